Source: an optimization exercise on an open RTL-to-GDS flow (aim: small area and a short achievable clock period). Production flows keep margins and buffers that such runs may drop.
At most, simulation tests tie the RTL to the original design; equivalence was not proved.
Runs are listed by start time; runs that overlapped did not see each other's results, and the first one shown may already differ from the original design.
The series may have gaps, and a smaller design here may also do less where the tests do not look.
No functional check of the RTL was part of runs 1, 2 and 5 to 13.

==> flow/design.v <==
module thumb (read_instruction_n, instruction_address,
              instruction, read_data_n, write_data_n,
              data_address, data_in, data_out, reset_n, clk);
  output read_instruction_n;   
  output [32-1:0] instruction_address;  
  input [16-1:0] instruction;   
  output read_data_n;      
  output write_data_n;     
  output [32-1:0] data_address;  
  input [32-1:0] data_in;        
  output [32-1:0] data_out;      
  input reset_n;     
  input clk;         
  reg read_instruction_n, read_data_n, write_data_n;
  wire [32-1:0] instruction_address;
  reg [32-1:0] data_address;
  wire [16-1:0] instruction;
  wire [32-1:0] data_in;
  wire [32-1:0] data_out;
  wire reset_n;
  wire clk;
  reg [32-1:0] PC;         
  reg [32-1:0] LR;         
  reg [32-1:0] SP;         
  reg [16-1:0] IR;        
  reg [32-1:0] R [8-1:0];  
  reg N_Flag;              
  reg Z_Flag;              
  reg C_Flag;              
  reg V_Flag;              
  reg branch_taken;        
  reg [32-1:0] branch_target;  
  reg [32:0] ALU_out;      
  reg [32-1:0] DR;         
  integer i, wb_i;                 
  integer found_i, found_wb_i;     
  reg [16-1:0] IF_IR;     
  reg [32-1:0] IF_PC, ID_PC;            
  reg [32-1:0] ID_Rd, ID_Rn, ID_Rm_Rs;  
  reg [32-1:0] EX_ALU_out; 
  reg [5:0] ID_opcode, EX_opcode;  
  reg [10:0] ID_imm_offset;  
  reg [7:0] EX_imm_offset;   
  reg [3:0] ID_cond;         
  reg [2:0] ID_Rd_code, EX_Rd_code;   
  assign instruction_address = PC;   
  assign data_out = DR;   
  function condition_passed;
    input [3:0] cond_code;   
  begin
    case (cond_code)   
      4'b0000: condition_passed = Z_Flag;   
      4'b0001: condition_passed = ~Z_Flag;  
      4'b0010: condition_passed = C_Flag;   
      4'b0011: condition_passed = ~C_Flag;  
      4'b0100: condition_passed = N_Flag;   
      4'b0101: condition_passed = ~N_Flag;  
      4'b0110: condition_passed = V_Flag;   
      4'b0111: condition_passed = ~V_Flag;  
      4'b1000: condition_passed = (C_Flag & (~Z_Flag));  
      4'b1001: condition_passed = ((~C_Flag) & Z_Flag);  
      4'b1010: condition_passed = (N_Flag == V_Flag);   
      4'b1011: condition_passed = (N_Flag != V_Flag);   
      4'b1100: condition_passed = ~Z_Flag & (N_Flag == V_Flag);
      4'b1101: condition_passed = Z_Flag & (N_Flag != V_Flag);
      4'b1110: condition_passed = 1'b1;     
      default: condition_passed = 1'b1;  
    endcase
  end   
  endfunction   
  always @(negedge reset_n or posedge clk) begin
    if (~reset_n) begin
      PC <= 0;               
      read_instruction_n <= 0;  
      IF_IR <= 16'hDE00;  
    end
    else begin         
      read_instruction_n <= 0;  
      if (branch_taken) begin   
        PC <= branch_target;    
        IF_IR <= 16'hDE00;   
        IF_PC <= branch_target;            
      end
      else begin
        PC <= PC + 2;          
        IF_IR <= instruction;  
        IF_PC <= PC + 2;       
      end
    end
  end   
  always @(posedge clk) begin
    case (IF_IR[16-1:13])
      3'b000: begin  
        case (IF_IR[12:11])
          2'b11: begin
            case (IF_IR[10:9])
              2'b10: begin  
                ID_opcode <= 6'b00_0001;
                ID_imm_offset[2:0] <= IF_IR[8:6];
                ID_Rn <= R[IF_IR[5:3]];
                ID_Rd <= R[IF_IR[2:0]];
                ID_Rd_code <= IF_IR[2:0];
              end
              2'b00: begin
                ID_opcode <= 6'b00_0011;
                ID_Rm_Rs <= R[IF_IR[8:6]];
                ID_Rn <= R[IF_IR[5:3]];
                ID_Rd <= R[IF_IR[2:0]];
                ID_Rd_code <= IF_IR[2:0];
              end
              2'b11: begin
                ID_opcode <= 6'b11_0101;
                ID_imm_offset[2:0] <= IF_IR[8:6];
                ID_Rn <= R[IF_IR[5:3]];
                ID_Rd <= R[IF_IR[2:0]];
                ID_Rd_code <= IF_IR[2:0];
              end
              default: begin  
                ID_opcode <= 6'b11_0111;
                ID_Rm_Rs <= R[IF_IR[8:6]];
                ID_Rn <= R[IF_IR[5:3]];
                ID_Rd <= R[IF_IR[2:0]];
                ID_Rd_code <= IF_IR[2:0];
              end
            endcase
          end  
          2'b10: begin
            ID_opcode <= 6'b00_1000;
            ID_imm_offset[4:0] <= IF_IR[10:6];
            ID_Rm_Rs <= R[IF_IR[5:3]];
            ID_Rd <= R[IF_IR[2:0]];
            ID_Rd_code <= IF_IR[2:0];
          end
          2'b00: begin
            ID_opcode <= 6'b01_1110;
            ID_imm_offset[4:0] <= IF_IR[10:6];
            ID_Rm_Rs <= R[IF_IR[5:3]];
            ID_Rd <= R[IF_IR[2:0]];
            ID_Rd_code <= IF_IR[2:0];
          end
          default: begin  
            ID_opcode <= 6'b10_0000;
            ID_imm_offset[4:0] <= IF_IR[10:6];
            ID_Rm_Rs <= R[IF_IR[5:3]];
            ID_Rd <= R[IF_IR[2:0]];
            ID_Rd_code <= IF_IR[2:0];
          end
        endcase
      end  
      3'b001: begin  
        case (IF_IR[12:11])
          2'b10: begin
            ID_opcode <= 6'b00_0010;
            ID_Rd <= R[IF_IR[10:8]];
            ID_Rd_code <= IF_IR[10:8];
            ID_imm_offset[7:0] <= IF_IR[7:0];
          end
          2'b01: begin
            ID_opcode <= 6'b01_0000;
            ID_Rn <= R[IF_IR[10:8]];
            ID_imm_offset[7:0] <= IF_IR[7:0];
          end
          2'b00: begin
            ID_opcode <= 6'b10_0010;
            ID_Rd <= R[IF_IR[10:8]];
            ID_Rd_code <= IF_IR[10:8];
            ID_imm_offset[7:0] <= IF_IR[7:0];
          end
          default: begin  
            ID_opcode <= 6'b11_0110;
            ID_Rd <= R[IF_IR[10:8]];
            ID_Rd_code <= IF_IR[10:8];
            ID_imm_offset[7:0] <= IF_IR[7:0];
          end
        endcase
      end  
      3'b010: begin  
        casex (IF_IR[12:6])
          7'b000_0101: begin
            ID_opcode <= 6'b00_0000;
            ID_Rm_Rs <= R[IF_IR[5:3]];
            ID_Rd <= R[IF_IR[2:0]];
            ID_Rd_code <= IF_IR[2:0];
          end
          7'b000_0000: begin
            ID_opcode <= 6'b00_0111;
            ID_Rm_Rs <= R[IF_IR[5:3]];
            ID_Rd <= R[IF_IR[2:0]];
            ID_Rd_code <= IF_IR[2:0];
          end
          7'b000_0100: begin
            ID_opcode <= 6'b00_1001;
            ID_Rm_Rs <= R[IF_IR[5:3]];
            ID_Rd <= R[IF_IR[2:0]];
            ID_Rd_code <= IF_IR[2:0];
          end
          7'b000_1110: begin
            ID_opcode <= 6'b00_1100;
            ID_Rm_Rs <= R[IF_IR[5:3]];
            ID_Rd <= R[IF_IR[2:0]];
            ID_Rd_code <= IF_IR[2:0];
          end
          7'b000_1011: begin
            ID_opcode <= 6'b00_1111;
            ID_Rm_Rs <= R[IF_IR[5:3]];
            ID_Rn <= R[IF_IR[2:0]];
          end
          7'b000_1010: begin
            ID_opcode <= 6'b01_0001;
            ID_Rm_Rs <= R[IF_IR[5:3]];
            ID_Rn <= R[IF_IR[2:0]];
          end
          7'b000_0001: begin
            ID_opcode <= 6'b01_0010;
            ID_Rm_Rs <= R[IF_IR[5:3]];
            ID_Rd <= R[IF_IR[2:0]];
            ID_Rd_code <= IF_IR[2:0];
          end
          7'b000_0010: begin
            ID_opcode <= 6'b01_1111;
            ID_Rm_Rs <= R[IF_IR[5:3]];
            ID_Rd <= R[IF_IR[2:0]];
            ID_Rd_code <= IF_IR[2:0];
          end
          7'b000_0011: begin
            ID_opcode <= 6'b10_0001;
            ID_Rm_Rs <= R[IF_IR[5:3]];
            ID_Rd <= R[IF_IR[2:0]];
            ID_Rd_code <= IF_IR[2:0];
          end
          7'b000_0111: begin
            ID_opcode <= 6'b10_1011;
            ID_Rm_Rs <= R[IF_IR[5:3]];
            ID_Rd <= R[IF_IR[2:0]];
            ID_Rd_code <= IF_IR[2:0];
          end
          7'b000_0110: begin
            ID_opcode <= 6'b10_1100;
            ID_Rm_Rs <= R[IF_IR[5:3]];
            ID_Rd <= R[IF_IR[2:0]];
            ID_Rd_code <= IF_IR[2:0];
          end
          7'b000_1101: begin
            ID_opcode <= 6'b10_0011;
            ID_Rm_Rs <= R[IF_IR[5:3]];
            ID_Rd <= R[IF_IR[2:0]];
            ID_Rd_code <= IF_IR[2:0];
          end
          7'b000_1111: begin
            ID_opcode <= 6'b10_0100;
            ID_Rm_Rs <= R[IF_IR[5:3]];
            ID_Rd <= R[IF_IR[2:0]];
            ID_Rd_code <= IF_IR[2:0];
          end
          7'b000_1001: begin
            ID_opcode <= 6'b10_0101;
            ID_Rm_Rs <= R[IF_IR[5:3]];
            ID_Rd <= R[IF_IR[2:0]];
            ID_Rd_code <= IF_IR[2:0];
          end
          7'b000_1100: begin
            ID_opcode <= 6'b10_0110;
            ID_Rm_Rs <= R[IF_IR[5:3]];
            ID_Rd <= R[IF_IR[2:0]];
            ID_Rd_code <= IF_IR[2:0];
          end
          7'b000_1000: begin
            ID_opcode <= 6'b11_1010;
            ID_Rm_Rs <= R[IF_IR[5:3]];
            ID_Rn <= R[IF_IR[2:0]];
          end
          7'b1100_xxx: begin
            ID_opcode <= 6'b01_0101;
            ID_Rm_Rs <= R[IF_IR[8:6]];
            ID_Rn <= R[IF_IR[5:3]];
            ID_Rd <= R[IF_IR[2:0]];
            ID_Rd_code <= IF_IR[2:0];
          end
          7'b01_xxxxx: begin
            ID_opcode <= 6'b01_0110;
            ID_Rd <= R[IF_IR[10:8]];
            ID_Rd_code <= IF_IR[10:8];
            ID_imm_offset[7:0] <= IF_IR[7:0];
          end
          7'b1110_xxx: begin
            ID_opcode <= 6'b01_1001;
            ID_Rm_Rs <= R[IF_IR[8:6]];
            ID_Rn <= R[IF_IR[5:3]];
            ID_Rd <= R[IF_IR[2:0]];
            ID_Rd_code <= IF_IR[2:0];
          end
          7'b1101_xxx: begin
            ID_opcode <= 6'b01_1011;
            ID_Rm_Rs <= R[IF_IR[8:6]];
            ID_Rn <= R[IF_IR[5:3]];
            ID_Rd <= R[IF_IR[2:0]];
            ID_Rd_code <= IF_IR[2:0];
          end
          7'b1011_xxx: begin
            ID_opcode <= 6'b01_1100;
            ID_Rm_Rs <= R[IF_IR[8:6]];
            ID_Rn <= R[IF_IR[5:3]];
            ID_Rd <= R[IF_IR[2:0]];
            ID_Rd_code <= IF_IR[2:0];
          end
          7'b1111_xxx: begin
            ID_opcode <= 6'b01_1101;
            ID_Rm_Rs <= R[IF_IR[8:6]];
            ID_Rn <= R[IF_IR[5:3]];
            ID_Rd <= R[IF_IR[2:0]];
            ID_Rd_code <= IF_IR[2:0];
          end
          7'b1000_xxx: begin
            ID_opcode <= 6'b10_1111;
            ID_Rm_Rs <= R[IF_IR[8:6]];
            ID_Rn <= R[IF_IR[5:3]];
            ID_Rd <= R[IF_IR[2:0]];
            ID_Rd_code <= IF_IR[2:0];
          end
          7'b1010_xxx: begin
            ID_opcode <= 6'b11_0010;
            ID_Rm_Rs <= R[IF_IR[8:6]];
            ID_Rn <= R[IF_IR[5:3]];
            ID_Rd <= R[IF_IR[2:0]];
            ID_Rd_code <= IF_IR[2:0];
          end
          7'b1001_xxx: begin
            ID_opcode <= 6'b11_0100;
            ID_Rm_Rs <= R[IF_IR[8:6]];
            ID_Rn <= R[IF_IR[5:3]];
            ID_Rd <= R[IF_IR[2:0]];
            ID_Rd_code <= IF_IR[2:0];
          end
          default: ID_opcode <= 6'b11_1111;
        endcase
      end  
      3'b011: begin  
        case (IF_IR[12:11])
          2'b01: begin
            ID_opcode <= 6'b01_0100;
            ID_imm_offset[4:0] <= IF_IR[10:6];
            ID_Rn <= R[IF_IR[5:3]];
            ID_Rd <= R[IF_IR[2:0]];
            ID_Rd_code <= IF_IR[2:0];
          end
          2'b11: begin
            ID_opcode <= 6'b01_1000;
            ID_imm_offset[4:0] <= IF_IR[10:6];
            ID_Rn <= R[IF_IR[5:3]];
            ID_Rd <= R[IF_IR[2:0]];
            ID_Rd_code <= IF_IR[2:0];
          end
          2'b00: begin
            ID_opcode <= 6'b10_1110;
            ID_imm_offset[4:0] <= IF_IR[10:6];
            ID_Rn <= R[IF_IR[5:3]];
            ID_Rd <= R[IF_IR[2:0]];
            ID_Rd_code <= IF_IR[2:0];
          end
          default: begin  
            ID_opcode <= 6'b11_0001;
            ID_imm_offset[4:0] <= IF_IR[10:6];
            ID_Rn <= R[IF_IR[5:3]];
            ID_Rd <= R[IF_IR[2:0]];
            ID_Rd_code <= IF_IR[2:0];
          end
        endcase
      end  
      3'b100: begin  
        case (IF_IR[12:11])
          2'b11: begin
            ID_opcode <= 6'b01_0111;
            ID_Rd <= R[IF_IR[10:8]];
            ID_Rd_code <= IF_IR[10:8];
            ID_imm_offset[7:0] <= IF_IR[7:0];
          end
          2'b01: begin
            ID_opcode <= 6'b01_1010;
            ID_imm_offset[4:0] <= IF_IR[10:6];
            ID_Rn <= R[IF_IR[5:3]];
            ID_Rd <= R[IF_IR[2:0]];
            ID_Rd_code <= IF_IR[2:0];
          end
          2'b10: begin
            ID_opcode <= 6'b11_0000;
            ID_Rd <= R[IF_IR[10:8]];
            ID_Rd_code <= IF_IR[10:8];
            ID_imm_offset[7:0] <= IF_IR[7:0];
          end
          default: begin  
            ID_opcode <= 6'b11_0011;
            ID_imm_offset[4:0] <= IF_IR[10:6];
            ID_Rn <= R[IF_IR[5:3]];
            ID_Rd <= R[IF_IR[2:0]];
            ID_Rd_code <= IF_IR[2:0];
          end
        endcase
      end  
      3'b101: begin  
        case (IF_IR[12:11])
          2'b00: begin  
            ID_opcode <= 6'b00_0100;
            ID_Rd <= R[IF_IR[10:8]];
            ID_Rd_code <= IF_IR[10:8];
            ID_imm_offset[7:0] <= IF_IR[7:0];
          end
          2'b01: begin  
            ID_opcode <= 6'b00_0101;
            ID_Rd <= R[IF_IR[10:8]];
            ID_Rd_code <= IF_IR[10:8];
            ID_imm_offset[7:0] <= IF_IR[7:0];
          end
          2'b10: begin  
            case (IF_IR[10:8])
              3'b000: begin
                if (IF_IR[7] == 1'b0) begin
                  ID_opcode <= 6'b00_0110;
                  ID_imm_offset[6:0] <= IF_IR[6:0];
                end
                else begin  
                  ID_opcode <= 6'b11_1000;
                  ID_imm_offset[6:0] <= IF_IR[6:0];
                end
              end
              3'b100: begin
                ID_opcode <= 6'b10_1001;
                ID_imm_offset[7:0] <= IF_IR[7:0];
              end
              3'b101: begin
                ID_opcode <= 6'b10_1010;
                ID_imm_offset[7:0] <= IF_IR[7:0];
              end
              default: ID_opcode <= 6'b11_1111;
            endcase
          end  
          default: begin  
            case (IF_IR[10:8])
              3'b100: begin
                ID_opcode <= 6'b10_0111;
                ID_imm_offset[7:0] <= IF_IR[7:0];
              end
              3'b101: begin
                ID_opcode <= 6'b10_1000;
                ID_imm_offset[7:0] <= IF_IR[7:0];
              end
              default: ID_opcode <= 6'b11_1111;
            endcase
          end  
        endcase
      end  
      3'b110: begin  
        case (IF_IR[12:11])
          2'b01: begin
            ID_opcode <= 6'b01_0011;
            ID_Rn <= R[IF_IR[10:8]];
            ID_imm_offset[7:0] <= IF_IR[7:0];
          end
          2'b00: begin
            ID_opcode <= 6'b10_1101;
            ID_Rn <= R[IF_IR[10:8]];
            ID_imm_offset[7:0] <= IF_IR[7:0];
          end
          default: begin  
            if (IF_IR[11:8] == 4'b1110) ID_opcode <= 6'b11_1111;
            else if (IF_IR[11:8] == 4'b1111) begin
              ID_opcode <= 6'b11_1001;  
              ID_imm_offset[7:0] <= IF_IR[7:0];
            end
            else begin  
              ID_opcode <= 6'b00_1010;
              ID_cond <= IF_IR[11:8];
              ID_imm_offset[7:0] <= IF_IR[7:0];
            end
          end  
        endcase
      end  
      3'b111: begin  
        case (IF_IR[12:11])
          2'b00: begin
            ID_opcode <= 6'b00_1011;
            ID_imm_offset <= IF_IR[10:0];
          end
          2'b10: begin
            ID_opcode <= 6'b00_1101;
            ID_imm_offset <= IF_IR[10:0];
          end
          2'b11: begin
            ID_opcode <= 6'b00_1110;
            ID_imm_offset <= IF_IR[10:0];
          end   
          default: ID_opcode <= 6'b11_1111;
        endcase
      end  
      default: ID_opcode <= 6'b11_1111;  
    endcase
    if (branch_taken)
      ID_opcode <= 6'b11_1111;
    ID_PC <= IF_PC;
  end   
  always @(negedge reset_n or posedge clk) begin
    if (~reset_n) begin
      branch_taken <= 1'b0;   
      read_data_n <= 1'b1;    
      write_data_n <= 1'b1;
      EX_opcode <= 6'b11_1111;    
      SP <= 0;
      LR <= 0;
      N_Flag <= 1'b0;
      Z_Flag <= 1'b0;
      C_Flag <= 1'b0;
      V_Flag <= 1'b0;
    end
    else begin   
      read_data_n <= 1'b1;    
      write_data_n <= 1'b1;
      if (branch_taken) begin
        EX_opcode <= 6'b11_1111;
        branch_taken <= 1'b0;
      end
      else begin
        case (ID_opcode)   
          6'b00_0000: ALU_out = ID_Rd + ID_Rm_Rs + C_Flag;
          6'b00_0001: ALU_out = ID_Rn + ID_imm_offset[2:0];
          6'b00_0010: ALU_out = ID_Rd + ID_imm_offset[7:0];
          6'b00_0011: ALU_out = ID_Rn + ID_Rm_Rs;
          6'b00_0100: EX_ALU_out <= (ID_PC & 33'hfffffffc)
            + {ID_imm_offset[7:0], 2'b00};  
          6'b00_0101: EX_ALU_out <= SP + {ID_imm_offset[7:0], 2'b00};
          6'b00_0110: SP <= SP + {ID_imm_offset[6:0], 2'b00};
          6'b00_0111: ALU_out = ID_Rd & ID_Rm_Rs;
          6'b00_1000: begin
            if (ID_imm_offset[4:0] == 0) begin
              if (ID_Rm_Rs[32-1] == 0)
                ALU_out = 0;
              else
                ALU_out = 33'h1ffffffff;  
            end
            else begin   
              ALU_out = {1'b0, ID_Rm_Rs};
              for (i = 0;  i < 32;  i = i + 1) begin
                if (i < ID_imm_offset[4:0]) begin
                  {ALU_out[32-1:0], ALU_out[32]} =
                    {ALU_out[32-1:0], ALU_out[32]} >> 1;
                  ALU_out[32-1] = ID_Rm_Rs[32-1];
                end  
              end  
            end  
          end  
          6'b00_1001: begin
            if (ID_Rm_Rs[7:0] < 32) begin
              ALU_out = {1'b0, ID_Rd};
              for (i = 0;  i < 32;  i = i + 1) begin
                if (i < ID_Rm_Rs[7:0]) begin
                  {ALU_out[32-1:0], ALU_out[32]} =
                    {ALU_out[32-1:0], ALU_out[32]} >> 1;
                  ALU_out[32-1] = ID_Rd[32-1];
                end  
              end  
            end  
            else begin  
              if (ID_Rd[32-1] == 0)
                ALU_out = 0;
              else  
                ALU_out = 33'h1ffffffff;  
            end  
          end  
          6'b00_1010: begin   
            if (condition_passed(ID_cond)) begin
              for (i = 32-1;  i > 8;  i = i - 1)
                ALU_out[i] = ID_imm_offset[7];  
              ALU_out[8:1] = ID_imm_offset[7:0];
              ALU_out[0] = 1'b0;
              branch_taken <= 1'b1;
              branch_target <= ID_PC+2 + ALU_out[32-1:0];
            end
          end  
          6'b00_1011: begin   
            for (i = 32-1;  i > 11;  i = i - 1)
              ALU_out[i] = ID_imm_offset[10];  
            ALU_out[11:1] = ID_imm_offset[10:0];
            ALU_out[0] = 1'b0;
            branch_taken <= 1'b1;
            branch_target <= (ID_PC+2) + ALU_out[32-1:0];
          end  
          6'b00_1100: ALU_out[32-1:0] = ID_Rd & (~ID_Rm_Rs);
          6'b00_1101: begin
            for (i = 32-1;  i > 22;  i = i - 1)
              ALU_out[i] = ID_imm_offset[10];
            ALU_out[22:12] = ID_imm_offset[10:0];
            for (i = 11;  i >= 0;  i = i - 1)
              ALU_out[i] = 1'b0;
            LR <= ID_PC + ALU_out[32-1:0];
          end  
          6'b00_1110: begin
            ALU_out = LR + {ID_imm_offset[10:0], 1'b0};
            branch_taken <= 1'b1;
            branch_target <= ALU_out[32-1:0];
            LR <= ALU_out[32-1:0] | 'h00000001;
          end  
          6'b00_1111: ALU_out = ID_Rn + ID_Rm_Rs;
          6'b01_0000: ALU_out = ID_Rn - ID_imm_offset[7:0];
          6'b01_0001: ALU_out = ID_Rn - ID_Rm_Rs;
          6'b01_0010: ALU_out = ID_Rd ^ ID_Rm_Rs;  
          6'b01_0100: ALU_out = ID_Rn + {ID_imm_offset[4:0], 2'b00};
          6'b01_0101, 6'b01_1001, 6'b01_1011, 6'b01_1100, 6'b01_1101:
                  ALU_out = ID_Rn + ID_Rm_Rs;
          6'b01_0110: ALU_out = {ID_PC[32-1:2], 2'b00}
                            + {ID_imm_offset[7:0], 2'b00};
          6'b01_0111: ALU_out = SP + {ID_imm_offset[7:0], 2'b00};
          6'b01_1000: ALU_out = ID_Rn + ID_imm_offset[4:0];
          6'b01_1010: ALU_out = ID_Rn + {ID_imm_offset[4:0], 1'b0};
          6'b01_1110: ALU_out = {1'b0,ID_Rm_Rs} <<ID_imm_offset[4:0];
          6'b01_1111: if (ID_Rm_Rs[7:0] <= 32)
                    ALU_out = {1'b0, ID_Rd} << ID_Rm_Rs[7:0];
                  else
                    ALU_out = 0;
          6'b10_0000: {ALU_out[32-1:0], ALU_out[32]}
                    = {ID_Rm_Rs, 1'b0} >> ID_imm_offset[4:0];         
          6'b10_0001: if (ID_Rm_Rs[7:0] <= 32)
                    {ALU_out[32-1:0],ALU_out[32]}
                      = {ID_Rd, 1'b0} >> ID_Rm_Rs[7:0];         
                  else
                    ALU_out = 0;
          6'b10_0010: ALU_out[32-1:0] =
                    {24'b0, ID_imm_offset[7:0]};
          6'b10_0011: ALU_out[32-1:0] = ID_Rd * ID_Rm_Rs;
          6'b10_0100: ALU_out[32-1:0] = ~ID_Rm_Rs;
          6'b10_0101: ALU_out = 0 - {ID_Rm_Rs[32-1], ID_Rm_Rs};
          6'b10_0110: ALU_out[32-1:0] = ID_Rd | ID_Rm_Rs;
          6'b10_0111: begin  
            data_address <= SP;
            read_data_n <= 1'b0;
            SP <= SP + 4;
            EX_imm_offset[7:0] <= ID_imm_offset[7:0];
          end  
          6'b10_1001: begin  
            ALU_out[32-1:0] = SP - 4;
            found_i = 0;
            for (i = 0;  i < 8; i = i + 1)
              if (ID_imm_offset[i])  
                found_i = i;
            DR <= R[found_i];
            write_data_n <= 1'b0;
            data_address <= ALU_out[32-1:0];
            SP <= ALU_out[32-1:0];
            EX_imm_offset[7:0] <= ID_imm_offset[7:0];
          end  
          6'b10_1011: {ALU_out[32-1:0], ALU_out[32]} =
                    {ID_Rd, 1'b0} >> ID_Rm_Rs[4:0];         
          6'b10_1100: ALU_out = ID_Rd - ID_Rm_Rs - (~C_Flag);
          6'b10_1110: ALU_out = ID_Rn + {ID_imm_offset[4:0], 2'b00};
          6'b10_1111, 6'b11_0010, 6'b11_0100:
                  ALU_out = ID_Rn + ID_Rm_Rs;
          6'b11_0000: ALU_out = SP + {ID_imm_offset[7:0], 2'b00};
          6'b11_0001: ALU_out = ID_Rn + ID_imm_offset[4:0];
          6'b11_0011: ALU_out = ID_Rn + {ID_imm_offset[4:0], 1'b0};
          6'b11_0101: ALU_out = ID_Rn - ID_imm_offset[2:0];
          6'b11_0110: ALU_out = ID_Rd - ID_imm_offset[7:0];
          6'b11_0111: ALU_out = ID_Rn - ID_Rm_Rs;
          6'b11_1000: SP <= SP - {ID_imm_offset[6:0], 2'b00};
          6'b11_1001: begin  
            branch_taken <= 1'b1;
            branch_target <= ID_PC - 2;  
          end
          6'b11_1010: begin
            ALU_out = ID_Rn & ID_Rm_Rs;
            N_Flag <= ALU_out[32-1];
            Z_Flag <= (ALU_out[32-1:0] == 0);
          end
          default: ALU_out = 'bx;   
        endcase
        case (ID_opcode)   
          6'b00_0001: begin  
            EX_ALU_out[32-1:0] <=ALU_out[32-1:0];
            N_Flag <= ALU_out[32-1];
            Z_Flag <= (ALU_out[32-1:0] == 0);
            if (ID_imm_offset[2:0] != 3'b000) begin   
              C_Flag <= ALU_out[32];
              V_Flag <=
                (ALU_out[32] != ALU_out[32-1]);
            end
          end
          6'b00_0000, 6'b00_0010, 6'b00_0011, 6'b00_1111, 6'b01_0000, 6'b01_0001,
          6'b10_0101, 6'b10_1100, 6'b11_0101, 6'b11_0110, 6'b11_0111: begin
            EX_ALU_out[32-1:0] <= ALU_out[32-1:0];
            N_Flag <= ALU_out[32-1];
            Z_Flag <= (ALU_out[32-1:0] == 0);
            C_Flag <= ALU_out[32];
            V_Flag <=
              (ALU_out[32] != ALU_out[32-1]);
          end
          6'b00_1000, 6'b00_1001, 6'b01_1110, 6'b01_1111, 6'b10_0001: begin
            EX_ALU_out[32-1:0] <=ALU_out[32-1:0];
            N_Flag <= ALU_out[32-1];
            Z_Flag <= (ALU_out[32-1:0] == 0);
            C_Flag <= ALU_out[32];
          end
          6'b01_0100, 6'b01_0101, 6'b01_0110, 6'b01_0111, 6'b01_1000, 6'b01_1001,
          6'b01_1010, 6'b01_1011, 6'b01_1100, 6'b01_1101: begin
            data_address <= ALU_out[32-1:0];
            read_data_n <= 1'b0;
          end
          6'b10_0000: begin
            if (ID_imm_offset[4:0] == 0) begin
              C_Flag <= ALU_out[32-1];
              EX_ALU_out[32-1:0] <= 'b0;
            end
            else begin
              C_Flag <= ALU_out[32];
              EX_ALU_out[32-1:0] <=
                ALU_out[32-1:0];
            end
            N_Flag <= ALU_out[32-1];
            Z_Flag <= (ALU_out[32-1:0] == 0);
          end  
          6'b00_0111, 6'b00_1100, 6'b01_0010, 6'b10_0010, 6'b10_0011, 6'b10_0100, 6'b10_0110: begin
            EX_ALU_out[32-1:0] <=
              ALU_out[32-1:0];
            N_Flag <= ALU_out[32-1];
            Z_Flag <= (ALU_out[32-1:0] == 0);
          end
          6'b10_1011: begin
            if (ID_Rm_Rs[7:0] == 0)
              EX_ALU_out[32-1:0] <= ID_Rd;
            else if (ID_Rm_Rs[4:0] == 0) begin
              C_Flag <= ALU_out[32-1];
              EX_ALU_out[32-1:0] <= ID_Rd;
            end
            else begin  
              C_Flag <= ALU_out[32];
              EX_ALU_out[32-1:0] <=
                ALU_out[32-1:0];
            end
            N_Flag <= ALU_out[32-1];
            Z_Flag <= (ALU_out[32-1:0] == 0);
          end  
          6'b00_0100, 6'b00_0101: ;  
          6'b10_1110, 6'b10_1111, 6'b11_0000, 6'b11_0001, 6'b11_0010, 6'b11_0011,
          6'b11_0100: begin
            data_address <= ALU_out[32-1:0];
            DR <= ID_Rd;
            write_data_n <= 1'b0;
          end
          default: EX_ALU_out <= 'bx;
        endcase  
        EX_opcode <= ID_opcode;
        EX_Rd_code <= ID_Rd_code;
      end  
    end  
  end  
  always @(negedge reset_n or posedge clk) begin
    if (~reset_n)
      for (wb_i = 0;  wb_i < 8;  wb_i = wb_i + 1)
        R[wb_i] <= 'hffffffff;   
    else case (EX_opcode)
      6'b00_0000, 6'b00_0001, 6'b00_0010, 6'b00_0011, 6'b00_0100, 6'b00_0101, 6'b00_0111,
      6'b00_1000, 6'b00_1001, 6'b00_1100, 6'b01_0010, 6'b01_1110, 6'b01_1111, 6'b10_0000,
      6'b10_0001, 6'b10_0010, 6'b10_0011, 6'b10_0100, 6'b10_0101, 6'b10_1011,
      6'b10_1100, 6'b11_0101, 6'b11_0110, 6'b11_0111:
        R[EX_Rd_code] <= EX_ALU_out;   
      6'b01_0100, 6'b01_0101, 6'b01_0110, 6'b01_0111:
        R[EX_Rd_code] <= data_in;   
      6'b01_1000, 6'b01_1001: R[EX_Rd_code] <= {24'b0, data_in[7:0]};
      6'b01_1010, 6'b01_1011: R[EX_Rd_code] <=
                    {16'b0, data_in[16-1:0]};
      6'b01_1100: if (data_in[7])
                R[EX_Rd_code] <= {24'hffffff, data_in[7:0]};
              else
                R[EX_Rd_code] <= {24'h000000, data_in[7:0]};
      6'b01_1101: if (data_in[16-1])
                R[EX_Rd_code] <=              
                  {16'hffff, data_in[16-1:0]};
              else
                R[EX_Rd_code] <=              
                  {16'h0000, data_in[16-1:0]};
      6'b10_0111: begin
        found_wb_i = 0;
        for (wb_i = 0;  wb_i < 8;  wb_i = wb_i + 1)
          if (EX_imm_offset[wb_i])  
            found_wb_i = wb_i;
        R[found_wb_i] <= data_in;
      end  
      6'b11_1111: found_wb_i = 32'bx;
      default: found_wb_i = 32'bx;
    endcase
  end  
endmodule
==> flow/run.sh <==
#!/bin/bash
# synth_recipe.tcl (not shown) runs the flow's synth.tcl, then flattens the netlist and writes it again
# the make line also repeats each setting of config.mk as NAME=value (left out here)
make -C /OpenROAD-flow-scripts/flow DESIGN_CONFIG=/design/flow/config.mk WORK_HOME=/design/flow/orfs CLKGATE_MAP_FILE= SYNTH_SCRIPT=/design/flow/synth_recipe.tcl finish
==> flow/config.mk <==
export PLATFORM = sky130hd
export DESIGN_NAME = thumb
export DESIGN_NICKNAME = thumb
export VERILOG_FILES = /design/flow/design.v
export SDC_FILE = /design/flow/constraint.sdc
export NUM_CORES = 4
export LEC_CHECK = 0
export CAP_MARGIN = 40
export CORE_MARGIN = 2
export CORE_UTILIZATION = 30
export GPL_ROUTABILITY_DRIVEN = 1
export PLACE_DENSITY = 0.45
export SLEW_MARGIN = 20
==> flow/constraint.sdc <==
create_clock -name core_clock -period 15.0 [get_ports {clk}]
set_input_delay 3.0000 -clock core_clock [delete_from_list [all_inputs] [get_ports {clk}]]
set_output_delay 3.0000 -clock core_clock [all_outputs]
set_load 0.01 [all_outputs]
==> results of run 1 <==
## through the flow
stage,std cells,instance area (um^2)
floorplan,13370,101100
global placement,17700,110400
detailed placement,17880,112200
CTS,18060,115400
global route,18130,116000
finish,18210,116200
## cells by family (layout without fill, tap and decap cells)
kind of cell | after synthesis | in the layout | synth area share
and+or+nand+nor | 4634 | 4634 | 0.2023
AOI/OAI and AO/OA | 4157 | 4157 | 0.2697
buffers and inverters | 1860 | 2094 | 0.07048
adders and majority gates | 904 | 904 | 0.1435
DFF | 734 | 734 | 0.1988
xor gates and xnor gates | 556 | 556 | 0.04817
muxes | 520 | 520 | 0.06693
other | 1 | 98 | 0.00003709
## layer usage
layer / vias up / global-route usage / wire length (um)
met5: - / 0 / 428
met3: 2387 / 0.1645 / 99100
met4: 42 / 0.3754 / 81730
li1: 48890 / - / -
met2: 9471 / 0.6457 / 324300
met1: 61160 / 0.5840 / 320500
## area by class of cell
class	instances	area, um^2	area share
Clock inverter	56	529.3	0.004554
Sequential cell	734	20130	0.1732
Multi-Input combinational cell	10770	74720	0.6429
Antenna cell	97	242.7	0.002089
Inverter	831	3123	0.02687
Timing Repair Buffer	1086	9109	0.07838
Tap cell	4515	5649	0.04861
Clock buffer	121	2714	0.02335
## critical path: cells and delay by family (launching register included)
kind	cells	cell delay (ns)
adders and majority gates	9	4.42
AOI/OAI and AO/OA	9	2.21
and+or+nand+nor	10	2.19
buffers and inverters	9	1.89
DFF	1	0.34
## layout by cell type, fill, tap and decap left out, types with 100 or more instances in the layout
master and instances:
fa_1 426, mux4_2 111, a221oi_1 207, nand2_1 1879, ha_1 477, nand3_1 351, a21oi_1 941, clkdlybuf4s50_1 146
xnor2_1 354, clkbuf_16 103, buf_4 784, o21ai_0 1077, nor4_1 115, o221ai_1 130, nor3_1 318, o22ai_1 224
inv_1 780, a31oi_1 146, o211ai_1 141, dfstp_2 269, a22oi_1 185, xor2_1 192, edfxtp_1 317, nor2_1 1276
a211oi_1 144, mux2i_1 272, dfrtp_1 100, mux2_2 134
## worst paths after layout
kind / from / end / slack (ns) / cells after the start
min in group asynchronous: reset_n / IF_IR[4]$_DFF_PN0_ / 2.11 / 1
worst max-delay path: ID_Rd[14]$_DFFE_PP_ / Z_Flag$_DFFE_PN0P_ / 3.70 / 37
worst max register to register: ID_Rd[14]$_DFFE_PP_ / Z_Flag$_DFFE_PN0P_ / 3.70 / 37
max in group asynchronous: reset_n / SP[22]$_DFFE_PN0P_ / 10.87 / 3
worst min-delay path: IF_PC[22]$_DFFE_PP_ / ID_PC[22]$_DFF_P_ / 0.28 / 0
worst min register to register: IF_PC[22]$_DFFE_PP_ / ID_PC[22]$_DFF_P_ / 0.28 / 0
==> flow_summary.toml, run 1 <==
[status]
status = "complete, no violations"

[critical_path]
crit_path_max_incr_delay_ns = 0.79
crit_path_end_kind = "flip-flop"
arrival_ns = 12.01
required_ns = 15.72
cp_max_fo = 11
cp-start-kind = "flip-flop"
critPathKind = "reg -> reg"
cpMaxStageDelayCell = "clkinv_1"
path_common_cell = "fa_1"

[timing]
hold_viol = 0
tightest_slew_ns = 1.167
fmax_ghz = 0.08852
setup_tns_ns = 0
hold_slack_ns = 0.2840
layout_min_cycle_time_ns = 11.30
finClkSkew_ns = 0.1182
finalCritPeriodShare = 0.7531
slew_headroom = 0.2194
slew_viol_final = 0
setup_violations = 0
rsz0062_at_grt = "false"
setup_ws_ns = 3.704

[floorplanning]
core.rowCount = 213
die_w_um = 584.5
core_area_um2 = 336100
ios = 149
start_util = 0.3008
die-area_um2 = 341700
die_y_um = 584.5

[run]
maxCapViolCount = 0

[cells_and_area]
syn2layout_area_growth_pct = 14.95
largest_reg_flops = 256
n_fill_cell = 36260
finalNetCount = 14480
layout-drive-gt1-share = 0.1444
fin_util = 0.3458
regMostFlops = "R"

[synth]
synth_top_area_frac = 0.09415
synth-async-reset-ratio = 0.5163
ys_top_cells_by_area = "edfxtp_1, fa_1, dfstp_2"
synth.most_common_cell = "nand2_1"
synth.distinct_cells = 127
synth_edf_count = 317
synth_cells = 13370
syn_area_per_cell_um2 = 7.564
syn-num-nets = 14320
netlist_area_um2 = 101100
synth-seq-cells = 734
synth_flop_cell = "edfxtp_1"
synth_common_cells = "nand2_1, nor2_1, o21ai_0"
yosys.area.top_type = "edfxtp_1"
yosysSeqAreaShare = 0.1988
ys.warnings.count = 2

[clock_tree]
h-tree-depth = 3
insertion_delay_ns = 0.91
cts-root-buf = "clkbuf_16"
postCtsHoldBufs = 0
cts_tree = "yes"
post_cts_buffers = 0
cts_max_path_buffers = 4
cts.reportedPaths.clkPinSlew_ns = 0.06
post_cts_resized = 0
cts_buffers = 98
clock-sinks = 734

[route]
drtAntennaViolNets = 0
viasPerCell = 6.696
drc_errors = 0
dr.pass1.iters = 10
routed_wl_um = 826000
dr_total_vias = 121900
first_iter_violations = 20140
wl_per_cell_um = 45.36

[placed_design]
io_buffer_count = 147
gp_congestion = 1.147
dp_hpwl_um = 640700
place_ws_ns = 3.462

[grt]
antenna_found_initial = 136
grt_max_degree = 83
grt_usage = 0.4677
grt_pass1_wl_um = 1081000
grt-ovfl-total = 0
grt_pass1_vias = 111200

[hold_path]
holdCritPathClass = "reg -> reg"
Power of run 1 is left out: the tool's default activity adds up to more than one toggle a clock period on the data nets, which glitch-free logic cannot reach.
==> run 2: changes to the inputs <==
==> flow/design.v (replaced) <==
module thumb (read_instruction_n, instruction_address,
              instruction, read_data_n, write_data_n,
              data_address, data_in, data_out, reset_n, clk);
  output read_instruction_n;
  output [31:0] instruction_address;
  input [15:0] instruction;
  output read_data_n;
  output write_data_n;
  output [31:0] data_address;
  input [31:0] data_in;
  output [31:0] data_out;
  input reset_n;
  input clk;
  reg read_data_n, write_data_n;
  reg [31:0] PC, SP, LR;
  reg [31:0] R [0:7];
  reg [7:0] rvalid;           
  reg N_Flag, Z_Flag, C_Flag, V_Flag;
  reg [15:0] IF_IR;
  reg if_bub;                 
  reg branch_taken;
  reg [31:0] opA, opB, opS;
  reg e_a32, e_b32, e_cin1, e_cinc;
  reg e_radd, e_rlog, e_rshr, e_rshl, e_rmul;
  reg [3:0] e_tt;
  reg e_fill;
  reg e_fN, e_fZ, e_fC, e_fV;
  reg e_lsr0, e_zpre, e_rorc;
  reg e_wb, e_ld, e_st;
  reg [2:0] e_rd;
  reg [2:0] e_ldt;            
  reg e_spwe, e_lrwe, e_lror1, e_br, e_bc;
  reg [3:0] e_cond;
  reg [31:0] EXR, DR;
  reg w_we, w_ld;
  reg [2:0] w_rd;
  reg [2:0] w_ldt;
  assign read_instruction_n = 1'b0;
  assign instruction_address = PC;
  assign data_address = EXR;
  assign data_out = DR;
  integer i;
  wire ldb = w_ldt[0], ldh = w_ldt[1], lds = w_ldt[2];
  wire [31:0] wb_data;
  assign wb_data[7:0] = w_ld ? data_in[7:0] : EXR[7:0];
  assign wb_data[15:8] = w_ld ? (ldb ? {8{lds & data_in[7]}} : data_in[15:8])
                              : EXR[15:8];
  assign wb_data[31:16] = w_ld ? (ldb ? {16{lds & data_in[7]}} :
                                  ldh ? {16{lds & data_in[15]}} :
                                  data_in[31:16]) : EXR[31:16];
  wire exv = ~branch_taken;
  wire cin = e_cinc ? C_Flag : e_cin1;
  wire [32:0] S = {e_a32, opA} + {e_b32, opB} + {32'b0, cin};
  wire [31:0] L;
  genvar g;
  generate for (g = 0; g < 32; g = g + 1) begin : lg
    assign L[g] = e_tt[{opA[g], opB[g]}];
  end endgenerate
  wire [32:0] sh0 = {opA, 1'b0};
  wire [32:0] sh1 = opB[0] ? {e_fill, sh0[32:1]} : sh0;
  wire [32:0] sh2 = opB[1] ? {{2{e_fill}}, sh1[32:2]} : sh1;
  wire [32:0] sh3 = opB[2] ? {{4{e_fill}}, sh2[32:4]} : sh2;
  wire [32:0] sh4 = opB[3] ? {{8{e_fill}}, sh3[32:8]} : sh3;
  wire [32:0] sh5 = opB[4] ? {{16{e_fill}}, sh4[32:16]} : sh4;
  wire [32:0] sh6 = opB[5] ? {{32{e_fill}}, sh5[32]} : sh5;
  wire [31:0] SH = sh6[32:1];
  wire shc = sh6[0];
  wire [31:0] SHL;
  generate for (g = 0; g < 32; g = g + 1) begin : rv
    assign SHL[g] = SH[31-g];
  end endgenerate
  wire [31:0] ms, mc;
  thumb_mul mul (.a(opA), .b(opB), .s(ms), .c(mc));
  wire [31:0] P = ms + mc;
  wire [31:0] res = ({32{e_radd}} & S[31:0]) | ({32{e_rlog}} & L) |
                    ({32{e_rshr}} & SH) | ({32{e_rshl}} & SHL) |
                    ({32{e_rmul}} & P);
  wire Nn = e_lsr0 ? shc : res[31];
  wire Zn = e_lsr0 ? e_zpre : (res == 32'b0);
  wire Cn = e_radd ? S[32] : (e_rorc ? opA[31] : shc);
  wire Vn = S[32] ^ S[31];
  reg cpass;
  always @* begin
    case (e_cond)
      4'b0000: cpass = Z_Flag;
      4'b0001: cpass = ~Z_Flag;
      4'b0010: cpass = C_Flag;
      4'b0011: cpass = ~C_Flag;
      4'b0100: cpass = N_Flag;
      4'b0101: cpass = ~N_Flag;
      4'b0110: cpass = V_Flag;
      4'b0111: cpass = ~V_Flag;
      4'b1000: cpass = C_Flag & ~Z_Flag;
      4'b1001: cpass = ~C_Flag & Z_Flag;
      4'b1010: cpass = (N_Flag == V_Flag);
      4'b1011: cpass = (N_Flag != V_Flag);
      4'b1100: cpass = ~Z_Flag & (N_Flag == V_Flag);
      4'b1101: cpass = Z_Flag & (N_Flag != V_Flag);
      default: cpass = 1'b1;
    endcase
  end
  wire sp_we = exv & e_spwe;
  wire lr_we = exv & e_lrwe;
  wire [31:0] SP_next = sp_we ? S[31:0] : SP;
  wire [31:0] LR_next = lr_we ? {S[31:1], S[0] | e_lror1} : LR;
  wire [15:0] ir = IF_IR;
  wire idv = ~if_bub & ~branch_taken;
  reg [2:0] found;
  always @* begin
    found = 3'd0;
    for (i = 0; i < 8; i = i + 1)
      if (ir[i]) found = i;
  end
  wire f_dp = (ir[15:10] == 6'b010000);
  wire f_i8 = (ir[15:13] == 3'b001);
  wire [2:0] ix = f_i8 ? ir[10:8] : (f_dp ? ir[2:0] : ir[5:3]);
  wire [2:0] iy = f_dp ? ir[5:3] : ir[8:6];
  wire is_push = (ir[15:8] == 8'b10110100);
  wire is_pop = (ir[15:8] == 8'b10111100);
  wire [2:0] iz = is_push ? found : ((ir[15:12] == 4'b1001) ? ir[10:8] : ir[2:0]);
  wire [31:0] X = R[ix] | {32{~rvalid[ix]}};
  wire [31:0] Y = R[iy] | {32{~rvalid[iy]}};
  wire [31:0] Zr = R[iz] | {32{~rvalid[iz]}};
  wire fwd = is_push & w_we & (w_rd == found);
  wire [31:0] Zv = fwd ? wb_data : Zr;
  wire [31:0] Xrev;
  generate for (g = 0; g < 32; g = g + 1) begin : xr
    assign Xrev[g] = X[31-g];
  end endgenerate
  wire [31:0] pc2 = PC + 32'd2;
  reg [2:0] asel;      
  reg [1:0] bsel;      
  reg [3:0] ksel;      
  reg binv;
  reg a32, b32, cin1, cinc;
  reg radd, rlog, rshr, rshl, rmul;
  reg [3:0] tt;
  reg fill_s;          
  reg fN, fZ, fC, fV;
  reg lsr0, rorc;
  reg wb, ld, st;
  reg [2:0] rd, ldt;
  reg spwe, lrwe, lror1, br, bc;
  reg [1:0] amode;     
  reg ror;
  wire [7:0] rs8 = Y[7:0];
  wire [4:0] imm5 = ir[10:6];
  reg [5:0] amt;
  always @* begin
    case (amode)
      2'd0: amt = {1'b0, imm5};
      2'd1: amt = (imm5 == 5'd0) ? 6'd32 : {1'b0, imm5};
      2'd2: amt = (rs8 > 8'd32) ? 6'd33 : rs8[5:0];
      default: amt = ror ? {1'b0, rs8[4:0]} :
                     ((rs8 >= 8'd32) ? 6'd32 : {1'b0, rs8[4:0]});
    endcase
  end
  always @* begin
    asel = 3'd0; bsel = 2'd0; ksel = 4'd0; binv = 1'b0;
    a32 = 1'b0; b32 = 1'b0; cin1 = 1'b0; cinc = 1'b0;
    radd = 1'b0; rlog = 1'b0; rshr = 1'b0; rshl = 1'b0; rmul = 1'b0;
    tt = 4'b0000; fill_s = 1'b0;
    fN = 1'b0; fZ = 1'b0; fC = 1'b0; fV = 1'b0;
    lsr0 = 1'b0; rorc = 1'b0;
    wb = 1'b0; ld = 1'b0; st = 1'b0; rd = ir[2:0]; ldt = 3'b000;
    spwe = 1'b0; lrwe = 1'b0; lror1 = 1'b0; br = 1'b0; bc = 1'b0;
    amode = 2'd0; ror = 1'b0;
    case (ir[15:13])
      3'b000: begin
        if (ir[12:11] == 2'b11) begin     
          radd = 1'b1; wb = 1'b1; fN = 1'b1; fZ = 1'b1;
          bsel = ir[10] ? 2'd2 : 2'd0;    
          ksel = 4'd0;
          binv = ir[9]; b32 = ir[9]; cin1 = ir[9];
          if (ir[10] == 1'b0 || ir[9] == 1'b1 || ir[8:6] != 3'b000) begin
            fC = 1'b1; fV = 1'b1;
          end
        end
        else begin                        
          wb = 1'b1; fN = 1'b1; fZ = 1'b1; fC = 1'b1;
          bsel = 2'd3;
          case (ir[12:11])
            2'b00: begin asel = 3'd1; rshl = 1'b1; amode = 2'd0; end
            2'b01: begin rshr = 1'b1; amode = 2'd1; lsr0 = (imm5 == 5'd0); end
            default: begin rshr = 1'b1; amode = 2'd1; fill_s = 1'b1; end
          endcase
        end
      end
      3'b001: begin                       
        rd = ir[10:8]; fN = 1'b1; fZ = 1'b1;
        bsel = 2'd2; ksel = 4'd1;
        case (ir[12:11])
          2'b00: begin rlog = 1'b1; tt = 4'b1010; wb = 1'b1; end        
          2'b01: begin radd = 1'b1; binv = 1'b1; b32 = 1'b1; cin1 = 1'b1;
                       fC = 1'b1; fV = 1'b1; end                          
          2'b10: begin radd = 1'b1; wb = 1'b1; fC = 1'b1; fV = 1'b1; end  
          default: begin radd = 1'b1; binv = 1'b1; b32 = 1'b1; cin1 = 1'b1;
                       wb = 1'b1; fC = 1'b1; fV = 1'b1; end               
        endcase
      end
      3'b010: begin
        if (ir[12:10] == 3'b000) begin    
          fN = 1'b1; fZ = 1'b1;
          case (ir[9:6])
            4'h0: begin rlog = 1'b1; tt = 4'b1000; wb = 1'b1; end   
            4'h1: begin rlog = 1'b1; tt = 4'b0110; wb = 1'b1; end   
            4'h2: begin asel = 3'd1; bsel = 2'd3; amode = 2'd2; rshl = 1'b1;
                        fC = 1'b1; wb = 1'b1; end                   
            4'h3: begin bsel = 2'd3; amode = 2'd2; rshr = 1'b1;
                        fC = 1'b1; wb = 1'b1; end                   
            4'h4: begin bsel = 2'd3; amode = 2'd3; rshr = 1'b1; fill_s = 1'b1;
                        fC = 1'b1; wb = 1'b1; end                   
            4'h5: begin radd = 1'b1; cinc = 1'b1; fC = 1'b1; fV = 1'b1;
                        wb = 1'b1; end                              
            4'h6: begin radd = 1'b1; bsel = 2'd1; cinc = 1'b1; b32 = |Y[31:1];
                        fC = 1'b1; fV = 1'b1; wb = 1'b1; end       
            4'h7: begin bsel = 2'd3; amode = 2'd3; ror = 1'b1; rshr = 1'b1;
                        fC = (rs8 != 8'd0); rorc = (rs8[4:0] == 5'd0);
                        wb = 1'b1; end                              
            4'h8: begin rlog = 1'b1; tt = 4'b1000; end              
            4'h9: begin radd = 1'b1; asel = 3'd7; binv = 1'b1; b32 = ~Y[31];
                        cin1 = 1'b1; fC = 1'b1; fV = 1'b1; wb = 1'b1; end  
            4'hA: begin radd = 1'b1; binv = 1'b1; b32 = 1'b1; cin1 = 1'b1;
                        fC = 1'b1; fV = 1'b1; end                   
            4'hB: begin radd = 1'b1; fC = 1'b1; fV = 1'b1; end      
            4'hC: begin rlog = 1'b1; tt = 4'b1110; end             
            4'hD: begin rmul = 1'b1; wb = 1'b1; end                 
            4'hE: begin rlog = 1'b1; tt = 4'b0100; wb = 1'b1; end   
            default: begin rlog = 1'b1; tt = 4'b0101; wb = 1'b1; end  
          endcase
        end
        else if (ir[12:11] == 2'b01) begin    
          asel = 3'd3; bsel = 2'd2; ksel = 4'd5; radd = 1'b1;
          ld = 1'b1; wb = 1'b1; rd = ir[10:8];
        end
        else if (ir[12] == 1'b1) begin        
          radd = 1'b1;
          case (ir[11:9])
            3'b000: st = 1'b1;
            3'b001: st = 1'b1;
            3'b010: st = 1'b1;
            3'b011: begin ld = 1'b1; ldt = 3'b101; end
            3'b100: begin ld = 1'b1; ldt = 3'b000; end
            3'b101: begin ld = 1'b1; ldt = 3'b010; end
            3'b110: begin ld = 1'b1; ldt = 3'b001; end
            default: begin ld = 1'b1; ldt = 3'b110; end
          endcase
          wb = ld;
        end
      end
      3'b011: begin                       
        radd = 1'b1; bsel = 2'd2;
        ksel = ir[12] ? 4'd3 : 4'd2;      
        ld = ir[11]; st = ~ir[11]; wb = ir[11];
        ldt = ir[12] ? 3'b001 : 3'b000;
      end
      3'b100: begin
        radd = 1'b1; bsel = 2'd2;
        ld = ir[11]; st = ~ir[11]; wb = ir[11];
        if (ir[12] == 1'b0) begin         
          ksel = 4'd4; ldt = 3'b010;
        end
        else begin                        
          asel = 3'd5; ksel = 4'd5; rd = ir[10:8];
        end
      end
      3'b101: begin
        if (ir[12] == 1'b0) begin         
          radd = 1'b1; bsel = 2'd2; ksel = 4'd5; wb = 1'b1; rd = ir[10:8];
          asel = ir[11] ? 3'd5 : 3'd3;
        end
        else if (ir[11:8] == 4'b0000) begin   
          radd = 1'b1; bsel = 2'd2; ksel = 4'd6; asel = 3'd5; spwe = 1'b1;
          binv = ir[7]; cin1 = ir[7];
        end
        else if (ir[11:8] == 4'b0100) begin   
          radd = 1'b1; bsel = 2'd2; ksel = 4'd8; asel = 3'd5; spwe = 1'b1;
          st = 1'b1;
        end
        else if (ir[11:8] == 4'b1100) begin   
          rlog = 1'b1; tt = 4'b1100; bsel = 2'd2; ksel = 4'd7; asel = 3'd5;
          spwe = 1'b1; ld = 1'b1; wb = 1'b1; rd = found;
        end
      end
      3'b110: begin
        if (ir[12] == 1'b1) begin
          if (ir[11:8] == 4'b1111) begin      
            radd = 1'b1; asel = 3'd2; bsel = 2'd2; ksel = 4'd13; br = 1'b1;
          end
          else if (ir[11:8] != 4'b1110) begin  
            radd = 1'b1; asel = 3'd4; bsel = 2'd2; ksel = 4'd9; bc = 1'b1;
          end
        end
      end
      default: begin
        case (ir[12:11])
          2'b00: begin radd = 1'b1; asel = 3'd4; bsel = 2'd2; ksel = 4'd10;
                       br = 1'b1; end           
          2'b10: begin radd = 1'b1; asel = 3'd2; bsel = 2'd2; ksel = 4'd11;
                       lrwe = 1'b1; end         
          2'b11: begin radd = 1'b1; asel = 3'd6; bsel = 2'd2; ksel = 4'd12;
                       lrwe = 1'b1; lror1 = 1'b1; br = 1'b1; end   
          default: ;
        endcase
      end
    endcase
  end
  reg [31:0] K;
  always @* begin
    case (ksel)
      4'd0: K = {29'b0, ir[8:6]};
      4'd1: K = {24'b0, ir[7:0]};
      4'd2: K = {25'b0, ir[10:6], 2'b0};
      4'd3: K = {27'b0, ir[10:6]};
      4'd4: K = {26'b0, ir[10:6], 1'b0};
      4'd5: K = {22'b0, ir[7:0], 2'b0};
      4'd6: K = {23'b0, ir[6:0], 2'b0};
      4'd7: K = 32'd4;
      4'd8: K = 32'hfffffffc;
      4'd9: K = {{23{ir[7]}}, ir[7:0], 1'b0};
      4'd10: K = {{20{ir[10]}}, ir[10:0], 1'b0};
      4'd11: K = {{9{ir[10]}}, ir[10:0], 12'b0};
      4'd12: K = {20'b0, ir[10:0], 1'b0};
      default: K = 32'hfffffffe;
    endcase
  end
  reg [31:0] A_d, B_d;
  wire [31:0] nY2 = ~Y + 32'd2;
  always @* begin
    case (asel)
      3'd0: A_d = X;
      3'd1: A_d = Xrev;
      3'd2: A_d = PC;
      3'd3: A_d = {PC[31:2], 2'b00};
      3'd4: A_d = pc2;
      3'd5: A_d = SP_next;
      3'd6: A_d = LR_next;
      default: A_d = 32'b0;
    endcase
    case (bsel)
      2'd0: B_d = Y ^ {32{binv}};
      2'd1: B_d = nY2;
      2'd2: B_d = K ^ {32{binv}};
      default: B_d = {26'b0, amt};
    endcase
  end
  always @(posedge clk) begin
    opA <= A_d;
    opB <= B_d;
    opS <= Zv;
    e_a32 <= a32; e_b32 <= b32; e_cin1 <= cin1; e_cinc <= cinc;
    e_radd <= radd; e_rlog <= rlog; e_rshr <= rshr; e_rshl <= rshl;
    e_rmul <= rmul;
    e_tt <= tt;
    e_fill <= fill_s & X[31];
    e_lsr0 <= lsr0; e_zpre <= (X == 32'b0); e_rorc <= rorc;
    e_rd <= rd; e_ldt <= ldt;
    e_cond <= ir[11:8];
    e_lror1 <= lror1;
    e_fN <= idv & fN; e_fZ <= idv & fZ; e_fC <= idv & fC; e_fV <= idv & fV;
    e_wb <= idv & wb; e_ld <= idv & ld; e_st <= idv & st;
    e_spwe <= idv & spwe; e_lrwe <= idv & lrwe;
    e_br <= idv & br; e_bc <= idv & bc;
  end
  always @(negedge reset_n or posedge clk) begin
    if (~reset_n) begin
      PC <= 32'b0;
      if_bub <= 1'b1;
    end
    else begin
      PC <= branch_taken ? EXR : pc2;
      if_bub <= branch_taken;
    end
  end
  always @(posedge clk) IF_IR <= instruction;
  always @(negedge reset_n or posedge clk) begin
    if (~reset_n) begin
      branch_taken <= 1'b0;
      read_data_n <= 1'b1;
      write_data_n <= 1'b1;
      w_we <= 1'b0;
      SP <= 32'b0;
      LR <= 32'b0;
      N_Flag <= 1'b0;
      Z_Flag <= 1'b0;
      C_Flag <= 1'b0;
      V_Flag <= 1'b0;
    end
    else begin
      branch_taken <= exv & (e_br | (e_bc & cpass));
      read_data_n <= ~(exv & e_ld);
      write_data_n <= ~(exv & e_st);
      w_we <= exv & e_wb;
      SP <= SP_next;
      LR <= LR_next;
      if (exv & e_fN) N_Flag <= Nn;
      if (exv & e_fZ) Z_Flag <= Zn;
      if (exv & e_fC) C_Flag <= Cn;
      if (exv & e_fV) V_Flag <= Vn;
    end
  end
  always @(posedge clk) begin
    EXR <= res;
    DR <= opS;
    w_rd <= e_rd;
    w_ld <= e_ld;
    w_ldt <= e_ldt;
  end
  always @(negedge reset_n or posedge clk) begin
    if (~reset_n)
      rvalid <= 8'b0;
    else if (w_we)
      rvalid[w_rd] <= 1'b1;
  end
  always @(posedge clk) begin
    if (w_we) R[w_rd] <= wb_data;
  end
endmodule
module thumb_mul (a, b, s, c);
  input [31:0] a, b;
  output [31:0] s, c;
  wire one0 = b[0] ^ 1'b0;
  wire two0 = (b[1] & ~b[0] & ~1'b0) | (~b[1] & b[0] & 1'b0);
  wire neg0 = b[1];
  wire pp0_0 = ((one0 & a[0]) | (two0 & 1'b0)) ^ neg0;
  wire pp0_1 = ((one0 & a[1]) | (two0 & a[0])) ^ neg0;
  wire pp0_2 = ((one0 & a[2]) | (two0 & a[1])) ^ neg0;
  wire pp0_3 = ((one0 & a[3]) | (two0 & a[2])) ^ neg0;
  wire pp0_4 = ((one0 & a[4]) | (two0 & a[3])) ^ neg0;
  wire pp0_5 = ((one0 & a[5]) | (two0 & a[4])) ^ neg0;
  wire pp0_6 = ((one0 & a[6]) | (two0 & a[5])) ^ neg0;
  wire pp0_7 = ((one0 & a[7]) | (two0 & a[6])) ^ neg0;
  wire pp0_8 = ((one0 & a[8]) | (two0 & a[7])) ^ neg0;
  wire pp0_9 = ((one0 & a[9]) | (two0 & a[8])) ^ neg0;
  wire pp0_10 = ((one0 & a[10]) | (two0 & a[9])) ^ neg0;
  wire pp0_11 = ((one0 & a[11]) | (two0 & a[10])) ^ neg0;
  wire pp0_12 = ((one0 & a[12]) | (two0 & a[11])) ^ neg0;
  wire pp0_13 = ((one0 & a[13]) | (two0 & a[12])) ^ neg0;
  wire pp0_14 = ((one0 & a[14]) | (two0 & a[13])) ^ neg0;
  wire pp0_15 = ((one0 & a[15]) | (two0 & a[14])) ^ neg0;
  wire pp0_16 = ((one0 & a[16]) | (two0 & a[15])) ^ neg0;
  wire pp0_17 = ((one0 & a[17]) | (two0 & a[16])) ^ neg0;
  wire pp0_18 = ((one0 & a[18]) | (two0 & a[17])) ^ neg0;
  wire pp0_19 = ((one0 & a[19]) | (two0 & a[18])) ^ neg0;
  wire pp0_20 = ((one0 & a[20]) | (two0 & a[19])) ^ neg0;
  wire pp0_21 = ((one0 & a[21]) | (two0 & a[20])) ^ neg0;
  wire pp0_22 = ((one0 & a[22]) | (two0 & a[21])) ^ neg0;
  wire pp0_23 = ((one0 & a[23]) | (two0 & a[22])) ^ neg0;
  wire pp0_24 = ((one0 & a[24]) | (two0 & a[23])) ^ neg0;
  wire pp0_25 = ((one0 & a[25]) | (two0 & a[24])) ^ neg0;
  wire pp0_26 = ((one0 & a[26]) | (two0 & a[25])) ^ neg0;
  wire pp0_27 = ((one0 & a[27]) | (two0 & a[26])) ^ neg0;
  wire pp0_28 = ((one0 & a[28]) | (two0 & a[27])) ^ neg0;
  wire pp0_29 = ((one0 & a[29]) | (two0 & a[28])) ^ neg0;
  wire pp0_30 = ((one0 & a[30]) | (two0 & a[29])) ^ neg0;
  wire pp0_31 = ((one0 & a[31]) | (two0 & a[30])) ^ neg0;
  wire one1 = b[2] ^ b[1];
  wire two1 = (b[3] & ~b[2] & ~b[1]) | (~b[3] & b[2] & b[1]);
  wire neg1 = b[3];
  wire pp1_2 = ((one1 & a[0]) | (two1 & 1'b0)) ^ neg1;
  wire pp1_3 = ((one1 & a[1]) | (two1 & a[0])) ^ neg1;
  wire pp1_4 = ((one1 & a[2]) | (two1 & a[1])) ^ neg1;
  wire pp1_5 = ((one1 & a[3]) | (two1 & a[2])) ^ neg1;
  wire pp1_6 = ((one1 & a[4]) | (two1 & a[3])) ^ neg1;
  wire pp1_7 = ((one1 & a[5]) | (two1 & a[4])) ^ neg1;
  wire pp1_8 = ((one1 & a[6]) | (two1 & a[5])) ^ neg1;
  wire pp1_9 = ((one1 & a[7]) | (two1 & a[6])) ^ neg1;
  wire pp1_10 = ((one1 & a[8]) | (two1 & a[7])) ^ neg1;
  wire pp1_11 = ((one1 & a[9]) | (two1 & a[8])) ^ neg1;
  wire pp1_12 = ((one1 & a[10]) | (two1 & a[9])) ^ neg1;
  wire pp1_13 = ((one1 & a[11]) | (two1 & a[10])) ^ neg1;
  wire pp1_14 = ((one1 & a[12]) | (two1 & a[11])) ^ neg1;
  wire pp1_15 = ((one1 & a[13]) | (two1 & a[12])) ^ neg1;
  wire pp1_16 = ((one1 & a[14]) | (two1 & a[13])) ^ neg1;
  wire pp1_17 = ((one1 & a[15]) | (two1 & a[14])) ^ neg1;
  wire pp1_18 = ((one1 & a[16]) | (two1 & a[15])) ^ neg1;
  wire pp1_19 = ((one1 & a[17]) | (two1 & a[16])) ^ neg1;
  wire pp1_20 = ((one1 & a[18]) | (two1 & a[17])) ^ neg1;
  wire pp1_21 = ((one1 & a[19]) | (two1 & a[18])) ^ neg1;
  wire pp1_22 = ((one1 & a[20]) | (two1 & a[19])) ^ neg1;
  wire pp1_23 = ((one1 & a[21]) | (two1 & a[20])) ^ neg1;
  wire pp1_24 = ((one1 & a[22]) | (two1 & a[21])) ^ neg1;
  wire pp1_25 = ((one1 & a[23]) | (two1 & a[22])) ^ neg1;
  wire pp1_26 = ((one1 & a[24]) | (two1 & a[23])) ^ neg1;
  wire pp1_27 = ((one1 & a[25]) | (two1 & a[24])) ^ neg1;
  wire pp1_28 = ((one1 & a[26]) | (two1 & a[25])) ^ neg1;
  wire pp1_29 = ((one1 & a[27]) | (two1 & a[26])) ^ neg1;
  wire pp1_30 = ((one1 & a[28]) | (two1 & a[27])) ^ neg1;
  wire pp1_31 = ((one1 & a[29]) | (two1 & a[28])) ^ neg1;
  wire one2 = b[4] ^ b[3];
  wire two2 = (b[5] & ~b[4] & ~b[3]) | (~b[5] & b[4] & b[3]);
  wire neg2 = b[5];
  wire pp2_4 = ((one2 & a[0]) | (two2 & 1'b0)) ^ neg2;
  wire pp2_5 = ((one2 & a[1]) | (two2 & a[0])) ^ neg2;
  wire pp2_6 = ((one2 & a[2]) | (two2 & a[1])) ^ neg2;
  wire pp2_7 = ((one2 & a[3]) | (two2 & a[2])) ^ neg2;
  wire pp2_8 = ((one2 & a[4]) | (two2 & a[3])) ^ neg2;
  wire pp2_9 = ((one2 & a[5]) | (two2 & a[4])) ^ neg2;
  wire pp2_10 = ((one2 & a[6]) | (two2 & a[5])) ^ neg2;
  wire pp2_11 = ((one2 & a[7]) | (two2 & a[6])) ^ neg2;
  wire pp2_12 = ((one2 & a[8]) | (two2 & a[7])) ^ neg2;
  wire pp2_13 = ((one2 & a[9]) | (two2 & a[8])) ^ neg2;
  wire pp2_14 = ((one2 & a[10]) | (two2 & a[9])) ^ neg2;
  wire pp2_15 = ((one2 & a[11]) | (two2 & a[10])) ^ neg2;
  wire pp2_16 = ((one2 & a[12]) | (two2 & a[11])) ^ neg2;
  wire pp2_17 = ((one2 & a[13]) | (two2 & a[12])) ^ neg2;
  wire pp2_18 = ((one2 & a[14]) | (two2 & a[13])) ^ neg2;
  wire pp2_19 = ((one2 & a[15]) | (two2 & a[14])) ^ neg2;
  wire pp2_20 = ((one2 & a[16]) | (two2 & a[15])) ^ neg2;
  wire pp2_21 = ((one2 & a[17]) | (two2 & a[16])) ^ neg2;
  wire pp2_22 = ((one2 & a[18]) | (two2 & a[17])) ^ neg2;
  wire pp2_23 = ((one2 & a[19]) | (two2 & a[18])) ^ neg2;
  wire pp2_24 = ((one2 & a[20]) | (two2 & a[19])) ^ neg2;
  wire pp2_25 = ((one2 & a[21]) | (two2 & a[20])) ^ neg2;
  wire pp2_26 = ((one2 & a[22]) | (two2 & a[21])) ^ neg2;
  wire pp2_27 = ((one2 & a[23]) | (two2 & a[22])) ^ neg2;
  wire pp2_28 = ((one2 & a[24]) | (two2 & a[23])) ^ neg2;
  wire pp2_29 = ((one2 & a[25]) | (two2 & a[24])) ^ neg2;
  wire pp2_30 = ((one2 & a[26]) | (two2 & a[25])) ^ neg2;
  wire pp2_31 = ((one2 & a[27]) | (two2 & a[26])) ^ neg2;
  wire one3 = b[6] ^ b[5];
  wire two3 = (b[7] & ~b[6] & ~b[5]) | (~b[7] & b[6] & b[5]);
  wire neg3 = b[7];
  wire pp3_6 = ((one3 & a[0]) | (two3 & 1'b0)) ^ neg3;
  wire pp3_7 = ((one3 & a[1]) | (two3 & a[0])) ^ neg3;
  wire pp3_8 = ((one3 & a[2]) | (two3 & a[1])) ^ neg3;
  wire pp3_9 = ((one3 & a[3]) | (two3 & a[2])) ^ neg3;
  wire pp3_10 = ((one3 & a[4]) | (two3 & a[3])) ^ neg3;
  wire pp3_11 = ((one3 & a[5]) | (two3 & a[4])) ^ neg3;
  wire pp3_12 = ((one3 & a[6]) | (two3 & a[5])) ^ neg3;
  wire pp3_13 = ((one3 & a[7]) | (two3 & a[6])) ^ neg3;
  wire pp3_14 = ((one3 & a[8]) | (two3 & a[7])) ^ neg3;
  wire pp3_15 = ((one3 & a[9]) | (two3 & a[8])) ^ neg3;
  wire pp3_16 = ((one3 & a[10]) | (two3 & a[9])) ^ neg3;
  wire pp3_17 = ((one3 & a[11]) | (two3 & a[10])) ^ neg3;
  wire pp3_18 = ((one3 & a[12]) | (two3 & a[11])) ^ neg3;
  wire pp3_19 = ((one3 & a[13]) | (two3 & a[12])) ^ neg3;
  wire pp3_20 = ((one3 & a[14]) | (two3 & a[13])) ^ neg3;
  wire pp3_21 = ((one3 & a[15]) | (two3 & a[14])) ^ neg3;
  wire pp3_22 = ((one3 & a[16]) | (two3 & a[15])) ^ neg3;
  wire pp3_23 = ((one3 & a[17]) | (two3 & a[16])) ^ neg3;
  wire pp3_24 = ((one3 & a[18]) | (two3 & a[17])) ^ neg3;
  wire pp3_25 = ((one3 & a[19]) | (two3 & a[18])) ^ neg3;
  wire pp3_26 = ((one3 & a[20]) | (two3 & a[19])) ^ neg3;
  wire pp3_27 = ((one3 & a[21]) | (two3 & a[20])) ^ neg3;
  wire pp3_28 = ((one3 & a[22]) | (two3 & a[21])) ^ neg3;
  wire pp3_29 = ((one3 & a[23]) | (two3 & a[22])) ^ neg3;
  wire pp3_30 = ((one3 & a[24]) | (two3 & a[23])) ^ neg3;
  wire pp3_31 = ((one3 & a[25]) | (two3 & a[24])) ^ neg3;
  wire one4 = b[8] ^ b[7];
  wire two4 = (b[9] & ~b[8] & ~b[7]) | (~b[9] & b[8] & b[7]);
  wire neg4 = b[9];
  wire pp4_8 = ((one4 & a[0]) | (two4 & 1'b0)) ^ neg4;
  wire pp4_9 = ((one4 & a[1]) | (two4 & a[0])) ^ neg4;
  wire pp4_10 = ((one4 & a[2]) | (two4 & a[1])) ^ neg4;
  wire pp4_11 = ((one4 & a[3]) | (two4 & a[2])) ^ neg4;
  wire pp4_12 = ((one4 & a[4]) | (two4 & a[3])) ^ neg4;
  wire pp4_13 = ((one4 & a[5]) | (two4 & a[4])) ^ neg4;
  wire pp4_14 = ((one4 & a[6]) | (two4 & a[5])) ^ neg4;
  wire pp4_15 = ((one4 & a[7]) | (two4 & a[6])) ^ neg4;
  wire pp4_16 = ((one4 & a[8]) | (two4 & a[7])) ^ neg4;
  wire pp4_17 = ((one4 & a[9]) | (two4 & a[8])) ^ neg4;
  wire pp4_18 = ((one4 & a[10]) | (two4 & a[9])) ^ neg4;
  wire pp4_19 = ((one4 & a[11]) | (two4 & a[10])) ^ neg4;
  wire pp4_20 = ((one4 & a[12]) | (two4 & a[11])) ^ neg4;
  wire pp4_21 = ((one4 & a[13]) | (two4 & a[12])) ^ neg4;
  wire pp4_22 = ((one4 & a[14]) | (two4 & a[13])) ^ neg4;
  wire pp4_23 = ((one4 & a[15]) | (two4 & a[14])) ^ neg4;
  wire pp4_24 = ((one4 & a[16]) | (two4 & a[15])) ^ neg4;
  wire pp4_25 = ((one4 & a[17]) | (two4 & a[16])) ^ neg4;
  wire pp4_26 = ((one4 & a[18]) | (two4 & a[17])) ^ neg4;
  wire pp4_27 = ((one4 & a[19]) | (two4 & a[18])) ^ neg4;
  wire pp4_28 = ((one4 & a[20]) | (two4 & a[19])) ^ neg4;
  wire pp4_29 = ((one4 & a[21]) | (two4 & a[20])) ^ neg4;
  wire pp4_30 = ((one4 & a[22]) | (two4 & a[21])) ^ neg4;
  wire pp4_31 = ((one4 & a[23]) | (two4 & a[22])) ^ neg4;
  wire one5 = b[10] ^ b[9];
  wire two5 = (b[11] & ~b[10] & ~b[9]) | (~b[11] & b[10] & b[9]);
  wire neg5 = b[11];
  wire pp5_10 = ((one5 & a[0]) | (two5 & 1'b0)) ^ neg5;
  wire pp5_11 = ((one5 & a[1]) | (two5 & a[0])) ^ neg5;
  wire pp5_12 = ((one5 & a[2]) | (two5 & a[1])) ^ neg5;
  wire pp5_13 = ((one5 & a[3]) | (two5 & a[2])) ^ neg5;
  wire pp5_14 = ((one5 & a[4]) | (two5 & a[3])) ^ neg5;
  wire pp5_15 = ((one5 & a[5]) | (two5 & a[4])) ^ neg5;
  wire pp5_16 = ((one5 & a[6]) | (two5 & a[5])) ^ neg5;
  wire pp5_17 = ((one5 & a[7]) | (two5 & a[6])) ^ neg5;
  wire pp5_18 = ((one5 & a[8]) | (two5 & a[7])) ^ neg5;
  wire pp5_19 = ((one5 & a[9]) | (two5 & a[8])) ^ neg5;
  wire pp5_20 = ((one5 & a[10]) | (two5 & a[9])) ^ neg5;
  wire pp5_21 = ((one5 & a[11]) | (two5 & a[10])) ^ neg5;
  wire pp5_22 = ((one5 & a[12]) | (two5 & a[11])) ^ neg5;
  wire pp5_23 = ((one5 & a[13]) | (two5 & a[12])) ^ neg5;
  wire pp5_24 = ((one5 & a[14]) | (two5 & a[13])) ^ neg5;
  wire pp5_25 = ((one5 & a[15]) | (two5 & a[14])) ^ neg5;
  wire pp5_26 = ((one5 & a[16]) | (two5 & a[15])) ^ neg5;
  wire pp5_27 = ((one5 & a[17]) | (two5 & a[16])) ^ neg5;
  wire pp5_28 = ((one5 & a[18]) | (two5 & a[17])) ^ neg5;
  wire pp5_29 = ((one5 & a[19]) | (two5 & a[18])) ^ neg5;
  wire pp5_30 = ((one5 & a[20]) | (two5 & a[19])) ^ neg5;
  wire pp5_31 = ((one5 & a[21]) | (two5 & a[20])) ^ neg5;
  wire one6 = b[12] ^ b[11];
  wire two6 = (b[13] & ~b[12] & ~b[11]) | (~b[13] & b[12] & b[11]);
  wire neg6 = b[13];
  wire pp6_12 = ((one6 & a[0]) | (two6 & 1'b0)) ^ neg6;
  wire pp6_13 = ((one6 & a[1]) | (two6 & a[0])) ^ neg6;
  wire pp6_14 = ((one6 & a[2]) | (two6 & a[1])) ^ neg6;
  wire pp6_15 = ((one6 & a[3]) | (two6 & a[2])) ^ neg6;
  wire pp6_16 = ((one6 & a[4]) | (two6 & a[3])) ^ neg6;
  wire pp6_17 = ((one6 & a[5]) | (two6 & a[4])) ^ neg6;
  wire pp6_18 = ((one6 & a[6]) | (two6 & a[5])) ^ neg6;
  wire pp6_19 = ((one6 & a[7]) | (two6 & a[6])) ^ neg6;
  wire pp6_20 = ((one6 & a[8]) | (two6 & a[7])) ^ neg6;
  wire pp6_21 = ((one6 & a[9]) | (two6 & a[8])) ^ neg6;
  wire pp6_22 = ((one6 & a[10]) | (two6 & a[9])) ^ neg6;
  wire pp6_23 = ((one6 & a[11]) | (two6 & a[10])) ^ neg6;
  wire pp6_24 = ((one6 & a[12]) | (two6 & a[11])) ^ neg6;
  wire pp6_25 = ((one6 & a[13]) | (two6 & a[12])) ^ neg6;
  wire pp6_26 = ((one6 & a[14]) | (two6 & a[13])) ^ neg6;
  wire pp6_27 = ((one6 & a[15]) | (two6 & a[14])) ^ neg6;
  wire pp6_28 = ((one6 & a[16]) | (two6 & a[15])) ^ neg6;
  wire pp6_29 = ((one6 & a[17]) | (two6 & a[16])) ^ neg6;
  wire pp6_30 = ((one6 & a[18]) | (two6 & a[17])) ^ neg6;
  wire pp6_31 = ((one6 & a[19]) | (two6 & a[18])) ^ neg6;
  wire one7 = b[14] ^ b[13];
  wire two7 = (b[15] & ~b[14] & ~b[13]) | (~b[15] & b[14] & b[13]);
  wire neg7 = b[15];
  wire pp7_14 = ((one7 & a[0]) | (two7 & 1'b0)) ^ neg7;
  wire pp7_15 = ((one7 & a[1]) | (two7 & a[0])) ^ neg7;
  wire pp7_16 = ((one7 & a[2]) | (two7 & a[1])) ^ neg7;
  wire pp7_17 = ((one7 & a[3]) | (two7 & a[2])) ^ neg7;
  wire pp7_18 = ((one7 & a[4]) | (two7 & a[3])) ^ neg7;
  wire pp7_19 = ((one7 & a[5]) | (two7 & a[4])) ^ neg7;
  wire pp7_20 = ((one7 & a[6]) | (two7 & a[5])) ^ neg7;
  wire pp7_21 = ((one7 & a[7]) | (two7 & a[6])) ^ neg7;
  wire pp7_22 = ((one7 & a[8]) | (two7 & a[7])) ^ neg7;
  wire pp7_23 = ((one7 & a[9]) | (two7 & a[8])) ^ neg7;
  wire pp7_24 = ((one7 & a[10]) | (two7 & a[9])) ^ neg7;
  wire pp7_25 = ((one7 & a[11]) | (two7 & a[10])) ^ neg7;
  wire pp7_26 = ((one7 & a[12]) | (two7 & a[11])) ^ neg7;
  wire pp7_27 = ((one7 & a[13]) | (two7 & a[12])) ^ neg7;
  wire pp7_28 = ((one7 & a[14]) | (two7 & a[13])) ^ neg7;
  wire pp7_29 = ((one7 & a[15]) | (two7 & a[14])) ^ neg7;
  wire pp7_30 = ((one7 & a[16]) | (two7 & a[15])) ^ neg7;
  wire pp7_31 = ((one7 & a[17]) | (two7 & a[16])) ^ neg7;
  wire one8 = b[16] ^ b[15];
  wire two8 = (b[17] & ~b[16] & ~b[15]) | (~b[17] & b[16] & b[15]);
  wire neg8 = b[17];
  wire pp8_16 = ((one8 & a[0]) | (two8 & 1'b0)) ^ neg8;
  wire pp8_17 = ((one8 & a[1]) | (two8 & a[0])) ^ neg8;
  wire pp8_18 = ((one8 & a[2]) | (two8 & a[1])) ^ neg8;
  wire pp8_19 = ((one8 & a[3]) | (two8 & a[2])) ^ neg8;
  wire pp8_20 = ((one8 & a[4]) | (two8 & a[3])) ^ neg8;
  wire pp8_21 = ((one8 & a[5]) | (two8 & a[4])) ^ neg8;
  wire pp8_22 = ((one8 & a[6]) | (two8 & a[5])) ^ neg8;
  wire pp8_23 = ((one8 & a[7]) | (two8 & a[6])) ^ neg8;
  wire pp8_24 = ((one8 & a[8]) | (two8 & a[7])) ^ neg8;
  wire pp8_25 = ((one8 & a[9]) | (two8 & a[8])) ^ neg8;
  wire pp8_26 = ((one8 & a[10]) | (two8 & a[9])) ^ neg8;
  wire pp8_27 = ((one8 & a[11]) | (two8 & a[10])) ^ neg8;
  wire pp8_28 = ((one8 & a[12]) | (two8 & a[11])) ^ neg8;
  wire pp8_29 = ((one8 & a[13]) | (two8 & a[12])) ^ neg8;
  wire pp8_30 = ((one8 & a[14]) | (two8 & a[13])) ^ neg8;
  wire pp8_31 = ((one8 & a[15]) | (two8 & a[14])) ^ neg8;
  wire one9 = b[18] ^ b[17];
  wire two9 = (b[19] & ~b[18] & ~b[17]) | (~b[19] & b[18] & b[17]);
  wire neg9 = b[19];
  wire pp9_18 = ((one9 & a[0]) | (two9 & 1'b0)) ^ neg9;
  wire pp9_19 = ((one9 & a[1]) | (two9 & a[0])) ^ neg9;
  wire pp9_20 = ((one9 & a[2]) | (two9 & a[1])) ^ neg9;
  wire pp9_21 = ((one9 & a[3]) | (two9 & a[2])) ^ neg9;
  wire pp9_22 = ((one9 & a[4]) | (two9 & a[3])) ^ neg9;
  wire pp9_23 = ((one9 & a[5]) | (two9 & a[4])) ^ neg9;
  wire pp9_24 = ((one9 & a[6]) | (two9 & a[5])) ^ neg9;
  wire pp9_25 = ((one9 & a[7]) | (two9 & a[6])) ^ neg9;
  wire pp9_26 = ((one9 & a[8]) | (two9 & a[7])) ^ neg9;
  wire pp9_27 = ((one9 & a[9]) | (two9 & a[8])) ^ neg9;
  wire pp9_28 = ((one9 & a[10]) | (two9 & a[9])) ^ neg9;
  wire pp9_29 = ((one9 & a[11]) | (two9 & a[10])) ^ neg9;
  wire pp9_30 = ((one9 & a[12]) | (two9 & a[11])) ^ neg9;
  wire pp9_31 = ((one9 & a[13]) | (two9 & a[12])) ^ neg9;
  wire one10 = b[20] ^ b[19];
  wire two10 = (b[21] & ~b[20] & ~b[19]) | (~b[21] & b[20] & b[19]);
  wire neg10 = b[21];
  wire pp10_20 = ((one10 & a[0]) | (two10 & 1'b0)) ^ neg10;
  wire pp10_21 = ((one10 & a[1]) | (two10 & a[0])) ^ neg10;
  wire pp10_22 = ((one10 & a[2]) | (two10 & a[1])) ^ neg10;
  wire pp10_23 = ((one10 & a[3]) | (two10 & a[2])) ^ neg10;
  wire pp10_24 = ((one10 & a[4]) | (two10 & a[3])) ^ neg10;
  wire pp10_25 = ((one10 & a[5]) | (two10 & a[4])) ^ neg10;
  wire pp10_26 = ((one10 & a[6]) | (two10 & a[5])) ^ neg10;
  wire pp10_27 = ((one10 & a[7]) | (two10 & a[6])) ^ neg10;
  wire pp10_28 = ((one10 & a[8]) | (two10 & a[7])) ^ neg10;
  wire pp10_29 = ((one10 & a[9]) | (two10 & a[8])) ^ neg10;
  wire pp10_30 = ((one10 & a[10]) | (two10 & a[9])) ^ neg10;
  wire pp10_31 = ((one10 & a[11]) | (two10 & a[10])) ^ neg10;
  wire one11 = b[22] ^ b[21];
  wire two11 = (b[23] & ~b[22] & ~b[21]) | (~b[23] & b[22] & b[21]);
  wire neg11 = b[23];
  wire pp11_22 = ((one11 & a[0]) | (two11 & 1'b0)) ^ neg11;
  wire pp11_23 = ((one11 & a[1]) | (two11 & a[0])) ^ neg11;
  wire pp11_24 = ((one11 & a[2]) | (two11 & a[1])) ^ neg11;
  wire pp11_25 = ((one11 & a[3]) | (two11 & a[2])) ^ neg11;
  wire pp11_26 = ((one11 & a[4]) | (two11 & a[3])) ^ neg11;
  wire pp11_27 = ((one11 & a[5]) | (two11 & a[4])) ^ neg11;
  wire pp11_28 = ((one11 & a[6]) | (two11 & a[5])) ^ neg11;
  wire pp11_29 = ((one11 & a[7]) | (two11 & a[6])) ^ neg11;
  wire pp11_30 = ((one11 & a[8]) | (two11 & a[7])) ^ neg11;
  wire pp11_31 = ((one11 & a[9]) | (two11 & a[8])) ^ neg11;
  wire one12 = b[24] ^ b[23];
  wire two12 = (b[25] & ~b[24] & ~b[23]) | (~b[25] & b[24] & b[23]);
  wire neg12 = b[25];
  wire pp12_24 = ((one12 & a[0]) | (two12 & 1'b0)) ^ neg12;
  wire pp12_25 = ((one12 & a[1]) | (two12 & a[0])) ^ neg12;
  wire pp12_26 = ((one12 & a[2]) | (two12 & a[1])) ^ neg12;
  wire pp12_27 = ((one12 & a[3]) | (two12 & a[2])) ^ neg12;
  wire pp12_28 = ((one12 & a[4]) | (two12 & a[3])) ^ neg12;
  wire pp12_29 = ((one12 & a[5]) | (two12 & a[4])) ^ neg12;
  wire pp12_30 = ((one12 & a[6]) | (two12 & a[5])) ^ neg12;
  wire pp12_31 = ((one12 & a[7]) | (two12 & a[6])) ^ neg12;
  wire one13 = b[26] ^ b[25];
  wire two13 = (b[27] & ~b[26] & ~b[25]) | (~b[27] & b[26] & b[25]);
  wire neg13 = b[27];
  wire pp13_26 = ((one13 & a[0]) | (two13 & 1'b0)) ^ neg13;
  wire pp13_27 = ((one13 & a[1]) | (two13 & a[0])) ^ neg13;
  wire pp13_28 = ((one13 & a[2]) | (two13 & a[1])) ^ neg13;
  wire pp13_29 = ((one13 & a[3]) | (two13 & a[2])) ^ neg13;
  wire pp13_30 = ((one13 & a[4]) | (two13 & a[3])) ^ neg13;
  wire pp13_31 = ((one13 & a[5]) | (two13 & a[4])) ^ neg13;
  wire one14 = b[28] ^ b[27];
  wire two14 = (b[29] & ~b[28] & ~b[27]) | (~b[29] & b[28] & b[27]);
  wire neg14 = b[29];
  wire pp14_28 = ((one14 & a[0]) | (two14 & 1'b0)) ^ neg14;
  wire pp14_29 = ((one14 & a[1]) | (two14 & a[0])) ^ neg14;
  wire pp14_30 = ((one14 & a[2]) | (two14 & a[1])) ^ neg14;
  wire pp14_31 = ((one14 & a[3]) | (two14 & a[2])) ^ neg14;
  wire one15 = b[30] ^ b[29];
  wire two15 = (b[31] & ~b[30] & ~b[29]) | (~b[31] & b[30] & b[29]);
  wire neg15 = b[31];
  wire pp15_30 = ((one15 & a[0]) | (two15 & 1'b0)) ^ neg15;
  wire pp15_31 = ((one15 & a[1]) | (two15 & a[0])) ^ neg15;
  wire hs1;
  wire hc2;
  assign hs1 = pp0_24 ^ pp1_24;
  assign hc2 = pp0_24 & pp1_24;
  wire hs3;
  wire hc4;
  assign hs3 = pp0_25 ^ pp1_25;
  assign hc4 = pp0_25 & pp1_25;
  wire fs5;
  wire fc6;
  assign fs5 = pp0_26 ^ pp1_26 ^ pp2_26;
  assign fc6 = (pp0_26 & pp1_26) | (pp2_26 & (pp0_26 ^ pp1_26));
  wire hs7;
  wire hc8;
  assign hs7 = pp3_26 ^ pp4_26;
  assign hc8 = pp3_26 & pp4_26;
  wire fs9;
  wire fc10;
  assign fs9 = pp0_27 ^ pp1_27 ^ pp2_27;
  assign fc10 = (pp0_27 & pp1_27) | (pp2_27 & (pp0_27 ^ pp1_27));
  wire hs11;
  wire hc12;
  assign hs11 = pp3_27 ^ pp4_27;
  assign hc12 = pp3_27 & pp4_27;
  wire fs13;
  wire fc14;
  assign fs13 = pp0_28 ^ pp1_28 ^ pp2_28;
  assign fc14 = (pp0_28 & pp1_28) | (pp2_28 & (pp0_28 ^ pp1_28));
  wire fs15;
  wire fc16;
  assign fs15 = pp3_28 ^ pp4_28 ^ pp5_28;
  assign fc16 = (pp3_28 & pp4_28) | (pp5_28 & (pp3_28 ^ pp4_28));
  wire hs17;
  wire hc18;
  assign hs17 = pp6_28 ^ pp7_28;
  assign hc18 = pp6_28 & pp7_28;
  wire fs19;
  wire fc20;
  assign fs19 = pp0_29 ^ pp1_29 ^ pp2_29;
  assign fc20 = (pp0_29 & pp1_29) | (pp2_29 & (pp0_29 ^ pp1_29));
  wire fs21;
  wire fc22;
  assign fs21 = pp3_29 ^ pp4_29 ^ pp5_29;
  assign fc22 = (pp3_29 & pp4_29) | (pp5_29 & (pp3_29 ^ pp4_29));
  wire hs23;
  wire hc24;
  assign hs23 = pp6_29 ^ pp7_29;
  assign hc24 = pp6_29 & pp7_29;
  wire fs25;
  wire fc26;
  assign fs25 = pp0_30 ^ pp1_30 ^ pp2_30;
  assign fc26 = (pp0_30 & pp1_30) | (pp2_30 & (pp0_30 ^ pp1_30));
  wire fs27;
  wire fc28;
  assign fs27 = pp3_30 ^ pp4_30 ^ pp5_30;
  assign fc28 = (pp3_30 & pp4_30) | (pp5_30 & (pp3_30 ^ pp4_30));
  wire fs29;
  wire fc30;
  assign fs29 = pp6_30 ^ pp7_30 ^ pp8_30;
  assign fc30 = (pp6_30 & pp7_30) | (pp8_30 & (pp6_30 ^ pp7_30));
  wire hs31;
  wire hc32;
  assign hs31 = pp9_30 ^ pp10_30;
  assign hc32 = pp9_30 & pp10_30;
  wire fs33;
  wire fc34;
  assign fs33 = pp0_31 ^ pp1_31 ^ pp2_31;
  assign fc34 = (pp0_31 & pp1_31) | (pp2_31 & (pp0_31 ^ pp1_31));
  wire fs35;
  wire fc36;
  assign fs35 = pp3_31 ^ pp4_31 ^ pp5_31;
  assign fc36 = (pp3_31 & pp4_31) | (pp5_31 & (pp3_31 ^ pp4_31));
  wire fs37;
  wire fc38;
  assign fs37 = pp6_31 ^ pp7_31 ^ pp8_31;
  assign fc38 = (pp6_31 & pp7_31) | (pp8_31 & (pp6_31 ^ pp7_31));
  wire hs39;
  wire hc40;
  assign hs39 = pp9_31 ^ pp10_31;
  assign hc40 = pp9_31 & pp10_31;
  wire hs41;
  wire hc42;
  assign hs41 = pp0_16 ^ pp1_16;
  assign hc42 = pp0_16 & pp1_16;
  wire hs43;
  wire hc44;
  assign hs43 = pp0_17 ^ pp1_17;
  assign hc44 = pp0_17 & pp1_17;
  wire fs45;
  wire fc46;
  assign fs45 = pp0_18 ^ pp1_18 ^ pp2_18;
  assign fc46 = (pp0_18 & pp1_18) | (pp2_18 & (pp0_18 ^ pp1_18));
  wire hs47;
  wire hc48;
  assign hs47 = pp3_18 ^ pp4_18;
  assign hc48 = pp3_18 & pp4_18;
  wire fs49;
  wire fc50;
  assign fs49 = pp0_19 ^ pp1_19 ^ pp2_19;
  assign fc50 = (pp0_19 & pp1_19) | (pp2_19 & (pp0_19 ^ pp1_19));
  wire hs51;
  wire hc52;
  assign hs51 = pp3_19 ^ pp4_19;
  assign hc52 = pp3_19 & pp4_19;
  wire fs53;
  wire fc54;
  assign fs53 = pp0_20 ^ pp1_20 ^ pp2_20;
  assign fc54 = (pp0_20 & pp1_20) | (pp2_20 & (pp0_20 ^ pp1_20));
  wire fs55;
  wire fc56;
  assign fs55 = pp3_20 ^ pp4_20 ^ pp5_20;
  assign fc56 = (pp3_20 & pp4_20) | (pp5_20 & (pp3_20 ^ pp4_20));
  wire hs57;
  wire hc58;
  assign hs57 = pp6_20 ^ pp7_20;
  assign hc58 = pp6_20 & pp7_20;
  wire fs59;
  wire fc60;
  assign fs59 = pp0_21 ^ pp1_21 ^ pp2_21;
  assign fc60 = (pp0_21 & pp1_21) | (pp2_21 & (pp0_21 ^ pp1_21));
  wire fs61;
  wire fc62;
  assign fs61 = pp3_21 ^ pp4_21 ^ pp5_21;
  assign fc62 = (pp3_21 & pp4_21) | (pp5_21 & (pp3_21 ^ pp4_21));
  wire hs63;
  wire hc64;
  assign hs63 = pp6_21 ^ pp7_21;
  assign hc64 = pp6_21 & pp7_21;
  wire fs65;
  wire fc66;
  assign fs65 = pp0_22 ^ pp1_22 ^ pp2_22;
  assign fc66 = (pp0_22 & pp1_22) | (pp2_22 & (pp0_22 ^ pp1_22));
  wire fs67;
  wire fc68;
  assign fs67 = pp3_22 ^ pp4_22 ^ pp5_22;
  assign fc68 = (pp3_22 & pp4_22) | (pp5_22 & (pp3_22 ^ pp4_22));
  wire fs69;
  wire fc70;
  assign fs69 = pp6_22 ^ pp7_22 ^ pp8_22;
  assign fc70 = (pp6_22 & pp7_22) | (pp8_22 & (pp6_22 ^ pp7_22));
  wire hs71;
  wire hc72;
  assign hs71 = pp9_22 ^ pp10_22;
  assign hc72 = pp9_22 & pp10_22;
  wire fs73;
  wire fc74;
  assign fs73 = pp0_23 ^ pp1_23 ^ pp2_23;
  assign fc74 = (pp0_23 & pp1_23) | (pp2_23 & (pp0_23 ^ pp1_23));
  wire fs75;
  wire fc76;
  assign fs75 = pp3_23 ^ pp4_23 ^ pp5_23;
  assign fc76 = (pp3_23 & pp4_23) | (pp5_23 & (pp3_23 ^ pp4_23));
  wire fs77;
  wire fc78;
  assign fs77 = pp6_23 ^ pp7_23 ^ pp8_23;
  assign fc78 = (pp6_23 & pp7_23) | (pp8_23 & (pp6_23 ^ pp7_23));
  wire hs79;
  wire hc80;
  assign hs79 = pp9_23 ^ pp10_23;
  assign hc80 = pp9_23 & pp10_23;
  wire fs81;
  wire fc82;
  assign fs81 = pp2_24 ^ pp3_24 ^ pp4_24;
  assign fc82 = (pp2_24 & pp3_24) | (pp4_24 & (pp2_24 ^ pp3_24));
  wire fs83;
  wire fc84;
  assign fs83 = pp5_24 ^ pp6_24 ^ pp7_24;
  assign fc84 = (pp5_24 & pp6_24) | (pp7_24 & (pp5_24 ^ pp6_24));
  wire fs85;
  wire fc86;
  assign fs85 = pp8_24 ^ pp9_24 ^ pp10_24;
  assign fc86 = (pp8_24 & pp9_24) | (pp10_24 & (pp8_24 ^ pp9_24));
  wire fs87;
  wire fc88;
  assign fs87 = pp11_24 ^ pp12_24 ^ neg12;
  assign fc88 = (pp11_24 & pp12_24) | (neg12 & (pp11_24 ^ pp12_24));
  wire fs89;
  wire fc90;
  assign fs89 = pp2_25 ^ pp3_25 ^ pp4_25;
  assign fc90 = (pp2_25 & pp3_25) | (pp4_25 & (pp2_25 ^ pp3_25));
  wire fs91;
  wire fc92;
  assign fs91 = pp5_25 ^ pp6_25 ^ pp7_25;
  assign fc92 = (pp5_25 & pp6_25) | (pp7_25 & (pp5_25 ^ pp6_25));
  wire fs93;
  wire fc94;
  assign fs93 = pp8_25 ^ pp9_25 ^ pp10_25;
  assign fc94 = (pp8_25 & pp9_25) | (pp10_25 & (pp8_25 ^ pp9_25));
  wire fs95;
  wire fc96;
  assign fs95 = pp11_25 ^ pp12_25 ^ hs3;
  assign fc96 = (pp11_25 & pp12_25) | (hs3 & (pp11_25 ^ pp12_25));
  wire fs97;
  wire fc98;
  assign fs97 = pp5_26 ^ pp6_26 ^ pp7_26;
  assign fc98 = (pp5_26 & pp6_26) | (pp7_26 & (pp5_26 ^ pp6_26));
  wire fs99;
  wire fc100;
  assign fs99 = pp8_26 ^ pp9_26 ^ pp10_26;
  assign fc100 = (pp8_26 & pp9_26) | (pp10_26 & (pp8_26 ^ pp9_26));
  wire fs101;
  wire fc102;
  assign fs101 = pp11_26 ^ pp12_26 ^ pp13_26;
  assign fc102 = (pp11_26 & pp12_26) | (pp13_26 & (pp11_26 ^ pp12_26));
  wire fs103;
  wire fc104;
  assign fs103 = neg13 ^ fs5 ^ hs7;
  assign fc104 = (neg13 & fs5) | (hs7 & (neg13 ^ fs5));
  wire fs105;
  wire fc106;
  assign fs105 = pp5_27 ^ pp6_27 ^ pp7_27;
  assign fc106 = (pp5_27 & pp6_27) | (pp7_27 & (pp5_27 ^ pp6_27));
  wire fs107;
  wire fc108;
  assign fs107 = pp8_27 ^ pp9_27 ^ pp10_27;
  assign fc108 = (pp8_27 & pp9_27) | (pp10_27 & (pp8_27 ^ pp9_27));
  wire fs109;
  wire fc110;
  assign fs109 = pp11_27 ^ pp12_27 ^ pp13_27;
  assign fc110 = (pp11_27 & pp12_27) | (pp13_27 & (pp11_27 ^ pp12_27));
  wire fs111;
  wire fc112;
  assign fs111 = fs9 ^ hs11 ^ fc6;
  assign fc112 = (fs9 & hs11) | (fc6 & (fs9 ^ hs11));
  wire fs113;
  wire fc114;
  assign fs113 = pp8_28 ^ pp9_28 ^ pp10_28;
  assign fc114 = (pp8_28 & pp9_28) | (pp10_28 & (pp8_28 ^ pp9_28));
  wire fs115;
  wire fc116;
  assign fs115 = pp11_28 ^ pp12_28 ^ pp13_28;
  assign fc116 = (pp11_28 & pp12_28) | (pp13_28 & (pp11_28 ^ pp12_28));
  wire fs117;
  wire fc118;
  assign fs117 = pp14_28 ^ neg14 ^ fs13;
  assign fc118 = (pp14_28 & neg14) | (fs13 & (pp14_28 ^ neg14));
  wire fs119;
  wire fc120;
  assign fs119 = fs15 ^ hs17 ^ fc10;
  assign fc120 = (fs15 & hs17) | (fc10 & (fs15 ^ hs17));
  wire fs121;
  wire fc122;
  assign fs121 = pp8_29 ^ pp9_29 ^ pp10_29;
  assign fc122 = (pp8_29 & pp9_29) | (pp10_29 & (pp8_29 ^ pp9_29));
  wire fs123;
  wire fc124;
  assign fs123 = pp11_29 ^ pp12_29 ^ pp13_29;
  assign fc124 = (pp11_29 & pp12_29) | (pp13_29 & (pp11_29 ^ pp12_29));
  wire fs125;
  wire fc126;
  assign fs125 = pp14_29 ^ fs19 ^ fs21;
  assign fc126 = (pp14_29 & fs19) | (fs21 & (pp14_29 ^ fs19));
  wire fs127;
  wire fc128;
  assign fs127 = hs23 ^ fc14 ^ fc16;
  assign fc128 = (hs23 & fc14) | (fc16 & (hs23 ^ fc14));
  wire fs129;
  wire fc130;
  assign fs129 = pp11_30 ^ pp12_30 ^ pp13_30;
  assign fc130 = (pp11_30 & pp12_30) | (pp13_30 & (pp11_30 ^ pp12_30));
  wire fs131;
  wire fc132;
  assign fs131 = pp14_30 ^ pp15_30 ^ neg15;
  assign fc132 = (pp14_30 & pp15_30) | (neg15 & (pp14_30 ^ pp15_30));
  wire fs133;
  wire fc134;
  assign fs133 = fs25 ^ fs27 ^ fs29;
  assign fc134 = (fs25 & fs27) | (fs29 & (fs25 ^ fs27));
  wire fs135;
  wire fc136;
  assign fs135 = hs31 ^ fc20 ^ fc22;
  assign fc136 = (hs31 & fc20) | (fc22 & (hs31 ^ fc20));
  wire fs137;
  wire fc138;
  assign fs137 = pp11_31 ^ pp12_31 ^ pp13_31;
  assign fc138 = (pp11_31 & pp12_31) | (pp13_31 & (pp11_31 ^ pp12_31));
  wire fs139;
  wire fc140;
  assign fs139 = pp14_31 ^ pp15_31 ^ fs33;
  assign fc140 = (pp14_31 & pp15_31) | (fs33 & (pp14_31 ^ pp15_31));
  wire fs141;
  wire fc142;
  assign fs141 = fs35 ^ fs37 ^ hs39;
  assign fc142 = (fs35 & fs37) | (hs39 & (fs35 ^ fs37));
  wire fs143;
  wire fc144;
  assign fs143 = fc26 ^ fc28 ^ fc30;
  assign fc144 = (fc26 & fc28) | (fc30 & (fc26 ^ fc28));
  wire hs145;
  wire hc146;
  assign hs145 = pp0_10 ^ pp1_10;
  assign hc146 = pp0_10 & pp1_10;
  wire hs147;
  wire hc148;
  assign hs147 = pp0_11 ^ pp1_11;
  assign hc148 = pp0_11 & pp1_11;
  wire fs149;
  wire fc150;
  assign fs149 = pp0_12 ^ pp1_12 ^ pp2_12;
  assign fc150 = (pp0_12 & pp1_12) | (pp2_12 & (pp0_12 ^ pp1_12));
  wire hs151;
  wire hc152;
  assign hs151 = pp3_12 ^ pp4_12;
  assign hc152 = pp3_12 & pp4_12;
  wire fs153;
  wire fc154;
  assign fs153 = pp0_13 ^ pp1_13 ^ pp2_13;
  assign fc154 = (pp0_13 & pp1_13) | (pp2_13 & (pp0_13 ^ pp1_13));
  wire hs155;
  wire hc156;
  assign hs155 = pp3_13 ^ pp4_13;
  assign hc156 = pp3_13 & pp4_13;
  wire fs157;
  wire fc158;
  assign fs157 = pp0_14 ^ pp1_14 ^ pp2_14;
  assign fc158 = (pp0_14 & pp1_14) | (pp2_14 & (pp0_14 ^ pp1_14));
  wire fs159;
  wire fc160;
  assign fs159 = pp3_14 ^ pp4_14 ^ pp5_14;
  assign fc160 = (pp3_14 & pp4_14) | (pp5_14 & (pp3_14 ^ pp4_14));
  wire hs161;
  wire hc162;
  assign hs161 = pp6_14 ^ pp7_14;
  assign hc162 = pp6_14 & pp7_14;
  wire fs163;
  wire fc164;
  assign fs163 = pp0_15 ^ pp1_15 ^ pp2_15;
  assign fc164 = (pp0_15 & pp1_15) | (pp2_15 & (pp0_15 ^ pp1_15));
  wire fs165;
  wire fc166;
  assign fs165 = pp3_15 ^ pp4_15 ^ pp5_15;
  assign fc166 = (pp3_15 & pp4_15) | (pp5_15 & (pp3_15 ^ pp4_15));
  wire hs167;
  wire hc168;
  assign hs167 = pp6_15 ^ pp7_15;
  assign hc168 = pp6_15 & pp7_15;
  wire fs169;
  wire fc170;
  assign fs169 = pp2_16 ^ pp3_16 ^ pp4_16;
  assign fc170 = (pp2_16 & pp3_16) | (pp4_16 & (pp2_16 ^ pp3_16));
  wire fs171;
  wire fc172;
  assign fs171 = pp5_16 ^ pp6_16 ^ pp7_16;
  assign fc172 = (pp5_16 & pp6_16) | (pp7_16 & (pp5_16 ^ pp6_16));
  wire fs173;
  wire fc174;
  assign fs173 = pp8_16 ^ neg8 ^ hs41;
  assign fc174 = (pp8_16 & neg8) | (hs41 & (pp8_16 ^ neg8));
  wire fs175;
  wire fc176;
  assign fs175 = pp2_17 ^ pp3_17 ^ pp4_17;
  assign fc176 = (pp2_17 & pp3_17) | (pp4_17 & (pp2_17 ^ pp3_17));
  wire fs177;
  wire fc178;
  assign fs177 = pp5_17 ^ pp6_17 ^ pp7_17;
  assign fc178 = (pp5_17 & pp6_17) | (pp7_17 & (pp5_17 ^ pp6_17));
  wire fs179;
  wire fc180;
  assign fs179 = pp8_17 ^ hs43 ^ hc42;
  assign fc180 = (pp8_17 & hs43) | (hc42 & (pp8_17 ^ hs43));
  wire fs181;
  wire fc182;
  assign fs181 = pp5_18 ^ pp6_18 ^ pp7_18;
  assign fc182 = (pp5_18 & pp6_18) | (pp7_18 & (pp5_18 ^ pp6_18));
  wire fs183;
  wire fc184;
  assign fs183 = pp8_18 ^ pp9_18 ^ neg9;
  assign fc184 = (pp8_18 & pp9_18) | (neg9 & (pp8_18 ^ pp9_18));
  wire fs185;
  wire fc186;
  assign fs185 = fs45 ^ hs47 ^ hc44;
  assign fc186 = (fs45 & hs47) | (hc44 & (fs45 ^ hs47));
  wire fs187;
  wire fc188;
  assign fs187 = pp5_19 ^ pp6_19 ^ pp7_19;
  assign fc188 = (pp5_19 & pp6_19) | (pp7_19 & (pp5_19 ^ pp6_19));
  wire fs189;
  wire fc190;
  assign fs189 = pp8_19 ^ pp9_19 ^ fs49;
  assign fc190 = (pp8_19 & pp9_19) | (fs49 & (pp8_19 ^ pp9_19));
  wire fs191;
  wire fc192;
  assign fs191 = hs51 ^ fc46 ^ hc48;
  assign fc192 = (hs51 & fc46) | (hc48 & (hs51 ^ fc46));
  wire fs193;
  wire fc194;
  assign fs193 = pp8_20 ^ pp9_20 ^ pp10_20;
  assign fc194 = (pp8_20 & pp9_20) | (pp10_20 & (pp8_20 ^ pp9_20));
  wire fs195;
  wire fc196;
  assign fs195 = neg10 ^ fs53 ^ fs55;
  assign fc196 = (neg10 & fs53) | (fs55 & (neg10 ^ fs53));
  wire fs197;
  wire fc198;
  assign fs197 = hs57 ^ fc50 ^ hc52;
  assign fc198 = (hs57 & fc50) | (hc52 & (hs57 ^ fc50));
  wire fs199;
  wire fc200;
  assign fs199 = pp8_21 ^ pp9_21 ^ pp10_21;
  assign fc200 = (pp8_21 & pp9_21) | (pp10_21 & (pp8_21 ^ pp9_21));
  wire fs201;
  wire fc202;
  assign fs201 = fs59 ^ fs61 ^ hs63;
  assign fc202 = (fs59 & fs61) | (hs63 & (fs59 ^ fs61));
  wire fs203;
  wire fc204;
  assign fs203 = fc54 ^ fc56 ^ hc58;
  assign fc204 = (fc54 & fc56) | (hc58 & (fc54 ^ fc56));
  wire fs205;
  wire fc206;
  assign fs205 = pp11_22 ^ neg11 ^ fs65;
  assign fc206 = (pp11_22 & neg11) | (fs65 & (pp11_22 ^ neg11));
  wire fs207;
  wire fc208;
  assign fs207 = fs67 ^ fs69 ^ hs71;
  assign fc208 = (fs67 & fs69) | (hs71 & (fs67 ^ fs69));
  wire fs209;
  wire fc210;
  assign fs209 = fc60 ^ fc62 ^ hc64;
  assign fc210 = (fc60 & fc62) | (hc64 & (fc60 ^ fc62));
  wire fs211;
  wire fc212;
  assign fs211 = pp11_23 ^ fs73 ^ fs75;
  assign fc212 = (pp11_23 & fs73) | (fs75 & (pp11_23 ^ fs73));
  wire fs213;
  wire fc214;
  assign fs213 = fs77 ^ hs79 ^ fc66;
  assign fc214 = (fs77 & hs79) | (fc66 & (fs77 ^ hs79));
  wire fs215;
  wire fc216;
  assign fs215 = fc68 ^ fc70 ^ hc72;
  assign fc216 = (fc68 & fc70) | (hc72 & (fc68 ^ fc70));
  wire fs217;
  wire fc218;
  assign fs217 = hs1 ^ fs81 ^ fs83;
  assign fc218 = (hs1 & fs81) | (fs83 & (hs1 ^ fs81));
  wire fs219;
  wire fc220;
  assign fs219 = fs85 ^ fs87 ^ fc74;
  assign fc220 = (fs85 & fs87) | (fc74 & (fs85 ^ fs87));
  wire fs221;
  wire fc222;
  assign fs221 = fc76 ^ fc78 ^ hc80;
  assign fc222 = (fc76 & fc78) | (hc80 & (fc76 ^ fc78));
  wire fs223;
  wire fc224;
  assign fs223 = hc2 ^ fs89 ^ fs91;
  assign fc224 = (hc2 & fs89) | (fs91 & (hc2 ^ fs89));
  wire fs225;
  wire fc226;
  assign fs225 = fs93 ^ fs95 ^ fc82;
  assign fc226 = (fs93 & fs95) | (fc82 & (fs93 ^ fs95));
  wire fs227;
  wire fc228;
  assign fs227 = fc84 ^ fc86 ^ fc88;
  assign fc228 = (fc84 & fc86) | (fc88 & (fc84 ^ fc86));
  wire fs229;
  wire fc230;
  assign fs229 = hc4 ^ fs97 ^ fs99;
  assign fc230 = (hc4 & fs97) | (fs99 & (hc4 ^ fs97));
  wire fs231;
  wire fc232;
  assign fs231 = fs101 ^ fs103 ^ fc90;
  assign fc232 = (fs101 & fs103) | (fc90 & (fs101 ^ fs103));
  wire fs233;
  wire fc234;
  assign fs233 = fc92 ^ fc94 ^ fc96;
  assign fc234 = (fc92 & fc94) | (fc96 & (fc92 ^ fc94));
  wire fs235;
  wire fc236;
  assign fs235 = hc8 ^ fs105 ^ fs107;
  assign fc236 = (hc8 & fs105) | (fs107 & (hc8 ^ fs105));
  wire fs237;
  wire fc238;
  assign fs237 = fs109 ^ fs111 ^ fc98;
  assign fc238 = (fs109 & fs111) | (fc98 & (fs109 ^ fs111));
  wire fs239;
  wire fc240;
  assign fs239 = fc100 ^ fc102 ^ fc104;
  assign fc240 = (fc100 & fc102) | (fc104 & (fc100 ^ fc102));
  wire fs241;
  wire fc242;
  assign fs241 = hc12 ^ fs113 ^ fs115;
  assign fc242 = (hc12 & fs113) | (fs115 & (hc12 ^ fs113));
  wire fs243;
  wire fc244;
  assign fs243 = fs117 ^ fs119 ^ fc106;
  assign fc244 = (fs117 & fs119) | (fc106 & (fs117 ^ fs119));
  wire fs245;
  wire fc246;
  assign fs245 = fc108 ^ fc110 ^ fc112;
  assign fc246 = (fc108 & fc110) | (fc112 & (fc108 ^ fc110));
  wire fs247;
  wire fc248;
  assign fs247 = hc18 ^ fs121 ^ fs123;
  assign fc248 = (hc18 & fs121) | (fs123 & (hc18 ^ fs121));
  wire fs249;
  wire fc250;
  assign fs249 = fs125 ^ fs127 ^ fc114;
  assign fc250 = (fs125 & fs127) | (fc114 & (fs125 ^ fs127));
  wire fs251;
  wire fc252;
  assign fs251 = fc116 ^ fc118 ^ fc120;
  assign fc252 = (fc116 & fc118) | (fc120 & (fc116 ^ fc118));
  wire fs253;
  wire fc254;
  assign fs253 = hc24 ^ fs129 ^ fs131;
  assign fc254 = (hc24 & fs129) | (fs131 & (hc24 ^ fs129));
  wire fs255;
  wire fc256;
  assign fs255 = fs133 ^ fs135 ^ fc122;
  assign fc256 = (fs133 & fs135) | (fc122 & (fs133 ^ fs135));
  wire fs257;
  wire fc258;
  assign fs257 = fc124 ^ fc126 ^ fc128;
  assign fc258 = (fc124 & fc126) | (fc128 & (fc124 ^ fc126));
  wire fs259;
  wire fc260;
  assign fs259 = hc32 ^ fs137 ^ fs139;
  assign fc260 = (hc32 & fs137) | (fs139 & (hc32 ^ fs137));
  wire fs261;
  wire fc262;
  assign fs261 = fs141 ^ fs143 ^ fc130;
  assign fc262 = (fs141 & fs143) | (fc130 & (fs141 ^ fs143));
  wire fs263;
  wire fc264;
  assign fs263 = fc132 ^ fc134 ^ fc136;
  assign fc264 = (fc132 & fc134) | (fc136 & (fc132 ^ fc134));
  wire hs265;
  wire hc266;
  assign hs265 = pp0_6 ^ pp1_6;
  assign hc266 = pp0_6 & pp1_6;
  wire hs267;
  wire hc268;
  assign hs267 = pp0_7 ^ pp1_7;
  assign hc268 = pp0_7 & pp1_7;
  wire fs269;
  wire fc270;
  assign fs269 = pp0_8 ^ pp1_8 ^ pp2_8;
  assign fc270 = (pp0_8 & pp1_8) | (pp2_8 & (pp0_8 ^ pp1_8));
  wire hs271;
  wire hc272;
  assign hs271 = pp3_8 ^ pp4_8;
  assign hc272 = pp3_8 & pp4_8;
  wire fs273;
  wire fc274;
  assign fs273 = pp0_9 ^ pp1_9 ^ pp2_9;
  assign fc274 = (pp0_9 & pp1_9) | (pp2_9 & (pp0_9 ^ pp1_9));
  wire hs275;
  wire hc276;
  assign hs275 = pp3_9 ^ pp4_9;
  assign hc276 = pp3_9 & pp4_9;
  wire fs277;
  wire fc278;
  assign fs277 = pp2_10 ^ pp3_10 ^ pp4_10;
  assign fc278 = (pp2_10 & pp3_10) | (pp4_10 & (pp2_10 ^ pp3_10));
  wire fs279;
  wire fc280;
  assign fs279 = pp5_10 ^ neg5 ^ hs145;
  assign fc280 = (pp5_10 & neg5) | (hs145 & (pp5_10 ^ neg5));
  wire fs281;
  wire fc282;
  assign fs281 = pp2_11 ^ pp3_11 ^ pp4_11;
  assign fc282 = (pp2_11 & pp3_11) | (pp4_11 & (pp2_11 ^ pp3_11));
  wire fs283;
  wire fc284;
  assign fs283 = pp5_11 ^ hs147 ^ hc146;
  assign fc284 = (pp5_11 & hs147) | (hc146 & (pp5_11 ^ hs147));
  wire fs285;
  wire fc286;
  assign fs285 = pp5_12 ^ pp6_12 ^ neg6;
  assign fc286 = (pp5_12 & pp6_12) | (neg6 & (pp5_12 ^ pp6_12));
  wire fs287;
  wire fc288;
  assign fs287 = fs149 ^ hs151 ^ hc148;
  assign fc288 = (fs149 & hs151) | (hc148 & (fs149 ^ hs151));
  wire fs289;
  wire fc290;
  assign fs289 = pp5_13 ^ pp6_13 ^ fs153;
  assign fc290 = (pp5_13 & pp6_13) | (fs153 & (pp5_13 ^ pp6_13));
  wire fs291;
  wire fc292;
  assign fs291 = hs155 ^ fc150 ^ hc152;
  assign fc292 = (hs155 & fc150) | (hc152 & (hs155 ^ fc150));
  wire fs293;
  wire fc294;
  assign fs293 = neg7 ^ fs157 ^ fs159;
  assign fc294 = (neg7 & fs157) | (fs159 & (neg7 ^ fs157));
  wire fs295;
  wire fc296;
  assign fs295 = hs161 ^ fc154 ^ hc156;
  assign fc296 = (hs161 & fc154) | (hc156 & (hs161 ^ fc154));
  wire fs297;
  wire fc298;
  assign fs297 = fs163 ^ fs165 ^ hs167;
  assign fc298 = (fs163 & fs165) | (hs167 & (fs163 ^ fs165));
  wire fs299;
  wire fc300;
  assign fs299 = fc158 ^ fc160 ^ hc162;
  assign fc300 = (fc158 & fc160) | (hc162 & (fc158 ^ fc160));
  wire fs301;
  wire fc302;
  assign fs301 = fs169 ^ fs171 ^ fs173;
  assign fc302 = (fs169 & fs171) | (fs173 & (fs169 ^ fs171));
  wire fs303;
  wire fc304;
  assign fs303 = fc164 ^ fc166 ^ hc168;
  assign fc304 = (fc164 & fc166) | (hc168 & (fc164 ^ fc166));
  wire fs305;
  wire fc306;
  assign fs305 = fs175 ^ fs177 ^ fs179;
  assign fc306 = (fs175 & fs177) | (fs179 & (fs175 ^ fs177));
  wire fs307;
  wire fc308;
  assign fs307 = fc170 ^ fc172 ^ fc174;
  assign fc308 = (fc170 & fc172) | (fc174 & (fc170 ^ fc172));
  wire fs309;
  wire fc310;
  assign fs309 = fs181 ^ fs183 ^ fs185;
  assign fc310 = (fs181 & fs183) | (fs185 & (fs181 ^ fs183));
  wire fs311;
  wire fc312;
  assign fs311 = fc176 ^ fc178 ^ fc180;
  assign fc312 = (fc176 & fc178) | (fc180 & (fc176 ^ fc178));
  wire fs313;
  wire fc314;
  assign fs313 = fs187 ^ fs189 ^ fs191;
  assign fc314 = (fs187 & fs189) | (fs191 & (fs187 ^ fs189));
  wire fs315;
  wire fc316;
  assign fs315 = fc182 ^ fc184 ^ fc186;
  assign fc316 = (fc182 & fc184) | (fc186 & (fc182 ^ fc184));
  wire fs317;
  wire fc318;
  assign fs317 = fs193 ^ fs195 ^ fs197;
  assign fc318 = (fs193 & fs195) | (fs197 & (fs193 ^ fs195));
  wire fs319;
  wire fc320;
  assign fs319 = fc188 ^ fc190 ^ fc192;
  assign fc320 = (fc188 & fc190) | (fc192 & (fc188 ^ fc190));
  wire fs321;
  wire fc322;
  assign fs321 = fs199 ^ fs201 ^ fs203;
  assign fc322 = (fs199 & fs201) | (fs203 & (fs199 ^ fs201));
  wire fs323;
  wire fc324;
  assign fs323 = fc194 ^ fc196 ^ fc198;
  assign fc324 = (fc194 & fc196) | (fc198 & (fc194 ^ fc196));
  wire fs325;
  wire fc326;
  assign fs325 = fs205 ^ fs207 ^ fs209;
  assign fc326 = (fs205 & fs207) | (fs209 & (fs205 ^ fs207));
  wire fs327;
  wire fc328;
  assign fs327 = fc200 ^ fc202 ^ fc204;
  assign fc328 = (fc200 & fc202) | (fc204 & (fc200 ^ fc202));
  wire fs329;
  wire fc330;
  assign fs329 = fs211 ^ fs213 ^ fs215;
  assign fc330 = (fs211 & fs213) | (fs215 & (fs211 ^ fs213));
  wire fs331;
  wire fc332;
  assign fs331 = fc206 ^ fc208 ^ fc210;
  assign fc332 = (fc206 & fc208) | (fc210 & (fc206 ^ fc208));
  wire fs333;
  wire fc334;
  assign fs333 = fs217 ^ fs219 ^ fs221;
  assign fc334 = (fs217 & fs219) | (fs221 & (fs217 ^ fs219));
  wire fs335;
  wire fc336;
  assign fs335 = fc212 ^ fc214 ^ fc216;
  assign fc336 = (fc212 & fc214) | (fc216 & (fc212 ^ fc214));
  wire fs337;
  wire fc338;
  assign fs337 = fs223 ^ fs225 ^ fs227;
  assign fc338 = (fs223 & fs225) | (fs227 & (fs223 ^ fs225));
  wire fs339;
  wire fc340;
  assign fs339 = fc218 ^ fc220 ^ fc222;
  assign fc340 = (fc218 & fc220) | (fc222 & (fc218 ^ fc220));
  wire fs341;
  wire fc342;
  assign fs341 = fs229 ^ fs231 ^ fs233;
  assign fc342 = (fs229 & fs231) | (fs233 & (fs229 ^ fs231));
  wire fs343;
  wire fc344;
  assign fs343 = fc224 ^ fc226 ^ fc228;
  assign fc344 = (fc224 & fc226) | (fc228 & (fc224 ^ fc226));
  wire fs345;
  wire fc346;
  assign fs345 = fs235 ^ fs237 ^ fs239;
  assign fc346 = (fs235 & fs237) | (fs239 & (fs235 ^ fs237));
  wire fs347;
  wire fc348;
  assign fs347 = fc230 ^ fc232 ^ fc234;
  assign fc348 = (fc230 & fc232) | (fc234 & (fc230 ^ fc232));
  wire fs349;
  wire fc350;
  assign fs349 = fs241 ^ fs243 ^ fs245;
  assign fc350 = (fs241 & fs243) | (fs245 & (fs241 ^ fs243));
  wire fs351;
  wire fc352;
  assign fs351 = fc236 ^ fc238 ^ fc240;
  assign fc352 = (fc236 & fc238) | (fc240 & (fc236 ^ fc238));
  wire fs353;
  wire fc354;
  assign fs353 = fs247 ^ fs249 ^ fs251;
  assign fc354 = (fs247 & fs249) | (fs251 & (fs247 ^ fs249));
  wire fs355;
  wire fc356;
  assign fs355 = fc242 ^ fc244 ^ fc246;
  assign fc356 = (fc242 & fc244) | (fc246 & (fc242 ^ fc244));
  wire fs357;
  wire fc358;
  assign fs357 = fs253 ^ fs255 ^ fs257;
  assign fc358 = (fs253 & fs255) | (fs257 & (fs253 ^ fs255));
  wire fs359;
  wire fc360;
  assign fs359 = fc248 ^ fc250 ^ fc252;
  assign fc360 = (fc248 & fc250) | (fc252 & (fc248 ^ fc250));
  wire fs361;
  wire fc362;
  assign fs361 = fs259 ^ fs261 ^ fs263;
  assign fc362 = (fs259 & fs261) | (fs263 & (fs259 ^ fs261));
  wire fs363;
  wire fc364;
  assign fs363 = fc254 ^ fc256 ^ fc258;
  assign fc364 = (fc254 & fc256) | (fc258 & (fc254 ^ fc256));
  wire hs365;
  wire hc366;
  assign hs365 = pp0_4 ^ pp1_4;
  assign hc366 = pp0_4 & pp1_4;
  wire hs367;
  wire hc368;
  assign hs367 = pp0_5 ^ pp1_5;
  assign hc368 = pp0_5 & pp1_5;
  wire fs369;
  wire fc370;
  assign fs369 = pp2_6 ^ pp3_6 ^ neg3;
  assign fc370 = (pp2_6 & pp3_6) | (neg3 & (pp2_6 ^ pp3_6));
  wire fs371;
  wire fc372;
  assign fs371 = pp2_7 ^ pp3_7 ^ hs267;
  assign fc372 = (pp2_7 & pp3_7) | (hs267 & (pp2_7 ^ pp3_7));
  wire fs373;
  wire fc374;
  assign fs373 = neg4 ^ fs269 ^ hs271;
  assign fc374 = (neg4 & fs269) | (hs271 & (neg4 ^ fs269));
  wire fs375;
  wire fc376;
  assign fs375 = fs273 ^ hs275 ^ fc270;
  assign fc376 = (fs273 & hs275) | (fc270 & (fs273 ^ hs275));
  wire fs377;
  wire fc378;
  assign fs377 = fs277 ^ fs279 ^ fc274;
  assign fc378 = (fs277 & fs279) | (fc274 & (fs277 ^ fs279));
  wire fs379;
  wire fc380;
  assign fs379 = fs281 ^ fs283 ^ fc278;
  assign fc380 = (fs281 & fs283) | (fc278 & (fs281 ^ fs283));
  wire fs381;
  wire fc382;
  assign fs381 = fs285 ^ fs287 ^ fc282;
  assign fc382 = (fs285 & fs287) | (fc282 & (fs285 ^ fs287));
  wire fs383;
  wire fc384;
  assign fs383 = fs289 ^ fs291 ^ fc286;
  assign fc384 = (fs289 & fs291) | (fc286 & (fs289 ^ fs291));
  wire fs385;
  wire fc386;
  assign fs385 = fs293 ^ fs295 ^ fc290;
  assign fc386 = (fs293 & fs295) | (fc290 & (fs293 ^ fs295));
  wire fs387;
  wire fc388;
  assign fs387 = fs297 ^ fs299 ^ fc294;
  assign fc388 = (fs297 & fs299) | (fc294 & (fs297 ^ fs299));
  wire fs389;
  wire fc390;
  assign fs389 = fs301 ^ fs303 ^ fc298;
  assign fc390 = (fs301 & fs303) | (fc298 & (fs301 ^ fs303));
  wire fs391;
  wire fc392;
  assign fs391 = fs305 ^ fs307 ^ fc302;
  assign fc392 = (fs305 & fs307) | (fc302 & (fs305 ^ fs307));
  wire fs393;
  wire fc394;
  assign fs393 = fs309 ^ fs311 ^ fc306;
  assign fc394 = (fs309 & fs311) | (fc306 & (fs309 ^ fs311));
  wire fs395;
  wire fc396;
  assign fs395 = fs313 ^ fs315 ^ fc310;
  assign fc396 = (fs313 & fs315) | (fc310 & (fs313 ^ fs315));
  wire fs397;
  wire fc398;
  assign fs397 = fs317 ^ fs319 ^ fc314;
  assign fc398 = (fs317 & fs319) | (fc314 & (fs317 ^ fs319));
  wire fs399;
  wire fc400;
  assign fs399 = fs321 ^ fs323 ^ fc318;
  assign fc400 = (fs321 & fs323) | (fc318 & (fs321 ^ fs323));
  wire fs401;
  wire fc402;
  assign fs401 = fs325 ^ fs327 ^ fc322;
  assign fc402 = (fs325 & fs327) | (fc322 & (fs325 ^ fs327));
  wire fs403;
  wire fc404;
  assign fs403 = fs329 ^ fs331 ^ fc326;
  assign fc404 = (fs329 & fs331) | (fc326 & (fs329 ^ fs331));
  wire fs405;
  wire fc406;
  assign fs405 = fs333 ^ fs335 ^ fc330;
  assign fc406 = (fs333 & fs335) | (fc330 & (fs333 ^ fs335));
  wire fs407;
  wire fc408;
  assign fs407 = fs337 ^ fs339 ^ fc334;
  assign fc408 = (fs337 & fs339) | (fc334 & (fs337 ^ fs339));
  wire fs409;
  wire fc410;
  assign fs409 = fs341 ^ fs343 ^ fc338;
  assign fc410 = (fs341 & fs343) | (fc338 & (fs341 ^ fs343));
  wire fs411;
  wire fc412;
  assign fs411 = fs345 ^ fs347 ^ fc342;
  assign fc412 = (fs345 & fs347) | (fc342 & (fs345 ^ fs347));
  wire fs413;
  wire fc414;
  assign fs413 = fs349 ^ fs351 ^ fc346;
  assign fc414 = (fs349 & fs351) | (fc346 & (fs349 ^ fs351));
  wire fs415;
  wire fc416;
  assign fs415 = fs353 ^ fs355 ^ fc350;
  assign fc416 = (fs353 & fs355) | (fc350 & (fs353 ^ fs355));
  wire fs417;
  wire fc418;
  assign fs417 = fs357 ^ fs359 ^ fc354;
  assign fc418 = (fs357 & fs359) | (fc354 & (fs357 ^ fs359));
  wire fs419;
  wire fc420;
  assign fs419 = fs361 ^ fs363 ^ fc358;
  assign fc420 = (fs361 & fs363) | (fc358 & (fs361 ^ fs363));
  wire hs421;
  wire hc422;
  assign hs421 = pp0_2 ^ pp1_2;
  assign hc422 = pp0_2 & pp1_2;
  wire hs423;
  wire hc424;
  assign hs423 = pp0_3 ^ pp1_3;
  assign hc424 = pp0_3 & pp1_3;
  wire fs425;
  wire fc426;
  assign fs425 = pp2_4 ^ neg2 ^ hs365;
  assign fc426 = (pp2_4 & neg2) | (hs365 & (pp2_4 ^ neg2));
  wire fs427;
  wire fc428;
  assign fs427 = pp2_5 ^ hs367 ^ hc366;
  assign fc428 = (pp2_5 & hs367) | (hc366 & (pp2_5 ^ hs367));
  wire fs429;
  wire fc430;
  assign fs429 = hs265 ^ fs369 ^ hc368;
  assign fc430 = (hs265 & fs369) | (hc368 & (hs265 ^ fs369));
  wire fs431;
  wire fc432;
  assign fs431 = hc266 ^ fs371 ^ fc370;
  assign fc432 = (hc266 & fs371) | (fc370 & (hc266 ^ fs371));
  wire fs433;
  wire fc434;
  assign fs433 = hc268 ^ fs373 ^ fc372;
  assign fc434 = (hc268 & fs373) | (fc372 & (hc268 ^ fs373));
  wire fs435;
  wire fc436;
  assign fs435 = hc272 ^ fs375 ^ fc374;
  assign fc436 = (hc272 & fs375) | (fc374 & (hc272 ^ fs375));
  wire fs437;
  wire fc438;
  assign fs437 = hc276 ^ fs377 ^ fc376;
  assign fc438 = (hc276 & fs377) | (fc376 & (hc276 ^ fs377));
  wire fs439;
  wire fc440;
  assign fs439 = fc280 ^ fs379 ^ fc378;
  assign fc440 = (fc280 & fs379) | (fc378 & (fc280 ^ fs379));
  wire fs441;
  wire fc442;
  assign fs441 = fc284 ^ fs381 ^ fc380;
  assign fc442 = (fc284 & fs381) | (fc380 & (fc284 ^ fs381));
  wire fs443;
  wire fc444;
  assign fs443 = fc288 ^ fs383 ^ fc382;
  assign fc444 = (fc288 & fs383) | (fc382 & (fc288 ^ fs383));
  wire fs445;
  wire fc446;
  assign fs445 = fc292 ^ fs385 ^ fc384;
  assign fc446 = (fc292 & fs385) | (fc384 & (fc292 ^ fs385));
  wire fs447;
  wire fc448;
  assign fs447 = fc296 ^ fs387 ^ fc386;
  assign fc448 = (fc296 & fs387) | (fc386 & (fc296 ^ fs387));
  wire fs449;
  wire fc450;
  assign fs449 = fc300 ^ fs389 ^ fc388;
  assign fc450 = (fc300 & fs389) | (fc388 & (fc300 ^ fs389));
  wire fs451;
  wire fc452;
  assign fs451 = fc304 ^ fs391 ^ fc390;
  assign fc452 = (fc304 & fs391) | (fc390 & (fc304 ^ fs391));
  wire fs453;
  wire fc454;
  assign fs453 = fc308 ^ fs393 ^ fc392;
  assign fc454 = (fc308 & fs393) | (fc392 & (fc308 ^ fs393));
  wire fs455;
  wire fc456;
  assign fs455 = fc312 ^ fs395 ^ fc394;
  assign fc456 = (fc312 & fs395) | (fc394 & (fc312 ^ fs395));
  wire fs457;
  wire fc458;
  assign fs457 = fc316 ^ fs397 ^ fc396;
  assign fc458 = (fc316 & fs397) | (fc396 & (fc316 ^ fs397));
  wire fs459;
  wire fc460;
  assign fs459 = fc320 ^ fs399 ^ fc398;
  assign fc460 = (fc320 & fs399) | (fc398 & (fc320 ^ fs399));
  wire fs461;
  wire fc462;
  assign fs461 = fc324 ^ fs401 ^ fc400;
  assign fc462 = (fc324 & fs401) | (fc400 & (fc324 ^ fs401));
  wire fs463;
  wire fc464;
  assign fs463 = fc328 ^ fs403 ^ fc402;
  assign fc464 = (fc328 & fs403) | (fc402 & (fc328 ^ fs403));
  wire fs465;
  wire fc466;
  assign fs465 = fc332 ^ fs405 ^ fc404;
  assign fc466 = (fc332 & fs405) | (fc404 & (fc332 ^ fs405));
  wire fs467;
  wire fc468;
  assign fs467 = fc336 ^ fs407 ^ fc406;
  assign fc468 = (fc336 & fs407) | (fc406 & (fc336 ^ fs407));
  wire fs469;
  wire fc470;
  assign fs469 = fc340 ^ fs409 ^ fc408;
  assign fc470 = (fc340 & fs409) | (fc408 & (fc340 ^ fs409));
  wire fs471;
  wire fc472;
  assign fs471 = fc344 ^ fs411 ^ fc410;
  assign fc472 = (fc344 & fs411) | (fc410 & (fc344 ^ fs411));
  wire fs473;
  wire fc474;
  assign fs473 = fc348 ^ fs413 ^ fc412;
  assign fc474 = (fc348 & fs413) | (fc412 & (fc348 ^ fs413));
  wire fs475;
  wire fc476;
  assign fs475 = fc352 ^ fs415 ^ fc414;
  assign fc476 = (fc352 & fs415) | (fc414 & (fc352 ^ fs415));
  wire fs477;
  wire fc478;
  assign fs477 = fc356 ^ fs417 ^ fc416;
  assign fc478 = (fc356 & fs417) | (fc416 & (fc356 ^ fs417));
  wire fs479;
  wire fc480;
  assign fs479 = fc360 ^ fs419 ^ fc418;
  assign fc480 = (fc360 & fs419) | (fc418 & (fc360 ^ fs419));
  assign s[0] = pp0_0;
  assign c[0] = neg0;
  assign s[1] = pp0_1;
  assign c[1] = 1'b0;
  assign s[2] = neg1;
  assign c[2] = hs421;
  assign s[3] = hs423;
  assign c[3] = hc422;
  assign s[4] = fs425;
  assign c[4] = hc424;
  assign s[5] = fs427;
  assign c[5] = fc426;
  assign s[6] = fs429;
  assign c[6] = fc428;
  assign s[7] = fs431;
  assign c[7] = fc430;
  assign s[8] = fs433;
  assign c[8] = fc432;
  assign s[9] = fs435;
  assign c[9] = fc434;
  assign s[10] = fs437;
  assign c[10] = fc436;
  assign s[11] = fs439;
  assign c[11] = fc438;
  assign s[12] = fs441;
  assign c[12] = fc440;
  assign s[13] = fs443;
  assign c[13] = fc442;
  assign s[14] = fs445;
  assign c[14] = fc444;
  assign s[15] = fs447;
  assign c[15] = fc446;
  assign s[16] = fs449;
  assign c[16] = fc448;
  assign s[17] = fs451;
  assign c[17] = fc450;
  assign s[18] = fs453;
  assign c[18] = fc452;
  assign s[19] = fs455;
  assign c[19] = fc454;
  assign s[20] = fs457;
  assign c[20] = fc456;
  assign s[21] = fs459;
  assign c[21] = fc458;
  assign s[22] = fs461;
  assign c[22] = fc460;
  assign s[23] = fs463;
  assign c[23] = fc462;
  assign s[24] = fs465;
  assign c[24] = fc464;
  assign s[25] = fs467;
  assign c[25] = fc466;
  assign s[26] = fs469;
  assign c[26] = fc468;
  assign s[27] = fs471;
  assign c[27] = fc470;
  assign s[28] = fs473;
  assign c[28] = fc472;
  assign s[29] = fs475;
  assign c[29] = fc474;
  assign s[30] = fs477;
  assign c[30] = fc476;
  assign s[31] = fs479;
  assign c[31] = fc478;
endmodule
==> run 2 against run 1 <==
Still clean on timing, DRC and antenna. Setup slack gained 2.8 ns. Clock-buffer cell count shrank 18. Global-route usage shrank 19 points. Synthesized cell count shrank 55%. First-iteration DRC count shrank 70%. Flip-flop and latch count shrank 145. Fmax grew 33%. Die area shrank 47%. Core utilization shrank 0.59 points. Clock skew shrank 0.091 ns. Wire length shrank 69%. Critical endpoint unchanged.
==> flow_summary.toml, run 2 <==
[clock_tree]
cts_max_path_buffers = 3
postCtsHoldBufs = 0
cts.reportedPaths.clkPinSlew_ns = 0.07
post_cts_buffers = 0
cts-root-buf = "clkbuf_16"
post_cts_resized = 0
insertion_delay_ns = 0.66
clock-sinks = 589
h-tree-depth = 3
cts_tree = "yes"
cts_buffers = 73

[synth]
synth.distinct_cells = 111
synth.most_common_cell = "nand2_1"
ys_top_cells_by_area = "edfxtp_1, mux4_2, dfxtp_1"
synth-seq-cells = 589
synth_edf_count = 256
synth_top_family_by_area = "compound AO/OA/AOI/OAI gates"
synth-async-reset-ratio = 0.1919
synth_fa_ha_area_frac = 0.1012
yosys.area_share.simple = 0.1528
synth_common_cells = "nand2_1, o21ai_0, nor2_1"
ys.warnings.count = 1
synth_xor_area_frac = 0.03996
yosysSeqAreaShare = 0.2820
yosys.area.top_type = "edfxtp_1"
synth-compound-area-share = 0.2244
netlist_area_um2 = 52920
syn_area_per_cell_um2 = 8.808
synth_flop_cell = "edfxtp_1"
synth_mux_area_frac = 0.1329
syn-num-nets = 6351
synth_cells = 6008
synth_top_area_frac = 0.1453

[cells_and_area]
n_fill_cell = 18210
final_cell_mix = "nand2_1, o21ai_0, nor2_1, a21oi_1, inv_1"
finalNetCount = 6203
largest_reg_flops = 256
regMostFlops = "R"
syn2layout_area_growth_pct = 12.87
final_cells = 8267
layout-drive-gt1-share = 0.1304
final_common_cell = "nand2_1"

[route]
drtAntennaViolNets = 0
dr.pass1.iters = 8
drc_errors = 0
first_iter_violations = 5956
routed_wl_um = 257000
viasPerCell = 6.086
wl_per_cell_um = 31.08
dr_total_vias = 50320

[hold_path]
min_delay_worst_endpoint = "DR[26]$_DFF_P_"
min_path_cells = 0
worstHoldStart = "opS[26]$_DFF_P_"
holdCritPathClass = "reg -> reg"

[placed_design]
gp_congestion = 0.9965
dp.cells = 8117
dp_hpwl_um = 184500
io_buffer_count = 147

[timing]
finClkSkew_ns = 0.02706
rsz0062_at_grt = "false"
slew_viol_final = 0
tightest_slew_ns = 0.9818
fmax_ghz = 0.1176
slew_headroom = 0.3386
hold_viol = 0
setup_tns_ns = 0
layout_min_cycle_time_ns = 8.500
finalCritPeriodShare = 0.5667
setup_violations = 0

[floorplanning]
ios = 149
die_y_um = 424.0
die-area_um2 = 179800
die_w_um = 424.0
core.rowCount = 154
core_area_um2 = 175700
start_util = 0.3011

[grt]
antenna_found_initial = 16
grt_usage = 0.2779
grt_pass1_vias = 48070
grt_max_degree = 81
grt_pass1_wl_um = 365800
grt-ovfl-total = 0

[critical_path]
required_ns = 15.57
path_delay_family = "adder cells"
cp_max_fo = 78
path_common_cell = "fa_1"
ff2ff_path_depth = 26
r2r_setup_slack_ns = 6.50
crit_path_end_kind = "flip-flop"
arrival_ns = 9.07
cp-start-kind = "flip-flop"
critPathKind = "reg -> reg"
cp_num_buf_inv = 6
timing.rr.end = "Z_Flag$_DFFE_PN0P_"
r2r-start = "opB[5]$_DFF_P_"
cpMaxStageDelayCell = "buf_4"
critPathLaunch = "opB[5]$_DFF_P_"
crit_path_max_incr_delay_ns = 0.67

[run]
maxCapViolCount = 0

[status]
status = "complete, no violations"
-- run 2: changes by cell type in the layout (fill, tap and decap cells not counted), moves of 159 or more --
cell,change
inv_1,-494
xnor2_1,-221
nor2_1,-842
nand2_1,-1228
ha_1,-372
nor3_1,-235
dfstp_2,-266
o21ai_0,-613
nand3_1,-212
dfxtp_1,+159
a21oi_1,-545
buf_4,-577
fa_1,-238
-- run 2: worst max-delay path by stage --
stage	endpoint	slack (ns)	depth (start not counted)
4_1_cts	Z_Flag$_DFFE_PN0P_	6.66	26
2_1_floorplan	Z_Flag$_DFFE_PN0P_	7.00	31
3_5_place_dp	Z_Flag$_DFFE_PN0P_	6.64	26
5_1_grt	Z_Flag$_DFFE_PN0P_	5.91	26
6_report	Z_Flag$_DFFE_PN0P_	6.50	26
3_3_place_gp	Z_Flag$_DFFE_PN0P_	6.75	26
-- run 2: cell type report --
type | instances | area [um^2] | area share
antenna | 6 | 15.01 | 0.0002514
clock buffer | 103 | 2190 | 0.03666
clock inverter | 33 | 454.2 | 0.007604
inverter | 294 | 1104 | 0.01848
multi-input combinational | 4523 | 34700 | 0.5810
sequential | 589 | 14970 | 0.2506
tap | 2340 | 2928 | 0.04902
timing repair buffer | 379 | 3367 | 0.05637
-- run 2: cells by family (layout without fill, tap and decap cells) --
| kind of cell | Yosys count | in the layout |
|---|---|---|
| AOI/OAI and AO/OA | 1824 | 1824 |
| xor gates and xnor gates | 232 | 232 |
| adders and majority gates | 321 | 321 |
| buffers and inverters | 896 | 809 |
| DFF | 589 | 589 |
| muxes | 420 | 420 |
| other | 1 | 7 |
| and+or+nand+nor | 1725 | 1725 |
-- run 2: worst register-to-register path, cell delays in order, from the launching register on --
cell	delay, ns
dfxtp_4	0.45
buf_4	0.55
buf_4	0.68
or3_1	0.25
o211ai_1	0.08
o21ai_0	0.11
o21ai_0	0.14
fa_1	0.52
inv_1	0.06
fa_1	0.55
fa_1	0.45
fa_1	0.55
inv_1	0.06
fa_1	0.54
inv_1	0.06
ha_1	0.43
a21oi_1	0.33
o21ai_0	0.23
a221oi_1	0.46
inv_1	0.14
o21ai_0	0.36
o2111ai_1	0.20
a2111oi_0	0.41
nand4_1	0.20
nor3_1	0.20
nand4_1	0.18
o31ai_1	0.24
-- run 2: metrics by stage --
| stage | hold slack (ns) | area, um^2 | util | setup WS [ns] |
|---|---|---|---|---|
| after floorplan | 0.3096 | 52920 | - | 7.003 |
| after global placement | 0.3116 | 56610 | 0.3221 | 6.748 |
| after detailed placement | 0.3121 | 56950 | 0.3241 | 6.642 |
| after CTS | 0.3258 | 59590 | 0.3391 | 6.656 |
| after global routing | 0.3340 | 59720 | 0.3398 | 5.915 |
| final | 0.3235 | 59730 | 0.3399 | 6.500 |
-- run 2: routing by layer --
metal | wire [um] | track usage
met1 | 101500 | 0.3510
met2 | 120500 | 0.4570
met3 | 20220 | 0.04824
met4 | 14730 | 0.1370
met5 | 30 | 0
Power of run 2 is left out for the same reason.
==> run 3: changes to the inputs <==
--- a/flow/design.v
+++ b/flow/design.v
@@ -17,4 +17,5 @@
   reg [7:0] rvalid;           
   reg N_Flag, Z_Flag, C_Flag, V_Flag;
+  reg n_mul, z_exr, z_mul;    
   reg [15:0] IF_IR;
   reg if_bub;                 
@@ -33,5 +34,5 @@
   reg [3:0] e_cond;
   reg [31:0] EXR, DR;
-  reg w_we, w_ld;
+  reg w_we, w_ld, w_mul;
   reg [2:0] w_rd;
   reg [2:0] w_ldt;
@@ -43,10 +44,12 @@
   wire ldb = w_ldt[0], ldh = w_ldt[1], lds = w_ldt[2];
   wire [31:0] wb_data;
-  assign wb_data[7:0] = w_ld ? data_in[7:0] : EXR[7:0];
+  wire [31:0] P = EXR + DR;
+  wire [31:0] wr = w_mul ? P : EXR;
+  assign wb_data[7:0] = w_ld ? data_in[7:0] : wr[7:0];
   assign wb_data[15:8] = w_ld ? (ldb ? {8{lds & data_in[7]}} : data_in[15:8])
-                              : EXR[15:8];
+                              : wr[15:8];
   assign wb_data[31:16] = w_ld ? (ldb ? {16{lds & data_in[7]}} :
                                   ldh ? {16{lds & data_in[15]}} :
-                                  data_in[31:16]) : EXR[31:16];
+                                  data_in[31:16]) : wr[31:16];
   wire exv = ~branch_taken;
   wire cin = e_cinc ? C_Flag : e_cin1;
@@ -72,10 +75,10 @@
   wire [31:0] ms, mc;
   thumb_mul mul (.a(opA), .b(opB), .s(ms), .c(mc));
-  wire [31:0] P = ms + mc;
   wire [31:0] res = ({32{e_radd}} & S[31:0]) | ({32{e_rlog}} & L) |
                     ({32{e_rshr}} & SH) | ({32{e_rshl}} & SHL) |
-                    ({32{e_rmul}} & P);
+                    ({32{e_rmul}} & ms);
   wire Nn = e_lsr0 ? shc : res[31];
-  wire Zn = e_lsr0 ? e_zpre : (res == 32'b0);
+  wire N_eff = n_mul ? P[31] : N_Flag;
+  wire Z_eff = z_exr ? (EXR == 32'b0) : (z_mul ? (P == 32'b0) : Z_Flag);
   wire Cn = e_radd ? S[32] : (e_rorc ? opA[31] : shc);
   wire Vn = S[32] ^ S[31];
@@ -83,18 +86,18 @@
   always @* begin
     case (e_cond)
-      4'b0000: cpass = Z_Flag;
-      4'b0001: cpass = ~Z_Flag;
+      4'b0000: cpass = Z_eff;
+      4'b0001: cpass = ~Z_eff;
       4'b0010: cpass = C_Flag;
       4'b0011: cpass = ~C_Flag;
-      4'b0100: cpass = N_Flag;
-      4'b0101: cpass = ~N_Flag;
+      4'b0100: cpass = N_eff;
+      4'b0101: cpass = ~N_eff;
       4'b0110: cpass = V_Flag;
       4'b0111: cpass = ~V_Flag;
-      4'b1000: cpass = C_Flag & ~Z_Flag;
-      4'b1001: cpass = ~C_Flag & Z_Flag;
-      4'b1010: cpass = (N_Flag == V_Flag);
-      4'b1011: cpass = (N_Flag != V_Flag);
-      4'b1100: cpass = ~Z_Flag & (N_Flag == V_Flag);
-      4'b1101: cpass = Z_Flag & (N_Flag != V_Flag);
+      4'b1000: cpass = C_Flag & ~Z_eff;
+      4'b1001: cpass = ~C_Flag & Z_eff;
+      4'b1010: cpass = (N_eff == V_Flag);
+      4'b1011: cpass = (N_eff != V_Flag);
+      4'b1100: cpass = ~Z_eff & (N_eff == V_Flag);
+      4'b1101: cpass = Z_eff & (N_eff != V_Flag);
       default: cpass = 1'b1;
     endcase
@@ -119,7 +122,23 @@
   wire is_pop = (ir[15:8] == 8'b10111100);
   wire [2:0] iz = is_push ? found : ((ir[15:12] == 4'b1001) ? ir[10:8] : ir[2:0]);
-  wire [31:0] X = R[ix] | {32{~rvalid[ix]}};
-  wire [31:0] Y = R[iy] | {32{~rvalid[iy]}};
-  wire [31:0] Zr = R[iz] | {32{~rvalid[iz]}};
+  function [31:0] rread;
+    input [2:0] idx;
+    input [255:0] rf;
+    input [7:0] vld;
+    integer k;
+    reg [7:0] sel;
+    begin
+      sel = 8'b0;
+      sel[idx] = 1'b1;
+      sel = sel & vld;
+      rread = {32{~|sel}};
+      for (k = 0; k < 8; k = k + 1)
+        rread = rread | ({32{sel[k]}} & rf[32*k +: 32]);
+    end
+  endfunction
+  wire [255:0] rflat = {R[7], R[6], R[5], R[4], R[3], R[2], R[1], R[0]};
+  wire [31:0] X = rread(ix, rflat, rvalid);
+  wire [31:0] Y = rread(iy, rflat, rvalid);
+  wire [31:0] Zr = rread(iz, rflat, rvalid);
   wire fwd = is_push & w_we & (w_rd == found);
   wire [31:0] Zv = fwd ? wb_data : Zr;
@@ -384,4 +403,7 @@
       N_Flag <= 1'b0;
       Z_Flag <= 1'b0;
+      n_mul <= 1'b0;
+      z_exr <= 1'b0;
+      z_mul <= 1'b0;
       C_Flag <= 1'b0;
       V_Flag <= 1'b0;
@@ -394,6 +416,16 @@
       SP <= SP_next;
       LR <= LR_next;
-      if (exv & e_fN) N_Flag <= Nn;
-      if (exv & e_fZ) Z_Flag <= Zn;
+      if (exv & e_fN) begin
+        N_Flag <= Nn; n_mul <= e_rmul;
+      end
+      else begin
+        N_Flag <= N_eff; n_mul <= 1'b0;
+      end
+      if (exv & e_fZ) begin
+        Z_Flag <= e_zpre; z_exr <= ~e_lsr0 & ~e_rmul; z_mul <= e_rmul;
+      end
+      else begin
+        Z_Flag <= Z_eff; z_exr <= 1'b0; z_mul <= 1'b0;
+      end
       if (exv & e_fC) C_Flag <= Cn;
       if (exv & e_fV) V_Flag <= Vn;
@@ -402,5 +434,6 @@
   always @(posedge clk) begin
     EXR <= res;
-    DR <= opS;
+    DR <= e_rmul ? mc : opS;
+    w_mul <= e_rmul;
     w_rd <= e_rd;
     w_ld <= e_ld;
==> run 3 against run 2 <==
Still clean. Core utilization about the same. Wire length up 0.51%. Final cell count up 2.3%. Setup slack better by 1.5 ns. Non-clock buffer count up 14.
==> flow_summary.toml, run 3 <==
[floorplanning]
ios = 149
die_y_um = 419.8
start_util = 0.3020
die_w_um = 419.8
core.rowCount = 152
die-area_um2 = 176200
core_area_um2 = 171700

[synth]
ys_top_cells_by_area = "edfxtp_1, dfxtp_1, fa_1"
synth_cells = 6278
synth-seq-cells = 592
synth_flop_cell = "edfxtp_1"
yosysSeqAreaShare = 0.2891
synth.most_common_cell = "nand2_1"
synth_top_area_frac = 0.1482
synth_common_cells = "nand2_1, o21ai_0, clkbuf_1"
synth.distinct_cells = 99
netlist_area_um2 = 51860
synth_edf_count = 256
ys.warnings.count = 1
syn_area_per_cell_um2 = 8.261
synth-async-reset-ratio = 0.1943
yosys.area.top_type = "edfxtp_1"
syn-num-nets = 6631

[clock_tree]
h-tree-depth = 3
cts-root-buf = "clkbuf_16"
cts.reportedPaths.clkPinSlew_ns = 0.07
insertion_delay_ns = 0.67
post_cts_resized = 0
cts_tree = "yes"
clock-sinks = 592
cts_max_path_buffers = 3
postCtsHoldBufs = 0
cts_buffers = 68
post_cts_buffers = 0

[grt]
grt_usage = 0.2838
grt-ovfl-total = 0
grt_max_degree = 87
antenna_found_initial = 18
grt_pass1_wl_um = 365000
grt_pass1_vias = 48220

[cells_and_area]
final_cells = 8461
layout-drive-gt1-share = 0.09174
final_cell_mix = "nand2_1, o21ai_0, nor2_1, a21oi_1, edfxtp_1"
largest_reg_flops = 256
regMostFlops = "R"
final_common_cell = "nand2_1"
syn2layout_area_growth_pct = 12.45
finalNetCount = 6437
final_cell_area_um2 = 58320

[critical_path]
path_cells = "buf_4 -> nor2b_1 -> nand2b_1 -> and2_1 -> buf_4 -> a22oi_1 -> o21ai_0 -> fa_1 -> fa_1 -> fa_1 -> fa_1 -> fa_1 -> xor2_1 -> xnor2_1 -> xnor2_1 -> xnor2_1 -> xnor2_1 -> xnor2_1 -> xnor2_1 -> o221ai_1 -> nand2b_1 -> a31oi_1"
arrival_ns = 7.54
cpMaxStageDelayCell = "dfxtp_4"
cp-start-kind = "flip-flop"
critPathKind = "reg -> reg"
crit_path_end_kind = "flip-flop"
crit_path_max_incr_delay_ns = 0.75
required_ns = 15.52
path_common_cell = "xnor2_1"
cp_num_buf_inv = 2
path_delay_family = "adder cells"
cp_max_fo = 59
ff2ff_path_depth = 22
crit_cells = 22

[timing]
finClkSkew_ns = 0.03653
slew_viol_final = 0
tightest_slew_ns = 1.005
slew_headroom = 0.3252
layout_min_cycle_time_ns = 7.020
rsz0062_at_grt = "false"
hold_viol = 0
fmax_ghz = 0.1425
setup_violations = 0
setup_tns_ns = 0
finalCritPeriodShare = 0.4680

[route]
dr.pass1.iters = 13
drc_errors = 0
viasPerCell = 6.161
first_iter_violations = 7469
routed_wl_um = 258300
drtAntennaViolNets = 0
wl_per_cell_um = 30.53
dr_total_vias = 52130

[placed_design]
gp_congestion = 0.9824
dp.cells = 8315
placed_area_um2 = 55840
dp_hpwl_um = 183200
io_buffer_count = 147

[status]
status = "complete, no violations"

[run]
maxCapViolCount = 0

[hold_path]
min_path_cells = 0
holdCritPathClass = "reg -> reg"
run 3: cell count changes after synthesis, moves of 40 or more:
cell	previous run	this run
mux4_2	218	37
a222oi_1	5	185
inv_1	286	112
nand2_1	653	822
o21ai_0	465	612
a211oi_1	168	27
maj3_1	28	131
clkbuf_1	443	536
buf_2	58	9
a221oi_1	110	63
o211ai_1	48	88
run 3: cell families after synthesis:
kind of cell	Yosys count	share of synthesized area
AO/OA/AOI/OAI	2101	0.2665
XOR/XNOR	242	0.04087
buffers and inverters	771	0.05609
AND/OR/NAND/NOR	1923	0.1701
adder cells (fa/ha/maj)	434	0.1257
multiplexers	214	0.05158
flip-flops	592	0.2891
other	1	0.00007231
run 3: final cells by class:
| type | instances | area (um^2) |
|---|---|---|
| Fill cell | 17850 | 113400 |
| Multi-Input combinational cell | 4915 | 34120 |
| Sequential cell | 592 | 15070 |
| Timing Repair Buffer | 393 | 3495 |
| Tap cell | 2310 | 2890 |
| Clock buffer | 87 | 1918 |
| Inverter | 114 | 427.9 |
| Clock inverter | 36 | 360.3 |
| Antenna cell | 14 | 35.03 |
run 3: path summary, 6_finish.rpt:
path | from | endpoint | slack, ns
worst max-delay path | opB[3]$_DFF_P_ | N_Flag$_DFF_PN0_ | 7.98
worst min-delay path | e_rd[0]$_DFF_P_ | w_rd[0]$_DFF_P_ | 0.32
worst max register to register | opB[3]$_DFF_P_ | N_Flag$_DFF_PN0_ | 7.98
worst min register to register | e_rd[0]$_DFF_P_ | w_rd[0]$_DFF_P_ | 0.32
max in group asynchronous | reset_n | LR[26]$_DFF_PN0_ | 11.69
min in group asynchronous | reset_n | rvalid[1]$_DFFE_PN0P_ | 2.18
run 3: layer usage:
layer,share of wire,track usage
met1,0.39,0.3595
met2,0.45,0.4558
met3,0.079,0.03975
met4,0.073,0.1758
met5,0.00038,0
run 3: metrics by stage:
stage	utilization	setup WS, ns	hold WS (ns)
global placement	0.3230	8.035	0.3174
CTS	0.3384	8.101	0.3266
detailed placement	0.3252	8.118	0.3144
floorplan	-	8.186	0.3096
finish	0.3396	7.980	0.3242
global route	0.3396	7.643	0.3387
Power of run 3 is left out for the same reason.
==> run 4: changes to the inputs <==
--- a/flow/config.mk
+++ b/flow/config.mk
@@ -6,4 +6,5 @@
 export NUM_CORES = 4
 export LEC_CHECK = 0
+export ABC_AREA = 1
 export CAP_MARGIN = 40
 export CORE_MARGIN = 2
==> run 4 against run 3 <==
Still clean on timing, DRC and antenna. Global-route usage increased by 3.4 points. Core utilization increased by 0.66 points. Fmax increased by 6.6%. Design area decreased by 7.0%. Non-clock buffer count decreased by 87. Hold slack about the same. Setup slack improved by 0.43 ns. Clock-buffer cell count increased by 16. Synthesized cell count increased by 2.9%. Clock skew increased by 0.022 ns. Synthesized area decreased by 8.5%. Critical endpoint is now EXR[30]$_DFF_P_.
==> flow_summary.toml, run 4 <==
[status]
status = "complete, no violations"

[floorplanning]
core_area_um2 = 156600
die_w_um = 401.7
die-area_um2 = 161400
ios = 149
start_util = 0.3031
core.rowCount = 145
die_y_um = 401.7

[placed_design]
io_buffer_count = 147
dp.cells = 8490
gp_congestion = 0.9784
dp_hpwl_um = 199500
placed_area_um2 = 51500

[cells_and_area]
final_common_cell = "nand2_1"
layout-drive-gt1-share = 0.06797
final_cell_mix = "nand2_1, inv_1, o21ai_0, nor2_1, o22ai_1"
finalNetCount = 6868
fin_util = 0.3462
regMostFlops = "R"
syn2layout_area_growth_pct = 14.24
final_cell_area_um2 = 54210
largest_reg_flops = 256
final_cells = 8637

[clock_tree]
postCtsHoldBufs = 0
h-tree-depth = 3
cts_tree = "yes"
cts-root-buf = "clkbuf_16"
post_cts_buffers = 0
clock-sinks = 592
post_cts_resized = 0
cts_max_path_buffers = 3
insertion_delay_ns = 0.72
cts.reportedPaths.clkPinSlew_ns = 0.06
cts_buffers = 74

[grt]
grt_pass1_vias = 47050
grt-ovfl-total = 0
antenna_found_initial = 22
use_met1 = 0.4317
grt_usage = 0.3178
grt_pass1_wl_um = 366700
busiest_layer = "met2"
grt_max_degree = 59
met3_usage = 0.07130
grt_use_met2 = 0.4759

[route]
first_iter_violations = 6666
drtAntennaViolNets = 0
viasPerCell = 5.759
dr.pass1.iters = 8
dr_total_vias = 49740
wl_per_cell_um = 30.61
routed_wl_um = 264400
drc_errors = 0

[timing]
setup_violations = 0
fmax_ghz = 0.1518
setup_tns_ns = 0
tightest_slew_ns = 0.9672
finClkSkew_ns = 0.05894
layout_min_cycle_time_ns = 6.588
slew_viol_final = 0
rsz0062_at_grt = "false"
finalCritPeriodShare = 0.4392
slew_headroom = 0.3522
hold_viol = 0

[critical_path]
cp_max_fo = 27
arrival_ns = 7.11
cp-start-kind = "flip-flop"
required_ns = 15.52
critPathKind = "reg -> reg"
crit_path_end_kind = "flip-flop"

[synth]
syn_area_per_cell_um2 = 7.349
synth_cells = 6457
yosysSeqAreaShare = 0.3160
netlist_area_um2 = 47450
synth.distinct_cells = 74
synth_edf_count = 256
synth.most_common_cell = "nand2_1"
yosys.area.top_type = "edfxtp_1"
synth-seq-cells = 592
ys_top_cells_by_area = "edfxtp_1, nand2_1, dfxtp_1"
synth_common_cells = "nand2_1, inv_1, o21ai_0"
synth_top_area_frac = 0.1620
ys.warnings.count = 1
synth-async-reset-ratio = 0.1943
syn-num-nets = 6810
synth_flop_cell = "edfxtp_1"

[hold_path]
holdCritPathClass = "reg -> reg"

[run]
maxCapViolCount = 0
[run 4: cell types whose count changed after synthesis, moves of 131 or more]
cell / change
inv_1: +650
a222oi_1: -185
clkbuf_1: -290
maj3_1: -131
o22ai_1: +280
nand2_1: +760
xor2_1: +187
nand3_1: +148
o21ai_0: -167
[run 4: routing by layer]
layer,up-vias,wire length [um]
met2,3007,112900
li1,21830,-
met1,24350,109800
met5,-,73
met4,10,14010
met3,540,27520
[run 4: area by class of cell]
class	count	area, um^2
Antenna cell	3	7.507
Timing Repair Buffer	306	2750
Fill cell	16870	102400
Multi-Input combinational cell	4722	28170
Tap cell	2058	2575
Sequential cell	592	15000
Clock buffer	103	2113
Clock inverter	34	509.2
Inverter	819	3079
[run 4: metrics by stage]
step	worst slack, ns	hold WS, ns
2_1_floorplan	9.694	0.3096
3_3_place_gp	8.487	0.3138
3_5_place_dp	8.525	0.3121
4_1_cts	8.500	0.3254
5_1_grt	8.030	0.3317
6_report	8.412	0.3240
[run 4: worst paths after layout]
check | from | end | slack, ns | depth (start not counted)
worst max-delay path | opB[3]$_DFF_P_ | EXR[30]$_DFF_P_ | 8.41 | 17
worst min-delay path | e_rd[1]$_DFF_P_ | w_rd[1]$_DFF_P_ | 0.32 | 0
worst max register to register | opB[3]$_DFF_P_ | EXR[30]$_DFF_P_ | 8.41 | 17
worst min register to register | e_rd[1]$_DFF_P_ | w_rd[1]$_DFF_P_ | 0.32 | 0
max in group asynchronous | reset_n | PC[5]$_DFF_PN0_ | 11.55 | 3
min in group asynchronous | reset_n | rvalid[7]$_DFFE_PN0P_ | 2.25 | 1
[run 4: cells by family (layout without fill, tap and decap cells)]
family                   count (synthesis)  count (layout)  share of synthesized area
AND/OR/NAND/NOR                       2548            2548                     0.2253
flip-flops                             592             592                     0.3160
other                                    1               4                 0.00007903
buffers and inverters                 1143            1262                    0.09268
XOR/XNOR                               338             338                    0.06239
multiplexers                             2               2                  0.0004219
adder cells (fa/ha/maj)                303             303                     0.1098
AO/OA/AOI/OAI                         1530            1530                     0.1934
[run 4: worst max-delay path, cell delays in order (launching register included)]
cell       delay, ns
dfxtp_2         0.65
clkinv_1        0.38
buf_4           0.32
nand2_1         0.43
inv_1           0.24
o21ai_2         0.16
buf_4           0.35
o22ai_1         0.14
xor2_1          0.19
fa_1            0.47
fa_1            0.52
fa_1            0.58
fa_1            0.46
fa_1            0.58
inv_1           0.07
fa_1            0.52
a22oi_1         0.21
o2111ai_1       0.14
Power of run 4 is left out for the same reason.
==> run 5: changes to the inputs <==
--- a/flow/design.v
+++ b/flow/design.v
@@ -22,4 +22,5 @@
   reg branch_taken;
   reg [31:0] opA, opB, opS;
+  reg [15:0] e_one, e_two, e_neg;   
   reg e_a32, e_b32, e_cin1, e_cinc;
   reg e_radd, e_rlog, e_rshr, e_rshl, e_rmul;
@@ -74,5 +75,5 @@
   end endgenerate
   wire [31:0] ms, mc;
-  thumb_mul mul (.a(opA), .b(opB), .s(ms), .c(mc));
+  thumb_mul mul (.a(opA), .one(e_one), .two(e_two), .neg(e_neg), .s(ms), .c(mc));
   wire [31:0] res = ({32{e_radd}} & S[31:0]) | ({32{e_rlog}} & L) |
                     ({32{e_rshr}} & SH) | ({32{e_rshl}} & SHL) |
@@ -109,17 +110,27 @@
   wire [15:0] ir = IF_IR;
   wire idv = ~if_bub & ~branch_taken;
-  reg [2:0] found;
-  always @* begin
-    found = 3'd0;
-    for (i = 0; i < 8; i = i + 1)
-      if (ir[i]) found = i;
-  end
-  wire f_dp = (ir[15:10] == 6'b010000);
-  wire f_i8 = (ir[15:13] == 3'b001);
-  wire [2:0] ix = f_i8 ? ir[10:8] : (f_dp ? ir[2:0] : ir[5:3]);
-  wire [2:0] iy = f_dp ? ir[5:3] : ir[8:6];
+  function [2:0] hibit;
+    input [7:0] l;
+    integer k;
+    begin
+      hibit = 3'd0;
+      for (k = 0; k < 8; k = k + 1)
+        if (l[k]) hibit = k;
+    end
+  endfunction
+  wire [15:0] in = instruction;
+  wire n_dp = (in[15:10] == 6'b010000);
+  wire n_i8 = (in[15:13] == 3'b001);
+  wire n_push = (in[15:8] == 8'b10110100);
+  wire [2:0] ix_n = n_i8 ? in[10:8] : (n_dp ? in[2:0] : in[5:3]);
+  wire [2:0] iy_n = n_dp ? in[5:3] : in[8:6];
+  wire [2:0] iz_n = n_push ? hibit(in[7:0]) :
+                    ((in[15:12] == 4'b1001) ? in[10:8] : in[2:0]);
+  reg [2:0] ix, iy, iz;
+  always @(posedge clk) begin
+    ix <= ix_n; iy <= iy_n; iz <= iz_n;
+  end
+  wire [2:0] found = hibit(ir[7:0]);
   wire is_push = (ir[15:8] == 8'b10110100);
-  wire is_pop = (ir[15:8] == 8'b10111100);
-  wire [2:0] iz = is_push ? found : ((ir[15:12] == 4'b1001) ? ir[10:8] : ir[2:0]);
   function [31:0] rread;
     input [2:0] idx;
@@ -141,5 +152,5 @@
   wire [31:0] Y = rread(iy, rflat, rvalid);
   wire [31:0] Zr = rread(iz, rflat, rvalid);
-  wire fwd = is_push & w_we & (w_rd == found);
+  wire fwd = is_push & w_we & (w_rd == iz);
   wire [31:0] Zv = fwd ? wb_data : Zr;
   wire [31:0] Xrev;
@@ -368,4 +379,10 @@
     opB <= B_d;
     opS <= Zv;
+    for (i = 0; i < 16; i = i + 1) begin
+      e_one[i] <= Y[2*i] ^ ((i == 0) ? 1'b0 : Y[2*i-1]);
+      e_two[i] <= (Y[2*i+1] & ~Y[2*i] & ~((i == 0) ? 1'b0 : Y[2*i-1])) |
+                  (~Y[2*i+1] & Y[2*i] & ((i == 0) ? 1'b0 : Y[2*i-1]));
+      e_neg[i] <= Y[2*i+1];
+    end
     e_a32 <= a32; e_b32 <= b32; e_cin1 <= cin1; e_cinc <= cinc;
     e_radd <= radd; e_rlog <= rlog; e_rshr <= rshr; e_rshl <= rshl;
@@ -450,10 +467,11 @@
   end
 endmodule
-module thumb_mul (a, b, s, c);
-  input [31:0] a, b;
+module thumb_mul (a, one, two, neg, s, c);
+  input [31:0] a;
+  input [15:0] one, two, neg;
   output [31:0] s, c;
-  wire one0 = b[0] ^ 1'b0;
-  wire two0 = (b[1] & ~b[0] & ~1'b0) | (~b[1] & b[0] & 1'b0);
-  wire neg0 = b[1];
+  wire one0 = one[0];
+  wire two0 = two[0];
+  wire neg0 = neg[0];
   wire pp0_0 = ((one0 & a[0]) | (two0 & 1'b0)) ^ neg0;
   wire pp0_1 = ((one0 & a[1]) | (two0 & a[0])) ^ neg0;
@@ -488,7 +506,7 @@
   wire pp0_30 = ((one0 & a[30]) | (two0 & a[29])) ^ neg0;
   wire pp0_31 = ((one0 & a[31]) | (two0 & a[30])) ^ neg0;
-  wire one1 = b[2] ^ b[1];
-  wire two1 = (b[3] & ~b[2] & ~b[1]) | (~b[3] & b[2] & b[1]);
-  wire neg1 = b[3];
+  wire one1 = one[1];
+  wire two1 = two[1];
+  wire neg1 = neg[1];
   wire pp1_2 = ((one1 & a[0]) | (two1 & 1'b0)) ^ neg1;
   wire pp1_3 = ((one1 & a[1]) | (two1 & a[0])) ^ neg1;
@@ -521,7 +539,7 @@
   wire pp1_30 = ((one1 & a[28]) | (two1 & a[27])) ^ neg1;
   wire pp1_31 = ((one1 & a[29]) | (two1 & a[28])) ^ neg1;
-  wire one2 = b[4] ^ b[3];
-  wire two2 = (b[5] & ~b[4] & ~b[3]) | (~b[5] & b[4] & b[3]);
-  wire neg2 = b[5];
+  wire one2 = one[2];
+  wire two2 = two[2];
+  wire neg2 = neg[2];
   wire pp2_4 = ((one2 & a[0]) | (two2 & 1'b0)) ^ neg2;
   wire pp2_5 = ((one2 & a[1]) | (two2 & a[0])) ^ neg2;
@@ -552,7 +570,7 @@
   wire pp2_30 = ((one2 & a[26]) | (two2 & a[25])) ^ neg2;
   wire pp2_31 = ((one2 & a[27]) | (two2 & a[26])) ^ neg2;
-  wire one3 = b[6] ^ b[5];
-  wire two3 = (b[7] & ~b[6] & ~b[5]) | (~b[7] & b[6] & b[5]);
-  wire neg3 = b[7];
+  wire one3 = one[3];
+  wire two3 = two[3];
+  wire neg3 = neg[3];
   wire pp3_6 = ((one3 & a[0]) | (two3 & 1'b0)) ^ neg3;
   wire pp3_7 = ((one3 & a[1]) | (two3 & a[0])) ^ neg3;
@@ -581,7 +599,7 @@
   wire pp3_30 = ((one3 & a[24]) | (two3 & a[23])) ^ neg3;
   wire pp3_31 = ((one3 & a[25]) | (two3 & a[24])) ^ neg3;
-  wire one4 = b[8] ^ b[7];
-  wire two4 = (b[9] & ~b[8] & ~b[7]) | (~b[9] & b[8] & b[7]);
-  wire neg4 = b[9];
+  wire one4 = one[4];
+  wire two4 = two[4];
+  wire neg4 = neg[4];
   wire pp4_8 = ((one4 & a[0]) | (two4 & 1'b0)) ^ neg4;
   wire pp4_9 = ((one4 & a[1]) | (two4 & a[0])) ^ neg4;
@@ -608,7 +626,7 @@
   wire pp4_30 = ((one4 & a[22]) | (two4 & a[21])) ^ neg4;
   wire pp4_31 = ((one4 & a[23]) | (two4 & a[22])) ^ neg4;
-  wire one5 = b[10] ^ b[9];
-  wire two5 = (b[11] & ~b[10] & ~b[9]) | (~b[11] & b[10] & b[9]);
-  wire neg5 = b[11];
+  wire one5 = one[5];
+  wire two5 = two[5];
+  wire neg5 = neg[5];
   wire pp5_10 = ((one5 & a[0]) | (two5 & 1'b0)) ^ neg5;
   wire pp5_11 = ((one5 & a[1]) | (two5 & a[0])) ^ neg5;
@@ -633,7 +651,7 @@
   wire pp5_30 = ((one5 & a[20]) | (two5 & a[19])) ^ neg5;
   wire pp5_31 = ((one5 & a[21]) | (two5 & a[20])) ^ neg5;
-  wire one6 = b[12] ^ b[11];
-  wire two6 = (b[13] & ~b[12] & ~b[11]) | (~b[13] & b[12] & b[11]);
-  wire neg6 = b[13];
+  wire one6 = one[6];
+  wire two6 = two[6];
+  wire neg6 = neg[6];
   wire pp6_12 = ((one6 & a[0]) | (two6 & 1'b0)) ^ neg6;
   wire pp6_13 = ((one6 & a[1]) | (two6 & a[0])) ^ neg6;
@@ -656,7 +674,7 @@
   wire pp6_30 = ((one6 & a[18]) | (two6 & a[17])) ^ neg6;
   wire pp6_31 = ((one6 & a[19]) | (two6 & a[18])) ^ neg6;
-  wire one7 = b[14] ^ b[13];
-  wire two7 = (b[15] & ~b[14] & ~b[13]) | (~b[15] & b[14] & b[13]);
-  wire neg7 = b[15];
+  wire one7 = one[7];
+  wire two7 = two[7];
+  wire neg7 = neg[7];
   wire pp7_14 = ((one7 & a[0]) | (two7 & 1'b0)) ^ neg7;
   wire pp7_15 = ((one7 & a[1]) | (two7 & a[0])) ^ neg7;
@@ -677,7 +695,7 @@
   wire pp7_30 = ((one7 & a[16]) | (two7 & a[15])) ^ neg7;
   wire pp7_31 = ((one7 & a[17]) | (two7 & a[16])) ^ neg7;
-  wire one8 = b[16] ^ b[15];
-  wire two8 = (b[17] & ~b[16] & ~b[15]) | (~b[17] & b[16] & b[15]);
-  wire neg8 = b[17];
+  wire one8 = one[8];
+  wire two8 = two[8];
+  wire neg8 = neg[8];
   wire pp8_16 = ((one8 & a[0]) | (two8 & 1'b0)) ^ neg8;
   wire pp8_17 = ((one8 & a[1]) | (two8 & a[0])) ^ neg8;
@@ -696,7 +714,7 @@
   wire pp8_30 = ((one8 & a[14]) | (two8 & a[13])) ^ neg8;
   wire pp8_31 = ((one8 & a[15]) | (two8 & a[14])) ^ neg8;
-  wire one9 = b[18] ^ b[17];
-  wire two9 = (b[19] & ~b[18] & ~b[17]) | (~b[19] & b[18] & b[17]);
-  wire neg9 = b[19];
+  wire one9 = one[9];
+  wire two9 = two[9];
+  wire neg9 = neg[9];
   wire pp9_18 = ((one9 & a[0]) | (two9 & 1'b0)) ^ neg9;
   wire pp9_19 = ((one9 & a[1]) | (two9 & a[0])) ^ neg9;
@@ -713,7 +731,7 @@
   wire pp9_30 = ((one9 & a[12]) | (two9 & a[11])) ^ neg9;
   wire pp9_31 = ((one9 & a[13]) | (two9 & a[12])) ^ neg9;
-  wire one10 = b[20] ^ b[19];
-  wire two10 = (b[21] & ~b[20] & ~b[19]) | (~b[21] & b[20] & b[19]);
-  wire neg10 = b[21];
+  wire one10 = one[10];
+  wire two10 = two[10];
+  wire neg10 = neg[10];
   wire pp10_20 = ((one10 & a[0]) | (two10 & 1'b0)) ^ neg10;
   wire pp10_21 = ((one10 & a[1]) | (two10 & a[0])) ^ neg10;
@@ -728,7 +746,7 @@
   wire pp10_30 = ((one10 & a[10]) | (two10 & a[9])) ^ neg10;
   wire pp10_31 = ((one10 & a[11]) | (two10 & a[10])) ^ neg10;
-  wire one11 = b[22] ^ b[21];
-  wire two11 = (b[23] & ~b[22] & ~b[21]) | (~b[23] & b[22] & b[21]);
-  wire neg11 = b[23];
+  wire one11 = one[11];
+  wire two11 = two[11];
+  wire neg11 = neg[11];
   wire pp11_22 = ((one11 & a[0]) | (two11 & 1'b0)) ^ neg11;
   wire pp11_23 = ((one11 & a[1]) | (two11 & a[0])) ^ neg11;
@@ -741,7 +759,7 @@
   wire pp11_30 = ((one11 & a[8]) | (two11 & a[7])) ^ neg11;
   wire pp11_31 = ((one11 & a[9]) | (two11 & a[8])) ^ neg11;
-  wire one12 = b[24] ^ b[23];
-  wire two12 = (b[25] & ~b[24] & ~b[23]) | (~b[25] & b[24] & b[23]);
-  wire neg12 = b[25];
+  wire one12 = one[12];
+  wire two12 = two[12];
+  wire neg12 = neg[12];
   wire pp12_24 = ((one12 & a[0]) | (two12 & 1'b0)) ^ neg12;
   wire pp12_25 = ((one12 & a[1]) | (two12 & a[0])) ^ neg12;
@@ -752,7 +770,7 @@
   wire pp12_30 = ((one12 & a[6]) | (two12 & a[5])) ^ neg12;
   wire pp12_31 = ((one12 & a[7]) | (two12 & a[6])) ^ neg12;
-  wire one13 = b[26] ^ b[25];
-  wire two13 = (b[27] & ~b[26] & ~b[25]) | (~b[27] & b[26] & b[25]);
-  wire neg13 = b[27];
+  wire one13 = one[13];
+  wire two13 = two[13];
+  wire neg13 = neg[13];
   wire pp13_26 = ((one13 & a[0]) | (two13 & 1'b0)) ^ neg13;
   wire pp13_27 = ((one13 & a[1]) | (two13 & a[0])) ^ neg13;
@@ -761,14 +779,14 @@
   wire pp13_30 = ((one13 & a[4]) | (two13 & a[3])) ^ neg13;
   wire pp13_31 = ((one13 & a[5]) | (two13 & a[4])) ^ neg13;
-  wire one14 = b[28] ^ b[27];
-  wire two14 = (b[29] & ~b[28] & ~b[27]) | (~b[29] & b[28] & b[27]);
-  wire neg14 = b[29];
+  wire one14 = one[14];
+  wire two14 = two[14];
+  wire neg14 = neg[14];
   wire pp14_28 = ((one14 & a[0]) | (two14 & 1'b0)) ^ neg14;
   wire pp14_29 = ((one14 & a[1]) | (two14 & a[0])) ^ neg14;
   wire pp14_30 = ((one14 & a[2]) | (two14 & a[1])) ^ neg14;
   wire pp14_31 = ((one14 & a[3]) | (two14 & a[2])) ^ neg14;
-  wire one15 = b[30] ^ b[29];
-  wire two15 = (b[31] & ~b[30] & ~b[29]) | (~b[31] & b[30] & b[29]);
-  wire neg15 = b[31];
+  wire one15 = one[15];
+  wire two15 = two[15];
+  wire neg15 = neg[15];
   wire pp15_30 = ((one15 & a[0]) | (two15 & 1'b0)) ^ neg15;
   wire pp15_31 = ((one15 & a[1]) | (two15 & a[0])) ^ neg15;
==> run 5 against run 4 <==
Still clean on timing, DRC and antenna. Sequential share of layout area rose by 1.7 points. Clock-buffer cell count fell by 1. Synthesized area rose by 0.87%. Wire length rose by 0.31%. Synthesized cell count fell by 5.6%. Non-clock buffer count rose by 17. Hold slack improved by 0.0042 ns. Setup slack improved by 0.71 ns. Register-to-register slack improved by 0.71 ns. Critical endpoint is now e_b32$_DFF_P_.
==> flow_summary.toml, run 5 <==
[status]
status = "complete, no violations"

[critical_path]
crit_path_end_kind = "flip-flop"
ff2ff_path_depth = 21
r2r-start = "iy[0]$_DFF_P_"
cp_max_fo = 29
crit_path_max_incr_delay_ns = 0.62
critPathKind = "reg -> reg"
path_cells = "inv_1 -> ha_1 -> xnor2_4 -> nand4_4 -> inv_2 -> nor2_1 -> nand2_2 -> buf_4 -> nand4_2 -> inv_2 -> ha_1 -> nand4_1 -> inv_1 -> nand4_1 -> nor2_1 -> nand3_1 -> nor2_1 -> nand4_1 -> nor3_1 -> o221a_2 -> a21oi_1"
r2r_setup_slack_ns = 9.12
cpMaxStageDelayCell = "inv_2"
critPathLaunch = "iy[0]$_DFF_P_"
arrival_ns = 6.48
cp-start-kind = "flip-flop"
timing.rr.end = "e_b32$_DFF_P_"
required_ns = 15.60

[route]
viasPerCell = 5.787
drc_errors = 0
routed_wl_um = 265200
drtAntennaViolNets = 0
dr_total_vias = 48130
dr.pass1.iters = 10
first_iter_violations = 6256
wl_per_cell_um = 31.89

[cells_and_area]
final_common_cell = "nand2_1"
syn2layout_area_growth_pct = 14.63
final_cell_mix = "nand2_1, inv_1, o21ai_0, o22ai_1, nor2_1"
n_fill_cell = 16650
layout-drive-gt1-share = 0.07209
largest_reg_flops = 256
finalNetCount = 6542
regMostFlops = "R"

[floorplanning]
die-area_um2 = 162800
die_y_um = 403.4
start_util = 0.3022
ios = 149
die_w_um = 403.4
core.rowCount = 146
core_area_um2 = 158400

[synth]
yosysSeqAreaShare = 0.3371
synth-async-reset-ratio = 0.1772
synth_xor_area_frac = 0.07139
yosys.area_share.simple = 0.1759
synth_mux_area_frac = 0.005150
synth_top_area_frac = 0.1606
synth_common_cells = "nand2_1, inv_1, o21ai_0"
syn_area_per_cell_um2 = 7.856
synth-compound-area-share = 0.2046
synth_cells = 6093
ys.warnings.count = 1
synth_flop_cell = "dfxtp_1"
synth_top_family_by_area = "compound AO/OA/AOI/OAI gates"
synth_edf_count = 256
syn-num-nets = 6461
synth_fa_ha_area_frac = 0.1128
ys_top_cells_by_area = "edfxtp_1, dfxtp_1, nand2_1"
netlist_area_um2 = 47860
yosys.area.top_type = "edfxtp_1"
synth-seq-cells = 649
synth.most_common_cell = "nand2_1"
synth.distinct_cells = 79

[hold_path]
min_path_cells = 0
holdCritPathClass = "reg -> reg"
min_delay_worst_endpoint = "w_rd[1]$_DFF_P_"
worstHoldStart = "e_rd[1]$_DFF_P_"

[timing]
fmax_ghz = 0.1700
slew_viol_final = 0
finalCritPeriodShare = 0.3921
hold_viol = 0
tightest_slew_ns = 1.048
setup_tns_ns = 0
finClkSkew_ns = 0.04016
layout_min_cycle_time_ns = 5.881
setup_violations = 0
slew_headroom = 0.2937
rsz0062_at_grt = "false"

[clock_tree]
cts-root-buf = "clkbuf_16"
h-tree-depth = 3
insertion_delay_ns = 0.72
clock-sinks = 649
postCtsHoldBufs = 0
post_cts_resized = 0
cts_buffers = 80
cts_tree = "yes"
cts.reportedPaths.clkPinSlew_ns = 0.06
post_cts_buffers = 0
cts_max_path_buffers = 3

[grt]
grt_usage = 0.3181
grt_max_degree = 76
grt_pass1_vias = 45690
grt_pass1_wl_um = 365700
grt-ovfl-total = 0
antenna_found_initial = 21

[placed_design]
dp_hpwl_um = 200400
gp_congestion = 0.9939
io_buffer_count = 147

[run]
maxCapViolCount = 0
==> run 5: cell count changes after synthesis, moves of 16 or more <==
cell / previous run / this run
a21oi_1: 322 / 291
a221oi_1: 39 / 96
a22oi_1: 44 / 23
a31oi_1: 27 / 11
a41oi_1: 10 / 31
buf_1: 32 / 51
dfxtp_1: 221 / 278
mux2i_1: 2 / 19
nand2_1: 1582 / 1185
nand3_1: 251 / 184
nor2_1: 440 / 365
o221ai_1: 17 / 33
o22ai_1: 408 / 434
xor2_1: 292 / 348
==> run 5: through the flow <==
| stage | utilization | cells | setup slack, ns | hold slack [ns] | cell area, um^2 |
|---|---|---|---|---|---|
| after CTS | 0.3456 | 8300 | 9.194 | 0.3295 | 54730 |
| final | 0.3464 | 8316 | 9.119 | 0.3282 | 54870 |
| after global routing | 0.3464 | 8314 | 8.798 | 0.3355 | 54860 |
| after global placement | 0.3268 | 8130 | 9.347 | 0.3144 | 51750 |
| after detailed placement | 0.3281 | 8150 | 9.220 | 0.3128 | 51960 |
| after floorplan | - | 6093 | 10.05 | 0.3096 | 47860 |
==> run 5: routing by layer <==
layer | GRT usage | vias to the layer above | share of wire
li1 | - | 21000 | -
met1 | 0.4221 | 23560 | 0.41
met2 | 0.4882 | 2913 | 0.44
met3 | 0.06579 | 639 | 0.095
met4 | 0.1631 | 10 | 0.061
met5 | 0 | - | 0.00025
==> run 5: worst max-delay path by stage <==
stage	to	slack, ns
floorplan	EXR[30]$_DFF_P_	10.05
finish	e_b32$_DFF_P_	9.12
CTS	e_b32$_DFF_P_	9.19
global placement	e_b32$_DFF_P_	9.35
detailed placement	e_b32$_DFF_P_	9.22
global route	e_b32$_DFF_P_	8.80
==> run 5: cell families (layout without fill, tap and decap cells) <==
| kind of cell | count (synthesis) | after routing |
|---|---|---|
| simple gates | 1974 | 1974 |
| compound gates | 1585 | 1585 |
| buf+inv | 1154 | 1303 |
| flops | 649 | 649 |
| xor+xnor | 388 | 388 |
| fa+ha+maj | 318 | 318 |
| mux | 24 | 24 |
| other cells | 1 | 3 |
==> run 5: cell type report <==
type	instances	area [um^2]	area share
clock inverter	48	574.3	0.01047
multi-input combinational	4290	27360	0.4987
inverter	830	3120	0.05687
sequential	649	16140	0.2941
timing repair buffer	323	2874	0.05238
clock buffer	102	2198	0.04007
tap	2072	2592	0.04725
antenna	2	5.005	0.00009122
==> run 5: critical path, delay by kind of cell, from the launching register on <==
kind	cells	cell delay, ns
compound gates	2	0.28
xor+xnor	1	0.36
fa+ha+maj	2	0.58
buf+inv	5	1.53
flops	1	0.47
simple gates	11	2.54
Power of run 5 is left out for the same reason.
## Run 6: large edit since run 5, in outline
flow/design.v: 1817 -> 1733 lines; modules unchanged: 0
  thumb: edited, 468 -> 470 lines
  thumb_mul: edited, 1349 -> 1263 lines, shown in part
==> module thumb, changes in run 6 <==
@@ -34,5 +34,5 @@
   reg e_spwe, e_lrwe, e_lror1, e_br, e_bc;
   reg [3:0] e_cond;
-  reg [31:0] EXR, DR;
+  reg [31:0] EXR, DR, MR;     
   reg w_we, w_ld, w_mul;
   reg [2:0] w_rd;
@@ -45,5 +45,7 @@
   wire ldb = w_ldt[0], ldh = w_ldt[1], lds = w_ldt[2];
   wire [31:0] wb_data;
-  wire [31:0] P = EXR + DR;
+  wire [31:0] q1 = EXR ^ DR ^ MR;
+  wire [31:0] q2 = (EXR & DR) | (MR & (EXR ^ DR));
+  wire [31:0] P = q1 + {q2[30:0], 1'b0};
   wire [31:0] wr = w_mul ? P : EXR;
   assign wb_data[7:0] = w_ld ? data_in[7:0] : wr[7:0];
@@ -74,9 +76,8 @@
     assign SHL[g] = SH[31-g];
   end endgenerate
-  wire [31:0] ms, mc;
-  thumb_mul mul (.a(opA), .one(e_one), .two(e_two), .neg(e_neg), .s(ms), .c(mc));
+  wire [31:0] ms, mc, mt;
+  thumb_mul mul (.a(opA), .one(e_one), .two(e_two), .neg(e_neg), .s(ms), .c(mc), .t(mt));
   wire [31:0] res = ({32{e_radd}} & S[31:0]) | ({32{e_rlog}} & L) |
-                    ({32{e_rshr}} & SH) | ({32{e_rshl}} & SHL) |
-                    ({32{e_rmul}} & ms);
+                    ({32{e_rshr}} & SH) | ({32{e_rshl}} & SHL);
   wire Nn = e_lsr0 ? shc : res[31];
   wire N_eff = n_mul ? P[31] : N_Flag;
@@ -450,5 +451,6 @@
   end
   always @(posedge clk) begin
-    EXR <= res;
+    EXR <= e_rmul ? ms : res;
+    MR <= mt;
     DR <= e_rmul ? mc : opS;
     w_mul <= e_rmul;
==> module thumb_mul, changes in run 6, first 60 of 1541 lines <==
@@ -1,6 +1,6 @@
-module thumb_mul (a, one, two, neg, s, c);
+module thumb_mul (a, one, two, neg, s, c, t);
   input [31:0] a;
   input [15:0] one, two, neg;
-  output [31:0] s, c;
+  output [31:0] s, c, t;
   wire one0 = one[0];
   wire two0 = two[0];
@@ -387,963 +387,877 @@
   assign hs31 = pp9_30 ^ pp10_30;
   assign hc32 = pp9_30 & pp10_30;
-  wire fs33;
-  wire fc34;
-  assign fs33 = pp0_31 ^ pp1_31 ^ pp2_31;
-  assign fc34 = (pp0_31 & pp1_31) | (pp2_31 & (pp0_31 ^ pp1_31));
-  wire fs35;
-  wire fc36;
-  assign fs35 = pp3_31 ^ pp4_31 ^ pp5_31;
-  assign fc36 = (pp3_31 & pp4_31) | (pp5_31 & (pp3_31 ^ pp4_31));
+  wire hs33;
+  wire hc34;
+  assign hs33 = pp0_16 ^ pp1_16;
+  assign hc34 = pp0_16 & pp1_16;
+  wire hs35;
+  wire hc36;
+  assign hs35 = pp0_17 ^ pp1_17;
+  assign hc36 = pp0_17 & pp1_17;
   wire fs37;
   wire fc38;
-  assign fs37 = pp6_31 ^ pp7_31 ^ pp8_31;
-  assign fc38 = (pp6_31 & pp7_31) | (pp8_31 & (pp6_31 ^ pp7_31));
+  assign fs37 = pp0_18 ^ pp1_18 ^ pp2_18;
+  assign fc38 = (pp0_18 & pp1_18) | (pp2_18 & (pp0_18 ^ pp1_18));
   wire hs39;
   wire hc40;
-  assign hs39 = pp9_31 ^ pp10_31;
-  assign hc40 = pp9_31 & pp10_31;
-  wire hs41;
-  wire hc42;
-  assign hs41 = pp0_16 ^ pp1_16;
-  assign hc42 = pp0_16 & pp1_16;
+  assign hs39 = pp3_18 ^ pp4_18;
+  assign hc40 = pp3_18 & pp4_18;
+  wire fs41;
+  wire fc42;
+  assign fs41 = pp0_19 ^ pp1_19 ^ pp2_19;
+  assign fc42 = (pp0_19 & pp1_19) | (pp2_19 & (pp0_19 ^ pp1_19));
   wire hs43;
   wire hc44;
-  assign hs43 = pp0_17 ^ pp1_17;
-  assign hc44 = pp0_17 & pp1_17;
+  assign hs43 = pp3_19 ^ pp4_19;
+  assign hc44 = pp3_19 & pp4_19;
   wire fs45;
   wire fc46;
-  assign fs45 = pp0_18 ^ pp1_18 ^ pp2_18;
-  assign fc46 = (pp0_18 & pp1_18) | (pp2_18 & (pp0_18 ^ pp1_18));
-  wire hs47;
-  wire hc48;
==> run 6 against run 5 <==
Final cell count up 3.1%. Synthesized area up 1.8%. Core utilization up 0.16 points. Largest cell class unchanged. Highest routed layer unchanged.
==> flow_summary.toml, run 6 <==
[critical_path]
arrival_ns = 6.46
path_common_cell = "nand2_1"
required_ns = 15.58
critPathKind = "reg -> reg"
crit_path_end_kind = "flip-flop"
cpMaxStageDelayCell = "inv_1"
crit_path_max_incr_delay_ns = 0.47
ff2ff_path_depth = 34
cp_max_fo = 22
cp-start-kind = "flip-flop"

[floorplanning]
core_area_um2 = 160900
core.rowCount = 147
die_y_um = 407.1
ios = 149
die-area_um2 = 165700
start_util = 0.3028
die_w_um = 407.1

[clock_tree]
cts-root-buf = "clkbuf_16"
cts.reportedPaths.clkPinSlew_ns = 0.07
h-tree-depth = 3
cts_tree = "yes"
clock-sinks = 677
post_cts_resized = 0
postCtsHoldBufs = 0
insertion_delay_ns = 0.73
cts_buffers = 83
cts_max_path_buffers = 3
post_cts_buffers = 0

[grt]
grt_usage = 0.3113
grt-ovfl-total = 0
grt_pass1_wl_um = 362600
antenna_found_initial = 37
grt_max_degree = 71
grt_pass1_vias = 45830

[route]
viasPerCell = 5.748
first_iter_violations = 7235
dr.pass1.iters = 9
drtAntennaViolNets = 0
dr_total_vias = 49280
drc_errors = 0
routed_wl_um = 264200
wl_per_cell_um = 30.82

[synth]
synth_common_cells = "nand2_1, inv_1, o22ai_1"
ys_top_cells_by_area = "edfxtp_1, dfxtp_1, nand2_1"
netlist_area_um2 = 48740
synth-async-reset-ratio = 0.1699
synth_top_area_frac = 0.1577
yosys.area.top_type = "edfxtp_1"
yosysSeqAreaShare = 0.3425
synth-seq-cells = 677
ys.warnings.count = 1
synth_edf_count = 256
synth.most_common_cell = "nand2_1"
syn-num-nets = 6624
synth_cells = 6255
synth.distinct_cells = 75
syn_area_per_cell_um2 = 7.792
synth_flop_cell = "dfxtp_1"

[cells_and_area]
regMostFlops = "R"
n_fill_cell = 17080
final_cell_mix = "nand2_1, inv_1, o22ai_1, o21ai_0, nor2_1"
final_common_cell = "nand2_1"
finalNetCount = 6705
regArea_um2 = 16700
syn2layout_area_growth_pct = 14.92
layout-drive-gt1-share = 0.06618
largest_reg_flops = 256
multi_input_area_um2 = 27350

[timing]
slew_headroom = 0.2685
hold_viol = 0
tightest_slew_ns = 1.097
slew_viol_final = 0
layout_min_cycle_time_ns = 5.880
finalCritPeriodShare = 0.3920
fmax_ghz = 0.1701
hold_slack_ns = 0.3223
setup_violations = 0
rsz0062_at_grt = "false"
setup_tns_ns = 0
finClkSkew_ns = 0.06616

[placed_design]
dp_hpwl_um = 199300
io_buffer_count = 147
gp_congestion = 0.9981

[hold_path]
holdCritPathClass = "reg -> reg"
min_path_cells = 0

[status]
status = "complete, no violations"

[run]
maxCapViolCount = 0
## run 6: cell types whose count changed after synthesis, sizes merged, moves of 16 or more
cell / delta
a21oi: +70
a221oi: -37
a31oi: +23
a41oi: -16
dfxtp: +28
inv: +101
nand2: -50
nand3: +19
nor2: +42
o211ai: +18
## run 6: cell type report
type,count,share of cell area
well taps,2160,0.04825
clock buffers,121,0.04298
diodes,7,0.0003128
clock inverters,35,0.009561
flip-flops and latches,677,0.2982
multi-input cells,4333,0.4883
repair buffers,310,0.04991
inverters,931,0.06242
## run 6: stage by stage
step / worst slack (ns) / std cells / cell area (um^2) / utilization
final: 9.120 / 8574 / 56010 / 0.3480
after global routing: 8.790 / 8567 / 55990 / 0.3479
after CTS: 9.301 / 8557 / 55900 / 0.3473
after detailed placement: 9.330 / 8401 / 52960 / 0.3291
after global placement: 9.431 / 8375 / 52670 / 0.3273
after floorplan: 9.950 / 6255 / 48740 / -
## run 6: final timing paths
| check | slack, ns | to | from |
|---|---|---|---|
| setup / recovery | 9.12 | e_b32$_DFF_P_ | iy[0]$_DFF_P_ |
| hold / removal | 0.32 | w_rd[1]$_DFF_P_ | e_rd[1]$_DFF_P_ |
| setup reg to reg | 9.12 | e_b32$_DFF_P_ | iy[0]$_DFF_P_ |
| max in group asynchronous | 11.63 | z_exr$_DFF_PN0_ | reset_n |
| hold reg to reg | 0.32 | w_rd[1]$_DFF_P_ | e_rd[1]$_DFF_P_ |
| min in group asynchronous | 2.24 | LR[21]$_DFF_PN0_ | reset_n |
## run 6: kinds of logic (layout without fill, tap and decap cells)
kind of cell	after synthesis	count (layout)	share of synthesized area
buffers and inverters	1245	1397	0.09838
other	1	8	0.00007694
DFF	677	677	0.3425
and+or+nand+nor	1956	1956	0.1692
adders and majority gates	319	319	0.1113
AOI/OAI and AO/OA	1660	1660	0.2065
xor gates and xnor gates	376	376	0.06757
muxes	21	21	0.004390
## run 6: critical path: cells and delay by family (launching register included)
| family | cells | cell delay, ns |
|---|---|---|
| AND/OR/NAND/NOR | 20 | 2.86 |
| adder cells (fa/ha/maj) | 2 | 0.48 |
| AO/OA/AOI/OAI | 3 | 0.32 |
| flip-flops | 1 | 0.38 |
| buffers and inverters | 9 | 1.69 |
## run 6: metal layers
| layer | wire length, um | vias up | global-route usage |
|---|---|---|---|
| met5 | 137 | - | 0 |
| li1 | - | 21420 | - |
| met4 | 13850 | 16 | 0.1352 |
| met3 | 28330 | 615 | 0.07520 |
| met2 | 110100 | 3143 | 0.4560 |
| met1 | 111800 | 24090 | 0.4325 |
Power of run 6 is left out for the same reason.
==> run 7: changes to the inputs <==
--- a/flow/config.mk
+++ b/flow/config.mk
@@ -7,8 +7,10 @@
 export LEC_CHECK = 0
 export ABC_AREA = 1
-export CAP_MARGIN = 40
+export CAP_MARGIN = 20
 export CORE_MARGIN = 2
-export CORE_UTILIZATION = 30
+export CORE_UTILIZATION = 50
+export CTS_CLUSTER_DIAMETER = 60
+export CTS_CLUSTER_SIZE = 30
 export GPL_ROUTABILITY_DRIVEN = 1
-export PLACE_DENSITY = 0.45
+export PLACE_DENSITY = 0.65
 export SLEW_MARGIN = 20
==> run 7 against run 6 <==
Still clean. Core utilization grew 21 points. Die area shrank 40%. Critical path depth decreased by 1. Final cell count down 11%. Non-clock buffer count down 57. Sequential share of layout area up 1.0 points. Setup slack got worse by 0.17 ns. Global-route usage increased by 16 points. Register-to-register slack lost 0.17 ns. Clock-buffer cell count shrank 48. Fmax shrank 2.9%. Largest cell class unchanged.
==> flow_summary.toml, run 7 <==
[status]
status = "complete, no violations"

[cells_and_area]
final_cell_mix = "nand2_1, inv_1, o22ai_1, o21ai_0, nor2_1"
finalNetCount = 6636
final_common_cell = "nand2_1"
layout-drive-gt1-share = 0.05866
largest_reg_flops = 256
syn2layout_area_growth_pct = 11.04
final_cell_area_um2 = 54120
regMostFlops = "R"

[timing]
slew_viol_final = 0
rsz0062_at_grt = "false"
fmax_ghz = 0.1652
finalCritPeriodShare = 0.4036
layout_min_cycle_time_ns = 6.053
setup_tns_ns = 0
slew_headroom = 0.1450
finClkSkew_ns = 0.06759
tightest_slew_ns = 1.269
setup_violations = 0
hold_viol = 0

[floorplanning]
core_area_um2 = 96710
die-area_um2 = 99990
die_y_um = 316.2
ios = 149
start_util = 0.5040
die_w_um = 316.2
core.rowCount = 114

[synth]
synth_edf_count = 256
synth_flop_cell = "dfxtp_1"
synth_top_area_frac = 0.1577
synth-async-reset-ratio = 0.1699
synth_cells = 6255
synth_common_cells = "nand2_1, inv_1, o22ai_1"
syn_area_per_cell_um2 = 7.792
ys.warnings.count = 1
yosysSeqAreaShare = 0.3425
syn-num-nets = 6624
synth.distinct_cells = 75
synth-seq-cells = 677
synth.most_common_cell = "nand2_1"
netlist_area_um2 = 48740
ys_top_cells_by_area = "edfxtp_1, dfxtp_1, nand2_1"
yosys.area.top_type = "edfxtp_1"

[clock_tree]
post_cts_buffers = 0
clock-sinks = 677
cts.reportedPaths.clkPinSlew_ns = 0.09
postCtsHoldBufs = 0
cts-root-buf = "clkbuf_16"
h-tree-depth = 3
cts_buffers = 71
cts_max_path_buffers = 3
cts_tree = "yes"
post_cts_resized = 0
insertion_delay_ns = 0.71

[critical_path]
cpMaxStageDelayCell = "nor4_2"
cp_max_fo = 21
critPathKind = "reg -> reg"
arrival_ns = 6.61
path_common_cell = "nand2_1"
crit_path_max_incr_delay_ns = 0.72
required_ns = 15.56
crit_path_end_kind = "flip-flop"
cp-start-kind = "flip-flop"

[grt]
grt_usage = 0.4691
grt_max_degree = 71
grt-ovfl-total = 0
grt_pass1_vias = 45420
grt_pass1_wl_um = 333600
antenna_found_initial = 23

[run]
maxCapViolCount = 0

[route]
drtAntennaViolNets = 0
drc_errors = 0
first_iter_violations = 8338
viasPerCell = 6.556
routed_wl_um = 240100
dr.pass1.iters = 9
wl_per_cell_um = 31.57
dr_total_vias = 49870

[placed_design]
io_buffer_count = 147
dp_hpwl_um = 179200
placed_area_um2 = 51410
gp_congestion = 1.072

[hold_path]
holdCritPathClass = "reg -> reg"
==> run 7: metal layers <==
| layer | up-vias | wire [um] | track usage |
|---|---|---|---|
| li1 | 21290 | - | - |
| met1 | 23610 | 87820 | 0.6191 |
| met2 | 4041 | 95630 | 0.6588 |
| met3 | 910 | 37460 | 0.1607 |
| met4 | 22 | 19050 | 0.2905 |
| met5 | - | 156 | 0 |
==> run 7: final timing paths <==
path | depth (start not counted) | from | to | slack [ns]
min in group asynchronous | 1 | reset_n | SP[10]$_DFF_PN0_ | 2.35
max in group asynchronous | 2 | reset_n | PC[0]$_DFFE_PN0P_ | 11.21
setup / recovery | 33 | iy[0]$_DFF_P_ | e_b32$_DFF_P_ | 8.95
hold / removal | 0 | e_rd[2]$_DFF_P_ | w_rd[2]$_DFF_P_ | 0.33
setup reg to reg | 33 | iy[0]$_DFF_P_ | e_b32$_DFF_P_ | 8.95
hold reg to reg | 0 | e_rd[2]$_DFF_P_ | w_rd[2]$_DFF_P_ | 0.33
==> run 7: critical path: cells and delay by family (launching register included) <==
| family | cells | cell delay [ns] |
|---|---|---|
| flip-flops | 1 | 0.41 |
| adder cells (fa/ha/maj) | 2 | 0.52 |
| buffers and inverters | 9 | 1.70 |
| AO/OA/AOI/OAI | 3 | 0.34 |
| AND/OR/NAND/NOR | 19 | 2.91 |
==> run 7: cell families after synthesis <==
| logic type | count (synthesis) | share of synthesized area |
|---|---|---|
| AND/OR/NAND/NOR | 1956 | 0.1692 |
| AO/OA/AOI/OAI | 1660 | 0.2065 |
| buffers and inverters | 1245 | 0.09838 |
| flip-flops | 677 | 0.3425 |
| XOR/XNOR | 376 | 0.06757 |
| adder cells (fa/ha/maj) | 319 | 0.1113 |
| multiplexers | 21 | 0.004390 |
| other | 1 | 0.00007694 |
==> run 7: metrics by stage <==
step	worst slack (ns)	cells	hold WS, ns	utilization
2_1_floorplan	9.950	6255	0.3096	-
3_3_place_gp	9.423	7468	0.3129	0.5313
3_5_place_dp	9.348	7469	0.3147	0.5316
4_1_cts	9.287	7600	0.3349	0.5592
5_1_grt	8.570	7601	0.3431	0.5594
6_report	8.947	7607	0.3319	0.5596
==> run 7: layout make-up <==
type | instances | area [um^2]
sequential | 677 | 16700
fill | 9178 | 42590
timing repair buffer | 253 | 2285
multi-input combinational | 4333 | 27360
antenna | 6 | 15.01
clock buffer | 73 | 1794
tap | 1276 | 1597
clock inverter | 58 | 869.6
inverter | 931 | 3495
Power of run 7 is left out for the same reason.
==> run 8: changes to the inputs <==
--- a/flow/design.v
+++ b/flow/design.v
@@ -28,5 +28,5 @@
   reg e_fill;
   reg e_fN, e_fZ, e_fC, e_fV;
-  reg e_lsr0, e_zpre, e_rorc;
+  reg e_lsr0, e_zpre, e_rorc, e_sbc;
   reg e_wb, e_ld, e_st;
   reg [2:0] e_rd;
@@ -83,6 +83,10 @@
   wire N_eff = n_mul ? P[31] : N_Flag;
   wire Z_eff = z_exr ? (EXR == 32'b0) : (z_mul ? (P == 32'b0) : Z_Flag);
-  wire Cn = e_radd ? S[32] : (e_rorc ? opA[31] : shc);
-  wire Vn = S[32] ^ S[31];
+  wire s1ones = &S[30:1];
+  wire T31 = S[31] ^ (e_sbc & s1ones);
+  wire T32 = S[32] ^ (e_sbc & s1ones & S[31]);
+  wire Cn = e_radd ? T32 : (e_rorc ? opA[31] : shc);
+  wire Vn = T32 ^ T31;
+  wire e_wp = e_rmul | e_sbc;    
   reg cpass;
   always @* begin
@@ -170,4 +174,5 @@
   reg fN, fZ, fC, fV;
   reg lsr0, rorc;
+  reg sbc;             
   reg wb, ld, st;
   reg [2:0] rd, ldt;
@@ -193,5 +198,5 @@
     tt = 4'b0000; fill_s = 1'b0;
     fN = 1'b0; fZ = 1'b0; fC = 1'b0; fV = 1'b0;
-    lsr0 = 1'b0; rorc = 1'b0;
+    lsr0 = 1'b0; rorc = 1'b0; sbc = 1'b0;
     wb = 1'b0; ld = 1'b0; st = 1'b0; rd = ir[2:0]; ldt = 3'b000;
     spwe = 1'b0; lrwe = 1'b0; lror1 = 1'b0; br = 1'b0; bc = 1'b0;
@@ -244,6 +249,6 @@
             4'h5: begin radd = 1'b1; cinc = 1'b1; fC = 1'b1; fV = 1'b1;
                         wb = 1'b1; end                              
-            4'h6: begin radd = 1'b1; bsel = 2'd1; cinc = 1'b1; b32 = |Y[31:1];
-                        fC = 1'b1; fV = 1'b1; wb = 1'b1; end       
+            4'h6: begin radd = 1'b1; binv = 1'b1; b32 = 1'b1; cinc = 1'b1;
+                        sbc = 1'b1; fC = 1'b1; fV = 1'b1; wb = 1'b1; end  
             4'h7: begin bsel = 2'd3; amode = 2'd3; ror = 1'b1; rshr = 1'b1;
                         fC = (rs8 != 8'd0); rorc = (rs8[4:0] == 5'd0);
@@ -357,5 +362,4 @@
   end
   reg [31:0] A_d, B_d;
-  wire [31:0] nY2 = ~Y + 32'd2;
   always @* begin
     case (asel)
@@ -371,5 +375,4 @@
     case (bsel)
       2'd0: B_d = Y ^ {32{binv}};
-      2'd1: B_d = nY2;
       2'd2: B_d = K ^ {32{binv}};
       default: B_d = {26'b0, amt};
@@ -391,5 +394,5 @@
     e_tt <= tt;
     e_fill <= fill_s & X[31];
-    e_lsr0 <= lsr0; e_zpre <= (X == 32'b0); e_rorc <= rorc;
+    e_lsr0 <= lsr0; e_zpre <= (X == 32'b0); e_rorc <= rorc; e_sbc <= sbc;
     e_rd <= rd; e_ldt <= ldt;
     e_cond <= ir[11:8];
@@ -435,5 +438,5 @@
       LR <= LR_next;
       if (exv & e_fN) begin
-        N_Flag <= Nn; n_mul <= e_rmul;
+        N_Flag <= Nn; n_mul <= e_wp;
       end
       else begin
@@ -441,5 +444,5 @@
       end
       if (exv & e_fZ) begin
-        Z_Flag <= e_zpre; z_exr <= ~e_lsr0 & ~e_rmul; z_mul <= e_rmul;
+        Z_Flag <= e_zpre; z_exr <= ~e_lsr0 & ~e_wp; z_mul <= e_wp;
       end
       else begin
@@ -452,7 +455,7 @@
   always @(posedge clk) begin
     EXR <= e_rmul ? ms : res;
-    MR <= mt;
-    DR <= e_rmul ? mc : opS;
-    w_mul <= e_rmul;
+    MR <= {32{e_rmul}} & mt;
+    DR <= e_rmul ? mc : (e_sbc ? 32'd2 : opS);
+    w_mul <= e_wp;
     w_rd <= e_rd;
     w_ld <= e_ld;
==> flow/config.mk (replaced) <==
export PLATFORM = sky130hd
export DESIGN_NAME = thumb
export DESIGN_NICKNAME = thumb
export VERILOG_FILES = /design/flow/design.v
export SDC_FILE = /design/flow/constraint.sdc
export NUM_CORES = 4
export LEC_CHECK = 0
export ABC_AREA = 1
export CAP_MARGIN = 40
export CORE_MARGIN = 2
export CORE_UTILIZATION = 30
export GPL_ROUTABILITY_DRIVEN = 1
export PLACE_DENSITY = 0.45
export SLEW_MARGIN = 20
==> run 8 against run 7 <==
Clock skew fell by 0.0072 ns. Largest cell class unchanged. Die area rose by 64%. Still clean on timing, DRC and antenna. First-iteration DRC count fell by 23%. Wire length rose by 9.7%. Flip-flop and latch count rose by 1. Non-clock buffer count rose by 54. Core utilization fell by 21 points.
==> flow_summary.toml, run 8 <==
[synth]
yosys.area.top_type = "edfxtp_1"
synth.most_common_cell = "nand2_1"
yosysSeqAreaShare = 0.3468
synth_edf_count = 256
synth.distinct_cells = 73
synth_cells = 6152
ys.warnings.count = 1
synth_common_cells = "nand2_1, inv_1, o21ai_0"
syn-num-nets = 6505
synth-seq-cells = 678
synth_flop_cell = "dfxtp_1"
ys_top_cells_by_area = "edfxtp_1, dfxtp_1, nand2_1"
synth-async-reset-ratio = 0.1696
syn_area_per_cell_um2 = 7.834
netlist_area_um2 = 48190
synth_top_area_frac = 0.1595

[route]
dr.pass1.iters = 9
viasPerCell = 5.748
routed_wl_um = 263400
dr_total_vias = 48230
first_iter_violations = 6456
drtAntennaViolNets = 0
drc_errors = 0
wl_per_cell_um = 31.39

[clock_tree]
cts_tree = "yes"
post_cts_resized = 0
h-tree-depth = 3
postCtsHoldBufs = 0
insertion_delay_ns = 0.75
cts_max_path_buffers = 3
cts-root-buf = "clkbuf_16"
cts_buffers = 85
post_cts_buffers = 0
cts.reportedPaths.clkPinSlew_ns = 0.06
clock-sinks = 678

[floorplanning]
die_y_um = 404.8
ios = 149
core.rowCount = 147
start_util = 0.3012
core_area_um2 = 160000
die-area_um2 = 163900
die_w_um = 404.8

[placed_design]
place_ws_ns = 9.189
dp_hpwl_um = 196800
gp_congestion = 1.005
io_buffer_count = 147

[grt]
antenna_found_initial = 26
grt-ovfl-total = 0
grt_pass1_wl_um = 363900
grt_max_degree = 72
grt_pass1_vias = 46320
grt_usage = 0.3149

[cells_and_area]
layout-drive-gt1-share = 0.07195
final_cell_mix = "nand2_1, inv_1, o21ai_0, o22ai_1, nor2_1"
syn2layout_area_growth_pct = 15.42
final_common_cell = "nand2_1"
regMostFlops = "R"
finalNetCount = 6576
fin_util = 0.3476
largest_reg_flops = 256

[timing]
slew_headroom = 0.3233
tightest_slew_ns = 1.004
slew_viol_final = 0
hold_viol = 0
setup_ws_ns = 9.396
finalCritPeriodShare = 0.3736
rsz0062_at_grt = "false"
finClkSkew_ns = 0.06036
setup_tns_ns = 0
fmax_ghz = 0.1785
layout_min_cycle_time_ns = 5.604
setup_violations = 0

[critical_path]
cp_max_fo = 5
cp-start-kind = "flip-flop"
arrival_ns = 6.22
critPathKind = "reg -> reg"
crit_path_end_kind = "flip-flop"
required_ns = 15.62

[hold_path]
holdCritPathClass = "reg -> reg"

[status]
status = "complete, no violations"

[run]
maxCapViolCount = 0
## run 8: cells by family (layout without fill, tap and decap cells)
logic type	after synthesis	in the layout	synth area share
compound gates	1592	1592	0.2047
xor+xnor	369	369	0.06706
fa+ha+maj	303	303	0.1084
buf+inv	1173	1317	0.09250
flops	678	678	0.3468
mux	20	20	0.004258
other cells	1	9	0.00007781
simple gates	2016	2016	0.1762
## run 8: final timing paths
| path | end | start | cells past startpoint | slack, ns |
|---|---|---|---|---|
| setup reg to reg | C_Flag$_DFFE_PN0P_ | C_Flag$_DFFE_PN0P_ | 22 | 9.40 |
| hold reg to reg | w_ldt[2]$_DFF_P_ | e_ldt[2]$_DFF_P_ | 0 | 0.33 |
| max in group asynchronous | z_mul$_DFF_PN0_ | reset_n | 2 | 11.46 |
| hold / removal | w_ldt[2]$_DFF_P_ | e_ldt[2]$_DFF_P_ | 0 | 0.33 |
| setup / recovery | C_Flag$_DFFE_PN0P_ | C_Flag$_DFFE_PN0P_ | 22 | 9.40 |
| min in group asynchronous | w_we$_DFF_PN0_ | reset_n | 1 | 2.30 |
## run 8: metrics by stage
stage          instance area (um^2)  std cells  hold WS (ns)
6_report                      55620       8390        0.3286
5_1_grt                       55600       8382        0.3444
4_1_cts                       55520       8375        0.3352
3_5_place_dp                  52430       8215        0.3154
3_3_place_gp                  52110       8193        0.3163
2_1_floorplan                 48190       6152        0.3096
## run 8: area by class of cell
type                       count  area (um^2)
multi-input combinational   4301        27130
antenna                        8        20.02
sequential                   678        16720
inverter                     850         3193
clock buffer                 103         2317
tap                         2086         2610
fill                       16900       104400
timing repair buffer         307         2863
clock inverter                57        769.5
## run 8: critical path, stage by stage, from the launching register on
cell	delay [ns]
dfrtp_1	0.40
inv_1	0.07
a21oi_1	0.46
fa_1	0.30
inv_1	0.06
fa_1	0.40
inv_1	0.07
nand3_1	0.06
nand2_1	0.12
a21oi_1	0.12
o21ai_0	0.50
a21boi_0	0.25
o21ai_0	0.37
xor2_1	0.37
nand3_1	0.13
nor3_1	0.24
nand4_1	0.11
nor2_1	0.41
ha_1	0.25
xnor2_1	0.13
xor2_1	0.22
o21ai_0	0.11
mux2_2	0.29
## run 8: metal layers
metal  GRT usage  vias to the layer above  part of all wire  wire (um)
li1            -                    21100                 -          -
met1      0.4201                    23650              0.41     107400
met2      0.4633                     2862              0.42     110600
met3     0.08144                      614              0.11      28430
met4      0.1713                        6             0.064      16820
met5           0                        -           0.00015         39
Power of run 8 is left out for the same reason.
==> run 9: changes to the inputs <==
--- a/flow/design.v
+++ b/flow/design.v
@@ -34,5 +34,5 @@
   reg e_spwe, e_lrwe, e_lror1, e_br, e_bc;
   reg [3:0] e_cond;
-  reg [31:0] EXR, DR, MR;     
+  reg [31:0] EXR, DR, MR, MU;   
   reg w_we, w_ld, w_mul;
   reg [2:0] w_rd;
@@ -46,6 +46,8 @@
   wire [31:0] wb_data;
   wire [31:0] q1 = EXR ^ DR ^ MR;
-  wire [31:0] q2 = (EXR & DR) | (MR & (EXR ^ DR));
-  wire [31:0] P = q1 + {q2[30:0], 1'b0};
+  wire [31:0] q2 = {(EXR[30:0] & DR[30:0]) | (MR[30:0] & (EXR[30:0] ^ DR[30:0])), 1'b0};
+  wire [31:0] q3 = q1 ^ q2 ^ MU;
+  wire [31:0] q4 = {(q1[30:0] & q2[30:0]) | (MU[30:0] & (q1[30:0] ^ q2[30:0])), 1'b0};
+  wire [31:0] P = q3 + q4;
   wire [31:0] wr = w_mul ? P : EXR;
   assign wb_data[7:0] = w_ld ? data_in[7:0] : wr[7:0];
@@ -57,5 +59,8 @@
   wire exv = ~branch_taken;
   wire cin = e_cinc ? C_Flag : e_cin1;
-  wire [32:0] S = {e_a32, opA} + {e_b32, opB} + {32'b0, cin};
+  wire [33:0] S0 = {e_a32, opA, 1'b1} + {e_b32, opB, cin};
+  wire [32:0] S = S0[33:1];
+  wire [32:0] ag = {e_a32, opA} & {e_b32, opB};
+  wire [32:0] ap = {e_a32, opA} ^ {e_b32, opB};
   wire [31:0] L;
   genvar g;
@@ -76,6 +81,6 @@
     assign SHL[g] = SH[31-g];
   end endgenerate
-  wire [31:0] ms, mc, mt;
-  thumb_mul mul (.a(opA), .one(e_one), .two(e_two), .neg(e_neg), .s(ms), .c(mc), .t(mt));
+  wire [31:0] ms, mc, mt, mu;
+  thumb_mul mul (.a(opA), .one(e_one), .two(e_two), .neg(e_neg), .s(ms), .c(mc), .t(mt), .u(mu));
   wire [31:0] res = ({32{e_radd}} & S[31:0]) | ({32{e_rlog}} & L) |
                     ({32{e_rshr}} & SH) | ({32{e_rshl}} & SHL);
@@ -83,5 +88,5 @@
   wire N_eff = n_mul ? P[31] : N_Flag;
   wire Z_eff = z_exr ? (EXR == 32'b0) : (z_mul ? (P == 32'b0) : Z_Flag);
-  wire s1ones = &S[30:1];
+  wire s1ones = ((ag[0] | (ap[0] & cin)) ^ ap[1]) & (&(ag[29:1] ^ ap[30:2]));
   wire T31 = S[31] ^ (e_sbc & s1ones);
   wire T32 = S[32] ^ (e_sbc & s1ones & S[31]);
@@ -456,4 +461,5 @@
     EXR <= e_rmul ? ms : res;
     MR <= {32{e_rmul}} & mt;
+    MU <= {32{e_rmul}} & mu;
     DR <= e_rmul ? mc : (e_sbc ? 32'd2 : opS);
     w_mul <= e_wp;
@@ -472,8 +478,8 @@
   end
 endmodule
-module thumb_mul (a, one, two, neg, s, c, t);
+module thumb_mul (a, one, two, neg, s, c, t, u);
   input [31:0] a;
   input [15:0] one, two, neg;
-  output [31:0] s, c, t;
+  output [31:0] s, c, t, u;
   wire one0 = one[0];
   wire two0 = two[0];
@@ -860,877 +866,795 @@
   assign hs31 = pp9_30 ^ pp10_30;
   assign hc32 = pp9_30 & pp10_30;
-  wire hs33;
-  wire hc34;
-  assign hs33 = pp0_16 ^ pp1_16;
-  assign hc34 = pp0_16 & pp1_16;
-  wire hs35;
-  wire hc36;
-  assign hs35 = pp0_17 ^ pp1_17;
-  assign hc36 = pp0_17 & pp1_17;
+  wire fs33;
+  wire fc34;
+  assign fs33 = pp0_31 ^ pp1_31 ^ pp2_31;
+  assign fc34 = (pp0_31 & pp1_31) | (pp2_31 & (pp0_31 ^ pp1_31));
+  wire fs35;
+  wire fc36;
+  assign fs35 = pp3_31 ^ pp4_31 ^ pp5_31;
+  assign fc36 = (pp3_31 & pp4_31) | (pp5_31 & (pp3_31 ^ pp4_31));
   wire fs37;
   wire fc38;
-  assign fs37 = pp0_18 ^ pp1_18 ^ pp2_18;
-  assign fc38 = (pp0_18 & pp1_18) | (pp2_18 & (pp0_18 ^ pp1_18));
+  assign fs37 = pp6_31 ^ pp7_31 ^ pp8_31;
+  assign fc38 = (pp6_31 & pp7_31) | (pp8_31 & (pp6_31 ^ pp7_31));
   wire hs39;
   wire hc40;
-  assign hs39 = pp3_18 ^ pp4_18;
-  assign hc40 = pp3_18 & pp4_18;
-  wire fs41;
-  wire fc42;
-  assign fs41 = pp0_19 ^ pp1_19 ^ pp2_19;
-  assign fc42 = (pp0_19 & pp1_19) | (pp2_19 & (pp0_19 ^ pp1_19));
+  assign hs39 = pp9_31 ^ pp10_31;
+  assign hc40 = pp9_31 & pp10_31;
+  wire hs41;
+  wire hc42;
+  assign hs41 = pp0_16 ^ pp1_16;
+  assign hc42 = pp0_16 & pp1_16;
   wire hs43;
   wire hc44;
-  assign hs43 = pp3_19 ^ pp4_19;
-  assign hc44 = pp3_19 & pp4_19;
+  assign hs43 = pp0_17 ^ pp1_17;
+  assign hc44 = pp0_17 & pp1_17;
   wire fs45;
   wire fc46;
-  assign fs45 = pp0_20 ^ pp1_20 ^ pp2_20;
-  assign fc46 = (pp0_20 & pp1_20) | (pp2_20 & (pp0_20 ^ pp1_20));
-  wire fs47;
-  wire fc48;
-  assign fs47 = pp3_20 ^ pp4_20 ^ pp5_20;
-  assign fc48 = (pp3_20 & pp4_20) | (pp5_20 & (pp3_20 ^ pp4_20));
-  wire hs49;
-  wire hc50;
-  assign hs49 = pp6_20 ^ pp7_20;
-  assign hc50 = pp6_20 & pp7_20;
-  wire fs51;
-  wire fc52;
-  assign fs51 = pp0_21 ^ pp1_21 ^ pp2_21;
-  assign fc52 = (pp0_21 & pp1_21) | (pp2_21 & (pp0_21 ^ pp1_21));
+  assign fs45 = pp0_18 ^ pp1_18 ^ pp2_18;
+  assign fc46 = (pp0_18 & pp1_18) | (pp2_18 & (pp0_18 ^ pp1_18));
+  wire hs47;
+  wire hc48;
+  assign hs47 = pp3_18 ^ pp4_18;
+  assign hc48 = pp3_18 & pp4_18;
+  wire fs49;
+  wire fc50;
+  assign fs49 = pp0_19 ^ pp1_19 ^ pp2_19;
+  assign fc50 = (pp0_19 & pp1_19) | (pp2_19 & (pp0_19 ^ pp1_19));
+  wire hs51;
+  wire hc52;
+  assign hs51 = pp3_19 ^ pp4_19;
+  assign hc52 = pp3_19 & pp4_19;
   wire fs53;
   wire fc54;
-  assign fs53 = pp3_21 ^ pp4_21 ^ pp5_21;
-  assign fc54 = (pp3_21 & pp4_21) | (pp5_21 & (pp3_21 ^ pp4_21));
-  wire hs55;
-  wire hc56;
-  assign hs55 = pp6_21 ^ pp7_21;
-  assign hc56 = pp6_21 & pp7_21;
-  wire fs57;
-  wire fc58;
-  assign fs57 = pp0_22 ^ pp1_22 ^ pp2_22;
-  assign fc58 = (pp0_22 & pp1_22) | (pp2_22 & (pp0_22 ^ pp1_22));
+  assign fs53 = pp0_20 ^ pp1_20 ^ pp2_20;
+  assign fc54 = (pp0_20 & pp1_20) | (pp2_20 & (pp0_20 ^ pp1_20));
+  wire fs55;
+  wire fc56;
+  assign fs55 = pp3_20 ^ pp4_20 ^ pp5_20;
+  assign fc56 = (pp3_20 & pp4_20) | (pp5_20 & (pp3_20 ^ pp4_20));
+  wire hs57;
+  wire hc58;
+  assign hs57 = pp6_20 ^ pp7_20;
+  assign hc58 = pp6_20 & pp7_20;
   wire fs59;
   wire fc60;
-  assign fs59 = pp3_22 ^ pp4_22 ^ pp5_22;
-  assign fc60 = (pp3_22 & pp4_22) | (pp5_22 & (pp3_22 ^ pp4_22));
+  assign fs59 = pp0_21 ^ pp1_21 ^ pp2_21;
+  assign fc60 = (pp0_21 & pp1_21) | (pp2_21 & (pp0_21 ^ pp1_21));
   wire fs61;
   wire fc62;
-  assign fs61 = pp6_22 ^ pp7_22 ^ pp8_22;
-  assign fc62 = (pp6_22 & pp7_22) | (pp8_22 & (pp6_22 ^ pp7_22));
+  assign fs61 = pp3_21 ^ pp4_21 ^ pp5_21;
+  assign fc62 = (pp3_21 & pp4_21) | (pp5_21 & (pp3_21 ^ pp4_21));
   wire hs63;
   wire hc64;
-  assign hs63 = pp9_22 ^ pp10_22;
-  assign hc64 = pp9_22 & pp10_22;
+  assign hs63 = pp6_21 ^ pp7_21;
+  assign hc64 = pp6_21 & pp7_21;
   wire fs65;
   wire fc66;
-  assign fs65 = pp0_23 ^ pp1_23 ^ pp2_23;
-  assign fc66 = (pp0_23 & pp1_23) | (pp2_23 & (pp0_23 ^ pp1_23));
+  assign fs65 = pp0_22 ^ pp1_22 ^ pp2_22;
+  assign fc66 = (pp0_22 & pp1_22) | (pp2_22 & (pp0_22 ^ pp1_22));
   wire fs67;
   wire fc68;
-  assign fs67 = pp3_23 ^ pp4_23 ^ pp5_23;
-  assign fc68 = (pp3_23 & pp4_23) | (pp5_23 & (pp3_23 ^ pp4_23));
+  assign fs67 = pp3_22 ^ pp4_22 ^ pp5_22;
+  assign fc68 = (pp3_22 & pp4_22) | (pp5_22 & (pp3_22 ^ pp4_22));
   wire fs69;
   wire fc70;
-  assign fs69 = pp6_23 ^ pp7_23 ^ pp8_23;
-  assign fc70 = (pp6_23 & pp7_23) | (pp8_23 & (pp6_23 ^ pp7_23));
+  assign fs69 = pp6_22 ^ pp7_22 ^ pp8_22;
+  assign fc70 = (pp6_22 & pp7_22) | (pp8_22 & (pp6_22 ^ pp7_22));
   wire hs71;
   wire hc72;
-  assign hs71 = pp9_23 ^ pp10_23;
-  assign hc72 = pp9_23 & pp10_23;
+  assign hs71 = pp9_22 ^ pp10_22;
+  assign hc72 = pp9_22 & pp10_22;
   wire fs73;
   wire fc74;
-  assign fs73 = pp2_24 ^ pp3_24 ^ pp4_24;
-  assign fc74 = (pp2_24 & pp3_24) | (pp4_24 & (pp2_24 ^ pp3_24));
+  assign fs73 = pp0_23 ^ pp1_23 ^ pp2_23;
+  assign fc74 = (pp0_23 & pp1_23) | (pp2_23 & (pp0_23 ^ pp1_23));
   wire fs75;
   wire fc76;
-  assign fs75 = pp5_24 ^ pp6_24 ^ pp7_24;
-  assign fc76 = (pp5_24 & pp6_24) | (pp7_24 & (pp5_24 ^ pp6_24));
+  assign fs75 = pp3_23 ^ pp4_23 ^ pp5_23;
+  assign fc76 = (pp3_23 & pp4_23) | (pp5_23 & (pp3_23 ^ pp4_23));
   wire fs77;
   wire fc78;
-  assign fs77 = pp8_24 ^ pp9_24 ^ pp10_24;
-  assign fc78 = (pp8_24 & pp9_24) | (pp10_24 & (pp8_24 ^ pp9_24));
-  wire fs79;
-  wire fc80;
-  assign fs79 = pp11_24 ^ pp12_24 ^ neg12;
-  assign fc80 = (pp11_24 & pp12_24) | (neg12 & (pp11_24 ^ pp12_24));
+  assign fs77 = pp6_23 ^ pp7_23 ^ pp8_23;
+  assign fc78 = (pp6_23 & pp7_23) | (pp8_23 & (pp6_23 ^ pp7_23));
+  wire hs79;
+  wire hc80;
+  assign hs79 = pp9_23 ^ pp10_23;
+  assign hc80 = pp9_23 & pp10_23;
   wire fs81;
   wire fc82;
-  assign fs81 = pp2_25 ^ pp3_25 ^ pp4_25;
-  assign fc82 = (pp2_25 & pp3_25) | (pp4_25 & (pp2_25 ^ pp3_25));
+  assign fs81 = pp2_24 ^ pp3_24 ^ pp4_24;
+  assign fc82 = (pp2_24 & pp3_24) | (pp4_24 & (pp2_24 ^ pp3_24));
   wire fs83;
   wire fc84;
-  assign fs83 = pp5_25 ^ pp6_25 ^ pp7_25;
-  assign fc84 = (pp5_25 & pp6_25) | (pp7_25 & (pp5_25 ^ pp6_25));
+  assign fs83 = pp5_24 ^ pp6_24 ^ pp7_24;
+  assign fc84 = (pp5_24 & pp6_24) | (pp7_24 & (pp5_24 ^ pp6_24));
   wire fs85;
   wire fc86;
-  assign fs85 = pp8_25 ^ pp9_25 ^ pp10_25;
-  assign fc86 = (pp8_25 & pp9_25) | (pp10_25 & (pp8_25 ^ pp9_25));
+  assign fs85 = pp8_24 ^ pp9_24 ^ pp10_24;
+  assign fc86 = (pp8_24 & pp9_24) | (pp10_24 & (pp8_24 ^ pp9_24));
   wire fs87;
   wire fc88;
-  assign fs87 = pp11_25 ^ pp12_25 ^ hs3;
-  assign fc88 = (pp11_25 & pp12_25) | (hs3 & (pp11_25 ^ pp12_25));
+  assign fs87 = pp11_24 ^ pp12_24 ^ neg12;
+  assign fc88 = (pp11_24 & pp12_24) | (neg12 & (pp11_24 ^ pp12_24));
   wire fs89;
   wire fc90;
-  assign fs89 = pp5_26 ^ pp6_26 ^ pp7_26;
-  assign fc90 = (pp5_26 & pp6_26) | (pp7_26 & (pp5_26 ^ pp6_26));
+  assign fs89 = pp2_25 ^ pp3_25 ^ pp4_25;
+  assign fc90 = (pp2_25 & pp3_25) | (pp4_25 & (pp2_25 ^ pp3_25));
   wire fs91;
   wire fc92;
-  assign fs91 = pp8_26 ^ pp9_26 ^ pp10_26;
-  assign fc92 = (pp8_26 & pp9_26) | (pp10_26 & (pp8_26 ^ pp9_26));
+  assign fs91 = pp5_25 ^ pp6_25 ^ pp7_25;
+  assign fc92 = (pp5_25 & pp6_25) | (pp7_25 & (pp5_25 ^ pp6_25));
   wire fs93;
   wire fc94;
-  assign fs93 = pp11_26 ^ pp12_26 ^ pp13_26;
-  assign fc94 = (pp11_26 & pp12_26) | (pp13_26 & (pp11_26 ^ pp12_26));
+  assign fs93 = pp8_25 ^ pp9_25 ^ pp10_25;
+  assign fc94 = (pp8_25 & pp9_25) | (pp10_25 & (pp8_25 ^ pp9_25));
   wire fs95;
   wire fc96;
-  assign fs95 = neg13 ^ fs5 ^ hs7;
-  assign fc96 = (neg13 & fs5) | (hs7 & (neg13 ^ fs5));
+  assign fs95 = pp11_25 ^ pp12_25 ^ hs3;
+  assign fc96 = (pp11_25 & pp12_25) | (hs3 & (pp11_25 ^ pp12_25));
   wire fs97;
   wire fc98;
-  assign fs97 = pp5_27 ^ pp6_27 ^ pp7_27;
-  assign fc98 = (pp5_27 & pp6_27) | (pp7_27 & (pp5_27 ^ pp6_27));
+  assign fs97 = pp5_26 ^ pp6_26 ^ pp7_26;
+  assign fc98 = (pp5_26 & pp6_26) | (pp7_26 & (pp5_26 ^ pp6_26));
   wire fs99;
   wire fc100;
-  assign fs99 = pp8_27 ^ pp9_27 ^ pp10_27;
-  assign fc100 = (pp8_27 & pp9_27) | (pp10_27 & (pp8_27 ^ pp9_27));
+  assign fs99 = pp8_26 ^ pp9_26 ^ pp10_26;
+  assign fc100 = (pp8_26 & pp9_26) | (pp10_26 & (pp8_26 ^ pp9_26));
   wire fs101;
   wire fc102;
-  assign fs101 = pp11_27 ^ pp12_27 ^ pp13_27;
-  assign fc102 = (pp11_27 & pp12_27) | (pp13_27 & (pp11_27 ^ pp12_27));
+  assign fs101 = pp11_26 ^ pp12_26 ^ pp13_26;
+  assign fc102 = (pp11_26 & pp12_26) | (pp13_26 & (pp11_26 ^ pp12_26));
   wire fs103;
   wire fc104;
-  assign fs103 = fs9 ^ hs11 ^ fc6;
-  assign fc104 = (fs9 & hs11) | (fc6 & (fs9 ^ hs11));
+  assign fs103 = neg13 ^ fs5 ^ hs7;
+  assign fc104 = (neg13 & fs5) | (hs7 & (neg13 ^ fs5));
   wire fs105;
   wire fc106;
-  assign fs105 = pp8_28 ^ pp9_28 ^ pp10_28;
-  assign fc106 = (pp8_28 & pp9_28) | (pp10_28 & (pp8_28 ^ pp9_28));
+  assign fs105 = pp5_27 ^ pp6_27 ^ pp7_27;
+  assign fc106 = (pp5_27 & pp6_27) | (pp7_27 & (pp5_27 ^ pp6_27));
   wire fs107;
   wire fc108;
-  assign fs107 = pp11_28 ^ pp12_28 ^ pp13_28;
-  assign fc108 = (pp11_28 & pp12_28) | (pp13_28 & (pp11_28 ^ pp12_28));
+  assign fs107 = pp8_27 ^ pp9_27 ^ pp10_27;
+  assign fc108 = (pp8_27 & pp9_27) | (pp10_27 & (pp8_27 ^ pp9_27));
   wire fs109;
   wire fc110;
-  assign fs109 = pp14_28 ^ neg14 ^ fs13;
-  assign fc110 = (pp14_28 & neg14) | (fs13 & (pp14_28 ^ neg14));
+  assign fs109 = pp11_27 ^ pp12_27 ^ pp13_27;
+  assign fc110 = (pp11_27 & pp12_27) | (pp13_27 & (pp11_27 ^ pp12_27));
   wire fs111;
   wire fc112;
-  assign fs111 = fs15 ^ hs17 ^ fc10;
-  assign fc112 = (fs15 & hs17) | (fc10 & (fs15 ^ hs17));
+  assign fs111 = fs9 ^ hs11 ^ fc6;
+  assign fc112 = (fs9 & hs11) | (fc6 & (fs9 ^ hs11));
   wire fs113;
   wire fc114;
-  assign fs113 = pp8_29 ^ pp9_29 ^ pp10_29;
-  assign fc114 = (pp8_29 & pp9_29) | (pp10_29 & (pp8_29 ^ pp9_29));
+  assign fs113 = pp8_28 ^ pp9_28 ^ pp10_28;
+  assign fc114 = (pp8_28 & pp9_28) | (pp10_28 & (pp8_28 ^ pp9_28));
   wire fs115;
   wire fc116;
-  assign fs115 = pp11_29 ^ pp12_29 ^ pp13_29;
-  assign fc116 = (pp11_29 & pp12_29) | (pp13_29 & (pp11_29 ^ pp12_29));
+  assign fs115 = pp11_28 ^ pp12_28 ^ pp13_28;
+  assign fc116 = (pp11_28 & pp12_28) | (pp13_28 & (pp11_28 ^ pp12_28));
   wire fs117;
   wire fc118;
-  assign fs117 = pp14_29 ^ fs19 ^ fs21;
-  assign fc118 = (pp14_29 & fs19) | (fs21 & (pp14_29 ^ fs19));
+  assign fs117 = pp14_28 ^ neg14 ^ fs13;
+  assign fc118 = (pp14_28 & neg14) | (fs13 & (pp14_28 ^ neg14));
   wire fs119;
   wire fc120;
-  assign fs119 = hs23 ^ fc14 ^ fc16;
-  assign fc120 = (hs23 & fc14) | (fc16 & (hs23 ^ fc14));
+  assign fs119 = fs15 ^ hs17 ^ fc10;
+  assign fc120 = (fs15 & hs17) | (fc10 & (fs15 ^ hs17));
   wire fs121;
   wire fc122;
-  assign fs121 = pp11_30 ^ pp12_30 ^ pp13_30;
-  assign fc122 = (pp11_30 & pp12_30) | (pp13_30 & (pp11_30 ^ pp12_30));
+  assign fs121 = pp8_29 ^ pp9_29 ^ pp10_29;
+  assign fc122 = (pp8_29 & pp9_29) | (pp10_29 & (pp8_29 ^ pp9_29));
   wire fs123;
   wire fc124;
-  assign fs123 = pp14_30 ^ pp15_30 ^ neg15;
-  assign fc124 = (pp14_30 & pp15_30) | (neg15 & (pp14_30 ^ pp15_30));
+  assign fs123 = pp11_29 ^ pp12_29 ^ pp13_29;
+  assign fc124 = (pp11_29 & pp12_29) | (pp13_29 & (pp11_29 ^ pp12_29));
   wire fs125;
   wire fc126;
-  assign fs125 = fs25 ^ fs27 ^ fs29;
-  assign fc126 = (fs25 & fs27) | (fs29 & (fs25 ^ fs27));
+  assign fs125 = pp14_29 ^ fs19 ^ fs21;
+  assign fc126 = (pp14_29 & fs19) | (fs21 & (pp14_29 ^ fs19));
   wire fs127;
   wire fc128;
-  assign fs127 = hs31 ^ fc20 ^ fc22;
-  assign fc128 = (hs31 & fc20) | (fc22 & (hs31 ^ fc20));
-  wire hs129;
-  wire hc130;
-  assign hs129 = pp0_10 ^ pp1_10;
-  assign hc130 = pp0_10 & pp1_10;
-  wire hs131;
-  wire hc132;
-  assign hs131 = pp0_11 ^ pp1_11;
-  assign hc132 = pp0_11 & pp1_11;
+  assign fs127 = hs23 ^ fc14 ^ fc16;
+  assign fc128 = (hs23 & fc14) | (fc16 & (hs23 ^ fc14));
+  wire fs129;
+  wire fc130;
+  assign fs129 = pp11_30 ^ pp12_30 ^ pp13_30;
+  assign fc130 = (pp11_30 & pp12_30) | (pp13_30 & (pp11_30 ^ pp12_30));
+  wire fs131;
+  wire fc132;
+  assign fs131 = pp14_30 ^ pp15_30 ^ neg15;
+  assign fc132 = (pp14_30 & pp15_30) | (neg15 & (pp14_30 ^ pp15_30));
   wire fs133;
   wire fc134;
-  assign fs133 = pp0_12 ^ pp1_12 ^ pp2_12;
-  assign fc134 = (pp0_12 & pp1_12) | (pp2_12 & (pp0_12 ^ pp1_12));
-  wire hs135;
-  wire hc136;
-  assign hs135 = pp3_12 ^ pp4_12;
-  assign hc136 = pp3_12 & pp4_12;
+  assign fs133 = fs25 ^ fs27 ^ fs29;
+  assign fc134 = (fs25 & fs27) | (fs29 & (fs25 ^ fs27));
+  wire fs135;
+  wire fc136;
+  assign fs135 = hs31 ^ fc20 ^ fc22;
+  assign fc136 = (hs31 & fc20) | (fc22 & (hs31 ^ fc20));
   wire fs137;
   wire fc138;
-  assign fs137 = pp0_13 ^ pp1_13 ^ pp2_13;
-  assign fc138 = (pp0_13 & pp1_13) | (pp2_13 & (pp0_13 ^ pp1_13));
-  wire hs139;
-  wire hc140;
-  assign hs139 = pp3_13 ^ pp4_13;
-  assign hc140 = pp3_13 & pp4_13;
+  assign fs137 = pp11_31 ^ pp12_31 ^ pp13_31;
+  assign fc138 = (pp11_31 & pp12_31) | (pp13_31 & (pp11_31 ^ pp12_31));
+  wire fs139;
+  wire fc140;
+  assign fs139 = pp14_31 ^ pp15_31 ^ fs33;
+  assign fc140 = (pp14_31 & pp15_31) | (fs33 & (pp14_31 ^ pp15_31));
   wire fs141;
   wire fc142;
-  assign fs141 = pp0_14 ^ pp1_14 ^ pp2_14;
-  assign fc142 = (pp0_14 & pp1_14) | (pp2_14 & (pp0_14 ^ pp1_14));
+  assign fs141 = fs35 ^ fs37 ^ hs39;
+  assign fc142 = (fs35 & fs37) | (hs39 & (fs35 ^ fs37));
   wire fs143;
   wire fc144;
-  assign fs143 = pp3_14 ^ pp4_14 ^ pp5_14;
-  assign fc144 = (pp3_14 & pp4_14) | (pp5_14 & (pp3_14 ^ pp4_14));
+  assign fs143 = fc26 ^ fc28 ^ fc30;
+  assign fc144 = (fc26 & fc28) | (fc30 & (fc26 ^ fc28));
   wire hs145;
   wire hc146;
-  assign hs145 = pp6_14 ^ pp7_14;
-  assign hc146 = pp6_14 & pp7_14;
-  wire fs147;
-  wire fc148;
-  assign fs147 = pp0_15 ^ pp1_15 ^ pp2_15;
-  assign fc148 = (pp0_15 & pp1_15) | (pp2_15 & (pp0_15 ^ pp1_15));
+  assign hs145 = pp0_10 ^ pp1_10;
+  assign hc146 = pp0_10 & pp1_10;
+  wire hs147;
+  wire hc148;
+  assign hs147 = pp0_11 ^ pp1_11;
+  assign hc148 = pp0_11 & pp1_11;
   wire fs149;
   wire fc150;
-  assign fs149 = pp3_15 ^ pp4_15 ^ pp5_15;
-  assign fc150 = (pp3_15 & pp4_15) | (pp5_15 & (pp3_15 ^ pp4_15));
+  assign fs149 = pp0_12 ^ pp1_12 ^ pp2_12;
+  assign fc150 = (pp0_12 & pp1_12) | (pp2_12 & (pp0_12 ^ pp1_12));
   wire hs151;
   wire hc152;
-  assign hs151 = pp6_15 ^ pp7_15;
-  assign hc152 = pp6_15 & pp7_15;
+  assign hs151 = pp3_12 ^ pp4_12;
+  assign hc152 = pp3_12 & pp4_12;
   wire fs153;
   wire fc154;
-  assign fs153 = pp2_16 ^ pp3_16 ^ pp4_16;
-  assign fc154 = (pp2_16 & pp3_16) | (pp4_16 & (pp2_16 ^ pp3_16));
-  wire fs155;
-  wire fc156;
-  assign fs155 = pp5_16 ^ pp6_16 ^ pp7_16;
-  assign fc156 = (pp5_16 & pp6_16) | (pp7_16 & (pp5_16 ^ pp6_16));
+  assign fs153 = pp0_13 ^ pp1_13 ^ pp2_13;
+  assign fc154 = (pp0_13 & pp1_13) | (pp2_13 & (pp0_13 ^ pp1_13));
+  wire hs155;
+  wire hc156;
+  assign hs155 = pp3_13 ^ pp4_13;
+  assign hc156 = pp3_13 & pp4_13;
   wire fs157;
   wire fc158;
-  assign fs157 = pp8_16 ^ neg8 ^ hs33;
-  assign fc158 = (pp8_16 & neg8) | (hs33 & (pp8_16 ^ neg8));
+  assign fs157 = pp0_14 ^ pp1_14 ^ pp2_14;
+  assign fc158 = (pp0_14 & pp1_14) | (pp2_14 & (pp0_14 ^ pp1_14));
   wire fs159;
   wire fc160;
-  assign fs159 = pp2_17 ^ pp3_17 ^ pp4_17;
-  assign fc160 = (pp2_17 & pp3_17) | (pp4_17 & (pp2_17 ^ pp3_17));
-  wire fs161;
-  wire fc162;
-  assign fs161 = pp5_17 ^ pp6_17 ^ pp7_17;
-  assign fc162 = (pp5_17 & pp6_17) | (pp7_17 & (pp5_17 ^ pp6_17));
+  assign fs159 = pp3_14 ^ pp4_14 ^ pp5_14;
+  assign fc160 = (pp3_14 & pp4_14) | (pp5_14 & (pp3_14 ^ pp4_14));
+  wire hs161;
+  wire hc162;
+  assign hs161 = pp6_14 ^ pp7_14;
+  assign hc162 = pp6_14 & pp7_14;
   wire fs163;
   wire fc164;
-  assign fs163 = pp8_17 ^ hs35 ^ hc34;
-  assign fc164 = (pp8_17 & hs35) | (hc34 & (pp8_17 ^ hs35));
+  assign fs163 = pp0_15 ^ pp1_15 ^ pp2_15;
+  assign fc164 = (pp0_15 & pp1_15) | (pp2_15 & (pp0_15 ^ pp1_15));
   wire fs165;
   wire fc166;
-  assign fs165 = pp5_18 ^ pp6_18 ^ pp7_18;
-  assign fc166 = (pp5_18 & pp6_18) | (pp7_18 & (pp5_18 ^ pp6_18));
-  wire fs167;
-  wire fc168;
-  assign fs167 = pp8_18 ^ pp9_18 ^ neg9;
-  assign fc168 = (pp8_18 & pp9_18) | (neg9 & (pp8_18 ^ pp9_18));
+  assign fs165 = pp3_15 ^ pp4_15 ^ pp5_15;
+  assign fc166 = (pp3_15 & pp4_15) | (pp5_15 & (pp3_15 ^ pp4_15));
+  wire hs167;
+  wire hc168;
+  assign hs167 = pp6_15 ^ pp7_15;
+  assign hc168 = pp6_15 & pp7_15;
   wire fs169;
   wire fc170;
-  assign fs169 = fs37 ^ hs39 ^ hc36;
-  assign fc170 = (fs37 & hs39) | (hc36 & (fs37 ^ hs39));
+  assign fs169 = pp2_16 ^ pp3_16 ^ pp4_16;
+  assign fc170 = (pp2_16 & pp3_16) | (pp4_16 & (pp2_16 ^ pp3_16));
   wire fs171;
   wire fc172;
-  assign fs171 = pp5_19 ^ pp6_19 ^ pp7_19;
-  assign fc172 = (pp5_19 & pp6_19) | (pp7_19 & (pp5_19 ^ pp6_19));
+  assign fs171 = pp5_16 ^ pp6_16 ^ pp7_16;
+  assign fc172 = (pp5_16 & pp6_16) | (pp7_16 & (pp5_16 ^ pp6_16));
   wire fs173;
   wire fc174;
-  assign fs173 = pp8_19 ^ pp9_19 ^ fs41;
-  assign fc174 = (pp8_19 & pp9_19) | (fs41 & (pp8_19 ^ pp9_19));
+  assign fs173 = pp8_16 ^ neg8 ^ hs41;
+  assign fc174 = (pp8_16 & neg8) | (hs41 & (pp8_16 ^ neg8));
   wire fs175;
   wire fc176;
-  assign fs175 = hs43 ^ fc38 ^ hc40;
-  assign fc176 = (hs43 & fc38) | (hc40 & (hs43 ^ fc38));
+  assign fs175 = pp2_17 ^ pp3_17 ^ pp4_17;
+  assign fc176 = (pp2_17 & pp3_17) | (pp4_17 & (pp2_17 ^ pp3_17));
   wire fs177;
   wire fc178;
-  assign fs177 = pp8_20 ^ pp9_20 ^ pp10_20;
-  assign fc178 = (pp8_20 & pp9_20) | (pp10_20 & (pp8_20 ^ pp9_20));
+  assign fs177 = pp5_17 ^ pp6_17 ^ pp7_17;
+  assign fc178 = (pp5_17 & pp6_17) | (pp7_17 & (pp5_17 ^ pp6_17));
   wire fs179;
   wire fc180;
-  assign fs179 = neg10 ^ fs45 ^ fs47;
-  assign fc180 = (neg10 & fs45) | (fs47 & (neg10 ^ fs45));
+  assign fs179 = pp8_17 ^ hs43 ^ hc42;
+  assign fc180 = (pp8_17 & hs43) | (hc42 & (pp8_17 ^ hs43));
   wire fs181;
   wire fc182;
-  assign fs181 = hs49 ^ fc42 ^ hc44;
-  assign fc182 = (hs49 & fc42) | (hc44 & (hs49 ^ fc42));
+  assign fs181 = pp5_18 ^ pp6_18 ^ pp7_18;
+  assign fc182 = (pp5_18 & pp6_18) | (pp7_18 & (pp5_18 ^ pp6_18));
   wire fs183;
   wire fc184;
-  assign fs183 = pp8_21 ^ pp9_21 ^ pp10_21;
-  assign fc184 = (pp8_21 & pp9_21) | (pp10_21 & (pp8_21 ^ pp9_21));
+  assign fs183 = pp8_18 ^ pp9_18 ^ neg9;
+  assign fc184 = (pp8_18 & pp9_18) | (neg9 & (pp8_18 ^ pp9_18));
   wire fs185;
   wire fc186;
-  assign fs185 = fs51 ^ fs53 ^ hs55;
-  assign fc186 = (fs51 & fs53) | (hs55 & (fs51 ^ fs53));
+  assign fs185 = fs45 ^ hs47 ^ hc44;
+  assign fc186 = (fs45 & hs47) | (hc44 & (fs45 ^ hs47));
   wire fs187;
   wire fc188;
-  assign fs187 = fc46 ^ fc48 ^ hc50;
-  assign fc188 = (fc46 & fc48) | (hc50 & (fc46 ^ fc48));
+  assign fs187 = pp5_19 ^ pp6_19 ^ pp7_19;
+  assign fc188 = (pp5_19 & pp6_19) | (pp7_19 & (pp5_19 ^ pp6_19));
   wire fs189;
   wire fc190;
-  assign fs189 = pp11_22 ^ neg11 ^ fs57;
-  assign fc190 = (pp11_22 & neg11) | (fs57 & (pp11_22 ^ neg11));
+  assign fs189 = pp8_19 ^ pp9_19 ^ fs49;
+  assign fc190 = (pp8_19 & pp9_19) | (fs49 & (pp8_19 ^ pp9_19));
   wire fs191;
   wire fc192;
-  assign fs191 = fs59 ^ fs61 ^ hs63;
-  assign fc192 = (fs59 & fs61) | (hs63 & (fs59 ^ fs61));
+  assign fs191 = hs51 ^ fc46 ^ hc48;
+  assign fc192 = (hs51 & fc46) | (hc48 & (hs51 ^ fc46));
   wire fs193;
   wire fc194;
-  assign fs193 = fc52 ^ fc54 ^ hc56;
-  assign fc194 = (fc52 & fc54) | (hc56 & (fc52 ^ fc54));
+  assign fs193 = pp8_20 ^ pp9_20 ^ pp10_20;
+  assign fc194 = (pp8_20 & pp9_20) | (pp10_20 & (pp8_20 ^ pp9_20));
   wire fs195;
   wire fc196;
-  assign fs195 = pp11_23 ^ fs65 ^ fs67;
-  assign fc196 = (pp11_23 & fs65) | (fs67 & (pp11_23 ^ fs65));
+  assign fs195 = neg10 ^ fs53 ^ fs55;
+  assign fc196 = (neg10 & fs53) | (fs55 & (neg10 ^ fs53));
   wire fs197;
   wire fc198;
-  assign fs197 = fs69 ^ hs71 ^ fc58;
-  assign fc198 = (fs69 & hs71) | (fc58 & (fs69 ^ hs71));
+  assign fs197 = hs57 ^ fc50 ^ hc52;
+  assign fc198 = (hs57 & fc50) | (hc52 & (hs57 ^ fc50));
   wire fs199;
   wire fc200;
-  assign fs199 = fc60 ^ fc62 ^ hc64;
-  assign fc200 = (fc60 & fc62) | (hc64 & (fc60 ^ fc62));
+  assign fs199 = pp8_21 ^ pp9_21 ^ pp10_21;
+  assign fc200 = (pp8_21 & pp9_21) | (pp10_21 & (pp8_21 ^ pp9_21));
   wire fs201;
   wire fc202;
-  assign fs201 = hs1 ^ fs73 ^ fs75;
-  assign fc202 = (hs1 & fs73) | (fs75 & (hs1 ^ fs73));
+  assign fs201 = fs59 ^ fs61 ^ hs63;
+  assign fc202 = (fs59 & fs61) | (hs63 & (fs59 ^ fs61));
   wire fs203;
   wire fc204;
-  assign fs203 = fs77 ^ fs79 ^ fc66;
-  assign fc204 = (fs77 & fs79) | (fc66 & (fs77 ^ fs79));
+  assign fs203 = fc54 ^ fc56 ^ hc58;
+  assign fc204 = (fc54 & fc56) | (hc58 & (fc54 ^ fc56));
   wire fs205;
   wire fc206;
-  assign fs205 = fc68 ^ fc70 ^ hc72;
-  assign fc206 = (fc68 & fc70) | (hc72 & (fc68 ^ fc70));
+  assign fs205 = pp11_22 ^ neg11 ^ fs65;
+  assign fc206 = (pp11_22 & neg11) | (fs65 & (pp11_22 ^ neg11));
   wire fs207;
   wire fc208;
-  assign fs207 = hc2 ^ fs81 ^ fs83;
-  assign fc208 = (hc2 & fs81) | (fs83 & (hc2 ^ fs81));
+  assign fs207 = fs67 ^ fs69 ^ hs71;
+  assign fc208 = (fs67 & fs69) | (hs71 & (fs67 ^ fs69));
   wire fs209;
   wire fc210;
-  assign fs209 = fs85 ^ fs87 ^ fc74;
-  assign fc210 = (fs85 & fs87) | (fc74 & (fs85 ^ fs87));
+  assign fs209 = fc60 ^ fc62 ^ hc64;
+  assign fc210 = (fc60 & fc62) | (hc64 & (fc60 ^ fc62));
   wire fs211;
   wire fc212;
-  assign fs211 = fc76 ^ fc78 ^ fc80;
-  assign fc212 = (fc76 & fc78) | (fc80 & (fc76 ^ fc78));
+  assign fs211 = pp11_23 ^ fs73 ^ fs75;
+  assign fc212 = (pp11_23 & fs73) | (fs75 & (pp11_23 ^ fs73));
   wire fs213;
   wire fc214;
-  assign fs213 = hc4 ^ fs89 ^ fs91;
-  assign fc214 = (hc4 & fs89) | (fs91 & (hc4 ^ fs89));
+  assign fs213 = fs77 ^ hs79 ^ fc66;
+  assign fc214 = (fs77 & hs79) | (fc66 & (fs77 ^ hs79));
   wire fs215;
   wire fc216;
-  assign fs215 = fs93 ^ fs95 ^ fc82;
-  assign fc216 = (fs93 & fs95) | (fc82 & (fs93 ^ fs95));
+  assign fs215 = fc68 ^ fc70 ^ hc72;
+  assign fc216 = (fc68 & fc70) | (hc72 & (fc68 ^ fc70));
   wire fs217;
   wire fc218;
-  assign fs217 = fc84 ^ fc86 ^ fc88;
-  assign fc218 = (fc84 & fc86) | (fc88 & (fc84 ^ fc86));
+  assign fs217 = hs1 ^ fs81 ^ fs83;
+  assign fc218 = (hs1 & fs81) | (fs83 & (hs1 ^ fs81));
   wire fs219;
   wire fc220;
-  assign fs219 = hc8 ^ fs97 ^ fs99;
-  assign fc220 = (hc8 & fs97) | (fs99 & (hc8 ^ fs97));
+  assign fs219 = fs85 ^ fs87 ^ fc74;
+  assign fc220 = (fs85 & fs87) | (fc74 & (fs85 ^ fs87));
   wire fs221;
   wire fc222;
-  assign fs221 = fs101 ^ fs103 ^ fc90;
-  assign fc222 = (fs101 & fs103) | (fc90 & (fs101 ^ fs103));
+  assign fs221 = fc76 ^ fc78 ^ hc80;
+  assign fc222 = (fc76 & fc78) | (hc80 & (fc76 ^ fc78));
   wire fs223;
   wire fc224;
-  assign fs223 = fc92 ^ fc94 ^ fc96;
-  assign fc224 = (fc92 & fc94) | (fc96 & (fc92 ^ fc94));
+  assign fs223 = hc2 ^ fs89 ^ fs91;
+  assign fc224 = (hc2 & fs89) | (fs91 & (hc2 ^ fs89));
   wire fs225;
   wire fc226;
-  assign fs225 = hc12 ^ fs105 ^ fs107;
-  assign fc226 = (hc12 & fs105) | (fs107 & (hc12 ^ fs105));
+  assign fs225 = fs93 ^ fs95 ^ fc82;
+  assign fc226 = (fs93 & fs95) | (fc82 & (fs93 ^ fs95));
   wire fs227;
   wire fc228;
-  assign fs227 = fs109 ^ fs111 ^ fc98;
-  assign fc228 = (fs109 & fs111) | (fc98 & (fs109 ^ fs111));
+  assign fs227 = fc84 ^ fc86 ^ fc88;
+  assign fc228 = (fc84 & fc86) | (fc88 & (fc84 ^ fc86));
   wire fs229;
   wire fc230;
-  assign fs229 = fc100 ^ fc102 ^ fc104;
-  assign fc230 = (fc100 & fc102) | (fc104 & (fc100 ^ fc102));
+  assign fs229 = hc4 ^ fs97 ^ fs99;
+  assign fc230 = (hc4 & fs97) | (fs99 & (hc4 ^ fs97));
   wire fs231;
   wire fc232;
-  assign fs231 = hc18 ^ fs113 ^ fs115;
-  assign fc232 = (hc18 & fs113) | (fs115 & (hc18 ^ fs113));
+  assign fs231 = fs101 ^ fs103 ^ fc90;
+  assign fc232 = (fs101 & fs103) | (fc90 & (fs101 ^ fs103));
   wire fs233;
   wire fc234;
-  assign fs233 = fs117 ^ fs119 ^ fc106;
-  assign fc234 = (fs117 & fs119) | (fc106 & (fs117 ^ fs119));
+  assign fs233 = fc92 ^ fc94 ^ fc96;
+  assign fc234 = (fc92 & fc94) | (fc96 & (fc92 ^ fc94));
   wire fs235;
   wire fc236;
-  assign fs235 = fc108 ^ fc110 ^ fc112;
-  assign fc236 = (fc108 & fc110) | (fc112 & (fc108 ^ fc110));
+  assign fs235 = hc8 ^ fs105 ^ fs107;
+  assign fc236 = (hc8 & fs105) | (fs107 & (hc8 ^ fs105));
   wire fs237;
   wire fc238;
-  assign fs237 = hc24 ^ fs121 ^ fs123;
-  assign fc238 = (hc24 & fs121) | (fs123 & (hc24 ^ fs121));
+  assign fs237 = fs109 ^ fs111 ^ fc98;
+  assign fc238 = (fs109 & fs111) | (fc98 & (fs109 ^ fs111));
   wire fs239;
   wire fc240;
-  assign fs239 = fs125 ^ fs127 ^ fc114;
-  assign fc240 = (fs125 & fs127) | (fc114 & (fs125 ^ fs127));
+  assign fs239 = fc100 ^ fc102 ^ fc104;
+  assign fc240 = (fc100 & fc102) | (fc104 & (fc100 ^ fc102));
   wire fs241;
   wire fc242;
-  assign fs241 = fc116 ^ fc118 ^ fc120;
-  assign fc242 = (fc116 & fc118) | (fc120 & (fc116 ^ fc118));
-  wire hs243;
-  wire hc244;
-  assign hs243 = pp0_6 ^ pp1_6;
-  assign hc244 = pp0_6 & pp1_6;
-  wire hs245;
-  wire hc246;
-  assign hs245 = pp0_7 ^ pp1_7;
-  assign hc246 = pp0_7 & pp1_7;
+  assign fs241 = hc12 ^ fs113 ^ fs115;
+  assign fc242 = (hc12 & fs113) | (fs115 & (hc12 ^ fs113));
+  wire fs243;
+  wire fc244;
+  assign fs243 = fs117 ^ fs119 ^ fc106;
+  assign fc244 = (fs117 & fs119) | (fc106 & (fs117 ^ fs119));
+  wire fs245;
+  wire fc246;
+  assign fs245 = fc108 ^ fc110 ^ fc112;
+  assign fc246 = (fc108 & fc110) | (fc112 & (fc108 ^ fc110));
   wire fs247;
   wire fc248;
-  assign fs247 = pp0_8 ^ pp1_8 ^ pp2_8;
-  assign fc248 = (pp0_8 & pp1_8) | (pp2_8 & (pp0_8 ^ pp1_8));
-  wire hs249;
-  wire hc250;
-  assign hs249 = pp3_8 ^ pp4_8;
-  assign hc250 = pp3_8 & pp4_8;
+  assign fs247 = hc18 ^ fs121 ^ fs123;
+  assign fc248 = (hc18 & fs121) | (fs123 & (hc18 ^ fs121));
+  wire fs249;
+  wire fc250;
+  assign fs249 = fs125 ^ fs127 ^ fc114;
+  assign fc250 = (fs125 & fs127) | (fc114 & (fs125 ^ fs127));
   wire fs251;
   wire fc252;
-  assign fs251 = pp0_9 ^ pp1_9 ^ pp2_9;
-  assign fc252 = (pp0_9 & pp1_9) | (pp2_9 & (pp0_9 ^ pp1_9));
-  wire hs253;
-  wire hc254;
-  assign hs253 = pp3_9 ^ pp4_9;
-  assign hc254 = pp3_9 & pp4_9;
+  assign fs251 = fc116 ^ fc118 ^ fc120;
+  assign fc252 = (fc116 & fc118) | (fc120 & (fc116 ^ fc118));
+  wire fs253;
+  wire fc254;
+  assign fs253 = hc24 ^ fs129 ^ fs131;
+  assign fc254 = (hc24 & fs129) | (fs131 & (hc24 ^ fs129));
   wire fs255;
   wire fc256;
-  assign fs255 = pp2_10 ^ pp3_10 ^ pp4_10;
-  assign fc256 = (pp2_10 & pp3_10) | (pp4_10 & (pp2_10 ^ pp3_10));
+  assign fs255 = fs133 ^ fs135 ^ fc122;
+  assign fc256 = (fs133 & fs135) | (fc122 & (fs133 ^ fs135));
   wire fs257;
   wire fc258;
-  assign fs257 = pp5_10 ^ neg5 ^ hs129;
-  assign fc258 = (pp5_10 & neg5) | (hs129 & (pp5_10 ^ neg5));
+  assign fs257 = fc124 ^ fc126 ^ fc128;
+  assign fc258 = (fc124 & fc126) | (fc128 & (fc124 ^ fc126));
   wire fs259;
   wire fc260;
-  assign fs259 = pp2_11 ^ pp3_11 ^ pp4_11;
-  assign fc260 = (pp2_11 & pp3_11) | (pp4_11 & (pp2_11 ^ pp3_11));
+  assign fs259 = hc32 ^ fs137 ^ fs139;
+  assign fc260 = (hc32 & fs137) | (fs139 & (hc32 ^ fs137));
   wire fs261;
   wire fc262;
-  assign fs261 = pp5_11 ^ hs131 ^ hc130;
-  assign fc262 = (pp5_11 & hs131) | (hc130 & (pp5_11 ^ hs131));
+  assign fs261 = fs141 ^ fs143 ^ fc130;
+  assign fc262 = (fs141 & fs143) | (fc130 & (fs141 ^ fs143));
   wire fs263;
   wire fc264;
-  assign fs263 = pp5_12 ^ pp6_12 ^ neg6;
-  assign fc264 = (pp5_12 & pp6_12) | (neg6 & (pp5_12 ^ pp6_12));
-  wire fs265;
-  wire fc266;
-  assign fs265 = fs133 ^ hs135 ^ hc132;
-  assign fc266 = (fs133 & hs135) | (hc132 & (fs133 ^ hs135));
-  wire fs267;
-  wire fc268;
-  assign fs267 = pp5_13 ^ pp6_13 ^ fs137;
-  assign fc268 = (pp5_13 & pp6_13) | (fs137 & (pp5_13 ^ pp6_13));
+  assign fs263 = fc132 ^ fc134 ^ fc136;
+  assign fc264 = (fc132 & fc134) | (fc136 & (fc132 ^ fc134));
+  wire hs265;
+  wire hc266;
+  assign hs265 = pp0_6 ^ pp1_6;
+  assign hc266 = pp0_6 & pp1_6;
+  wire hs267;
+  wire hc268;
+  assign hs267 = pp0_7 ^ pp1_7;
+  assign hc268 = pp0_7 & pp1_7;
   wire fs269;
   wire fc270;
-  assign fs269 = hs139 ^ fc134 ^ hc136;
-  assign fc270 = (hs139 & fc134) | (hc136 & (hs139 ^ fc134));
-  wire fs271;
-  wire fc272;
-  assign fs271 = neg7 ^ fs141 ^ fs143;
-  assign fc272 = (neg7 & fs141) | (fs143 & (neg7 ^ fs141));
+  assign fs269 = pp0_8 ^ pp1_8 ^ pp2_8;
+  assign fc270 = (pp0_8 & pp1_8) | (pp2_8 & (pp0_8 ^ pp1_8));
+  wire hs271;
+  wire hc272;
+  assign hs271 = pp3_8 ^ pp4_8;
+  assign hc272 = pp3_8 & pp4_8;
   wire fs273;
   wire fc274;
-  assign fs273 = hs145 ^ fc138 ^ hc140;
-  assign fc274 = (hs145 & fc138) | (hc140 & (hs145 ^ fc138));
-  wire fs275;
-  wire fc276;
-  assign fs275 = fs147 ^ fs149 ^ hs151;
-  assign fc276 = (fs147 & fs149) | (hs151 & (fs147 ^ fs149));
+  assign fs273 = pp0_9 ^ pp1_9 ^ pp2_9;
+  assign fc274 = (pp0_9 & pp1_9) | (pp2_9 & (pp0_9 ^ pp1_9));
+  wire hs275;
+  wire hc276;
+  assign hs275 = pp3_9 ^ pp4_9;
+  assign hc276 = pp3_9 & pp4_9;
   wire fs277;
   wire fc278;
-  assign fs277 = fc142 ^ fc144 ^ hc146;
-  assign fc278 = (fc142 & fc144) | (hc146 & (fc142 ^ fc144));
+  assign fs277 = pp2_10 ^ pp3_10 ^ pp4_10;
+  assign fc278 = (pp2_10 & pp3_10) | (pp4_10 & (pp2_10 ^ pp3_10));
   wire fs279;
   wire fc280;
-  assign fs279 = fs153 ^ fs155 ^ fs157;
-  assign fc280 = (fs153 & fs155) | (fs157 & (fs153 ^ fs155));
+  assign fs279 = pp5_10 ^ neg5 ^ hs145;
+  assign fc280 = (pp5_10 & neg5) | (hs145 & (pp5_10 ^ neg5));
   wire fs281;
   wire fc282;
-  assign fs281 = fc148 ^ fc150 ^ hc152;
-  assign fc282 = (fc148 & fc150) | (hc152 & (fc148 ^ fc150));
+  assign fs281 = pp2_11 ^ pp3_11 ^ pp4_11;
+  assign fc282 = (pp2_11 & pp3_11) | (pp4_11 & (pp2_11 ^ pp3_11));
   wire fs283;
   wire fc284;
-  assign fs283 = fs159 ^ fs161 ^ fs163;
-  assign fc284 = (fs159 & fs161) | (fs163 & (fs159 ^ fs161));
+  assign fs283 = pp5_11 ^ hs147 ^ hc146;
+  assign fc284 = (pp5_11 & hs147) | (hc146 & (pp5_11 ^ hs147));
   wire fs285;
   wire fc286;
-  assign fs285 = fc154 ^ fc156 ^ fc158;
-  assign fc286 = (fc154 & fc156) | (fc158 & (fc154 ^ fc156));
+  assign fs285 = pp5_12 ^ pp6_12 ^ neg6;
+  assign fc286 = (pp5_12 & pp6_12) | (neg6 & (pp5_12 ^ pp6_12));
   wire fs287;
   wire fc288;
-  assign fs287 = fs165 ^ fs167 ^ fs169;
-  assign fc288 = (fs165 & fs167) | (fs169 & (fs165 ^ fs167));
+  assign fs287 = fs149 ^ hs151 ^ hc148;
+  assign fc288 = (fs149 & hs151) | (hc148 & (fs149 ^ hs151));
   wire fs289;
   wire fc290;
-  assign fs289 = fc160 ^ fc162 ^ fc164;
-  assign fc290 = (fc160 & fc162) | (fc164 & (fc160 ^ fc162));
+  assign fs289 = pp5_13 ^ pp6_13 ^ fs153;
+  assign fc290 = (pp5_13 & pp6_13) | (fs153 & (pp5_13 ^ pp6_13));
   wire fs291;
   wire fc292;
-  assign fs291 = fs171 ^ fs173 ^ fs175;
-  assign fc292 = (fs171 & fs173) | (fs175 & (fs171 ^ fs173));
+  assign fs291 = hs155 ^ fc150 ^ hc152;
+  assign fc292 = (hs155 & fc150) | (hc152 & (hs155 ^ fc150));
   wire fs293;
   wire fc294;
-  assign fs293 = fc166 ^ fc168 ^ fc170;
-  assign fc294 = (fc166 & fc168) | (fc170 & (fc166 ^ fc168));
+  assign fs293 = neg7 ^ fs157 ^ fs159;
+  assign fc294 = (neg7 & fs157) | (fs159 & (neg7 ^ fs157));
   wire fs295;
   wire fc296;
-  assign fs295 = fs177 ^ fs179 ^ fs181;
-  assign fc296 = (fs177 & fs179) | (fs181 & (fs177 ^ fs179));
+  assign fs295 = hs161 ^ fc154 ^ hc156;
+  assign fc296 = (hs161 & fc154) | (hc156 & (hs161 ^ fc154));
   wire fs297;
   wire fc298;
-  assign fs297 = fc172 ^ fc174 ^ fc176;
-  assign fc298 = (fc172 & fc174) | (fc176 & (fc172 ^ fc174));
+  assign fs297 = fs163 ^ fs165 ^ hs167;
+  assign fc298 = (fs163 & fs165) | (hs167 & (fs163 ^ fs165));
   wire fs299;
   wire fc300;
-  assign fs299 = fs183 ^ fs185 ^ fs187;
-  assign fc300 = (fs183 & fs185) | (fs187 & (fs183 ^ fs185));
+  assign fs299 = fc158 ^ fc160 ^ hc162;
+  assign fc300 = (fc158 & fc160) | (hc162 & (fc158 ^ fc160));
   wire fs301;
   wire fc302;
-  assign fs301 = fc178 ^ fc180 ^ fc182;
-  assign fc302 = (fc178 & fc180) | (fc182 & (fc178 ^ fc180));
+  assign fs301 = fs169 ^ fs171 ^ fs173;
+  assign fc302 = (fs169 & fs171) | (fs173 & (fs169 ^ fs171));
   wire fs303;
   wire fc304;
-  assign fs303 = fs189 ^ fs191 ^ fs193;
-  assign fc304 = (fs189 & fs191) | (fs193 & (fs189 ^ fs191));
+  assign fs303 = fc164 ^ fc166 ^ hc168;
+  assign fc304 = (fc164 & fc166) | (hc168 & (fc164 ^ fc166));
   wire fs305;
   wire fc306;
-  assign fs305 = fc184 ^ fc186 ^ fc188;
-  assign fc306 = (fc184 & fc186) | (fc188 & (fc184 ^ fc186));
+  assign fs305 = fs175 ^ fs177 ^ fs179;
+  assign fc306 = (fs175 & fs177) | (fs179 & (fs175 ^ fs177));
   wire fs307;
   wire fc308;
-  assign fs307 = fs195 ^ fs197 ^ fs199;
-  assign fc308 = (fs195 & fs197) | (fs199 & (fs195 ^ fs197));
+  assign fs307 = fc170 ^ fc172 ^ fc174;
+  assign fc308 = (fc170 & fc172) | (fc174 & (fc170 ^ fc172));
   wire fs309;
   wire fc310;
-  assign fs309 = fc190 ^ fc192 ^ fc194;
-  assign fc310 = (fc190 & fc192) | (fc194 & (fc190 ^ fc192));
+  assign fs309 = fs181 ^ fs183 ^ fs185;
+  assign fc310 = (fs181 & fs183) | (fs185 & (fs181 ^ fs183));
   wire fs311;
   wire fc312;
-  assign fs311 = fs201 ^ fs203 ^ fs205;
-  assign fc312 = (fs201 & fs203) | (fs205 & (fs201 ^ fs203));
+  assign fs311 = fc176 ^ fc178 ^ fc180;
+  assign fc312 = (fc176 & fc178) | (fc180 & (fc176 ^ fc178));
   wire fs313;
   wire fc314;
-  assign fs313 = fc196 ^ fc198 ^ fc200;
-  assign fc314 = (fc196 & fc198) | (fc200 & (fc196 ^ fc198));
+  assign fs313 = fs187 ^ fs189 ^ fs191;
+  assign fc314 = (fs187 & fs189) | (fs191 & (fs187 ^ fs189));
   wire fs315;
   wire fc316;
-  assign fs315 = fs207 ^ fs209 ^ fs211;
-  assign fc316 = (fs207 & fs209) | (fs211 & (fs207 ^ fs209));
+  assign fs315 = fc182 ^ fc184 ^ fc186;
+  assign fc316 = (fc182 & fc184) | (fc186 & (fc182 ^ fc184));
   wire fs317;
   wire fc318;
-  assign fs317 = fc202 ^ fc204 ^ fc206;
-  assign fc318 = (fc202 & fc204) | (fc206 & (fc202 ^ fc204));
+  assign fs317 = fs193 ^ fs195 ^ fs197;
+  assign fc318 = (fs193 & fs195) | (fs197 & (fs193 ^ fs195));
   wire fs319;
   wire fc320;
-  assign fs319 = fs213 ^ fs215 ^ fs217;
-  assign fc320 = (fs213 & fs215) | (fs217 & (fs213 ^ fs215));
+  assign fs319 = fc188 ^ fc190 ^ fc192;
+  assign fc320 = (fc188 & fc190) | (fc192 & (fc188 ^ fc190));
   wire fs321;
   wire fc322;
-  assign fs321 = fc208 ^ fc210 ^ fc212;
-  assign fc322 = (fc208 & fc210) | (fc212 & (fc208 ^ fc210));
+  assign fs321 = fs199 ^ fs201 ^ fs203;
+  assign fc322 = (fs199 & fs201) | (fs203 & (fs199 ^ fs201));
   wire fs323;
   wire fc324;
-  assign fs323 = fs219 ^ fs221 ^ fs223;
-  assign fc324 = (fs219 & fs221) | (fs223 & (fs219 ^ fs221));
+  assign fs323 = fc194 ^ fc196 ^ fc198;
+  assign fc324 = (fc194 & fc196) | (fc198 & (fc194 ^ fc196));
   wire fs325;
   wire fc326;
-  assign fs325 = fc214 ^ fc216 ^ fc218;
-  assign fc326 = (fc214 & fc216) | (fc218 & (fc214 ^ fc216));
+  assign fs325 = fs205 ^ fs207 ^ fs209;
+  assign fc326 = (fs205 & fs207) | (fs209 & (fs205 ^ fs207));
   wire fs327;
   wire fc328;
-  assign fs327 = fs225 ^ fs227 ^ fs229;
-  assign fc328 = (fs225 & fs227) | (fs229 & (fs225 ^ fs227));
+  assign fs327 = fc200 ^ fc202 ^ fc204;
+  assign fc328 = (fc200 & fc202) | (fc204 & (fc200 ^ fc202));
   wire fs329;
   wire fc330;
-  assign fs329 = fc220 ^ fc222 ^ fc224;
-  assign fc330 = (fc220 & fc222) | (fc224 & (fc220 ^ fc222));
+  assign fs329 = fs211 ^ fs213 ^ fs215;
+  assign fc330 = (fs211 & fs213) | (fs215 & (fs211 ^ fs213));
   wire fs331;
   wire fc332;
-  assign fs331 = fs231 ^ fs233 ^ fs235;
-  assign fc332 = (fs231 & fs233) | (fs235 & (fs231 ^ fs233));
+  assign fs331 = fc206 ^ fc208 ^ fc210;
+  assign fc332 = (fc206 & fc208) | (fc210 & (fc206 ^ fc208));
   wire fs333;
   wire fc334;
-  assign fs333 = fc226 ^ fc228 ^ fc230;
-  assign fc334 = (fc226 & fc228) | (fc230 & (fc226 ^ fc228));
+  assign fs333 = fs217 ^ fs219 ^ fs221;
+  assign fc334 = (fs217 & fs219) | (fs221 & (fs217 ^ fs219));
   wire fs335;
   wire fc336;
-  assign fs335 = fs237 ^ fs239 ^ fs241;
-  assign fc336 = (fs237 & fs239) | (fs241 & (fs237 ^ fs239));
+  assign fs335 = fc212 ^ fc214 ^ fc216;
+  assign fc336 = (fc212 & fc214) | (fc216 & (fc212 ^ fc214));
   wire fs337;
   wire fc338;
-  assign fs337 = fc232 ^ fc234 ^ fc236;
-  assign fc338 = (fc232 & fc234) | (fc236 & (fc232 ^ fc234));
-  wire hs339;
-  wire hc340;
-  assign hs339 = pp0_4 ^ pp1_4;
-  assign hc340 = pp0_4 & pp1_4;
-  wire hs341;
-  wire hc342;
-  assign hs341 = pp0_5 ^ pp1_5;
-  assign hc342 = pp0_5 & pp1_5;
+  assign fs337 = fs223 ^ fs225 ^ fs227;
+  assign fc338 = (fs223 & fs225) | (fs227 & (fs223 ^ fs225));
+  wire fs339;
+  wire fc340;
+  assign fs339 = fc218 ^ fc220 ^ fc222;
+  assign fc340 = (fc218 & fc220) | (fc222 & (fc218 ^ fc220));
+  wire fs341;
+  wire fc342;
+  assign fs341 = fs229 ^ fs231 ^ fs233;
+  assign fc342 = (fs229 & fs231) | (fs233 & (fs229 ^ fs231));
   wire fs343;
   wire fc344;
-  assign fs343 = pp2_6 ^ pp3_6 ^ neg3;
-  assign fc344 = (pp2_6 & pp3_6) | (neg3 & (pp2_6 ^ pp3_6));
+  assign fs343 = fc224 ^ fc226 ^ fc228;
+  assign fc344 = (fc224 & fc226) | (fc228 & (fc224 ^ fc226));
   wire fs345;
   wire fc346;
-  assign fs345 = pp2_7 ^ pp3_7 ^ hs245;
-  assign fc346 = (pp2_7 & pp3_7) | (hs245 & (pp2_7 ^ pp3_7));
+  assign fs345 = fs235 ^ fs237 ^ fs239;
+  assign fc346 = (fs235 & fs237) | (fs239 & (fs235 ^ fs237));
   wire fs347;
   wire fc348;
-  assign fs347 = neg4 ^ fs247 ^ hs249;
-  assign fc348 = (neg4 & fs247) | (hs249 & (neg4 ^ fs247));
+  assign fs347 = fc230 ^ fc232 ^ fc234;
+  assign fc348 = (fc230 & fc232) | (fc234 & (fc230 ^ fc232));
   wire fs349;
   wire fc350;
-  assign fs349 = fs251 ^ hs253 ^ fc248;
-  assign fc350 = (fs251 & hs253) | (fc248 & (fs251 ^ hs253));
+  assign fs349 = fs241 ^ fs243 ^ fs245;
+  assign fc350 = (fs241 & fs243) | (fs245 & (fs241 ^ fs243));
   wire fs351;
   wire fc352;
-  assign fs351 = fs255 ^ fs257 ^ fc252;
-  assign fc352 = (fs255 & fs257) | (fc252 & (fs255 ^ fs257));
+  assign fs351 = fc236 ^ fc238 ^ fc240;
+  assign fc352 = (fc236 & fc238) | (fc240 & (fc236 ^ fc238));
   wire fs353;
   wire fc354;
-  assign fs353 = fs259 ^ fs261 ^ fc256;
-  assign fc354 = (fs259 & fs261) | (fc256 & (fs259 ^ fs261));
+  assign fs353 = fs247 ^ fs249 ^ fs251;
+  assign fc354 = (fs247 & fs249) | (fs251 & (fs247 ^ fs249));
   wire fs355;
   wire fc356;
-  assign fs355 = fs263 ^ fs265 ^ fc260;
-  assign fc356 = (fs263 & fs265) | (fc260 & (fs263 ^ fs265));
+  assign fs355 = fc242 ^ fc244 ^ fc246;
+  assign fc356 = (fc242 & fc244) | (fc246 & (fc242 ^ fc244));
   wire fs357;
   wire fc358;
-  assign fs357 = fs267 ^ fs269 ^ fc264;
-  assign fc358 = (fs267 & fs269) | (fc264 & (fs267 ^ fs269));
+  assign fs357 = fs253 ^ fs255 ^ fs257;
+  assign fc358 = (fs253 & fs255) | (fs257 & (fs253 ^ fs255));
   wire fs359;
   wire fc360;
-  assign fs359 = fs271 ^ fs273 ^ fc268;
-  assign fc360 = (fs271 & fs273) | (fc268 & (fs271 ^ fs273));
+  assign fs359 = fc248 ^ fc250 ^ fc252;
+  assign fc360 = (fc248 & fc250) | (fc252 & (fc248 ^ fc250));
   wire fs361;
   wire fc362;
-  assign fs361 = fs275 ^ fs277 ^ fc272;
-  assign fc362 = (fs275 & fs277) | (fc272 & (fs275 ^ fs277));
+  assign fs361 = fs259 ^ fs261 ^ fs263;
+  assign fc362 = (fs259 & fs261) | (fs263 & (fs259 ^ fs261));
   wire fs363;
   wire fc364;
-  assign fs363 = fs279 ^ fs281 ^ fc276;
-  assign fc364 = (fs279 & fs281) | (fc276 & (fs279 ^ fs281));
-  wire fs365;
-  wire fc366;
-  assign fs365 = fs283 ^ fs285 ^ fc280;
-  assign fc366 = (fs283 & fs285) | (fc280 & (fs283 ^ fs285));
-  wire fs367;
-  wire fc368;
-  assign fs367 = fs287 ^ fs289 ^ fc284;
-  assign fc368 = (fs287 & fs289) | (fc284 & (fs287 ^ fs289));
-  wire fs369;
-  wire fc370;
-  assign fs369 = fs291 ^ fs293 ^ fc288;
-  assign fc370 = (fs291 & fs293) | (fc288 & (fs291 ^ fs293));
-  wire fs371;
-  wire fc372;
-  assign fs371 = fs295 ^ fs297 ^ fc292;
-  assign fc372 = (fs295 & fs297) | (fc292 & (fs295 ^ fs297));
-  wire fs373;
-  wire fc374;
-  assign fs373 = fs299 ^ fs301 ^ fc296;
-  assign fc374 = (fs299 & fs301) | (fc296 & (fs299 ^ fs301));
-  wire fs375;
-  wire fc376;
-  assign fs375 = fs303 ^ fs305 ^ fc300;
-  assign fc376 = (fs303 & fs305) | (fc300 & (fs303 ^ fs305));
-  wire fs377;
-  wire fc378;
-  assign fs377 = fs307 ^ fs309 ^ fc304;
-  assign fc378 = (fs307 & fs309) | (fc304 & (fs307 ^ fs309));
-  wire fs379;
-  wire fc380;
-  assign fs379 = fs311 ^ fs313 ^ fc308;
-  assign fc380 = (fs311 & fs313) | (fc308 & (fs311 ^ fs313));
-  wire fs381;
-  wire fc382;
-  assign fs381 = fs315 ^ fs317 ^ fc312;
-  assign fc382 = (fs315 & fs317) | (fc312 & (fs315 ^ fs317));
-  wire fs383;
-  wire fc384;
-  assign fs383 = fs319 ^ fs321 ^ fc316;
-  assign fc384 = (fs319 & fs321) | (fc316 & (fs319 ^ fs321));
-  wire fs385;
-  wire fc386;
-  assign fs385 = fs323 ^ fs325 ^ fc320;
-  assign fc386 = (fs323 & fs325) | (fc320 & (fs323 ^ fs325));
-  wire fs387;
-  wire fc388;
-  assign fs387 = fs327 ^ fs329 ^ fc324;
-  assign fc388 = (fs327 & fs329) | (fc324 & (fs327 ^ fs329));
-  wire fs389;
-  wire fc390;
-  assign fs389 = fs331 ^ fs333 ^ fc328;
-  assign fc390 = (fs331 & fs333) | (fc328 & (fs331 ^ fs333));
-  wire fs391;
-  wire fc392;
-  assign fs391 = fs335 ^ fs337 ^ fc332;
-  assign fc392 = (fs335 & fs337) | (fc332 & (fs335 ^ fs337));
-  wire px393;
-  assign px393 = pp0_31 ^ pp1_31;
-  wire px394;
-  assign px394 = pp2_31 ^ pp3_31;
-  wire px395;
-  assign px395 = pp4_31 ^ pp5_31;
-  wire px396;
-  assign px396 = pp6_31 ^ pp7_31;
-  wire px397;
-  assign px397 = pp8_31 ^ pp9_31;
-  wire px398;
-  assign px398 = pp10_31 ^ pp11_31;
-  wire px399;
-  assign px399 = pp12_31 ^ pp13_31;
-  wire px400;
-  assign px400 = pp14_31 ^ pp15_31;
-  wire px401;
-  assign px401 = hc32 ^ px393;
-  wire px402;
-  assign px402 = px394 ^ px395;
-  wire px403;
-  assign px403 = px396 ^ px397;
-  wire px404;
-  assign px404 = px398 ^ px399;
-  wire px405;
-  assign px405 = px400 ^ fc26;
-  wire px406;
-  assign px406 = fc28 ^ fc30;
-  wire px407;
-  assign px407 = fc122 ^ fc124;
-  wire px408;
-  assign px408 = px401 ^ px402;
-  wire px409;
-  assign px409 = px403 ^ px404;
-  wire px410;
-  assign px410 = px405 ^ px406;
-  wire px411;
-  assign px411 = px407 ^ px408;
-  wire px412;
-  assign px412 = px409 ^ fc126;
-  wire px413;
-  assign px413 = fc128 ^ fc238;
-  wire px414;
-  assign px414 = px410 ^ px411;
-  wire px415;
-  assign px415 = px412 ^ px413;
-  wire px416;
-  assign px416 = px414 ^ fc240;
-  wire px417;
-  assign px417 = fc242 ^ px415;
-  wire px418;
-  assign px418 = px416 ^ px417;
-  wire px419;
-  assign px419 = fc336 ^ fc338;
-  wire px420;
-  assign px420 = px418 ^ px419;
-  wire px421;
-  assign px421 = fc392 ^ px420;
+  assign fs363 = fc254 ^ fc256 ^ fc258;
+  assign fc364 = (fc254 & fc256) | (fc258 & (fc254 ^ fc256));
   assign s[0] = pp0_0;
   assign c[0] = neg0;
   assign t[0] = 1'b0;
+  assign u[0] = 1'b0;
   assign s[1] = pp0_1;
   assign c[1] = 1'b0;
   assign t[1] = 1'b0;
+  assign u[1] = 1'b0;
   assign s[2] = pp0_2;
   assign c[2] = pp1_2;
   assign t[2] = neg1;
+  assign u[2] = 1'b0;
   assign s[3] = pp0_3;
   assign c[3] = pp1_3;
   assign t[3] = 1'b0;
-  assign s[4] = pp2_4;
-  assign c[4] = neg2;
-  assign t[4] = hs339;
-  assign s[5] = pp2_5;
-  assign c[5] = hs341;
-  assign t[5] = hc340;
-  assign s[6] = hs243;
-  assign c[6] = fs343;
-  assign t[6] = hc342;
-  assign s[7] = hc244;
-  assign c[7] = fs345;
-  assign t[7] = fc344;
-  assign s[8] = hc246;
-  assign c[8] = fs347;
-  assign t[8] = fc346;
-  assign s[9] = hc250;
-  assign c[9] = fs349;
-  assign t[9] = fc348;
-  assign s[10] = hc254;
-  assign c[10] = fs351;
-  assign t[10] = fc350;
-  assign s[11] = fc258;
-  assign c[11] = fs353;
-  assign t[11] = fc352;
-  assign s[12] = fc262;
-  assign c[12] = fs355;
-  assign t[12] = fc354;
-  assign s[13] = fc266;
-  assign c[13] = fs357;
-  assign t[13] = fc356;
-  assign s[14] = fc270;
-  assign c[14] = fs359;
-  assign t[14] = fc358;
-  assign s[15] = fc274;
-  assign c[15] = fs361;
-  assign t[15] = fc360;
-  assign s[16] = fc278;
-  assign c[16] = fs363;
-  assign t[16] = fc362;
-  assign s[17] = fc282;
-  assign c[17] = fs365;
-  assign t[17] = fc364;
-  assign s[18] = fc286;
-  assign c[18] = fs367;
-  assign t[18] = fc366;
-  assign s[19] = fc290;
-  assign c[19] = fs369;
-  assign t[19] = fc368;
-  assign s[20] = fc294;
-  assign c[20] = fs371;
-  assign t[20] = fc370;
-  assign s[21] = fc298;
-  assign c[21] = fs373;
-  assign t[21] = fc372;
-  assign s[22] = fc302;
-  assign c[22] = fs375;
-  assign t[22] = fc374;
-  assign s[23] = fc306;
-  assign c[23] = fs377;
-  assign t[23] = fc376;
-  assign s[24] = fc310;
-  assign c[24] = fs379;
-  assign t[24] = fc378;
-  assign s[25] = fc314;
-  assign c[25] = fs381;
-  assign t[25] = fc380;
-  assign s[26] = fc318;
-  assign c[26] = fs383;
-  assign t[26] = fc382;
-  assign s[27] = fc322;
-  assign c[27] = fs385;
-  assign t[27] = fc384;
-  assign s[28] = fc326;
-  assign c[28] = fs387;
-  assign t[28] = fc386;
-  assign s[29] = fc330;
-  assign c[29] = fs389;
-  assign t[29] = fc388;
-  assign s[30] = fc334;
-  assign c[30] = fs391;
-  assign t[30] = fc390;
-  assign s[31] = px421;
-  assign c[31] = 1'b0;
-  assign t[31] = 1'b0;
+  assign u[3] = 1'b0;
+  assign s[4] = pp0_4;
+  assign c[4] = pp1_4;
+  assign t[4] = pp2_4;
+  assign u[4] = neg2;
+  assign s[5] = pp0_5;
+  assign c[5] = pp1_5;
+  assign t[5] = pp2_5;
+  assign u[5] = 1'b0;
+  assign s[6] = pp2_6;
+  assign c[6] = pp3_6;
+  assign t[6] = neg3;
+  assign u[6] = hs265;
+  assign s[7] = pp2_7;
+  assign c[7] = pp3_7;
+  assign t[7] = hs267;
+  assign u[7] = hc266;
+  assign s[8] = neg4;
+  assign c[8] = fs269;
+  assign t[8] = hs271;
+  assign u[8] = hc268;
+  assign s[9] = fs273;
+  assign c[9] = hs275;
+  assign t[9] = fc270;
+  assign u[9] = hc272;
+  assign s[10] = fs277;
+  assign c[10] = fs279;
+  assign t[10] = fc274;
+  assign u[10] = hc276;
+  assign s[11] = fs281;
+  assign c[11] = fs283;
+  assign t[11] = fc278;
+  assign u[11] = fc280;
+  assign s[12] = fs285;
+  assign c[12] = fs287;
+  assign t[12] = fc282;
+  assign u[12] = fc284;
+  assign s[13] = fs289;
+  assign c[13] = fs291;
+  assign t[13] = fc286;
+  assign u[13] = fc288;
+  assign s[14] = fs293;
+  assign c[14] = fs295;
+  assign t[14] = fc290;
+  assign u[14] = fc292;
+  assign s[15] = fs297;
+  assign c[15] = fs299;
+  assign t[15] = fc294;
+  assign u[15] = fc296;
+  assign s[16] = fs301;
+  assign c[16] = fs303;
+  assign t[16] = fc298;
+  assign u[16] = fc300;
+  assign s[17] = fs305;
+  assign c[17] = fs307;
+  assign t[17] = fc302;
+  assign u[17] = fc304;
+  assign s[18] = fs309;
+  assign c[18] = fs311;
+  assign t[18] = fc306;
+  assign u[18] = fc308;
+  assign s[19] = fs313;
+  assign c[19] = fs315;
+  assign t[19] = fc310;
+  assign u[19] = fc312;
+  assign s[20] = fs317;
+  assign c[20] = fs319;
+  assign t[20] = fc314;
+  assign u[20] = fc316;
+  assign s[21] = fs321;
+  assign c[21] = fs323;
+  assign t[21] = fc318;
+  assign u[21] = fc320;
+  assign s[22] = fs325;
+  assign c[22] = fs327;
+  assign t[22] = fc322;
+  assign u[22] = fc324;
+  assign s[23] = fs329;
+  assign c[23] = fs331;
+  assign t[23] = fc326;
+  assign u[23] = fc328;
+  assign s[24] = fs333;
+  assign c[24] = fs335;
+  assign t[24] = fc330;
+  assign u[24] = fc332;
+  assign s[25] = fs337;
+  assign c[25] = fs339;
+  assign t[25] = fc334;
+  assign u[25] = fc336;
+  assign s[26] = fs341;
+  assign c[26] = fs343;
+  assign t[26] = fc338;
+  assign u[26] = fc340;
+  assign s[27] = fs345;
+  assign c[27] = fs347;
+  assign t[27] = fc342;
+  assign u[27] = fc344;
+  assign s[28] = fs349;
+  assign c[28] = fs351;
+  assign t[28] = fc346;
+  assign u[28] = fc348;
+  assign s[29] = fs353;
+  assign c[29] = fs355;
+  assign t[29] = fc350;
+  assign u[29] = fc352;
+  assign s[30] = fs357;
+  assign c[30] = fs359;
+  assign t[30] = fc354;
+  assign u[30] = fc356;
+  assign s[31] = fs361;
+  assign c[31] = fs363;
+  assign t[31] = fc358;
+  assign u[31] = fc360;
 endmodule
==> flow/flow/run.sh (new file) <==
#!/bin/bash
export BUFFER_PORTS_ARGS="-buffer_cell sky130_fd_sc_hd__buf_4"
bash standard.sh > standard.log 2>&1
==> flow/standard.sh (new file) <==
#!/bin/bash
# synth_recipe.tcl (not shown) runs the flow's synth.tcl, then flattens the netlist and writes it again
# the make line also repeats each setting of config.mk as NAME=value (left out here)
make -C /OpenROAD-flow-scripts/flow DESIGN_CONFIG=/design/flow/config.mk WORK_HOME=/design/flow/orfs CLKGATE_MAP_FILE= SYNTH_SCRIPT=/design/flow/synth_recipe.tcl "${@:-finish}"
removed: flow/run.sh
==> run 9 against run 8 <==
Still clean on timing, DRC and antenna. Setup slack better by 0.58 ns. Fmax up 12%. Clock skew decreased by 0.0031 ns. Clock-buffer cell count grew 4. Final cell count rose by 2.2%. Wire length rose by 0.54%. Core utilization shrank 0.18 points. Global-route usage decreased by 0.91 points. Synthesized area increased by 2.7%. Sequential share of layout area is 0.33 points higher. Non-clock buffer count is 20 higher. Via count up 1.3%. Critical endpoint is now branch_taken$_DFF_PN0_. Largest cell class unchanged.
==> flow_summary.toml, run 9 <==
[status]
status = "complete, no violations"

[route]
drtAntennaViolNets = 0
dr_total_vias = 48860
first_iter_violations = 6866
drc_errors = 0
dr.pass1.iters = 6
routed_wl_um = 264800
viasPerCell = 5.698
wl_per_cell_um = 30.88

[timing]
layout_min_cycle_time_ns = 5.022
fmax_ghz = 0.1991
slew_viol_final = 0
tightest_slew_ns = 1.002
setup_violations = 0
hold_viol = 0
rsz0062_at_grt = "false"
slew_headroom = 0.3323
finClkSkew_ns = 0.05727
finalCritPeriodShare = 0.3348
setup_tns_ns = 0
setup_ws_ns = 9.978

[critical_path]
crit_path_max_incr_delay_ns = 0.66
path_common_cell = "nand2_1"
cp_max_fo = 4
ff2ff_path_depth = 24
required_ns = 15.62
critPathKind = "reg -> reg"
cp-start-kind = "flip-flop"
crit_path_end_kind = "flip-flop"
path_cells = "inv_1 -> fa_1 -> fa_1 -> inv_1 -> ha_1 -> inv_1 -> o21bai_1 -> a21boi_0 -> nand2_1 -> nor2_1 -> nand2_1 -> nand2_1 -> nand2_1 -> inv_1 -> nand2_1 -> nor2_1 -> nand3_1 -> nand2_1 -> nand2_1 -> nand2_1 -> nand2_1 -> nand3b_1 -> o21bai_1 -> a21oi_1"
cpMaxStageDelayCell = "dfxtp_1"
arrival_ns = 5.64

[synth]
syn-num-nets = 6614
synth_top_area_frac = 0.1553
synth.distinct_cells = 78
synth-seq-cells = 706
synth_cells = 6228
yosys.area.top_type = "edfxtp_1"
ys_top_cells_by_area = "edfxtp_1, dfxtp_1, fa_1"
netlist_area_um2 = 49500
ys.warnings.count = 1
synth-async-reset-ratio = 0.1629
synth_edf_count = 256
syn_area_per_cell_um2 = 7.948
synth_flop_cell = "dfxtp_1"
synth_common_cells = "nand2_1, inv_1, o22ai_1"
yosysSeqAreaShare = 0.3490
synth.most_common_cell = "nand2_1"

[cells_and_area]
final_common_cell = "nand2_1"
regMostFlops = "R"
n_fill_cell = 17290
final_cell_mix = "nand2_1, inv_1, o22ai_1, o21ai_0, nor2_1"
syn2layout_area_growth_pct = 14.86
final_cell_area_um2 = 56860
final_cells = 8576
layout-drive-gt1-share = 0.09663
largest_reg_flops = 256
finalNetCount = 6697

[floorplanning]
core_area_um2 = 164400
die_y_um = 410.2
die-area_um2 = 168300
die_w_um = 410.2
start_util = 0.3010
ios = 149
core.rowCount = 149

[clock_tree]
post_cts_buffers = 0
cts_max_path_buffers = 3
clock-sinks = 706
cts-root-buf = "clkbuf_16"
cts_tree = "yes"
insertion_delay_ns = 0.74
post_cts_resized = 0
cts_buffers = 88
h-tree-depth = 3
cts.reportedPaths.clkPinSlew_ns = 0.06
postCtsHoldBufs = 0

[hold_path]
holdCritPathClass = "reg -> reg"
min_path_cells = 0

[placed_design]
io_buffer_count = 147
placed_area_um2 = 53570
dp.cells = 8399
dp_hpwl_um = 195600
place_ws_ns = 9.933
gp_congestion = 1.023

[grt]
grt_pass1_vias = 46540
grt_max_degree = 71
grt_usage = 0.3058
grt_pass1_wl_um = 365000
antenna_found_initial = 12
grt-ovfl-total = 0

[run]
maxCapViolCount = 0
## run 9: area by class of cell
type / count / area (um^2) / share of cell area
inverter: 996 / 3741 / 0.06580
antenna: 2 / 5.005 / 0.00008802
clock inverter: 57 / 804.5 / 0.01415
timing repair buffer: 327 / 2614 / 0.04597
sequential: 706 / 17280 / 0.3039
tap: 2189 / 2739 / 0.04817
clock buffer: 107 / 2384 / 0.04192
multi-input combinational: 4192 / 27290 / 0.4800
## run 9: per-layer routing
layer  global-route usage  vias to the layer above  part of all wire
met4               0.1543                        6             0.059
met5                    0                        -           0.00016
met3              0.07383                      610              0.10
li1                     -                    21280                 -
met1               0.4102                    24090              0.41
met2               0.4565                     2878              0.42
## run 9: worst max-delay path, delay by kind of cell (launching register included)
| family | cells | cell delay [ns] |
|---|---|---|
| buffers and inverters | 4 | 0.48 |
| flip-flops | 1 | 0.66 |
| AO/OA/AOI/OAI | 4 | 0.52 |
| AND/OR/NAND/NOR | 13 | 1.82 |
| adder cells (fa/ha/maj) | 3 | 1.47 |
## run 9: final timing paths
| kind | from | endpoint | slack (ns) |
|---|---|---|---|
| worst max-delay path | EXR[28]$_DFF_P_ | branch_taken$_DFF_PN0_ | 9.98 |
| worst min-delay path | e_ldt[1]$_DFF_P_ | w_ldt[1]$_DFF_P_ | 0.32 |
| max in group asynchronous | reset_n | LR[22]$_DFF_PN0_ | 11.69 |
| worst max register to register | EXR[28]$_DFF_P_ | branch_taken$_DFF_PN0_ | 9.98 |
| min in group asynchronous | reset_n | rvalid[4]$_DFFE_PN0P_ | 2.26 |
| worst min register to register | e_ldt[1]$_DFF_P_ | w_ldt[1]$_DFF_P_ | 0.32 |
## run 9: kinds of logic (layout without fill, tap and decap cells)
logic type                 after synthesis  count (layout)  synth area share
adders and majority gates              336             336            0.1184
and+or+nand+nor                       1835            1835            0.1569
muxes                                   21              21          0.004297
DFF                                    706             706            0.3490
buffers and inverters                 1330            1487            0.1024
AOI/OAI and AO/OA                     1638            1638            0.2051
other                                    1               3        0.00007576
xor gates and xnor gates               361             361           0.06387
## run 9: metrics by stage
stage,hold slack [ns],util
floorplan,0.3096,-
global placement,0.3128,0.3236
detailed placement,0.3132,0.3258
CTS,0.3258,0.3452
global route,0.3377,0.3458
finish,0.3237,0.3458
Power of run 9 is not shown: the default activity estimate is doubtful for this run.
==> run 10: changes to the inputs <==
--- a/flow/design.v
+++ b/flow/design.v
@@ -50,4 +50,5 @@
   wire [31:0] q4 = {(q1[30:0] & q2[30:0]) | (MU[30:0] & (q1[30:0] ^ q2[30:0])), 1'b0};
   wire [31:0] P = q3 + q4;
+  wire Pz = ~|((q3 ^ q4) ^ {q3[30:0] | q4[30:0], 1'b0});
   wire [31:0] wr = w_mul ? P : EXR;
   assign wb_data[7:0] = w_ld ? data_in[7:0] : wr[7:0];
@@ -87,5 +88,5 @@
   wire Nn = e_lsr0 ? shc : res[31];
   wire N_eff = n_mul ? P[31] : N_Flag;
-  wire Z_eff = z_exr ? (EXR == 32'b0) : (z_mul ? (P == 32'b0) : Z_Flag);
+  wire Z_eff = z_exr ? (EXR == 32'b0) : (z_mul ? Pz : Z_Flag);
   wire s1ones = ((ag[0] | (ap[0] & cin)) ^ ap[1]) & (&(ag[29:1] ^ ap[30:2]));
   wire T31 = S[31] ^ (e_sbc & s1ones);
--- a/flow/config.mk
+++ b/flow/config.mk
@@ -7,8 +7,10 @@
 export LEC_CHECK = 0
 export ABC_AREA = 1
-export CAP_MARGIN = 40
+export CAP_MARGIN = 20
 export CORE_MARGIN = 2
-export CORE_UTILIZATION = 30
+export CORE_UTILIZATION = 45
+export CTS_CLUSTER_DIAMETER = 100
+export CTS_CLUSTER_SIZE = 20
 export GPL_ROUTABILITY_DRIVEN = 1
-export PLACE_DENSITY = 0.45
+export PLACE_DENSITY = 0.6
 export SLEW_MARGIN = 20
==> run 10 against run 9 <==
Via count up 2.7%. Wire length is 7.2% lower. Synthesized area grew 2.3%. Non-clock buffer count is 55 lower. Critical endpoint is now R[0][30]$_DFFE_PP_.
==> flow_summary.toml, run 10 <==
[synth]
synth_flop_cell = "dfxtp_1"
ys_top_cells_by_area = "edfxtp_1, dfxtp_1, nand2_1"
netlist_area_um2 = 50650
syn-num-nets = 6866
synth-seq-cells = 706
synth_edf_count = 256
syn_area_per_cell_um2 = 7.852
synth.most_common_cell = "nand2_1"
synth_cells = 6451
synth_top_area_frac = 0.1518
synth.distinct_cells = 79
ys.warnings.count = 1
yosysSeqAreaShare = 0.3410
synth_common_cells = "nand2_1, inv_1, o21ai_0, o22ai_1, nor2_1"
synth-async-reset-ratio = 0.1629
yosys.area.top_type = "edfxtp_1"

[grt]
grt-ovfl-total = 0
grt_max_degree = 74
antenna_found_initial = 15
grt_pass1_vias = 47440
grt_usage = 0.4149
grt_pass1_wl_um = 346500

[timing]
fmax_ghz = 0.2034
setup_tns_ns = 0
layout_min_cycle_time_ns = 4.917
finClkSkew_ns = 0.04800
setup_violations = 0
tightest_slew_ns = 1.212
slew_viol_final = 0
rsz0062_at_grt = "false"
finalCritPeriodShare = 0.3278
hold_viol = 0
slew_headroom = 0.1872
setup_ws_ns = 10.08

[critical_path]
r2r_setup_slack_ns = 10.08
ff2ff_path_depth = 19
required_ns = 15.50
cpMaxStageDelayCell = "o21ai_0"
cp_max_fo = 8
crit_path_max_incr_delay_ns = 0.60
path_common_cell = "nand2_1"
critPathKind = "reg -> reg"
critPathLaunch = "EXR[4]$_DFF_P_"
r2r-start = "EXR[4]$_DFF_P_"
timing.rr.end = "R[0][30]$_DFFE_PP_"
cp-start-kind = "flip-flop"
arrival_ns = 5.42
path_cells = "fa_1 -> inv_1 -> fa_1 -> inv_1 -> ha_1 -> nand2_1 -> nand2_1 -> o21ai_0 -> o21ai_0 -> nand2_1 -> nand2_1 -> nand2_1 -> nand2_1 -> nand2_1 -> nand2_1 -> a21oi_1 -> o21ai_0 -> o211ai_1 -> nand2_1"
crit_path_end_kind = "flip-flop"
crit_end = "R[0][30]$_DFFE_PP_"

[clock_tree]
post_cts_resized = 0
cts-root-buf = "clkbuf_16"
postCtsHoldBufs = 0
post_cts_buffers = 0
h-tree-depth = 2
cts_buffers = 47
cts_max_path_buffers = 3
clock-sinks = 706
cts_tree = "yes"
cts.reportedPaths.clkPinSlew_ns = 0.09
insertion_delay_ns = 0.71

[placed_design]
placed_area_um2 = 53380
io_buffer_count = 147
dp_hpwl_um = 181100
gp_congestion = 1.051
place_ws_ns = 9.741

[floorplanning]
core_area_um2 = 112000
die_y_um = 339.5
ios = 149
die-area_um2 = 115300
start_util = 0.4521
core.rowCount = 123
die_w_um = 339.5

[route]
routed_wl_um = 245600
drc_errors = 0
dr.pass1.iters = 6
first_iter_violations = 7862
viasPerCell = 6.291
drtAntennaViolNets = 0
dr_total_vias = 50190
wl_per_cell_um = 30.78

[cells_and_area]
layout-drive-gt1-share = 0.07736
regMostFlops = "R"
finalNetCount = 6854
syn2layout_area_growth_pct = 8.376
final_common_cell = "nand2_1"
largest_reg_flops = 256
final_cell_area_um2 = 54900
final_cell_mix = "nand2_1, inv_1, o22ai_1, o21ai_0, nor2_1"

[hold_path]
holdCritPathClass = "reg -> reg"

[status]
status = "complete, no violations"

[run]
maxCapViolCount = 0
==> run 10: cell families after synthesis <==
| logic type | after synthesis | share of synthesized area |
|---|---|---|
| and+or+nand+nor | 2102 | 0.1770 |
| AOI/OAI and AO/OA | 1582 | 0.1927 |
| buffers and inverters | 1313 | 0.09962 |
| DFF | 706 | 0.3410 |
| xor gates and xnor gates | 366 | 0.06343 |
| adders and majority gates | 365 | 0.1229 |
| muxes | 16 | 0.003186 |
| other | 1 | 0.00007403 |
==> run 10: layer usage <==
| metal | track usage | share of wire | up-vias |
|---|---|---|---|
| met5 | 0 | 0.00040 | - |
| met4 | 0.2388 | 0.071 | 16 |
| met3 | 0.1384 | 0.14 | 835 |
| met2 | 0.5992 | 0.41 | 3715 |
| met1 | 0.5418 | 0.38 | 23970 |
| li1 | - | - | 21660 |
==> run 10: worst max-delay path, delay by kind of cell (launching register included) <==
| kind | cells | cell delay [ns] |
|---|---|---|
| adder cells (fa/ha/maj) | 3 | 1.53 |
| AO/OA/AOI/OAI | 5 | 1.49 |
| AND/OR/NAND/NOR | 9 | 1.19 |
| flip-flops | 1 | 0.40 |
| buffers and inverters | 2 | 0.10 |
==> run 10: stage by stage <==
| step | hold WS [ns] | instances | utilization |
|---|---|---|---|
| finish | 0.3237 | 7979 | 0.4900 |
| global route | 0.3312 | 7976 | 0.4899 |
| CTS | 0.3308 | 7975 | 0.4897 |
| detailed placement | 0.3157 | 7889 | 0.4764 |
| global placement | 0.3153 | 7889 | 0.4763 |
| floorplan | 0.3096 | 6451 | - |
==> run 10: how the worst min path moves through the flow <==
stage | slack (ns) | from | to | cells after the start
2_1_floorplan | 0.31 | e_ldt[0]$_DFF_P_ | w_ldt[0]$_DFF_P_ | 0
3_3_place_gp | 0.32 | e_ldt[2]$_DFF_P_ | w_ldt[2]$_DFF_P_ | 0
3_5_place_dp | 0.32 | e_rd[1]$_DFF_P_ | w_rd[1]$_DFF_P_ | 0
4_1_cts | 0.33 | e_rd[2]$_DFF_P_ | w_rd[2]$_DFF_P_ | 0
5_1_grt | 0.33 | e_rd[2]$_DFF_P_ | w_rd[2]$_DFF_P_ | 0
6_report | 0.32 | e_rd[2]$_DFF_P_ | w_rd[2]$_DFF_P_ | 0
==> run 10: cell type report <==
type | instances | area, um^2
antenna | 3 | 7.507
timing repair buffer | 272 | 2043
fill | 11120 | 57140
clock buffer | 69 | 1301
sequential | 706 | 17280
multi-input combinational | 4432 | 28510
tap | 1500 | 1877
clock inverter | 17 | 186.4
inverter | 980 | 3685
Power of run 10 is not shown: the default activity estimate is doubtful for this run.
==> run 11: changes to the inputs <==
--- a/flow/design.v
+++ b/flow/design.v
@@ -34,5 +34,5 @@
   reg e_spwe, e_lrwe, e_lror1, e_br, e_bc;
   reg [3:0] e_cond;
-  reg [31:0] EXR, DR, MR, MU;   
+  reg [31:0] EXR, DR, MR;     
   reg w_we, w_ld, w_mul;
   reg [2:0] w_rd;
@@ -45,8 +45,6 @@
   wire ldb = w_ldt[0], ldh = w_ldt[1], lds = w_ldt[2];
   wire [31:0] wb_data;
-  wire [31:0] q1 = EXR ^ DR ^ MR;
-  wire [31:0] q2 = {(EXR[30:0] & DR[30:0]) | (MR[30:0] & (EXR[30:0] ^ DR[30:0])), 1'b0};
-  wire [31:0] q3 = q1 ^ q2 ^ MU;
-  wire [31:0] q4 = {(q1[30:0] & q2[30:0]) | (MU[30:0] & (q1[30:0] ^ q2[30:0])), 1'b0};
+  wire [31:0] q3 = EXR ^ DR ^ MR;
+  wire [31:0] q4 = {(EXR[30:0] & DR[30:0]) | (MR[30:0] & (EXR[30:0] ^ DR[30:0])), 1'b0};
   wire [31:0] P = q3 + q4;
   wire Pz = ~|((q3 ^ q4) ^ {q3[30:0] | q4[30:0], 1'b0});
@@ -82,6 +80,6 @@
     assign SHL[g] = SH[31-g];
   end endgenerate
-  wire [31:0] ms, mc, mt, mu;
-  thumb_mul mul (.a(opA), .one(e_one), .two(e_two), .neg(e_neg), .s(ms), .c(mc), .t(mt), .u(mu));
+  wire [31:0] ms, mc, mt;
+  thumb_mul mul (.a(opA), .one(e_one), .two(e_two), .neg(e_neg), .s(ms), .c(mc), .t(mt));
   wire [31:0] res = ({32{e_radd}} & S[31:0]) | ({32{e_rlog}} & L) |
                     ({32{e_rshr}} & SH) | ({32{e_rshl}} & SHL);
@@ -462,5 +460,4 @@
     EXR <= e_rmul ? ms : res;
     MR <= {32{e_rmul}} & mt;
-    MU <= {32{e_rmul}} & mu;
     DR <= e_rmul ? mc : (e_sbc ? 32'd2 : opS);
     w_mul <= e_wp;
@@ -479,8 +476,8 @@
   end
 endmodule
-module thumb_mul (a, one, two, neg, s, c, t, u);
+module thumb_mul (a, one, two, neg, s, c, t);
   input [31:0] a;
   input [15:0] one, two, neg;
-  output [31:0] s, c, t, u;
+  output [31:0] s, c, t;
   wire one0 = one[0];
   wire two0 = two[0];
@@ -1531,131 +1528,211 @@
   assign fs363 = fc254 ^ fc256 ^ fc258;
   assign fc364 = (fc254 & fc256) | (fc258 & (fc254 ^ fc256));
+  wire hs365;
+  wire hc366;
+  assign hs365 = pp0_4 ^ pp1_4;
+  assign hc366 = pp0_4 & pp1_4;
+  wire hs367;
+  wire hc368;
+  assign hs367 = pp0_5 ^ pp1_5;
+  assign hc368 = pp0_5 & pp1_5;
+  wire fs369;
+  wire fc370;
+  assign fs369 = pp2_6 ^ pp3_6 ^ neg3;
+  assign fc370 = (pp2_6 & pp3_6) | (neg3 & (pp2_6 ^ pp3_6));
+  wire fs371;
+  wire fc372;
+  assign fs371 = pp2_7 ^ pp3_7 ^ hs267;
+  assign fc372 = (pp2_7 & pp3_7) | (hs267 & (pp2_7 ^ pp3_7));
+  wire fs373;
+  wire fc374;
+  assign fs373 = neg4 ^ fs269 ^ hs271;
+  assign fc374 = (neg4 & fs269) | (hs271 & (neg4 ^ fs269));
+  wire fs375;
+  wire fc376;
+  assign fs375 = fs273 ^ hs275 ^ fc270;
+  assign fc376 = (fs273 & hs275) | (fc270 & (fs273 ^ hs275));
+  wire fs377;
+  wire fc378;
+  assign fs377 = fs277 ^ fs279 ^ fc274;
+  assign fc378 = (fs277 & fs279) | (fc274 & (fs277 ^ fs279));
+  wire fs379;
+  wire fc380;
+  assign fs379 = fs281 ^ fs283 ^ fc278;
+  assign fc380 = (fs281 & fs283) | (fc278 & (fs281 ^ fs283));
+  wire fs381;
+  wire fc382;
+  assign fs381 = fs285 ^ fs287 ^ fc282;
+  assign fc382 = (fs285 & fs287) | (fc282 & (fs285 ^ fs287));
+  wire fs383;
+  wire fc384;
+  assign fs383 = fs289 ^ fs291 ^ fc286;
+  assign fc384 = (fs289 & fs291) | (fc286 & (fs289 ^ fs291));
+  wire fs385;
+  wire fc386;
+  assign fs385 = fs293 ^ fs295 ^ fc290;
+  assign fc386 = (fs293 & fs295) | (fc290 & (fs293 ^ fs295));
+  wire fs387;
+  wire fc388;
+  assign fs387 = fs297 ^ fs299 ^ fc294;
+  assign fc388 = (fs297 & fs299) | (fc294 & (fs297 ^ fs299));
+  wire fs389;
+  wire fc390;
+  assign fs389 = fs301 ^ fs303 ^ fc298;
+  assign fc390 = (fs301 & fs303) | (fc298 & (fs301 ^ fs303));
+  wire fs391;
+  wire fc392;
+  assign fs391 = fs305 ^ fs307 ^ fc302;
+  assign fc392 = (fs305 & fs307) | (fc302 & (fs305 ^ fs307));
+  wire fs393;
+  wire fc394;
+  assign fs393 = fs309 ^ fs311 ^ fc306;
+  assign fc394 = (fs309 & fs311) | (fc306 & (fs309 ^ fs311));
+  wire fs395;
+  wire fc396;
+  assign fs395 = fs313 ^ fs315 ^ fc310;
+  assign fc396 = (fs313 & fs315) | (fc310 & (fs313 ^ fs315));
+  wire fs397;
+  wire fc398;
+  assign fs397 = fs317 ^ fs319 ^ fc314;
+  assign fc398 = (fs317 & fs319) | (fc314 & (fs317 ^ fs319));
+  wire fs399;
+  wire fc400;
+  assign fs399 = fs321 ^ fs323 ^ fc318;
+  assign fc400 = (fs321 & fs323) | (fc318 & (fs321 ^ fs323));
+  wire fs401;
+  wire fc402;
+  assign fs401 = fs325 ^ fs327 ^ fc322;
+  assign fc402 = (fs325 & fs327) | (fc322 & (fs325 ^ fs327));
+  wire fs403;
+  wire fc404;
+  assign fs403 = fs329 ^ fs331 ^ fc326;
+  assign fc404 = (fs329 & fs331) | (fc326 & (fs329 ^ fs331));
+  wire fs405;
+  wire fc406;
+  assign fs405 = fs333 ^ fs335 ^ fc330;
+  assign fc406 = (fs333 & fs335) | (fc330 & (fs333 ^ fs335));
+  wire fs407;
+  wire fc408;
+  assign fs407 = fs337 ^ fs339 ^ fc334;
+  assign fc408 = (fs337 & fs339) | (fc334 & (fs337 ^ fs339));
+  wire fs409;
+  wire fc410;
+  assign fs409 = fs341 ^ fs343 ^ fc338;
+  assign fc410 = (fs341 & fs343) | (fc338 & (fs341 ^ fs343));
+  wire fs411;
+  wire fc412;
+  assign fs411 = fs345 ^ fs347 ^ fc342;
+  assign fc412 = (fs345 & fs347) | (fc342 & (fs345 ^ fs347));
+  wire fs413;
+  wire fc414;
+  assign fs413 = fs349 ^ fs351 ^ fc346;
+  assign fc414 = (fs349 & fs351) | (fc346 & (fs349 ^ fs351));
+  wire fs415;
+  wire fc416;
+  assign fs415 = fs353 ^ fs355 ^ fc350;
+  assign fc416 = (fs353 & fs355) | (fc350 & (fs353 ^ fs355));
+  wire fs417;
+  wire fc418;
+  assign fs417 = fs357 ^ fs359 ^ fc354;
+  assign fc418 = (fs357 & fs359) | (fc354 & (fs357 ^ fs359));
+  wire fs419;
+  wire fc420;
+  assign fs419 = fs361 ^ fs363 ^ fc358;
+  assign fc420 = (fs361 & fs363) | (fc358 & (fs361 ^ fs363));
   assign s[0] = pp0_0;
   assign c[0] = neg0;
   assign t[0] = 1'b0;
-  assign u[0] = 1'b0;
   assign s[1] = pp0_1;
   assign c[1] = 1'b0;
   assign t[1] = 1'b0;
-  assign u[1] = 1'b0;
   assign s[2] = pp0_2;
   assign c[2] = pp1_2;
   assign t[2] = neg1;
-  assign u[2] = 1'b0;
   assign s[3] = pp0_3;
   assign c[3] = pp1_3;
   assign t[3] = 1'b0;
-  assign u[3] = 1'b0;
-  assign s[4] = pp0_4;
-  assign c[4] = pp1_4;
-  assign t[4] = pp2_4;
-  assign u[4] = neg2;
-  assign s[5] = pp0_5;
-  assign c[5] = pp1_5;
-  assign t[5] = pp2_5;
-  assign u[5] = 1'b0;
-  assign s[6] = pp2_6;
-  assign c[6] = pp3_6;
-  assign t[6] = neg3;
-  assign u[6] = hs265;
-  assign s[7] = pp2_7;
-  assign c[7] = pp3_7;
-  assign t[7] = hs267;
-  assign u[7] = hc266;
-  assign s[8] = neg4;
-  assign c[8] = fs269;
-  assign t[8] = hs271;
-  assign u[8] = hc268;
-  assign s[9] = fs273;
-  assign c[9] = hs275;
-  assign t[9] = fc270;
-  assign u[9] = hc272;
-  assign s[10] = fs277;
-  assign c[10] = fs279;
-  assign t[10] = fc274;
-  assign u[10] = hc276;
-  assign s[11] = fs281;
-  assign c[11] = fs283;
-  assign t[11] = fc278;
-  assign u[11] = fc280;
-  assign s[12] = fs285;
-  assign c[12] = fs287;
-  assign t[12] = fc282;
-  assign u[12] = fc284;
-  assign s[13] = fs289;
-  assign c[13] = fs291;
-  assign t[13] = fc286;
-  assign u[13] = fc288;
-  assign s[14] = fs293;
-  assign c[14] = fs295;
-  assign t[14] = fc290;
-  assign u[14] = fc292;
-  assign s[15] = fs297;
-  assign c[15] = fs299;
-  assign t[15] = fc294;
-  assign u[15] = fc296;
-  assign s[16] = fs301;
-  assign c[16] = fs303;
-  assign t[16] = fc298;
-  assign u[16] = fc300;
-  assign s[17] = fs305;
-  assign c[17] = fs307;
-  assign t[17] = fc302;
-  assign u[17] = fc304;
-  assign s[18] = fs309;
-  assign c[18] = fs311;
-  assign t[18] = fc306;
-  assign u[18] = fc308;
-  assign s[19] = fs313;
-  assign c[19] = fs315;
-  assign t[19] = fc310;
-  assign u[19] = fc312;
-  assign s[20] = fs317;
-  assign c[20] = fs319;
-  assign t[20] = fc314;
-  assign u[20] = fc316;
-  assign s[21] = fs321;
-  assign c[21] = fs323;
-  assign t[21] = fc318;
-  assign u[21] = fc320;
-  assign s[22] = fs325;
-  assign c[22] = fs327;
-  assign t[22] = fc322;
-  assign u[22] = fc324;
-  assign s[23] = fs329;
-  assign c[23] = fs331;
-  assign t[23] = fc326;
-  assign u[23] = fc328;
-  assign s[24] = fs333;
-  assign c[24] = fs335;
-  assign t[24] = fc330;
-  assign u[24] = fc332;
-  assign s[25] = fs337;
-  assign c[25] = fs339;
-  assign t[25] = fc334;
-  assign u[25] = fc336;
-  assign s[26] = fs341;
-  assign c[26] = fs343;
-  assign t[26] = fc338;
-  assign u[26] = fc340;
-  assign s[27] = fs345;
-  assign c[27] = fs347;
-  assign t[27] = fc342;
-  assign u[27] = fc344;
-  assign s[28] = fs349;
-  assign c[28] = fs351;
-  assign t[28] = fc346;
-  assign u[28] = fc348;
-  assign s[29] = fs353;
-  assign c[29] = fs355;
-  assign t[29] = fc350;
-  assign u[29] = fc352;
-  assign s[30] = fs357;
-  assign c[30] = fs359;
-  assign t[30] = fc354;
-  assign u[30] = fc356;
-  assign s[31] = fs361;
-  assign c[31] = fs363;
-  assign t[31] = fc358;
-  assign u[31] = fc360;
+  assign s[4] = pp2_4;
+  assign c[4] = neg2;
+  assign t[4] = hs365;
+  assign s[5] = pp2_5;
+  assign c[5] = hs367;
+  assign t[5] = hc366;
+  assign s[6] = hs265;
+  assign c[6] = fs369;
+  assign t[6] = hc368;
+  assign s[7] = hc266;
+  assign c[7] = fs371;
+  assign t[7] = fc370;
+  assign s[8] = hc268;
+  assign c[8] = fs373;
+  assign t[8] = fc372;
+  assign s[9] = hc272;
+  assign c[9] = fs375;
+  assign t[9] = fc374;
+  assign s[10] = hc276;
+  assign c[10] = fs377;
+  assign t[10] = fc376;
+  assign s[11] = fc280;
+  assign c[11] = fs379;
+  assign t[11] = fc378;
+  assign s[12] = fc284;
+  assign c[12] = fs381;
+  assign t[12] = fc380;
+  assign s[13] = fc288;
+  assign c[13] = fs383;
+  assign t[13] = fc382;
+  assign s[14] = fc292;
+  assign c[14] = fs385;
+  assign t[14] = fc384;
+  assign s[15] = fc296;
+  assign c[15] = fs387;
+  assign t[15] = fc386;
+  assign s[16] = fc300;
+  assign c[16] = fs389;
+  assign t[16] = fc388;
+  assign s[17] = fc304;
+  assign c[17] = fs391;
+  assign t[17] = fc390;
+  assign s[18] = fc308;
+  assign c[18] = fs393;
+  assign t[18] = fc392;
+  assign s[19] = fc312;
+  assign c[19] = fs395;
+  assign t[19] = fc394;
+  assign s[20] = fc316;
+  assign c[20] = fs397;
+  assign t[20] = fc396;
+  assign s[21] = fc320;
+  assign c[21] = fs399;
+  assign t[21] = fc398;
+  assign s[22] = fc324;
+  assign c[22] = fs401;
+  assign t[22] = fc400;
+  assign s[23] = fc328;
+  assign c[23] = fs403;
+  assign t[23] = fc402;
+  assign s[24] = fc332;
+  assign c[24] = fs405;
+  assign t[24] = fc404;
+  assign s[25] = fc336;
+  assign c[25] = fs407;
+  assign t[25] = fc406;
+  assign s[26] = fc340;
+  assign c[26] = fs409;
+  assign t[26] = fc408;
+  assign s[27] = fc344;
+  assign c[27] = fs411;
+  assign t[27] = fc410;
+  assign s[28] = fc348;
+  assign c[28] = fs413;
+  assign t[28] = fc412;
+  assign s[29] = fc352;
+  assign c[29] = fs415;
+  assign t[29] = fc414;
+  assign s[30] = fc356;
+  assign c[30] = fs417;
+  assign t[30] = fc416;
+  assign s[31] = fc360;
+  assign c[31] = fs419;
+  assign t[31] = fc418;
 endmodule
==> run 11 against run 10 <==
Still clean on timing, DRC and antenna. Hold slack improved by 0.011 ns. Core utilization rose by 0.28 points. First-iteration DRC count fell by 0.31%. Synthesized cell count fell by 2.1%. Register-to-register slack got worse by 0.04 ns. Fmax fell by 0.81%. Critical path depth fell by 5. Final cell count fell by 1.9%. Critical path type unchanged.
==> flow_summary.toml, run 11 <==
[status]
status = "complete, no violations"

[cells_and_area]
n_fill_cell = 10690
largest_reg_flops = 256
syn2layout_area_growth_pct = 8.445
multi_input_area_um2 = 28160
regArea_um2 = 16740
regMostFlops = "R"
finalNetCount = 6731
final_cell_mix = "nand2_1, inv_1, o21ai_0, nor2_1, o22ai_1"
layout-drive-gt1-share = 0.07413
final_common_cell = "nand2_1"

[clock_tree]
postCtsHoldBufs = 0
cts-root-buf = "clkbuf_16"
post_cts_buffers = 0
clock-sinks = 679
h-tree-depth = 2
insertion_delay_ns = 0.70
cts_buffers = 44
cts.reportedPaths.clkPinSlew_ns = 0.09
cts_tree = "yes"
cts_max_path_buffers = 3
post_cts_resized = 0

[grt]
grt_usage = 0.4172
antenna_found_initial = 13
grt_pass1_vias = 45490
grt_max_degree = 71
grt-ovfl-total = 0
grt_pass1_wl_um = 335400

[synth]
syn_area_per_cell_um2 = 7.855
ys_top_cells_by_area = "edfxtp_1, dfxtp_1, fa_1"
synth_common_cells = "nand2_1, inv_1, o21ai_0"
synth.most_common_cell = "nand2_1"
synth-seq-cells = 679
syn-num-nets = 6728
synth.distinct_cells = 75
synth_cells = 6315
yosysSeqAreaShare = 0.3374
ys.warnings.count = 1
synth_top_area_frac = 0.1550
yosys.area.top_type = "edfxtp_1"
synth-async-reset-ratio = 0.1694
synth_edf_count = 256
synth_flop_cell = "dfxtp_1"
netlist_area_um2 = 49600

[critical_path]
path_common_cell = "nand2_1"
critPathKind = "reg -> reg"
cp_num_buf_inv = 1
timing.rr.end = "R[6][29]$_DFFE_PP_"
r2r_setup_slack_ns = 10.04
cp_max_fo = 9
crit_path_end_kind = "flip-flop"
crit_end = "R[6][29]$_DFFE_PP_"
critPathLaunch = "EXR[6]$_DFF_P_"
path_cells = "fa_1 -> ha_1 -> nand2_1 -> inv_1 -> nand2_1 -> nand3_1 -> nand2_1 -> nand2_1 -> a31oi_1 -> o21bai_1 -> a21oi_1 -> nor2_1 -> nor3b_1 -> o21ai_0"
cp-start-kind = "flip-flop"
cpMaxStageDelayCell = "dfxtp_1"
path_delay_family = "simple AND/OR/NAND/NOR gates"
crit_cells = 14
crit_path_max_incr_delay_ns = 0.82
r2r-start = "EXR[6]$_DFF_P_"
required_ns = 15.30
ff2ff_path_depth = 14
arrival_ns = 5.26

[floorplanning]
ios = 149
core_area_um2 = 109200
start_util = 0.4544
die-area_um2 = 112900
die_y_um = 336
core.rowCount = 121
die_w_um = 336

[timing]
tightest_slew_ns = 1.243
setup_tns_ns = 0
hold_viol = 0
rsz0062_at_grt = "false"
slew_headroom = 0.1715
layout_min_cycle_time_ns = 4.957
finClkSkew_ns = 0.04167
slew_viol_final = 0
finalCritPeriodShare = 0.3304
setup_violations = 0
fmax_ghz = 0.2017

[route]
drtAntennaViolNets = 0
first_iter_violations = 7838
wl_per_cell_um = 30.76
viasPerCell = 6.273
routed_wl_um = 240900
dr_total_vias = 49130
drc_errors = 0
dr.pass1.iters = 9

[hold_path]
holdCritPathClass = "reg -> reg"

[run]
maxCapViolCount = 0

[placed_design]
io_buffer_count = 147
dp_hpwl_um = 179300
gp_congestion = 1.040
[run 11: cell count changes in the layout (fill, tap and decap cells not counted), sizes merged, moves of 12 or more]
| cell | change |
|---|---|
| a21oi | -27 |
| buf | +13 |
| dfxtp | -27 |
| inv | -41 |
| nand2 | -63 |
| nand4 | -13 |
| nor2 | +47 |
| o2111ai | +13 |
| o21ai | +12 |
| o22ai | -17 |
| xor2 | +21 |
[run 11: metal layers]
layer	global-route usage	up-vias	part of all wire
li1	-	21300	-
met1	0.5368	23520	0.38
met2	0.6044	3492	0.41
met3	0.1296	794	0.13
met4	0.2713	16	0.080
met5	0	-	0.00043
[run 11: logic make-up after synthesis]
logic type | share of synthesized area
other | 0.00007560
muxes | 0.003910
buffers and inverters | 0.09757
AOI/OAI and AO/OA | 0.1936
and+or+nand+nor | 0.1756
DFF | 0.3374
adders and majority gates | 0.1247
xor gates and xnor gates | 0.06710
[run 11: worst min-delay path by stage]
stage                          start               end  slack [ns]  cells past startpoint
floorplan           e_ldt[0]$_DFF_P_  w_ldt[0]$_DFF_P_        0.31                      0
global placement    e_ldt[2]$_DFF_P_  w_ldt[2]$_DFF_P_        0.32                      0
detailed placement  e_ldt[0]$_DFF_P_  w_ldt[0]$_DFF_P_        0.31                      0
CTS                 e_ldt[0]$_DFF_P_  w_ldt[0]$_DFF_P_        0.33                      0
global route        e_ldt[1]$_DFF_P_  w_ldt[1]$_DFF_P_        0.35                      0
finish              e_ldt[0]$_DFF_P_  w_ldt[0]$_DFF_P_        0.34                      0
[run 11: worst register-to-register path, delay by kind of cell, from the launching register on]
kind	cells	cell delay (ns)
AOI/OAI and AO/OA	4	1.21
adders and majority gates	2	1.02
buffers and inverters	1	0.05
DFF	1	0.82
and+or+nand+nor	7	1.47
[run 11: area by class of cell]
| cell class | count | area share |
|---|---|---|
| multi-input cells | 4373 | 0.5234 |
| clock buffers | 69 | 0.02259 |
| repair buffers | 285 | 0.03985 |
| inverters | 935 | 0.06548 |
| well taps | 1476 | 0.03433 |
| clock inverters | 13 | 0.003047 |
| diodes | 1 | 0.00004652 |
| flip-flops and latches | 679 | 0.3112 |
[run 11: stage by stage]
stage / utilization / hold slack, ns / cell area (um^2) / setup slack [ns] / instances
after floorplan: - / 0.3096 / 49600 / 10.56 / 6315
after global placement: 0.4801 / 0.3156 / 52410 / 10.14 / 7748
after detailed placement: 0.4801 / 0.3150 / 52410 / 10.12 / 7748
after CTS: 0.4928 / 0.3342 / 53790 / 10.13 / 7830
after global routing: 0.4928 / 0.3463 / 53790 / 9.843 / 7830
final: 0.4928 / 0.3351 / 53790 / 10.04 / 7831
Power of run 11 is not shown: default switching activity piles up to over one toggle a cycle in this logic, so the estimate is an artifact.
==> run 12: changes to the inputs <==
==> flow/flow/run.sh (replaced) <==
#!/bin/bash
export BUFFER_PORTS_ARGS="-buffer_cell sky130_fd_sc_hd__buf_4"
bash standard.sh SETUP_SLACK_MARGIN=10.4 finish > standard.log 2>&1
==> run 12 against run 11 <==
Flip-flop and latch count did not move. Critical path depth rose by 1. Largest cell class unchanged. Core utilization rose by 0.10 points. Non-clock buffer count rose by 2. Wire length barely moved. Clock-buffer cell count did not move. Global-route usage barely moved.
==> flow_summary.toml, run 12 <==
[status]
status = "complete, no violations"

[hold_path]
worstHoldStart = "e_ldt[0]$_DFF_P_"
min_path_cells = 0
min_delay_worst_endpoint = "w_ldt[0]$_DFF_P_"
holdCritPathClass = "reg -> reg"

[synth]
synth_edf_count = 256
synth.distinct_cells = 75
yosys.area.top_type = "edfxtp_1"
ys.warnings.count = 1
synth-async-reset-ratio = 0.1694
yosysSeqAreaShare = 0.3374
syn_area_per_cell_um2 = 7.855
syn-num-nets = 6728
synth_common_cells = "nand2_1, inv_1, o21ai_0"
ys_top_cells_by_area = "edfxtp_1, dfxtp_1, fa_1"
netlist_area_um2 = 49600
synth-seq-cells = 679
synth_cells = 6315
synth_top_area_frac = 0.1550
synth_flop_cell = "dfxtp_1"
synth.most_common_cell = "nand2_1"

[critical_path]
required_ns = 15.55
cp_num_buf_inv = 1
r2r-start = "opA[16]$_DFF_P_"
arrival_ns = 5.20
path_delay_family = "adder cells"
cp_max_fo = 17
crit_path_max_incr_delay_ns = 0.58
timing.rr.end = "DR[31]$_DFF_P_"
crit_cells = 15
cpMaxStageDelayCell = "dfxtp_1"
path_cells = "clkinv_2 -> o22ai_1 -> xor2_1 -> fa_1 -> fa_1 -> fa_1 -> fa_1 -> xnor2_1 -> xor2_1 -> xor2_1 -> xor2_1 -> xnor2_1 -> nand2_1 -> nand2_1 -> o21ai_0"
ff2ff_path_depth = 15
r2r_setup_slack_ns = 10.35
crit_path_end_kind = "flip-flop"
critPathKind = "reg -> reg"
cp-start-kind = "flip-flop"

[floorplanning]
die_w_um = 336
start_util = 0.4544
core.rowCount = 121
die_y_um = 336
ios = 149
core_area_um2 = 109200
die-area_um2 = 112900

[grt]
grt_pass1_wl_um = 335200
grt_usage = 0.4172
grt_max_degree = 71
grt_pass1_vias = 45510
antenna_found_initial = 13
grt-ovfl-total = 0

[timing]
layout_min_cycle_time_ns = 4.648
rsz0062_at_grt = "true"
finClkSkew_ns = 0.04316
setup_violations = 0
tightest_slew_ns = 1.231
slew_headroom = 0.1728
slew_viol_final = 0
hold_viol = 0
setup_tns_ns = 0
fmax_ghz = 0.2152
finalCritPeriodShare = 0.3098

[route]
drc_errors = 0
routed_wl_um = 241000
dr_total_vias = 49380
drtAntennaViolNets = 0
dr.pass1.iters = 9
first_iter_violations = 7846
wl_per_cell_um = 30.76
viasPerCell = 6.303

[placed_design]
io_buffer_count = 147
dp_hpwl_um = 179300
gp_congestion = 1.040

[cells_and_area]
syn2layout_area_growth_pct = 8.670
n_fill_cell = 10690
finalNetCount = 6734
final_common_cell = "nand2_1"
final_cell_mix = "nand2_1, inv_1, o21ai_0, nor2_1, o22ai_1"
largest_reg_flops = 256
layout-drive-gt1-share = 0.07944
regMostFlops = "R"

[clock_tree]
cts_tree = "yes"
cts.reportedPaths.clkPinSlew_ns = 0.10
cts_buffers = 44
h-tree-depth = 2
clock-sinks = 679
cts_max_path_buffers = 3
postCtsHoldBufs = 0
insertion_delay_ns = 0.70
cts-root-buf = "clkbuf_16"

[run]
maxCapViolCount = 0
## run 12: cell types whose count changed in the layout (fill, tap and decap cells not counted), moves of 3 or more
cell	before	now
clkinvlp_4	1	4
dfxtp_1	305	293
dfxtp_2	2	14
nor2_1	430	425
nor2_2	10	15
## run 12: logic make-up after synthesis
| kind of cell | synth area share |
|---|---|
| compound gates | 0.1936 |
| xor+xnor | 0.06710 |
| fa+ha+maj | 0.1247 |
| buf+inv | 0.09757 |
| flops | 0.3374 |
| mux | 0.003910 |
| other cells | 0.00007560 |
| simple gates | 0.1756 |
## run 12: through the flow
step | hold slack, ns | cell area, um^2 | instances | setup slack, ns | util
finish | 0.3324 | 53900 | 7835 | 10.35 | 0.4938
global route | 0.3463 | 53900 | 7833 | 10.14 | 0.4938
CTS | 0.3342 | 53830 | 7832 | 10.29 | 0.4931
detailed placement | 0.3150 | 52410 | 7748 | 10.12 | 0.4801
global placement | 0.3156 | 52410 | 7748 | 10.14 | 0.4801
floorplan | 0.3096 | 49600 | 6315 | 10.56 | -
## run 12: layout make-up
type | count | area, um^2 | share of cell area
antenna | 2 | 5.005 | 0.00009285
clock buffer | 69 | 1215 | 0.02254
tap | 1476 | 1847 | 0.03426
sequential | 679 | 16760 | 0.3109
timing repair buffer | 287 | 2162 | 0.04011
multi-input combinational | 4374 | 28220 | 0.5235
clock inverter | 13 | 163.9 | 0.003041
inverter | 935 | 3535 | 0.06558
## run 12: worst max-delay path by stage
stage	to	from
3_5_place_dp	R[7][31]$_DFFE_PP_	data_in[15]
6_report	DR[31]$_DFF_P_	opA[16]$_DFF_P_
2_1_floorplan	DR[31]$_DFF_P_	e_neg[5]$_DFF_P_
5_1_grt	DR[31]$_DFF_P_	opA[16]$_DFF_P_
3_3_place_gp	opS[31]$_DFF_P_	data_in[15]
4_1_cts	DR[31]$_DFF_P_	e_one[2]$_DFF_P_
## run 12: per-layer routing
metal  part of all wire  GRT usage  wire [um]  vias to the layer above
met5            0.00048          0        116                        -
met2               0.41     0.6014      98460                     3547
met4              0.084     0.2771      20140                       18
li1                   -          -          -                    21310
met3               0.13     0.1272      31340                      836
met1               0.38     0.5384      90940                    23670
## run 12: what timing repair did
item,4_1_cts,5_1_grt
pin swaps,0,1
gates resized for setup,15,18
cloned,0,1
endpoints found under the setup margin,14,53
buffers inserted,2,0
Power of run 12 is left out for the same reason.
==> run 13: changes to the inputs <==
==> flow/design.v: back to that of run 10 <==
==> run 13 against run 12 <==
Still clean on timing, DRC and antenna. Non-clock buffer count shrank 13. Global-route usage down 0.20 points. Clock-buffer cell count unchanged. Final cell count is 1.9% higher. Critical path depth down 5. Critical path type unchanged. Register-to-register slack worse by 0.09 ns. Wire length up 2.1%. Critical endpoint is now opA[24]$_DFF_P_.
==> flow_summary.toml, run 13 <==
[clock_tree]
h-tree-depth = 2
insertion_delay_ns = 0.71
cts_max_path_buffers = 3
cts.reportedPaths.clkPinSlew_ns = 0.09
clock-sinks = 706
cts_tree = "yes"
cts_buffers = 47
cts-root-buf = "clkbuf_16"

[critical_path]
crit_path_end_kind = "flip-flop"
cp_max_fo = 27
r2r_setup_slack_ns = 10.26
ff2ff_path_depth = 10
crit_end = "opA[24]$_DFF_P_"
cp-start-kind = "flip-flop"
timing.rr.end = "opA[24]$_DFF_P_"
critPathKind = "reg -> reg"
arrival_ns = 5.26
r2r-start = "ix[0]$_DFF_P_"
critPathLaunch = "ix[0]$_DFF_P_"
required_ns = 15.52

[route]
dr.pass1.iters = 8
wl_per_cell_um = 30.82
routed_wl_um = 246000
highest_layer = "met5"
drc_errors = 0
wl_met3_um = 34460
viasPerCell = 6.319
dr_total_vias = 50440
first_iter_violations = 7730
met1Wirelength_um = 92120
wl_met2_um = 101400
drtAntennaViolNets = 0

[synth]
synth-async-reset-ratio = 0.1629
synth_common_cells = "nand2_1, inv_1, o21ai_0, o22ai_1, nor2_1"
yosys.area.top_type = "edfxtp_1"
syn-num-nets = 6866
synth.distinct_cells = 79
netlist_area_um2 = 50650
synth.most_common_cell = "nand2_1"
synth_edf_count = 256
synth-seq-cells = 706
ys.warnings.count = 1
yosysSeqAreaShare = 0.3410
synth_cells = 6451
synth_top_area_frac = 0.1518
ys_top_cells_by_area = "edfxtp_1, dfxtp_1, nand2_1"
synth_flop_cell = "dfxtp_1"
syn_area_per_cell_um2 = 7.852

[floorplanning]
die_y_um = 339.5
start_util = 0.4521
die_w_um = 339.5
ios = 149
core.rowCount = 123
die-area_um2 = 115300
core_area_um2 = 112000

[cells_and_area]
largest_reg_flops = 256
multi_input_area_um2 = 28560
finalNetCount = 6856
layout-drive-gt1-share = 0.08073
n_fill_cell = 11110
regMostFlops = "R"
final_cell_mix = "nand2_1, inv_1, o22ai_1, o21ai_0, nor2_1"
regArea_um2 = 17290
fin_util = 0.4907
final_common_cell = "nand2_1"
syn2layout_area_growth_pct = 8.532

[timing]
hold_viol = 0
rsz0062_at_grt = "false"
layout_min_cycle_time_ns = 4.738
finClkSkew_ns = 0.04941
slew_viol_final = 0
slew_headroom = 0.2048
setup_tns_ns = 0
finalCritPeriodShare = 0.3159
setup_violations = 0
fmax_ghz = 0.2111
tightest_slew_ns = 1.183

[placed_design]
gp_congestion = 1.051
dp_hpwl_um = 181100
io_buffer_count = 147

[grt]
grt_max_degree = 74
grt-ovfl-total = 0
grt_pass1_vias = 47420
grt_pass1_wl_um = 346700
grt_usage = 0.4152
antenna_found_initial = 14

[status]
status = "complete, no violations"

[hold_path]
holdCritPathClass = "reg -> reg"

[run]
maxCapViolCount = 0
## run 13: cell count changes after synthesis, sizes merged, moves of 17 or more
cell   previous run  this run
dfxtp           308       335
o22ai           413       430
xor2            347       326
a21oi           280       307
nand2          1171      1234
nor2            463       416
inv             911       949
## run 13: final cells by class
cell class | instances | area share
clock buffer | 69 | 0.02367
multi-input combinational | 4432 | 0.5196
inverter | 980 | 0.06709
timing repair buffer | 274 | 0.03744
tap | 1500 | 0.03414
clock inverter | 17 | 0.003391
sequential | 706 | 0.3145
antenna | 4 | 0.0001821
## run 13: per-layer routing
| metal | GRT usage | vias up |
|---|---|---|
| met5 | 0 | - |
| met4 | 0.2383 | 14 |
| met3 | 0.1380 | 864 |
| met2 | 0.6004 | 3817 |
| met1 | 0.5420 | 24080 |
| li1 | - | 21660 |
## run 13: cells by family (layout without fill, tap and decap cells)
logic type                 count (synthesis)  after routing  synth area share
and+or+nand+nor                         2102           2102            0.1770
AOI/OAI and AO/OA                       1582           1582            0.1927
buffers and inverters                   1313           1340           0.09962
DFF                                      706            706            0.3410
xor gates and xnor gates                 366            366           0.06343
adders and majority gates                365            365            0.1229
muxes                                     16             16          0.003186
other                                      1              5        0.00007403
## run 13: critical path: stages (launching register included)
cell and delay [ns]:
dfxtp_1 0.39, inv_1 0.07, ha_1 0.26, xnor2_1 0.20, nand2_1 0.09, buf_4 0.43
inv_1 0.58, a221oi_1 0.58, nand4_1 0.66, a221oi_1 1.06, nand4_1 0.17
## run 13: worst min-delay path by stage
stage	from	to	slack, ns	cells past startpoint
global placement	e_ldt[2]$_DFF_P_	w_ldt[2]$_DFF_P_	0.32	0
global route	e_rd[2]$_DFF_P_	w_rd[2]$_DFF_P_	0.33	0
finish	e_rd[2]$_DFF_P_	w_rd[2]$_DFF_P_	0.32	0
floorplan	e_ldt[0]$_DFF_P_	w_ldt[0]$_DFF_P_	0.31	0
CTS	e_rd[2]$_DFF_P_	w_rd[2]$_DFF_P_	0.33	0
detailed placement	e_rd[1]$_DFF_P_	w_rd[1]$_DFF_P_	0.32	0
## run 13: repair_timing
action	4_1_cts	5_1_grt
setup buffers	0	2
hold endpoints to repair	0	0
gates resized for setup	5	27
gates cloned	0	0
hold buffers	0	0
pin swaps	0	2
endpoints found under the setup margin	47	127
## run 13: per-stage QoR
stage          hold slack (ns)  worst slack [ns]  cells  cell area (um^2)
6_report                0.3230             10.26   7982             54980
5_1_grt                 0.3312             10.38   7978             54970
4_1_cts                 0.3308             10.42   7975             54870
2_1_floorplan           0.3096             10.81   6451             50650
3_3_place_gp            0.3153             9.800   7889             53370
3_5_place_dp            0.3157             9.741   7889             53380
Power of run 13 is not shown: the default activity estimate is doubtful for this run.
==> run 14: changes to the inputs <==
--- a/flow/design.v
+++ b/flow/design.v
@@ -34,5 +34,5 @@
   reg e_spwe, e_lrwe, e_lror1, e_br, e_bc;
   reg [3:0] e_cond;
-  reg [31:0] EXR, DR, MR, MU;   
+  reg [31:0] EXR, DR, MR;     
   reg w_we, w_ld, w_mul;
   reg [2:0] w_rd;
@@ -45,8 +45,6 @@
   wire ldb = w_ldt[0], ldh = w_ldt[1], lds = w_ldt[2];
   wire [31:0] wb_data;
-  wire [31:0] q1 = EXR ^ DR ^ MR;
-  wire [31:0] q2 = {(EXR[30:0] & DR[30:0]) | (MR[30:0] & (EXR[30:0] ^ DR[30:0])), 1'b0};
-  wire [31:0] q3 = q1 ^ q2 ^ MU;
-  wire [31:0] q4 = {(q1[30:0] & q2[30:0]) | (MU[30:0] & (q1[30:0] ^ q2[30:0])), 1'b0};
+  wire [31:0] q3 = EXR ^ DR ^ MR;
+  wire [31:0] q4 = {(EXR[30:0] & DR[30:0]) | (MR[30:0] & (EXR[30:0] ^ DR[30:0])), 1'b0};
   wire [31:0] P = q3 + q4;
   wire Pz = ~|((q3 ^ q4) ^ {q3[30:0] | q4[30:0], 1'b0});
@@ -82,6 +80,6 @@
     assign SHL[g] = SH[31-g];
   end endgenerate
-  wire [31:0] ms, mc, mt, mu;
-  thumb_mul mul (.a(opA), .one(e_one), .two(e_two), .neg(e_neg), .s(ms), .c(mc), .t(mt), .u(mu));
+  wire [31:0] ms, mc, mt;
+  thumb_mul mul (.a(opA), .one(e_one), .two(e_two), .neg(e_neg), .s(ms), .c(mc), .t(mt));
   wire [31:0] res = ({32{e_radd}} & S[31:0]) | ({32{e_rlog}} & L) |
                     ({32{e_rshr}} & SH) | ({32{e_rshl}} & SHL);
@@ -462,5 +460,4 @@
     EXR <= e_rmul ? ms : res;
     MR <= {32{e_rmul}} & mt;
-    MU <= {32{e_rmul}} & mu;
     DR <= e_rmul ? mc : (e_sbc ? 32'd2 : opS);
     w_mul <= e_wp;
@@ -479,8 +476,8 @@
   end
 endmodule
-module thumb_mul (a, one, two, neg, s, c, t, u);
+module thumb_mul (a, one, two, neg, s, c, t);
   input [31:0] a;
   input [15:0] one, two, neg;
-  output [31:0] s, c, t, u;
+  output [31:0] s, c, t;
   wire one0 = one[0];
   wire two0 = two[0];
@@ -867,795 +864,873 @@
   assign hs31 = pp9_30 ^ pp10_30;
   assign hc32 = pp9_30 & pp10_30;
-  wire fs33;
-  wire fc34;
-  assign fs33 = pp0_31 ^ pp1_31 ^ pp2_31;
-  assign fc34 = (pp0_31 & pp1_31) | (pp2_31 & (pp0_31 ^ pp1_31));
-  wire fs35;
-  wire fc36;
-  assign fs35 = pp3_31 ^ pp4_31 ^ pp5_31;
-  assign fc36 = (pp3_31 & pp4_31) | (pp5_31 & (pp3_31 ^ pp4_31));
+  wire hs33;
+  wire hc34;
+  assign hs33 = pp0_16 ^ pp1_16;
+  assign hc34 = pp0_16 & pp1_16;
+  wire hs35;
+  wire hc36;
+  assign hs35 = pp0_17 ^ pp1_17;
+  assign hc36 = pp0_17 & pp1_17;
   wire fs37;
   wire fc38;
-  assign fs37 = pp6_31 ^ pp7_31 ^ pp8_31;
-  assign fc38 = (pp6_31 & pp7_31) | (pp8_31 & (pp6_31 ^ pp7_31));
+  assign fs37 = pp0_18 ^ pp1_18 ^ pp2_18;
+  assign fc38 = (pp0_18 & pp1_18) | (pp2_18 & (pp0_18 ^ pp1_18));
   wire hs39;
   wire hc40;
-  assign hs39 = pp9_31 ^ pp10_31;
-  assign hc40 = pp9_31 & pp10_31;
-  wire hs41;
-  wire hc42;
-  assign hs41 = pp0_16 ^ pp1_16;
-  assign hc42 = pp0_16 & pp1_16;
+  assign hs39 = pp3_18 ^ pp4_18;
+  assign hc40 = pp3_18 & pp4_18;
+  wire fs41;
+  wire fc42;
+  assign fs41 = pp0_19 ^ pp1_19 ^ pp2_19;
+  assign fc42 = (pp0_19 & pp1_19) | (pp2_19 & (pp0_19 ^ pp1_19));
   wire hs43;
   wire hc44;
-  assign hs43 = pp0_17 ^ pp1_17;
-  assign hc44 = pp0_17 & pp1_17;
+  assign hs43 = pp3_19 ^ pp4_19;
+  assign hc44 = pp3_19 & pp4_19;
   wire fs45;
   wire fc46;
-  assign fs45 = pp0_18 ^ pp1_18 ^ pp2_18;
-  assign fc46 = (pp0_18 & pp1_18) | (pp2_18 & (pp0_18 ^ pp1_18));
-  wire hs47;
-  wire hc48;
-  assign hs47 = pp3_18 ^ pp4_18;
-  assign hc48 = pp3_18 & pp4_18;
-  wire fs49;
-  wire fc50;
-  assign fs49 = pp0_19 ^ pp1_19 ^ pp2_19;
-  assign fc50 = (pp0_19 & pp1_19) | (pp2_19 & (pp0_19 ^ pp1_19));
-  wire hs51;
-  wire hc52;
-  assign hs51 = pp3_19 ^ pp4_19;
-  assign hc52 = pp3_19 & pp4_19;
+  assign fs45 = pp0_20 ^ pp1_20 ^ pp2_20;
+  assign fc46 = (pp0_20 & pp1_20) | (pp2_20 & (pp0_20 ^ pp1_20));
+  wire fs47;
+  wire fc48;
+  assign fs47 = pp3_20 ^ pp4_20 ^ pp5_20;
+  assign fc48 = (pp3_20 & pp4_20) | (pp5_20 & (pp3_20 ^ pp4_20));
+  wire hs49;
+  wire hc50;
+  assign hs49 = pp6_20 ^ pp7_20;
+  assign hc50 = pp6_20 & pp7_20;
+  wire fs51;
+  wire fc52;
+  assign fs51 = pp0_21 ^ pp1_21 ^ pp2_21;
+  assign fc52 = (pp0_21 & pp1_21) | (pp2_21 & (pp0_21 ^ pp1_21));
   wire fs53;
   wire fc54;
-  assign fs53 = pp0_20 ^ pp1_20 ^ pp2_20;
-  assign fc54 = (pp0_20 & pp1_20) | (pp2_20 & (pp0_20 ^ pp1_20));
-  wire fs55;
-  wire fc56;
-  assign fs55 = pp3_20 ^ pp4_20 ^ pp5_20;
-  assign fc56 = (pp3_20 & pp4_20) | (pp5_20 & (pp3_20 ^ pp4_20));
-  wire hs57;
-  wire hc58;
-  assign hs57 = pp6_20 ^ pp7_20;
-  assign hc58 = pp6_20 & pp7_20;
+  assign fs53 = pp3_21 ^ pp4_21 ^ pp5_21;
+  assign fc54 = (pp3_21 & pp4_21) | (pp5_21 & (pp3_21 ^ pp4_21));
+  wire hs55;
+  wire hc56;
+  assign hs55 = pp6_21 ^ pp7_21;
+  assign hc56 = pp6_21 & pp7_21;
+  wire fs57;
+  wire fc58;
+  assign fs57 = pp0_22 ^ pp1_22 ^ pp2_22;
+  assign fc58 = (pp0_22 & pp1_22) | (pp2_22 & (pp0_22 ^ pp1_22));
   wire fs59;
   wire fc60;
-  assign fs59 = pp0_21 ^ pp1_21 ^ pp2_21;
-  assign fc60 = (pp0_21 & pp1_21) | (pp2_21 & (pp0_21 ^ pp1_21));
+  assign fs59 = pp3_22 ^ pp4_22 ^ pp5_22;
+  assign fc60 = (pp3_22 & pp4_22) | (pp5_22 & (pp3_22 ^ pp4_22));
   wire fs61;
   wire fc62;
-  assign fs61 = pp3_21 ^ pp4_21 ^ pp5_21;
-  assign fc62 = (pp3_21 & pp4_21) | (pp5_21 & (pp3_21 ^ pp4_21));
+  assign fs61 = pp6_22 ^ pp7_22 ^ pp8_22;
+  assign fc62 = (pp6_22 & pp7_22) | (pp8_22 & (pp6_22 ^ pp7_22));
   wire hs63;
   wire hc64;
-  assign hs63 = pp6_21 ^ pp7_21;
-  assign hc64 = pp6_21 & pp7_21;
+  assign hs63 = pp9_22 ^ pp10_22;
+  assign hc64 = pp9_22 & pp10_22;
   wire fs65;
   wire fc66;
-  assign fs65 = pp0_22 ^ pp1_22 ^ pp2_22;
-  assign fc66 = (pp0_22 & pp1_22) | (pp2_22 & (pp0_22 ^ pp1_22));
+  assign fs65 = pp0_23 ^ pp1_23 ^ pp2_23;
+  assign fc66 = (pp0_23 & pp1_23) | (pp2_23 & (pp0_23 ^ pp1_23));
   wire fs67;
   wire fc68;
-  assign fs67 = pp3_22 ^ pp4_22 ^ pp5_22;
-  assign fc68 = (pp3_22 & pp4_22) | (pp5_22 & (pp3_22 ^ pp4_22));
+  assign fs67 = pp3_23 ^ pp4_23 ^ pp5_23;
+  assign fc68 = (pp3_23 & pp4_23) | (pp5_23 & (pp3_23 ^ pp4_23));
   wire fs69;
   wire fc70;
-  assign fs69 = pp6_22 ^ pp7_22 ^ pp8_22;
-  assign fc70 = (pp6_22 & pp7_22) | (pp8_22 & (pp6_22 ^ pp7_22));
+  assign fs69 = pp6_23 ^ pp7_23 ^ pp8_23;
+  assign fc70 = (pp6_23 & pp7_23) | (pp8_23 & (pp6_23 ^ pp7_23));
   wire hs71;
   wire hc72;
-  assign hs71 = pp9_22 ^ pp10_22;
-  assign hc72 = pp9_22 & pp10_22;
+  assign hs71 = pp9_23 ^ pp10_23;
+  assign hc72 = pp9_23 & pp10_23;
   wire fs73;
   wire fc74;
-  assign fs73 = pp0_23 ^ pp1_23 ^ pp2_23;
-  assign fc74 = (pp0_23 & pp1_23) | (pp2_23 & (pp0_23 ^ pp1_23));
+  assign fs73 = pp2_24 ^ pp3_24 ^ pp4_24;
+  assign fc74 = (pp2_24 & pp3_24) | (pp4_24 & (pp2_24 ^ pp3_24));
   wire fs75;
   wire fc76;
-  assign fs75 = pp3_23 ^ pp4_23 ^ pp5_23;
-  assign fc76 = (pp3_23 & pp4_23) | (pp5_23 & (pp3_23 ^ pp4_23));
+  assign fs75 = pp5_24 ^ pp6_24 ^ pp7_24;
+  assign fc76 = (pp5_24 & pp6_24) | (pp7_24 & (pp5_24 ^ pp6_24));
   wire fs77;
   wire fc78;
-  assign fs77 = pp6_23 ^ pp7_23 ^ pp8_23;
-  assign fc78 = (pp6_23 & pp7_23) | (pp8_23 & (pp6_23 ^ pp7_23));
-  wire hs79;
-  wire hc80;
-  assign hs79 = pp9_23 ^ pp10_23;
-  assign hc80 = pp9_23 & pp10_23;
+  assign fs77 = pp8_24 ^ pp9_24 ^ pp10_24;
+  assign fc78 = (pp8_24 & pp9_24) | (pp10_24 & (pp8_24 ^ pp9_24));
+  wire fs79;
+  wire fc80;
+  assign fs79 = pp11_24 ^ pp12_24 ^ neg12;
+  assign fc80 = (pp11_24 & pp12_24) | (neg12 & (pp11_24 ^ pp12_24));
   wire fs81;
   wire fc82;
-  assign fs81 = pp2_24 ^ pp3_24 ^ pp4_24;
-  assign fc82 = (pp2_24 & pp3_24) | (pp4_24 & (pp2_24 ^ pp3_24));
+  assign fs81 = pp2_25 ^ pp3_25 ^ pp4_25;
+  assign fc82 = (pp2_25 & pp3_25) | (pp4_25 & (pp2_25 ^ pp3_25));
   wire fs83;
   wire fc84;
-  assign fs83 = pp5_24 ^ pp6_24 ^ pp7_24;
-  assign fc84 = (pp5_24 & pp6_24) | (pp7_24 & (pp5_24 ^ pp6_24));
+  assign fs83 = pp5_25 ^ pp6_25 ^ pp7_25;
+  assign fc84 = (pp5_25 & pp6_25) | (pp7_25 & (pp5_25 ^ pp6_25));
   wire fs85;
   wire fc86;
-  assign fs85 = pp8_24 ^ pp9_24 ^ pp10_24;
-  assign fc86 = (pp8_24 & pp9_24) | (pp10_24 & (pp8_24 ^ pp9_24));
+  assign fs85 = pp8_25 ^ pp9_25 ^ pp10_25;
+  assign fc86 = (pp8_25 & pp9_25) | (pp10_25 & (pp8_25 ^ pp9_25));
   wire fs87;
   wire fc88;
-  assign fs87 = pp11_24 ^ pp12_24 ^ neg12;
-  assign fc88 = (pp11_24 & pp12_24) | (neg12 & (pp11_24 ^ pp12_24));
+  assign fs87 = pp11_25 ^ pp12_25 ^ hs3;
+  assign fc88 = (pp11_25 & pp12_25) | (hs3 & (pp11_25 ^ pp12_25));
   wire fs89;
   wire fc90;
-  assign fs89 = pp2_25 ^ pp3_25 ^ pp4_25;
-  assign fc90 = (pp2_25 & pp3_25) | (pp4_25 & (pp2_25 ^ pp3_25));
+  assign fs89 = pp5_26 ^ pp6_26 ^ pp7_26;
+  assign fc90 = (pp5_26 & pp6_26) | (pp7_26 & (pp5_26 ^ pp6_26));
   wire fs91;
   wire fc92;
-  assign fs91 = pp5_25 ^ pp6_25 ^ pp7_25;
-  assign fc92 = (pp5_25 & pp6_25) | (pp7_25 & (pp5_25 ^ pp6_25));
+  assign fs91 = pp8_26 ^ pp9_26 ^ pp10_26;
+  assign fc92 = (pp8_26 & pp9_26) | (pp10_26 & (pp8_26 ^ pp9_26));
   wire fs93;
   wire fc94;
-  assign fs93 = pp8_25 ^ pp9_25 ^ pp10_25;
-  assign fc94 = (pp8_25 & pp9_25) | (pp10_25 & (pp8_25 ^ pp9_25));
+  assign fs93 = pp11_26 ^ pp12_26 ^ pp13_26;
+  assign fc94 = (pp11_26 & pp12_26) | (pp13_26 & (pp11_26 ^ pp12_26));
   wire fs95;
   wire fc96;
-  assign fs95 = pp11_25 ^ pp12_25 ^ hs3;
-  assign fc96 = (pp11_25 & pp12_25) | (hs3 & (pp11_25 ^ pp12_25));
+  assign fs95 = neg13 ^ fs5 ^ hs7;
+  assign fc96 = (neg13 & fs5) | (hs7 & (neg13 ^ fs5));
   wire fs97;
   wire fc98;
-  assign fs97 = pp5_26 ^ pp6_26 ^ pp7_26;
-  assign fc98 = (pp5_26 & pp6_26) | (pp7_26 & (pp5_26 ^ pp6_26));
+  assign fs97 = pp5_27 ^ pp6_27 ^ pp7_27;
+  assign fc98 = (pp5_27 & pp6_27) | (pp7_27 & (pp5_27 ^ pp6_27));
   wire fs99;
   wire fc100;
-  assign fs99 = pp8_26 ^ pp9_26 ^ pp10_26;
-  assign fc100 = (pp8_26 & pp9_26) | (pp10_26 & (pp8_26 ^ pp9_26));
+  assign fs99 = pp8_27 ^ pp9_27 ^ pp10_27;
+  assign fc100 = (pp8_27 & pp9_27) | (pp10_27 & (pp8_27 ^ pp9_27));
   wire fs101;
   wire fc102;
-  assign fs101 = pp11_26 ^ pp12_26 ^ pp13_26;
-  assign fc102 = (pp11_26 & pp12_26) | (pp13_26 & (pp11_26 ^ pp12_26));
+  assign fs101 = pp11_27 ^ pp12_27 ^ pp13_27;
+  assign fc102 = (pp11_27 & pp12_27) | (pp13_27 & (pp11_27 ^ pp12_27));
   wire fs103;
   wire fc104;
-  assign fs103 = neg13 ^ fs5 ^ hs7;
-  assign fc104 = (neg13 & fs5) | (hs7 & (neg13 ^ fs5));
+  assign fs103 = fs9 ^ hs11 ^ fc6;
+  assign fc104 = (fs9 & hs11) | (fc6 & (fs9 ^ hs11));
   wire fs105;
   wire fc106;
-  assign fs105 = pp5_27 ^ pp6_27 ^ pp7_27;
-  assign fc106 = (pp5_27 & pp6_27) | (pp7_27 & (pp5_27 ^ pp6_27));
+  assign fs105 = pp8_28 ^ pp9_28 ^ pp10_28;
+  assign fc106 = (pp8_28 & pp9_28) | (pp10_28 & (pp8_28 ^ pp9_28));
   wire fs107;
   wire fc108;
-  assign fs107 = pp8_27 ^ pp9_27 ^ pp10_27;
-  assign fc108 = (pp8_27 & pp9_27) | (pp10_27 & (pp8_27 ^ pp9_27));
+  assign fs107 = pp11_28 ^ pp12_28 ^ pp13_28;
+  assign fc108 = (pp11_28 & pp12_28) | (pp13_28 & (pp11_28 ^ pp12_28));
   wire fs109;
   wire fc110;
-  assign fs109 = pp11_27 ^ pp12_27 ^ pp13_27;
-  assign fc110 = (pp11_27 & pp12_27) | (pp13_27 & (pp11_27 ^ pp12_27));
+  assign fs109 = pp14_28 ^ neg14 ^ fs13;
+  assign fc110 = (pp14_28 & neg14) | (fs13 & (pp14_28 ^ neg14));
   wire fs111;
   wire fc112;
-  assign fs111 = fs9 ^ hs11 ^ fc6;
-  assign fc112 = (fs9 & hs11) | (fc6 & (fs9 ^ hs11));
+  assign fs111 = fs15 ^ hs17 ^ fc10;
+  assign fc112 = (fs15 & hs17) | (fc10 & (fs15 ^ hs17));
   wire fs113;
   wire fc114;
-  assign fs113 = pp8_28 ^ pp9_28 ^ pp10_28;
-  assign fc114 = (pp8_28 & pp9_28) | (pp10_28 & (pp8_28 ^ pp9_28));
+  assign fs113 = pp8_29 ^ pp9_29 ^ pp10_29;
+  assign fc114 = (pp8_29 & pp9_29) | (pp10_29 & (pp8_29 ^ pp9_29));
   wire fs115;
   wire fc116;
-  assign fs115 = pp11_28 ^ pp12_28 ^ pp13_28;
-  assign fc116 = (pp11_28 & pp12_28) | (pp13_28 & (pp11_28 ^ pp12_28));
+  assign fs115 = pp11_29 ^ pp12_29 ^ pp13_29;
+  assign fc116 = (pp11_29 & pp12_29) | (pp13_29 & (pp11_29 ^ pp12_29));
   wire fs117;
   wire fc118;
-  assign fs117 = pp14_28 ^ neg14 ^ fs13;
-  assign fc118 = (pp14_28 & neg14) | (fs13 & (pp14_28 ^ neg14));
+  assign fs117 = pp14_29 ^ fs19 ^ fs21;
+  assign fc118 = (pp14_29 & fs19) | (fs21 & (pp14_29 ^ fs19));
   wire fs119;
   wire fc120;
-  assign fs119 = fs15 ^ hs17 ^ fc10;
-  assign fc120 = (fs15 & hs17) | (fc10 & (fs15 ^ hs17));
+  assign fs119 = hs23 ^ fc14 ^ fc16;
+  assign fc120 = (hs23 & fc14) | (fc16 & (hs23 ^ fc14));
   wire fs121;
   wire fc122;
-  assign fs121 = pp8_29 ^ pp9_29 ^ pp10_29;
-  assign fc122 = (pp8_29 & pp9_29) | (pp10_29 & (pp8_29 ^ pp9_29));
+  assign fs121 = pp11_30 ^ pp12_30 ^ pp13_30;
+  assign fc122 = (pp11_30 & pp12_30) | (pp13_30 & (pp11_30 ^ pp12_30));
   wire fs123;
   wire fc124;
-  assign fs123 = pp11_29 ^ pp12_29 ^ pp13_29;
-  assign fc124 = (pp11_29 & pp12_29) | (pp13_29 & (pp11_29 ^ pp12_29));
+  assign fs123 = pp14_30 ^ pp15_30 ^ neg15;
+  assign fc124 = (pp14_30 & pp15_30) | (neg15 & (pp14_30 ^ pp15_30));
   wire fs125;
   wire fc126;
-  assign fs125 = pp14_29 ^ fs19 ^ fs21;
-  assign fc126 = (pp14_29 & fs19) | (fs21 & (pp14_29 ^ fs19));
+  assign fs125 = fs25 ^ fs27 ^ fs29;
+  assign fc126 = (fs25 & fs27) | (fs29 & (fs25 ^ fs27));
   wire fs127;
   wire fc128;
-  assign fs127 = hs23 ^ fc14 ^ fc16;
-  assign fc128 = (hs23 & fc14) | (fc16 & (hs23 ^ fc14));
-  wire fs129;
-  wire fc130;
-  assign fs129 = pp11_30 ^ pp12_30 ^ pp13_30;
-  assign fc130 = (pp11_30 & pp12_30) | (pp13_30 & (pp11_30 ^ pp12_30));
-  wire fs131;
-  wire fc132;
-  assign fs131 = pp14_30 ^ pp15_30 ^ neg15;
-  assign fc132 = (pp14_30 & pp15_30) | (neg15 & (pp14_30 ^ pp15_30));
+  assign fs127 = hs31 ^ fc20 ^ fc22;
+  assign fc128 = (hs31 & fc20) | (fc22 & (hs31 ^ fc20));
+  wire hs129;
+  wire hc130;
+  assign hs129 = pp0_10 ^ pp1_10;
+  assign hc130 = pp0_10 & pp1_10;
+  wire hs131;
+  wire hc132;
+  assign hs131 = pp0_11 ^ pp1_11;
+  assign hc132 = pp0_11 & pp1_11;
   wire fs133;
   wire fc134;
-  assign fs133 = fs25 ^ fs27 ^ fs29;
-  assign fc134 = (fs25 & fs27) | (fs29 & (fs25 ^ fs27));
-  wire fs135;
-  wire fc136;
-  assign fs135 = hs31 ^ fc20 ^ fc22;
-  assign fc136 = (hs31 & fc20) | (fc22 & (hs31 ^ fc20));
+  assign fs133 = pp0_12 ^ pp1_12 ^ pp2_12;
+  assign fc134 = (pp0_12 & pp1_12) | (pp2_12 & (pp0_12 ^ pp1_12));
+  wire hs135;
+  wire hc136;
+  assign hs135 = pp3_12 ^ pp4_12;
+  assign hc136 = pp3_12 & pp4_12;
   wire fs137;
   wire fc138;
-  assign fs137 = pp11_31 ^ pp12_31 ^ pp13_31;
-  assign fc138 = (pp11_31 & pp12_31) | (pp13_31 & (pp11_31 ^ pp12_31));
-  wire fs139;
-  wire fc140;
-  assign fs139 = pp14_31 ^ pp15_31 ^ fs33;
-  assign fc140 = (pp14_31 & pp15_31) | (fs33 & (pp14_31 ^ pp15_31));
+  assign fs137 = pp0_13 ^ pp1_13 ^ pp2_13;
+  assign fc138 = (pp0_13 & pp1_13) | (pp2_13 & (pp0_13 ^ pp1_13));
+  wire hs139;
+  wire hc140;
+  assign hs139 = pp3_13 ^ pp4_13;
+  assign hc140 = pp3_13 & pp4_13;
   wire fs141;
   wire fc142;
-  assign fs141 = fs35 ^ fs37 ^ hs39;
-  assign fc142 = (fs35 & fs37) | (hs39 & (fs35 ^ fs37));
+  assign fs141 = pp0_14 ^ pp1_14 ^ pp2_14;
+  assign fc142 = (pp0_14 & pp1_14) | (pp2_14 & (pp0_14 ^ pp1_14));
   wire fs143;
   wire fc144;
-  assign fs143 = fc26 ^ fc28 ^ fc30;
-  assign fc144 = (fc26 & fc28) | (fc30 & (fc26 ^ fc28));
+  assign fs143 = pp3_14 ^ pp4_14 ^ pp5_14;
+  assign fc144 = (pp3_14 & pp4_14) | (pp5_14 & (pp3_14 ^ pp4_14));
   wire hs145;
   wire hc146;
-  assign hs145 = pp0_10 ^ pp1_10;
-  assign hc146 = pp0_10 & pp1_10;
-  wire hs147;
-  wire hc148;
-  assign hs147 = pp0_11 ^ pp1_11;
-  assign hc148 = pp0_11 & pp1_11;
+  assign hs145 = pp6_14 ^ pp7_14;
+  assign hc146 = pp6_14 & pp7_14;
+  wire fs147;
+  wire fc148;
+  assign fs147 = pp0_15 ^ pp1_15 ^ pp2_15;
+  assign fc148 = (pp0_15 & pp1_15) | (pp2_15 & (pp0_15 ^ pp1_15));
   wire fs149;
   wire fc150;
-  assign fs149 = pp0_12 ^ pp1_12 ^ pp2_12;
-  assign fc150 = (pp0_12 & pp1_12) | (pp2_12 & (pp0_12 ^ pp1_12));
+  assign fs149 = pp3_15 ^ pp4_15 ^ pp5_15;
+  assign fc150 = (pp3_15 & pp4_15) | (pp5_15 & (pp3_15 ^ pp4_15));
   wire hs151;
   wire hc152;
-  assign hs151 = pp3_12 ^ pp4_12;
-  assign hc152 = pp3_12 & pp4_12;
+  assign hs151 = pp6_15 ^ pp7_15;
+  assign hc152 = pp6_15 & pp7_15;
   wire fs153;
   wire fc154;
-  assign fs153 = pp0_13 ^ pp1_13 ^ pp2_13;
-  assign fc154 = (pp0_13 & pp1_13) | (pp2_13 & (pp0_13 ^ pp1_13));
-  wire hs155;
-  wire hc156;
-  assign hs155 = pp3_13 ^ pp4_13;
-  assign hc156 = pp3_13 & pp4_13;
+  assign fs153 = pp2_16 ^ pp3_16 ^ pp4_16;
+  assign fc154 = (pp2_16 & pp3_16) | (pp4_16 & (pp2_16 ^ pp3_16));
+  wire fs155;
+  wire fc156;
+  assign fs155 = pp5_16 ^ pp6_16 ^ pp7_16;
+  assign fc156 = (pp5_16 & pp6_16) | (pp7_16 & (pp5_16 ^ pp6_16));
   wire fs157;
   wire fc158;
-  assign fs157 = pp0_14 ^ pp1_14 ^ pp2_14;
-  assign fc158 = (pp0_14 & pp1_14) | (pp2_14 & (pp0_14 ^ pp1_14));
+  assign fs157 = pp8_16 ^ neg8 ^ hs33;
+  assign fc158 = (pp8_16 & neg8) | (hs33 & (pp8_16 ^ neg8));
   wire fs159;
   wire fc160;
-  assign fs159 = pp3_14 ^ pp4_14 ^ pp5_14;
-  assign fc160 = (pp3_14 & pp4_14) | (pp5_14 & (pp3_14 ^ pp4_14));
-  wire hs161;
-  wire hc162;
-  assign hs161 = pp6_14 ^ pp7_14;
-  assign hc162 = pp6_14 & pp7_14;
+  assign fs159 = pp2_17 ^ pp3_17 ^ pp4_17;
+  assign fc160 = (pp2_17 & pp3_17) | (pp4_17 & (pp2_17 ^ pp3_17));
+  wire fs161;
+  wire fc162;
+  assign fs161 = pp5_17 ^ pp6_17 ^ pp7_17;
+  assign fc162 = (pp5_17 & pp6_17) | (pp7_17 & (pp5_17 ^ pp6_17));
   wire fs163;
   wire fc164;
-  assign fs163 = pp0_15 ^ pp1_15 ^ pp2_15;
-  assign fc164 = (pp0_15 & pp1_15) | (pp2_15 & (pp0_15 ^ pp1_15));
+  assign fs163 = pp8_17 ^ hs35 ^ hc34;
+  assign fc164 = (pp8_17 & hs35) | (hc34 & (pp8_17 ^ hs35));
   wire fs165;
   wire fc166;
-  assign fs165 = pp3_15 ^ pp4_15 ^ pp5_15;
-  assign fc166 = (pp3_15 & pp4_15) | (pp5_15 & (pp3_15 ^ pp4_15));
-  wire hs167;
-  wire hc168;
-  assign hs167 = pp6_15 ^ pp7_15;
-  assign hc168 = pp6_15 & pp7_15;
+  assign fs165 = pp5_18 ^ pp6_18 ^ pp7_18;
+  assign fc166 = (pp5_18 & pp6_18) | (pp7_18 & (pp5_18 ^ pp6_18));
+  wire fs167;
+  wire fc168;
+  assign fs167 = pp8_18 ^ pp9_18 ^ neg9;
+  assign fc168 = (pp8_18 & pp9_18) | (neg9 & (pp8_18 ^ pp9_18));
   wire fs169;
   wire fc170;
-  assign fs169 = pp2_16 ^ pp3_16 ^ pp4_16;
-  assign fc170 = (pp2_16 & pp3_16) | (pp4_16 & (pp2_16 ^ pp3_16));
+  assign fs169 = fs37 ^ hs39 ^ hc36;
+  assign fc170 = (fs37 & hs39) | (hc36 & (fs37 ^ hs39));
   wire fs171;
   wire fc172;
-  assign fs171 = pp5_16 ^ pp6_16 ^ pp7_16;
-  assign fc172 = (pp5_16 & pp6_16) | (pp7_16 & (pp5_16 ^ pp6_16));
+  assign fs171 = pp5_19 ^ pp6_19 ^ pp7_19;
+  assign fc172 = (pp5_19 & pp6_19) | (pp7_19 & (pp5_19 ^ pp6_19));
   wire fs173;
   wire fc174;
-  assign fs173 = pp8_16 ^ neg8 ^ hs41;
-  assign fc174 = (pp8_16 & neg8) | (hs41 & (pp8_16 ^ neg8));
+  assign fs173 = pp8_19 ^ pp9_19 ^ fs41;
+  assign fc174 = (pp8_19 & pp9_19) | (fs41 & (pp8_19 ^ pp9_19));
   wire fs175;
   wire fc176;
-  assign fs175 = pp2_17 ^ pp3_17 ^ pp4_17;
-  assign fc176 = (pp2_17 & pp3_17) | (pp4_17 & (pp2_17 ^ pp3_17));
+  assign fs175 = hs43 ^ fc38 ^ hc40;
+  assign fc176 = (hs43 & fc38) | (hc40 & (hs43 ^ fc38));
   wire fs177;
   wire fc178;
-  assign fs177 = pp5_17 ^ pp6_17 ^ pp7_17;
-  assign fc178 = (pp5_17 & pp6_17) | (pp7_17 & (pp5_17 ^ pp6_17));
+  assign fs177 = pp8_20 ^ pp9_20 ^ pp10_20;
+  assign fc178 = (pp8_20 & pp9_20) | (pp10_20 & (pp8_20 ^ pp9_20));
   wire fs179;
   wire fc180;
-  assign fs179 = pp8_17 ^ hs43 ^ hc42;
-  assign fc180 = (pp8_17 & hs43) | (hc42 & (pp8_17 ^ hs43));
+  assign fs179 = neg10 ^ fs45 ^ fs47;
+  assign fc180 = (neg10 & fs45) | (fs47 & (neg10 ^ fs45));
   wire fs181;
   wire fc182;
-  assign fs181 = pp5_18 ^ pp6_18 ^ pp7_18;
-  assign fc182 = (pp5_18 & pp6_18) | (pp7_18 & (pp5_18 ^ pp6_18));
+  assign fs181 = hs49 ^ fc42 ^ hc44;
+  assign fc182 = (hs49 & fc42) | (hc44 & (hs49 ^ fc42));
   wire fs183;
   wire fc184;
-  assign fs183 = pp8_18 ^ pp9_18 ^ neg9;
-  assign fc184 = (pp8_18 & pp9_18) | (neg9 & (pp8_18 ^ pp9_18));
+  assign fs183 = pp8_21 ^ pp9_21 ^ pp10_21;
+  assign fc184 = (pp8_21 & pp9_21) | (pp10_21 & (pp8_21 ^ pp9_21));
   wire fs185;
   wire fc186;
-  assign fs185 = fs45 ^ hs47 ^ hc44;
-  assign fc186 = (fs45 & hs47) | (hc44 & (fs45 ^ hs47));
+  assign fs185 = fs51 ^ fs53 ^ hs55;
+  assign fc186 = (fs51 & fs53) | (hs55 & (fs51 ^ fs53));
   wire fs187;
   wire fc188;
-  assign fs187 = pp5_19 ^ pp6_19 ^ pp7_19;
-  assign fc188 = (pp5_19 & pp6_19) | (pp7_19 & (pp5_19 ^ pp6_19));
+  assign fs187 = fc46 ^ fc48 ^ hc50;
+  assign fc188 = (fc46 & fc48) | (hc50 & (fc46 ^ fc48));
   wire fs189;
   wire fc190;
-  assign fs189 = pp8_19 ^ pp9_19 ^ fs49;
-  assign fc190 = (pp8_19 & pp9_19) | (fs49 & (pp8_19 ^ pp9_19));
+  assign fs189 = pp11_22 ^ neg11 ^ fs57;
+  assign fc190 = (pp11_22 & neg11) | (fs57 & (pp11_22 ^ neg11));
   wire fs191;
   wire fc192;
-  assign fs191 = hs51 ^ fc46 ^ hc48;
-  assign fc192 = (hs51 & fc46) | (hc48 & (hs51 ^ fc46));
+  assign fs191 = fs59 ^ fs61 ^ hs63;
+  assign fc192 = (fs59 & fs61) | (hs63 & (fs59 ^ fs61));
   wire fs193;
   wire fc194;
-  assign fs193 = pp8_20 ^ pp9_20 ^ pp10_20;
-  assign fc194 = (pp8_20 & pp9_20) | (pp10_20 & (pp8_20 ^ pp9_20));
+  assign fs193 = fc52 ^ fc54 ^ hc56;
+  assign fc194 = (fc52 & fc54) | (hc56 & (fc52 ^ fc54));
   wire fs195;
   wire fc196;
-  assign fs195 = neg10 ^ fs53 ^ fs55;
-  assign fc196 = (neg10 & fs53) | (fs55 & (neg10 ^ fs53));
+  assign fs195 = pp11_23 ^ fs65 ^ fs67;
+  assign fc196 = (pp11_23 & fs65) | (fs67 & (pp11_23 ^ fs65));
   wire fs197;
   wire fc198;
-  assign fs197 = hs57 ^ fc50 ^ hc52;
-  assign fc198 = (hs57 & fc50) | (hc52 & (hs57 ^ fc50));
+  assign fs197 = fs69 ^ hs71 ^ fc58;
+  assign fc198 = (fs69 & hs71) | (fc58 & (fs69 ^ hs71));
   wire fs199;
   wire fc200;
-  assign fs199 = pp8_21 ^ pp9_21 ^ pp10_21;
-  assign fc200 = (pp8_21 & pp9_21) | (pp10_21 & (pp8_21 ^ pp9_21));
+  assign fs199 = fc60 ^ fc62 ^ hc64;
+  assign fc200 = (fc60 & fc62) | (hc64 & (fc60 ^ fc62));
   wire fs201;
   wire fc202;
-  assign fs201 = fs59 ^ fs61 ^ hs63;
-  assign fc202 = (fs59 & fs61) | (hs63 & (fs59 ^ fs61));
+  assign fs201 = hs1 ^ fs73 ^ fs75;
+  assign fc202 = (hs1 & fs73) | (fs75 & (hs1 ^ fs73));
   wire fs203;
   wire fc204;
-  assign fs203 = fc54 ^ fc56 ^ hc58;
-  assign fc204 = (fc54 & fc56) | (hc58 & (fc54 ^ fc56));
+  assign fs203 = fs77 ^ fs79 ^ fc66;
+  assign fc204 = (fs77 & fs79) | (fc66 & (fs77 ^ fs79));
   wire fs205;
   wire fc206;
-  assign fs205 = pp11_22 ^ neg11 ^ fs65;
-  assign fc206 = (pp11_22 & neg11) | (fs65 & (pp11_22 ^ neg11));
+  assign fs205 = fc68 ^ fc70 ^ hc72;
+  assign fc206 = (fc68 & fc70) | (hc72 & (fc68 ^ fc70));
   wire fs207;
   wire fc208;
-  assign fs207 = fs67 ^ fs69 ^ hs71;
-  assign fc208 = (fs67 & fs69) | (hs71 & (fs67 ^ fs69));
+  assign fs207 = hc2 ^ fs81 ^ fs83;
+  assign fc208 = (hc2 & fs81) | (fs83 & (hc2 ^ fs81));
   wire fs209;
   wire fc210;
-  assign fs209 = fc60 ^ fc62 ^ hc64;
-  assign fc210 = (fc60 & fc62) | (hc64 & (fc60 ^ fc62));
+  assign fs209 = fs85 ^ fs87 ^ fc74;
+  assign fc210 = (fs85 & fs87) | (fc74 & (fs85 ^ fs87));
   wire fs211;
   wire fc212;
-  assign fs211 = pp11_23 ^ fs73 ^ fs75;
-  assign fc212 = (pp11_23 & fs73) | (fs75 & (pp11_23 ^ fs73));
+  assign fs211 = fc76 ^ fc78 ^ fc80;
+  assign fc212 = (fc76 & fc78) | (fc80 & (fc76 ^ fc78));
   wire fs213;
   wire fc214;
-  assign fs213 = fs77 ^ hs79 ^ fc66;
-  assign fc214 = (fs77 & hs79) | (fc66 & (fs77 ^ hs79));
+  assign fs213 = hc4 ^ fs89 ^ fs91;
+  assign fc214 = (hc4 & fs89) | (fs91 & (hc4 ^ fs89));
   wire fs215;
   wire fc216;
-  assign fs215 = fc68 ^ fc70 ^ hc72;
-  assign fc216 = (fc68 & fc70) | (hc72 & (fc68 ^ fc70));
+  assign fs215 = fs93 ^ fs95 ^ fc82;
+  assign fc216 = (fs93 & fs95) | (fc82 & (fs93 ^ fs95));
   wire fs217;
   wire fc218;
-  assign fs217 = hs1 ^ fs81 ^ fs83;
-  assign fc218 = (hs1 & fs81) | (fs83 & (hs1 ^ fs81));
+  assign fs217 = fc84 ^ fc86 ^ fc88;
+  assign fc218 = (fc84 & fc86) | (fc88 & (fc84 ^ fc86));
   wire fs219;
   wire fc220;
-  assign fs219 = fs85 ^ fs87 ^ fc74;
-  assign fc220 = (fs85 & fs87) | (fc74 & (fs85 ^ fs87));
+  assign fs219 = hc8 ^ fs97 ^ fs99;
+  assign fc220 = (hc8 & fs97) | (fs99 & (hc8 ^ fs97));
   wire fs221;
   wire fc222;
-  assign fs221 = fc76 ^ fc78 ^ hc80;
-  assign fc222 = (fc76 & fc78) | (hc80 & (fc76 ^ fc78));
+  assign fs221 = fs101 ^ fs103 ^ fc90;
+  assign fc222 = (fs101 & fs103) | (fc90 & (fs101 ^ fs103));
   wire fs223;
   wire fc224;
-  assign fs223 = hc2 ^ fs89 ^ fs91;
-  assign fc224 = (hc2 & fs89) | (fs91 & (hc2 ^ fs89));
+  assign fs223 = fc92 ^ fc94 ^ fc96;
+  assign fc224 = (fc92 & fc94) | (fc96 & (fc92 ^ fc94));
   wire fs225;
   wire fc226;
-  assign fs225 = fs93 ^ fs95 ^ fc82;
-  assign fc226 = (fs93 & fs95) | (fc82 & (fs93 ^ fs95));
+  assign fs225 = hc12 ^ fs105 ^ fs107;
+  assign fc226 = (hc12 & fs105) | (fs107 & (hc12 ^ fs105));
   wire fs227;
   wire fc228;
-  assign fs227 = fc84 ^ fc86 ^ fc88;
-  assign fc228 = (fc84 & fc86) | (fc88 & (fc84 ^ fc86));
+  assign fs227 = fs109 ^ fs111 ^ fc98;
+  assign fc228 = (fs109 & fs111) | (fc98 & (fs109 ^ fs111));
   wire fs229;
   wire fc230;
-  assign fs229 = hc4 ^ fs97 ^ fs99;
-  assign fc230 = (hc4 & fs97) | (fs99 & (hc4 ^ fs97));
+  assign fs229 = fc100 ^ fc102 ^ fc104;
+  assign fc230 = (fc100 & fc102) | (fc104 & (fc100 ^ fc102));
   wire fs231;
   wire fc232;
-  assign fs231 = fs101 ^ fs103 ^ fc90;
-  assign fc232 = (fs101 & fs103) | (fc90 & (fs101 ^ fs103));
+  assign fs231 = hc18 ^ fs113 ^ fs115;
+  assign fc232 = (hc18 & fs113) | (fs115 & (hc18 ^ fs113));
   wire fs233;
   wire fc234;
-  assign fs233 = fc92 ^ fc94 ^ fc96;
-  assign fc234 = (fc92 & fc94) | (fc96 & (fc92 ^ fc94));
+  assign fs233 = fs117 ^ fs119 ^ fc106;
+  assign fc234 = (fs117 & fs119) | (fc106 & (fs117 ^ fs119));
   wire fs235;
   wire fc236;
-  assign fs235 = hc8 ^ fs105 ^ fs107;
-  assign fc236 = (hc8 & fs105) | (fs107 & (hc8 ^ fs105));
+  assign fs235 = fc108 ^ fc110 ^ fc112;
+  assign fc236 = (fc108 & fc110) | (fc112 & (fc108 ^ fc110));
   wire fs237;
   wire fc238;
-  assign fs237 = fs109 ^ fs111 ^ fc98;
-  assign fc238 = (fs109 & fs111) | (fc98 & (fs109 ^ fs111));
+  assign fs237 = hc24 ^ fs121 ^ fs123;
+  assign fc238 = (hc24 & fs121) | (fs123 & (hc24 ^ fs121));
   wire fs239;
   wire fc240;
-  assign fs239 = fc100 ^ fc102 ^ fc104;
-  assign fc240 = (fc100 & fc102) | (fc104 & (fc100 ^ fc102));
+  assign fs239 = fs125 ^ fs127 ^ fc114;
+  assign fc240 = (fs125 & fs127) | (fc114 & (fs125 ^ fs127));
   wire fs241;
   wire fc242;
-  assign fs241 = hc12 ^ fs113 ^ fs115;
-  assign fc242 = (hc12 & fs113) | (fs115 & (hc12 ^ fs113));
-  wire fs243;
-  wire fc244;
-  assign fs243 = fs117 ^ fs119 ^ fc106;
-  assign fc244 = (fs117 & fs119) | (fc106 & (fs117 ^ fs119));
-  wire fs245;
-  wire fc246;
-  assign fs245 = fc108 ^ fc110 ^ fc112;
-  assign fc246 = (fc108 & fc110) | (fc112 & (fc108 ^ fc110));
+  assign fs241 = fc116 ^ fc118 ^ fc120;
+  assign fc242 = (fc116 & fc118) | (fc120 & (fc116 ^ fc118));
+  wire hs243;
+  wire hc244;
+  assign hs243 = pp0_6 ^ pp1_6;
+  assign hc244 = pp0_6 & pp1_6;
+  wire hs245;
+  wire hc246;
+  assign hs245 = pp0_7 ^ pp1_7;
+  assign hc246 = pp0_7 & pp1_7;
   wire fs247;
   wire fc248;
-  assign fs247 = hc18 ^ fs121 ^ fs123;
-  assign fc248 = (hc18 & fs121) | (fs123 & (hc18 ^ fs121));
-  wire fs249;
-  wire fc250;
-  assign fs249 = fs125 ^ fs127 ^ fc114;
-  assign fc250 = (fs125 & fs127) | (fc114 & (fs125 ^ fs127));
+  assign fs247 = pp0_8 ^ pp1_8 ^ pp2_8;
+  assign fc248 = (pp0_8 & pp1_8) | (pp2_8 & (pp0_8 ^ pp1_8));
+  wire hs249;
+  wire hc250;
+  assign hs249 = pp3_8 ^ pp4_8;
+  assign hc250 = pp3_8 & pp4_8;
   wire fs251;
   wire fc252;
-  assign fs251 = fc116 ^ fc118 ^ fc120;
-  assign fc252 = (fc116 & fc118) | (fc120 & (fc116 ^ fc118));
-  wire fs253;
-  wire fc254;
-  assign fs253 = hc24 ^ fs129 ^ fs131;
-  assign fc254 = (hc24 & fs129) | (fs131 & (hc24 ^ fs129));
+  assign fs251 = pp0_9 ^ pp1_9 ^ pp2_9;
+  assign fc252 = (pp0_9 & pp1_9) | (pp2_9 & (pp0_9 ^ pp1_9));
+  wire hs253;
+  wire hc254;
+  assign hs253 = pp3_9 ^ pp4_9;
+  assign hc254 = pp3_9 & pp4_9;
   wire fs255;
   wire fc256;
-  assign fs255 = fs133 ^ fs135 ^ fc122;
-  assign fc256 = (fs133 & fs135) | (fc122 & (fs133 ^ fs135));
+  assign fs255 = pp2_10 ^ pp3_10 ^ pp4_10;
+  assign fc256 = (pp2_10 & pp3_10) | (pp4_10 & (pp2_10 ^ pp3_10));
   wire fs257;
   wire fc258;
-  assign fs257 = fc124 ^ fc126 ^ fc128;
-  assign fc258 = (fc124 & fc126) | (fc128 & (fc124 ^ fc126));
+  assign fs257 = pp5_10 ^ neg5 ^ hs129;
+  assign fc258 = (pp5_10 & neg5) | (hs129 & (pp5_10 ^ neg5));
   wire fs259;
   wire fc260;
-  assign fs259 = hc32 ^ fs137 ^ fs139;
-  assign fc260 = (hc32 & fs137) | (fs139 & (hc32 ^ fs137));
+  assign fs259 = pp2_11 ^ pp3_11 ^ pp4_11;
+  assign fc260 = (pp2_11 & pp3_11) | (pp4_11 & (pp2_11 ^ pp3_11));
   wire fs261;
   wire fc262;
-  assign fs261 = fs141 ^ fs143 ^ fc130;
-  assign fc262 = (fs141 & fs143) | (fc130 & (fs141 ^ fs143));
+  assign fs261 = pp5_11 ^ hs131 ^ hc130;
+  assign fc262 = (pp5_11 & hs131) | (hc130 & (pp5_11 ^ hs131));
   wire fs263;
   wire fc264;
-  assign fs263 = fc132 ^ fc134 ^ fc136;
-  assign fc264 = (fc132 & fc134) | (fc136 & (fc132 ^ fc134));
-  wire hs265;
-  wire hc266;
-  assign hs265 = pp0_6 ^ pp1_6;
-  assign hc266 = pp0_6 & pp1_6;
-  wire hs267;
-  wire hc268;
-  assign hs267 = pp0_7 ^ pp1_7;
-  assign hc268 = pp0_7 & pp1_7;
+  assign fs263 = pp5_12 ^ pp6_12 ^ neg6;
+  assign fc264 = (pp5_12 & pp6_12) | (neg6 & (pp5_12 ^ pp6_12));
+  wire fs265;
+  wire fc266;
+  assign fs265 = fs133 ^ hs135 ^ hc132;
+  assign fc266 = (fs133 & hs135) | (hc132 & (fs133 ^ hs135));
+  wire fs267;
+  wire fc268;
+  assign fs267 = pp5_13 ^ pp6_13 ^ fs137;
+  assign fc268 = (pp5_13 & pp6_13) | (fs137 & (pp5_13 ^ pp6_13));
   wire fs269;
   wire fc270;
-  assign fs269 = pp0_8 ^ pp1_8 ^ pp2_8;
-  assign fc270 = (pp0_8 & pp1_8) | (pp2_8 & (pp0_8 ^ pp1_8));
-  wire hs271;
-  wire hc272;
-  assign hs271 = pp3_8 ^ pp4_8;
-  assign hc272 = pp3_8 & pp4_8;
+  assign fs269 = hs139 ^ fc134 ^ hc136;
+  assign fc270 = (hs139 & fc134) | (hc136 & (hs139 ^ fc134));
+  wire fs271;
+  wire fc272;
+  assign fs271 = neg7 ^ fs141 ^ fs143;
+  assign fc272 = (neg7 & fs141) | (fs143 & (neg7 ^ fs141));
   wire fs273;
   wire fc274;
-  assign fs273 = pp0_9 ^ pp1_9 ^ pp2_9;
-  assign fc274 = (pp0_9 & pp1_9) | (pp2_9 & (pp0_9 ^ pp1_9));
-  wire hs275;
-  wire hc276;
-  assign hs275 = pp3_9 ^ pp4_9;
-  assign hc276 = pp3_9 & pp4_9;
+  assign fs273 = hs145 ^ fc138 ^ hc140;
+  assign fc274 = (hs145 & fc138) | (hc140 & (hs145 ^ fc138));
+  wire fs275;
+  wire fc276;
+  assign fs275 = fs147 ^ fs149 ^ hs151;
+  assign fc276 = (fs147 & fs149) | (hs151 & (fs147 ^ fs149));
   wire fs277;
   wire fc278;
-  assign fs277 = pp2_10 ^ pp3_10 ^ pp4_10;
-  assign fc278 = (pp2_10 & pp3_10) | (pp4_10 & (pp2_10 ^ pp3_10));
+  assign fs277 = fc142 ^ fc144 ^ hc146;
+  assign fc278 = (fc142 & fc144) | (hc146 & (fc142 ^ fc144));
   wire fs279;
   wire fc280;
-  assign fs279 = pp5_10 ^ neg5 ^ hs145;
-  assign fc280 = (pp5_10 & neg5) | (hs145 & (pp5_10 ^ neg5));
+  assign fs279 = fs153 ^ fs155 ^ fs157;
+  assign fc280 = (fs153 & fs155) | (fs157 & (fs153 ^ fs155));
   wire fs281;
   wire fc282;
-  assign fs281 = pp2_11 ^ pp3_11 ^ pp4_11;
-  assign fc282 = (pp2_11 & pp3_11) | (pp4_11 & (pp2_11 ^ pp3_11));
+  assign fs281 = fc148 ^ fc150 ^ hc152;
+  assign fc282 = (fc148 & fc150) | (hc152 & (fc148 ^ fc150));
   wire fs283;
   wire fc284;
-  assign fs283 = pp5_11 ^ hs147 ^ hc146;
-  assign fc284 = (pp5_11 & hs147) | (hc146 & (pp5_11 ^ hs147));
+  assign fs283 = fs159 ^ fs161 ^ fs163;
+  assign fc284 = (fs159 & fs161) | (fs163 & (fs159 ^ fs161));
   wire fs285;
   wire fc286;
-  assign fs285 = pp5_12 ^ pp6_12 ^ neg6;
-  assign fc286 = (pp5_12 & pp6_12) | (neg6 & (pp5_12 ^ pp6_12));
+  assign fs285 = fc154 ^ fc156 ^ fc158;
+  assign fc286 = (fc154 & fc156) | (fc158 & (fc154 ^ fc156));
   wire fs287;
   wire fc288;
-  assign fs287 = fs149 ^ hs151 ^ hc148;
-  assign fc288 = (fs149 & hs151) | (hc148 & (fs149 ^ hs151));
+  assign fs287 = fs165 ^ fs167 ^ fs169;
+  assign fc288 = (fs165 & fs167) | (fs169 & (fs165 ^ fs167));
   wire fs289;
   wire fc290;
-  assign fs289 = pp5_13 ^ pp6_13 ^ fs153;
-  assign fc290 = (pp5_13 & pp6_13) | (fs153 & (pp5_13 ^ pp6_13));
+  assign fs289 = fc160 ^ fc162 ^ fc164;
+  assign fc290 = (fc160 & fc162) | (fc164 & (fc160 ^ fc162));
   wire fs291;
   wire fc292;
-  assign fs291 = hs155 ^ fc150 ^ hc152;
-  assign fc292 = (hs155 & fc150) | (hc152 & (hs155 ^ fc150));
+  assign fs291 = fs171 ^ fs173 ^ fs175;
+  assign fc292 = (fs171 & fs173) | (fs175 & (fs171 ^ fs173));
   wire fs293;
   wire fc294;
-  assign fs293 = neg7 ^ fs157 ^ fs159;
-  assign fc294 = (neg7 & fs157) | (fs159 & (neg7 ^ fs157));
+  assign fs293 = fc166 ^ fc168 ^ fc170;
+  assign fc294 = (fc166 & fc168) | (fc170 & (fc166 ^ fc168));
   wire fs295;
   wire fc296;
-  assign fs295 = hs161 ^ fc154 ^ hc156;
-  assign fc296 = (hs161 & fc154) | (hc156 & (hs161 ^ fc154));
+  assign fs295 = fs177 ^ fs179 ^ fs181;
+  assign fc296 = (fs177 & fs179) | (fs181 & (fs177 ^ fs179));
   wire fs297;
   wire fc298;
-  assign fs297 = fs163 ^ fs165 ^ hs167;
-  assign fc298 = (fs163 & fs165) | (hs167 & (fs163 ^ fs165));
+  assign fs297 = fc172 ^ fc174 ^ fc176;
+  assign fc298 = (fc172 & fc174) | (fc176 & (fc172 ^ fc174));
   wire fs299;
   wire fc300;
-  assign fs299 = fc158 ^ fc160 ^ hc162;
-  assign fc300 = (fc158 & fc160) | (hc162 & (fc158 ^ fc160));
+  assign fs299 = fs183 ^ fs185 ^ fs187;
+  assign fc300 = (fs183 & fs185) | (fs187 & (fs183 ^ fs185));
   wire fs301;
   wire fc302;
-  assign fs301 = fs169 ^ fs171 ^ fs173;
-  assign fc302 = (fs169 & fs171) | (fs173 & (fs169 ^ fs171));
+  assign fs301 = fc178 ^ fc180 ^ fc182;
+  assign fc302 = (fc178 & fc180) | (fc182 & (fc178 ^ fc180));
   wire fs303;
   wire fc304;
-  assign fs303 = fc164 ^ fc166 ^ hc168;
-  assign fc304 = (fc164 & fc166) | (hc168 & (fc164 ^ fc166));
+  assign fs303 = fs189 ^ fs191 ^ fs193;
+  assign fc304 = (fs189 & fs191) | (fs193 & (fs189 ^ fs191));
   wire fs305;
   wire fc306;
-  assign fs305 = fs175 ^ fs177 ^ fs179;
-  assign fc306 = (fs175 & fs177) | (fs179 & (fs175 ^ fs177));
+  assign fs305 = fc184 ^ fc186 ^ fc188;
+  assign fc306 = (fc184 & fc186) | (fc188 & (fc184 ^ fc186));
   wire fs307;
   wire fc308;
-  assign fs307 = fc170 ^ fc172 ^ fc174;
-  assign fc308 = (fc170 & fc172) | (fc174 & (fc170 ^ fc172));
+  assign fs307 = fs195 ^ fs197 ^ fs199;
+  assign fc308 = (fs195 & fs197) | (fs199 & (fs195 ^ fs197));
   wire fs309;
   wire fc310;
-  assign fs309 = fs181 ^ fs183 ^ fs185;
-  assign fc310 = (fs181 & fs183) | (fs185 & (fs181 ^ fs183));
+  assign fs309 = fc190 ^ fc192 ^ fc194;
+  assign fc310 = (fc190 & fc192) | (fc194 & (fc190 ^ fc192));
   wire fs311;
   wire fc312;
-  assign fs311 = fc176 ^ fc178 ^ fc180;
-  assign fc312 = (fc176 & fc178) | (fc180 & (fc176 ^ fc178));
+  assign fs311 = fs201 ^ fs203 ^ fs205;
+  assign fc312 = (fs201 & fs203) | (fs205 & (fs201 ^ fs203));
   wire fs313;
   wire fc314;
-  assign fs313 = fs187 ^ fs189 ^ fs191;
-  assign fc314 = (fs187 & fs189) | (fs191 & (fs187 ^ fs189));
+  assign fs313 = fc196 ^ fc198 ^ fc200;
+  assign fc314 = (fc196 & fc198) | (fc200 & (fc196 ^ fc198));
   wire fs315;
   wire fc316;
-  assign fs315 = fc182 ^ fc184 ^ fc186;
-  assign fc316 = (fc182 & fc184) | (fc186 & (fc182 ^ fc184));
+  assign fs315 = fs207 ^ fs209 ^ fs211;
+  assign fc316 = (fs207 & fs209) | (fs211 & (fs207 ^ fs209));
   wire fs317;
   wire fc318;
-  assign fs317 = fs193 ^ fs195 ^ fs197;
-  assign fc318 = (fs193 & fs195) | (fs197 & (fs193 ^ fs195));
+  assign fs317 = fc202 ^ fc204 ^ fc206;
+  assign fc318 = (fc202 & fc204) | (fc206 & (fc202 ^ fc204));
   wire fs319;
   wire fc320;
-  assign fs319 = fc188 ^ fc190 ^ fc192;
-  assign fc320 = (fc188 & fc190) | (fc192 & (fc188 ^ fc190));
+  assign fs319 = fs213 ^ fs215 ^ fs217;
+  assign fc320 = (fs213 & fs215) | (fs217 & (fs213 ^ fs215));
   wire fs321;
   wire fc322;
-  assign fs321 = fs199 ^ fs201 ^ fs203;
-  assign fc322 = (fs199 & fs201) | (fs203 & (fs199 ^ fs201));
+  assign fs321 = fc208 ^ fc210 ^ fc212;
+  assign fc322 = (fc208 & fc210) | (fc212 & (fc208 ^ fc210));
   wire fs323;
   wire fc324;
-  assign fs323 = fc194 ^ fc196 ^ fc198;
-  assign fc324 = (fc194 & fc196) | (fc198 & (fc194 ^ fc196));
+  assign fs323 = fs219 ^ fs221 ^ fs223;
+  assign fc324 = (fs219 & fs221) | (fs223 & (fs219 ^ fs221));
   wire fs325;
   wire fc326;
-  assign fs325 = fs205 ^ fs207 ^ fs209;
-  assign fc326 = (fs205 & fs207) | (fs209 & (fs205 ^ fs207));
+  assign fs325 = fc214 ^ fc216 ^ fc218;
+  assign fc326 = (fc214 & fc216) | (fc218 & (fc214 ^ fc216));
   wire fs327;
   wire fc328;
-  assign fs327 = fc200 ^ fc202 ^ fc204;
-  assign fc328 = (fc200 & fc202) | (fc204 & (fc200 ^ fc202));
+  assign fs327 = fs225 ^ fs227 ^ fs229;
+  assign fc328 = (fs225 & fs227) | (fs229 & (fs225 ^ fs227));
   wire fs329;
   wire fc330;
-  assign fs329 = fs211 ^ fs213 ^ fs215;
-  assign fc330 = (fs211 & fs213) | (fs215 & (fs211 ^ fs213));
+  assign fs329 = fc220 ^ fc222 ^ fc224;
+  assign fc330 = (fc220 & fc222) | (fc224 & (fc220 ^ fc222));
   wire fs331;
   wire fc332;
-  assign fs331 = fc206 ^ fc208 ^ fc210;
-  assign fc332 = (fc206 & fc208) | (fc210 & (fc206 ^ fc208));
+  assign fs331 = fs231 ^ fs233 ^ fs235;
+  assign fc332 = (fs231 & fs233) | (fs235 & (fs231 ^ fs233));
   wire fs333;
   wire fc334;
-  assign fs333 = fs217 ^ fs219 ^ fs221;
-  assign fc334 = (fs217 & fs219) | (fs221 & (fs217 ^ fs219));
+  assign fs333 = fc226 ^ fc228 ^ fc230;
+  assign fc334 = (fc226 & fc228) | (fc230 & (fc226 ^ fc228));
   wire fs335;
   wire fc336;
-  assign fs335 = fc212 ^ fc214 ^ fc216;
-  assign fc336 = (fc212 & fc214) | (fc216 & (fc212 ^ fc214));
+  assign fs335 = fs237 ^ fs239 ^ fs241;
+  assign fc336 = (fs237 & fs239) | (fs241 & (fs237 ^ fs239));
   wire fs337;
   wire fc338;
-  assign fs337 = fs223 ^ fs225 ^ fs227;
-  assign fc338 = (fs223 & fs225) | (fs227 & (fs223 ^ fs225));
-  wire fs339;
-  wire fc340;
-  assign fs339 = fc218 ^ fc220 ^ fc222;
-  assign fc340 = (fc218 & fc220) | (fc222 & (fc218 ^ fc220));
-  wire fs341;
-  wire fc342;
-  assign fs341 = fs229 ^ fs231 ^ fs233;
-  assign fc342 = (fs229 & fs231) | (fs233 & (fs229 ^ fs231));
+  assign fs337 = fc232 ^ fc234 ^ fc236;
+  assign fc338 = (fc232 & fc234) | (fc236 & (fc232 ^ fc234));
+  wire hs339;
+  wire hc340;
+  assign hs339 = pp0_4 ^ pp1_4;
+  assign hc340 = pp0_4 & pp1_4;
+  wire hs341;
+  wire hc342;
+  assign hs341 = pp0_5 ^ pp1_5;
+  assign hc342 = pp0_5 & pp1_5;
   wire fs343;
   wire fc344;
-  assign fs343 = fc224 ^ fc226 ^ fc228;
-  assign fc344 = (fc224 & fc226) | (fc228 & (fc224 ^ fc226));
+  assign fs343 = pp2_6 ^ pp3_6 ^ neg3;
+  assign fc344 = (pp2_6 & pp3_6) | (neg3 & (pp2_6 ^ pp3_6));
   wire fs345;
   wire fc346;
-  assign fs345 = fs235 ^ fs237 ^ fs239;
-  assign fc346 = (fs235 & fs237) | (fs239 & (fs235 ^ fs237));
+  assign fs345 = pp2_7 ^ pp3_7 ^ hs245;
+  assign fc346 = (pp2_7 & pp3_7) | (hs245 & (pp2_7 ^ pp3_7));
   wire fs347;
   wire fc348;
-  assign fs347 = fc230 ^ fc232 ^ fc234;
-  assign fc348 = (fc230 & fc232) | (fc234 & (fc230 ^ fc232));
+  assign fs347 = neg4 ^ fs247 ^ hs249;
+  assign fc348 = (neg4 & fs247) | (hs249 & (neg4 ^ fs247));
   wire fs349;
   wire fc350;
-  assign fs349 = fs241 ^ fs243 ^ fs245;
-  assign fc350 = (fs241 & fs243) | (fs245 & (fs241 ^ fs243));
+  assign fs349 = fs251 ^ hs253 ^ fc248;
+  assign fc350 = (fs251 & hs253) | (fc248 & (fs251 ^ hs253));
   wire fs351;
   wire fc352;
-  assign fs351 = fc236 ^ fc238 ^ fc240;
-  assign fc352 = (fc236 & fc238) | (fc240 & (fc236 ^ fc238));
+  assign fs351 = fs255 ^ fs257 ^ fc252;
+  assign fc352 = (fs255 & fs257) | (fc252 & (fs255 ^ fs257));
   wire fs353;
   wire fc354;
-  assign fs353 = fs247 ^ fs249 ^ fs251;
-  assign fc354 = (fs247 & fs249) | (fs251 & (fs247 ^ fs249));
+  assign fs353 = fs259 ^ fs261 ^ fc256;
+  assign fc354 = (fs259 & fs261) | (fc256 & (fs259 ^ fs261));
   wire fs355;
   wire fc356;
-  assign fs355 = fc242 ^ fc244 ^ fc246;
-  assign fc356 = (fc242 & fc244) | (fc246 & (fc242 ^ fc244));
+  assign fs355 = fs263 ^ fs265 ^ fc260;
+  assign fc356 = (fs263 & fs265) | (fc260 & (fs263 ^ fs265));
   wire fs357;
   wire fc358;
-  assign fs357 = fs253 ^ fs255 ^ fs257;
-  assign fc358 = (fs253 & fs255) | (fs257 & (fs253 ^ fs255));
+  assign fs357 = fs267 ^ fs269 ^ fc264;
+  assign fc358 = (fs267 & fs269) | (fc264 & (fs267 ^ fs269));
   wire fs359;
   wire fc360;
-  assign fs359 = fc248 ^ fc250 ^ fc252;
-  assign fc360 = (fc248 & fc250) | (fc252 & (fc248 ^ fc250));
+  assign fs359 = fs271 ^ fs273 ^ fc268;
+  assign fc360 = (fs271 & fs273) | (fc268 & (fs271 ^ fs273));
   wire fs361;
   wire fc362;
-  assign fs361 = fs259 ^ fs261 ^ fs263;
-  assign fc362 = (fs259 & fs261) | (fs263 & (fs259 ^ fs261));
+  assign fs361 = fs275 ^ fs277 ^ fc272;
+  assign fc362 = (fs275 & fs277) | (fc272 & (fs275 ^ fs277));
   wire fs363;
   wire fc364;
-  assign fs363 = fc254 ^ fc256 ^ fc258;
-  assign fc364 = (fc254 & fc256) | (fc258 & (fc254 ^ fc256));
+  assign fs363 = fs279 ^ fs281 ^ fc276;
+  assign fc364 = (fs279 & fs281) | (fc276 & (fs279 ^ fs281));
+  wire fs365;
+  wire fc366;
+  assign fs365 = fs283 ^ fs285 ^ fc280;
+  assign fc366 = (fs283 & fs285) | (fc280 & (fs283 ^ fs285));
+  wire fs367;
+  wire fc368;
+  assign fs367 = fs287 ^ fs289 ^ fc284;
+  assign fc368 = (fs287 & fs289) | (fc284 & (fs287 ^ fs289));
+  wire fs369;
+  wire fc370;
+  assign fs369 = fs291 ^ fs293 ^ fc288;
+  assign fc370 = (fs291 & fs293) | (fc288 & (fs291 ^ fs293));
+  wire fs371;
+  wire fc372;
+  assign fs371 = fs295 ^ fs297 ^ fc292;
+  assign fc372 = (fs295 & fs297) | (fc292 & (fs295 ^ fs297));
+  wire fs373;
+  wire fc374;
+  assign fs373 = fs299 ^ fs301 ^ fc296;
+  assign fc374 = (fs299 & fs301) | (fc296 & (fs299 ^ fs301));
+  wire fs375;
+  wire fc376;
+  assign fs375 = fs303 ^ fs305 ^ fc300;
+  assign fc376 = (fs303 & fs305) | (fc300 & (fs303 ^ fs305));
+  wire fs377;
+  wire fc378;
+  assign fs377 = fs307 ^ fs309 ^ fc304;
+  assign fc378 = (fs307 & fs309) | (fc304 & (fs307 ^ fs309));
+  wire fs379;
+  wire fc380;
+  assign fs379 = fs311 ^ fs313 ^ fc308;
+  assign fc380 = (fs311 & fs313) | (fc308 & (fs311 ^ fs313));
+  wire fs381;
+  wire fc382;
+  assign fs381 = fs315 ^ fs317 ^ fc312;
+  assign fc382 = (fs315 & fs317) | (fc312 & (fs315 ^ fs317));
+  wire fs383;
+  wire fc384;
+  assign fs383 = fs319 ^ fs321 ^ fc316;
+  assign fc384 = (fs319 & fs321) | (fc316 & (fs319 ^ fs321));
+  wire fs385;
+  wire fc386;
+  assign fs385 = fs323 ^ fs325 ^ fc320;
+  assign fc386 = (fs323 & fs325) | (fc320 & (fs323 ^ fs325));
+  wire fs387;
+  wire fc388;
+  assign fs387 = fs327 ^ fs329 ^ fc324;
+  assign fc388 = (fs327 & fs329) | (fc324 & (fs327 ^ fs329));
+  wire fs389;
+  wire fc390;
+  assign fs389 = fs331 ^ fs333 ^ fc328;
+  assign fc390 = (fs331 & fs333) | (fc328 & (fs331 ^ fs333));
+  wire fs391;
+  wire fc392;
+  assign fs391 = fs335 ^ fs337 ^ fc332;
+  assign fc392 = (fs335 & fs337) | (fc332 & (fs335 ^ fs337));
+  wire px393;
+  assign px393 = pp0_31 ^ pp1_31;
+  wire px394;
+  assign px394 = pp2_31 ^ pp3_31;
+  wire px395;
+  assign px395 = pp4_31 ^ pp5_31;
+  wire px396;
+  assign px396 = pp6_31 ^ pp7_31;
+  wire px397;
+  assign px397 = pp8_31 ^ pp9_31;
+  wire px398;
+  assign px398 = pp10_31 ^ pp11_31;
+  wire px399;
+  assign px399 = pp12_31 ^ pp13_31;
+  wire px400;
+  assign px400 = pp14_31 ^ pp15_31;
+  wire px401;
+  assign px401 = hc32 ^ px393;
+  wire px402;
+  assign px402 = px394 ^ px395;
+  wire px403;
+  assign px403 = px396 ^ px397;
+  wire px404;
+  assign px404 = px398 ^ px399;
+  wire px405;
+  assign px405 = px400 ^ fc26;
+  wire px406;
+  assign px406 = fc28 ^ fc30;
+  wire px407;
+  assign px407 = fc122 ^ fc124;
+  wire px408;
+  assign px408 = px401 ^ px402;
+  wire px409;
+  assign px409 = px403 ^ px404;
+  wire px410;
+  assign px410 = px405 ^ px406;
+  wire px411;
+  assign px411 = px407 ^ px408;
+  wire px412;
+  assign px412 = px409 ^ fc126;
+  wire px413;
+  assign px413 = fc128 ^ fc238;
+  wire px414;
+  assign px414 = px410 ^ px411;
+  wire px415;
+  assign px415 = px412 ^ px413;
+  wire px416;
+  assign px416 = px414 ^ fc240;
+  wire px417;
+  assign px417 = fc242 ^ px415;
+  wire px418;
+  assign px418 = px416 ^ px417;
+  wire px419;
+  assign px419 = fc336 ^ px418;
   assign s[0] = pp0_0;
   assign c[0] = neg0;
   assign t[0] = 1'b0;
-  assign u[0] = 1'b0;
   assign s[1] = pp0_1;
   assign c[1] = 1'b0;
   assign t[1] = 1'b0;
-  assign u[1] = 1'b0;
   assign s[2] = pp0_2;
   assign c[2] = pp1_2;
   assign t[2] = neg1;
-  assign u[2] = 1'b0;
   assign s[3] = pp0_3;
   assign c[3] = pp1_3;
   assign t[3] = 1'b0;
-  assign u[3] = 1'b0;
-  assign s[4] = pp0_4;
-  assign c[4] = pp1_4;
-  assign t[4] = pp2_4;
-  assign u[4] = neg2;
-  assign s[5] = pp0_5;
-  assign c[5] = pp1_5;
-  assign t[5] = pp2_5;
-  assign u[5] = 1'b0;
-  assign s[6] = pp2_6;
-  assign c[6] = pp3_6;
-  assign t[6] = neg3;
-  assign u[6] = hs265;
-  assign s[7] = pp2_7;
-  assign c[7] = pp3_7;
-  assign t[7] = hs267;
-  assign u[7] = hc266;
-  assign s[8] = neg4;
-  assign c[8] = fs269;
-  assign t[8] = hs271;
-  assign u[8] = hc268;
-  assign s[9] = fs273;
-  assign c[9] = hs275;
-  assign t[9] = fc270;
-  assign u[9] = hc272;
-  assign s[10] = fs277;
-  assign c[10] = fs279;
-  assign t[10] = fc274;
-  assign u[10] = hc276;
-  assign s[11] = fs281;
-  assign c[11] = fs283;
-  assign t[11] = fc278;
-  assign u[11] = fc280;
-  assign s[12] = fs285;
-  assign c[12] = fs287;
-  assign t[12] = fc282;
-  assign u[12] = fc284;
-  assign s[13] = fs289;
-  assign c[13] = fs291;
-  assign t[13] = fc286;
-  assign u[13] = fc288;
-  assign s[14] = fs293;
-  assign c[14] = fs295;
-  assign t[14] = fc290;
-  assign u[14] = fc292;
-  assign s[15] = fs297;
-  assign c[15] = fs299;
-  assign t[15] = fc294;
-  assign u[15] = fc296;
-  assign s[16] = fs301;
-  assign c[16] = fs303;
-  assign t[16] = fc298;
-  assign u[16] = fc300;
-  assign s[17] = fs305;
-  assign c[17] = fs307;
-  assign t[17] = fc302;
-  assign u[17] = fc304;
-  assign s[18] = fs309;
-  assign c[18] = fs311;
-  assign t[18] = fc306;
-  assign u[18] = fc308;
-  assign s[19] = fs313;
-  assign c[19] = fs315;
-  assign t[19] = fc310;
-  assign u[19] = fc312;
-  assign s[20] = fs317;
-  assign c[20] = fs319;
-  assign t[20] = fc314;
-  assign u[20] = fc316;
-  assign s[21] = fs321;
-  assign c[21] = fs323;
-  assign t[21] = fc318;
-  assign u[21] = fc320;
-  assign s[22] = fs325;
-  assign c[22] = fs327;
-  assign t[22] = fc322;
-  assign u[22] = fc324;
-  assign s[23] = fs329;
-  assign c[23] = fs331;
-  assign t[23] = fc326;
-  assign u[23] = fc328;
-  assign s[24] = fs333;
-  assign c[24] = fs335;
-  assign t[24] = fc330;
-  assign u[24] = fc332;
-  assign s[25] = fs337;
-  assign c[25] = fs339;
-  assign t[25] = fc334;
-  assign u[25] = fc336;
-  assign s[26] = fs341;
-  assign c[26] = fs343;
-  assign t[26] = fc338;
-  assign u[26] = fc340;
-  assign s[27] = fs345;
-  assign c[27] = fs347;
-  assign t[27] = fc342;
-  assign u[27] = fc344;
-  assign s[28] = fs349;
-  assign c[28] = fs351;
-  assign t[28] = fc346;
-  assign u[28] = fc348;
-  assign s[29] = fs353;
-  assign c[29] = fs355;
-  assign t[29] = fc350;
-  assign u[29] = fc352;
-  assign s[30] = fs357;
-  assign c[30] = fs359;
-  assign t[30] = fc354;
-  assign u[30] = fc356;
-  assign s[31] = fs361;
-  assign c[31] = fs363;
-  assign t[31] = fc358;
-  assign u[31] = fc360;
+  assign s[4] = pp2_4;
+  assign c[4] = neg2;
+  assign t[4] = hs339;
+  assign s[5] = pp2_5;
+  assign c[5] = hs341;
+  assign t[5] = hc340;
+  assign s[6] = hs243;
+  assign c[6] = fs343;
+  assign t[6] = hc342;
+  assign s[7] = hc244;
+  assign c[7] = fs345;
+  assign t[7] = fc344;
+  assign s[8] = hc246;
+  assign c[8] = fs347;
+  assign t[8] = fc346;
+  assign s[9] = hc250;
+  assign c[9] = fs349;
+  assign t[9] = fc348;
+  assign s[10] = hc254;
+  assign c[10] = fs351;
+  assign t[10] = fc350;
+  assign s[11] = fc258;
+  assign c[11] = fs353;
+  assign t[11] = fc352;
+  assign s[12] = fc262;
+  assign c[12] = fs355;
+  assign t[12] = fc354;
+  assign s[13] = fc266;
+  assign c[13] = fs357;
+  assign t[13] = fc356;
+  assign s[14] = fc270;
+  assign c[14] = fs359;
+  assign t[14] = fc358;
+  assign s[15] = fc274;
+  assign c[15] = fs361;
+  assign t[15] = fc360;
+  assign s[16] = fc278;
+  assign c[16] = fs363;
+  assign t[16] = fc362;
+  assign s[17] = fc282;
+  assign c[17] = fs365;
+  assign t[17] = fc364;
+  assign s[18] = fc286;
+  assign c[18] = fs367;
+  assign t[18] = fc366;
+  assign s[19] = fc290;
+  assign c[19] = fs369;
+  assign t[19] = fc368;
+  assign s[20] = fc294;
+  assign c[20] = fs371;
+  assign t[20] = fc370;
+  assign s[21] = fc298;
+  assign c[21] = fs373;
+  assign t[21] = fc372;
+  assign s[22] = fc302;
+  assign c[22] = fs375;
+  assign t[22] = fc374;
+  assign s[23] = fc306;
+  assign c[23] = fs377;
+  assign t[23] = fc376;
+  assign s[24] = fc310;
+  assign c[24] = fs379;
+  assign t[24] = fc378;
+  assign s[25] = fc314;
+  assign c[25] = fs381;
+  assign t[25] = fc380;
+  assign s[26] = fc318;
+  assign c[26] = fs383;
+  assign t[26] = fc382;
+  assign s[27] = fc322;
+  assign c[27] = fs385;
+  assign t[27] = fc384;
+  assign s[28] = fc326;
+  assign c[28] = fs387;
+  assign t[28] = fc386;
+  assign s[29] = fc330;
+  assign c[29] = fs389;
+  assign t[29] = fc388;
+  assign s[30] = fc334;
+  assign c[30] = fs391;
+  assign t[30] = fc390;
+  assign s[31] = px419;
+  assign c[31] = fc338;
+  assign t[31] = fc392;
 endmodule
==> flow/flow/run.sh (replaced) <==
#!/bin/bash
export BUFFER_PORTS_ARGS="-buffer_cell sky130_fd_sc_hd__buf_4"
bash standard.sh SETUP_SLACK_MARGIN=10.8 finish > standard.log 2>&1
==> run 14 against run 13 <==
Critical path depth down 9. Non-clock buffer count up 181. Global-route usage up 2.4 points. Via count up 1.4%. Wire length up 3.8%. Synthesized area down 1.7%. Design area up 3.7%. Clock-buffer cell count down 1. Sequential share of layout area down 1.5 points. First-iteration DRC count up 8.5%. Critical path type is now reg -> out.
==> flow_summary.toml, run 14 <==
[status]
status = "complete, no violations"

[critical_path]
required_ns = 12.00
r2r-start = "IF_IR[11]$_DFF_P_"
cp_num_buf_inv = 1
arrival_ns = 1.41
r2r_setup_slack_ns = 10.72
timing.rr.end = "opA[27]$_DFF_P_"
crit_path_max_incr_delay_ns = 0.51
critPathKind = "reg -> out"
path_cells = "buf_6"
cpMaxStageDelayCell = "dfrtp_2"
path_delay_family = "flip-flops"
cp-start-kind = "flip-flop"
crit_path_end_kind = "output port"
crit_cells = 1
critPathLaunch = "PC[14]$_DFF_PN0_"
cp_max_fo = 2
ff2ff_path_depth = 13
crit_end = "instruction_address[14]"

[floorplanning]
start_util = 0.4517
ios = 149
core.rowCount = 122
die_w_um = 336.6
die_y_um = 336.6
core_area_um2 = 110200
die-area_um2 = 113300

[route]
viasPerCell = 6.284
routed_wl_um = 255400
drc_errors = 0
wl_per_cell_um = 31.40
dr.pass1.iters = 9
first_iter_violations = 8390
dr_total_vias = 51120
drtAntennaViolNets = 0

[synth]
synth_flop_cell = "dfxtp_1"
synth.most_common_cell = "nand2_1"
syn_area_per_cell_um2 = 7.739
syn-num-nets = 6846
synth_cells = 6433
ys.warnings.count = 1
synth_common_cells = "nand2_1, inv_1, o22ai_1"
ys_top_cells_by_area = "edfxtp_1, dfxtp_1, nand2_1"
synth.distinct_cells = 68
yosys.area.top_type = "edfxtp_1"
synth_edf_count = 256
synth_top_area_frac = 0.1544
yosysSeqAreaShare = 0.3362
synth-async-reset-ratio = 0.1694
synth-seq-cells = 679
netlist_area_um2 = 49780

[cells_and_area]
syn2layout_area_growth_pct = 14.55
fin_util = 0.5174
final_cell_mix = "nand2_1, inv_1, o22ai_1, o21ai_0, nor2_1"
n_fill_cell = 10760
regMostFlops = "R"
multi_input_area_um2 = 28410
final_common_cell = "nand2_1"
final_cell_area_um2 = 57030
layout-drive-gt1-share = 0.1333
finalNetCount = 7016
final_cells = 8135
largest_reg_flops = 256
regArea_um2 = 17070

[clock_tree]
postCtsHoldBufs = 0
h-tree-depth = 2
cts.reportedPaths.clkPinSlew_ns = 0.09
cts-root-buf = "clkbuf_16"
clock-sinks = 679
insertion_delay_ns = 0.73
cts_tree = "yes"
cts_max_path_buffers = 3
cts_buffers = 46

[timing]
slew_viol_final = 0
tightest_slew_ns = 1.246
setup_tns_ns = 0
finClkSkew_ns = 0.08592
fmax_ghz = 0.2269
rsz0062_at_grt = "true"
hold_viol = 0
layout_min_cycle_time_ns = 4.407
slew_headroom = 0.1694
finalCritPeriodShare = 0.2938
setup_violations = 0

[grt]
grt_pass1_wl_um = 351300
antenna_found_initial = 33
grt-ovfl-total = 0
grt_max_degree = 71
grt_pass1_vias = 46130
grt_usage = 0.4390

[placed_design]
placed_area_um2 = 52600
io_buffer_count = 147
dp_hpwl_um = 183600
dp.cells = 7865
gp_congestion = 1.036

[hold_path]
holdCritPathClass = "reg -> reg"

[run]
maxCapViolCount = 0
[run 14: cell types whose count changed after synthesis, moves of 16 or more]
| cell | previous run | this run |
|---|---|---|
| a41oi_1 | 23 | 4 |
| inv_2 | 33 | 17 |
| a221oi_1 | 46 | 26 |
| nand2_1 | 1221 | 1189 |
| o22ai_1 | 421 | 520 |
| dfxtp_1 | 335 | 308 |
| nor4_1 | 39 | 70 |
| inv_1 | 914 | 980 |
| nand4_1 | 83 | 52 |
| o21ai_0 | 421 | 449 |
| clkbuf_1 | 242 | 258 |
| a21oi_1 | 304 | 271 |
[run 14: final cells by class]
| type | instances | area share |
|---|---|---|
| multi-input combinational | 4388 | 0.4981 |
| sequential | 679 | 0.2992 |
| timing repair buffer | 455 | 0.07126 |
| inverter | 1028 | 0.07104 |
| tap | 1488 | 0.03265 |
| clock buffer | 68 | 0.02218 |
| clock inverter | 17 | 0.004761 |
| timing repair inverter | 5 | 0.0004388 |
| antenna | 7 | 0.0003072 |
[run 14: logic make-up after synthesis]
group / Yosys count / synth area share
buffers and inverters: 1366 / 0.1043
adder cells (fa/ha/maj): 363 / 0.1243
multiplexers: 22 / 0.004524
XOR/XNOR: 372 / 0.06545
AND/OR/NAND/NOR: 2064 / 0.1754
flip-flops: 679 / 0.3362
AO/OA/AOI/OAI: 1566 / 0.1898
other: 1 / 0.00007533
[run 14: worst min-delay path by stage]
| stage | startpoint | endpoint | slack [ns] | cells after the start |
|---|---|---|---|---|
| floorplan | e_ldt[0]$_DFF_P_ | w_ldt[0]$_DFF_P_ | 0.31 | 0 |
| global placement | e_rd[1]$_DFF_P_ | w_rd[1]$_DFF_P_ | 0.31 | 0 |
| detailed placement | e_rd[1]$_DFF_P_ | w_rd[1]$_DFF_P_ | 0.32 | 0 |
| CTS | e_rd[1]$_DFF_P_ | w_rd[1]$_DFF_P_ | 0.35 | 0 |
| global route | e_rd[2]$_DFF_P_ | w_rd[2]$_DFF_P_ | 0.35 | 0 |
| finish | e_rd[1]$_DFF_P_ | w_rd[1]$_DFF_P_ | 0.35 | 0 |
[run 14: what timing repair did]
action                                  in CTS  in global routing
setup buffers                              126                 44
pin swaps                                   12                 27
cloned                                       6                  2
gates resized for setup                    370                119
endpoints found under the setup margin     215                239
[run 14: metal layers]
layer | vias to the layer above | global-route usage | wire, um
met5 | - | 0 | 247
met4 | 38 | 0.2558 | 19490
met3 | 845 | 0.1531 | 37370
met1 | 24460 | 0.5777 | 95930
li1 | 21880 | - | -
met2 | 3897 | 0.6212 | 102400
[run 14: stage by stage]
stage          hold slack, ns  setup WS (ns)
3_5_place_dp           0.3197          10.03
6_report               0.3456          10.59
4_1_cts                0.3451          10.59
2_1_floorplan          0.3096          10.80
3_3_place_gp           0.3128          10.03
5_1_grt                0.3509          10.58
Power of run 14 is left out: the tool's default activity adds up to more than one toggle a clock period on the data nets, which glitch-free logic cannot reach.
==> run 15: changes to the inputs <==
==> flow/flow/run.sh (replaced) <==
#!/bin/bash
export BUFFER_PORTS_ARGS="-buffer_cell sky130_fd_sc_hd__buf_4"
bash standard.sh SETUP_SLACK_MARGIN=10.4 finish > standard.log 2>&1
==> run 15 against run 14 <==
Via count shrank 2.3%. Clock skew down 0.038 ns. Synthesized cell count stayed put. Highest routed layer unchanged. Design area down 4.5%. Critical endpoint is now data_address[3]. Register-to-register slack worse by 0.26 ns. Fmax is 4.2% lower. Clock-buffer cell count rose by 1. Core utilization down 2.3 points. Sequential share of layout area up 0.86 points.
==> flow_summary.toml, run 15 <==
[grt]
grt_max_degree = 76
grt_pass1_wl_um = 350700
grt-ovfl-total = 0
antenna_found_initial = 26
grt_usage = 0.4385
grt_pass1_vias = 45670

[synth]
netlist_area_um2 = 49780
synth_edf_count = 256
syn-num-nets = 6846
yosysSeqAreaShare = 0.3362
synth.distinct_cells = 68
ys.warnings.count = 1
synth_flop_cell = "dfxtp_1"
syn_area_per_cell_um2 = 7.739
synth_common_cells = "nand2_1, inv_1, o22ai_1"
synth-seq-cells = 679
ys_top_cells_by_area = "edfxtp_1, dfxtp_1, nand2_1"
synth.most_common_cell = "nand2_1"
synth_cells = 6433
yosys.area.top_type = "edfxtp_1"
synth-async-reset-ratio = 0.1694
synth_top_area_frac = 0.1544

[placed_design]
io_buffer_count = 147
dp_hpwl_um = 186800
placed_area_um2 = 52650
place_ws_ns = 9.985
gp_congestion = 1.028

[route]
highest_layer = "met5"
wl_met2_um = 103400
dr.pass1.iters = 7
wl_per_cell_um = 31.75
wl_met3_um = 33560
drtAntennaViolNets = 0
first_iter_violations = 8183
dr_total_vias = 49930
viasPerCell = 6.250
drc_errors = 0
met1Wirelength_um = 97810
routed_wl_um = 253600

[timing]
fmax_ghz = 0.2174
layout_min_cycle_time_ns = 4.600
slew_viol_final = 0
finClkSkew_ns = 0.04807
finalCritPeriodShare = 0.3067
rsz0062_at_grt = "true"
slew_headroom = 0.1570
setup_ws_ns = 10.40
hold_viol = 0
setup_tns_ns = 0
tightest_slew_ns = 1.248
setup_violations = 0

[critical_path]
crit_path_max_incr_delay_ns = 0.71
cpMaxStageDelayCell = "dfxtp_1"
required_ns = 12.00
path_cells = "buf_4"
path_delay_family = "flip-flops"
critPathKind = "reg -> out"
cp_num_buf_inv = 1
cp_max_fo = 4
cp-start-kind = "flip-flop"
arrival_ns = 1.60
crit_path_end_kind = "output port"

[cells_and_area]
final_common_cell = "nand2_1"
layout-drive-gt1-share = 0.08287
fin_util = 0.4941
largest_reg_flops = 256
regMostFlops = "R"
final_cell_mix = "nand2_1, inv_1, o22ai_1, o21ai_0, nor2_1"
syn2layout_area_growth_pct = 9.390
final_cell_area_um2 = 54460
finalNetCount = 6870

[clock_tree]
cts_buffers = 46
postCtsHoldBufs = 0
cts_max_path_buffers = 3
h-tree-depth = 2
insertion_delay_ns = 0.70
cts.reportedPaths.clkPinSlew_ns = 0.09
clock-sinks = 679
cts-root-buf = "clkbuf_16"
cts_tree = "yes"

[run]
maxCapViolCount = 0

[floorplanning]
die_y_um = 336.6
ios = 149
die-area_um2 = 113300
core.rowCount = 122
core_area_um2 = 110200
die_w_um = 336.6
start_util = 0.4517

[status]
status = "complete, no violations"

[hold_path]
holdCritPathClass = "reg -> reg"
[run 15: changes by cell type in the layout (fill, tap and decap cells not counted), sizes merged, moves of 2 or more]
cell,delta
buf,-137
inv,+17
clkinv,-14
clkinvlp,-10
bufbuf,-2
diode,+2
[run 15: final timing paths]
check / cells past startpoint / startpoint / endpoint / slack [ns]
worst min register to register: 0 / e_rd[0]$_DFF_P_ / w_rd[0]$_DFF_P_ / 0.33
max in group asynchronous: 3 / reset_n / SP[31]$_DFF_PN0_ / 11.45
worst max-delay path: 1 / EXR[3]$_DFF_P_ / data_address[3] / 10.40
worst max register to register: 17 / opA[14]$_DFF_P_ / EXR[31]$_DFF_P_ / 10.46
min in group asynchronous: 1 / reset_n / rvalid[1]$_DFFE_PN0P_ / 2.31
worst min-delay path: 0 / e_rd[0]$_DFF_P_ / w_rd[0]$_DFF_P_ / 0.33
[run 15: per-layer routing]
metal	global-route usage	vias up
met3	0.1280	773
met4	0.2645	20
li1	-	21600
met2	0.6251	3644
met1	0.5855	23890
met5	0	-
[run 15: layout make-up]
class / instances / area (um^2)
Timing Repair Buffer: 314 / 2371
Tap cell: 1488 / 1862
Fill cell: 11010 / 55750
Clock buffer: 69 / 1257
Multi-Input combinational cell: 4388 / 28040
Sequential cell: 679 / 16760
Antenna cell: 9 / 22.52
Inverter: 1028 / 3939
Clock inverter: 14 / 202.7
[run 15: logic make-up after synthesis]
family / after synthesis / share of synthesized area
adder cells (fa/ha/maj): 363 / 0.1243
buffers and inverters: 1366 / 0.1043
XOR/XNOR: 372 / 0.06545
AO/OA/AOI/OAI: 1566 / 0.1898
flip-flops: 679 / 0.3362
multiplexers: 22 / 0.004524
AND/OR/NAND/NOR: 2064 / 0.1754
other: 1 / 0.00007533
[run 15: repair_timing]
action,in CTS,in global routing
setup buffers,0,25
setup endpoints to repair,26,41
resized for setup,16,29
pin swaps,0,1
cloned,0,0
[run 15: metrics by stage]
step / std cells / hold WS, ns
6_report: 7989 / 0.3264
5_1_grt: 7980 / 0.3320
4_1_cts: 7952 / 0.3267
3_5_place_dp: 7869 / 0.3180
3_3_place_gp: 7869 / 0.3139
2_1_floorplan: 6433 / 0.3096
Power of run 15 is left out for the same reason.
==> run 16: changes to the inputs <==
--- a/flow/design.v
+++ b/flow/design.v
@@ -35,4 +35,5 @@
   reg [3:0] e_cond;
   reg [31:0] EXR, DR, MR;     
+  reg [1:0] MX;               
   reg w_we, w_ld, w_mul;
   reg [2:0] w_rd;
@@ -45,5 +46,5 @@
   wire ldb = w_ldt[0], ldh = w_ldt[1], lds = w_ldt[2];
   wire [31:0] wb_data;
-  wire [31:0] q3 = EXR ^ DR ^ MR;
+  wire [31:0] q3 = EXR ^ DR ^ MR ^ {MX[1] ^ MX[0], 31'b0};
   wire [31:0] q4 = {(EXR[30:0] & DR[30:0]) | (MR[30:0] & (EXR[30:0] ^ DR[30:0])), 1'b0};
   wire [31:0] P = q3 + q4;
@@ -81,5 +82,6 @@
   end endgenerate
   wire [31:0] ms, mc, mt;
-  thumb_mul mul (.a(opA), .one(e_one), .two(e_two), .neg(e_neg), .s(ms), .c(mc), .t(mt));
+  wire [1:0] mx;
+  thumb_mul mul (.a(opA), .one(e_one), .two(e_two), .neg(e_neg), .s(ms), .c(mc), .t(mt), .x(mx));
   wire [31:0] res = ({32{e_radd}} & S[31:0]) | ({32{e_rlog}} & L) |
                     ({32{e_rshr}} & SH) | ({32{e_rshl}} & SHL);
@@ -460,4 +462,5 @@
     EXR <= e_rmul ? ms : res;
     MR <= {32{e_rmul}} & mt;
+    MX <= {2{e_rmul}} & mx;
     DR <= e_rmul ? mc : (e_sbc ? 32'd2 : opS);
     w_mul <= e_wp;
@@ -476,8 +479,9 @@
   end
 endmodule
-module thumb_mul (a, one, two, neg, s, c, t);
+module thumb_mul (a, one, two, neg, s, c, t, x);
   input [31:0] a;
   input [15:0] one, two, neg;
   output [31:0] s, c, t;
+  output [1:0] x;        
   wire one0 = one[0];
   wire two0 = two[0];
@@ -1633,9 +1637,7 @@
   assign px416 = px414 ^ fc240;
   wire px417;
-  assign px417 = fc242 ^ px415;
-  wire px418;
-  assign px418 = px416 ^ px417;
-  wire px419;
-  assign px419 = fc336 ^ px418;
+  assign px417 = px415 ^ px416;
+  assign x[0] = fc242;
+  assign x[1] = fc336;
   assign s[0] = pp0_0;
   assign c[0] = neg0;
@@ -1731,5 +1733,5 @@
   assign c[30] = fs391;
   assign t[30] = fc390;
-  assign s[31] = px419;
+  assign s[31] = px417;
   assign c[31] = fc338;
   assign t[31] = fc392;
==> run 16 against run 15 <==
Core utilization shrank 0.093 points. Final cell count shrank 0.13%. Synthesized cell count about the same. Wire length is 0.80% lower. Critical path depth up 10. Register-to-register slack worse by 0.26 ns. Die area rose by 0.15%. Hold slack improved by 0.0084 ns. Flip-flop and latch count rose by 2. Non-clock buffer count down 28. Clock skew up 0.011 ns. Largest cell class unchanged.
==> flow_summary.toml, run 16 <==
[cells_and_area]
largest_reg_flops = 256
finalNetCount = 6857
layout-drive-gt1-share = 0.07840
final_common_cell = "nand2_1"
syn2layout_area_growth_pct = 9.011
final_cell_mix = "nand2_1, inv_1, o22ai_1, o21ai_0, nor2_1"
n_fill_cell = 10950
regMostFlops = "R"

[floorplanning]
die_w_um = 336.9
core_area_um2 = 110200
ios = 149
die_y_um = 336.9
die-area_um2 = 113500
start_util = 0.4524
core.rowCount = 122

[critical_path]
ff2ff_path_depth = 11
arrival_ns = 5.27
r2r_setup_slack_ns = 10.20
crit_path_end_kind = "flip-flop"
timing.rr.end = "opA[21]$_DFF_P_"
required_ns = 15.47
cp-start-kind = "flip-flop"
critPathKind = "reg -> reg"
r2r-start = "ix[0]$_DFF_P_"
cp_max_fo = 18

[timing]
slew_headroom = 0.1178
finalCritPeriodShare = 0.3200
hold_viol = 0
slew_viol_final = 0
setup_violations = 0
fmax_ghz = 0.2083
tightest_slew_ns = 1.316
setup_tns_ns = 0
rsz0062_at_grt = "true"
layout_min_cycle_time_ns = 4.800
finClkSkew_ns = 0.05952

[synth]
synth_common_cells = "nand2_1, inv_1, o22ai_1"
ys_top_cells_by_area = "edfxtp_1, dfxtp_1, nand2_1"
synth_top_area_frac = 0.1542
synth_flop_cell = "dfxtp_1"
synth.most_common_cell = "nand2_1"
synth_edf_count = 256
ys.warnings.count = 1
yosysSeqAreaShare = 0.3364
yosys.area.top_type = "edfxtp_1"
syn-num-nets = 6849
netlist_area_um2 = 49860
synth.distinct_cells = 69
synth-async-reset-ratio = 0.1689
syn_area_per_cell_um2 = 7.747
synth-seq-cells = 681
synth_cells = 6436

[hold_path]
min_delay_worst_endpoint = "w_rd[0]$_DFF_P_"
worstHoldStart = "e_rd[0]$_DFF_P_"
holdCritPathClass = "reg -> reg"
min_path_cells = 0

[clock_tree]
cts_tree = "yes"
insertion_delay_ns = 0.71
postCtsHoldBufs = 0
cts.reportedPaths.clkPinSlew_ns = 0.09
cts_max_path_buffers = 3
h-tree-depth = 2
cts_buffers = 46
cts-root-buf = "clkbuf_16"
clock-sinks = 681

[grt]
grt_max_degree = 71
grt-ovfl-total = 0
grt_pass1_vias = 46170
grt_pass1_wl_um = 346400
grt_usage = 0.4320
antenna_found_initial = 19

[route]
drc_errors = 0
first_iter_violations = 8501
viasPerCell = 6.328
dr_total_vias = 50490
dr.pass1.iters = 9
drtAntennaViolNets = 0
routed_wl_um = 251600
wl_per_cell_um = 31.53

[status]
status = "complete, no violations"

[placed_design]
dp_hpwl_um = 184000
io_buffer_count = 147
gp_congestion = 1.049

[run]
maxCapViolCount = 0
## run 16: area by class of cell
cell class	count	area, um^2	area share
multi-input cells	4445	28270	0.5201
flip-flops and latches	681	16800	0.3091
inverters	983	3716	0.06837
repair buffers	286	2180	0.04010
well taps	1488	1862	0.03425
clock buffers	69	1247	0.02295
clock inverters	15	245.2	0.004512
diodes	11	27.53	0.0005064
repair inverters	1	5.005	0.00009208
## run 16: critical path: stages, from the launching register on
cell	delay [ns]
dfxtp_1	0.39
inv_1	0.08
ha_1	0.23
nand2_1	0.08
nand2_1	0.13
nand3_1	0.88
inv_1	0.50
buf_4	0.40
a21oi_1	0.20
nand3_1	0.58
a221oi_1	0.76
nand4_1	0.32
## run 16: per-layer routing
metal / part of all wire / GRT usage / vias to the layer above / wire length, um
met5: 0.00032 / 0 / - / 80
met4: 0.077 / 0.2731 / 12 / 19370
met3: 0.15 / 0.1484 / 848 / 36970
met2: 0.40 / 0.6052 / 3890 / 100600
met1: 0.38 / 0.5665 / 24120 / 94610
li1: - / - / 21620 / -
## run 16: what timing repair did
item,in CTS,in global routing
resized for setup,17,15
pin swaps,0,2
gates cloned,0,2
setup buffers,0,7
endpoints found under the setup margin,16,32
## run 16: worst max-delay path by stage
| stage | startpoint | to | slack, ns | depth (start not counted) |
|---|---|---|---|---|
| 2_1_floorplan | e_neg[1]$_DFF_P_ | DR[27]$_DFF_P_ | 10.81 | 11 |
| 3_3_place_gp | data_in[7] | opS[31]$_DFF_P_ | 9.95 | 7 |
| 3_5_place_dp | data_in[7] | opS[31]$_DFF_P_ | 9.92 | 7 |
| 4_1_cts | EXR[13]$_DFF_P_ | data_address[13] | 10.41 | 1 |
| 5_1_grt | ix[0]$_DFF_P_ | opA[25]$_DFF_P_ | 10.40 | 14 |
| 6_report | ix[0]$_DFF_P_ | opA[21]$_DFF_P_ | 10.20 | 11 |
## run 16: cell families after synthesis
| group | share of synthesized area |
|---|---|
| AND/OR/NAND/NOR | 0.1787 |
| AO/OA/AOI/OAI | 0.1925 |
| buffers and inverters | 0.09987 |
| flip-flops | 0.3364 |
| XOR/XNOR | 0.06464 |
| adder cells (fa/ha/maj) | 0.1241 |
| multiplexers | 0.003689 |
| other | 0.00007521 |
## run 16: through the flow
stage / hold WS, ns / cells / area (um^2) / util / setup slack [ns]
after global placement: 0.3129 / 7874 / 52660 / 0.4778 / 9.951
after global routing: 0.3421 / 7968 / 54330 / 0.4929 / 10.40
after CTS: 0.3359 / 7959 / 54210 / 0.4919 / 10.41
final: 0.3348 / 7979 / 54350 / 0.4932 / 10.20
after floorplan: 0.3096 / 6436 / 49860 / - / 10.81
after detailed placement: 0.3157 / 7875 / 52690 / 0.4781 / 9.924
Power of run 16 is left out for the same reason.
==> run 17: changes to the inputs <==
==> flow/config.mk (replaced) <==
export PLATFORM = sky130hd
export DESIGN_NAME = thumb
export DESIGN_NICKNAME = thumb
export VERILOG_FILES = /design/flow/design.v
export SDC_FILE = /design/flow/constraint.sdc
export NUM_CORES = 4
export LEC_CHECK = 0
export CAP_MARGIN = 10
export CORE_MARGIN = 2
export CORE_UTILIZATION = 55
export CTS_CLUSTER_DIAMETER = 100
export CTS_CLUSTER_SIZE = 20
export GPL_ROUTABILITY_DRIVEN = 1
export PLACE_DENSITY = 0.7
export SLEW_MARGIN = 10
==> run 17 against run 16 <==
Clock skew is 0.0029 ns lower. Design area is 5.3% lower. Critical path depth is 10 lower. Critical path type is now reg -> out. Core utilization is 10 points higher. Global-route usage is 2.0 points higher. Setup slack better by 0.15 ns. Fmax is 3.3% higher. Sequential share of layout area is 1.7 points higher. Clock-buffer cell count stayed put. Synthesized cell count is 24% lower. Register-to-register slack better by 0.20 ns. Via count is 12% lower.
==> flow_summary.toml, run 17 <==
[grt]
grt_use_met2 = 0.6180
grt_pass1_vias = 40790
busiest_layer = "met2"
antenna_found_initial = 10
use_met1 = 0.5870
grt_max_degree = 78
grt_usage = 0.4516
met3_usage = 0.1941
grt-ovfl-total = 0
grt_pass1_wl_um = 294300

[critical_path]
crit_path_max_incr_delay_ns = 0.78
r2r-start = "iy[0]$_DFF_P_"
critPathKind = "reg -> out"
crit_path_end_kind = "output port"
cp_num_buf_inv = 1
critPathLaunch = "EXR[21]$_DFF_P_"
arrival_ns = 1.65
path_cells = "buf_4"
cp-start-kind = "flip-flop"
cp_max_fo = 5
cpMaxStageDelayCell = "dfxtp_1"
path_delay_family = "flip-flops"
required_ns = 12.00

[route]
drc_errors = 0
dr.pass1.iters = 20
wl_per_cell_um = 34.75
drtAntennaViolNets = 0
dr_total_vias = 44220
viasPerCell = 7.374
routed_wl_um = 208300
first_iter_violations = 10120

[timing]
fmax_ghz = 0.2151
setup_tns_ns = 0
layout_min_cycle_time_ns = 4.649
slew_headroom = 0.04186
setup_violations = 0
rsz0062_at_grt = "true"
finClkSkew_ns = 0.05661
finalCritPeriodShare = 0.3099
tightest_slew_ns = 1.433
slew_viol_final = 0
hold_viol = 0

[cells_and_area]
syn2layout_area_growth_pct = 7.457
largest_reg_flops = 256
finalNetCount = 5210
n_fill_cell = 7371
layout-drive-gt1-share = 0.1171
final_common_cell = "a22oi_1"
final_cell_mix = "a22oi_1, nand2_1, dfxtp_1, buf_4, xnor2_1"
regMostFlops = "R"

[clock_tree]
clock-sinks = 681
cts_tree = "yes"
cts_buffers = 43
insertion_delay_ns = 0.67
cts-root-buf = "clkbuf_16"
h-tree-depth = 2
postCtsHoldBufs = 0
cts_max_path_buffers = 3
cts.reportedPaths.clkPinSlew_ns = 0.09

[floorplanning]
start_util = 0.5533
ios = 149
core.rowCount = 108
die_y_um = 299.2
core_area_um2 = 86620
die-area_um2 = 89510
die_w_um = 299.2

[placed_design]
gp_congestion = 1.037
io_buffer_count = 147
dp_hpwl_um = 142500

[synth]
synth_top_area_frac = 0.1604
synth_edf_count = 256
ys_top_cells_by_area = "edfxtp_1, dfxtp_1, fa_1"
ys.warnings.count = 1
synth_common_cells = "a22oi_1, clkbuf_1, nand2_1"
synth-seq-cells = 681
synth-async-reset-ratio = 0.1689
synth_flop_cell = "dfxtp_1"
netlist_area_um2 = 47920
synth.most_common_cell = "a22oi_1"
syn_area_per_cell_um2 = 9.782
yosys.area.top_type = "edfxtp_1"
synth.distinct_cells = 108
synth_cells = 4899
yosysSeqAreaShare = 0.3500
syn-num-nets = 5312

[hold_path]
worstHoldStart = "e_rd[1]$_DFF_P_"
holdCritPathClass = "reg -> reg"

[status]
status = "complete, no violations"

[run]
maxCapViolCount = 0
[run 17: cell count changes after synthesis, sizes merged, moves of 170 or more]
cell,previous run,this run
xnor2,33,273
nor2,441,247
o21ai,459,252
a222oi,0,170
o22ai,465,11
inv,951,264
nand2,1213,319
a22oi,35,408
[run 17: what timing repair did]
action	4_1_cts	5_1_grt
pin swaps	0	2
buffers inserted	0	3
endpoints found under the setup margin	4	58
gates resized for setup	4	23
endpoints found under the hold margin	0	0
[run 17: final cells by class]
| type | instances | area, um^2 | area share |
|---|---|---|---|
| clock inverter | 11 | 145.1 | 0.002818 |
| clock buffer | 69 | 1205 | 0.02340 |
| sequential | 681 | 16800 | 0.3262 |
| multi-input combinational | 3513 | 28660 | 0.5566 |
| antenna | 9 | 22.52 | 0.0004373 |
| timing repair buffer | 293 | 2221 | 0.04313 |
| tap | 1155 | 1445 | 0.02806 |
| inverter | 265 | 994.7 | 0.01932 |
[run 17: stage by stage]
stage          instances  worst slack, ns  hold slack (ns)    util  area [um^2]
6_report            5996            10.35           0.3051  0.5945        51500
4_1_cts             5984            10.41           0.3102  0.5931        51380
3_5_place_dp        5904            10.17           0.3189  0.5773        50010
2_1_floorplan       4899            10.71           0.3096       -        47920
5_1_grt             5988            10.36           0.3229  0.5943        51480
3_3_place_gp        5904            10.27           0.3115  0.5773        50010
[run 17: worst paths after layout]
path	slack, ns	depth (start not counted)	endpoint
setup reg to reg	10.40	12	opB[25]$_SDFF_PP0_
max in group asynchronous	11.19	2	LR[3]$_DFF_PN0_
hold reg to reg	0.31	0	w_rd[1]$_DFF_P_
min in group asynchronous	2.47	1	C_Flag$_DFFE_PN0P_
setup / recovery	10.35	1	data_address[21]
hold / removal	0.31	0	w_rd[1]$_DFF_P_
[run 17: cells by family after synthesis]
group | Yosys count | share of synthesized area
AO/OA/AOI/OAI | 1486 | 0.2226
XOR/XNOR | 466 | 0.08545
adder cells (fa/ha/maj) | 363 | 0.1291
buffers and inverters | 705 | 0.05687
flip-flops | 681 | 0.3500
multiplexers | 147 | 0.04830
other | 1 | 0.00007825
AND/OR/NAND/NOR | 1050 | 0.1076
[run 17: layer usage]
layer	wire [um]	vias up
met5	208	-
met4	17300	12
met3	36520	956
met2	82430	4248
met1	71880	21040
li1	-	17960
Power of run 17 is left out for the same reason.
==> run 18: changes to the inputs <==
==> flow/config.mk (replaced) <==
export PLATFORM = sky130hd
export DESIGN_NAME = thumb
export DESIGN_NICKNAME = thumb
export VERILOG_FILES = /design/flow/design.v
export SDC_FILE = /design/flow/constraint.sdc
export NUM_CORES = 4
export LEC_CHECK = 0
export CAP_MARGIN = 20
export CORE_MARGIN = 2
export CORE_UTILIZATION = 45
export CTS_CLUSTER_DIAMETER = 100
export CTS_CLUSTER_SIZE = 20
export GPL_ROUTABILITY_DRIVEN = 1
export PLACE_DENSITY = 0.6
export SLEW_MARGIN = 20
==> run 18 against run 17 <==
Fmax about the same. Clock-buffer cell count is the same. Final cell count is 3.9% higher. First-iteration DRC count shrank 17%. Non-clock buffer count rose by 1. Critical path depth unchanged. Synthesized area unchanged. Wire length rose by 3.4%. Sequential share of layout area decreased by 0.14 points. Design area up 0.47%. Setup slack improved by 0.0044 ns. Critical endpoint is now data_address[24]. Highest routed layer unchanged.
==> flow_summary.toml, run 18 <==
[status]
status = "complete, no violations"

[timing]
hold_viol = 0
finClkSkew_ns = 0.04407
rsz0062_at_grt = "true"
slew_headroom = 0.1456
layout_min_cycle_time_ns = 4.644
fmax_ghz = 0.2153
setup_violations = 0
hold_slack_ns = 0.3306
setup_tns_ns = 0
tightest_slew_ns = 1.282
finalCritPeriodShare = 0.3096
slew_viol_final = 0

[synth]
synth_top_family_by_area = "compound AO/OA/AOI/OAI gates"
synth_flop_cell = "dfxtp_1"
yosys.area.top_type = "edfxtp_1"
synth.most_common_cell = "a22oi_1"
yosys.area_share.simple = 0.1076
syn-num-nets = 5312
synth_xor_area_frac = 0.08545
ys.warnings.count = 1
synth_common_cells = "a22oi_1, clkbuf_1, nand2_1"
syn_area_per_cell_um2 = 9.782
synth_fa_ha_area_frac = 0.1291
yosysSeqAreaShare = 0.3500
synth_top_area_frac = 0.1604
synth-seq-cells = 681
netlist_area_um2 = 47920
synth_mux_area_frac = 0.04830
synth_edf_count = 256
synth-compound-area-share = 0.2226
ys_top_cells_by_area = "edfxtp_1, dfxtp_1, fa_1"
synth-async-reset-ratio = 0.1689
synth_cells = 4899
synth.distinct_cells = 108

[run]
maxCapViolCount = 0

[critical_path]
path_cells = "buf_4"
required_ns = 12.00
cp-start-kind = "flip-flop"
path_delay_family = "flip-flops"
cp_max_fo = 5
arrival_ns = 1.64
critPathKind = "reg -> out"
crit_path_max_incr_delay_ns = 0.76
cp_num_buf_inv = 1
crit_path_end_kind = "output port"
cpMaxStageDelayCell = "dfxtp_1"

[route]
viasPerCell = 6.979
drtAntennaViolNets = 0
first_iter_violations = 8412
wl_per_cell_um = 34.57
dr.pass1.iters = 22
dr_total_vias = 43470
routed_wl_um = 215400
drc_errors = 0

[grt]
grt_usage = 0.3851
grt_pass1_wl_um = 302300
met3_usage = 0.1384
grt_max_degree = 76
grt-ovfl-total = 0
grt_use_met2 = 0.5395
grt_pass1_vias = 40270
antenna_found_initial = 15
busiest_layer = "met2"
use_met1 = 0.5105

[floorplanning]
die_w_um = 330.3
ios = 149
core_area_um2 = 105400
core.rowCount = 119
start_util = 0.4546
die-area_um2 = 109100
die_y_um = 330.3

[cells_and_area]
regArea_um2 = 16810
final_common_cell = "a22oi_1"
largest_reg_flops = 256
regMostFlops = "R"
syn2layout_area_growth_pct = 7.961
n_fill_cell = 9876
layout-drive-gt1-share = 0.1176
finalNetCount = 5209
multi_input_area_um2 = 28690
final_cell_mix = "a22oi_1, nand2_1, dfxtp_1, buf_4, xnor2_1"
final_cell_area_um2 = 51740

[hold_path]
holdCritPathClass = "reg -> reg"

[placed_design]
placed_area_um2 = 50310
io_buffer_count = 147
gp_congestion = 1.016
dp_hpwl_um = 148600

[clock_tree]
cts_tree = "yes"
cts.reportedPaths.clkPinSlew_ns = 0.09
cts_max_path_buffers = 3
clock-sinks = 681
postCtsHoldBufs = 0
cts-root-buf = "clkbuf_16"
h-tree-depth = 2
insertion_delay_ns = 0.66
cts_buffers = 41
## run 18: cell counts after synthesis
No cell type changed its count.
## run 18: repair_timing
| item | in CTS | in global routing |
|---|---|---|
| resized for setup | 7 | 24 |
| cloned | 0 | 0 |
| setup endpoints to repair | 34 | 72 |
| pin swaps | 0 | 2 |
| buffers inserted | 0 | 3 |
## run 18: path summary, 6_finish.rpt
kind / startpoint / slack [ns] / endpoint / cells past startpoint
hold / removal: e_rd[1]$_DFF_P_ / 0.33 / w_rd[1]$_DFF_P_ / 0
max in group asynchronous: reset_n / 11.31 / SP[8]$_DFF_PN0_ / 2
min in group asynchronous: reset_n / 2.40 / V_Flag$_DFFE_PN0P_ / 1
hold reg to reg: e_rd[1]$_DFF_P_ / 0.33 / w_rd[1]$_DFF_P_ / 0
setup reg to reg: EXR[15]$_DFF_P_ / 10.42 / R[6][22]$_DFFE_PP_ / 10
setup / recovery: EXR[24]$_DFF_P_ / 10.36 / data_address[24] / 1
## run 18: layout make-up
cell class / instances / area share
multi-input cells: 3513 / 0.5545
flip-flops and latches: 681 / 0.3248
repair buffers: 294 / 0.04317
well taps: 1391 / 0.03364
clock buffers: 69 / 0.02206
inverters: 265 / 0.01923
clock inverters: 7 / 0.002128
diodes: 9 / 0.0004353
## run 18: through the flow
step                        util  std cells  setup WS (ns)
after floorplan                -       4899          10.71
after global placement    0.4773       6141          10.16
after detailed placement  0.4773       6141          10.10
after CTS                 0.4894       6217          10.30
after global routing      0.4906       6220          10.27
final                     0.4908       6229          10.36
## run 18: cells by family after synthesis
group                    Yosys count
adder cells (fa/ha/maj)          363
XOR/XNOR                         466
flip-flops                       681
buffers and inverters            705
other                              1
multiplexers                     147
AO/OA/AOI/OAI                   1486
AND/OR/NAND/NOR                 1050
## run 18: per-layer routing
metal | wire length, um | up-vias
li1 | - | 17950
met1 | 78800 | 21240
met2 | 87540 | 3519
met3 | 32920 | 740
met4 | 16000 | 16
met5 | 91 | -
Power of run 18 is left out for the same reason.
==> run 19: changes to the inputs <==
==> flow/flow/run.sh (replaced) <==
#!/bin/bash
export BUFFER_PORTS_ARGS="-buffer_cell sky130_fd_sc_hd__buf_4"
bash standard.sh SETUP_SLACK_MARGIN=10.8 finish > standard.log 2>&1
==> run 19 against run 18 <==
Still clean on timing, DRC and antenna. Non-clock buffer count rose by 107. Register-to-register slack improved by 0.38 ns. Core utilization rose by 1.9 points. Clock skew fell by 0.0054 ns. First-iteration DRC count is 6.9% higher. Die area stayed put. Sequential share of layout area down 0.90 points. Final cell count grew 1.8%. Synthesized area stayed put. Fmax rose by 6.1%. Via count is 2.5% higher.
==> flow_summary.toml, run 19 <==
[cells_and_area]
layout-drive-gt1-share = 0.1669
final_common_cell = "a22oi_1"
largest_reg_flops = 256
syn2layout_area_growth_pct = 12.17
n_fill_cell = 9648
final_cell_mix = "a22oi_1, nand2_1, buf_4, xnor2_1, inv_1"
finalNetCount = 5320
fin_util = 0.5099
regMostFlops = "R"

[clock_tree]
cts.reportedPaths.clkPinSlew_ns = 0.09
cts_buffers = 43
insertion_delay_ns = 0.66
h-tree-depth = 2
cts_tree = "yes"
cts_max_path_buffers = 3
cts-root-buf = "clkbuf_16"
clock-sinks = 681

[floorplanning]
die_w_um = 330.3
die-area_um2 = 109100
ios = 149
core.rowCount = 119
start_util = 0.4546
die_y_um = 330.3
core_area_um2 = 105400

[synth]
synth_flop_cell = "dfxtp_1"
ys.warnings.count = 1
yosys.area_share.simple = 0.1076
yosysSeqAreaShare = 0.3500
syn_area_per_cell_um2 = 9.782
synth.distinct_cells = 108
synth_top_area_frac = 0.1604
synth_cells = 4899
synth-async-reset-ratio = 0.1689
synth-compound-area-share = 0.2226
synth.most_common_cell = "a22oi_1"
synth_top_family_by_area = "compound AO/OA/AOI/OAI gates"
ys_top_cells_by_area = "edfxtp_1, dfxtp_1, fa_1"
yosys.area.top_type = "edfxtp_1"
netlist_area_um2 = 47920
synth_fa_ha_area_frac = 0.1291
synth_common_cells = "a22oi_1, clkbuf_1, nand2_1"
syn-num-nets = 5312
synth_xor_area_frac = 0.08545
synth-seq-cells = 681
synth_edf_count = 256
synth_mux_area_frac = 0.04830

[critical_path]
cp_max_fo = 3
crit_path_max_incr_delay_ns = 0.57
cpMaxStageDelayCell = "dfrtp_2"
path_delay_family = "flip-flops"
required_ns = 12.00
path_cells = "buf_6"
crit_path_end_kind = "output port"
arrival_ns = 1.38
cp-start-kind = "flip-flop"
critPathKind = "reg -> out"
cp_num_buf_inv = 1

[placed_design]
io_buffer_count = 147
dp_hpwl_um = 148600
gp_congestion = 1.013

[timing]
hold_viol = 0
finClkSkew_ns = 0.03869
fmax_ghz = 0.2285
slew_viol_final = 0
slew_headroom = 0.1081
finalCritPeriodShare = 0.2918
layout_min_cycle_time_ns = 4.377
tightest_slew_ns = 1.329
setup_tns_ns = 0
setup_violations = 0
rsz0062_at_grt = "true"

[grt]
grt_usage = 0.3938
grt_max_degree = 77
grt_pass1_wl_um = 308000
antenna_found_initial = 19
grt_pass1_vias = 40870
grt-ovfl-total = 0

[status]
status = "complete, no violations"

[route]
drc_errors = 0
dr.pass1.iters = 22
routed_wl_um = 222500
viasPerCell = 7.027
drtAntennaViolNets = 0
wl_per_cell_um = 35.09
first_iter_violations = 8990
dr_total_vias = 44550

[run]
maxCapViolCount = 0

[hold_path]
holdCritPathClass = "reg -> reg"
==> run 19: per-stage QoR <==
| step | setup WS [ns] | cells | hold slack [ns] | area [um^2] |
|---|---|---|---|---|
| final | 10.62 | 6340 | 0.3301 | 53760 |
| after global routing | 10.64 | 6333 | 0.3442 | 53740 |
| after CTS | 10.63 | 6306 | 0.3325 | 52990 |
| after detailed placement | 9.879 | 6146 | 0.3136 | 50370 |
| after global placement | 10.02 | 6146 | 0.3142 | 50360 |
| after floorplan | 10.88 | 4899 | 0.3096 | 47930 |
==> run 19: logic make-up (layout without fill, tap and decap cells) <==
family                     Yosys count  count (layout)
other                                1               8
buffers and inverters              705             746
AOI/OAI and AO/OA                 1486            1487
DFF                                681             681
adders and majority gates          363             363
and+or+nand+nor                   1050            1051
xor gates and xnor gates           466             466
muxes                              147             147
==> run 19: timing repair <==
action | in CTS | in global routing
buffers inserted | 79 | 24
resized for setup | 229 | 116
pin swaps | 4 | 11
hold buffers | 0 | 0
endpoints found under the setup margin | 303 | 234
cloned | 1 | 3
==> run 19: worst register-to-register path, delay by kind of cell, from the launching register on <==
family / cells / cell delay (ns)
flops: 1 / 0.40
compound gates: 1 / 0.11
fa+ha+maj: 1 / 0.22
buf+inv: 5 / 0.83
simple gates: 6 / 2.31
xor+xnor: 1 / 0.18
==> run 19: final timing paths <==
check                                   from                endpoint  slack, ns  cells past startpoint
max                        PC[0]$_DFFE_PN0P_  instruction_address[0]      10.62                      1
max in group asynchronous            reset_n        PC[25]$_DFF_PN0_      11.27                      2
min                          e_rd[0]$_DFF_P_         w_rd[0]$_DFF_P_       0.33                      0
min reg2reg                  e_rd[0]$_DFF_P_         w_rd[0]$_DFF_P_       0.33                      0
max reg2reg                    iy[1]$_DFF_P_       e_two[11]$_DFF_P_      10.80                     14
min in group asynchronous            reset_n  branch_taken$_DFF_PN0_       2.30                      1
==> run 19: per-layer routing <==
layer | wire length, um | share of wire | vias up | track usage
met1 | 79010 | 0.36 | 21610 | 0.5117
met4 | 18090 | 0.081 | 16 | 0.2460
li1 | - | - | 18190 | -
met2 | 90050 | 0.40 | 3882 | 0.5584
met5 | 106 | 0.00048 | - | 0
met3 | 35240 | 0.16 | 856 | 0.1385
==> run 19: area by class of cell <==
| class | instances | area, um^2 | area share |
|---|---|---|---|
| multi-input combinational | 3515 | 29100 | 0.5413 |
| sequential | 681 | 16980 | 0.3159 |
| timing repair buffer | 401 | 3572 | 0.06645 |
| tap | 1391 | 1740 | 0.03238 |
| clock buffer | 70 | 1187 | 0.02209 |
| inverter | 265 | 997.2 | 0.01855 |
| clock inverter | 10 | 163.9 | 0.003049 |
| antenna | 7 | 17.52 | 0.0003259 |
Power of run 19 is left out for the same reason.
==> run 20: changes to the inputs <==
==> flow/flow/run.sh (replaced) <==
#!/bin/bash
export BUFFER_PORTS_ARGS="-buffer_cell sky130_fd_sc_hd__buf_4"
bash standard.sh SETUP_SLACK_MARGIN=10.6 finish > standard.log 2>&1
==> run 20 against run 19 <==
Still clean on timing, DRC and antenna. Non-clock buffer count fell by 103. Sequential share of layout area rose by 0.90 points. Register-to-register slack lost 0.14 ns. Synthesized area is the same. First-iteration DRC count fell by 4.7%. Design area is 3.4% lower. Final cell count is 1.7% lower. Clock skew is 0.0046 ns higher. Critical path type unchanged. Critical endpoint is now data_address[1]. Largest cell class unchanged. Highest routed layer unchanged.
==> flow_summary.toml, run 20 <==
[status]
status = "complete, no violations"

[synth]
yosys.area_share.simple = 0.1076
synth-compound-area-share = 0.2226
synth_flop_cell = "dfxtp_1"
synth_fa_ha_area_frac = 0.1291
synth_cells = 4899
syn_area_per_cell_um2 = 9.782
ys.warnings.count = 1
ys_top_cells_by_area = "edfxtp_1, dfxtp_1, fa_1"
synth_xor_area_frac = 0.08545
synth_top_family_by_area = "compound AO/OA/AOI/OAI gates"
synth_edf_count = 256
synth_mux_area_frac = 0.04830
synth_common_cells = "a22oi_1, clkbuf_1, nand2_1"
synth-seq-cells = 681
yosys.area.top_type = "edfxtp_1"
yosysSeqAreaShare = 0.3500
synth-async-reset-ratio = 0.1689
synth_top_area_frac = 0.1604
synth.distinct_cells = 108
synth.most_common_cell = "a22oi_1"
syn-num-nets = 5312
netlist_area_um2 = 47920

[critical_path]
path_cells = "buf_4"
cp_max_fo = 5
crit_path_end_kind = "output port"
path_delay_family = "flip-flops"
arrival_ns = 1.41
required_ns = 12.00
cp_num_buf_inv = 1
cpMaxStageDelayCell = "dfxtp_1"
cp-start-kind = "flip-flop"
crit_path_max_incr_delay_ns = 0.55
critPathKind = "reg -> out"

[grt]
grt_usage = 0.3852
grt_max_degree = 76
grt_pass1_wl_um = 302600
grt_pass1_vias = 40290
grt-ovfl-total = 0
antenna_found_initial = 14

[clock_tree]
cts_max_path_buffers = 3
cts.reportedPaths.clkPinSlew_ns = 0.09
cts_buffers = 41
clock-sinks = 681
cts-root-buf = "clkbuf_16"
h-tree-depth = 2
insertion_delay_ns = 0.66
cts_tree = "yes"

[timing]
rsz0062_at_grt = "true"
finalCritPeriodShare = 0.2942
slew_headroom = 0.1491
finClkSkew_ns = 0.04332
layout_min_cycle_time_ns = 4.414
setup_violations = 0
setup_tns_ns = 0
hold_viol = 0
fmax_ghz = 0.2266
tightest_slew_ns = 1.267
slew_viol_final = 0

[route]
drc_errors = 0
first_iter_violations = 8571
drtAntennaViolNets = 0
wl_per_cell_um = 34.58
viasPerCell = 6.996
dr_total_vias = 43590
dr.pass1.iters = 22
routed_wl_um = 215500

[run]
maxCapViolCount = 0

[cells_and_area]
final_cell_mix = "a22oi_1, nand2_1, buf_4, xnor2_1, dfxtp_1"
final_common_cell = "a22oi_1"
finalNetCount = 5213
syn2layout_area_growth_pct = 8.355
layout-drive-gt1-share = 0.1289
multi_input_area_um2 = 28740
n_fill_cell = 9864
regMostFlops = "R"
largest_reg_flops = 256
regArea_um2 = 16870

[floorplanning]
core.rowCount = 119
ios = 149
core_area_um2 = 105400
die_w_um = 330.3
start_util = 0.4546
die_y_um = 330.3
die-area_um2 = 109100

[placed_design]
dp_hpwl_um = 148600
gp_congestion = 1.016
io_buffer_count = 147

[hold_path]
holdCritPathClass = "reg -> reg"
==> run 20: cell counts after synthesis <==
No cell type changed its count.
==> run 20: worst paths after layout <==
path | start | to | slack (ns) | depth (start not counted)
min reg2reg | e_rd[1]$_DFF_P_ | w_rd[1]$_DFF_P_ | 0.33 | 0
min | e_rd[1]$_DFF_P_ | w_rd[1]$_DFF_P_ | 0.33 | 0
max reg2reg | iy[0]$_DFF_P_ | opB[2]$_DFF_P_ | 10.66 | 12
max in group asynchronous | reset_n | PC[7]$_DFF_PN0_ | 11.25 | 2
max | EXR[1]$_DFF_P_ | data_address[1] | 10.59 | 1
min in group asynchronous | reset_n | V_Flag$_DFFE_PN0P_ | 2.39 | 1
==> run 20: kinds of logic after synthesis <==
| logic type | after synthesis |
|---|---|
| adder cells (fa/ha/maj) | 363 |
| XOR/XNOR | 466 |
| multiplexers | 147 |
| flip-flops | 681 |
| other | 1 |
| AO/OA/AOI/OAI | 1486 |
| AND/OR/NAND/NOR | 1050 |
| buffers and inverters | 705 |
==> run 20: stage by stage <==
step | instances | utilization | hold slack (ns) | worst slack [ns] | instance area, um^2
detailed placement | 6141 | 0.4773 | 0.3143 | 10.10 | 50310
global placement | 6141 | 0.4773 | 0.3124 | 10.16 | 50310
global route | 6224 | 0.4924 | 0.3502 | 10.45 | 51910
CTS | 6217 | 0.4903 | 0.3329 | 10.52 | 51690
finish | 6231 | 0.4926 | 0.3307 | 10.59 | 51930
floorplan | 4899 | - | 0.3096 | 10.71 | 47920
==> run 20: metal layers <==
layer	wire, um	part of all wire	global-route usage
met5	69	0.00032	0
met4	16160	0.075	0.2281
met3	32530	0.15	0.1332
met2	87210	0.40	0.5384
met1	79540	0.37	0.5134
==> run 20: layout make-up <==
class	count	share of cell area
Multi-Input combinational cell	3513	0.5535
Sequential cell	681	0.3249
Timing Repair Buffer	298	0.04448
Tap cell	1391	0.03352
Clock buffer	69	0.02198
Inverter	265	0.01916
Clock inverter	7	0.002120
Antenna cell	7	0.0003373
==> run 20: timing repair <==
item	in CTS	in global routing
hold buffers	0	0
setup buffers	0	7
pin swaps	1	5
resized for setup	65	39
setup endpoints to repair	173	80
Power of run 20 is left out for the same reason.

## re-timing with driven ports
How much do the figures lean on ideal ports? The routed layouts below were timed once more, with nothing changed but the port constraints. Step 1 assumes that a clkbuf_16 drives the clock port and a buf_2 every other input. Step 2, shift: input delay + t, output delay - t, t = (earliest + latest rising clock arrival at the registers) / 2. This alone moves slack from input paths to output paths. a / b / c = ideal / step 1 / step 2; a / b = the first two.
run | shift t [ns] | setup slack, ns | worst setup path after step 2 | slew at the worst register clock pin (ns)
run 1 | 0.964 | 3.704 / 3.704 / 3.704 | register to register | 0.09 / 0.09
run 2 | 0.718 | 6.500 / 6.500 / 6.500 | register to register | 0.07 / 0.07
run 3 | 0.722 | 7.980 / 7.980 / 7.980 | register to register | 0.07 / 0.07
run 4 | 0.764 | 8.412 / 8.412 / 8.412 | register to register | 0.07 / 0.07
run 5 | 0.783 | 9.119 / 9.119 / 9.119 | register to register | 0.07 / 0.07
run 6 | 0.778 | 9.120 / 9.120 / 9.120 | register to register | 0.07 / 0.07
run 7 | 0.751 | 8.947 / 8.947 / 8.947 | register to register | 0.11 / 0.11
run 8 | 0.810 | 9.396 / 9.396 / 8.992 | input to register | 0.07 / 0.07
run 9 | 0.797 | 9.978 / 9.978 / 9.900 | input to register | 0.07 / 0.07
run 10 | 0.767 | 10.083 / 10.083 / 9.792 | input to register | 0.10 / 0.10
run 11 | 0.764 | 10.043 / 10.043 / 10.037 | input to register | 0.10 / 0.10
run 12 | 0.767 | 10.352 / 10.274 / 9.962 | input to register | 0.10 / 0.10
run 13 | 0.762 | 10.262 / 10.262 / 9.826 | input to register | 0.10 / 0.10
run 14 | 0.766 | 10.593 / 10.518 / 10.291 | input to register | 0.10 / 0.10
run 15 | 0.757 | 10.400 / 10.319 / 9.894 | input to register | 0.11 / 0.11
run 16 | 0.768 | 10.200 / 10.200 / 10.021 | input to register | 0.10 / 0.10
run 17 | 0.706 | 10.352 / 10.282 / 10.050 | input to register | 0.10 / 0.10
run 18 | 0.702 | 10.356 / 10.288 / 9.998 | input to register | 0.10 / 0.10
run 19 | 0.710 | 10.623 / 10.555 / 10.204 | input to register | 0.10 / 0.10
run 20 | 0.705 | 10.586 / 10.520 / 10.154 | input to register | 0.10 / 0.10
After both steps every run listed still meets setup and hold. For run 15, which loses most, drivers alone change the setup slack by -0.081 ns; drivers and shift together by -0.506 ns.
